Source: an optimization exercise on an open RTL-to-GDS flow (aim: small area, a short achievable clock period and few clock cycles). Production flows keep margins and buffers that such runs may drop. Only simulation tests tie the RTL to the original design; equivalence was not proved. Runs are listed by start time; runs that overlapped did not see each other's results, and the first one shown may already differ from the original design. The series may have gaps, and a smaller design here may also do less where the tests do not look.

`flow/design.v`:
```
module goldschmidt_divider (
    input wire clk,
    input wire rst_n,
    input wire start,
    input wire [15:0] numerator,       
    input wire [15:0] denominator,     
    output reg [15:0] quotient,        
    output reg valid,
    output reg error
);
reg [4:0] count;
reg [15:0]temp;
localparam [3:0]
    IDLE              = 4'h0,
    VALIDATE_INPUT    = 4'h1,
    NORMALIZE_DENOM   = 4'h2,
    LOOKUP_INIT_APPROX= 4'h3,
    CONVERT           = 4'h4, 
	 FACTOR_CALC       = 4'hB,
    FIRST_MULT        = 4'h5, 
    GOLDSCHMIDT_ITER  = 4'h6, 
    APPLY_CORRECTION  = 4'h7,
    ROUND_RESULT      = 4'h8,
    OUTPUT_RESULT     = 4'h9,
    ERROR_STATE       = 4'hF;
localparam [31:0] Q8_24_ONE = 32'h01000000;   
localparam [31:0] Q8_24_TWO = 32'h02000000;   
localparam [15:0] Q4_12_ONE = 16'h1000;       
localparam [15:0] Q4_12_HALF = 16'h0800;      
localparam MAX_ITERATIONS = 3;
reg [3:0] state, next_state;
reg [2:0] iteration_counter;
reg [31:0] num_q8_24;         
reg [31:0] denom_q8_24;       
reg [31:0] factor_q8_24;      
reg [64:0] mul_temp_64;         
reg [15:0] num_reg, denom_reg;
reg[15:0] denom_norm_reg;
reg[4:0]p; 
reg signed[5:0] shift;
reg[15:0] factor_0;
reg [1:0] fmult_count;
reg [1:0] iter_mult_count;
 always @(*) begin
    if      (denom_reg[15]) p = 15;
    else if (denom_reg[14]) p = 14;
    else if (denom_reg[13]) p = 13;
    else if (denom_reg[12]) p = 12;
    else if (denom_reg[11]) p = 11;
    else if (denom_reg[10]) p = 10;
    else if (denom_reg[9 ]) p = 9;
    else if (denom_reg[8 ]) p = 8;
    else if (denom_reg[7 ]) p = 7;
    else if (denom_reg[6 ]) p = 6;
    else if (denom_reg[5 ]) p = 5;
    else if (denom_reg[4 ]) p = 4;
    else if (denom_reg[3 ]) p = 3;
    else if (denom_reg[2 ]) p = 2;
    else if (denom_reg[1 ]) p = 1;
    else if (denom_reg[0 ]) p = 0;
    else              p = 0; 
	 shift = $signed(11 - p);
	end
reg[2:0]index;
always @(*) begin
    case (index)
      3'd0: factor_0 = 16'd8192;   
      3'd1: factor_0 = 16'd7282;   
      3'd2: factor_0 = 16'd6554;   
      3'd3: factor_0 = 16'd5958;   
      3'd4: factor_0 = 16'd5461;   
      3'd5: factor_0 = 16'd5041;   
      3'd6: factor_0 = 16'd4681;   
      3'd7: factor_0 = 16'd4369;   
      default: factor_0= 16'd0;
    endcase
  end
always @(*) begin
    next_state = state;
    case (state)
        IDLE: begin
            if (start) 
                next_state = VALIDATE_INPUT;
        end
        VALIDATE_INPUT: begin
            if (denom_reg == 16'h0000)   
                next_state = ERROR_STATE;
            else if (num_reg == 16'h0000)   
                next_state = OUTPUT_RESULT;
				else if (denom_reg==16'h1000)    
						next_state= OUTPUT_RESULT;
				else if (num_reg==denom_reg)   
						next_state=OUTPUT_RESULT;
            else
                next_state = NORMALIZE_DENOM;
        end
        NORMALIZE_DENOM: begin
            next_state = LOOKUP_INIT_APPROX;
        end
        LOOKUP_INIT_APPROX: begin
            next_state = CONVERT;
        end
        CONVERT: begin
        next_state = FIRST_MULT; 
		  end
		  FIRST_MULT: begin
            if (fmult_count == 2'd2)
					next_state = FACTOR_CALC;
				else
					next_state = FIRST_MULT;   
        end
		  FACTOR_CALC: begin
				next_state = GOLDSCHMIDT_ITER;
		  end
        GOLDSCHMIDT_ITER: begin
            if (iter_mult_count == 2'd2) begin
					if (iteration_counter == MAX_ITERATIONS - 1)
						next_state = APPLY_CORRECTION;
					else
						next_state = FACTOR_CALC;   
				end else begin
					next_state = GOLDSCHMIDT_ITER;   
				end
        end
        APPLY_CORRECTION: begin
            next_state = ROUND_RESULT;
        end
        ROUND_RESULT: begin
            next_state = OUTPUT_RESULT;
        end
        OUTPUT_RESULT: begin
            next_state = IDLE;
        end
        ERROR_STATE: begin
            next_state = IDLE;
        end
        default: next_state = IDLE;
    endcase
end
always @(posedge clk) begin
        case (state)
            NORMALIZE_DENOM: begin
                if (shift >= 0) begin
							denom_norm_reg <= denom_reg << shift;
					end else begin
							denom_norm_reg <= denom_reg >> -shift;
							end
				end
            LOOKUP_INIT_APPROX: begin
                index <= denom_norm_reg[11:8] - 4'd8;
            end
            default: ;
        endcase
end
always @(posedge clk or negedge rst_n) begin
    if (!rst_n) begin
        state <= IDLE;
        valid <= 1'b0;
        error <= 1'b0;
        quotient <= 16'h0000;
        iteration_counter <= 3'b000;
        num_reg <= 16'h0000;
        denom_reg <= 16'h0000;
        num_q8_24 <= 32'h00000000;
        denom_q8_24 <= 32'h00000000;
        factor_q8_24 <= 32'h00000000;
        mul_temp_64 <= 64'h00000000;
		  fmult_count <= 2'd0;
		  iter_mult_count <= 2'd0;
    end else begin
        state <= next_state;
        case (state)
            IDLE: begin
                valid <= 1'b0;
                error <= 1'b0;
                if (start) begin
                    num_reg <= numerator;
                    denom_reg <= denominator;
                    iteration_counter <= 3'b000;
						  fmult_count <= 2'd0;
						  iter_mult_count <= 2'd0;
                end
            end
            VALIDATE_INPUT: begin
                if (num_reg == 16'h0000) 
                    quotient <= 16'h0000;   
					else if (denom_reg==16'h1000) 
						  quotient <= num_reg;
					else if (num_reg==denom_reg)
							quotient<=16'h1000;
            end
				CONVERT: begin 
            denom_q8_24 <= {denom_norm_reg, 12'b0};  
            num_q8_24 <= {num_reg, 12'b0}; 
				factor_q8_24 <= factor_0 << 12;  
				end
				FIRST_MULT: begin
					case (fmult_count)
						2'd0: begin
							mul_temp_64 <= num_q8_24 * factor_q8_24;
							fmult_count <= 2'd1;
						end
						2'd1: begin
							num_q8_24 <= mul_temp_64[55:24];
							mul_temp_64 <= denom_q8_24 * factor_q8_24;
							fmult_count <= 2'd2;
						end
						2'd2: begin
							denom_q8_24 <= mul_temp_64[55:24];
							fmult_count <= 2'd0;
						end
					endcase
				end
				FACTOR_CALC: begin
					factor_q8_24 <= Q8_24_TWO - denom_q8_24;
				end
            GOLDSCHMIDT_ITER: begin
					 case (iter_mult_count)
						  2'd0: begin
								mul_temp_64 <= num_q8_24 * factor_q8_24;
								iter_mult_count <= 2'd1;
						  end
						  2'd1: begin
								num_q8_24 <= mul_temp_64[55:24];
								mul_temp_64 <= denom_q8_24 * factor_q8_24;
								iter_mult_count <= 2'd2;
						  end
						  2'd2: begin
								denom_q8_24 <= mul_temp_64[55:24];
								iter_mult_count <= 2'd0;
								iteration_counter <= iteration_counter + 1;
						  end
					 endcase
				end
            APPLY_CORRECTION: begin
                if (shift>=0) begin
                    num_q8_24 <= num_q8_24 << (shift);
                end else begin
                    num_q8_24 <= num_q8_24 >> (-shift);
                end
            end
            ROUND_RESULT: begin
                quotient <= num_q8_24[27:12];   
            end
            OUTPUT_RESULT: begin
                valid <= 1'b1;
                error <= 1'b0;
            end
            ERROR_STATE: begin
                valid <= 1'b1;
                error <= 1'b1;
                quotient <= 16'h0000;
            end
        endcase
    end
end
endmodule
```
`flow/run.sh`:
```
#!/bin/bash
# synth_recipe.tcl (not shown) runs the flow's synth.tcl, then flattens the netlist and writes it again
# the make line also repeats each setting of config.mk as NAME=value (left out here)
make -C /OpenROAD-flow-scripts/flow DESIGN_CONFIG=/design/flow/config.mk WORK_HOME=/design/flow/orfs CLKGATE_MAP_FILE= SYNTH_SCRIPT=/design/flow/synth_recipe.tcl finish
```
`flow/config.mk`:
```
export PLATFORM = sky130hd
export DESIGN_NAME = goldschmidt_divider
export DESIGN_NICKNAME = goldschmidt_divider
export VERILOG_FILES = /design/flow/design.v
export SDC_FILE = /design/flow/constraint.sdc
export NUM_CORES = 4
export LEC_CHECK = 0
export CAP_MARGIN = 20
export CORE_MARGIN = 2
export CORE_UTILIZATION = 40
export SLEW_MARGIN = 20
```
`flow/constraint.sdc`:
```
create_clock -name core_clock -period 11.0 [get_ports {clk}]
set_input_delay 2.2000 -clock core_clock [delete_from_list [all_inputs] [get_ports {clk}]]
set_output_delay 2.2000 -clock core_clock [all_outputs]
set_load 0.01 [all_outputs]
```
==> results of run 1 <==
==> cell usage after synthesis, drive strengths merged (53+ instances only) <==
cell type,number
nor2,169
fa,1738
clkbuf,548
a21o,53
o21ai,195
ha,438
a21oi,173
buf,61
nand3,76
xor2,55
dfrtp,189
and2,1033
inv,1707
nand2,1265
xnor2,89
mux2i,150
==> layout make-up <==
type / instances / area [µm²]
Antenna cell: 2 / 5.005
Clock buffer: 32 / 757.0
Clock inverter: 22 / 221.5
Fill cell: 18900 / 109800
Inverter: 1709 / 6417
Multi-Input combinational cell: 5985 / 62350
Sequential cell: 222 / 5634
Tap cell: 2511 / 3142
Timing Repair Buffer: 227 / 1838
==> worst reg2reg max path, cell delays in order (launching register included) <==
cell and delay (ns):
dfrtp_2 0.89, buf_4 0.62, nand2_1 0.23, fa_1 0.53, fa_1 0.55, inv_1 0.06
fa_1 0.48, fa_1 0.58, fa_1 0.44, fa_1 0.47, fa_1 0.50, inv_1 0.06
fa_1 0.47, inv_1 0.04, ha_1 0.40, nand3_1 0.16, nor4_1 0.49, o221ai_1 0.24
o21ai_0 0.14, a31oi_1 0.12, a41oi_1 0.90, o21ai_0 0.40, o21ai_0 0.36, xnor2_1 0.16
o221ai_1 0.12
==> stage by stage <==
stage          area (µm²)  worst slack [ns]  cells  utilization [%]  hold WS (ns)
2_1_floorplan       76640             3.435   8525                -        0.4469
3_3_place_gp        79370             1.887  10650            41.73        0.4607
3_5_place_dp        79370             1.659  10650            41.73        0.4710
4_1_cts             80350             1.640  10710            42.25        0.4896
5_1_grt             80360             1.139  10710            42.26        0.5017
6_report            80370             1.451  10710            42.26        0.4905
==> worst max-delay path by stage <==
stage	depth (start not counted)	slack, ns	to
after floorplan	27	3.43	mul_temp_64[52]$_DFFE_PN0P_
after global placement	24	1.89	mul_temp_64[52]$_DFFE_PN0P_
after detailed placement	24	1.66	mul_temp_64[55]$_DFFE_PN0P_
after CTS	24	1.64	mul_temp_64[55]$_DFFE_PN0P_
after global routing	24	1.14	mul_temp_64[55]$_DFFE_PN0P_
final	24	1.45	mul_temp_64[55]$_DFFE_PN0P_
==> kinds of logic (layout without fill, tap and decap cells) <==
kind of cell,count (synthesis),after routing,share of synthesized area [%]
compound gates,714,714,6.021
other cells,0,2,0
buf+inv,2318,1990,11.50
fa+ha+maj,2176,2176,52.55
mux,225,225,3.531
flops,222,222,7.281
simple gates,2726,2726,17.46
xor+xnor,144,144,1.665
==> routing by layer <==
layer / up-vias / routed length (µm)
met4: 8 / 10600
met1: 30770 / 101900
met5: - / 51
li1: 24810 / -
met2: 2430 / 116300
met3: 509 / 18370
==> qor.csv, run 1 <==
metric,value,unit
"antenna viol nets, final",0,
met1 Use GR,34.91,%
number of global-route vias before repair,63690,
final hold vios,0,
crit path DAT,10.03,ns
CTS tree,yes,
Worst-path clk slew,0.06,ns
DR WL/cell,23.08,µm
setup bufs post-CTS,0,
Yosys reg bits,222,
routability-driven placement congestion ratio,0.9541,
antenna violations before repair,6,
WP data required,11.48,ns
IO Count,53,
Worst Hold Class,reg -> reg,
total global routing overflow,0,
max-slew violations,0,
Synth Net Count,10740,
"most used cell, CP",fa_1,
min cycle time layout,9.549,ns
die height,441.7,µm
Die ar.,195100,µm²
initial core utilization,40.30,%
count of cell types in the netlist,93,
Synthesis Warnings,1,
met2 usage,42.35,%
Area Overhead vs Synth,4.860,%
DRC Markers,0,
global route hottest layer,met2,
setup TNS,0,ns
Worst Hold End,factor_q8_24[20]$_DFFE_PN0P_,
Row Count,160,
main area contributors after synthesis,"fa_1 45%, and2_1 8.4%, inv_1 8.3%",
CP max FO,33,
Max Freq,104.7,MHz
Mean Syn Cell Area,8.991,µm²
1st-pass router iterations,8,
Post-synth EDFFs,19,
fraction of layout cells with a size suffix above 1,4.587,%
unrepaired setup endpoints after global routing,no,
CTS Buf Count,29,
reg2reg path depth,24,
"leading cell types in the layout, fill and taps excluded","1738 x fa_1, 1703 x inv_1, 1264 x nand2_1",
Clk Tree Root Cell,clkbuf_16,
Crit-path slowest cell,a41oi_1,
Synth Cell Area,76640,µm²
clk_skew,0.05914,ns
post-synthesis sequential area ratio,7.281,%
post-synth top area share,45.40,%
"commonest non-fill, non-tap cell in the layout",fa_1,
core footprint,190200,µm²
Skew-Pair Late Insertion Delay,0.65,ns
PostCTS Resize Cnt,0,
"area leader, netlist",fa_1,
nature of the critical path startpoint,flop,
worst path cell trace,buf_4 -> nand2_1 -> fa_1 -> fa_1 -> inv_1 -> fa_1 -> fa_1 -> fa_1 -> fa_1 -> fa_1 -> inv_1 -> fa_1 -> inv_1 -> ha_1 -> nand3_1 -> nor4_1 -> o221ai_1 -> o21ai_0 -> a31oi_1 -> a41oi_1 -> o21ai_0 -> o21ai_0 -> xnor2_1 -> o221ai_1,
Least-Margin Pin Slew,1.223,ns
r2r startpoint,factor_q8_24[17]$_DFFE_PN0P_,
clock buffer depth,3,
Post-synth ARST share,85.14,%
R2R Path End,mul_temp_64[55]$_DFFE_PN0P_,
CTS Hold Bufs,0,
CTS sink cnt,222,
GR Layer Usage met3,3.892,%
first-pass GRT wire length,390600,µm
hold path startpoint,factor_0[8]$_DFF_P_,
CP Buf/Inv Count,4,
ys flop type,dfrtp_1,
GRT Util Overall,25.88,%
H-tree depth,1,
Crit Path Class,reg -> reg,
"slowest stage delay, CP",0.90,ns
Max-cap violations,0,
Setup crit start,factor_q8_24[17]$_DFFE_PN0P_,
status,timing/DRC/antenna clean,
setup violators final,0,
Min-Delay Path Depth,2,
via count,58530,
port buffer count,52,
1st-iter DRT viols,4919,
CP Capture Type,flop,
Rel. slew slack,18.45,%
Via density,5.465,
largest net degree at the start of global routing,85,
HPWL Detailed,192300,µm
period utilization,86.81,%
synthesized instance count,8525,
Worst R2R Setup Slack,1.45,ns
fin nets,10390,
final wirelength,247200,µm
cell family with most CP delay,adder cells,
chip width,441.7,µm
Testbench counts, summed over its fixed seeds: cycles 367,940.
Power of run 1 is left out: the tool's default activity adds up to more than one toggle a clock period on the data nets, which glitch-free logic cannot reach.
==> run 2, diff against run 1 <==
==> flow/design.v (replaced) <==
module goldschmidt_divider (
    input wire clk,
    input wire rst_n,
    input wire start,
    input wire [15:0] numerator,       
    input wire [15:0] denominator,     
    output reg [15:0] quotient,        
    output reg valid,
    output reg error
);
reg        busy;
reg [4:0]  cnt;
reg [29:0] xn;       
reg [30:0] accn;
reg [25:0] xd;       
reg [26:0] accd;
reg [24:0] y;        
reg [3:0]  lz;       
reg        eq, dz;
wire first = (cnt == 5'd1) | (cnt == 5'd4) | (cnt == 5'd9) | (cnt == 5'd14);
wire last  = (cnt == 5'd3) | (cnt == 5'd8) | (cnt == 5'd13) | (cnt == 5'd18);
wire norm  = (cnt == 5'd0);
wire done  = (cnt == 5'd19);
wire [30:0] x2n = {xn, 1'b0};
wire [26:0] x2d = {xd, 1'b0};
wire [35:0] sumn = (first ? {5'd0, x2n} : {5'd0, accn}) + x2n * y[4:0];
wire [31:0] sumd = (first ? {5'd0, x2d} : {5'd0, accd}) + x2d * y[4:0];
wire [15:0] d = xd[15:0];
wire        z3 = (d[15:8] == 8'd0);
wire [15:0] d3 = z3 ? {d[7:0], 8'd0} : d;
wire        z2 = (d3[15:12] == 4'd0);
wire [15:0] d2 = z2 ? {d3[11:0], 4'd0} : d3;
wire        z1 = (d2[15:14] == 2'd0);
wire [15:0] d1 = z1 ? {d2[13:0], 2'd0} : d2;
wire        z0 = ~d1[15];
wire [15:0] d0 = z0 ? {d1[14:0], 1'b0} : d1;
wire [11:0] dn = d0[15:4];
reg [12:0] f0m1;     
always @(*) begin
    case (dn[10:8])
        3'd0: f0m1 = 13'd8191;
        3'd1: f0m1 = 13'd7281;
        3'd2: f0m1 = 13'd6553;
        3'd3: f0m1 = 13'd5957;
        3'd4: f0m1 = 13'd5460;
        3'd5: f0m1 = 13'd5040;
        3'd6: f0m1 = 13'd4680;
        default: f0m1 = 13'd4368;
    endcase
end
wire [44:0] qsh = {15'd0, xn} << lz;
always @(posedge clk or negedge rst_n) begin
    if (!rst_n) begin
        busy  <= 1'b0;
        valid <= 1'b0;
    end else begin
        valid <= busy & done;
        if (!busy)
            busy <= start;
        else if (done)
            busy <= 1'b0;
    end
end
always @(posedge clk) begin
    cnt  <= busy ? cnt + 5'd1 : 5'd0;
    accn <= sumn[35:5];
    accd <= sumd[31:5];
    quotient <= eq ? 16'h1000 : qsh[31:16];
    error    <= dz;
    if (!busy)
        xn <= {numerator, 14'd0};
    else if (last)
        xn <= sumn[34:5];
    if (!busy)
        xd <= {10'd0, denominator};
    else if (norm)
        xd <= {dn, 14'd0};
    else if (last)
        xd <= sumd[30:5];
    if (norm)
        y <= {12'd0, f0m1};
    else if (last)
        y <= ~sumd[29:5];
    else
        y <= {5'd0, y[24:5]};
    if (norm) begin
        lz <= {z3, z2, z1, z0};
        eq <= (xn[29:14] == d);
        dz <= (d == 16'd0);
    end
end
endmodule
==> run 2 against run 1 <==
Net effect:
- sequential share of layout area up 11 points
- setup slack improved by 2.0 ns
- global-route usage down 4.0 points
- hold slack worse by 0.13 ns
- fmax grew 27%
- routed wire length fell by 79%
- non-clock buffer count fell by 158
- register-to-register slack improved by 2.0 ns
- via count fell by 73%
- core utilization increased by 1.4 points
- cell count shrank 73%
==> qor.csv, run 2 <==
metric,value,unit
Synthesis Warnings,1,
"slowest stage delay, CP",0.57,ns
ys flop type,dfxtp_1,
hold path startpoint,dz$_DFFE_PP_,
DR WL/cell,18.51,µm
CTS Buf Count,17,
1st-iter DRT viols,1106,
final wirelength,52550,µm
setup TNS,0,ns
clock buffer depth,2,
fin worst setup slack,3.484,ns
Die ar.,49760,µm²
Row Count,80,
"area leader, netlist",fa_1,
Via density,5.550,
routability-driven placement congestion ratio,0.9204,
most common cell in the netlist,nand2_1,
crit path DAT,7.77,ns
status,timing/DRC/antenna clean,
fraction of layout cells with a size suffix above 1,7.329,%
CP max FO,56,
DRC Markers,0,
PostCTS Resize Cnt,0,
post-synthesis sequential area ratio,19.45,%
final hold vios,0,
# diodes,0,
biggest regs,"accn x30, xn x30",
setup bufs post-CTS,0,
H-tree depth,4,
via count,15760,
Post-synth EDFFs,38,
die height,223.1,µm
CTS tree,yes,
nature of the critical path startpoint,flop,
Clk Tree Root Cell,clkbuf_16,
number of global-route vias before repair,15900,
main area contributors after synthesis,"fa_1 16%, dfxtp_1 13%, ha_1 9.2%",
period utilization,68.32,%
Synth Net Count,2576,
Yosys reg bits,167,
total global routing overflow,0,
Setup crit start,y[2]$_DFF_P_,
Crit Path Class,reg -> reg,
Worst-path clk slew,0.07,ns
HPWL Detailed,40550,µm
min cycle time layout,7.516,ns
"commonest non-fill, non-tap cell in the layout",nand2_1,
"antenna viol nets, final",0,
Synth Cell Area,19190,µm²
synthesized instance count,2244,
antenna violations before repair,0,
CTS Hold Bufs,0,
CP Capture Type,flop,
port buffer count,52,
Max Freq,133.1,MHz
1st-pass router iterations,5,
Rel. slew slack,29.40,%
setup violators final,0,
count of cell types in the netlist,91,
Least-Margin Pin Slew,1.055,ns
post-synth top area share,16.27,%
IO Count,53,
GRT Util Overall,21.88,%
worst hold slack,0.3566,ns
Max-cap violations,0,
Setup WS pre-CTS,3.532,ns
Commonest cells post-synth,"247 x nand2_1, 230 x inv_1, 174 x and2_1",
Post-synth ARST share,1.198,%
max-slew violations,0,
fin nets,2543,
clk_skew,0.01556,ns
Area Overhead vs Synth,8.148,%
core footprint,47550,µm²
Skew-Pair Late Insertion Delay,0.50,ns
initial core utilization,40.37,%
Crit-path slowest cell,fa_1,
Mean Syn Cell Area,8.554,µm²
r2r startpoint,y[2]$_DFF_P_,
largest net degree at the start of global routing,58,
chip width,223.1,µm
Worst Hold Class,reg -> reg,
unrepaired setup endpoints after global routing,no,
WP data required,11.25,ns
CTS sink cnt,167,
"leading cell types in the layout, fill and taps excluded","247 x nand2_1, 230 x inv_1, 174 x and2_1",
first-pass GRT wire length,85860,µm
[run 2: changes by cell type in the layout (fill, tap and decap cells not counted), sizes merged, moves of 113 or more]
cell / change
and2: -856
buf: -158
dfrtp: -187
dfxtp: +113
fa: -1582
ha: -297
inv: -1473
nand2: -1017
o21ai: -114
[run 2: layout make-up]
class | instances | area, µm²
Tap cell | 615 | 769.5
Fill cell | 4646 | 26790
Sequential cell | 167 | 3735
Multi-Input combinational cell | 1717 | 14110
Clock buffer | 22 | 506.7
Clock inverter | 10 | 93.84
Timing Repair Buffer | 69 | 648.1
Inverter | 239 | 897.1
[run 2: through the flow]
| stage | utilization, % | cell area (µm²) | cells |
|---|---|---|---|
| 4_1_cts | 43.66 | 20760 | 2839 |
| 6_report | 43.66 | 20760 | 2839 |
| 3_5_place_dp | 42.40 | 20160 | 2807 |
| 5_1_grt | 43.66 | 20760 | 2839 |
| 3_3_place_gp | 42.40 | 20160 | 2807 |
| 2_1_floorplan | - | 19190 | 2244 |
[run 2: final timing paths]
| path | end | slack (ns) | cells past startpoint |
|---|---|---|---|
| worst min register to register | error$_DFF_P_ | 0.36 | 0 |
| worst max-delay path | xn[27]$_DFFE_PP_ | 3.48 | 27 |
| worst max register to register | xn[27]$_DFFE_PP_ | 3.48 | 27 |
| worst min-delay path | error$_DFF_P_ | 0.36 | 0 |
| max in group asynchronous | valid$_DFF_PN0_ | 9.02 | 1 |
| min in group asynchronous | busy$_DFF_PN0_ | 1.87 | 1 |
[run 2: cell families after synthesis]
| logic type | share of synthesized area, % |
|---|---|
| AO/OA/AOI/OAI | 17.01 |
| XOR/XNOR | 5.749 |
| adder cells (fa/ha/maj) | 25.46 |
| buffers and inverters | 7.164 |
| flip-flops | 19.45 |
| multiplexers | 7.144 |
| AND/OR/NAND/NOR | 18.02 |
[run 2: worst max-delay path, delay by kind of cell, from the launching register on]
kind | cells | cell delay, ns
and+or+nand+nor | 4 | 0.52
AOI/OAI and AO/OA | 14 | 3.58
buffers and inverters | 2 | 0.49
xor gates and xnor gates | 2 | 0.17
DFF | 1 | 0.31
adders and majority gates | 5 | 2.19
[run 2: routing by layer]
metal	wire (µm)	GRT usage, %	vias up	share of wire (%)
met5	0	0	-	0
met4	1425	7.166	0	2.7
met3	2356	3.490	78	4.5
met2	25360	37.10	380	48
met1	23400	28.45	7744	45
li1	-	-	7555	-
Testbench counts for the RTL of run 2, summed over its fixed seeds: cycles 336,000.
Power of run 2 is left out for the same reason.
==> run 3, diff against run 2 <==
--- a/flow/design.v
+++ b/flow/design.v
@@ -17,14 +17,14 @@
 reg [24:0] y;        
 reg [3:0]  lz;       
 reg        eq, dz;
-wire first = (cnt == 5'd1) | (cnt == 5'd4) | (cnt == 5'd9) | (cnt == 5'd14);
-wire last  = (cnt == 5'd3) | (cnt == 5'd8) | (cnt == 5'd13) | (cnt == 5'd18);
-wire norm  = (cnt == 5'd0);
-wire done  = (cnt == 5'd19);
+reg last, norm, done;
+wire [4:0] cnt_nx = busy ? cnt + 5'd1 : 5'd0;
 wire [30:0] x2n = {xn, 1'b0};
 wire [26:0] x2d = {xd, 1'b0};
-wire [35:0] sumn = (first ? {5'd0, x2n} : {5'd0, accn}) + x2n * y[4:0];
-wire [31:0] sumd = (first ? {5'd0, x2d} : {5'd0, accd}) + x2d * y[4:0];
+wire [35:0] sumn, sumd36;
+wire [31:0] sumd = sumd36[31:0];
+gs_macc #(.W(31), .O(36)) mn (.a(accn), .x(x2n), .y(y[4:0]), .s(sumn));
+gs_macc #(.W(27), .O(36)) md (.a(accd), .x(x2d), .y(y[4:0]), .s(sumd36));
 wire [15:0] d = xd[15:0];
 wire        z3 = (d[15:8] == 8'd0);
 wire [15:0] d3 = z3 ? {d[7:0], 8'd0} : d;
@@ -62,9 +62,24 @@
     end
 end
 always @(posedge clk) begin
-    cnt  <= busy ? cnt + 5'd1 : 5'd0;
-    accn <= sumn[35:5];
-    accd <= sumd[31:5];
+    cnt  <= cnt_nx;
+    norm <= (cnt_nx == 5'd0);
+    last <= (cnt_nx == 5'd3) | (cnt_nx == 5'd8) | (cnt_nx == 5'd13) | (cnt_nx == 5'd18);
+    done <= (cnt_nx == 5'd19);
+    if (!busy)
+        accn <= {numerator, 15'd0};
+    else if (norm)
+        accn <= x2n;
+    else if (last)
+        accn <= {sumn[34:5], 1'b0};
+    else
+        accn <= sumn[35:5];
+    if (norm)
+        accd <= {dn, 15'd0};
+    else if (last)
+        accd <= {sumd[30:5], 1'b0};
+    else
+        accd <= sumd[31:5];
     quotient <= eq ? 16'h1000 : qsh[31:16];
     error    <= dz;
     if (!busy)
@@ -90,3 +105,25 @@
     end
 end
 endmodule
+module gs_macc #(parameter W = 31, parameter O = 36) (
+    input  wire [W-1:0] a,
+    input  wire [W-1:0] x,
+    input  wire [4:0]   y,
+    output wire [O-1:0] s
+);
+wire [O-1:0] p0 = {{(O-W){1'b0}}, a};
+wire [O-1:0] p1 = {{(O-W){1'b0}}, x & {W{y[0]}}};
+wire [O-1:0] p2 = {{(O-W){1'b0}}, x & {W{y[1]}}} << 1;
+wire [O-1:0] p3 = {{(O-W){1'b0}}, x & {W{y[2]}}} << 2;
+wire [O-1:0] p4 = {{(O-W){1'b0}}, x & {W{y[3]}}} << 3;
+wire [O-1:0] p5 = {{(O-W){1'b0}}, x & {W{y[4]}}} << 4;
+wire [O-1:0] s1 = p0 ^ p1 ^ p2;
+wire [O-1:0] c1 = ((p0 & p1) | (p0 & p2) | (p1 & p2)) << 1;
+wire [O-1:0] s2 = p3 ^ p4 ^ p5;
+wire [O-1:0] c2 = ((p3 & p4) | (p3 & p5) | (p4 & p5)) << 1;
+wire [O-1:0] s3 = s1 ^ c1 ^ s2;
+wire [O-1:0] c3 = ((s1 & c1) | (s1 & s2) | (c1 & s2)) << 1;
+wire [O-1:0] s4 = s3 ^ c3 ^ c2;
+wire [O-1:0] c4 = ((s3 & c3) | (s3 & c2) | (c3 & c2)) << 1;
+assign s = s4 + c4;
+endmodule
==> run 3 against run 2 <==
Net effect:
- still clean on timing, DRC and antenna
- sequential cell count is 3 higher
- hold slack better by 0.0060 ns
- non-clock buffer count down 1
- critical endpoint is now accn[28]$_DFF_P_
- largest cell class unchanged
==> qor.csv, run 3 <==
metric,value,unit
IO Count,53,
first-pass GRT wire length,84030,µm
fraction of layout cells with a size suffix above 1,4.810,%
max-slew violations,0,
register area,3809,µm²
Setup WS pre-CTS,5.036,ns
Via density,5.543,
Synth Cell Area,18010,µm²
WP data required,11.34,ns
core footprint,44320,µm²
utilization after layout,43.88,%
period utilization,55.13,%
CP max FO,31,
clk_skew,0.01403,ns
Setup crit start,y[4]$_DFF_P_,
Synth Net Count,2435,
die height,216.2,µm
port buffer count,52,
most common cell in the netlist,nand2_1,
total global routing overflow,0,
Row Count,77,
unrepaired setup endpoints after global routing,no,
synthesized instance count,2119,
CP Capture Type,flop,
count of cell types in the netlist,81,
"leading cell types in the layout, fill and taps excluded","299 x nand2_1, 281 x inv_1, 214 x fa_1",
CTS Hold Bufs,0,
# diodes,0,
status,timing/DRC/antenna clean,
nature of the critical path startpoint,flop,
routability-driven placement congestion ratio,0.9063,
antenna violations before repair,0,
"area leader, netlist",fa_1,
post-synth top area share,23.78,%
Worst-path clk slew,0.08,ns
final hold vios,0,
Mean Syn Cell Area,8.500,µm²
initial core utilization,40.64,%
Commonest cells post-synth,"299 x nand2_1, 283 x inv_1, 214 x fa_1",
Synthesis Warnings,1,
CTS Buf Count,17,
setup TNS,0,ns
hold path startpoint,dz$_DFFE_PP_,
"antenna viol nets, final",0,
DR WL/cell,19.34,µm
Least-Margin Pin Slew,0.9515,ns
min cycle time layout,6.065,ns
fin nets,2382,
setup bufs post-CTS,0,
post-synthesis sequential area ratio,21.06,%
ys flop type,dfxtp_1,
Multi-input gate area,12600,µm²
chip width,216.2,µm
Skew-Pair Late Insertion Delay,0.48,ns
1st-pass router iterations,5,
CTS tree,yes,
number of global-route vias before repair,15350,
HPWL Detailed,37750,µm
"commonest non-fill, non-tap cell in the layout",nand2_1,
fin worst setup slack,4.935,ns
Rel. slew slack,36.41,%
setup violators final,0,
crit path DAT,6.40,ns
GRT Util Overall,22.98,%
Area Overhead vs Synth,7.975,%
clock buffer depth,2,
H-tree depth,4,
largest net degree at the start of global routing,57,
PostCTS Resize Cnt,0,
CTS sink cnt,170,
DRC Markers,0,
biggest regs,"accn x30, xn x30",
Crit Path Class,reg -> reg,
Fill cells,4414,
Post-synth ARST share,1.176,%
via count,14810,
1st-iter DRT viols,1000,
Post-synth EDFFs,38,
Max Freq,164.9,MHz
Clk Tree Root Cell,clkbuf_16,
Worst Hold Class,reg -> reg,
Max-cap violations,0,
Yosys reg bits,170,
r2r startpoint,y[4]$_DFF_P_,
final wirelength,51650,µm
main area contributors after synthesis,"fa_1 24%, dfxtp_1 14%, edfxtp_1 6.3%",
Die ar.,46740,µm²
-- run 3: final timing paths --
kind	to	slack (ns)	cells after the start
max in group asynchronous	busy$_DFF_PN0_	8.99	1
worst min-delay path	error$_DFF_P_	0.36	0
worst max-delay path	accn[28]$_DFF_P_	4.94	16
worst min register to register	error$_DFF_P_	0.36	0
worst max register to register	accn[28]$_DFF_P_	4.94	16
min in group asynchronous	valid$_DFF_PN0_	1.87	1
-- run 3: logic make-up after synthesis --
family	synth area share [%]
and+or+nand+nor	17.35
buffers and inverters	9.002
adders and majority gates	28.44
AOI/OAI and AO/OA	16.00
DFF	21.06
xor gates and xnor gates	3.258
muxes	4.883
-- run 3: layout make-up --
type | instances | area share (%)
timing repair buffer | 68 | 3.294
tap | 592 | 3.809
clock buffer | 21 | 2.483
inverter | 288 | 5.558
sequential | 170 | 19.58
clock inverter | 11 | 0.5018
multi-input combinational | 1521 | 64.77
-- run 3: critical path, cell delays in order (launching register included) --
cell	delay, ns
dfxtp_2	0.73
buf_4	0.47
nand2_1	0.14
fa_1	0.53
fa_1	0.57
inv_1	0.06
fa_1	0.44
ha_1	0.37
a21o_1	0.20
a211oi_1	0.31
a21oi_1	0.21
o31a_1	0.38
a21boi_0	0.72
o41ai_1	0.15
xnor2_1	0.33
mux2_2	0.21
o21ai_0	0.07
-- run 3: metrics by stage --
stage	cell area, µm²	cells	hold WS (ns)
after floorplan	18010	2119	0.3233
final	19450	2671	0.3626
after global placement	18870	2639	0.3530
after CTS	19450	2671	0.3681
after global routing	19450	2671	0.3816
after detailed placement	18870	2639	0.3525
-- run 3: metal layers --
metal | vias up | track usage [%] | part of all wire, %
met2 | 521 | 37.47 | 46
met1 | 7316 | 30.50 | 44
met4 | 0 | 9.817 | 3.9
li1 | 6853 | - | -
met3 | 116 | 3.340 | 5.9
met5 | - | 0 | 0
Testbench counts for the RTL of run 3, summed over its fixed seeds: cycles 336,000.
Power of run 3 is left out for the same reason.
==> run 4, diff against run 3 <==
--- a/flow/config.mk
+++ b/flow/config.mk
@@ -8,4 +8,5 @@
 export CAP_MARGIN = 20
 export CORE_MARGIN = 2
 export CORE_UTILIZATION = 40
+export SETUP_SLACK_MARGIN = 5
 export SLEW_MARGIN = 20
==> run 4 against run 3 <==
Net effect:
- still clean on timing, DRC and antenna
- die area unchanged
- global-route usage stayed put
- clock skew about the same
- fmax up 7.5%
- cell count did not move
- setup slack improved by 0.42 ns
- synthesized cell count stayed put
- first-iteration DRC count grew 5.6%
- critical endpoint unchanged
- largest cell class unchanged
- highest routed layer unchanged
==> qor.csv, run 4 <==
metric,value,unit
status,timing/DRC/antenna clean,
"leading cell types in the layout, fill and taps excluded","299 x nand2_1, 281 x inv_1, 214 x fa_1",
min cycle time layout,5.643,ns
Synth Cell Area,18010,µm²
Post-synth EDFFs,38,
die height,216.2,µm
Synth Net Count,2435,
HPWL Detailed,37750,µm
placed instance area,18870,µm²
first-pass GRT wire length,84030,µm
routability-driven placement congestion ratio,0.9063,
setup violators final,0,
initial core utilization,40.64,%
register area,3811,µm²
period utilization,51.30,%
Max Freq,177.2,MHz
post-synthesis sequential area ratio,21.06,%
hold path startpoint,dz$_DFFE_PP_,
Row Count,77,
Final Cell Area,19480,µm²
Least-Margin Pin Slew,0.9208,ns
Top Layer Used,met4,
GRT Util Overall,22.98,%
number of global-route vias before repair,15350,
Yosys reg bits,170,
Worst Hold End,error$_DFF_P_,
setup bufs post-CTS,0,
Mean Syn Cell Area,8.500,µm²
clk_skew,0.01362,ns
main area contributors after synthesis,"fa_1 24%, dfxtp_1 14%, edfxtp_1 6.3%",
Worst Hold Class,reg -> reg,
"commonest non-fill, non-tap cell in the layout",nand2_1,
met1 wire length,22810,µm
nature of the critical path startpoint,flop,
final wirelength,51670,µm
"antenna viol nets, final",0,
port buffer count,52,
reg2reg path depth,16,
Die ar.,46740,µm²
1st-pass router iterations,5,
Fill cells,4411,
Clk Tree Root Cell,clkbuf_16,
most common cell in the netlist,nand2_1,
Via density,5.551,
Post-synth ARST share,1.176,%
crit path DAT,5.98,ns
clock buffer depth,2,
CTS Buf Count,17,
H-tree depth,4,
R2R Path End,accn[28]$_DFF_P_,
Max-cap violations,0,
Crit Path Class,reg -> reg,
Worst R2R Setup Slack,5.36,ns
1st-iter DRT viols,1056,
chip width,216.2,µm
final hold vios,0,
Synthesis Warnings,1,
CP Capture Type,flop,
core footprint,44320,µm²
total global routing overflow,0,
Worst-path clk slew,0.08,ns
fin worst setup slack,5.357,ns
ys flop type,dfxtp_1,
IO Count,53,
DR WL/cell,19.34,µm
max-slew violations,0,
largest net degree at the start of global routing,57,
unrepaired setup endpoints after global routing,no,
Multi-input gate area,12610,µm²
Skew-Pair Late Insertion Delay,0.48,ns
"area leader, netlist",fa_1,
Rel. slew slack,38.47,%
fin nets,2382,
utilization after layout,43.95,%
Area Overhead vs Synth,8.141,%
CP max FO,31,
# diodes,0,
WP data required,11.34,ns
Min-Delay Path Depth,0,
antenna violations before repair,0,
CTS tree,yes,
CTS sink cnt,170,
r2r startpoint,y[4]$_DFF_P_,
DRC Markers,0,
synthesized instance count,2119,
via count,14830,
met3 WL,2948,µm
biggest regs,"accn x30, xn x30",
count of cell types in the netlist,81,
post-synth top area share,23.78,%
fraction of layout cells with a size suffix above 1,4.906,%
CTS Hold Bufs,0,
setup TNS,0,ns
routed wl met2,23920,µm
Setup WS pre-CTS,5.036,ns
Commonest cells post-synth,"299 x nand2_1, 283 x inv_1, 214 x fa_1",
[run 4: final cells by class]
class | instances | area share, %
Clock buffer | 21 | 2.479
Clock inverter | 11 | 0.5010
Inverter | 288 | 5.550
Multi-Input combinational cell | 1521 | 64.74
Sequential cell | 170 | 19.57
Tap cell | 592 | 3.803
Timing Repair Buffer | 68 | 3.366
[run 4: critical path, stage by stage (launching register included)]
cell and delay (ns):
dfxtp_4 0.57, buf_4 0.43, nand2_1 0.14, fa_1 0.53, fa_1 0.57, inv_1 0.06
fa_1 0.45, ha_1 0.37, a21o_1 0.21, a211oi_1 0.31, a21oi_1 0.21, o31a_1 0.38
a21boi_1 0.49, o41ai_1 0.14, xnor2_1 0.31, mux2_2 0.21, o21ai_0 0.07
[run 4: per-stage QoR]
stage               hold slack, ns  cells
detailed placement          0.3525   2639
CTS                         0.3681   2671
global placement            0.3530   2639
finish                      0.3620   2671
global route                0.3816   2671
floorplan                   0.3233   2119
[run 4: repair_timing]
action	CTS	global route
gates resized for setup	1	7
endpoints found under the hold margin	0	0
endpoints found under the setup margin	3	40
[run 4: worst max path at each step]
stage,startpoint,to,slack [ns],depth (start not counted)
final,y[4]$_DFF_P_,accn[28]$_DFF_P_,5.36,16
after global routing,xd[5]$_DFFE_PP_,accd[23]$_DFF_P_,5.04,16
after CTS,y[4]$_DFF_P_,accn[27]$_DFF_P_,5.08,16
after detailed placement,y[4]$_DFF_P_,accn[29]$_DFF_P_,5.04,16
after global placement,y[4]$_DFF_P_,xn[24]$_DFFE_PP_,5.17,15
after floorplan,y[4]$_DFF_P_,accd[23]$_DFF_P_,5.99,17
[run 4: per-layer routing]
metal / GRT usage, % / up-vias
li1: - / 6857
met1: 30.50 / 7365
met2: 37.47 / 482
met3: 3.340 / 122
met4: 9.817 / 0
met5: 0 / -
[run 4: kinds of logic after synthesis]
| family | share of synthesized area [%] |
|---|---|
| and+or+nand+nor | 17.35 |
| AOI/OAI and AO/OA | 16.00 |
| buffers and inverters | 9.002 |
| adders and majority gates | 28.44 |
| DFF | 21.06 |
| muxes | 4.883 |
| xor gates and xnor gates | 3.258 |
Power of run 4 is left out for the same reason.
==> run 5, diff against run 4 <==
--- a/flow/design.v
+++ b/flow/design.v
@@ -16,8 +16,8 @@
 reg [26:0] accd;
 reg [24:0] y;        
 reg [3:0]  lz;       
-reg        eq, dz;
-reg last, norm, done;
+reg        eq, dz, d3one;
+reg last, done;
 wire [4:0] cnt_nx = busy ? cnt + 5'd1 : 5'd0;
 wire [30:0] x2n = {xn, 1'b0};
 wire [26:0] x2d = {xd, 1'b0};
@@ -25,7 +25,7 @@
 wire [31:0] sumd = sumd36[31:0];
 gs_macc #(.W(31), .O(36)) mn (.a(accn), .x(x2n), .y(y[4:0]), .s(sumn));
 gs_macc #(.W(27), .O(36)) md (.a(accd), .x(x2d), .y(y[4:0]), .s(sumd36));
-wire [15:0] d = xd[15:0];
+wire [15:0] d = denominator;
 wire        z3 = (d[15:8] == 8'd0);
 wire [15:0] d3 = z3 ? {d[7:0], 8'd0} : d;
 wire        z2 = (d3[15:12] == 4'd0);
@@ -48,7 +48,8 @@
         default: f0m1 = 13'd4368;
     endcase
 end
-wire [44:0] qsh = {15'd0, xn} << lz;
+wire [29:0] n4  = xn + (d3one ? 30'd0 : {9'd0, accn[30:10]});
+wire [44:0] qsh = {15'd0, n4} << lz;
 always @(posedge clk or negedge rst_n) begin
     if (!rst_n) begin
         busy  <= 1'b0;
@@ -63,45 +64,30 @@
 end
 always @(posedge clk) begin
     cnt  <= cnt_nx;
-    norm <= (cnt_nx == 5'd0);
-    last <= (cnt_nx == 5'd3) | (cnt_nx == 5'd8) | (cnt_nx == 5'd13) | (cnt_nx == 5'd18);
-    done <= (cnt_nx == 5'd19);
-    if (!busy)
-        accn <= {numerator, 15'd0};
-    else if (norm)
-        accn <= x2n;
-    else if (last)
-        accn <= {sumn[34:5], 1'b0};
-    else
-        accn <= sumn[35:5];
-    if (norm)
-        accd <= {dn, 15'd0};
-    else if (last)
-        accd <= {sumd[30:5], 1'b0};
-    else
-        accd <= sumd[31:5];
+    last <= (cnt_nx == 5'd2) | (cnt_nx == 5'd7) | (cnt_nx == 5'd12);
+    done <= (cnt_nx == 5'd16);
     quotient <= eq ? 16'h1000 : qsh[31:16];
     error    <= dz;
-    if (!busy)
-        xn <= {numerator, 14'd0};
-    else if (last)
-        xn <= sumn[34:5];
-    if (!busy)
-        xd <= {10'd0, denominator};
-    else if (norm)
-        xd <= {dn, 14'd0};
-    else if (last)
-        xd <= sumd[30:5];
-    if (norm)
-        y <= {12'd0, f0m1};
-    else if (last)
-        y <= ~sumd[29:5];
-    else
-        y <= {5'd0, y[24:5]};
-    if (norm) begin
-        lz <= {z3, z2, z1, z0};
-        eq <= (xn[29:14] == d);
-        dz <= (d == 16'd0);
+    if (!busy) begin
+        xn   <= {numerator, 14'd0};
+        accn <= {numerator, 15'd0};
+        xd   <= {dn, 14'd0};
+        accd <= {dn, 15'd0};
+        y    <= {12'd0, f0m1};
+        lz   <= {z3, z2, z1, z0};
+        eq   <= (numerator == denominator);
+        dz   <= (denominator == 16'd0);
+    end else if (last) begin
+        xn   <= sumn[34:5];
+        accn <= {sumn[34:5], 1'b0};
+        xd   <= sumd[30:5];
+        accd <= {sumd[30:5], 1'b0};
+        y    <= ~sumd[29:5];
+        d3one <= sumd[29];
+    end else begin
+        accn <= sumn[35:5];
+        accd <= sumd[31:5];
+        y    <= {5'd0, y[24:5]};
     end
 end
 endmodule
==> run 5 against run 4 <==
Net effect:
- highest routed layer is now met5
- via count increased by 3.2%
- global-route usage shrank 0.82 points
- synthesized cell count rose by 3.5%
- sequential cell count is the same
- routed wire length fell by 1.2%
- hold slack worse by 0.011 ns
- fmax decreased by 0.89%
- cell count is 4.5% higher
- critical path depth grew 1
- die area grew 4.1%
- non-clock buffer count grew 1
==> qor.csv, run 5 <==
metric,value,unit
status,timing/DRC/antenna clean,
via count,15300,
Yosys reg bits,170,
largest net degree at the start of global routing,58,
CP max FO,47,
Skew-Pair Late Insertion Delay,0.49,ns
Area Overhead vs Synth,8.719,%
initial core utilization,40.37,%
worst path cell trace,buf_6 -> nand2_1 -> fa_1 -> fa_1 -> fa_1 -> inv_1 -> fa_1 -> a211o_1 -> a211oi_1 -> nor3_1 -> o2111ai_1 -> a21oi_1 -> o21ai_1 -> a21oi_1 -> xor2_1 -> and2_1 -> mux2_2,
WP data required,11.24,ns
1st-iter DRT viols,978,
Commonest cells post-synth,"315 x nand2_1, 274 x inv_1, 215 x fa_1",
main area contributors after synthesis,"fa_1 23%, dfxtp_1 14%, nand2_1 6.3%",
post-synth top area share,22.95,%
CTS sink cnt,170,
Post-synth ARST share,1.176,%
"slowest stage delay, CP",0.53,ns
CP Buf/Inv Count,2,
port buffer count,52,
Die ar.,48640,µm²
GR Layer Usage met3,3.904,%
period utilization,51.76,%
Worst-path clk slew,0.09,ns
"antenna viol nets, final",0,
Crit Path Class,reg -> reg,
clock buffer depth,2,
CP Capture Type,flop,
final wirelength,51060,µm
fin nets,2508,
"area leader, netlist",fa_1,
clk_skew,0.01757,ns
count of cell types in the netlist,99,
Rel. slew slack,27.07,%
Clk Tree Root Cell,clkbuf_16,
"commonest non-fill, non-tap cell in the layout",nand2_1,
PostCTS Resize Cnt,2,
H-tree depth,4,
Fill cells,4579,
setup bufs post-CTS,0,
antenna violations before repair,3,
most common cell in the netlist,nand2_1,
CTS tree,yes,
register area,3775,µm²
DR WL/cell,18.29,µm
Max Freq,175.6,MHz
Post-synth EDFFs,35,
chip width,220.5,µm
Synth Cell Area,18760,µm²
ys flop type,dfxtp_1,
crit path DAT,5.93,ns
GRT Util Overall,22.16,%
setup TNS,0,ns
global route hottest layer,met2,
cell family with most CP delay,adder cells,
min cycle time layout,5.693,ns
CTS Buf Count,17,
Crit-path slowest cell,fa_1,
CTS Hold Bufs,0,
HPWL Detailed,38730,µm
Mean Syn Cell Area,8.553,µm²
setup violators final,0,
IO Count,53,
"most used cell, CP",fa_1,
synthesized instance count,2193,
1st-pass router iterations,5,
core footprint,46460,µm²
biggest regs,"accn x30, xn x30",
routability-driven placement congestion ratio,0.8742,
final hold vios,0,
number of global-route vias before repair,15770,
Via density,5.482,
die height,220.5,µm
DRC Markers,0,
"leading cell types in the layout, fill and taps excluded","315 x nand2_1, 272 x inv_1, 215 x fa_1",
met1 Use GR,29.88,%
Synthesis Warnings,1,
max-slew violations,0,
Row Count,79,
unrepaired setup endpoints after global routing,yes,
Multi-input gate area,13510,µm²
nature of the critical path startpoint,flop,
Worst Hold Class,reg -> reg,
met2 usage,36.70,%
Max-cap violations,0,
post-synthesis sequential area ratio,20.07,%
fraction of layout cells with a size suffix above 1,5.266,%
total global routing overflow,0,
Synth Net Count,2530,
# diodes,0,
first-pass GRT wire length,83850,µm
Least-Margin Pin Slew,1.080,ns
-- run 5: cells by family (layout without fill, tap and decap cells) --
logic type	after synthesis	count (layout)	share of synthesized area (%)
xor+xnor	92	92	4.336
simple gates	737	737	18.74
flops	170	170	20.07
fa+ha+maj	302	302	28.75
mux	53	53	3.655
buf+inv	388	379	7.951
compound gates	451	451	16.50
-- run 5: worst paths after layout --
kind	to	slack, ns	start	cells after the start
worst min-delay path	error$_DFF_P_	0.35	dz$_DFFE_PN_	0
max in group asynchronous	busy$_DFF_PN0_	9.00	rst_n	1
worst max-delay path	xn[29]$_DFFE_PP_	5.31	y[4]$_DFF_P_	17
min in group asynchronous	valid$_DFF_PN0_	1.87	rst_n	1
worst min register to register	error$_DFF_P_	0.35	dz$_DFFE_PN_	0
worst max register to register	xn[29]$_DFFE_PP_	5.31	y[4]$_DFF_P_	17
-- run 5: stage by stage --
stage | hold slack, ns | instance area [µm²] | worst slack, ns | cells | util (%)
finish | 0.3514 | 20390 | 5.307 | 2791 | 43.89
global route | 0.3532 | 20390 | 4.920 | 2791 | 43.89
CTS | 0.3535 | 20370 | 5.033 | 2791 | 43.86
detailed placement | 0.3283 | 19740 | 4.938 | 2759 | 42.48
global placement | 0.3303 | 19740 | 5.023 | 2759 | 42.48
floorplan | 0.3233 | 18760 | 6.119 | 2193 | -
-- run 5: routing by layer --
metal | wire (µm) | share of wire (%)
met2 | 24090 | 47
met5 | 9 | 0.018
met3 | 2784 | 5.5
met4 | 1009 | 2.0
met1 | 23160 | 45
-- run 5: layout make-up --
type | count | share of cell area, %
tap | 607 | 3.724
clock inverter | 15 | 1.012
inverter | 278 | 5.142
timing repair buffer | 69 | 3.270
multi-input combinational | 1635 | 66.25
sequential | 170 | 18.51
clock buffer | 17 | 2.086
Testbench counts for the RTL of run 5, summed over its fixed seeds: cycles 288,000.
Power of run 5 is left out for the same reason.
==> run 6, diff against run 5 <==
==> flow/design.v (replaced) <==
module goldschmidt_divider (
    input wire clk,
    input wire rst_n,
    input wire start,
    input wire [15:0] numerator,       
    input wire [15:0] denominator,     
    output wire [15:0] quotient,       
    output reg valid,
    output wire error
);
reg        busy;
reg [2:0]  cnt;
reg [28:0] xn;       
reg [29:0] accn;
reg [24:0] xd;       
reg [25:0] accd;
reg [24:0] y;        
reg [3:0]  lz;       
reg        eq, dz, d3one;
wire [2:0] cnt_nx = busy ? cnt + 3'd1 : 3'd0;
wire       fin    = cnt[0];      
wire [42:0] sumn;
wire [38:0] sumd;
gs_mac #(.W(30), .O(43)) mn (.a(accn), .x({xn, 1'b0}), .y(y[12:0]), .s(sumn));
gs_mac #(.W(26), .O(39)) md (.a(accd), .x({xd, 1'b0}), .y(y[12:0]), .s(sumd));
wire [15:0] d = denominator;
wire        z3 = (d[15:8] == 8'd0);
wire [15:0] d3 = z3 ? {d[7:0], 8'd0} : d;
wire        z2 = (d3[15:12] == 4'd0);
wire [15:0] d2 = z2 ? {d3[11:0], 4'd0} : d3;
wire        z1 = (d2[15:14] == 2'd0);
wire [15:0] d1 = z1 ? {d2[13:0], 2'd0} : d2;
wire        z0 = ~d1[15];
wire [15:0] d0 = z0 ? {d1[14:0], 1'b0} : d1;
wire [11:0] dn = d0[15:4];
reg [12:0] f0m1;     
always @(*) begin
    case (dn[10:8])
        3'd0: f0m1 = 13'd8191;
        3'd1: f0m1 = 13'd7281;
        3'd2: f0m1 = 13'd6553;
        3'd3: f0m1 = 13'd5957;
        3'd4: f0m1 = 13'd5460;
        3'd5: f0m1 = 13'd5040;
        3'd6: f0m1 = 13'd4680;
        default: f0m1 = 13'd4368;
    endcase
end
wire [28:0] n4  = xn + (d3one ? 29'd0 : {11'd0, accn[29:12]});
wire [43:0] qsh = {15'd0, n4} << lz;
assign quotient = eq ? 16'h1000 : qsh[31:16];
assign error    = dz;
always @(posedge clk or negedge rst_n) begin
    if (!rst_n) begin
        busy  <= 1'b0;
        valid <= 1'b0;
    end else begin
        valid <= busy & (cnt == 3'd5);
        if (!busy)
            busy <= start;
        else if (cnt == 3'd5)
            busy <= 1'b0;
    end
end
always @(posedge clk) begin
    cnt <= cnt_nx;
    if (!busy) begin
        xn   <= {2'd0, numerator, 11'd0};
        accn <= {2'd0, numerator, 12'd0};
        xd   <= {2'd0, dn, 11'd0};
        accd <= {2'd0, dn, 12'd0};
        y    <= {12'd0, f0m1};
        lz   <= {z3, z2, z1, z0};
        eq   <= (numerator == denominator);
        dz   <= (denominator == 16'd0);
    end else if (fin) begin
        accn <= sumn[42:13];
        accd <= sumd[38:13];
        y    <= {13'd0, y[24:13]};
    end else begin
        xn   <= sumn[40:12];
        accn <= {sumn[40:12], 1'b0};
        xd   <= sumd[36:12];
        accd <= {sumd[36:12], 1'b0};
        y    <= ~sumd[36:12];
        d3one <= sumd[36];
    end
end
endmodule
module gs_mac #(parameter W = 30, parameter O = 43) (
    input  wire [W-1:0] a,
    input  wire [W-1:0] x,
    input  wire [12:0]  y,
    output wire [O-1:0] s
);
wire [O-1:0] p0 = {{(O-W){1'b0}}, x & {W{y[0]}}} << 0;
wire [O-1:0] p1 = {{(O-W){1'b0}}, x & {W{y[1]}}} << 1;
wire [O-1:0] p2 = {{(O-W){1'b0}}, x & {W{y[2]}}} << 2;
wire [O-1:0] p3 = {{(O-W){1'b0}}, x & {W{y[3]}}} << 3;
wire [O-1:0] p4 = {{(O-W){1'b0}}, x & {W{y[4]}}} << 4;
wire [O-1:0] p5 = {{(O-W){1'b0}}, x & {W{y[5]}}} << 5;
wire [O-1:0] p6 = {{(O-W){1'b0}}, x & {W{y[6]}}} << 6;
wire [O-1:0] p7 = {{(O-W){1'b0}}, x & {W{y[7]}}} << 7;
wire [O-1:0] p8 = {{(O-W){1'b0}}, x & {W{y[8]}}} << 8;
wire [O-1:0] p9 = {{(O-W){1'b0}}, x & {W{y[9]}}} << 9;
wire [O-1:0] p10 = {{(O-W){1'b0}}, x & {W{y[10]}}} << 10;
wire [O-1:0] p11 = {{(O-W){1'b0}}, x & {W{y[11]}}} << 11;
wire [O-1:0] p12 = {{(O-W){1'b0}}, x & {W{y[12]}}} << 12;
wire [O-1:0] pa = {{(O-W){1'b0}}, a};
wire [O-1:0] m0s = p0 ^ p1 ^ p2;
wire [O-1:0] m0c = ((p0 & p1) | (p0 & p2) | (p1 & p2)) << 1;
wire [O-1:0] m1s = p3 ^ p4 ^ p5;
wire [O-1:0] m1c = ((p3 & p4) | (p3 & p5) | (p4 & p5)) << 1;
wire [O-1:0] m2s = p6 ^ p7 ^ p8;
wire [O-1:0] m2c = ((p6 & p7) | (p6 & p8) | (p7 & p8)) << 1;
wire [O-1:0] m3s = p9 ^ p10 ^ p11;
wire [O-1:0] m3c = ((p9 & p10) | (p9 & p11) | (p10 & p11)) << 1;
wire [O-1:0] l0s0 = m0s ^ m0c ^ m1s;
wire [O-1:0] l0c0 = ((m0s & m0c) | (m0s & m1s) | (m0c & m1s)) << 1;
wire [O-1:0] l0s1 = m1c ^ m2s ^ m2c;
wire [O-1:0] l0c1 = ((m1c & m2s) | (m1c & m2c) | (m2s & m2c)) << 1;
wire [O-1:0] l0s2 = m3s ^ m3c ^ p12;
wire [O-1:0] l0c2 = ((m3s & m3c) | (m3s & p12) | (m3c & p12)) << 1;
wire [O-1:0] l1s0 = l0s0 ^ l0c0 ^ l0s1;
wire [O-1:0] l1c0 = ((l0s0 & l0c0) | (l0s0 & l0s1) | (l0c0 & l0s1)) << 1;
wire [O-1:0] l1s1 = l0c1 ^ l0s2 ^ l0c2;
wire [O-1:0] l1c1 = ((l0c1 & l0s2) | (l0c1 & l0c2) | (l0s2 & l0c2)) << 1;
wire [O-1:0] l2s0 = l1s0 ^ l1c0 ^ l1s1;
wire [O-1:0] l2c0 = ((l1s0 & l1c0) | (l1s0 & l1s1) | (l1c0 & l1s1)) << 1;
wire [O-1:0] l3s0 = l2s0 ^ l2c0 ^ l1c1;
wire [O-1:0] l3c0 = ((l2s0 & l2c0) | (l2s0 & l1c1) | (l2c0 & l1c1)) << 1;
wire [O-1:0] l4s0 = l3s0 ^ l3c0 ^ pa;
wire [O-1:0] l4c0 = ((l3s0 & l3c0) | (l3s0 & pa) | (l3c0 & pa)) << 1;
assign s = l4s0 + l4c0;
endmodule
==> run 6 against run 5 <==
Net effect:
- clock skew grew 0.00055 ns
- synthesized cell count is 58% higher
- highest routed layer unchanged
- hold slack gained 0.13 ns
- sequential cell count down 25
==> qor.csv, run 6 <==
metric,value,unit
"most used cell, CP",fa_1,
CP Capture Type,flop,
synthesized instance count,3475,
HPWL Detailed,62220,µm
post-synthesis sequential area ratio,10.50,%
Die ar.,79920,µm²
r2r startpoint,y[11]$_DFF_P_,
hold path startpoint,y[21]$_SDFF_PN0_,
WP data required,11.34,ns
Synth Net Count,4308,
CTS Buf Count,17,
Max-cap violations,0,
Crit-path slowest cell,fa_1,
Least-Margin Pin Slew,1.120,ns
Area Overhead vs Synth,28.89,%
ys flop type,dfxtp_1,
Worst R2R Setup Slack,4.48,ns
min cycle time layout,6.515,ns
Row Count,102,
largest net degree at the start of global routing,55,
CP Buf/Inv Count,7,
"antenna viol nets, final",0,
chip width,282.7,µm
routability-driven placement congestion ratio,0.9009,
Commonest cells post-synth,"619 x inv_1, 599 x fa_1, 464 x and2_1",
via count,26180,
CTS sink cnt,145,
fraction of layout cells with a size suffix above 1,25.31,%
"commonest non-fill, non-tap cell in the layout",inv_1,
main area contributors after synthesis,"fa_1 39%, and2_1 9.3%, ha_1 8.0%",
cell family with most CP delay,adder cells,
Yosys reg bits,145,
Min-Delay Path Depth,2,
fin nets,4542,
Mean Syn Cell Area,8.942,µm²
H-tree depth,4,
status,timing/DRC/antenna clean,
setup TNS,0,ns
clk_skew,0.01812,ns
core footprint,77210,µm²
clock buffer depth,2,
final hold vios,0,
DRC Markers,0,
biggest regs,"accn x29, xn x29",
die height,282.7,µm
1st-iter DRT viols,2067,
initial core utilization,40.24,%
"leading cell types in the layout, fill and taps excluded","572 x inv_1, 561 x fa_1, 431 x and2_1",
antenna violations before repair,12,
GRT Util Overall,26.39,%
total global routing overflow,0,
most common cell in the netlist,inv_1,
Worst Hold Class,reg -> reg,
final wirelength,107300,µm
number of global-route vias before repair,26820,
post-synth top area share,38.59,%
R2R Path End,accd[19]$_DFF_P_,
Clk Tree Root Cell,clkbuf_16,
crit path DAT,6.85,ns
max-slew violations,0,
Synth Cell Area,31070,µm²
Worst Hold End,y[8]$_DFF_P_,
Synthesis Warnings,1,
CTS tree,yes,
Skew-Pair Late Insertion Delay,0.44,ns
Crit Path Class,reg -> reg,
nature of the critical path startpoint,flop,
IO Count,53,
reg2reg path depth,25,
DR WL/cell,22.53,µm
first-pass GRT wire length,159300,µm
Worst-path clk slew,0.07,ns
Via density,5.495,
period utilization,59.23,%
unrepaired setup endpoints after global routing,yes,
count of cell types in the netlist,91,
Rel. slew slack,25.27,%
Max Freq,153.5,MHz
"slowest stage delay, CP",0.52,ns
Post-synth ARST share,1.379,%
CP max FO,11,
1st-pass router iterations,5,
"area leader, netlist",fa_1,
setup violators final,0,
Post-synth EDFFs,35,
port buffer count,52,
[run 6: changes by cell type after synthesis, sizes merged, moves of 8 or more]
cell	change
and2	+335
nand2b	-12
nor3	-15
o21ai	+17
a21oi	+8
clkbuf	+89
nand2	+56
a22o	+10
ha	+112
nor2b	-19
a211oi	-12
fa	+384
inv	+347
dfxtp	-25
[run 6: worst min-delay path, delay by kind of cell (launching register included)]
kind	cells	cell delay (ns)
AOI/OAI and AO/OA	2	0.13
DFF	1	0.31
[run 6: what timing repair did]
item | in CTS | in global routing
hold buffers | 0 | 0
setup endpoints to repair | 147 | 145
gates resized for setup | 483 | 361
hold endpoints to repair | 0 | 0
pin swaps | 231 | 176
cloned | 34 | 5
setup buffers | 204 | 85
[run 6: area by class of cell]
type,instances,area (µm²)
inverter,628,2357
sequential,145,3349
clock inverter,12,93.84
timing repair buffer,408,4812
multi-input combinational,2509,27650
fill,6783,37160
antenna,2,5.005
tap,1040,1301
clock buffer,20,478.0
[run 6: logic make-up after synthesis]
| logic type | Yosys count | share of synthesized area (%) |
|---|---|---|
| buf+inv | 821 | 10.04 |
| xor+xnor | 91 | 2.589 |
| compound gates | 480 | 10.49 |
| simple gates | 1088 | 17.87 |
| mux | 52 | 1.901 |
| flops | 145 | 10.50 |
| fa+ha+maj | 798 | 46.61 |
[run 6: layer usage]
| metal | global-route usage (%) | routed length, µm | up-vias | share of wire, % |
|---|---|---|---|---|
| met2 | 43.39 | 50200 | 1143 | 47 |
| li1 | - | - | 11310 | - |
| met1 | 35.47 | 43260 | 13430 | 40 |
| met4 | 9.456 | 5589 | 8 | 5.2 |
| met5 | 0 | 58 | - | 0.054 |
| met3 | 3.886 | 8211 | 287 | 7.7 |
[run 6: worst max path at each step]
stage,from,end,slack [ns],cells past startpoint
global route,y[10]$_DFF_P_,accd[19]$_DFF_P_,4.36,25
floorplan,y[9]$_DFF_P_,xd[18]$_DFFE_PP_,4.97,24
detailed placement,y[8]$_DFF_P_,accd[23]$_DFF_P_,3.59,22
CTS,y[5]$_DFF_P_,accd[19]$_DFF_P_,4.67,24
finish,y[11]$_DFF_P_,accd[19]$_DFF_P_,4.48,25
global placement,y[8]$_DFF_P_,accd[23]$_DFF_P_,3.64,22
[run 6: stage by stage]
stage / setup slack [ns] / util [%] / hold slack (ns) / cells / area, µm²
floorplan: 4.969 / - / 0.4470 / 3475 / 31380
global placement: 3.636 / 42.11 / 0.4625 / 4402 / 32520
detailed placement: 3.588 / 42.11 / 0.4698 / 4402 / 32520
CTS: 4.667 / 48.90 / 0.4835 / 4672 / 37760
global route: 4.360 / 51.87 / 0.5191 / 4763 / 40050
finish: 4.485 / 51.87 / 0.4850 / 4764 / 40050
Testbench counts for the RTL of run 6, summed over its fixed seeds: cycles 112,000.
Power of run 6 is left out for the same reason.
==> run 7, diff against run 6 <==
--- a/flow/design.v
+++ b/flow/design.v
@@ -90,46 +90,69 @@
 module gs_mac #(parameter W = 30, parameter O = 43) (
     input  wire [W-1:0] a,
     input  wire [W-1:0] x,
-    input  wire [12:0]  y,
+    input  wire [12:0] y,
     output wire [O-1:0] s
 );
-wire [O-1:0] p0 = {{(O-W){1'b0}}, x & {W{y[0]}}} << 0;
-wire [O-1:0] p1 = {{(O-W){1'b0}}, x & {W{y[1]}}} << 1;
-wire [O-1:0] p2 = {{(O-W){1'b0}}, x & {W{y[2]}}} << 2;
-wire [O-1:0] p3 = {{(O-W){1'b0}}, x & {W{y[3]}}} << 3;
-wire [O-1:0] p4 = {{(O-W){1'b0}}, x & {W{y[4]}}} << 4;
-wire [O-1:0] p5 = {{(O-W){1'b0}}, x & {W{y[5]}}} << 5;
-wire [O-1:0] p6 = {{(O-W){1'b0}}, x & {W{y[6]}}} << 6;
-wire [O-1:0] p7 = {{(O-W){1'b0}}, x & {W{y[7]}}} << 7;
-wire [O-1:0] p8 = {{(O-W){1'b0}}, x & {W{y[8]}}} << 8;
-wire [O-1:0] p9 = {{(O-W){1'b0}}, x & {W{y[9]}}} << 9;
-wire [O-1:0] p10 = {{(O-W){1'b0}}, x & {W{y[10]}}} << 10;
-wire [O-1:0] p11 = {{(O-W){1'b0}}, x & {W{y[11]}}} << 11;
-wire [O-1:0] p12 = {{(O-W){1'b0}}, x & {W{y[12]}}} << 12;
-wire [O-1:0] pa = {{(O-W){1'b0}}, a};
-wire [O-1:0] m0s = p0 ^ p1 ^ p2;
-wire [O-1:0] m0c = ((p0 & p1) | (p0 & p2) | (p1 & p2)) << 1;
-wire [O-1:0] m1s = p3 ^ p4 ^ p5;
-wire [O-1:0] m1c = ((p3 & p4) | (p3 & p5) | (p4 & p5)) << 1;
-wire [O-1:0] m2s = p6 ^ p7 ^ p8;
-wire [O-1:0] m2c = ((p6 & p7) | (p6 & p8) | (p7 & p8)) << 1;
-wire [O-1:0] m3s = p9 ^ p10 ^ p11;
-wire [O-1:0] m3c = ((p9 & p10) | (p9 & p11) | (p10 & p11)) << 1;
-wire [O-1:0] l0s0 = m0s ^ m0c ^ m1s;
-wire [O-1:0] l0c0 = ((m0s & m0c) | (m0s & m1s) | (m0c & m1s)) << 1;
-wire [O-1:0] l0s1 = m1c ^ m2s ^ m2c;
-wire [O-1:0] l0c1 = ((m1c & m2s) | (m1c & m2c) | (m2s & m2c)) << 1;
-wire [O-1:0] l0s2 = m3s ^ m3c ^ p12;
-wire [O-1:0] l0c2 = ((m3s & m3c) | (m3s & p12) | (m3c & p12)) << 1;
-wire [O-1:0] l1s0 = l0s0 ^ l0c0 ^ l0s1;
-wire [O-1:0] l1c0 = ((l0s0 & l0c0) | (l0s0 & l0s1) | (l0c0 & l0s1)) << 1;
-wire [O-1:0] l1s1 = l0c1 ^ l0s2 ^ l0c2;
-wire [O-1:0] l1c1 = ((l0c1 & l0s2) | (l0c1 & l0c2) | (l0s2 & l0c2)) << 1;
-wire [O-1:0] l2s0 = l1s0 ^ l1c0 ^ l1s1;
-wire [O-1:0] l2c0 = ((l1s0 & l1c0) | (l1s0 & l1s1) | (l1c0 & l1s1)) << 1;
-wire [O-1:0] l3s0 = l2s0 ^ l2c0 ^ l1c1;
-wire [O-1:0] l3c0 = ((l2s0 & l2c0) | (l2s0 & l1c1) | (l2c0 & l1c1)) << 1;
-wire [O-1:0] l4s0 = l3s0 ^ l3c0 ^ pa;
-wire [O-1:0] l4c0 = ((l3s0 & l3c0) | (l3s0 & pa) | (l3c0 & pa)) << 1;
-assign s = l4s0 + l4c0;
+wire [14:0] yy = {2'b00, y};
+wire [W+1:0] x1 = {2'b00, x};
+wire [W+1:0] x2 = {1'b0, x, 1'b0};
+wire b0h = yy[1], b0m = yy[0], b0l = 1'b0;
+wire one0 = b0m ^ b0l;
+wire two0 = (b0h & ~b0m & ~b0l) | (~b0h & b0m & b0l);
+wire neg0 = b0h & ~(b0m & b0l);
+wire [W+1:0] q0 = ({(W+2){one0}} & x1 | {(W+2){two0}} & x2) ^ {(W+2){neg0}};
+wire b1h = yy[3], b1m = yy[2], b1l = yy[1];
+wire one1 = b1m ^ b1l;
+wire two1 = (b1h & ~b1m & ~b1l) | (~b1h & b1m & b1l);
+wire neg1 = b1h & ~(b1m & b1l);
+wire [W+1:0] q1 = ({(W+2){one1}} & x1 | {(W+2){two1}} & x2) ^ {(W+2){neg1}};
+wire b2h = yy[5], b2m = yy[4], b2l = yy[3];
+wire one2 = b2m ^ b2l;
+wire two2 = (b2h & ~b2m & ~b2l) | (~b2h & b2m & b2l);
+wire neg2 = b2h & ~(b2m & b2l);
+wire [W+1:0] q2 = ({(W+2){one2}} & x1 | {(W+2){two2}} & x2) ^ {(W+2){neg2}};
+wire b3h = yy[7], b3m = yy[6], b3l = yy[5];
+wire one3 = b3m ^ b3l;
+wire two3 = (b3h & ~b3m & ~b3l) | (~b3h & b3m & b3l);
+wire neg3 = b3h & ~(b3m & b3l);
+wire [W+1:0] q3 = ({(W+2){one3}} & x1 | {(W+2){two3}} & x2) ^ {(W+2){neg3}};
+wire b4h = yy[9], b4m = yy[8], b4l = yy[7];
+wire one4 = b4m ^ b4l;
+wire two4 = (b4h & ~b4m & ~b4l) | (~b4h & b4m & b4l);
+wire neg4 = b4h & ~(b4m & b4l);
+wire [W+1:0] q4 = ({(W+2){one4}} & x1 | {(W+2){two4}} & x2) ^ {(W+2){neg4}};
+wire b5h = yy[11], b5m = yy[10], b5l = yy[9];
+wire one5 = b5m ^ b5l;
+wire two5 = (b5h & ~b5m & ~b5l) | (~b5h & b5m & b5l);
+wire neg5 = b5h & ~(b5m & b5l);
+wire [W+1:0] q5 = ({(W+2){one5}} & x1 | {(W+2){two5}} & x2) ^ {(W+2){neg5}};
+wire b6h = yy[13], b6m = yy[12], b6l = yy[11];
+wire one6 = b6m ^ b6l;
+wire two6 = (b6h & ~b6m & ~b6l) | (~b6h & b6m & b6l);
+wire neg6 = b6h & ~(b6m & b6l);
+wire [W+1:0] q6 = ({(W+2){one6}} & x1 | {(W+2){two6}} & x2) ^ {(W+2){neg6}};
+wire [O-1:0] r0 = ({{(O-W-2){1'b0}}, ~q0[W+1], q0[W:0]} << 0);
+wire [O-1:0] r1 = ({{(O-W-2){1'b0}}, ~q1[W+1], q1[W:0]} << 2) | ({{(O-1){1'b0}}, neg0} << 0);
+wire [O-1:0] r2 = ({{(O-W-2){1'b0}}, ~q2[W+1], q2[W:0]} << 4) | ({{(O-1){1'b0}}, neg1} << 2);
+wire [O-1:0] r3 = ({{(O-W-2){1'b0}}, ~q3[W+1], q3[W:0]} << 6) | ({{(O-1){1'b0}}, neg2} << 4);
+wire [O-1:0] r4 = ({{(O-W-2){1'b0}}, ~q4[W+1], q4[W:0]} << 8) | ({{(O-1){1'b0}}, neg3} << 6);
+wire [O-1:0] r5 = ({{(O-W-2){1'b0}}, ~q5[W+1], q5[W:0]} << 10) | ({{(O-1){1'b0}}, neg4} << 8);
+wire [O-1:0] r6 = ({{(O-W-2){1'b0}}, ~q6[W+1], q6[W:0]} << 12) | ({{(O-1){1'b0}}, neg5} << 10);
+wire [O-1:0] kc = {O{1'b0}} - (({{(O-1){1'b0}}, 1'b1} << (W+1+0)) + ({{(O-1){1'b0}}, 1'b1} << (W+1+2)) + ({{(O-1){1'b0}}, 1'b1} << (W+1+4)) + ({{(O-1){1'b0}}, 1'b1} << (W+1+6)) + ({{(O-1){1'b0}}, 1'b1} << (W+1+8)) + ({{(O-1){1'b0}}, 1'b1} << (W+1+10)) + ({{(O-1){1'b0}}, 1'b1} << (W+1+12)));
+wire [O-1:0] ra = {{(O-W){1'b0}}, a};
+wire [O-1:0] t0s0 = r0 ^ r1 ^ r2;
+wire [O-1:0] t0c0 = ((r0 & r1) | (r0 & r2) | (r1 & r2)) << 1;
+wire [O-1:0] t0s1 = r3 ^ r4 ^ r5;
+wire [O-1:0] t0c1 = ((r3 & r4) | (r3 & r5) | (r4 & r5)) << 1;
+wire [O-1:0] t0s2 = r6 ^ kc ^ ra;
+wire [O-1:0] t0c2 = ((r6 & kc) | (r6 & ra) | (kc & ra)) << 1;
+wire [O-1:0] t1s0 = t0s0 ^ t0c0 ^ t0s1;
+wire [O-1:0] t1c0 = ((t0s0 & t0c0) | (t0s0 & t0s1) | (t0c0 & t0s1)) << 1;
+wire [O-1:0] t1s1 = t0c1 ^ t0s2 ^ t0c2;
+wire [O-1:0] t1c1 = ((t0c1 & t0s2) | (t0c1 & t0c2) | (t0s2 & t0c2)) << 1;
+wire [O-1:0] t2s0 = t1s0 ^ t1c0 ^ t1s1;
+wire [O-1:0] t2c0 = ((t1s0 & t1c0) | (t1s0 & t1s1) | (t1c0 & t1s1)) << 1;
+wire [O-1:0] t3s0 = t2s0 ^ t2c0 ^ t1c1;
+wire [O-1:0] t3c0 = ((t2s0 & t2c0) | (t2s0 & t1c1) | (t2c0 & t1c1)) << 1;
+assign s = t3s0 + t3c0;
 endmodule
==> run 7 against run 6 <==
Net effect:
- routed wire length grew 7.0%
- core utilization shrank 0.66 points
- largest cell class unchanged
- clock skew shrank 0.0017 ns
- sequential cell count is the same
- hold slack lost 0.014 ns
- area after synthesis shrank 8.0%
- via count grew 4.7%
- setup slack gained 0.23 ns
- first-iteration DRC count grew 56%
- critical path depth shrank 4
==> qor.csv, run 7 <==
metric,value,unit
mux share of post-synthesis cell area,1.567,%
synthesized instance count,3425,
final hold vios,0,
H-tree depth,4,
1st-pass router iterations,8,
number of global-route vias before repair,26280,
final wirelength,114900,µm
CTS sink cnt,145,
CP Capture Type,primary output,
Post-synth ARST share,1.379,%
"area leader, netlist",fa_1,
setup TNS,0,ns
Clk Tree Root Cell,clkbuf_16,
chip width,271.3,µm
"commonest non-fill, non-tap cell in the layout",inv_1,
Rel. slew slack,37.50,%
Skew-Pair Late Insertion Delay,0.51,ns
Post-Synth XOR/XNOR Area,13.24,%
Mean Syn Cell Area,8.343,µm²
clk_skew,0.01639,ns
GRT Util Overall,29.55,%
fraction of the mapped netlist area in simple logic gates,9.379,%
1st-iter DRT viols,3222,
routability-driven placement congestion ratio,0.9469,
HPWL Detailed,70510,µm
count of cell types in the netlist,91,
CTS tree,yes,
Least-Margin Pin Slew,0.9374,ns
port buffer count,52,
Synthesis Warnings,1,
Post-synth EDFFs,35,
Row Count,98,
Worst-path clk slew,0.07,ns
Synth Area in Adders,31.39,%
largest family of logic cells by synthesized area,adder cells,
WP data required,8.80,ns
total global routing overflow,0,
ys flop type,dfxtp_1,
Worst Hold Class,reg -> reg,
fin nets,4126,
Die ar.,73600,µm²
via count,27410,
first-pass GRT wire length,165500,µm
post-synthesis sequential area ratio,11.42,%
Max Freq,159.1,MHz
most common cell in the netlist,inv_1,
"most used cell, CP",buf_4,
Max-cap violations,0,
Via density,6.044,
core footprint,71120,µm²
min cycle time layout,6.287,ns
CP max FO,7,
nature of the critical path startpoint,flop,
"antenna viol nets, final",0,
Synth Net Count,3982,
"slowest stage delay, CP",0.43,ns
Area Overhead vs Synth,27.44,%
post-synth top area share,22.77,%
DRC Markers,0,
antenna violations before repair,3,
biggest regs,"accn x29, xn x29",
die height,271.3,µm
Yosys reg bits,145,
status,timing/DRC/antenna clean,
main area contributors after synthesis,"fa_1 23%, xnor2_1 12%, ha_1 8.6%",
largest net degree at the start of global routing,66,
clock buffer depth,2,
Synth Cell Area,28580,µm²
CTS Buf Count,17,
period utilization,57.16,%
IO Count,53,
max-slew violations,0,
DR WL/cell,25.34,µm
Commonest cells post-synth,"537 x inv_1, 376 x xnor2_1, 325 x fa_1",
setup violators final,0,
"leading cell types in the layout, fill and taps excluded","515 x inv_1, 347 x xnor2_1, 306 x fa_1",
worst path cell trace,buf_6 -> buf_12 -> buf_4 -> nor2b_4 -> ha_4 -> a21oi_4 -> o211ai_1 -> buf_4 -> buf_4 -> a31oi_4 -> buf_12 -> a21oi_4 -> o31ai_2 -> a211oi_2 -> buf_4 -> mux2i_1 -> buf_4 -> buf_4 -> nand2_2 -> a221oi_2 -> buf_2,
crit path DAT,4.09,ns
fraction of layout cells with a size suffix above 1,22.84,%
Crit-path slowest cell,edfxtp_1,
unrepaired setup endpoints after global routing,yes,
compound-gate portion of the synthesized area,22.38,%
Crit Path Class,reg -> out,
initial core utilization,40.18,%
==> run 7: routing by layer <==
| layer | share of wire, % | track usage (%) | vias to the layer above |
|---|---|---|---|
| met5 | 0.010 | 0 | - |
| met4 | 6.2 | 14.55 | 2 |
| met3 | 11 | 6.227 | 394 |
| met2 | 44 | 45.93 | 1673 |
| met1 | 40 | 38.97 | 13470 |
| li1 | - | - | 11860 |
==> run 7: metrics by stage <==
step                      hold slack [ns]  std cells  utilization [%]  setup slack (ns)  area [µm²]
after global routing               0.4921       4533            51.20             4.577       36410
after floorplan                    0.4402       3425                -             5.001       28620
after global placement             0.4553       4214            41.85             3.353       29760
after detailed placement           0.4649       4214            41.85             3.356       29760
after CTS                          0.4750       4399            47.33             4.704       33660
final                              0.4706       4534            51.21             4.713       36420
==> run 7: what timing repair did <==
item,4_1_cts,5_1_grt
pin swaps,62,247
endpoints found under the hold margin,0,0
hold buffers,0,0
endpoints found under the setup margin,149,103
resized for setup,364,379
gates cloned,23,11
setup buffers,130,122
==> run 7: worst max-delay path, delay by kind of cell (launching register included) <==
| kind | cells | cell delay, ns |
|---|---|---|
| compound gates | 7 | 1.10 |
| flops | 1 | 0.43 |
| mux | 1 | 0.17 |
| simple gates | 2 | 0.19 |
| fa+ha+maj | 1 | 0.23 |
| buf+inv | 10 | 1.45 |
==> run 7: layout make-up <==
class,count,area [µm²]
Fill cell,6556,34700
Clock buffer,24,514.2
Clock inverter,8,66.31
Tap cell,950,1189
Timing Repair inverter,2,18.77
Antenna cell,2,5.005
Multi-Input combinational cell,2475,24910
Sequential cell,145,3314
Timing Repair Buffer,383,4282
Inverter,545,2122
==> run 7: logic make-up after synthesis <==
group / Yosys count
muxes: 41
and+or+nand+nor: 573
buffers and inverters: 806
AOI/OAI and AO/OA: 906
xor gates and xnor gates: 432
DFF: 145
adders and majority gates: 522
==> run 7: final timing paths <==
kind	start	endpoint	slack (ns)	cells after the start
max in group asynchronous	rst_n	valid$_DFF_PN0_	9.03	1
min in group asynchronous	rst_n	busy$_DFF_PN0_	1.85	1
worst min-delay path	xn[1]$_SDFFE_PN0N_	xn[1]$_SDFFE_PN0N_	0.47	2
worst max-delay path	d3one$_DFFE_PP_	quotient[7]	4.71	21
worst max register to register	y[9]$_DFF_P_	xd[19]$_DFFE_PP_	4.87	24
worst min register to register	xn[1]$_SDFFE_PN0N_	xn[1]$_SDFFE_PN0N_	0.47	2
Testbench counts for the RTL of run 7, summed over its fixed seeds: cycles 112,000.
Power of run 7 is left out for the same reason.
==> run 8, diff against run 7 <==
--- a/flow/config.mk
+++ b/flow/config.mk
@@ -8,5 +8,4 @@
 export CAP_MARGIN = 20
 export CORE_MARGIN = 2
 export CORE_UTILIZATION = 40
-export SETUP_SLACK_MARGIN = 5
 export SLEW_MARGIN = 20
==> run 8 against run 7 <==
Net effect:
- still clean on timing, DRC and antenna
- setup slack got worse by 1.8 ns
- clock skew decreased by 0.00090 ns
- design area decreased by 17%
- sequential share of layout area increased by 1.7 points
- cell count decreased by 6.4%
- register-to-register slack got worse by 1.9 ns
- core utilization decreased by 8.6 points
- first-iteration DRC count decreased by 19%
- area after synthesis unchanged
- via count decreased by 9.1%
- die area unchanged
- global-route usage decreased by 3.0 points
- critical path type is now reg -> reg
- largest cell class unchanged
==> qor.csv, run 8 <==
metric,value,unit
unrepaired setup endpoints after global routing,no,
antenna violations before repair,3,
CTS sink cnt,145,
Worst-path clk slew,0.07,ns
1st-iter DRT viols,2608,
hold path startpoint,xd[23]$_SDFFE_PN0N_,
setup TNS,0,ns
min cycle time layout,8.049,ns
Post-synth ARST share,1.379,%
"commonest non-fill, non-tap cell in the layout",inv_1,
Via density,5.876,
Min-Delay Path Depth,2,
Worst R2R Setup Slack,2.95,ns
routability-driven placement congestion ratio,0.9617,
ys flop type,dfxtp_1,
"area leader, netlist",fa_1,
"leading cell types in the layout, fill and taps excluded","535 x inv_1, 376 x xnor2_1, 325 x fa_1",
most common cell in the netlist,inv_1,
worst path cell trace,buf_4 -> nand3b_1 -> o21ai_4 -> buf_4 -> a22oi_1 -> xnor2_1 -> fa_1 -> inv_1 -> fa_1 -> fa_1 -> inv_1 -> fa_1 -> ha_1 -> and4_1 -> and4_1 -> a211oi_1 -> a211oi_1 -> o21ai_0 -> o31ai_1 -> a21oi_1 -> xor2_1 -> a221oi_1,
DRC Markers,0,
Crit Path Class,reg -> reg,
PostCTS Resize Cnt,0,
CTS Buf Count,17,
Die ar.,73600,µm²
CP Capture Type,flop,
via count,24920,
final wirelength,98050,µm
fin worst setup slack,2.951,ns
Max Freq,124.2,MHz
clock buffer depth,2,
r2r startpoint,y[1]$_DFF_P_,
"antenna viol nets, final",0,
number of global-route vias before repair,24570,
crit path DAT,8.37,ns
clk_skew,0.01548,ns
count of cell types in the netlist,91,
Max-cap violations,0,
CP max FO,38,
H-tree depth,4,
main area contributors after synthesis,"fa_1 23%, xnor2_1 12%, ha_1 8.6%",
fraction of layout cells with a size suffix above 1,4.134,%
status,timing/DRC/antenna clean,
post-synth top area share,22.77,%
"slowest stage delay, CP",0.91,ns
DR WL/cell,23.11,µm
period utilization,73.17,%
Commonest cells post-synth,"537 x inv_1, 376 x xnor2_1, 325 x fa_1",
1st-pass router iterations,6,
setup bufs post-CTS,0,
final hold vios,0,
Synthesis Warnings,1,
CTS tree,yes,
setup violators final,0,
R2R Path End,accd[23]$_DFF_P_,
cell family with most CP delay,compound AO/OA/AOI/OAI gates,
Synth Net Count,3982,
fin nets,3834,
synthesized instance count,3425,
chip width,271.3,µm
IO Count,53,
biggest regs,"accn x29, xn x29",
Worst Hold End,xd[23]$_SDFFE_PN0N_,
utilization after layout,42.59,%
first-pass GRT wire length,151200,µm
Final Cell Area,30290,µm²
post-synthesis sequential area ratio,11.42,%
Clk Tree Root Cell,clkbuf_16,
core footprint,71120,µm²
Area Overhead vs Synth,5.985,%
Crit-path slowest cell,a211oi_1,
HPWL Detailed,71690,µm
initial core utilization,40.18,%
Yosys reg bits,145,
"most used cell, CP",fa_1,
WP data required,11.32,ns
nature of the critical path startpoint,flop,
Mean Syn Cell Area,8.343,µm²
Post-synth EDFFs,35,
GRT Util Overall,26.57,%
CTS Hold Bufs,0,
Synth Cell Area,28580,µm²
port buffer count,52,
Worst Hold Class,reg -> reg,
Skew-Pair Late Insertion Delay,0.50,ns
reg2reg path depth,22,
Least-Margin Pin Slew,1.160,ns
Rel. slew slack,22.12,%
die height,271.3,µm
Row Count,98,
CP Buf/Inv Count,4,
Setup WS pre-CTS,3.185,ns
placed instance area,29710,µm²
max-slew violations,0,
total global routing overflow,0,
largest net degree at the start of global routing,64,
==> run 8: layout make-up <==
class	instances	area, µm²
Inverter	545	2048
Fill cell	7225	40830
Clock inverter	15	148.9
Tap cell	950	1189
Clock buffer	17	425.4
Antenna cell	2	5.005
Sequential cell	145	3268
Timing Repair Buffer	94	835.8
Multi-Input combinational cell	2474	22370
==> run 8: per-stage QoR <==
step | instances | hold slack, ns
3_3_place_gp | 4208 | 0.4408
6_report | 4242 | 0.4455
5_1_grt | 4240 | 0.4794
3_5_place_dp | 4208 | 0.4420
4_1_cts | 4240 | 0.4531
2_1_floorplan | 3425 | 0.4402
==> run 8: layer usage <==
metal  global-route usage, %  wire length (µm)  up-vias
met5                       0                12        -
met1                   36.00             41910    12190
met4                   9.731              3220        2
met3                   5.820              9154      189
li1                        -                 -    11280
met2                   41.53             43760     1263
==> run 8: kinds of logic (layout without fill, tap and decap cells) <==
family,count (synthesis),count (layout),share of synthesized area (%)
AO/OA/AOI/OAI,906,906,22.38
XOR/XNOR,432,432,13.24
adder cells (fa/ha/maj),522,522,31.39
buffers and inverters,806,671,10.62
flip-flops,145,145,11.42
multiplexers,41,41,1.567
other,0,2,0
AND/OR/NAND/NOR,573,573,9.379
==> run 8: how the worst max path moves through the flow <==
stage	start	endpoint	slack (ns)	depth (start not counted)
finish	y[1]$_DFF_P_	accd[23]$_DFF_P_	2.95	22
global route	y[1]$_DFF_P_	d3one$_DFFE_PP_	2.55	22
CTS	y[1]$_DFF_P_	accd[23]$_DFF_P_	3.11	22
detailed placement	y[1]$_DFF_P_	accd[23]$_DFF_P_	3.18	22
global placement	y[1]$_DFF_P_	d3one$_DFFE_PP_	3.27	22
floorplan	y[3]$_DFF_P_	xn[26]$_DFFE_PP_	4.66	22
==> run 8: worst reg2reg max path: stages, from the launching register on <==
cell	delay, ns
dfxtp_4	0.65
buf_4	0.59
nand3b_1	0.23
o21ai_4	0.37
buf_4	0.48
a22oi_1	0.14
xnor2_1	0.19
fa_1	0.53
inv_1	0.05
fa_1	0.49
fa_1	0.50
inv_1	0.05
fa_1	0.44
ha_1	0.35
and4_1	0.24
and4_1	0.20
a211oi_1	0.91
a211oi_1	0.27
o21ai_0	0.26
o31ai_1	0.20
a21oi_1	0.23
xor2_1	0.33
a221oi_1	0.15
Power of run 8 is left out for the same reason.
==> run 9, diff against run 8 <==
--- a/flow/design.v
+++ b/flow/design.v
@@ -14,15 +14,31 @@
 reg [29:0] accn;
 reg [24:0] xd;       
 reg [25:0] accd;
-reg [24:0] y;        
+reg [11:0] yh;       
+reg [6:0]  one_n, two_n, neg_n, one_d, two_d, neg_d;
 reg [3:0]  lz;       
 reg        eq, dz, d3one;
 wire [2:0] cnt_nx = busy ? cnt + 3'd1 : 3'd0;
 wire       fin    = cnt[0];      
 wire [42:0] sumn;
 wire [38:0] sumd;
-gs_mac #(.W(30), .O(43)) mn (.a(accn), .x({xn, 1'b0}), .y(y[12:0]), .s(sumn));
-gs_mac #(.W(26), .O(39)) md (.a(accd), .x({xd, 1'b0}), .y(y[12:0]), .s(sumd));
+gs_mac #(.W(30), .O(43)) mn (.a(accn), .x({xn, 1'b0}), .one(one_n), .two(two_n), .neg(neg_n), .s(sumn));
+gs_mac #(.W(26), .O(39)) md (.a(accd), .x({xd, 1'b0}), .one(one_d), .two(two_d), .neg(neg_d), .s(sumd));
+function [20:0] booth;       
+    input [12:0] v;
+    reg [15:0] w;
+    integer i;
+    begin
+        w = {2'b00, v, 1'b0};
+        for (i = 0; i < 7; i = i + 1) begin
+            booth[i]      = w[2*i+1] ^ w[2*i];
+            booth[7 + i]  = (w[2*i+2] & ~w[2*i+1] & ~w[2*i]) | (~w[2*i+2] & w[2*i+1] & w[2*i]);
+            booth[14 + i] = w[2*i+2] & ~(w[2*i+1] & w[2*i]);
+        end
+    end
+endfunction
+wire [12:0] nxdig = ~sumd[24:12];    
+wire [20:0] bnext = !busy ? booth(f0m1) : fin ? booth({1'b0, yh}) : booth(nxdig);
 wire [15:0] d = denominator;
 wire        z3 = (d[15:8] == 8'd0);
 wire [15:0] d3 = z3 ? {d[7:0], 8'd0} : d;
@@ -64,25 +80,25 @@
 end
 always @(posedge clk) begin
     cnt <= cnt_nx;
+    {neg_n, two_n, one_n} <= bnext;
+    {neg_d, two_d, one_d} <= bnext;
     if (!busy) begin
         xn   <= {2'd0, numerator, 11'd0};
         accn <= {2'd0, numerator, 12'd0};
         xd   <= {2'd0, dn, 11'd0};
         accd <= {2'd0, dn, 12'd0};
-        y    <= {12'd0, f0m1};
         lz   <= {z3, z2, z1, z0};
         eq   <= (numerator == denominator);
         dz   <= (denominator == 16'd0);
     end else if (fin) begin
         accn <= sumn[42:13];
         accd <= sumd[38:13];
-        y    <= {13'd0, y[24:13]};
     end else begin
         xn   <= sumn[40:12];
         accn <= {sumn[40:12], 1'b0};
         xd   <= sumd[36:12];
         accd <= {sumd[36:12], 1'b0};
-        y    <= ~sumd[36:12];
+        yh   <= ~sumd[36:25];
         d3one <= sumd[36];
     end
 end
@@ -90,46 +106,24 @@
 module gs_mac #(parameter W = 30, parameter O = 43) (
     input  wire [W-1:0] a,
     input  wire [W-1:0] x,
-    input  wire [12:0] y,
+    input  wire [6:0] one, two, neg,    
     output wire [O-1:0] s
 );
-wire [14:0] yy = {2'b00, y};
 wire [W+1:0] x1 = {2'b00, x};
 wire [W+1:0] x2 = {1'b0, x, 1'b0};
-wire b0h = yy[1], b0m = yy[0], b0l = 1'b0;
-wire one0 = b0m ^ b0l;
-wire two0 = (b0h & ~b0m & ~b0l) | (~b0h & b0m & b0l);
-wire neg0 = b0h & ~(b0m & b0l);
+wire one0 = one[0], two0 = two[0], neg0 = neg[0];
 wire [W+1:0] q0 = ({(W+2){one0}} & x1 | {(W+2){two0}} & x2) ^ {(W+2){neg0}};
-wire b1h = yy[3], b1m = yy[2], b1l = yy[1];
-wire one1 = b1m ^ b1l;
-wire two1 = (b1h & ~b1m & ~b1l) | (~b1h & b1m & b1l);
-wire neg1 = b1h & ~(b1m & b1l);
+wire one1 = one[1], two1 = two[1], neg1 = neg[1];
 wire [W+1:0] q1 = ({(W+2){one1}} & x1 | {(W+2){two1}} & x2) ^ {(W+2){neg1}};
-wire b2h = yy[5], b2m = yy[4], b2l = yy[3];
-wire one2 = b2m ^ b2l;
-wire two2 = (b2h & ~b2m & ~b2l) | (~b2h & b2m & b2l);
-wire neg2 = b2h & ~(b2m & b2l);
+wire one2 = one[2], two2 = two[2], neg2 = neg[2];
 wire [W+1:0] q2 = ({(W+2){one2}} & x1 | {(W+2){two2}} & x2) ^ {(W+2){neg2}};
-wire b3h = yy[7], b3m = yy[6], b3l = yy[5];
-wire one3 = b3m ^ b3l;
-wire two3 = (b3h & ~b3m & ~b3l) | (~b3h & b3m & b3l);
-wire neg3 = b3h & ~(b3m & b3l);
+wire one3 = one[3], two3 = two[3], neg3 = neg[3];
 wire [W+1:0] q3 = ({(W+2){one3}} & x1 | {(W+2){two3}} & x2) ^ {(W+2){neg3}};
-wire b4h = yy[9], b4m = yy[8], b4l = yy[7];
-wire one4 = b4m ^ b4l;
-wire two4 = (b4h & ~b4m & ~b4l) | (~b4h & b4m & b4l);
-wire neg4 = b4h & ~(b4m & b4l);
+wire one4 = one[4], two4 = two[4], neg4 = neg[4];
 wire [W+1:0] q4 = ({(W+2){one4}} & x1 | {(W+2){two4}} & x2) ^ {(W+2){neg4}};
-wire b5h = yy[11], b5m = yy[10], b5l = yy[9];
-wire one5 = b5m ^ b5l;
-wire two5 = (b5h & ~b5m & ~b5l) | (~b5h & b5m & b5l);
-wire neg5 = b5h & ~(b5m & b5l);
+wire one5 = one[5], two5 = two[5], neg5 = neg[5];
 wire [W+1:0] q5 = ({(W+2){one5}} & x1 | {(W+2){two5}} & x2) ^ {(W+2){neg5}};
-wire b6h = yy[13], b6m = yy[12], b6l = yy[11];
-wire one6 = b6m ^ b6l;
-wire two6 = (b6h & ~b6m & ~b6l) | (~b6h & b6m & b6l);
-wire neg6 = b6h & ~(b6m & b6l);
+wire one6 = one[6], two6 = two[6], neg6 = neg[6];
 wire [W+1:0] q6 = ({(W+2){one6}} & x1 | {(W+2){two6}} & x2) ^ {(W+2){neg6}};
 wire [O-1:0] r0 = ({{(O-W-2){1'b0}}, ~q0[W+1], q0[W:0]} << 0);
 wire [O-1:0] r1 = ({{(O-W-2){1'b0}}, ~q1[W+1], q1[W:0]} << 2) | ({{(O-1){1'b0}}, neg0} << 0);
--- a/flow/config.mk
+++ b/flow/config.mk
@@ -8,4 +8,5 @@
 export CAP_MARGIN = 20
 export CORE_MARGIN = 2
 export CORE_UTILIZATION = 40
+export SETUP_SLACK_MARGIN = 5
 export SLEW_MARGIN = 20
==> run 9 against run 8 <==
Net effect:
- sequential share of layout area rose by 0.25 points
- still clean on timing, DRC and antenna
- global-route usage rose by 0.91 points
- register-to-register slack improved by 2.0 ns
- fmax rose by 22%
==> qor.csv, run 9 <==
metric,value,unit
Synth Cell Area,28380,µm²
HPWL Detailed,64090,µm
routability-driven placement congestion ratio,0.8785,
"area leader, netlist",fa_1,
Worst-path clk slew,0.07,ns
core footprint,70150,µm²
met1 wire length,40720,µm
Synth Area in Adders,31.83,%
Crit-path slowest cell,mux4_2,
Via density,5.915,
worst path cell trace,buf_12 -> and2b_2 -> ha_1 -> and4b_1 -> o31a_1 -> o21a_4 -> o211ai_4 -> a21oi_2 -> or3_4 -> mux2_4 -> mux4_2 -> buf_4 -> a21o_1 -> a21oi_2 -> buf_2,
CTS sink cnt,152,
nature of the critical path startpoint,flop,
die height,270.4,µm
Least-Margin Pin Slew,1.075,ns
setup violators final,0,
CP max FO,11,
chip width,270.4,µm
port buffer count,52,
biggest regs,"accn x29, xn x29",
crit path DAT,4.40,ns
main area contributors after synthesis,"fa_1 23%, xnor2_1 12%, ha_1 8.9%",
WP data required,8.80,ns
max-slew violations,0,
status,timing/DRC/antenna clean,
Max Freq,151.5,MHz
ys flop type,dfxtp_1,
fraction of layout cells with a size suffix above 1,13.71,%
period utilization,60.03,%
"slowest stage delay, CP",0.49,ns
register area,3633,µm²
antenna violations before repair,2,
Multi-input gate area,22560,µm²
# diodes,0,
most common cell in the netlist,inv_1,
clock buffer depth,2,
Post-synth ARST share,1.316,%
Area Overhead vs Synth,15.94,%
Fill cells,6818,
1st-pass router iterations,6,
clk_skew,0.01374,ns
fin nets,3825,
met3 WL,11770,µm
Commonest cells post-synth,"536 x inv_1, 401 x xnor2_1, 325 x fa_1",
Synthesis Warnings,1,
post-synth top area share,22.93,%
largest net degree at the start of global routing,57,
number of global-route vias before repair,24480,
largest family of logic cells by synthesized area,adder cells,
Post-Synth XOR/XNOR Area,13.52,%
"antenna viol nets, final",0,
Skew-Pair Late Insertion Delay,0.47,ns
Worst Hold Class,reg -> reg,
compound-gate portion of the synthesized area,21.63,%
fraction of the mapped netlist area in simple logic gates,7.645,%
Synth Net Count,3824,
setup TNS,0,ns
"commonest non-fill, non-tap cell in the layout",inv_1,
mux share of post-synthesis cell area,2.050,%
Post-synth EDFFs,47,
total global routing overflow,0,
Yosys reg bits,152,
initial core utilization,40.45,%
Top Layer Used,met5,
"most used cell, CP",a21oi_2,
CTS Buf Count,17,
min cycle time layout,6.603,ns
CTS tree,yes,
Max-cap violations,0,
Clk Tree Root Cell,clkbuf_16,
via count,24940,
1st-iter DRT viols,2610,
cell family with most CP delay,compound AO/OA/AOI/OAI gates,
IO Count,53,
"leading cell types in the layout, fill and taps excluded","534 x inv_1, 384 x xnor2_1, 324 x fa_1",
unrepaired setup endpoints after global routing,yes,
final hold vios,0,
first-pass GRT wire length,153200,µm
Die ar.,73090,µm²
H-tree depth,4,
count of cell types in the netlist,100,
Mean Syn Cell Area,8.700,µm²
DR WL/cell,24.65,µm
CP Capture Type,primary output,
synthesized instance count,3262,
routed wl met2,45880,µm
CP Buf/Inv Count,3,
Rel. slew slack,28.28,%
post-synthesis sequential area ratio,12.42,%
final wirelength,103900,µm
Row Count,97,
DRC Markers,0,
Crit Path Class,reg -> out,
CTS Hold Bufs,0,
GRT Util Overall,27.49,%
==> run 9: cell types whose count changed in the layout (fill, tap and decap cells not counted), moves of 21 or more <==
cell,previous run,this run
bufbuf_16,0,21
buf_12,0,21
buf_4,42,122
o31ai_1,27,6
a21oi_1,149,96
nand2_1,228,157
dfxtp_1,106,66
nor2_1,138,109
a22oi_1,273,312
xor2_1,56,31
dfxtp_4,1,25
==> run 9: worst paths after layout <==
path / depth (start not counted) / slack [ns] / startpoint / to
worst max-delay path: 15 / 4.40 / d3one$_DFFE_PP_ / quotient[2]
worst max register to register: 21 / 4.97 / two_n[1]$_DFF_P_ / accn[26]$_DFF_P_
worst min register to register: 2 / 0.52 / cnt[2]$_SDFF_PN0_ / cnt[2]$_SDFF_PN0_
max in group asynchronous: 1 / 8.99 / rst_n / busy$_DFF_PN0_
worst min-delay path: 2 / 0.52 / cnt[2]$_SDFF_PN0_ / cnt[2]$_SDFF_PN0_
min in group asynchronous: 1 / 1.88 / rst_n / busy$_DFF_PN0_
==> run 9: cells by family after synthesis <==
family / count (synthesis)
adders and majority gates: 527
DFF: 152
xor gates and xnor gates: 438
AOI/OAI and AO/OA: 846
muxes: 50
buffers and inverters: 799
and+or+nand+nor: 450
==> run 9: cell type report <==
class / count / share of cell area, %
multi-input combinational: 2311 / 68.55
sequential: 152 / 11.04
timing repair buffer: 236 / 8.758
inverter: 545 / 6.267
tap: 940 / 3.575
clock buffer: 18 / 1.304
clock inverter: 14 / 0.4982
==> run 9: tightest hold or removal path: stages, from the launching register on <==
cell and delay (ns):
dfxtp_1 0.35, xnor2_1 0.07, nor2_1 0.07
==> run 9: per-layer routing <==
layer,vias up,track usage (%)
met5,-,0
met4,2,11.51
met3,312,6.979
met2,1361,43.70
met1,12250,35.45
li1,11010,-
==> run 9: through the flow <==
step	cells	hold slack [ns]	utilization (%)	setup WS, ns	area (µm²)
6_report	4216	0.5179	46.90	4.397	32900
5_1_grt	4216	0.5550	46.90	4.259	32900
4_1_cts	4172	0.5235	45.48	4.418	31900
3_5_place_dp	4049	0.5058	41.96	3.943	29430
3_3_place_gp	4049	0.4932	41.96	3.982	29430
2_1_floorplan	3262	0.4673	-	5.014	28380
==> run 9: what timing repair did <==
action / CTS / global route
pin swaps: 24 / 50
cloned: 21 / 7
hold endpoints to repair: 0 / 0
setup endpoints to repair: 140 / 70
gates resized for setup: 202 / 115
buffers inserted: 70 / 37
Testbench counts for the RTL of run 9, summed over its fixed seeds: cycles 112,000.
Power of run 9 is left out for the same reason.
==> run 10, diff against run 9 <==
--- a/flow/design.v
+++ b/flow/design.v
@@ -15,7 +15,7 @@
 reg [24:0] xd;       
 reg [25:0] accd;
 reg [11:0] yh;       
-reg [6:0]  one_n, two_n, neg_n, one_d, two_d, neg_d;
+reg [6:0]  one_n, two_n, neg_n, one_dn, two_dn, neg_dn;
 reg [3:0]  lz;       
 reg        eq, dz, d3one;
 wire [2:0] cnt_nx = busy ? cnt + 3'd1 : 3'd0;
@@ -23,7 +23,7 @@
 wire [42:0] sumn;
 wire [38:0] sumd;
 gs_mac #(.W(30), .O(43)) mn (.a(accn), .x({xn, 1'b0}), .one(one_n), .two(two_n), .neg(neg_n), .s(sumn));
-gs_mac #(.W(26), .O(39)) md (.a(accd), .x({xd, 1'b0}), .one(one_d), .two(two_d), .neg(neg_d), .s(sumd));
+gs_mac #(.W(26), .O(39)) md (.a(accd), .x({xd, 1'b0}), .one(~one_dn), .two(~two_dn), .neg(~neg_dn), .s(sumd));
 function [20:0] booth;       
     input [12:0] v;
     reg [15:0] w;
@@ -81,7 +81,7 @@
 always @(posedge clk) begin
     cnt <= cnt_nx;
     {neg_n, two_n, one_n} <= bnext;
-    {neg_d, two_d, one_d} <= bnext;
+    {neg_dn, two_dn, one_dn} <= ~bnext;
     if (!busy) begin
         xn   <= {2'd0, numerator, 11'd0};
         accn <= {2'd0, numerator, 12'd0};
==> run 10 against run 9 <==
Net effect:
- still clean
- core utilization is 0.49 points higher
- fmax up 7.9%
- critical endpoint is now quotient[7]
- register-to-register slack improved by 0.10 ns
- clock skew up 0.0035 ns
- via count is 4.1% higher
- setup slack improved by 0.49 ns
==> qor.csv, run 10 <==
metric,value,unit
fin nets,4072,
Commonest cells post-synth,"571 x inv_1, 389 x xnor2_1, 325 x fa_1",
antenna violations before repair,0,
period utilization,55.61,%
worst hold slack,0.5035,ns
biggest regs,"accn x29, xn x29",
WP data required,8.80,ns
1st-iter DRT viols,2601,
"antenna viol nets, final",0,
fraction of layout cells with a size suffix above 1,17.58,%
CP max FO,7,
Clk Tree Root Cell,clkbuf_16,
CTS Buf Count,17,
crit path DAT,3.92,ns
Final Cell Area,34630,µm²
min cycle time layout,6.117,ns
number of global-route vias before repair,25470,
setup TNS,0,ns
Post-synth EDFFs,47,
via count,25950,
CTS Hold Bufs,0,
max-slew violations,0,
HPWL Detailed,69220,µm
Post-synth ARST share,1.163,%
# diodes,0,
final wirelength,97880,µm
DRC Markers,0,
CTS tree,yes,
Max Freq,163.5,MHz
clock buffer depth,2,
"area leader, netlist",fa_1,
synthesized instance count,3456,
Max-cap violations,0,
first-pass GRT wire length,150200,µm
setup violators final,0,
"leading cell types in the layout, fill and taps excluded","550 x inv_1, 367 x xnor2_1, 322 x fa_1",
routability-driven placement congestion ratio,0.9131,
Crit Path Class,reg -> out,
Multi-input gate area,23850,µm²
Worst-path clk slew,0.07,ns
CP Capture Type,primary output,
status,timing/DRC/antenna clean,
clk_skew,0.01727,ns
CTS sink cnt,172,
Rel. slew slack,31.57,%
main area contributors after synthesis,"fa_1 22%, xnor2_1 12%, ha_1 8.6%",
Mean Syn Cell Area,8.545,µm²
final hold vios,0,
utilization after layout,47.39,%
chip width,275.7,µm
DR WL/cell,21.85,µm
port buffer count,52,
initial core utilization,40.41,%
Least-Margin Pin Slew,1.016,ns
Synth Cell Area,29530,µm²
Row Count,99,
IO Count,53,
Synth Net Count,4020,
count of cell types in the netlist,98,
post-synth top area share,22.03,%
unrepaired setup endpoints after global routing,yes,
nature of the critical path startpoint,flop,
1st-pass router iterations,6,
GRT Util Overall,25.43,%
core footprint,73080,µm²
most common cell in the netlist,inv_1,
register area,4013,µm²
Die ar.,76020,µm²
Synthesis Warnings,1,
"commonest non-fill, non-tap cell in the layout",inv_1,
post-synthesis sequential area ratio,13.29,%
Worst Hold Class,reg -> reg,
ys flop type,dfxtp_1,
die height,275.7,µm
H-tree depth,4,
Fill cells,7029,
Area Overhead vs Synth,17.27,%
Yosys reg bits,172,
Skew-Pair Late Insertion Delay,0.47,ns
total global routing overflow,0,
placed instance area,30590,µm²
largest net degree at the start of global routing,64,
Via density,5.793,
-- run 10: cell count changes after synthesis, moves of 10 or more --
cell	change
inv_1	+35
nor2b_1	+14
clkbuf_1	+10
nand3_1	+21
a22oi_1	-146
a22o_1	-13
dfxtp_1	+20
o22ai_1	+170
xnor2_1	-12
buf_1	+12
nor2_1	+16
-- run 10: worst max-delay path: stages (launching register included) --
cell	delay (ns)
edfxtp_1	0.52
buf_6	0.20
nor2b_4	0.13
ha_4	0.23
a21o_1	0.23
a211oi_4	0.28
o211ai_1	0.20
and3_4	0.26
buf_6	0.12
o21ai_4	0.16
xnor2_4	0.10
mux4_2	0.53
o21a_1	0.23
o211a_1	0.12
buf_2	0.13
-- run 10: area by class of cell --
type | instances | area share (%)
multi-input cells | 2430 | 68.88
well taps | 959 | 3.465
repair buffers | 304 | 7.948
clock inverters | 15 | 0.3685
flip-flops and latches | 172 | 11.59
repair inverters | 2 | 0.03613
clock buffers | 17 | 1.228
inverters | 581 | 6.492
-- run 10: worst paths after layout --
check,cells past startpoint,end,slack (ns),from
hold reg to reg,2,cnt[2]$_SDFF_PN0_,0.50,cnt[2]$_SDFF_PN0_
setup reg to reg,24,accd[22]$_DFF_P_,5.07,xd[13]$_DFFE_PP_
setup / recovery,14,quotient[7],4.88,d3one$_DFFE_PP_
hold / removal,2,cnt[2]$_SDFF_PN0_,0.50,cnt[2]$_SDFF_PN0_
min in group asynchronous,1,valid$_DFF_PN0_,1.88,rst_n
max in group asynchronous,1,busy$_DFF_PN0_,8.99,rst_n
-- run 10: routing by layer --
| metal | vias up | share of wire [%] | GRT usage (%) |
|---|---|---|---|
| met4 | 0 | 4.3 | 10.17 |
| met5 | - | 0 | 0 |
| met1 | 12840 | 42 | 34.51 |
| li1 | 11780 | - | - |
| met2 | 1152 | 46 | 41.16 |
| met3 | 177 | 7.0 | 3.097 |
-- run 10: through the flow --
stage / setup WS, ns / instances
CTS: 4.898 / 4410
detailed placement: 3.831 / 4244
finish: 4.883 / 4480
global route: 4.731 / 4480
global placement: 3.976 / 4244
floorplan: 5.008 / 3456
-- run 10: repair_timing --
action | CTS | global route
gates resized for setup | 287 | 185
buffers inserted | 133 | 68
pin swaps | 48 | 79
endpoints found under the setup margin | 155 | 116
gates cloned | 1 | 2
-- run 10: cell families after synthesis --
group	after synthesis	share of synthesized area, %
AO/OA/AOI/OAI	892	20.97
buffers and inverters	854	10.96
adder cells (fa/ha/maj)	529	30.67
AND/OR/NAND/NOR	516	8.651
XOR/XNOR	434	12.90
flip-flops	172	13.29
multiplexers	59	2.563
Testbench counts for the RTL of run 10, summed over its fixed seeds: cycles 112,000.
Power of run 10 is left out for the same reason.
==> run 11, diff against run 10 <==
--- a/flow/design.v
+++ b/flow/design.v
@@ -62,7 +62,9 @@
         default: f0m1 = 13'd4368;
     endcase
 end
-wire [28:0] n4  = xn + (d3one ? 29'd0 : {11'd0, accn[29:12]});
+reg  [10:0] xinc;
+wire [18:0] n4lo = {1'b0, xn[17:0]} + {1'b0, accn[29:12]};
+wire [28:0] n4   = {n4lo[18] ? xinc : xn[28:18], n4lo[17:0]};
 wire [43:0] qsh = {15'd0, n4} << lz;
 assign quotient = eq ? 16'h1000 : qsh[31:16];
 assign error    = dz;
@@ -80,6 +82,7 @@
 end
 always @(posedge clk) begin
     cnt <= cnt_nx;
+    xinc <= xn[28:18] + 11'd1;
     {neg_n, two_n, one_n} <= bnext;
     {neg_dn, two_dn, one_dn} <= ~bnext;
     if (!busy) begin
@@ -91,7 +94,7 @@
         eq   <= (numerator == denominator);
         dz   <= (denominator == 16'd0);
     end else if (fin) begin
-        accn <= sumn[42:13];
+        accn <= (cnt[2] & d3one) ? 30'd0 : sumn[42:13];
         accd <= sumd[38:13];
     end else begin
         xn   <= sumn[40:12];
--- a/flow/config.mk
+++ b/flow/config.mk
@@ -7,6 +7,6 @@
 export LEC_CHECK = 0
 export CAP_MARGIN = 20
 export CORE_MARGIN = 2
-export CORE_UTILIZATION = 40
+export CORE_UTILIZATION = 65
 export SETUP_SLACK_MARGIN = 5
 export SLEW_MARGIN = 20
==> run 11 against run 10 <==
Net effect:
- non-clock buffer count shrank 35
- synthesized cell count fell by 5.8%
- count of clock-buffer cells in the layout grew 3
- setup slack improved by 0.0040 ns
- area after synthesis shrank 2.8%
- routed wire length is 2.2% lower
- clock skew up 0.0013 ns
- critical endpoint is now quotient[12]
- largest cell class unchanged
- highest routed layer unchanged
==> qor.csv, run 11 <==
metric,value,unit
post-synth top area share,22.67,%
Worst-path clk slew,0.07,ns
1st-iter DRT viols,2897,
count of cell types in the netlist,100,
met1 wire length,34270,µm
first-pass GRT wire length,143900,µm
crit path DAT,3.91,ns
Worst Setup EP,quotient[12],
Clk Tree Root Cell,clkbuf_16,
utilization after layout,75.00,%
1st-pass router iterations,7,
fraction of the mapped netlist area in simple logic gates,7.158,%
fin nets,3871,
Synthesis Warnings,1,
Setup crit start,accn[12]$_DFF_P_,
via count,25600,
routed wl met2,45390,µm
Post-synth ARST share,1.093,%
Mean Syn Cell Area,8.813,µm²
Via density,6.559,
unrepaired setup endpoints after global routing,yes,
CTS tree,yes,
most common cell in the netlist,inv_1,
nature of the critical path startpoint,flop,
core footprint,43360,µm²
CP max FO,4,
Crit Path Class,reg -> out,
"commonest non-fill, non-tap cell in the layout",inv_1,
period utilization,55.58,%
Max-cap violations,0,
Placed Instances,3701,
GRT Util Overall,40.10,%
min cycle time layout,6.113,ns
met3 WL,8983,µm
final wirelength,95690,µm
Least-Margin Pin Slew,1.110,ns
Post-synth EDFFs,47,
clock buffer depth,2,
biggest regs,"accn x29, xn x29",
Rel. slew slack,25.92,%
Top Layer Used,met4,
Worst R2R Setup Slack,5.06,ns
Worst Hold Class,reg -> reg,
H-tree depth,4,
Skew-Pair Late Insertion Delay,0.46,ns
final hold vios,0,
Synth Cell Area,28700,µm²
largest family of logic cells by synthesized area,adder cells,
DR WL/cell,24.52,µm
"antenna viol nets, final",0,
HPWL Detailed,66030,µm
fraction of layout cells with a size suffix above 1,15.01,%
die height,214.1,µm
total global routing overflow,0,
Synth Area in Adders,31.65,%
# diodes,0,
chip width,214.1,µm
CTS Buf Count,17,
status,timing/DRC/antenna clean,
r2r startpoint,xd[13]$_DFFE_PP_,
initial core utilization,66.19,%
clk_skew,0.01857,ns
reg2reg path depth,26,
ys flop type,dfxtp_1,
Post-Layout Cell Count,3903,
compound-gate portion of the synthesized area,19.08,%
CTS sink cnt,183,
CP Capture Type,primary output,
mux share of post-synthesis cell area,3.487,%
Commonest cells post-synth,"555 x inv_1, 401 x xnor2_1, 325 x fa_1",
post-synthesis sequential area ratio,14.44,%
R2R Path End,one_dn[5]$_DFF_P_,
largest net degree at the start of global routing,56,
main area contributors after synthesis,"fa_1 23%, xnor2_1 12%, dfxtp_1 9.3%",
setup TNS,0,ns
antenna violations before repair,0,
Post-Synth XOR/XNOR Area,13.54,%
Max Freq,163.6,MHz
WP data required,8.80,ns
Row Count,76,
Yosys reg bits,183,
Synth Net Count,3823,
Fill cells,3227,
"leading cell types in the layout, fill and taps excluded","527 x inv_1, 394 x xnor2_1, 323 x fa_1",
setup violators final,0,
max-slew violations,0,
IO Count,53,
synthesized instance count,3257,
"area leader, netlist",fa_1,
number of global-route vias before repair,26020,
Die ar.,45850,µm²
Area Overhead vs Synth,13.30,%
DRC Markers,0,
routability-driven placement congestion ratio,0.9504,
port buffer count,52,
-- run 11: layout make-up --
cell class	count	area [µm²]	area share (%)
repair inverters	3	20.02	0.06156
inverters	566	2240	6.887
flip-flops and latches	183	4213	12.95
clock inverters	12	120.1	0.3693
multi-input cells	2265	22230	68.34
well taps	585	732.0	2.251
repair buffers	269	2492	7.664
clock buffers	20	478.0	1.470
-- run 11: worst max-delay path, stage by stage, from the launching register on --
cell and delay [ns]:
dfxtp_4 0.37, and2_4 0.16, fa_2 0.36, a21oi_2 0.16
o211a_1 0.23, o211ai_4 0.13, a211oi_4 0.31, a211oi_4 0.09
buf_6 0.14, clkbuf_16 0.15, mux2i_1 0.13, mux4_2 0.49
mux2_4 0.30, a221oi_2 0.25, buf_2 0.17
-- run 11: worst min path at each step --
| stage | startpoint | to | slack [ns] | depth (start not counted) |
|---|---|---|---|---|
| after detailed placement | xd[9]$_SDFFE_PN0N_ | xd[9]$_SDFFE_PN0N_ | 0.49 | 2 |
| after floorplan | xn[19]$_DFFE_PP_ | xinc[1]$_DFF_P_ | 0.46 | 1 |
| after global routing | xn[2]$_SDFFE_PN0N_ | xn[2]$_SDFFE_PN0N_ | 0.60 | 2 |
| after CTS | cnt[1]$_SDFF_PN0_ | cnt[1]$_SDFF_PN0_ | 0.57 | 3 |
| after global placement | xd[3]$_SDFFE_PN0N_ | xd[3]$_SDFFE_PN0N_ | 0.47 | 2 |
| final | cnt[1]$_SDFF_PN0_ | cnt[1]$_SDFF_PN0_ | 0.56 | 3 |
-- run 11: logic make-up after synthesis --
logic type,Yosys count
buf+inv,810
compound gates,783
fa+ha+maj,531
xor+xnor,443
simple gates,424
flops,183
mux,83
-- run 11: per-stage QoR --
| step | area, µm² | worst slack, ns | hold WS [ns] |
|---|---|---|---|
| after floorplan | 28710 | 5.005 | 0.4558 |
| after global placement | 29420 | 4.270 | 0.4728 |
| after detailed placement | 29420 | 4.091 | 0.4904 |
| after CTS | 31070 | 4.833 | 0.5677 |
| after global routing | 32520 | 4.799 | 0.5958 |
| final | 32520 | 4.887 | 0.5632 |
-- run 11: routing by layer --
layer  vias up  track usage [%]
met3       421            7.532
met1     12580            47.57
met2      1588            66.75
met5         -                0
li1      11010                -
met4         0            26.48
-- run 11: repair_timing --
item	in CTS	in global routing
pin swaps	12	31
buffers inserted	75	90
gates resized for setup	123	177
cloned	0	5
hold buffers	0	0
endpoints found under the setup margin	128	88
Testbench counts for the RTL of run 11, summed over its fixed seeds: cycles 112,000.
Power of run 11 is left out for the same reason.
==> run 12, diff against run 11 <==
--- a/flow/config.mk
+++ b/flow/config.mk
@@ -7,6 +7,6 @@
 export LEC_CHECK = 0
 export CAP_MARGIN = 20
 export CORE_MARGIN = 2
-export CORE_UTILIZATION = 65
+export CORE_UTILIZATION = 50
 export SETUP_SLACK_MARGIN = 5
 export SLEW_MARGIN = 20
==> run 12 against run 11 <==
Net effect:
- first-iteration DRC count fell by 9.7%
- hold slack improved by 0.0016 ns
- routed wire length rose by 2.5%
- clock skew fell by 0.0025 ns
- still clean
- via count fell by 2.7%
- die area rose by 29%
- critical path depth fell by 1
- fmax rose by 1.3%
- highest routed layer is now met5
- register-to-register slack improved by 0.06 ns
- setup slack improved by 0.080 ns
- synthesized cell count did not move
==> qor.csv, run 12 <==
metric,value,unit
status,timing/DRC/antenna clean,
mux share of post-synthesis cell area,3.487,%
"antenna viol nets, final",0,
# diodes,0,
Fill cells,5064,
Synthesis Warnings,1,
Least-Margin Pin Slew,1.066,ns
GRT Util Overall,32.66,%
Post-synth EDFFs,47,
antenna violations before repair,1,
Max-cap violations,0,
clk_skew,0.01606,ns
met3 WL,7509,µm
CP max FO,16,
initial core utilization,50.71,%
unrepaired setup endpoints after global routing,yes,
via count,24910,
Mean Syn Cell Area,8.813,µm²
Setup crit start,xn[7]$_SDFFE_PN0N_,
Synth Net Count,3823,
Post-Layout Cell Count,4049,
biggest regs,"accn x29, xn x29",
clock buffer depth,2,
port buffer count,52,
total global routing overflow,0,
Crit Path Class,reg -> out,
die height,243.6,µm
Clk Tree Root Cell,clkbuf_16,
routability-driven placement congestion ratio,0.9659,
synthesized instance count,3257,
CTS Buf Count,17,
Synth Cell Area,28700,µm²
fin nets,3846,
post-synth top area share,22.67,%
Worst Setup EP,quotient[12],
number of global-route vias before repair,25490,
Die ar.,59340,µm²
Worst-path clk slew,0.09,ns
Setup WS pre-CTS,3.557,ns
crit path DAT,3.83,ns
HPWL Detailed,69560,µm
main area contributors after synthesis,"fa_1 23%, xnor2_1 12%, dfxtp_1 9.3%",
largest net degree at the start of global routing,55,
"commonest non-fill, non-tap cell in the layout",inv_1,
Row Count,87,
Max Freq,165.7,MHz
fraction of the mapped netlist area in simple logic gates,7.158,%
fin worst setup slack,4.967,ns
first-pass GRT wire length,149900,µm
DRC Markers,0,
Yosys reg bits,183,
nature of the critical path startpoint,flop,
WP data required,8.80,ns
"leading cell types in the layout, fill and taps excluded","530 x inv_1, 397 x xnor2_1, 323 x fa_1",
CP Capture Type,primary output,
Commonest cells post-synth,"555 x inv_1, 401 x xnor2_1, 325 x fa_1",
1st-iter DRT viols,2615,
Skew-Pair Late Insertion Delay,0.46,ns
r2r startpoint,xd[13]$_DFFE_PP_,
"area leader, netlist",fa_1,
Rel. slew slack,28.82,%
setup violators final,0,
CTS sink cnt,183,
met1 wire length,38070,µm
Worst Hold Class,reg -> reg,
chip width,243.6,µm
DR WL/cell,24.22,µm
Placed Instances,3876,
H-tree depth,4,
CTS tree,yes,
1st-pass router iterations,6,
max-slew violations,0,
Post-Synth XOR/XNOR Area,13.54,%
routed wl met2,47240,µm
reg2reg path depth,23,
utilization after layout,57.25,%
Via density,6.152,
largest family of logic cells by synthesized area,adder cells,
count of cell types in the netlist,100,
Area Overhead vs Synth,12.91,%
core footprint,56600,µm²
fraction of layout cells with a size suffix above 1,13.88,%
final hold vios,0,
most common cell in the netlist,inv_1,
min cycle time layout,6.033,ns
final wirelength,98080,µm
R2R Path End,one_n[5]$_DFF_P_,
compound-gate portion of the synthesized area,19.08,%
Post-synth ARST share,1.093,%
post-synthesis sequential area ratio,14.44,%
ys flop type,dfxtp_1,
Worst R2R Setup Slack,5.12,ns
IO Count,53,
Synth Area in Adders,31.65,%
Top Layer Used,met5,
period utilization,54.85,%
setup TNS,0,ns
==> run 12: cell counts after synthesis <==
No cell type changed its count.
==> run 12: repair_timing <==
item                                    CTS  global route
hold buffers                              0             0
endpoints found under the setup margin  141            80
gates cloned                              0             2
buffers inserted                         86            53
resized for setup                       166           110
pin swaps                                15            39
==> run 12: kinds of logic (layout without fill, tap and decap cells) <==
logic type                 Yosys count  in the layout
muxes                               83             83
adders and majority gates          531            531
AOI/OAI and AO/OA                  783            783
buffers and inverters              810            846
and+or+nand+nor                    424            424
DFF                                183            183
xor gates and xnor gates           443            443
==> run 12: area by class of cell <==
type | count | area [µm²] | area share [%]
Clock buffer | 18 | 439.2 | 1.355
Clock inverter | 14 | 151.4 | 0.4671
Inverter | 566 | 2216 | 6.837
Multi-Input combinational cell | 2264 | 22120 | 68.26
Sequential cell | 183 | 4207 | 12.98
Tap cell | 756 | 945.9 | 2.919
Timing Repair Buffer | 247 | 2320 | 7.158
Timing Repair inverter | 1 | 7.507 | 0.02316
==> run 12: metal layers <==
metal / up-vias / track usage, %
met2: 1218 / 55.25
met4: 2 / 16.14
met1: 12430 / 40.74
li1: 10960 / -
met5: - / 0
met3: 292 / 4.880
==> run 12: worst max-delay path, cell delays in order (launching register included) <==
cell and delay, ns:
dfxtp_1 0.31, buf_4 0.21, ha_2 0.44, nand2_1 0.12, a211o_1 0.25, o211a_1 0.17, a211oi_2 0.21, xor2_1 0.26
buf_4 0.17, inv_1 0.04, mux4_2 0.47, mux2_4 0.31, a221oi_2 0.24, buf_2 0.16
==> run 12: worst min path at each step <==
stage,startpoint,slack [ns],cells past startpoint,end
3_3_place_gp,xd[6]$_SDFFE_PN0N_,0.48,2,xd[6]$_SDFFE_PN0N_
3_5_place_dp,xd[9]$_SDFFE_PN0N_,0.49,2,xd[9]$_SDFFE_PN0N_
2_1_floorplan,xn[19]$_DFFE_PP_,0.46,1,xinc[1]$_DFF_P_
4_1_cts,cnt[1]$_SDFF_PN0_,0.57,3,cnt[1]$_SDFF_PN0_
5_1_grt,xn[3]$_SDFFE_PN0N_,0.60,2,xn[3]$_SDFFE_PN0N_
6_report,cnt[1]$_SDFF_PN0_,0.56,3,cnt[1]$_SDFF_PN0_
==> run 12: through the flow <==
| step | hold slack, ns | instance area (µm²) |
|---|---|---|
| after global routing | 0.6039 | 32410 |
| after CTS | 0.5696 | 31460 |
| after floorplan | 0.4558 | 28710 |
| after detailed placement | 0.4894 | 29670 |
| after global placement | 0.4764 | 29670 |
| final | 0.5648 | 32410 |
Power of run 12 is left out for the same reason.
==> run 13, diff against run 12 <==
--- a/flow/design.v
+++ b/flow/design.v
@@ -66,7 +66,7 @@
 wire [18:0] n4lo = {1'b0, xn[17:0]} + {1'b0, accn[29:12]};
 wire [28:0] n4   = {n4lo[18] ? xinc : xn[28:18], n4lo[17:0]};
 wire [43:0] qsh = {15'd0, n4} << lz;
-assign quotient = eq ? 16'h1000 : qsh[31:16];
+assign quotient = qsh[31:16];
 assign error    = dz;
 always @(posedge clk or negedge rst_n) begin
     if (!rst_n) begin
@@ -90,14 +90,14 @@
         accn <= {2'd0, numerator, 12'd0};
         xd   <= {2'd0, dn, 11'd0};
         accd <= {2'd0, dn, 12'd0};
-        lz   <= {z3, z2, z1, z0};
+        lz   <= (numerator == denominator) ? 4'd0 : {z3, z2, z1, z0};
         eq   <= (numerator == denominator);
         dz   <= (denominator == 16'd0);
     end else if (fin) begin
-        accn <= (cnt[2] & d3one) ? 30'd0 : sumn[42:13];
+        accn <= (cnt[2] & (d3one | eq)) ? 30'd0 : sumn[42:13];
         accd <= sumd[38:13];
     end else begin
-        xn   <= sumn[40:12];
+        xn   <= (cnt[2] & eq) ? 29'h10000000 : sumn[40:12];
         accn <= {sumn[40:12], 1'b0};
         xd   <= sumd[36:12];
         accd <= {sumd[36:12], 1'b0};
--- a/flow/config.mk
+++ b/flow/config.mk
@@ -7,6 +7,6 @@
 export LEC_CHECK = 0
 export CAP_MARGIN = 20
 export CORE_MARGIN = 2
-export CORE_UTILIZATION = 50
+export CORE_UTILIZATION = 65
 export SETUP_SLACK_MARGIN = 5
 export SLEW_MARGIN = 20
==> run 13 against run 12 <==
Net effect:
- register-to-register slack got worse by 0.12 ns
- synthesized cell count rose by 2.8%
- still clean on timing, DRC and antenna
- via count up 7.7%
- sequential cell count stayed put
- cell count decreased by 0.17%
- core utilization rose by 19 points
- non-clock buffer count rose by 76
- largest cell class unchanged
==> qor.csv, run 13 <==
metric,value,unit
status,timing/DRC/antenna clean,
"leading cell types in the layout, fill and taps excluded","548 x inv_1, 392 x xnor2_1, 321 x fa_1",
core footprint,44220,µm²
post-synth top area share,22.37,%
Yosys reg bits,183,
# diodes,0,
total global routing overflow,0,
routability-driven placement congestion ratio,0.9652,
fin nets,4003,
Synthesis Warnings,1,
setup TNS,0,ns
Die ar.,46460,µm²
CTS Buf Count,17,
Least-Margin Pin Slew,1.037,ns
CTS Hold Bufs,0,
DR WL/cell,25.02,µm
setup violators final,0,
worst hold slack,0.5340,ns
IO Count,53,
clk_skew,0.01481,ns
Synth Cell Area,29090,µm²
initial core utilization,65.78,%
first-pass GRT wire length,152500,µm
Rel. slew slack,30.73,%
Worst Hold Class,reg -> reg,
die height,215.5,µm
main area contributors after synthesis,"fa_1 22%, xnor2_1 12%, dfxtp_1 9.2%",
reg2reg path depth,21,
Area Overhead vs Synth,15.60,%
nature of the critical path startpoint,flop,
H-tree depth,4,
WP data required,8.80,ns
port buffer count,52,
"commonest non-fill, non-tap cell in the layout",inv_1,
utilization after layout,76.04,%
via count,26830,
Post-synth ARST share,1.093,%
CTS tree,yes,
post-synthesis sequential area ratio,14.25,%
Clk Tree Root Cell,clkbuf_16,
synthesized instance count,3348,
1st-pass router iterations,6,
Worst-path clk slew,0.07,ns
Mean Syn Cell Area,8.689,µm²
Min-Delay Path Depth,2,
Skew-Pair Late Insertion Delay,0.47,ns
biggest regs,"accn x29, xn x29",
most common cell in the netlist,inv_1,
hold path startpoint,xd[1]$_SDFFE_PN0N_,
fraction of layout cells with a size suffix above 1,16.99,%
r2r startpoint,xn[11]$_DFFE_PP_,
HPWL Detailed,68020,µm
CTS sink cnt,183,
GRT Util Overall,42.38,%
Placed Instances,3786,
Via density,6.637,
clock buffer depth,2,
CP Capture Type,primary output,
1st-iter DRT viols,2798,
unrepaired setup endpoints after global routing,yes,
largest net degree at the start of global routing,54,
final wirelength,101100,µm
Crit Path Class,reg -> out,
min cycle time layout,6.109,ns
Synth Net Count,3914,
"antenna viol nets, final",0,
"area leader, netlist",fa_1,
Fill cells,3131,
antenna violations before repair,0,
Row Count,77,
CP max FO,5,
final hold vios,0,
chip width,215.5,µm
ys flop type,dfxtp_1,
Max Freq,163.7,MHz
crit path DAT,3.91,ns
Max-cap violations,0,
Setup crit start,xn[0]$_SDFFE_PN0N_,
Post-synth EDFFs,47,
period utilization,55.54,%
number of global-route vias before repair,27110,
Post-Layout Cell Count,4042,
Commonest cells post-synth,"576 x inv_1, 405 x xnor2_1, 325 x fa_1",
max-slew violations,0,
count of cell types in the netlist,92,
DRC Markers,0,
-- run 13: cell types whose count changed in the layout (fill, tap and decap cells not counted), sizes merged, moves of 8 or more --
cell / change
nor3: -14
a22o: -10
buf: +77
nand3: +11
nand4: +15
inv: +16
mux2i: -20
o21ai: +46
nand3b: -8
and2: +9
o211ai: +8
-- run 13: timing repair --
action | 4_1_cts | 5_1_grt
cloned | 3 | 2
setup buffers | 150 | 68
gates resized for setup | 220 | 173
pin swaps | 27 | 62
setup endpoints to repair | 163 | 107
-- run 13: kinds of logic after synthesis --
| logic type | count (synthesis) | share of synthesized area (%) |
|---|---|---|
| buf+inv | 840 | 10.95 |
| mux | 66 | 3.140 |
| compound gates | 852 | 19.90 |
| simple gates | 433 | 7.196 |
| flops | 183 | 14.25 |
| xor+xnor | 443 | 13.34 |
| fa+ha+maj | 531 | 31.23 |
-- run 13: metal layers --
metal / wire [µm] / global-route usage (%) / vias up
met2: 47380 / 70.19 / 1814
met5: 0 / 0 / -
met4: 9195 / 31.82 / 0
li1: - / - / 11460
met3: 9718 / 7.907 / 574
met1: 34850 / 49.05 / 12990
-- run 13: through the flow --
step | area [µm²] | setup WS [ns]
2_1_floorplan | 29100 | 5.005
3_3_place_gp | 29760 | 3.796
3_5_place_dp | 29760 | 3.713
4_1_cts | 32270 | 4.786
5_1_grt | 33630 | 4.809
6_report | 33630 | 4.891
-- run 13: worst max-delay path, stage by stage (launching register included) --
cell and delay (ns):
dfxtp_4 0.37, buf_12 0.14, nand2_4 0.05, fa_2 0.20, nor2b_2 0.04, o31a_1 0.28, o211ai_1 0.30, o21bai_2 0.17
a221oi_4 0.39, nand2_4 0.13, mux4_2 0.34, buf_6 0.15, mux2_4 0.27, mux4_2 0.47, buf_6 0.14
-- run 13: final timing paths --
| check | slack [ns] | end |
|---|---|---|
| max in group asynchronous | 8.98 | busy$_DFF_PN0_ |
| worst max register to register | 5.00 | accn[26]$_DFF_P_ |
| min in group asynchronous | 1.89 | busy$_DFF_PN0_ |
| worst min register to register | 0.53 | xd[1]$_SDFFE_PN0N_ |
| worst min-delay path | 0.53 | xd[1]$_SDFFE_PN0N_ |
| worst max-delay path | 4.89 | quotient[3] |
-- run 13: final cells by class --
cell class / instances / area (µm²) / area share (%)
Multi-Input combinational cell: 2327 / 22740 / 67.62
Sequential cell: 183 / 4248 / 12.63
Timing Repair Buffer: 323 / 2992 / 8.897
Inverter: 582 / 2295 / 6.824
Tap cell: 592 / 740.7 / 2.203
Clock buffer: 18 / 439.2 / 1.306
Clock inverter: 14 / 153.9 / 0.4577
Timing Repair inverter: 3 / 20.02 / 0.05953
Testbench counts for the RTL of run 13, summed over its fixed seeds: cycles 112,000.
Power of run 13 is left out for the same reason.
==> run 14, diff against run 13 <==
--- a/flow/design.v
+++ b/flow/design.v
@@ -128,25 +128,22 @@
 wire [W+1:0] q5 = ({(W+2){one5}} & x1 | {(W+2){two5}} & x2) ^ {(W+2){neg5}};
 wire one6 = one[6], two6 = two[6], neg6 = neg[6];
 wire [W+1:0] q6 = ({(W+2){one6}} & x1 | {(W+2){two6}} & x2) ^ {(W+2){neg6}};
-wire [O-1:0] r0 = ({{(O-W-2){1'b0}}, ~q0[W+1], q0[W:0]} << 0);
-wire [O-1:0] r1 = ({{(O-W-2){1'b0}}, ~q1[W+1], q1[W:0]} << 2) | ({{(O-1){1'b0}}, neg0} << 0);
-wire [O-1:0] r2 = ({{(O-W-2){1'b0}}, ~q2[W+1], q2[W:0]} << 4) | ({{(O-1){1'b0}}, neg1} << 2);
-wire [O-1:0] r3 = ({{(O-W-2){1'b0}}, ~q3[W+1], q3[W:0]} << 6) | ({{(O-1){1'b0}}, neg2} << 4);
-wire [O-1:0] r4 = ({{(O-W-2){1'b0}}, ~q4[W+1], q4[W:0]} << 8) | ({{(O-1){1'b0}}, neg3} << 6);
-wire [O-1:0] r5 = ({{(O-W-2){1'b0}}, ~q5[W+1], q5[W:0]} << 10) | ({{(O-1){1'b0}}, neg4} << 8);
-wire [O-1:0] r6 = ({{(O-W-2){1'b0}}, ~q6[W+1], q6[W:0]} << 12) | ({{(O-1){1'b0}}, neg5} << 10);
-wire [O-1:0] kc = {O{1'b0}} - (({{(O-1){1'b0}}, 1'b1} << (W+1+0)) + ({{(O-1){1'b0}}, 1'b1} << (W+1+2)) + ({{(O-1){1'b0}}, 1'b1} << (W+1+4)) + ({{(O-1){1'b0}}, 1'b1} << (W+1+6)) + ({{(O-1){1'b0}}, 1'b1} << (W+1+8)) + ({{(O-1){1'b0}}, 1'b1} << (W+1+10)) + ({{(O-1){1'b0}}, 1'b1} << (W+1+12)));
+wire [O-1:0] r0 = ({{(O-W-4){1'b0}}, ~q0[W+1], q0[W+1], q0[W+1], q0[W:0]} << 0);
+wire [O-1:0] r1 = ({{(O-W-3){1'b0}}, 1'b1, ~q1[W+1], q1[W:0]} << 2) | ({{(O-1){1'b0}}, neg0} << 0);
+wire [O-1:0] r2 = ({{(O-W-3){1'b0}}, 1'b1, ~q2[W+1], q2[W:0]} << 4) | ({{(O-1){1'b0}}, neg1} << 2);
+wire [O-1:0] r3 = ({{(O-W-3){1'b0}}, 1'b1, ~q3[W+1], q3[W:0]} << 6) | ({{(O-1){1'b0}}, neg2} << 4);
+wire [O-1:0] r4 = ({{(O-W-3){1'b0}}, 1'b1, ~q4[W+1], q4[W:0]} << 8) | ({{(O-1){1'b0}}, neg3} << 6);
+wire [O-1:0] r5 = ({{(O-W-3){1'b0}}, 1'b1, ~q5[W+1], q5[W:0]} << 10) | ({{(O-1){1'b0}}, neg4} << 8);
+wire [O-1:0] r6 = ({{(O-W-3){1'b0}}, 1'b1, ~q6[W+1], q6[W:0]} << 12) | ({{(O-1){1'b0}}, neg5} << 10);
 wire [O-1:0] ra = {{(O-W){1'b0}}, a};
 wire [O-1:0] t0s0 = r0 ^ r1 ^ r2;
 wire [O-1:0] t0c0 = ((r0 & r1) | (r0 & r2) | (r1 & r2)) << 1;
 wire [O-1:0] t0s1 = r3 ^ r4 ^ r5;
 wire [O-1:0] t0c1 = ((r3 & r4) | (r3 & r5) | (r4 & r5)) << 1;
-wire [O-1:0] t0s2 = r6 ^ kc ^ ra;
-wire [O-1:0] t0c2 = ((r6 & kc) | (r6 & ra) | (kc & ra)) << 1;
 wire [O-1:0] t1s0 = t0s0 ^ t0c0 ^ t0s1;
 wire [O-1:0] t1c0 = ((t0s0 & t0c0) | (t0s0 & t0s1) | (t0c0 & t0s1)) << 1;
-wire [O-1:0] t1s1 = t0c1 ^ t0s2 ^ t0c2;
-wire [O-1:0] t1c1 = ((t0c1 & t0s2) | (t0c1 & t0c2) | (t0s2 & t0c2)) << 1;
+wire [O-1:0] t1s1 = t0c1 ^ r6 ^ ra;
+wire [O-1:0] t1c1 = ((t0c1 & r6) | (t0c1 & ra) | (r6 & ra)) << 1;
 wire [O-1:0] t2s0 = t1s0 ^ t1c0 ^ t1s1;
 wire [O-1:0] t2c0 = ((t1s0 & t1c0) | (t1s0 & t1s1) | (t1c0 & t1s1)) << 1;
 wire [O-1:0] t3s0 = t2s0 ^ t2c0 ^ t1c1;
--- a/flow/config.mk
+++ b/flow/config.mk
@@ -7,6 +7,6 @@
 export LEC_CHECK = 0
 export CAP_MARGIN = 20
 export CORE_MARGIN = 2
-export CORE_UTILIZATION = 65
+export CORE_UTILIZATION = 50
 export SETUP_SLACK_MARGIN = 5
 export SLEW_MARGIN = 20
==> run 14 against run 13 <==
Net effect:
- setup slack gained 0.093 ns
- non-clock buffer count shrank 88
- core utilization shrank 19 points
- synthesized cell count shrank 1.1%
- hold slack gained 0.020 ns
- fmax grew 1.5%
- die area grew 28%
- critical path type unchanged
- critical endpoint is now quotient[4]
==> qor.csv, run 14 <==
metric,value,unit
status,timing/DRC/antenna clean,
final hold vios,0,
setup TNS,0,ns
final wirelength,100100,µm
antenna violations before repair,1,
largest net degree at the start of global routing,56,
WP data required,8.80,ns
Post-synth ARST share,1.093,%
clock buffer depth,2,
main area contributors after synthesis,"fa_1 22%, xnor2_1 12%, dfxtp_1 9.3%",
Via density,6.296,
cell family with most CP delay,multiplexers,
initial core utilization,50.31,%
CP max FO,6,
port buffer count,52,
Crit Path Class,reg -> out,
"leading cell types in the layout, fill and taps excluded","502 x inv_1, 390 x xnor2_1, 320 x fa_1",
CTS Hold Bufs,0,
fraction of layout cells with a size suffix above 1,14.13,%
Post-synth EDFFs,47,
post-synth top area share,22.27,%
Commonest cells post-synth,"526 x inv_1, 396 x xnor2_1, 321 x fa_1",
Max-cap violations,0,
period utilization,54.70,%
Yosys reg bits,183,
worst path cell trace,ha_4 -> a21o_1 -> a2111oi_4 -> nand3_4 -> a31oi_4 -> mux2_4 -> mux2i_4 -> mux2i_1 -> mux4_2 -> clkbuf_2,
nature of the critical path startpoint,flop,
DR WL/cell,24.46,µm
CTS tree,yes,
Die ar.,59660,µm²
Synth Cell Area,28860,µm²
# diodes,0,
CTS sink cnt,183,
Synthesis Warnings,1,
CP Capture Type,primary output,
1st-pass router iterations,5,
"commonest non-fill, non-tap cell in the layout",inv_1,
number of global-route vias before repair,26310,
IO Count,53,
biggest regs,"accn x29, xn x29",
Worst-path clk slew,0.08,ns
crit path DAT,3.82,ns
fin nets,3846,
clk_skew,0.01749,ns
most common cell in the netlist,inv_1,
"area leader, netlist",fa_1,
CP Buf/Inv Count,1,
core footprint,57370,µm²
min cycle time layout,6.017,ns
Clk Tree Root Cell,clkbuf_16,
HPWL Detailed,68950,µm
Skew-Pair Late Insertion Delay,0.50,ns
Rel. slew slack,17.29,%
max-slew violations,0,
count of cell types in the netlist,93,
Max Freq,166.2,MHz
"slowest stage delay, CP",0.51,ns
unrepaired setup endpoints after global routing,yes,
GRT Util Overall,33.06,%
Area Overhead vs Synth,13.05,%
Least-Margin Pin Slew,1.241,ns
Row Count,88,
setup violators final,0,
via count,25760,
synthesized instance count,3310,
post-synthesis sequential area ratio,14.36,%
total global routing overflow,0,
Synth Net Count,3842,
first-pass GRT wire length,152600,µm
"antenna viol nets, final",0,
1st-iter DRT viols,2204,
CTS Buf Count,17,
chip width,244.3,µm
Worst Hold Class,reg -> reg,
DRC Markers,0,
die height,244.3,µm
routability-driven placement congestion ratio,0.9560,
ys flop type,dfxtp_1,
H-tree depth,4,
Crit-path slowest cell,edfxtp_1,
Mean Syn Cell Area,8.719,µm²
[run 14: cell count changes in the layout (fill, tap and decap cells not counted), moves of 12 or more]
| cell | change |
|---|---|
| a22oi_1 | +20 |
| and2_1 | -12 |
| buf_4 | -75 |
| ha_1 | -20 |
| inv_1 | -46 |
| mux2i_1 | +28 |
| nor2_1 | +22 |
| nor3_1 | +17 |
| o21ai_1 | -13 |
[run 14: timing repair]
action	4_1_cts	5_1_grt
endpoints found under the hold margin	0	0
buffers inserted	61	62
pin swaps	13	36
gates cloned	2	7
endpoints found under the setup margin	162	95
resized for setup	179	168
[run 14: worst register-to-register path: stages (launching register included)]
cell and delay, ns:
dfxtp_4 0.42, buf_12 0.19, clkinvlp_4 0.11, buf_4 0.20, buf_12 0.16, xnor2_1 0.22
fa_1 0.49, fa_1 0.51, fa_1 0.50, inv_1 0.05, fa_1 0.44, ha_1 0.39
a21o_1 0.25, a21oi_1 0.16, nor2_1 0.05, o22a_1 0.28, o31a_1 0.38, a21o_1 0.25
a21oi_2 0.20, xor2_2 0.15, buf_4 0.17, o22ai_1 0.07
[run 14: final cells by class]
| cell class | instances | area [µm²] |
|---|---|---|
| timing repair inverter | 5 | 32.53 |
| fill | 5208 | 24740 |
| sequential | 183 | 4224 |
| clock buffer | 17 | 425.4 |
| clock inverter | 15 | 160.2 |
| inverter | 537 | 2123 |
| tap | 765 | 957.2 |
| multi-input combinational | 2335 | 22550 |
| timing repair buffer | 235 | 2151 |
[run 14: kinds of logic (layout without fill, tap and decap cells)]
group,after synthesis,in the layout,share of synthesized area (%)
buffers and inverters,794,809,10.41
adder cells (fa/ha/maj),497,497,29.90
AND/OR/NAND/NOR,474,476,8.034
multiplexers,84,84,3.603
XOR/XNOR,429,429,13.02
AO/OA/AOI/OAI,849,849,20.68
flip-flops,183,183,14.36
[run 14: metrics by stage]
stage | util [%] | hold WS (ns) | instance area [µm²] | std cells | setup WS, ns
2_1_floorplan | - | 0.4581 | 28870 | 3310 | 5.023
3_3_place_gp | 51.94 | 0.4957 | 29790 | 3928 | 3.591
3_5_place_dp | 51.94 | 0.5094 | 29790 | 3928 | 3.544
4_1_cts | 54.85 | 0.5273 | 31470 | 4023 | 4.792
5_1_grt | 56.87 | 0.5733 | 32630 | 4092 | 4.900
6_report | 56.87 | 0.5541 | 32630 | 4092 | 4.983
[run 14: worst paths after layout]
check / from / endpoint / slack (ns) / cells after the start
max: xn[15]$_DFFE_PP_ / quotient[4] / 4.98 / 10
min: xn[1]$_SDFFE_PN0N_ / xn[1]$_SDFFE_PN0N_ / 0.55 / 2
max reg2reg: neg_n[4]$_DFF_P_ / xn[20]$_DFFE_PP_ / 5.10 / 21
min reg2reg: xn[1]$_SDFFE_PN0N_ / xn[1]$_SDFFE_PN0N_ / 0.55 / 2
max in group asynchronous: rst_n / busy$_DFF_PN0_ / 8.97 / 1
min in group asynchronous: rst_n / busy$_DFF_PN0_ / 1.87 / 1
[run 14: per-layer routing]
metal	vias up	global-route usage (%)	wire length [µm]
li1	11320	-	-
met1	12780	40.87	38770
met2	1316	55.25	48080
met3	340	4.708	7368
met4	2	19.08	5880
met5	-	0	13
Testbench counts for the RTL of run 14, summed over its fixed seeds: cycles 112,000.
Power of run 14 is left out for the same reason.
==> run 15, diff against run 14 <==
--- a/flow/config.mk
+++ b/flow/config.mk
@@ -5,6 +5,7 @@
 export SDC_FILE = /design/flow/constraint.sdc
 export NUM_CORES = 4
 export LEC_CHECK = 0
+export ABC_AREA = 1
 export CAP_MARGIN = 20
 export CORE_MARGIN = 2
 export CORE_UTILIZATION = 50
==> run 15 against run 14 <==
Net effect:
- core utilization decreased by 2.2 points
- area after synthesis grew 0.59%
- critical path depth is 8 higher
- cell count up 11%
- design area down 3.4%
- count of clock-buffer cells in the layout is 2 higher
- hold slack got worse by 0.016 ns
- critical endpoint is now xn[19]$_DFFE_PP_
- critical path type is now reg -> reg
- highest routed layer is now met4
- sequential cell count stayed put
- setup slack improved by 0.11 ns
==> qor.csv, run 15 <==
metric,value,unit
Rel. slew slack,48.28,%
Fill cells,5597,
main area contributors after synthesis,"fa_1 22%, xor2_1 12%, dfxtp_1 9.2%",
DR WL/cell,22.70,µm
fin worst setup slack,5.091,ns
"commonest non-fill, non-tap cell in the layout",inv_1,
Synth Cell Area,29030,µm²
min cycle time layout,5.909,ns
synthesized instance count,3804,
post-synth top area share,22.14,%
1st-pass router iterations,6,
final hold vios,0,
CTS tree,yes,
CTS sink cnt,183,
fraction of layout cells with a size suffix above 1,8.457,%
# diodes,0,
1st-iter DRT viols,2220,
crit path DAT,6.08,ns
Post-Layout Cell Count,4549,
via count,26340,
unrepaired setup endpoints after global routing,yes,
Max Freq,169.2,MHz
total global routing overflow,0,
setup violators final,0,
first-pass GRT wire length,157900,µm
clk_skew,0.01263,ns
Setup WS pre-CTS,4.206,ns
Synth Net Count,4336,
H-tree depth,4,
post-synthesis sequential area ratio,14.28,%
largest net degree at the start of global routing,50,
Mean Syn Cell Area,7.631,µm²
Placed Instances,4442,
CTS Buf Count,17,
Max-cap violations,0,
DRC Markers,0,
nature of the critical path startpoint,flop,
Clk Tree Root Cell,clkbuf_16,
chip width,245.0,µm
Die ar.,60000,µm²
clock buffer depth,2,
GRT Util Overall,34.54,%
"antenna viol nets, final",0,
Area Overhead vs Synth,8.556,%
initial core utilization,50.41,%
Commonest cells post-synth,"703 x inv_1, 494 x nand2_1, 389 x o22ai_1",
"area leader, netlist",fa_1,
Row Count,88,
Via density,5.791,
biggest regs,"accn x29, xn x29",
IO Count,53,
routability-driven placement congestion ratio,1.017,
final wirelength,103200,µm
WP data required,11.17,ns
period utilization,53.72,%
CTS Hold Bufs,0,
Least-Margin Pin Slew,0.7676,ns
count of cell types in the netlist,54,
fin nets,4303,
core footprint,57590,µm²
status,timing/DRC/antenna clean,
CP max FO,28,
HPWL Detailed,80150,µm
Post-synth EDFFs,47,
die height,245.0,µm
Skew-Pair Late Insertion Delay,0.49,ns
most common cell in the netlist,inv_1,
Yosys reg bits,183,
max-slew violations,0,
Synthesis Warnings,1,
CP Capture Type,flop,
antenna violations before repair,0,
Crit Path Class,reg -> reg,
Worst-path clk slew,0.08,ns
number of global-route vias before repair,26490,
"leading cell types in the layout, fill and taps excluded","664 x inv_1, 490 x nand2_1, 388 x o22ai_1",
setup TNS,0,ns
Post-synth ARST share,1.093,%
ys flop type,dfxtp_1,
Worst Hold Class,reg -> reg,
port buffer count,52,
==> run 15: cell types whose count changed in the layout (fill, tap and decap cells not counted), sizes merged, moves of 55 or more <==
cell / delta
nand2: +375
xnor2: -367
xor2: +354
a22oi: -197
o22ai: +196
inv: +179
nand3: +165
buf: -89
o21ai: +71
mux2i: -55
==> run 15: cell families (layout without fill, tap and decap cells) <==
group           Yosys count  count (layout)  synth area share (%)
simple gates            960             960                 14.34
buf+inv                 953             933                 12.45
compound gates          790             790                 16.49
fa+ha+maj               497             497                 29.72
xor+xnor                416             416                 12.55
flops                   183             183                 14.28
mux                       5               5                0.1724
==> run 15: metal layers <==
layer,GRT usage [%],wire (µm),vias to the layer above
met5,0,0,-
met2,59.22,49630,1073
met4,18.11,6106,0
met1,42.78,41660,12750
li1,-,-,12260
met3,3.881,5849,263
==> run 15: timing repair <==
| action | CTS | global route |
|---|---|---|
| resized for setup | 48 | 86 |
| setup buffers | 29 | 45 |
| setup endpoints to repair | 97 | 72 |
| pin swaps | 0 | 7 |
| gates cloned | 0 | 1 |
==> run 15: final cells by class <==
type / instances / area (µm²) / area share, %
Tap cell: 765 / 957.2 / 3.037
Timing Repair Buffer: 156 / 1395 / 4.427
Inverter: 745 / 3002 / 9.525
Sequential cell: 183 / 4169 / 13.23
Clock inverter: 13 / 130.1 / 0.4129
Clock buffer: 19 / 432.9 / 1.374
Multi-Input combinational cell: 2668 / 21430 / 67.99
==> run 15: path summary, 6_finish.rpt <==
kind | startpoint | endpoint | slack [ns] | depth (start not counted)
min reg2reg | xn[27]$_SDFFE_PN0N_ | xinc[9]$_DFF_P_ | 0.54 | 1
max in group asynchronous | rst_n | valid$_DFF_PN0_ | 9.02 | 1
max | two_n[0]$_DFF_P_ | xn[19]$_DFFE_PP_ | 5.09 | 18
max reg2reg | two_n[0]$_DFF_P_ | xn[19]$_DFFE_PP_ | 5.09 | 18
min | xn[27]$_SDFFE_PN0N_ | xinc[9]$_DFF_P_ | 0.54 | 1
min in group asynchronous | rst_n | busy$_DFF_PN0_ | 1.87 | 1
==> run 15: per-stage QoR <==
stage                     hold slack (ns)  area [µm²]  utilization, %
after global routing               0.5671       31510           54.72
after CTS                          0.4915       30830           53.54
after detailed placement           0.4820       29930           51.97
after floorplan                    0.4504       29030               -
final                              0.5378       31510           54.72
after global placement             0.4797       29930           51.97
==> run 15: worst max-delay path, stage by stage, from the launching register on <==
cell	delay, ns
dfxtp_1	0.36
inv_2	0.51
o22ai_1	0.18
xor2_1	0.33
fa_1	0.47
inv_1	0.07
fa_1	0.45
fa_1	0.47
fa_1	0.53
inv_1	0.06
ha_1	0.38
a21o_1	0.23
a31oi_1	0.17
o21ai_0	0.15
a21oi_1	0.14
nand2_1	0.17
a21oi_1	0.34
xor2_1	0.32
o21ai_1	0.23
Power of run 15 is left out for the same reason.
==> run 16, diff against run 15 <==
--- a/flow/config.mk
+++ b/flow/config.mk
@@ -8,6 +8,6 @@
 export ABC_AREA = 1
 export CAP_MARGIN = 20
 export CORE_MARGIN = 2
-export CORE_UTILIZATION = 50
+export CORE_UTILIZATION = 60
 export SETUP_SLACK_MARGIN = 5
 export SLEW_MARGIN = 20
==> run 16 against run 15 <==
Net effect:
- die area shrank 16%
- count of clock-buffer cells in the layout shrank 2
- cell count shrank 2.9%
- setup slack lost 0.14 ns
- sequential share of layout area is essentially flat
- critical endpoint is now quotient[14]
- largest cell class unchanged
==> qor.csv, run 16 <==
metric,value,unit
CTS sink cnt,183,
fraction of layout cells with a size suffix above 1,10.31,%
largest net degree at the start of global routing,70,
Worst-path clk slew,0.08,ns
Post-synth EDFFs,47,
GRT Util Overall,42.21,%
Via density,6.403,
setup TNS,0,ns
final wirelength,106700,µm
via count,28280,
H-tree depth,4,
nature of the critical path startpoint,flop,
die height,224.0,µm
number of global-route vias before repair,27280,
clk_skew,0.02136,ns
antenna violations before repair,4,
Setup WS pre-CTS,4.411,ns
Die ar.,50160,µm²
CTS Hold Bufs,0,
clock buffer depth,2,
global route hottest layer,met2,
count of cell types in the netlist,54,
met2 usage,60.00,%
Synthesis Warnings,1,
Worst Hold Class,reg -> reg,
Post-synth ARST share,1.093,%
Max Freq,165.3,MHz
biggest regs,"accn x29, xn x29",
CP max FO,11,
Rel. slew slack,39.39,%
"commonest non-fill, non-tap cell in the layout",inv_1,
ys flop type,dfxtp_1,
initial core utilization,60.80,%
Yosys reg bits,183,
"antenna viol nets, final",0,
1st-pass router iterations,8,
fin worst setup slack,4.952,ns
CTS Buf Count,17,
post-synth top area share,22.14,%
HPWL Detailed,81510,µm
total global routing overflow,0,
synthesized instance count,3804,
min cycle time layout,6.048,ns
1st-iter DRT viols,3824,
Multi-input gate area,21630,µm²
CTS tree,yes,
DRC Markers,0,
Post-Layout Cell Count,4417,
post-synthesis sequential area ratio,14.28,%
Mean Syn Cell Area,7.631,µm²
most common cell in the netlist,inv_1,
fin nets,4321,
chip width,224.0,µm
routability-driven placement congestion ratio,1.075,
GR Layer Usage met3,11.27,%
max-slew violations,0,
status,timing/DRC/antenna clean,
"area leader, netlist",fa_1,
Max-cap violations,0,
Commonest cells post-synth,"703 x inv_1, 494 x nand2_1, 389 x o22ai_1",
# diodes,0,
"leading cell types in the layout, fill and taps excluded","664 x inv_1, 489 x nand2_1, 389 x o22ai_1",
Placed Instances,4286,
utilization after layout,66.64,%
Skew-Pair Late Insertion Delay,0.48,ns
core footprint,47750,µm²
Synth Cell Area,29030,µm²
main area contributors after synthesis,"fa_1 22%, xor2_1 12%, dfxtp_1 9.2%",
Row Count,80,
WP data required,8.80,ns
port buffer count,52,
Crit Path Class,reg -> out,
Fill cells,4048,
Synth Net Count,4336,
Least-Margin Pin Slew,0.9092,ns
register area,4222,µm²
first-pass GRT wire length,161000,µm
unrepaired setup endpoints after global routing,yes,
DR WL/cell,24.15,µm
Clk Tree Root Cell,clkbuf_16,
final hold vios,0,
period utilization,54.99,%
setup violators final,0,
met1 Use GR,59.78,%
crit path DAT,3.85,ns
IO Count,53,
CP Capture Type,primary output,
Area Overhead vs Synth,9.607,%
## run 16: worst paths after layout
path / start / end / slack (ns) / depth (start not counted)
min in group asynchronous: rst_n / valid$_DFF_PN0_ / 1.87 / 1
hold reg to reg: xn[27]$_SDFFE_PN0N_ / xinc[9]$_DFF_P_ / 0.55 / 1
hold / removal: xn[27]$_SDFFE_PN0N_ / xinc[9]$_DFF_P_ / 0.55 / 1
max in group asynchronous: rst_n / busy$_DFF_PN0_ / 9.02 / 1
setup / recovery: xn[16]$_DFFE_PP_ / quotient[14] / 4.95 / 17
setup reg to reg: xn[12]$_DFFE_PP_ / accn[24]$_DFF_P_ / 4.99 / 18
## run 16: cell families (layout without fill, tap and decap cells)
kind of cell               Yosys count  after routing  synth area share (%)
AOI/OAI and AO/OA                  790            790                 16.49
and+or+nand+nor                    960            960                 14.34
muxes                                5              5                0.1724
DFF                                183            183                 14.28
xor gates and xnor gates           416            416                 12.55
buffers and inverters              953            951                 12.45
adders and majority gates          497            497                 29.72
## run 16: area by class of cell
type,instances,area share (%)
Multi-Input combinational cell,2668,67.99
Sequential cell,183,13.27
Inverter,745,9.426
Timing Repair Buffer,171,4.963
Tap cell,615,2.418
Clock buffer,17,1.337
Clock inverter,15,0.5309
Timing Repair inverter,3,0.07078
## run 16: per-layer routing
metal	part of all wire, %	vias to the layer above
li1	-	12300
met1	41	13600
met3	13	404
met5	0.043	-
met2	41	1966
met4	5.4	6
## run 16: repair_timing
action / CTS / global route
cloned: 3 / 2
pin swaps: 3 / 9
setup endpoints to repair: 107 / 87
resized for setup: 72 / 145
buffers inserted: 10 / 84
## run 16: worst max-delay path, cell delays in order, from the launching register on
cell,delay [ns]
edfxtp_1,0.57
ha_1,0.43
inv_1,0.12
nor3_1,0.05
a211oi_1,0.19
o211ai_1,0.12
buf_4,0.17
buf_4,0.18
nand2_1,0.06
o21ai_0,0.09
o21ai_1,0.25
nand2_1,0.12
nand2_1,0.09
nand2_1,0.05
nand2_1,0.08
nand2_2,0.10
nand2_1,0.14
clkdlybuf4s50_1,0.55
## run 16: metrics by stage
| stage | cell area (µm²) | hold slack [ns] |
|---|---|---|
| 3_3_place_gp | 29690 | 0.4754 |
| 4_1_cts | 30570 | 0.5005 |
| 2_1_floorplan | 29030 | 0.4504 |
| 5_1_grt | 31820 | 0.5731 |
| 3_5_place_dp | 29690 | 0.4891 |
| 6_report | 31820 | 0.5521 |
Power of run 16 is left out for the same reason.
==> run 17, diff against run 16 <==
--- a/flow/config.mk
+++ b/flow/config.mk
@@ -6,8 +6,8 @@
 export NUM_CORES = 4
 export LEC_CHECK = 0
 export ABC_AREA = 1
-export CAP_MARGIN = 20
+export CAP_MARGIN = 10
 export CORE_MARGIN = 2
-export CORE_UTILIZATION = 60
+export CORE_UTILIZATION = 50
 export SETUP_SLACK_MARGIN = 5
-export SLEW_MARGIN = 20
+export SLEW_MARGIN = 10
==> run 17 against run 16 <==
Net effect:
- synthesized cell count unchanged
- critical endpoint is now xn[19]$_DFFE_PP_
- cell count increased by 3.0%
- core utilization shrank 12 points
- critical path depth increased by 1
- setup slack gained 0.13 ns
- global-route usage is 7.7 points lower
- count of clock-buffer cells in the layout is 2 higher
- register-to-register slack gained 0.09 ns
==> qor.csv, run 17 <==
metric,value,unit
status,timing/DRC/antenna clean,
CP max FO,28,
DRC Markers,0,
Crit Path Class,reg -> reg,
total global routing overflow,0,
Commonest cells post-synth,"703 x inv_1, 494 x nand2_1, 389 x o22ai_1",
ys flop type,dfxtp_1,
Mean Syn Cell Area,7.631,µm²
Rel. slew slack,30.36,%
setup TNS,0,ns
Area Overhead vs Synth,8.564,%
CTS Hold Bufs,0,
Via density,5.798,
antenna violations before repair,0,
Row Count,88,
GRT Util Overall,34.54,%
Worst-path clk slew,0.08,ns
final hold vios,0,
Max Freq,169.0,MHz
min cycle time layout,5.916,ns
CTS sink cnt,183,
Synth Net Count,4336,
post-synth top area share,22.14,%
post-synthesis sequential area ratio,14.28,%
number of global-route vias before repair,26490,
setup violators final,0,
Post-synth ARST share,1.093,%
first-pass GRT wire length,157900,µm
WP data required,11.17,ns
max-slew violations,0,
Max-cap violations,0,
fin worst setup slack,5.084,ns
synthesized instance count,3804,
routability-driven placement congestion ratio,1.017,
via count,26380,
clk_skew,0.01485,ns
Worst Hold Class,reg -> reg,
final wirelength,103300,µm
most common cell in the netlist,inv_1,
"area leader, netlist",fa_1,
chip width,245.0,µm
H-tree depth,4,
biggest regs,"accn x29, xn x29",
Setup WS pre-CTS,4.206,ns
CP Capture Type,flop,
die height,245.0,µm
fin nets,4303,
count of cell types in the netlist,54,
HPWL Detailed,80150,µm
IO Count,53,
period utilization,53.79,%
CTS Buf Count,17,
"commonest non-fill, non-tap cell in the layout",inv_1,
nature of the critical path startpoint,flop,
Synthesis Warnings,1,
unrepaired setup endpoints after global routing,yes,
main area contributors after synthesis,"fa_1 22%, xor2_1 12%, dfxtp_1 9.2%",
largest net degree at the start of global routing,50,
Post-synth EDFFs,47,
Yosys reg bits,183,
Fill cells,5596,
clock buffer depth,2,
Die ar.,60000,µm²
Skew-Pair Late Insertion Delay,0.49,ns
1st-iter DRT viols,2204,
Synth Cell Area,29030,µm²
CTS tree,yes,
"leading cell types in the layout, fill and taps excluded","664 x inv_1, 490 x nand2_1, 388 x o22ai_1",
Clk Tree Root Cell,clkbuf_16,
fraction of layout cells with a size suffix above 1,8.457,%
"antenna viol nets, final",0,
port buffer count,52,
DR WL/cell,22.70,µm
core footprint,57590,µm²
1st-pass router iterations,6,
Least-Margin Pin Slew,1.034,ns
crit path DAT,6.08,ns
initial core utilization,50.41,%
-- run 17: area by class of cell --
type                    instances  area [µm²]  share of cell area, %
multi-input cells            2668       21430                  67.99
flip-flops and latches        183        4169                  13.23
inverters                     745        3002                  9.524
repair buffers                156        1395                  4.427
well taps                     765       957.2                  3.037
clock buffers                  19       432.9                  1.374
clock inverters                13       130.1                 0.4129
diodes                          1       2.502               0.007940
-- run 17: stage by stage --
stage          utilization, %  instance area [µm²]  hold slack (ns)  cells
2_1_floorplan               -                29030           0.4504   3804
3_3_place_gp            51.97                29930           0.4797   4442
3_5_place_dp            51.97                29930           0.4820   4442
4_1_cts                 53.54                30830           0.4915   4503
5_1_grt                 54.72                31510           0.5671   4549
6_report                54.73                31520           0.5378   4550
-- run 17: critical path, stage by stage (launching register included) --
cell     delay (ns)
dfxtp_1        0.36
inv_2          0.50
o22ai_1        0.18
xor2_1         0.32
fa_1           0.47
inv_1          0.07
fa_1           0.45
fa_1           0.47
fa_1           0.53
inv_1          0.06
ha_1           0.38
a21o_1         0.23
a31oi_1        0.17
o21ai_0        0.15
a21oi_1        0.14
nand2_1        0.18
a21oi_1        0.34
xor2_1         0.32
o21ai_1        0.23
-- run 17: timing repair --
action | 4_1_cts | 5_1_grt
buffers inserted | 29 | 45
pin swaps | 0 | 7
gates cloned | 0 | 1
endpoints found under the setup margin | 97 | 72
resized for setup | 48 | 86
-- run 17: kinds of logic after synthesis --
family | Yosys count | synth area share, %
AOI/OAI and AO/OA | 790 | 16.49
and+or+nand+nor | 960 | 14.34
buffers and inverters | 953 | 12.45
DFF | 183 | 14.28
adders and majority gates | 497 | 29.72
xor gates and xnor gates | 416 | 12.55
muxes | 5 | 0.1724
-- run 17: worst paths after layout --
check | endpoint | cells past startpoint | from | slack, ns
max | xn[19]$_DFFE_PP_ | 18 | two_n[0]$_DFF_P_ | 5.08
min | xinc[9]$_DFF_P_ | 1 | xn[27]$_SDFFE_PN0N_ | 0.54
max reg2reg | xn[19]$_DFFE_PP_ | 18 | two_n[0]$_DFF_P_ | 5.08
min reg2reg | xinc[9]$_DFF_P_ | 1 | xn[27]$_SDFFE_PN0N_ | 0.54
max in group asynchronous | valid$_DFF_PN0_ | 1 | rst_n | 9.02
min in group asynchronous | busy$_DFF_PN0_ | 1 | rst_n | 1.87
-- run 17: per-layer routing --
metal	global-route usage [%]	part of all wire [%]	vias to the layer above
li1	-	-	12250
met1	42.78	40	12770
met2	59.22	48	1094
met3	3.881	5.7	269
met4	18.11	5.9	0
met5	0	0	-
Power of run 17 is left out for the same reason.
==> run 18, diff against run 17 <==
==> flow/flow/run.sh (new file) <==
#!/bin/bash
# The standard layout (standard.sh: the standard flow's own ORFS run, synthesis
# unchanged), with a larger setup margin for ORFS's timing repair.  The
# clock period and the constraints stay the design's.
set -euo pipefail
bash standard.sh SETUP_SLACK_MARGIN=6.5 finish > standard.log 2>&1
==> flow/standard.sh (new file) <==
#!/bin/bash
# synth_recipe.tcl (not shown) runs the flow's synth.tcl, then flattens the netlist and writes it again
# the make line also repeats each setting of config.mk as NAME=value (left out here)
make -C /OpenROAD-flow-scripts/flow DESIGN_CONFIG=/design/flow/config.mk WORK_HOME=/design/flow/orfs CLKGATE_MAP_FILE= SYNTH_SCRIPT=/design/flow/synth_recipe.tcl "${@:-finish}"
--- a/flow/config.mk
+++ b/flow/config.mk
@@ -6,8 +6,7 @@
 export NUM_CORES = 4
 export LEC_CHECK = 0
 export ABC_AREA = 1
-export CAP_MARGIN = 10
+export CAP_MARGIN = 20
 export CORE_MARGIN = 2
 export CORE_UTILIZATION = 50
-export SETUP_SLACK_MARGIN = 5
-export SLEW_MARGIN = 10
+export SLEW_MARGIN = 20
removed: flow/run.sh
==> run 18 against run 17 <==
Net effect:
- hold slack improved by 0.015 ns
- clock skew rose by 0.0041 ns
- core utilization rose by 16 points
- highest routed layer unchanged
==> qor.csv, run 18 <==
metric,value,unit
"antenna viol nets, final",0,
Yosys reg bits,183,
core footprint,57590,µm²
routability-driven placement congestion ratio,1.034,
DR WL/cell,25.26,µm
setup TNS,0,ns
CP Capture Type,primary output,
"commonest non-fill, non-tap cell in the layout",inv_1,
post-synth top area share,22.14,%
most common cell in the netlist,inv_1,
1st-iter DRT viols,2537,
number of global-route vias before repair,30090,
Synth Cell Area,29030,µm²
Synth Net Count,4336,
CTS Hold Bufs,0,
period utilization,49.27,%
Fill cells,4260,
status,timing/DRC/antenna clean,
"leading cell types in the layout, fill and taps excluded","581 x inv_1, 343 x nand2_1, 333 x xor2_1",
Setup crit start,xn[5]$_SDFFE_PN0N_,
Worst Hold Class,reg -> reg,
register area,4290,µm²
count of cell types in the netlist,54,
Post-synth EDFFs,47,
ys flop type,dfxtp_1,
Post-Layout Cell Count,4889,
Placed Instances,4438,
CTS Buf Count,17,
DRC Markers,0,
Multi-input gate area,26940,µm²
Commonest cells post-synth,"703 x inv_1, 494 x nand2_1, 389 x o22ai_1",
clk_skew,0.01890,ns
Max-cap violations,0,
worst hold slack,0.5529,ns
min cycle time layout,5.419,ns
final wirelength,123500,µm
initial core utilization,50.41,%
Crit Path Class,reg -> out,
synthesized instance count,3804,
chip width,245.0,µm
Worst-path clk slew,0.08,ns
Area Overhead vs Synth,41.27,%
via count,29520,
CP max FO,6,
nature of the critical path startpoint,flop,
CTS tree,yes,
Skew-Pair Late Insertion Delay,0.52,ns
first-pass GRT wire length,179600,µm
GRT Util Overall,39.67,%
H-tree depth,4,
Post-synth ARST share,1.093,%
hold path startpoint,xn[27]$_SDFFE_PN0N_,
Synthesis Warnings,1,
Die ar.,60000,µm²
largest net degree at the start of global routing,55,
Clk Tree Root Cell,clkbuf_16,
setup violators final,0,
"area leader, netlist",fa_1,
port buffer count,52,
crit path DAT,3.22,ns
total global routing overflow,0,
fraction of layout cells with a size suffix above 1,37.40,%
fin nets,4642,
main area contributors after synthesis,"fa_1 22%, xor2_1 12%, dfxtp_1 9.2%",
HPWL Detailed,81990,µm
clock buffer depth,2,
Least-Margin Pin Slew,0.9493,ns
die height,245.0,µm
Row Count,88,
final hold vios,0,
Rel. slew slack,36.71,%
Max Freq,184.5,MHz
r2r startpoint,xn[9]$_SDFFE_PN0N_,
post-synthesis sequential area ratio,14.28,%
antenna violations before repair,0,
biggest regs,"accn x29, xn x29",
unrepaired setup endpoints after global routing,yes,
max-slew violations,0,
Mean Syn Cell Area,7.631,µm²
1st-pass router iterations,5,
Worst R2R Setup Slack,5.61,ns
WP data required,8.80,ns
Via density,6.037,
IO Count,53,
CTS sink cnt,183,
## run 18: cell counts after synthesis
Identical to the previous run, type by type.
## run 18: path summary, 6_finish.rpt
path / endpoint / cells after the start
max: quotient[5] / 17
min: xinc[9]$_DFF_P_ / 1
max reg2reg: xn[16]$_DFFE_PP_ / 20
min reg2reg: xinc[9]$_DFF_P_ / 1
max in group asynchronous: busy$_DFF_PN0_ / 1
min in group asynchronous: valid$_DFF_PN0_ / 1
## run 18: cells by family after synthesis
kind of cell,Yosys count,share of synthesized area [%]
xor+xnor,416,12.55
mux,5,0.1724
fa+ha+maj,497,29.72
compound gates,790,16.49
simple gates,960,14.34
buf+inv,953,12.45
flops,183,14.28
## run 18: metrics by stage
stage	setup WS, ns	area [µm²]	utilization [%]
floorplan	6.275	30710	-
global placement	4.352	30790	53.46
detailed placement	4.301	30790	53.47
CTS	5.716	38400	66.68
global route	5.468	41010	71.21
finish	5.581	41010	71.21
## run 18: worst max-delay path, cell delays in order, from the launching register on
cell	delay, ns
dfxtp_2	0.44
ha_4	0.25
a21oi_1	0.24
o21ai_1	0.14
nand2_1	0.09
nand3_2	0.10
nand2_1	0.07
o211ai_1	0.09
buf_4	0.19
buf_8	0.15
nand2_4	0.06
o21ai_4	0.06
or2_4	0.24
o211ai_1	0.13
nand3_2	0.15
nand3_2	0.10
nand2_1	0.08
buf_2	0.14
## run 18: layout make-up
cell class              count  area share [%]
multi-input cells        2669           65.69
repair buffers            491           12.09
flip-flops and latches    183           10.46
inverters                 745           7.835
well taps                 765           2.334
clock buffers              17           1.037
clock inverters            15          0.5004
repair inverters            3         0.04882
diodes                      1        0.006102
## run 18: metal layers
| layer | up-vias | track usage (%) | routed length [µm] |
|---|---|---|---|
| met5 | - | 0 | 0 |
| met4 | 0 | 30.56 | 11310 |
| met3 | 503 | 5.970 | 7747 |
| met2 | 1444 | 68.08 | 60570 |
| met1 | 14640 | 44.35 | 43880 |
| li1 | 12930 | - | - |
## run 18: what timing repair did
action                                 in CTS  in global routing
cloned                                      9                  3
pin swaps                                 274                216
buffers inserted                          306                100
endpoints found under the hold margin       0                  0
resized for setup                        1121                388
setup endpoints to repair                 177                177
Power of run 18 is left out for the same reason.
==> run 19, diff against run 18 <==
==> flow/run.sh (new file) <==
#!/bin/bash
# synth_recipe.tcl (not shown) runs the flow's synth.tcl, then flattens the netlist and writes it again
# the make line also repeats each setting of config.mk as NAME=value (left out here)
make -C /OpenROAD-flow-scripts/flow DESIGN_CONFIG=/design/flow/config.mk WORK_HOME=/design/flow/orfs CLKGATE_MAP_FILE= SYNTH_SCRIPT=/design/flow/synth_recipe.tcl finish
--- a/flow/config.mk
+++ b/flow/config.mk
@@ -9,4 +9,6 @@
 export CAP_MARGIN = 20
 export CORE_MARGIN = 2
 export CORE_UTILIZATION = 50
+export PLACE_DENSITY = 0.75
+export SETUP_SLACK_MARGIN = 5
 export SLEW_MARGIN = 20
removed: flow/flow/run.sh
removed: flow/standard.sh
==> run 19 against run 18 <==
Net effect:
- sequential share of layout area rose by 2.6 points
- clock skew increased by 0.0038 ns
- global-route usage down 7.4 points
- via count is 7.5% lower
- area after synthesis did not move
- cell count fell by 6.4%
- hold slack lost 0.028 ns
- setup slack worse by 0.47 ns
- synthesized cell count stayed put
- count of clock-buffer cells in the layout is the same
- still clean
==> qor.csv, run 19 <==
metric,value,unit
setup TNS,0,ns
status,timing/DRC/antenna clean,
H-tree depth,4,
synthesized instance count,3804,
period utilization,53.52,%
most common cell in the netlist,inv_1,
"leading cell types in the layout, fill and taps excluded","665 x inv_1, 492 x nand2_1, 389 x o22ai_1",
DR WL/cell,21.46,µm
fin nets,4331,
die height,245.0,µm
antenna violations before repair,3,
Die ar.,60000,µm²
Area Overhead vs Synth,9.771,%
Rel. slew slack,42.02,%
Least-Margin Pin Slew,0.8697,ns
Worst-path clk slew,0.08,ns
first-pass GRT wire length,150300,µm
main area contributors after synthesis,"fa_1 22%, xor2_1 12%, dfxtp_1 9.2%",
Mean Syn Cell Area,7.631,µm²
fraction of layout cells with a size suffix above 1,9.024,%
"commonest non-fill, non-tap cell in the layout",inv_1,
min cycle time layout,5.887,ns
chip width,245.0,µm
R2R Path End,xn[24]$_DFFE_PP_,
Yosys reg bits,183,
Max Freq,169.9,MHz
ys flop type,dfxtp_1,
number of global-route vias before repair,25920,
port buffer count,52,
final hold vios,0,
Commonest cells post-synth,"703 x inv_1, 494 x nand2_1, 389 x o22ai_1",
clk_skew,0.02268,ns
core footprint,57590,µm²
DRC Markers,0,
CTS Hold Bufs,0,
Crit Path Class,reg -> reg,
Post-synth EDFFs,47,
CP Capture Type,flop,
IO Count,53,
max-slew violations,0,
Post-synth ARST share,1.093,%
crit path DAT,6.11,ns
largest net degree at the start of global routing,49,
Fill cells,5372,
initial core utilization,50.41,%
Worst Hold End,valid$_DFF_PN0_,
clock buffer depth,2,
WP data required,11.22,ns
"area leader, netlist",fa_1,
CP max FO,22,
1st-iter DRT viols,2979,
final wirelength,98250,µm
Max-cap violations,0,
count of cell types in the netlist,54,
HPWL Detailed,73920,µm
Worst Hold Class,reg -> reg,
reg2reg path depth,21,
Row Count,88,
via count,27320,
Synthesis Warnings,1,
Skew-Pair Late Insertion Delay,0.48,ns
Via density,5.967,
CTS tree,yes,
nature of the critical path startpoint,flop,
r2r startpoint,neg_n[3]$_DFF_P_,
setup violators final,0,
unrepaired setup endpoints after global routing,yes,
Synth Cell Area,29030,µm²
total global routing overflow,0,
hold path startpoint,cnt[2]$_SDFF_PN0_,
post-synth top area share,22.14,%
routability-driven placement congestion ratio,1.008,
Clk Tree Root Cell,clkbuf_16,
post-synthesis sequential area ratio,14.28,%
Worst R2R Setup Slack,5.11,ns
Min-Delay Path Depth,2,
CTS Buf Count,17,
CTS sink cnt,183,
biggest regs,"accn x29, xn x29",
GRT Util Overall,32.32,%
"antenna viol nets, final",0,
1st-pass router iterations,9,
Synth Net Count,4336,
==> run 19: cell counts after synthesis <==
No cell type changed its count.
==> run 19: cells by family after synthesis <==
| kind of cell | count (synthesis) | share of synthesized area, % |
|---|---|---|
| AO/OA/AOI/OAI | 790 | 16.49 |
| XOR/XNOR | 416 | 12.55 |
| adder cells (fa/ha/maj) | 497 | 29.72 |
| buffers and inverters | 953 | 12.45 |
| flip-flops | 183 | 14.28 |
| multiplexers | 5 | 0.1724 |
| AND/OR/NAND/NOR | 960 | 14.34 |
==> run 19: layout make-up <==
cell class                 instances  area, µm²  area share, %
inverter                         745       2999          9.412
multi-input combinational       2668      21380          67.11
timing repair buffer             181       1679          5.269
clock inverter                    15      232.7         0.7303
sequential                       183       4168          13.08
tap                              765      957.2          3.004
antenna                            1      2.502       0.007853
timing repair inverter             3      17.52        0.05497
clock buffer                      17      425.4          1.335
==> run 19: timing repair <==
item | CTS | global route
pin swaps | 0 | 4
endpoints found under the setup margin | 68 | 116
setup buffers | 5 | 89
hold endpoints to repair | 0 | 0
gates cloned | 0 | 4
resized for setup | 11 | 112
==> run 19: critical path: stages (launching register included) <==
cell and delay (ns):
dfxtp_1 0.31, buf_4 0.43, clkinvlp_4 0.19, buf_4 0.20, xor2_1 0.23, fa_1 0.49
fa_1 0.56, fa_1 0.51, inv_1 0.05, fa_1 0.45, ha_1 0.34, a21oi_1 0.22
o21ai_0 0.19, a21oi_1 0.20, o21ai_0 0.17, a21oi_1 0.30, o21bai_1 0.20, nand2_1 0.09
nand2_1 0.07, or2_2 0.30, nand3_1 0.07, nand2_1 0.05
==> run 19: worst max-delay path by stage <==
stage / startpoint / end
after floorplan: neg_dn[5]$_DFF_P_ / one_n[6]$_DFF_P_
after global placement: neg_dn[4]$_DFF_P_ / one_n[6]$_DFF_P_
after detailed placement: neg_dn[4]$_DFF_P_ / one_n[6]$_DFF_P_
after CTS: neg_n[3]$_DFF_P_ / xn[24]$_DFFE_PP_
after global routing: xn[15]$_DFFE_PP_ / quotient[11]
final: neg_n[3]$_DFF_P_ / xn[24]$_DFFE_PP_
==> run 19: per-layer routing <==
layer / share of wire, % / global-route usage [%] / wire length, µm / up-vias
met4: 3.1 / 9.164 / 3061 / 2
met2: 42 / 47.54 / 41520 / 1703
met3: 14 / 10.39 / 13390 / 241
li1: - / - / - / 12310
met5: 0.019 / 0 / 19 / -
met1: 41 / 45.36 / 40260 / 13060
==> run 19: stage by stage <==
stage | instances | utilization, % | cell area [µm²] | worst slack (ns) | hold slack [ns]
after floorplan | 3804 | - | 29030 | 5.597 | 0.4504
after global placement | 4446 | 52.02 | 29960 | 4.662 | 0.5194
after detailed placement | 4447 | 52.04 | 29970 | 4.625 | 0.5229
after CTS | 4484 | 53.29 | 30690 | 5.005 | 0.5357
after global routing | 4577 | 55.33 | 31860 | 4.908 | 0.5717
final | 4578 | 55.34 | 31870 | 5.113 | 0.5246
Power of run 19 is left out for the same reason.
==> run 20, diff against run 19 <==
--- a/flow/config.mk
+++ b/flow/config.mk
@@ -9,6 +9,5 @@
 export CAP_MARGIN = 20
 export CORE_MARGIN = 2
 export CORE_UTILIZATION = 50
-export PLACE_DENSITY = 0.75
-export SETUP_SLACK_MARGIN = 5
+export SETUP_SLACK_MARGIN = 4.5
 export SLEW_MARGIN = 20
==> run 20 against run 19 <==
Net effect:
- fmax shrank 7.3%
- hold slack lost 0.031 ns
- area after synthesis is the same
- highest routed layer is now met4
==> qor.csv, run 20 <==
metric,value,unit
status,timing/DRC/antenna clean,
Crit Path Class,reg -> reg,
initial core utilization,50.41,%
Rel. slew slack,44.00,%
Setup WS pre-CTS,4.206,ns
biggest regs,"accn x29, xn x29",
Via density,5.786,
Max Freq,157.4,MHz
max-slew violations,0,
WP data required,11.42,ns
Min-Delay Path Depth,1,
Skew-Pair Late Insertion Delay,0.49,ns
"area leader, netlist",fa_1,
CTS tree,yes,
Worst-path clk slew,0.08,ns
Mean Syn Cell Area,7.631,µm²
Row Count,88,
# diodes,0,
period utilization,57.75,%
Area Overhead vs Synth,5.918,%
fraction of layout cells with a size suffix above 1,5.335,%
HPWL Detailed,80150,µm
DR WL/cell,22.75,µm
1st-iter DRT viols,2040,
routability-driven placement congestion ratio,1.017,
Crit-path slowest cell,fa_1,
Synth Net Count,4336,
Final Cell Area,30750,µm²
fin nets,4249,
Post-synth ARST share,1.093,%
"commonest non-fill, non-tap cell in the layout",inv_1,
DRC Markers,0,
clock buffer depth,2,
"leading cell types in the layout, fill and taps excluded","690 x inv_1, 493 x nand2_1, 389 x o22ai_1",
main area contributors after synthesis,"fa_1 22%, xor2_1 12%, dfxtp_1 9.2%",
Worst Hold Class,reg -> reg,
port buffer count,52,
IO Count,53,
die height,245.0,µm
min cycle time layout,6.352,ns
core footprint,57590,µm²
ys flop type,dfxtp_1,
final wirelength,102300,µm
Yosys reg bits,183,
CTS Buf Count,17,
GRT Util Overall,34.37,%
Commonest cells post-synth,"703 x inv_1, 494 x nand2_1, 389 x o22ai_1",
unrepaired setup endpoints after global routing,yes,
clk_skew,0.01414,ns
setup violators final,0,
synthesized instance count,3804,
1st-pass router iterations,6,
Clk Tree Root Cell,clkbuf_16,
CTS Hold Bufs,0,
CP max FO,15,
H-tree depth,4,
placed instance area,29930,µm²
"slowest stage delay, CP",0.50,ns
post-synthesis sequential area ratio,14.28,%
CTS sink cnt,183,
first-pass GRT wire length,157000,µm
Synth Cell Area,29030,µm²
setup TNS,0,ns
fin worst setup slack,4.648,ns
crit path DAT,6.77,ns
via count,26010,
Max-cap violations,0,
Least-Margin Pin Slew,0.8388,ns
post-synth top area share,22.14,%
worst path cell trace,inv_1 -> o22ai_1 -> xor2_1 -> fa_1 -> inv_1 -> fa_1 -> fa_1 -> inv_1 -> fa_1 -> ha_1 -> a21oi_1 -> o21ai_0 -> a21oi_1 -> nand2_1 -> a21oi_1 -> inv_1 -> or2_2 -> nand2_1 -> ha_1 -> o22ai_1 -> inv_1 -> nand2_1,
Die ar.,60000,µm²
largest net degree at the start of global routing,50,
nature of the critical path startpoint,flop,
"most used cell, CP",inv_1,
Post-synth EDFFs,47,
number of global-route vias before repair,26280,
count of cell types in the netlist,54,
chip width,245.0,µm
Synthesis Warnings,1,
antenna violations before repair,1,
final hold vios,0,
reg2reg path depth,22,
most common cell in the netlist,inv_1,
total global routing overflow,0,
CP Capture Type,flop,
"antenna viol nets, final",0,
==> run 20: final timing paths <==
check / from / to / slack, ns
max reg2reg: xd[6]$_SDFFE_PN0N_ / one_dn[3]$_DFF_P_ / 4.65
max in group asynchronous: rst_n / valid$_DFF_PN0_ / 9.02
max: xd[6]$_SDFFE_PN0N_ / one_dn[3]$_DFF_P_ / 4.65
min reg2reg: xn[27]$_SDFFE_PN0N_ / xinc[9]$_DFF_P_ / 0.49
min in group asynchronous: rst_n / busy$_DFF_PN0_ / 1.87
min: xn[27]$_SDFFE_PN0N_ / xinc[9]$_DFF_P_ / 0.49
==> run 20: area by class of cell <==
| class | instances | area [µm²] |
|---|---|---|
| Fill cell | 5672 | 26840 |
| Multi-Input combinational cell | 2668 | 21290 |
| Sequential cell | 183 | 4156 |
| Inverter | 745 | 2859 |
| Tap cell | 765 | 957.2 |
| Timing Repair Buffer | 102 | 924.6 |
| Clock buffer | 19 | 432.9 |
| Clock inverter | 13 | 130.1 |
==> run 20: kinds of logic after synthesis <==
logic type / share of synthesized area (%)
and+or+nand+nor: 14.34
DFF: 14.28
adders and majority gates: 29.72
muxes: 0.1724
xor gates and xnor gates: 12.55
buffers and inverters: 12.45
AOI/OAI and AO/OA: 16.49
==> run 20: repair_timing <==
item,in CTS,in global routing
cloned,0,0
setup buffers,0,21
endpoints found under the setup margin,9,12
gates resized for setup,9,22
==> run 20: layer usage <==
metal	GRT usage (%)	vias up	routed length (µm)
met5	0	-	0
met4	17.84	0	5678
met3	3.575	230	5470
met2	58.90	1004	49560
met1	42.84	12640	41560
li1	-	12140	-
==> run 20: worst max-delay path: cells and delay by family (launching register included) <==
family                     cells  cell delay (ns)
DFF                            1             0.31
xor gates and xnor gates       1             0.19
buffers and inverters          5             0.84
and+or+nand+nor                4             0.88
AOI/OAI and AO/OA              6             1.43
adders and majority gates      6             2.62
==> run 20: metrics by stage <==
step / hold WS, ns / util [%] / instances
3_5_place_dp: 0.4820 / 51.97 / 4442
5_1_grt: 0.5174 / 53.39 / 4495
4_1_cts: 0.4915 / 52.97 / 4474
2_1_floorplan: 0.4504 / - / 3804
6_report: 0.4934 / 53.39 / 4495
3_3_place_gp: 0.4797 / 51.97 / 4442
Power of run 20 is left out for the same reason.
==> run 21, diff against run 20 <==
--- a/flow/design.v
+++ b/flow/design.v
@@ -66,7 +66,7 @@
 wire [18:0] n4lo = {1'b0, xn[17:0]} + {1'b0, accn[29:12]};
 wire [28:0] n4   = {n4lo[18] ? xinc : xn[28:18], n4lo[17:0]};
 wire [43:0] qsh = {15'd0, n4} << lz;
-assign quotient = qsh[31:16];
+assign quotient = eq ? 16'h1000 : qsh[31:16];
 assign error    = dz;
 always @(posedge clk or negedge rst_n) begin
     if (!rst_n) begin
@@ -90,14 +90,14 @@
         accn <= {2'd0, numerator, 12'd0};
         xd   <= {2'd0, dn, 11'd0};
         accd <= {2'd0, dn, 12'd0};
-        lz   <= (numerator == denominator) ? 4'd0 : {z3, z2, z1, z0};
+        lz   <= {z3, z2, z1, z0};
         eq   <= (numerator == denominator);
         dz   <= (denominator == 16'd0);
     end else if (fin) begin
-        accn <= (cnt[2] & (d3one | eq)) ? 30'd0 : sumn[42:13];
+        accn <= (cnt[2] & d3one) ? 30'd0 : sumn[42:13];
         accd <= sumd[38:13];
     end else begin
-        xn   <= (cnt[2] & eq) ? 29'h10000000 : sumn[40:12];
+        xn   <= sumn[40:12];
         accn <= {sumn[40:12], 1'b0};
         xd   <= sumd[36:12];
         accd <= {sumd[36:12], 1'b0};
--- a/flow/config.mk
+++ b/flow/config.mk
@@ -9,5 +9,5 @@
 export CAP_MARGIN = 20
 export CORE_MARGIN = 2
 export CORE_UTILIZATION = 50
-export SETUP_SLACK_MARGIN = 4.5
+export SETUP_SLACK_MARGIN = 5
 export SLEW_MARGIN = 20
==> run 21 against run 20 <==
Net effect:
- first-iteration DRC count shrank 6.3%
- register-to-register slack improved by 0.41 ns
- via count rose by 2.3%
- critical path type unchanged
- cell count up 2.2%
- setup slack improved by 0.41 ns
- sequential share of layout area is 0.48 points lower
- synthesized cell count increased by 0.58%
- critical endpoint is now xn[23]$_DFFE_PP_
==> qor.csv, run 21 <==
metric,value,unit
status,timing/DRC/antenna clean,
core footprint,57590,µm²
Max Freq,168.4,MHz
Post-synth ARST share,1.093,%
max-slew violations,0,
Synth Net Count,4358,
Clk Tree Root Cell,clkbuf_16,
Synth Cell Area,29120,µm²
number of global-route vias before repair,26720,
Max-cap violations,0,
Worst Hold Class,reg -> reg,
Worst-path clk slew,0.08,ns
IO Count,53,
DR WL/cell,22.13,µm
setup violators final,0,
CTS sink cnt,183,
"antenna viol nets, final",0,
Yosys reg bits,183,
via count,26600,
# diodes,0,
clock buffer depth,2,
unrepaired setup endpoints after global routing,yes,
Skew-Pair Late Insertion Delay,0.51,ns
largest net degree at the start of global routing,74,
Mean Syn Cell Area,7.610,µm²
Crit Path Class,reg -> reg,
GRT Util Overall,34.01,%
CTS Hold Bufs,0,
post-synth top area share,22.07,%
post-synthesis sequential area ratio,14.23,%
clk_skew,0.02463,ns
DRC Markers,0,
1st-iter DRT viols,1911,
Synthesis Warnings,1,
Row Count,88,
"commonest non-fill, non-tap cell in the layout",inv_1,
Via density,5.788,
nature of the critical path startpoint,flop,
1st-pass router iterations,5,
most common cell in the netlist,inv_1,
global route hottest layer,met2,
fin nets,4350,
crit path DAT,6.19,ns
WP data required,11.25,ns
CP Capture Type,flop,
antenna violations before repair,0,
Post-synth EDFFs,47,
first-pass GRT wire length,156300,µm
initial core utilization,50.56,%
die height,245.3,µm
setup TNS,0,ns
CTS tree,yes,
"leading cell types in the layout, fill and taps excluded","676 x inv_1, 488 x nand2_1, 372 x o22ai_1",
Rel. slew slack,40.88,%
chip width,245.3,µm
total global routing overflow,0,
HPWL Detailed,76670,µm
min cycle time layout,5.938,ns
Least-Margin Pin Slew,0.8868,ns
GR Layer Usage met3,5.271,%
final wirelength,101700,µm
ys flop type,dfxtp_1,
met1 Use GR,40.39,%
main area contributors after synthesis,"fa_1 22%, xor2_1 11%, dfxtp_1 9.2%",
port buffer count,52,
routability-driven placement congestion ratio,1.039,
Commonest cells post-synth,"712 x inv_1, 492 x nand2_1, 372 x o22ai_1, 372 x xor2_1, 321 x fa_1",
Area Overhead vs Synth,9.888,%
"area leader, netlist",fa_1,
period utilization,53.98,%
CTS Buf Count,17,
biggest regs,"accn x29, xn x29",
count of cell types in the netlist,61,
Die ar.,60180,µm²
final hold vios,0,
synthesized instance count,3826,
fraction of layout cells with a size suffix above 1,9.371,%
CP max FO,8,
H-tree depth,4,
met2 usage,58.85,%
-- run 21: changes by cell type after synthesis, moves of 6 or more --
| cell | change |
|---|---|
| a21o_1 | -7 |
| o22ai_1 | -17 |
| a21oi_1 | +20 |
| o21ai_0 | +27 |
| xnor2_1 | +6 |
| buf_1 | -18 |
| o21a_1 | -8 |
| xor2_1 | -15 |
| inv_1 | +9 |
| clkbuf_1 | +17 |
-- run 21: layout make-up --
cell class,instances,area [µm²]
multi-input combinational,2686,21520
timing repair buffer,179,1720
sequential,183,4170
inverter,750,3017
clock inverter,15,181.4
timing repair inverter,1,7.507
fill,5636,25590
tap,765,957.2
clock buffer,17,425.4
-- run 21: path summary, 6_finish.rpt --
path | startpoint | end | slack [ns] | depth (start not counted)
worst min-delay path | cnt[2]$_SDFF_PN0_ | valid$_DFF_PN0_ | 0.47 | 2
min in group asynchronous | rst_n | valid$_DFF_PN0_ | 1.85 | 1
worst max-delay path | xn[10]$_SDFFE_PN0N_ | xn[23]$_DFFE_PP_ | 5.06 | 21
worst min register to register | cnt[2]$_SDFF_PN0_ | valid$_DFF_PN0_ | 0.47 | 2
max in group asynchronous | rst_n | busy$_DFF_PN0_ | 9.03 | 1
worst max register to register | xn[10]$_SDFFE_PN0N_ | xn[23]$_DFFE_PP_ | 5.06 | 21
-- run 21: critical path: stages, from the launching register on --
cell and delay [ns]:
dfxtp_1 0.48, clkinvlp_4 0.29, buf_2 0.25, buf_4 0.15, o22ai_1 0.18, xor2_1 0.12
fa_1 0.55, inv_1 0.05, fa_1 0.50, fa_1 0.50, inv_1 0.06, fa_1 0.45
ha_1 0.40, a21oi_1 0.16, inv_1 0.08, a31oi_1 0.32, o21ai_0 0.21, a221oi_1 0.33
nand2_1 0.15, or2_2 0.30, nand3_1 0.09, nand2_1 0.06
-- run 21: cells by family (layout without fill, tap and decap cells) --
family | count (synthesis) | after routing | share of synthesized area, %
simple gates | 968 | 970 | 14.68
buf+inv | 959 | 962 | 12.53
compound gates | 812 | 812 | 16.69
fa+ha+maj | 497 | 497 | 29.63
xor+xnor | 407 | 407 | 12.24
flops | 183 | 183 | 14.23
-- run 21: metrics by stage --
| stage | area, µm² | util, % | std cells | hold WS [ns] | setup slack, ns |
|---|---|---|---|---|---|
| 4_1_cts | 30750 | 53.40 | 4504 | 0.4744 | 5.017 |
| 2_1_floorplan | 29120 | - | 3826 | 0.4415 | 5.404 |
| 3_5_place_dp | 30050 | 52.18 | 4469 | 0.4629 | 4.503 |
| 5_1_grt | 32000 | 55.56 | 4596 | 0.5094 | 4.963 |
| 3_3_place_gp | 30050 | 52.18 | 4469 | 0.4598 | 4.475 |
| 6_report | 32000 | 55.56 | 4596 | 0.4699 | 5.062 |
-- run 21: timing repair --
action	in CTS	in global routing
endpoints found under the hold margin	0	0
resized for setup	31	118
buffers inserted	3	89
pin swaps	1	5
endpoints found under the setup margin	143	103
cloned	0	3
-- run 21: per-layer routing --
| layer | routed length (µm) | up-vias |
|---|---|---|
| met5 | 0 | - |
| met4 | 6105 | 0 |
| met3 | 6610 | 314 |
| met2 | 49620 | 1140 |
| met1 | 39380 | 12770 |
| li1 | - | 12380 |
Testbench counts for the RTL of run 21, summed over its fixed seeds: cycles 112,000.
Power of run 21 is left out for the same reason.
==> run 22, diff against run 21 <==
==> flow/flow/run.sh (new file) <==
#!/bin/bash
# The standard layout (standard.sh), with one change to synthesis:
# SYNTH_ARGS=-noabc skips the quick ABC pass inside Yosys's "synth" fine
# stage, so extract_fa sees the adder trees as written and maps them to
# full adders without inverters between them.  Registers, their names and
# cell types are those of the standard synthesis; the final ABC mapping,
# floorplan, placement, CTS, routing and constraints are the standard ones.
set -euo pipefail
bash standard.sh SYNTH_ARGS=-noabc finish > standard.log 2>&1
==> flow/standard.sh (new file) <==
#!/bin/bash
# synth_recipe.tcl (not shown) runs the flow's synth.tcl, then flattens the netlist and writes it again
# the make line also repeats each setting of config.mk as NAME=value (left out here)
make -C /OpenROAD-flow-scripts/flow DESIGN_CONFIG=/design/flow/config.mk WORK_HOME=/design/flow/orfs CLKGATE_MAP_FILE= SYNTH_SCRIPT=/design/flow/synth_recipe.tcl "${@:-finish}"
removed: flow/run.sh
==> run 22 against run 21 <==
Net effect:
- sequential share of layout area up 0.79 points
- hold slack improved by 0.052 ns
- critical path type is now reg -> out
- fmax is 0.11% lower
- highest routed layer unchanged
- largest cell class unchanged
- non-clock buffer count is 61 lower
==> qor.csv, run 22 <==
metric,value,unit
most common cell in the netlist,nand2_1,
Worst R2R Setup Slack,5.08,ns
fin worst setup slack,5.056,ns
Commonest cells post-synth,"528 x nand2_1, 368 x o22ai_1, 368 x xor2_1",
1st-iter DRT viols,2196,
final wirelength,102900,µm
Row Count,86,
worst hold slack,0.5223,ns
# diodes,0,
worst path cell trace,nand2_4 -> inv_1 -> fa_1 -> nand3_1 -> nand2_1 -> nand2_1 -> nand2_1 -> nand2_1 -> nand2_2 -> nand2_4 -> nand2_8 -> o211ai_1 -> nand3_1 -> a21oi_2 -> o21ai_1 -> nor2_1 -> clkdlybuf4s50_1,
WP data required,8.80,ns
initial core utilization,50.55,%
Worst Hold Class,reg -> reg,
ys flop type,dfxtp_1,
total global routing overflow,0,
CP Buf/Inv Count,2,
"area leader, netlist",fa_1,
synthesized instance count,3466,
CTS tree,yes,
biggest regs,"accn x29, xn x29",
post-synth top area share,23.36,%
"leading cell types in the layout, fill and taps excluded","522 x nand2_1, 367 x o22ai_1, 366 x xor2_1",
Synth Cell Area,27850,µm²
Clk Tree Root Cell,clkbuf_16,
Worst Setup EP,quotient[15],
post-synthesis sequential area ratio,14.88,%
main area contributors after synthesis,"fa_1 23%, xor2_1 12%, dfxtp_1 9.6%",
DR WL/cell,24.70,µm
Max-cap violations,0,
fin nets,3951,
Least-Margin Pin Slew,1.062,ns
DRC Markers,0,
"commonest non-fill, non-tap cell in the layout",nand2_1,
min cycle time layout,5.944,ns
max-slew violations,0,
clk_skew,0.01259,ns
Die ar.,57600,µm²
number of global-route vias before repair,26810,
Rel. slew slack,29.18,%
routability-driven placement congestion ratio,1.018,
fraction of layout cells with a size suffix above 1,8.309,%
Worst-path clk slew,0.08,ns
die height,240.0,µm
Synthesis Warnings,1,
count of cell types in the netlist,58,
R2R Path End,one_n[4]$_DFF_P_,
H-tree depth,4,
period utilization,54.04,%
chip width,240.0,µm
Setup WS pre-CTS,4.525,ns
"antenna viol nets, final",0,
Max Freq,168.2,MHz
via count,25850,
Yosys reg bits,183,
hold path startpoint,yh[0]$_DFFE_PP_,
crit path DAT,3.74,ns
Crit Path Class,reg -> out,
core footprint,55090,µm²
status,timing/DRC/antenna clean,
"most used cell, CP",nand2_1,
nature of the critical path startpoint,flop,
Area Overhead vs Synth,8.321,%
final hold vios,0,
Mean Syn Cell Area,8.034,µm²
"slowest stage delay, CP",0.54,ns
Post-synth ARST share,1.093,%
Synth Net Count,4012,
Fill cells,5224,
Post-synth EDFFs,47,
WP depth,17,
antenna violations before repair,0,
clock buffer depth,2,
largest net degree at the start of global routing,79,
Via density,6.205,
setup violators final,0,
first-pass GRT wire length,157100,µm
r2r startpoint,xd[14]$_DFFE_PP_,
1st-pass router iterations,6,
cell family with most CP delay,simple AND/OR/NAND/NOR gates,
CTS Buf Count,17,
reg2reg path depth,19,
GRT Util Overall,35.95,%
CTS sink cnt,183,
Skew-Pair Late Insertion Delay,0.48,ns
IO Count,53,
HPWL Detailed,77070,µm
port buffer count,52,
setup TNS,0,ns
CP max FO,13,
Setup crit start,xn[0]$_SDFFE_PN0N_,
CP Capture Type,primary output,
Crit-path slowest cell,clkdlybuf4s50_1,
unrepaired setup endpoints after global routing,yes,
==> run 22: final cells by class <==
| class | count | area, µm² | area share (%) |
|---|---|---|---|
| sequential | 183 | 4170 | 13.83 |
| inverter | 337 | 1386 | 4.596 |
| timing repair buffer | 118 | 1176 | 3.899 |
| clock inverter | 15 | 225.2 | 0.7466 |
| tap | 748 | 935.9 | 3.103 |
| timing repair inverter | 1 | 7.507 | 0.02489 |
| multi-input combinational | 2747 | 21840 | 72.40 |
| clock buffer | 17 | 425.4 | 1.410 |
==> run 22: timing repair <==
| item | in CTS | in global routing |
|---|---|---|
| hold buffers | 0 | 0 |
| setup endpoints to repair | 31 | 52 |
| gates resized for setup | 46 | 68 |
| cloned | 1 | 1 |
| pin swaps | 4 | 5 |
| buffers inserted | 2 | 38 |
==> run 22: worst register-to-register path: stages, from the launching register on <==
cell,delay (ns)
edfxtp_1,0.42
inv_1,0.49
o22ai_1,0.22
xor2_1,0.20
fa_1,0.46
fa_1,0.55
fa_1,0.44
fa_1,0.47
ha_1,0.42
nand2_1,0.16
nor2_1,0.12
inv_1,0.11
nor2_1,0.17
nand4_1,0.13
o2111ai_2,0.21
xor2_2,0.27
inv_1,0.13
ha_1,0.32
a221oi_1,0.42
inv_1,0.08
==> run 22: layer usage <==
layer / track usage (%) / share of wire [%] / wire length [µm] / vias up
met5: 0 / 0 / 0 / -
met4: 22.79 / 6.9 / 7082 / 0
met3: 5.189 / 6.5 / 6696 / 337
met2: 60.61 / 48 / 49200 / 1208
met1: 43.13 / 39 / 39910 / 12700
li1: - / - / - / 11600
==> run 22: kinds of logic after synthesis <==
group | synth area share (%)
flops | 14.88
xor+xnor | 12.64
compound gates | 16.90
buf+inv | 7.364
fa+ha+maj | 31.72
simple gates | 16.49
==> run 22: how the worst min path moves through the flow <==
stage / cells past startpoint / slack, ns / endpoint
2_1_floorplan: 1 / 0.44 / xinc[9]$_DFF_P_
3_3_place_gp: 1 / 0.47 / xinc[9]$_DFF_P_
3_5_place_dp: 1 / 0.47 / xinc[9]$_DFF_P_
4_1_cts: 1 / 0.48 / xinc[9]$_DFF_P_
5_1_grt: 1 / 0.54 / two_n[0]$_DFF_P_
6_report: 1 / 0.52 / two_n[0]$_DFF_P_
==> run 22: through the flow <==
stage                     instances  util, %  instance area [µm²]
after floorplan                3466        -                27850
after global placement         4092    52.16                28730
after detailed placement       4092    52.16                28740
after CTS                      4127    53.58                29520
after global routing           4166    54.75                30160
final                          4166    54.75                30160
Power of run 22 is left out for the same reason.
==> run 23, diff against run 22 <==
==> flow/design.v (replaced) <==
module goldschmidt_divider (
    input wire clk,
    input wire rst_n,
    input wire start,
    input wire [15:0] numerator,       
    input wire [15:0] denominator,     
    output wire [15:0] quotient,       
    output reg valid,
    output wire error
);
reg        busy;
reg [2:0]  cnt;
reg [28:0] xn;       
reg [29:0] accn;
reg [24:0] xd;       
reg [25:0] accd;
reg [11:0] yh;       
reg [6:0]  one_n, two_n, neg_n, one_dn, two_dn, neg_dn;
reg [3:0]  lz;       
reg        eq, dz, d3one;
wire [2:0] cnt_nx = busy ? cnt + 3'd1 : 3'd0;
wire       fin    = cnt[0];      
wire [42:0] sumn;
wire [38:0] sumd;
gs_mac_n mn (.a(accn), .x({xn, 1'b0}), .one(one_n), .two(two_n), .neg(neg_n), .s(sumn));
gs_mac_d md (.a(accd), .x({xd, 1'b0}), .one(~one_dn), .two(~two_dn), .neg(~neg_dn), .s(sumd));
function [20:0] booth;       
    input [12:0] v;
    reg [15:0] w;
    integer i;
    begin
        w = {2'b00, v, 1'b0};
        for (i = 0; i < 7; i = i + 1) begin
            booth[i]      = w[2*i+1] ^ w[2*i];
            booth[7 + i]  = (w[2*i+2] & ~w[2*i+1] & ~w[2*i]) | (~w[2*i+2] & w[2*i+1] & w[2*i]);
            booth[14 + i] = w[2*i+2] & ~(w[2*i+1] & w[2*i]);
        end
    end
endfunction
wire [12:0] nxdig = ~sumd[24:12];    
wire [20:0] bnext = !busy ? booth(f0m1) : fin ? booth({1'b0, yh}) : booth(nxdig);
wire [15:0] d = denominator;
wire        z3 = (d[15:8] == 8'd0);
wire [15:0] d3 = z3 ? {d[7:0], 8'd0} : d;
wire        z2 = (d3[15:12] == 4'd0);
wire [15:0] d2 = z2 ? {d3[11:0], 4'd0} : d3;
wire        z1 = (d2[15:14] == 2'd0);
wire [15:0] d1 = z1 ? {d2[13:0], 2'd0} : d2;
wire        z0 = ~d1[15];
wire [15:0] d0 = z0 ? {d1[14:0], 1'b0} : d1;
wire [11:0] dn = d0[15:4];
reg [12:0] f0m1;     
always @(*) begin
    case (dn[10:8])
        3'd0: f0m1 = 13'd8191;
        3'd1: f0m1 = 13'd7281;
        3'd2: f0m1 = 13'd6553;
        3'd3: f0m1 = 13'd5957;
        3'd4: f0m1 = 13'd5460;
        3'd5: f0m1 = 13'd5040;
        3'd6: f0m1 = 13'd4680;
        default: f0m1 = 13'd4368;
    endcase
end
reg  [10:0] xinc;
wire [18:0] n4lo = {1'b0, xn[17:0]} + {1'b0, accn[29:12]};
wire [28:0] n4   = {n4lo[18] ? xinc : xn[28:18], n4lo[17:0]};
wire [43:0] qsh = {15'd0, n4} << lz;
assign quotient = eq ? 16'h1000 : qsh[31:16];
assign error    = dz;
always @(posedge clk or negedge rst_n) begin
    if (!rst_n) begin
        busy  <= 1'b0;
        valid <= 1'b0;
    end else begin
        valid <= busy & (cnt == 3'd5);
        if (!busy)
            busy <= start;
        else if (cnt == 3'd5)
            busy <= 1'b0;
    end
end
always @(posedge clk) begin
    cnt <= cnt_nx;
    xinc <= xn[28:18] + 11'd1;
    {neg_n, two_n, one_n} <= bnext;
    {neg_dn, two_dn, one_dn} <= ~bnext;
    if (!busy) begin
        xn   <= {2'd0, numerator, 11'd0};
        accn <= {2'd0, numerator, 12'd0};
        xd   <= {2'd0, dn, 11'd0};
        accd <= {2'd0, dn, 12'd0};
        lz   <= {z3, z2, z1, z0};
        eq   <= (numerator == denominator);
        dz   <= (denominator == 16'd0);
    end else if (fin) begin
        accn <= (cnt[2] & d3one) ? 30'd0 : sumn[42:13];
        accd <= sumd[38:13];
    end else begin
        xn   <= sumn[40:12];
        accn <= {sumn[40:12], 1'b0};
        xd   <= sumd[36:12];
        accd <= {sumd[36:12], 1'b0};
        yh   <= ~sumd[36:25];
        d3one <= sumd[36];
    end
end
endmodule
module gs_mac_n (
    input  wire [29:0] a,
    input  wire [29:0] x,
    input  wire [6:0] one, two, neg,
    output wire [42:0] s
);
wire [31:0] x1 = {2'b00, x};
wire [31:0] x2 = {1'b0, x, 1'b0};
wire [31:0] q0 = ({32{one[0]}} & x1 | {32{two[0]}} & x2) ^ {32{neg[0]}};
wire [31:0] q1 = ({32{one[1]}} & x1 | {32{two[1]}} & x2) ^ {32{neg[1]}};
wire [31:0] q2 = ({32{one[2]}} & x1 | {32{two[2]}} & x2) ^ {32{neg[2]}};
wire [31:0] q3 = ({32{one[3]}} & x1 | {32{two[3]}} & x2) ^ {32{neg[3]}};
wire [31:0] q4 = ({32{one[4]}} & x1 | {32{two[4]}} & x2) ^ {32{neg[4]}};
wire [31:0] q5 = ({32{one[5]}} & x1 | {32{two[5]}} & x2) ^ {32{neg[5]}};
wire [31:0] q6 = ({32{one[6]}} & x1 | {32{two[6]}} & x2) ^ {32{neg[6]}};
wire hs0 = q0[8] ^ q1[6];
wire hc0 = q0[8] & q1[6];
wire hs1 = q0[9] ^ q1[7];
wire hc1 = q0[9] & q1[7];
wire fs2 = q0[10] ^ q1[8] ^ q2[6];
wire fc2 = (q0[10] & q1[8]) | (q0[10] & q2[6]) | (q1[8] & q2[6]);
wire hs3 = q3[4] ^ q4[2];
wire hc3 = q3[4] & q4[2];
wire fs4 = q0[11] ^ q1[9] ^ q2[7];
wire fc4 = (q0[11] & q1[9]) | (q0[11] & q2[7]) | (q1[9] & q2[7]);
wire hs5 = q3[5] ^ q4[3];
wire hc5 = q3[5] & q4[3];
wire fs6 = q0[12] ^ q1[10] ^ q2[8];
wire fc6 = (q0[12] & q1[10]) | (q0[12] & q2[8]) | (q1[10] & q2[8]);
wire fs7 = q3[6] ^ q4[4] ^ q5[2];
wire fc7 = (q3[6] & q4[4]) | (q3[6] & q5[2]) | (q4[4] & q5[2]);
wire fs8 = q0[13] ^ q1[11] ^ q2[9];
wire fc8 = (q0[13] & q1[11]) | (q0[13] & q2[9]) | (q1[11] & q2[9]);
wire fs9 = q3[7] ^ q4[5] ^ q5[3];
wire fc9 = (q3[7] & q4[5]) | (q3[7] & q5[3]) | (q4[5] & q5[3]);
wire fs10 = q0[14] ^ q1[12] ^ q2[10];
wire fc10 = (q0[14] & q1[12]) | (q0[14] & q2[10]) | (q1[12] & q2[10]);
wire fs11 = q3[8] ^ q4[6] ^ q5[4];
wire fc11 = (q3[8] & q4[6]) | (q3[8] & q5[4]) | (q4[6] & q5[4]);
wire fs12 = q0[15] ^ q1[13] ^ q2[11];
wire fc12 = (q0[15] & q1[13]) | (q0[15] & q2[11]) | (q1[13] & q2[11]);
wire fs13 = q3[9] ^ q4[7] ^ q5[5];
wire fc13 = (q3[9] & q4[7]) | (q3[9] & q5[5]) | (q4[7] & q5[5]);
wire fs14 = q0[16] ^ q1[14] ^ q2[12];
wire fc14 = (q0[16] & q1[14]) | (q0[16] & q2[12]) | (q1[14] & q2[12]);
wire fs15 = q3[10] ^ q4[8] ^ q5[6];
wire fc15 = (q3[10] & q4[8]) | (q3[10] & q5[6]) | (q4[8] & q5[6]);
wire fs16 = q0[17] ^ q1[15] ^ q2[13];
wire fc16 = (q0[17] & q1[15]) | (q0[17] & q2[13]) | (q1[15] & q2[13]);
wire fs17 = q3[11] ^ q4[9] ^ q5[7];
wire fc17 = (q3[11] & q4[9]) | (q3[11] & q5[7]) | (q4[9] & q5[7]);
wire fs18 = q0[18] ^ q1[16] ^ q2[14];
wire fc18 = (q0[18] & q1[16]) | (q0[18] & q2[14]) | (q1[16] & q2[14]);
wire fs19 = q3[12] ^ q4[10] ^ q5[8];
wire fc19 = (q3[12] & q4[10]) | (q3[12] & q5[8]) | (q4[10] & q5[8]);
wire fs20 = q0[19] ^ q1[17] ^ q2[15];
wire fc20 = (q0[19] & q1[17]) | (q0[19] & q2[15]) | (q1[17] & q2[15]);
wire fs21 = q3[13] ^ q4[11] ^ q5[9];
wire fc21 = (q3[13] & q4[11]) | (q3[13] & q5[9]) | (q4[11] & q5[9]);
wire fs22 = q0[20] ^ q1[18] ^ q2[16];
wire fc22 = (q0[20] & q1[18]) | (q0[20] & q2[16]) | (q1[18] & q2[16]);
wire fs23 = q3[14] ^ q4[12] ^ q5[10];
wire fc23 = (q3[14] & q4[12]) | (q3[14] & q5[10]) | (q4[12] & q5[10]);
wire fs24 = q0[21] ^ q1[19] ^ q2[17];
wire fc24 = (q0[21] & q1[19]) | (q0[21] & q2[17]) | (q1[19] & q2[17]);
wire fs25 = q3[15] ^ q4[13] ^ q5[11];
wire fc25 = (q3[15] & q4[13]) | (q3[15] & q5[11]) | (q4[13] & q5[11]);
wire fs26 = q0[22] ^ q1[20] ^ q2[18];
wire fc26 = (q0[22] & q1[20]) | (q0[22] & q2[18]) | (q1[20] & q2[18]);
wire fs27 = q3[16] ^ q4[14] ^ q5[12];
wire fc27 = (q3[16] & q4[14]) | (q3[16] & q5[12]) | (q4[14] & q5[12]);
wire fs28 = q0[23] ^ q1[21] ^ q2[19];
wire fc28 = (q0[23] & q1[21]) | (q0[23] & q2[19]) | (q1[21] & q2[19]);
wire fs29 = q3[17] ^ q4[15] ^ q5[13];
wire fc29 = (q3[17] & q4[15]) | (q3[17] & q5[13]) | (q4[15] & q5[13]);
wire fs30 = q0[24] ^ q1[22] ^ q2[20];
wire fc30 = (q0[24] & q1[22]) | (q0[24] & q2[20]) | (q1[22] & q2[20]);
wire fs31 = q3[18] ^ q4[16] ^ q5[14];
wire fc31 = (q3[18] & q4[16]) | (q3[18] & q5[14]) | (q4[16] & q5[14]);
wire fs32 = q0[25] ^ q1[23] ^ q2[21];
wire fc32 = (q0[25] & q1[23]) | (q0[25] & q2[21]) | (q1[23] & q2[21]);
wire fs33 = q3[19] ^ q4[17] ^ q5[15];
wire fc33 = (q3[19] & q4[17]) | (q3[19] & q5[15]) | (q4[17] & q5[15]);
wire fs34 = q0[26] ^ q1[24] ^ q2[22];
wire fc34 = (q0[26] & q1[24]) | (q0[26] & q2[22]) | (q1[24] & q2[22]);
wire fs35 = q3[20] ^ q4[18] ^ q5[16];
wire fc35 = (q3[20] & q4[18]) | (q3[20] & q5[16]) | (q4[18] & q5[16]);
wire fs36 = q0[27] ^ q1[25] ^ q2[23];
wire fc36 = (q0[27] & q1[25]) | (q0[27] & q2[23]) | (q1[25] & q2[23]);
wire fs37 = q3[21] ^ q4[19] ^ q5[17];
wire fc37 = (q3[21] & q4[19]) | (q3[21] & q5[17]) | (q4[19] & q5[17]);
wire fs38 = q0[28] ^ q1[26] ^ q2[24];
wire fc38 = (q0[28] & q1[26]) | (q0[28] & q2[24]) | (q1[26] & q2[24]);
wire fs39 = q3[22] ^ q4[20] ^ q5[18];
wire fc39 = (q3[22] & q4[20]) | (q3[22] & q5[18]) | (q4[20] & q5[18]);
wire fs40 = q0[29] ^ q1[27] ^ q2[25];
wire fc40 = (q0[29] & q1[27]) | (q0[29] & q2[25]) | (q1[27] & q2[25]);
wire fs41 = q3[23] ^ q4[21] ^ q5[19];
wire fc41 = (q3[23] & q4[21]) | (q3[23] & q5[19]) | (q4[21] & q5[19]);
wire fs42 = q0[30] ^ q1[28] ^ q2[26];
wire fc42 = (q0[30] & q1[28]) | (q0[30] & q2[26]) | (q1[28] & q2[26]);
wire hs43 = q3[24] ^ q4[22];
wire hc43 = q3[24] & q4[22];
wire fs44 = q0[31] ^ q1[29] ^ q2[27];
wire fc44 = (q0[31] & q1[29]) | (q0[31] & q2[27]) | (q1[29] & q2[27]);
wire hs45 = q3[25] ^ q4[23];
wire hc45 = q3[25] & q4[23];
wire fs46 = q0[31] ^ q1[30] ^ q2[28];
wire fc46 = (q0[31] & q1[30]) | (q0[31] & q2[28]) | (q1[30] & q2[28]);
wire hs47 = q3[26] ^ q4[24];
wire hc47 = q3[26] & q4[24];
wire fs48 = ~q0[31] ^ ~q1[31] ^ q2[29];
wire fc48 = (~q0[31] & ~q1[31]) | (~q0[31] & q2[29]) | (~q1[31] & q2[29]);
wire hs49 = q3[27] ^ q4[25];
wire hc49 = q3[27] & q4[25];
wire fs50 = 1'b1 ^ q2[30] ^ q3[28];
wire fc50 = (1'b1 & q2[30]) | (1'b1 & q3[28]) | (q2[30] & q3[28]);
wire hs51 = q0[4] ^ q1[2];
wire hc51 = q0[4] & q1[2];
wire hs52 = q0[5] ^ q1[3];
wire hc52 = q0[5] & q1[3];
wire fs53 = q0[6] ^ q1[4] ^ q2[2];
wire fc53 = (q0[6] & q1[4]) | (q0[6] & q2[2]) | (q1[4] & q2[2]);
wire hs54 = q3[0] ^ neg[3];
wire hc54 = q3[0] & neg[3];
wire fs55 = q0[7] ^ q1[5] ^ q2[3];
wire fc55 = (q0[7] & q1[5]) | (q0[7] & q2[3]) | (q1[5] & q2[3]);
wire hs56 = q3[1] ^ a[7];
wire hc56 = q3[1] & a[7];
wire fs57 = q2[4] ^ q3[2] ^ q4[0];
wire fc57 = (q2[4] & q3[2]) | (q2[4] & q4[0]) | (q3[2] & q4[0]);
wire fs58 = neg[4] ^ a[8] ^ hs0;
wire fc58 = (neg[4] & a[8]) | (neg[4] & hs0) | (a[8] & hs0);
wire fs59 = q2[5] ^ q3[3] ^ q4[1];
wire fc59 = (q2[5] & q3[3]) | (q2[5] & q4[1]) | (q3[3] & q4[1]);
wire fs60 = a[9] ^ hs1 ^ hc0;
wire fc60 = (a[9] & hs1) | (a[9] & hc0) | (hs1 & hc0);
wire fs61 = q5[0] ^ neg[5] ^ a[10];
wire fc61 = (q5[0] & neg[5]) | (q5[0] & a[10]) | (neg[5] & a[10]);
wire fs62 = fs2 ^ hs3 ^ hc1;
wire fc62 = (fs2 & hs3) | (fs2 & hc1) | (hs3 & hc1);
wire fs63 = q5[1] ^ a[11] ^ fs4;
wire fc63 = (q5[1] & a[11]) | (q5[1] & fs4) | (a[11] & fs4);
wire fs64 = hs5 ^ fc2 ^ hc3;
wire fc64 = (hs5 & fc2) | (hs5 & hc3) | (fc2 & hc3);
wire fs65 = q6[0] ^ a[12] ^ fs6;
wire fc65 = (q6[0] & a[12]) | (q6[0] & fs6) | (a[12] & fs6);
wire fs66 = fs7 ^ fc4 ^ hc5;
wire fc66 = (fs7 & fc4) | (fs7 & hc5) | (fc4 & hc5);
wire fs67 = q6[1] ^ a[13] ^ fs8;
wire fc67 = (q6[1] & a[13]) | (q6[1] & fs8) | (a[13] & fs8);
wire fs68 = fs9 ^ fc6 ^ fc7;
wire fc68 = (fs9 & fc6) | (fs9 & fc7) | (fc6 & fc7);
wire fs69 = q6[2] ^ a[14] ^ fs10;
wire fc69 = (q6[2] & a[14]) | (q6[2] & fs10) | (a[14] & fs10);
wire fs70 = fs11 ^ fc8 ^ fc9;
wire fc70 = (fs11 & fc8) | (fs11 & fc9) | (fc8 & fc9);
wire fs71 = q6[3] ^ a[15] ^ fs12;
wire fc71 = (q6[3] & a[15]) | (q6[3] & fs12) | (a[15] & fs12);
wire fs72 = fs13 ^ fc10 ^ fc11;
wire fc72 = (fs13 & fc10) | (fs13 & fc11) | (fc10 & fc11);
wire fs73 = q6[4] ^ a[16] ^ fs14;
wire fc73 = (q6[4] & a[16]) | (q6[4] & fs14) | (a[16] & fs14);
wire fs74 = fs15 ^ fc12 ^ fc13;
wire fc74 = (fs15 & fc12) | (fs15 & fc13) | (fc12 & fc13);
wire fs75 = q6[5] ^ a[17] ^ fs16;
wire fc75 = (q6[5] & a[17]) | (q6[5] & fs16) | (a[17] & fs16);
wire fs76 = fs17 ^ fc14 ^ fc15;
wire fc76 = (fs17 & fc14) | (fs17 & fc15) | (fc14 & fc15);
wire fs77 = q6[6] ^ a[18] ^ fs18;
wire fc77 = (q6[6] & a[18]) | (q6[6] & fs18) | (a[18] & fs18);
wire fs78 = fs19 ^ fc16 ^ fc17;
wire fc78 = (fs19 & fc16) | (fs19 & fc17) | (fc16 & fc17);
wire fs79 = q6[7] ^ a[19] ^ fs20;
wire fc79 = (q6[7] & a[19]) | (q6[7] & fs20) | (a[19] & fs20);
wire fs80 = fs21 ^ fc18 ^ fc19;
wire fc80 = (fs21 & fc18) | (fs21 & fc19) | (fc18 & fc19);
wire fs81 = q6[8] ^ a[20] ^ fs22;
wire fc81 = (q6[8] & a[20]) | (q6[8] & fs22) | (a[20] & fs22);
wire fs82 = fs23 ^ fc20 ^ fc21;
wire fc82 = (fs23 & fc20) | (fs23 & fc21) | (fc20 & fc21);
wire fs83 = q6[9] ^ a[21] ^ fs24;
wire fc83 = (q6[9] & a[21]) | (q6[9] & fs24) | (a[21] & fs24);
wire fs84 = fs25 ^ fc22 ^ fc23;
wire fc84 = (fs25 & fc22) | (fs25 & fc23) | (fc22 & fc23);
wire fs85 = q6[10] ^ a[22] ^ fs26;
wire fc85 = (q6[10] & a[22]) | (q6[10] & fs26) | (a[22] & fs26);
wire fs86 = fs27 ^ fc24 ^ fc25;
wire fc86 = (fs27 & fc24) | (fs27 & fc25) | (fc24 & fc25);
wire fs87 = q6[11] ^ a[23] ^ fs28;
wire fc87 = (q6[11] & a[23]) | (q6[11] & fs28) | (a[23] & fs28);
wire fs88 = fs29 ^ fc26 ^ fc27;
wire fc88 = (fs29 & fc26) | (fs29 & fc27) | (fc26 & fc27);
wire fs89 = q6[12] ^ a[24] ^ fs30;
wire fc89 = (q6[12] & a[24]) | (q6[12] & fs30) | (a[24] & fs30);
wire fs90 = fs31 ^ fc28 ^ fc29;
wire fc90 = (fs31 & fc28) | (fs31 & fc29) | (fc28 & fc29);
wire fs91 = q6[13] ^ a[25] ^ fs32;
wire fc91 = (q6[13] & a[25]) | (q6[13] & fs32) | (a[25] & fs32);
wire fs92 = fs33 ^ fc30 ^ fc31;
wire fc92 = (fs33 & fc30) | (fs33 & fc31) | (fc30 & fc31);
wire fs93 = q6[14] ^ a[26] ^ fs34;
wire fc93 = (q6[14] & a[26]) | (q6[14] & fs34) | (a[26] & fs34);
wire fs94 = fs35 ^ fc32 ^ fc33;
wire fc94 = (fs35 & fc32) | (fs35 & fc33) | (fc32 & fc33);
wire fs95 = q6[15] ^ a[27] ^ fs36;
wire fc95 = (q6[15] & a[27]) | (q6[15] & fs36) | (a[27] & fs36);
wire fs96 = fs37 ^ fc34 ^ fc35;
wire fc96 = (fs37 & fc34) | (fs37 & fc35) | (fc34 & fc35);
wire fs97 = q6[16] ^ a[28] ^ fs38;
wire fc97 = (q6[16] & a[28]) | (q6[16] & fs38) | (a[28] & fs38);
wire fs98 = fs39 ^ fc36 ^ fc37;
wire fc98 = (fs39 & fc36) | (fs39 & fc37) | (fc36 & fc37);
wire fs99 = q6[17] ^ a[29] ^ fs40;
wire fc99 = (q6[17] & a[29]) | (q6[17] & fs40) | (a[29] & fs40);
wire fs100 = fs41 ^ fc38 ^ fc39;
wire fc100 = (fs41 & fc38) | (fs41 & fc39) | (fc38 & fc39);
wire fs101 = q5[20] ^ q6[18] ^ fs42;
wire fc101 = (q5[20] & q6[18]) | (q5[20] & fs42) | (q6[18] & fs42);
wire fs102 = hs43 ^ fc40 ^ fc41;
wire fc102 = (hs43 & fc40) | (hs43 & fc41) | (fc40 & fc41);
wire fs103 = q5[21] ^ q6[19] ^ fs44;
wire fc103 = (q5[21] & q6[19]) | (q5[21] & fs44) | (q6[19] & fs44);
wire fs104 = hs45 ^ fc42 ^ hc43;
wire fc104 = (hs45 & fc42) | (hs45 & hc43) | (fc42 & hc43);
wire fs105 = q5[22] ^ q6[20] ^ fs46;
wire fc105 = (q5[22] & q6[20]) | (q5[22] & fs46) | (q6[20] & fs46);
wire fs106 = hs47 ^ fc44 ^ hc45;
wire fc106 = (hs47 & fc44) | (hs47 & hc45) | (fc44 & hc45);
wire fs107 = q5[23] ^ q6[21] ^ fs48;
wire fc107 = (q5[23] & q6[21]) | (q5[23] & fs48) | (q6[21] & fs48);
wire fs108 = hs49 ^ fc46 ^ hc47;
wire fc108 = (hs49 & fc46) | (hs49 & hc47) | (fc46 & hc47);
wire fs109 = q4[26] ^ q5[24] ^ q6[22];
wire fc109 = (q4[26] & q5[24]) | (q4[26] & q6[22]) | (q5[24] & q6[22]);
wire fs110 = fs50 ^ fc48 ^ hc49;
wire fc110 = (fs50 & fc48) | (fs50 & hc49) | (fc48 & hc49);
wire fs111 = ~q2[31] ^ q3[29] ^ q4[27];
wire fc111 = (~q2[31] & q3[29]) | (~q2[31] & q4[27]) | (q3[29] & q4[27]);
wire fs112 = q5[25] ^ q6[23] ^ fc50;
wire fc112 = (q5[25] & q6[23]) | (q5[25] & fc50) | (q6[23] & fc50);
wire fs113 = 1'b1 ^ q3[30] ^ q4[28];
wire fc113 = (1'b1 & q3[30]) | (1'b1 & q4[28]) | (q3[30] & q4[28]);
wire hs114 = q5[26] ^ q6[24];
wire hc114 = q5[26] & q6[24];
wire fs115 = ~q3[31] ^ q4[29] ^ q5[27];
wire fc115 = (~q3[31] & q4[29]) | (~q3[31] & q5[27]) | (q4[29] & q5[27]);
wire hs116 = 1'b1 ^ q4[30];
wire hc116 = 1'b1 & q4[30];
wire hs117 = q0[2] ^ q1[0];
wire hc117 = q0[2] & q1[0];
wire hs118 = q0[3] ^ q1[1];
wire hc118 = q0[3] & q1[1];
wire fs119 = q2[0] ^ neg[2] ^ a[4];
wire fc119 = (q2[0] & neg[2]) | (q2[0] & a[4]) | (neg[2] & a[4]);
wire fs120 = q2[1] ^ a[5] ^ hs52;
wire fc120 = (q2[1] & a[5]) | (q2[1] & hs52) | (a[5] & hs52);
wire fs121 = a[6] ^ fs53 ^ hs54;
wire fc121 = (a[6] & fs53) | (a[6] & hs54) | (fs53 & hs54);
wire fs122 = fs55 ^ hs56 ^ fc53;
wire fc122 = (fs55 & hs56) | (fs55 & fc53) | (hs56 & fc53);
wire fs123 = fs57 ^ fs58 ^ fc55;
wire fc123 = (fs57 & fs58) | (fs57 & fc55) | (fs58 & fc55);
wire fs124 = fs59 ^ fs60 ^ fc57;
wire fc124 = (fs59 & fs60) | (fs59 & fc57) | (fs60 & fc57);
wire fs125 = fs61 ^ fs62 ^ fc59;
wire fc125 = (fs61 & fs62) | (fs61 & fc59) | (fs62 & fc59);
wire fs126 = fs63 ^ fs64 ^ fc61;
wire fc126 = (fs63 & fs64) | (fs63 & fc61) | (fs64 & fc61);
wire fs127 = fs65 ^ fs66 ^ fc63;
wire fc127 = (fs65 & fs66) | (fs65 & fc63) | (fs66 & fc63);
wire fs128 = fs67 ^ fs68 ^ fc65;
wire fc128 = (fs67 & fs68) | (fs67 & fc65) | (fs68 & fc65);
wire fs129 = fs69 ^ fs70 ^ fc67;
wire fc129 = (fs69 & fs70) | (fs69 & fc67) | (fs70 & fc67);
wire fs130 = fs71 ^ fs72 ^ fc69;
wire fc130 = (fs71 & fs72) | (fs71 & fc69) | (fs72 & fc69);
wire fs131 = fs73 ^ fs74 ^ fc71;
wire fc131 = (fs73 & fs74) | (fs73 & fc71) | (fs74 & fc71);
wire fs132 = fs75 ^ fs76 ^ fc73;
wire fc132 = (fs75 & fs76) | (fs75 & fc73) | (fs76 & fc73);
wire fs133 = fs77 ^ fs78 ^ fc75;
wire fc133 = (fs77 & fs78) | (fs77 & fc75) | (fs78 & fc75);
wire fs134 = fs79 ^ fs80 ^ fc77;
wire fc134 = (fs79 & fs80) | (fs79 & fc77) | (fs80 & fc77);
wire fs135 = fs81 ^ fs82 ^ fc79;
wire fc135 = (fs81 & fs82) | (fs81 & fc79) | (fs82 & fc79);
wire fs136 = fs83 ^ fs84 ^ fc81;
wire fc136 = (fs83 & fs84) | (fs83 & fc81) | (fs84 & fc81);
wire fs137 = fs85 ^ fs86 ^ fc83;
wire fc137 = (fs85 & fs86) | (fs85 & fc83) | (fs86 & fc83);
wire fs138 = fs87 ^ fs88 ^ fc85;
wire fc138 = (fs87 & fs88) | (fs87 & fc85) | (fs88 & fc85);
wire fs139 = fs89 ^ fs90 ^ fc87;
wire fc139 = (fs89 & fs90) | (fs89 & fc87) | (fs90 & fc87);
wire fs140 = fs91 ^ fs92 ^ fc89;
wire fc140 = (fs91 & fs92) | (fs91 & fc89) | (fs92 & fc89);
wire fs141 = fs93 ^ fs94 ^ fc91;
wire fc141 = (fs93 & fs94) | (fs93 & fc91) | (fs94 & fc91);
wire fs142 = fs95 ^ fs96 ^ fc93;
wire fc142 = (fs95 & fs96) | (fs95 & fc93) | (fs96 & fc93);
wire fs143 = fs97 ^ fs98 ^ fc95;
wire fc143 = (fs97 & fs98) | (fs97 & fc95) | (fs98 & fc95);
wire fs144 = fs99 ^ fs100 ^ fc97;
wire fc144 = (fs99 & fs100) | (fs99 & fc97) | (fs100 & fc97);
wire fs145 = fs101 ^ fs102 ^ fc99;
wire fc145 = (fs101 & fs102) | (fs101 & fc99) | (fs102 & fc99);
wire fs146 = fs103 ^ fs104 ^ fc101;
wire fc146 = (fs103 & fs104) | (fs103 & fc101) | (fs104 & fc101);
wire fs147 = fs105 ^ fs106 ^ fc103;
wire fc147 = (fs105 & fs106) | (fs105 & fc103) | (fs106 & fc103);
wire fs148 = fs107 ^ fs108 ^ fc105;
wire fc148 = (fs107 & fs108) | (fs107 & fc105) | (fs108 & fc105);
wire fs149 = fs109 ^ fs110 ^ fc107;
wire fc149 = (fs109 & fs110) | (fs109 & fc107) | (fs110 & fc107);
wire fs150 = fs111 ^ fs112 ^ fc109;
wire fc150 = (fs111 & fs112) | (fs111 & fc109) | (fs112 & fc109);
wire fs151 = fs113 ^ hs114 ^ fc111;
wire fc151 = (fs113 & hs114) | (fs113 & fc111) | (hs114 & fc111);
wire fs152 = q6[25] ^ fs115 ^ fc113;
wire fc152 = (q6[25] & fs115) | (q6[25] & fc113) | (fs115 & fc113);
wire fs153 = q5[28] ^ q6[26] ^ hs116;
wire fc153 = (q5[28] & q6[26]) | (q5[28] & hs116) | (q6[26] & hs116);
wire fs154 = ~q4[31] ^ q5[29] ^ q6[27];
wire fc154 = (~q4[31] & q5[29]) | (~q4[31] & q6[27]) | (q5[29] & q6[27]);
wire hs155 = 1'b1 ^ q5[30];
wire hc155 = 1'b1 & q5[30];
wire hs156 = q0[0] ^ neg[0];
wire hc156 = q0[0] & neg[0];
wire hs157 = q0[1] ^ a[1];
wire hc157 = q0[1] & a[1];
wire fs158 = neg[1] ^ a[2] ^ hs117;
wire fc158 = (neg[1] & a[2]) | (neg[1] & hs117) | (a[2] & hs117);
wire fs159 = a[3] ^ hs118 ^ hc117;
wire fc159 = (a[3] & hs118) | (a[3] & hc117) | (hs118 & hc117);
wire fs160 = hs51 ^ fs119 ^ hc118;
wire fc160 = (hs51 & fs119) | (hs51 & hc118) | (fs119 & hc118);
wire fs161 = hc51 ^ fs120 ^ fc119;
wire fc161 = (hc51 & fs120) | (hc51 & fc119) | (fs120 & fc119);
wire fs162 = hc52 ^ fs121 ^ fc120;
wire fc162 = (hc52 & fs121) | (hc52 & fc120) | (fs121 & fc120);
wire fs163 = hc54 ^ fs122 ^ fc121;
wire fc163 = (hc54 & fs122) | (hc54 & fc121) | (fs122 & fc121);
wire fs164 = hc56 ^ fs123 ^ fc122;
wire fc164 = (hc56 & fs123) | (hc56 & fc122) | (fs123 & fc122);
wire fs165 = fc58 ^ fs124 ^ fc123;
wire fc165 = (fc58 & fs124) | (fc58 & fc123) | (fs124 & fc123);
wire fs166 = fc60 ^ fs125 ^ fc124;
wire fc166 = (fc60 & fs125) | (fc60 & fc124) | (fs125 & fc124);
wire fs167 = fc62 ^ fs126 ^ fc125;
wire fc167 = (fc62 & fs126) | (fc62 & fc125) | (fs126 & fc125);
wire fs168 = fc64 ^ fs127 ^ fc126;
wire fc168 = (fc64 & fs127) | (fc64 & fc126) | (fs127 & fc126);
wire fs169 = fc66 ^ fs128 ^ fc127;
wire fc169 = (fc66 & fs128) | (fc66 & fc127) | (fs128 & fc127);
wire fs170 = fc68 ^ fs129 ^ fc128;
wire fc170 = (fc68 & fs129) | (fc68 & fc128) | (fs129 & fc128);
wire fs171 = fc70 ^ fs130 ^ fc129;
wire fc171 = (fc70 & fs130) | (fc70 & fc129) | (fs130 & fc129);
wire fs172 = fc72 ^ fs131 ^ fc130;
wire fc172 = (fc72 & fs131) | (fc72 & fc130) | (fs131 & fc130);
wire fs173 = fc74 ^ fs132 ^ fc131;
wire fc173 = (fc74 & fs132) | (fc74 & fc131) | (fs132 & fc131);
wire fs174 = fc76 ^ fs133 ^ fc132;
wire fc174 = (fc76 & fs133) | (fc76 & fc132) | (fs133 & fc132);
wire fs175 = fc78 ^ fs134 ^ fc133;
wire fc175 = (fc78 & fs134) | (fc78 & fc133) | (fs134 & fc133);
wire fs176 = fc80 ^ fs135 ^ fc134;
wire fc176 = (fc80 & fs135) | (fc80 & fc134) | (fs135 & fc134);
wire fs177 = fc82 ^ fs136 ^ fc135;
wire fc177 = (fc82 & fs136) | (fc82 & fc135) | (fs136 & fc135);
wire fs178 = fc84 ^ fs137 ^ fc136;
wire fc178 = (fc84 & fs137) | (fc84 & fc136) | (fs137 & fc136);
wire fs179 = fc86 ^ fs138 ^ fc137;
wire fc179 = (fc86 & fs138) | (fc86 & fc137) | (fs138 & fc137);
wire fs180 = fc88 ^ fs139 ^ fc138;
wire fc180 = (fc88 & fs139) | (fc88 & fc138) | (fs139 & fc138);
wire fs181 = fc90 ^ fs140 ^ fc139;
wire fc181 = (fc90 & fs140) | (fc90 & fc139) | (fs140 & fc139);
wire fs182 = fc92 ^ fs141 ^ fc140;
wire fc182 = (fc92 & fs141) | (fc92 & fc140) | (fs141 & fc140);
wire fs183 = fc94 ^ fs142 ^ fc141;
wire fc183 = (fc94 & fs142) | (fc94 & fc141) | (fs142 & fc141);
wire fs184 = fc96 ^ fs143 ^ fc142;
wire fc184 = (fc96 & fs143) | (fc96 & fc142) | (fs143 & fc142);
wire fs185 = fc98 ^ fs144 ^ fc143;
wire fc185 = (fc98 & fs144) | (fc98 & fc143) | (fs144 & fc143);
wire fs186 = fc100 ^ fs145 ^ fc144;
wire fc186 = (fc100 & fs145) | (fc100 & fc144) | (fs145 & fc144);
wire fs187 = fc102 ^ fs146 ^ fc145;
wire fc187 = (fc102 & fs146) | (fc102 & fc145) | (fs146 & fc145);
wire fs188 = fc104 ^ fs147 ^ fc146;
wire fc188 = (fc104 & fs147) | (fc104 & fc146) | (fs147 & fc146);
wire fs189 = fc106 ^ fs148 ^ fc147;
wire fc189 = (fc106 & fs148) | (fc106 & fc147) | (fs148 & fc147);
wire fs190 = fc108 ^ fs149 ^ fc148;
wire fc190 = (fc108 & fs149) | (fc108 & fc148) | (fs149 & fc148);
wire fs191 = fc110 ^ fs150 ^ fc149;
wire fc191 = (fc110 & fs150) | (fc110 & fc149) | (fs150 & fc149);
wire fs192 = fc112 ^ fs151 ^ fc150;
wire fc192 = (fc112 & fs151) | (fc112 & fc150) | (fs151 & fc150);
wire fs193 = hc114 ^ fs152 ^ fc151;
wire fc193 = (hc114 & fs152) | (hc114 & fc151) | (fs152 & fc151);
wire fs194 = fc115 ^ fs153 ^ fc152;
wire fc194 = (fc115 & fs153) | (fc115 & fc152) | (fs153 & fc152);
wire fs195 = hc116 ^ fs154 ^ fc153;
wire fc195 = (hc116 & fs154) | (hc116 & fc153) | (fs154 & fc153);
wire fs196 = q6[28] ^ hs155 ^ fc154;
wire fc196 = (q6[28] & hs155) | (q6[28] & fc154) | (hs155 & fc154);
wire fs197 = ~q5[31] ^ q6[29] ^ hc155;
wire fc197 = (~q5[31] & q6[29]) | (~q5[31] & hc155) | (q6[29] & hc155);
wire hs198 = 1'b1 ^ q6[30];
wire hc198 = 1'b1 & q6[30];
wire [42:0] t0 = {hs198, fs197, fs196, fs195, fs194, fs193, fs192, fs191, fs190, fs189, fs188, fs187, fs186, fs185, fs184, fs183, fs182, fs181, fs180, fs179, fs178, fs177, fs176, fs175, fs174, fs173, fs172, fs171, fs170, fs169, fs168, fs167, fs166, fs165, fs164, fs163, fs162, fs161, fs160, fs159, fs158, hs157, a[0]};
wire [42:0] t1 = {fc197, fc196, fc195, fc194, fc193, fc192, fc191, fc190, fc189, fc188, fc187, fc186, fc185, fc184, fc183, fc182, fc181, fc180, fc179, fc178, fc177, fc176, fc175, fc174, fc173, fc172, fc171, fc170, fc169, fc168, fc167, fc166, fc165, fc164, fc163, fc162, fc161, fc160, fc159, fc158, hc157, hc156, hs156};
assign s = t0 + t1;
endmodule
module gs_mac_d (
    input  wire [25:0] a,
    input  wire [25:0] x,
    input  wire [6:0] one, two, neg,
    output wire [38:0] s
);
wire [27:0] x1 = {2'b00, x};
wire [27:0] x2 = {1'b0, x, 1'b0};
wire [27:0] q0 = ({28{one[0]}} & x1 | {28{two[0]}} & x2) ^ {28{neg[0]}};
wire [27:0] q1 = ({28{one[1]}} & x1 | {28{two[1]}} & x2) ^ {28{neg[1]}};
wire [27:0] q2 = ({28{one[2]}} & x1 | {28{two[2]}} & x2) ^ {28{neg[2]}};
wire [27:0] q3 = ({28{one[3]}} & x1 | {28{two[3]}} & x2) ^ {28{neg[3]}};
wire [27:0] q4 = ({28{one[4]}} & x1 | {28{two[4]}} & x2) ^ {28{neg[4]}};
wire [27:0] q5 = ({28{one[5]}} & x1 | {28{two[5]}} & x2) ^ {28{neg[5]}};
wire [27:0] q6 = ({28{one[6]}} & x1 | {28{two[6]}} & x2) ^ {28{neg[6]}};
wire hs0 = q0[8] ^ q1[6];
wire hc0 = q0[8] & q1[6];
wire hs1 = q0[9] ^ q1[7];
wire hc1 = q0[9] & q1[7];
wire fs2 = q0[10] ^ q1[8] ^ q2[6];
wire fc2 = (q0[10] & q1[8]) | (q0[10] & q2[6]) | (q1[8] & q2[6]);
wire hs3 = q3[4] ^ q4[2];
wire hc3 = q3[4] & q4[2];
wire fs4 = q0[11] ^ q1[9] ^ q2[7];
wire fc4 = (q0[11] & q1[9]) | (q0[11] & q2[7]) | (q1[9] & q2[7]);
wire hs5 = q3[5] ^ q4[3];
wire hc5 = q3[5] & q4[3];
wire fs6 = q0[12] ^ q1[10] ^ q2[8];
wire fc6 = (q0[12] & q1[10]) | (q0[12] & q2[8]) | (q1[10] & q2[8]);
wire fs7 = q3[6] ^ q4[4] ^ q5[2];
wire fc7 = (q3[6] & q4[4]) | (q3[6] & q5[2]) | (q4[4] & q5[2]);
wire fs8 = q0[13] ^ q1[11] ^ q2[9];
wire fc8 = (q0[13] & q1[11]) | (q0[13] & q2[9]) | (q1[11] & q2[9]);
wire fs9 = q3[7] ^ q4[5] ^ q5[3];
wire fc9 = (q3[7] & q4[5]) | (q3[7] & q5[3]) | (q4[5] & q5[3]);
wire fs10 = q0[14] ^ q1[12] ^ q2[10];
wire fc10 = (q0[14] & q1[12]) | (q0[14] & q2[10]) | (q1[12] & q2[10]);
wire fs11 = q3[8] ^ q4[6] ^ q5[4];
wire fc11 = (q3[8] & q4[6]) | (q3[8] & q5[4]) | (q4[6] & q5[4]);
wire fs12 = q0[15] ^ q1[13] ^ q2[11];
wire fc12 = (q0[15] & q1[13]) | (q0[15] & q2[11]) | (q1[13] & q2[11]);
wire fs13 = q3[9] ^ q4[7] ^ q5[5];
wire fc13 = (q3[9] & q4[7]) | (q3[9] & q5[5]) | (q4[7] & q5[5]);
wire fs14 = q0[16] ^ q1[14] ^ q2[12];
wire fc14 = (q0[16] & q1[14]) | (q0[16] & q2[12]) | (q1[14] & q2[12]);
wire fs15 = q3[10] ^ q4[8] ^ q5[6];
wire fc15 = (q3[10] & q4[8]) | (q3[10] & q5[6]) | (q4[8] & q5[6]);
wire fs16 = q0[17] ^ q1[15] ^ q2[13];
wire fc16 = (q0[17] & q1[15]) | (q0[17] & q2[13]) | (q1[15] & q2[13]);
wire fs17 = q3[11] ^ q4[9] ^ q5[7];
wire fc17 = (q3[11] & q4[9]) | (q3[11] & q5[7]) | (q4[9] & q5[7]);
wire fs18 = q0[18] ^ q1[16] ^ q2[14];
wire fc18 = (q0[18] & q1[16]) | (q0[18] & q2[14]) | (q1[16] & q2[14]);
wire fs19 = q3[12] ^ q4[10] ^ q5[8];
wire fc19 = (q3[12] & q4[10]) | (q3[12] & q5[8]) | (q4[10] & q5[8]);
wire fs20 = q0[19] ^ q1[17] ^ q2[15];
wire fc20 = (q0[19] & q1[17]) | (q0[19] & q2[15]) | (q1[17] & q2[15]);
wire fs21 = q3[13] ^ q4[11] ^ q5[9];
wire fc21 = (q3[13] & q4[11]) | (q3[13] & q5[9]) | (q4[11] & q5[9]);
wire fs22 = q0[20] ^ q1[18] ^ q2[16];
wire fc22 = (q0[20] & q1[18]) | (q0[20] & q2[16]) | (q1[18] & q2[16]);
wire fs23 = q3[14] ^ q4[12] ^ q5[10];
wire fc23 = (q3[14] & q4[12]) | (q3[14] & q5[10]) | (q4[12] & q5[10]);
wire fs24 = q0[21] ^ q1[19] ^ q2[17];
wire fc24 = (q0[21] & q1[19]) | (q0[21] & q2[17]) | (q1[19] & q2[17]);
wire fs25 = q3[15] ^ q4[13] ^ q5[11];
wire fc25 = (q3[15] & q4[13]) | (q3[15] & q5[11]) | (q4[13] & q5[11]);
wire fs26 = q0[22] ^ q1[20] ^ q2[18];
wire fc26 = (q0[22] & q1[20]) | (q0[22] & q2[18]) | (q1[20] & q2[18]);
wire fs27 = q3[16] ^ q4[14] ^ q5[12];
wire fc27 = (q3[16] & q4[14]) | (q3[16] & q5[12]) | (q4[14] & q5[12]);
wire fs28 = q0[23] ^ q1[21] ^ q2[19];
wire fc28 = (q0[23] & q1[21]) | (q0[23] & q2[19]) | (q1[21] & q2[19]);
wire fs29 = q3[17] ^ q4[15] ^ q5[13];
wire fc29 = (q3[17] & q4[15]) | (q3[17] & q5[13]) | (q4[15] & q5[13]);
wire fs30 = q0[24] ^ q1[22] ^ q2[20];
wire fc30 = (q0[24] & q1[22]) | (q0[24] & q2[20]) | (q1[22] & q2[20]);
wire fs31 = q3[18] ^ q4[16] ^ q5[14];
wire fc31 = (q3[18] & q4[16]) | (q3[18] & q5[14]) | (q4[16] & q5[14]);
wire fs32 = q0[25] ^ q1[23] ^ q2[21];
wire fc32 = (q0[25] & q1[23]) | (q0[25] & q2[21]) | (q1[23] & q2[21]);
wire fs33 = q3[19] ^ q4[17] ^ q5[15];
wire fc33 = (q3[19] & q4[17]) | (q3[19] & q5[15]) | (q4[17] & q5[15]);
wire fs34 = q0[26] ^ q1[24] ^ q2[22];
wire fc34 = (q0[26] & q1[24]) | (q0[26] & q2[22]) | (q1[24] & q2[22]);
wire hs35 = q3[20] ^ q4[18];
wire hc35 = q3[20] & q4[18];
wire fs36 = q0[27] ^ q1[25] ^ q2[23];
wire fc36 = (q0[27] & q1[25]) | (q0[27] & q2[23]) | (q1[25] & q2[23]);
wire hs37 = q3[21] ^ q4[19];
wire hc37 = q3[21] & q4[19];
wire fs38 = q0[27] ^ q1[26] ^ q2[24];
wire fc38 = (q0[27] & q1[26]) | (q0[27] & q2[24]) | (q1[26] & q2[24]);
wire hs39 = q3[22] ^ q4[20];
wire hc39 = q3[22] & q4[20];
wire fs40 = ~q0[27] ^ ~q1[27] ^ q2[25];
wire fc40 = (~q0[27] & ~q1[27]) | (~q0[27] & q2[25]) | (~q1[27] & q2[25]);
wire hs41 = q3[23] ^ q4[21];
wire hc41 = q3[23] & q4[21];
wire fs42 = 1'b1 ^ q2[26] ^ q3[24];
wire fc42 = (1'b1 & q2[26]) | (1'b1 & q3[24]) | (q2[26] & q3[24]);
wire hs43 = q0[4] ^ q1[2];
wire hc43 = q0[4] & q1[2];
wire hs44 = q0[5] ^ q1[3];
wire hc44 = q0[5] & q1[3];
wire fs45 = q0[6] ^ q1[4] ^ q2[2];
wire fc45 = (q0[6] & q1[4]) | (q0[6] & q2[2]) | (q1[4] & q2[2]);
wire hs46 = q3[0] ^ neg[3];
wire hc46 = q3[0] & neg[3];
wire fs47 = q0[7] ^ q1[5] ^ q2[3];
wire fc47 = (q0[7] & q1[5]) | (q0[7] & q2[3]) | (q1[5] & q2[3]);
wire hs48 = q3[1] ^ a[7];
wire hc48 = q3[1] & a[7];
wire fs49 = q2[4] ^ q3[2] ^ q4[0];
wire fc49 = (q2[4] & q3[2]) | (q2[4] & q4[0]) | (q3[2] & q4[0]);
wire fs50 = neg[4] ^ a[8] ^ hs0;
wire fc50 = (neg[4] & a[8]) | (neg[4] & hs0) | (a[8] & hs0);
wire fs51 = q2[5] ^ q3[3] ^ q4[1];
wire fc51 = (q2[5] & q3[3]) | (q2[5] & q4[1]) | (q3[3] & q4[1]);
wire fs52 = a[9] ^ hs1 ^ hc0;
wire fc52 = (a[9] & hs1) | (a[9] & hc0) | (hs1 & hc0);
wire fs53 = q5[0] ^ neg[5] ^ a[10];
wire fc53 = (q5[0] & neg[5]) | (q5[0] & a[10]) | (neg[5] & a[10]);
wire fs54 = fs2 ^ hs3 ^ hc1;
wire fc54 = (fs2 & hs3) | (fs2 & hc1) | (hs3 & hc1);
wire fs55 = q5[1] ^ a[11] ^ fs4;
wire fc55 = (q5[1] & a[11]) | (q5[1] & fs4) | (a[11] & fs4);
wire fs56 = hs5 ^ fc2 ^ hc3;
wire fc56 = (hs5 & fc2) | (hs5 & hc3) | (fc2 & hc3);
wire fs57 = q6[0] ^ a[12] ^ fs6;
wire fc57 = (q6[0] & a[12]) | (q6[0] & fs6) | (a[12] & fs6);
wire fs58 = fs7 ^ fc4 ^ hc5;
wire fc58 = (fs7 & fc4) | (fs7 & hc5) | (fc4 & hc5);
wire fs59 = q6[1] ^ a[13] ^ fs8;
wire fc59 = (q6[1] & a[13]) | (q6[1] & fs8) | (a[13] & fs8);
wire fs60 = fs9 ^ fc6 ^ fc7;
wire fc60 = (fs9 & fc6) | (fs9 & fc7) | (fc6 & fc7);
wire fs61 = q6[2] ^ a[14] ^ fs10;
wire fc61 = (q6[2] & a[14]) | (q6[2] & fs10) | (a[14] & fs10);
wire fs62 = fs11 ^ fc8 ^ fc9;
wire fc62 = (fs11 & fc8) | (fs11 & fc9) | (fc8 & fc9);
wire fs63 = q6[3] ^ a[15] ^ fs12;
wire fc63 = (q6[3] & a[15]) | (q6[3] & fs12) | (a[15] & fs12);
wire fs64 = fs13 ^ fc10 ^ fc11;
wire fc64 = (fs13 & fc10) | (fs13 & fc11) | (fc10 & fc11);
wire fs65 = q6[4] ^ a[16] ^ fs14;
wire fc65 = (q6[4] & a[16]) | (q6[4] & fs14) | (a[16] & fs14);
wire fs66 = fs15 ^ fc12 ^ fc13;
wire fc66 = (fs15 & fc12) | (fs15 & fc13) | (fc12 & fc13);
wire fs67 = q6[5] ^ a[17] ^ fs16;
wire fc67 = (q6[5] & a[17]) | (q6[5] & fs16) | (a[17] & fs16);
wire fs68 = fs17 ^ fc14 ^ fc15;
wire fc68 = (fs17 & fc14) | (fs17 & fc15) | (fc14 & fc15);
wire fs69 = q6[6] ^ a[18] ^ fs18;
wire fc69 = (q6[6] & a[18]) | (q6[6] & fs18) | (a[18] & fs18);
wire fs70 = fs19 ^ fc16 ^ fc17;
wire fc70 = (fs19 & fc16) | (fs19 & fc17) | (fc16 & fc17);
wire fs71 = q6[7] ^ a[19] ^ fs20;
wire fc71 = (q6[7] & a[19]) | (q6[7] & fs20) | (a[19] & fs20);
wire fs72 = fs21 ^ fc18 ^ fc19;
wire fc72 = (fs21 & fc18) | (fs21 & fc19) | (fc18 & fc19);
wire fs73 = q6[8] ^ a[20] ^ fs22;
wire fc73 = (q6[8] & a[20]) | (q6[8] & fs22) | (a[20] & fs22);
wire fs74 = fs23 ^ fc20 ^ fc21;
wire fc74 = (fs23 & fc20) | (fs23 & fc21) | (fc20 & fc21);
wire fs75 = q6[9] ^ a[21] ^ fs24;
wire fc75 = (q6[9] & a[21]) | (q6[9] & fs24) | (a[21] & fs24);
wire fs76 = fs25 ^ fc22 ^ fc23;
wire fc76 = (fs25 & fc22) | (fs25 & fc23) | (fc22 & fc23);
wire fs77 = q6[10] ^ a[22] ^ fs26;
wire fc77 = (q6[10] & a[22]) | (q6[10] & fs26) | (a[22] & fs26);
wire fs78 = fs27 ^ fc24 ^ fc25;
wire fc78 = (fs27 & fc24) | (fs27 & fc25) | (fc24 & fc25);
wire fs79 = q6[11] ^ a[23] ^ fs28;
wire fc79 = (q6[11] & a[23]) | (q6[11] & fs28) | (a[23] & fs28);
wire fs80 = fs29 ^ fc26 ^ fc27;
wire fc80 = (fs29 & fc26) | (fs29 & fc27) | (fc26 & fc27);
wire fs81 = q6[12] ^ a[24] ^ fs30;
wire fc81 = (q6[12] & a[24]) | (q6[12] & fs30) | (a[24] & fs30);
wire fs82 = fs31 ^ fc28 ^ fc29;
wire fc82 = (fs31 & fc28) | (fs31 & fc29) | (fc28 & fc29);
wire fs83 = q6[13] ^ a[25] ^ fs32;
wire fc83 = (q6[13] & a[25]) | (q6[13] & fs32) | (a[25] & fs32);
wire fs84 = fs33 ^ fc30 ^ fc31;
wire fc84 = (fs33 & fc30) | (fs33 & fc31) | (fc30 & fc31);
wire fs85 = q5[16] ^ q6[14] ^ fs34;
wire fc85 = (q5[16] & q6[14]) | (q5[16] & fs34) | (q6[14] & fs34);
wire fs86 = hs35 ^ fc32 ^ fc33;
wire fc86 = (hs35 & fc32) | (hs35 & fc33) | (fc32 & fc33);
wire fs87 = q5[17] ^ q6[15] ^ fs36;
wire fc87 = (q5[17] & q6[15]) | (q5[17] & fs36) | (q6[15] & fs36);
wire fs88 = hs37 ^ fc34 ^ hc35;
wire fc88 = (hs37 & fc34) | (hs37 & hc35) | (fc34 & hc35);
wire fs89 = q5[18] ^ q6[16] ^ fs38;
wire fc89 = (q5[18] & q6[16]) | (q5[18] & fs38) | (q6[16] & fs38);
wire fs90 = hs39 ^ fc36 ^ hc37;
wire fc90 = (hs39 & fc36) | (hs39 & hc37) | (fc36 & hc37);
wire fs91 = q5[19] ^ q6[17] ^ fs40;
wire fc91 = (q5[19] & q6[17]) | (q5[19] & fs40) | (q6[17] & fs40);
wire fs92 = hs41 ^ fc38 ^ hc39;
wire fc92 = (hs41 & fc38) | (hs41 & hc39) | (fc38 & hc39);
wire fs93 = q4[22] ^ q5[20] ^ q6[18];
wire fc93 = (q4[22] & q5[20]) | (q4[22] & q6[18]) | (q5[20] & q6[18]);
wire fs94 = fs42 ^ fc40 ^ hc41;
wire fc94 = (fs42 & fc40) | (fs42 & hc41) | (fc40 & hc41);
wire fs95 = ~q2[27] ^ q3[25] ^ q4[23];
wire fc95 = (~q2[27] & q3[25]) | (~q2[27] & q4[23]) | (q3[25] & q4[23]);
wire fs96 = q5[21] ^ q6[19] ^ fc42;
wire fc96 = (q5[21] & q6[19]) | (q5[21] & fc42) | (q6[19] & fc42);
wire fs97 = 1'b1 ^ q3[26] ^ q4[24];
wire fc97 = (1'b1 & q3[26]) | (1'b1 & q4[24]) | (q3[26] & q4[24]);
wire hs98 = q5[22] ^ q6[20];
wire hc98 = q5[22] & q6[20];
wire fs99 = ~q3[27] ^ q4[25] ^ q5[23];
wire fc99 = (~q3[27] & q4[25]) | (~q3[27] & q5[23]) | (q4[25] & q5[23]);
wire hs100 = 1'b1 ^ q4[26];
wire hc100 = 1'b1 & q4[26];
wire hs101 = q0[2] ^ q1[0];
wire hc101 = q0[2] & q1[0];
wire hs102 = q0[3] ^ q1[1];
wire hc102 = q0[3] & q1[1];
wire fs103 = q2[0] ^ neg[2] ^ a[4];
wire fc103 = (q2[0] & neg[2]) | (q2[0] & a[4]) | (neg[2] & a[4]);
wire fs104 = q2[1] ^ a[5] ^ hs44;
wire fc104 = (q2[1] & a[5]) | (q2[1] & hs44) | (a[5] & hs44);
wire fs105 = a[6] ^ fs45 ^ hs46;
wire fc105 = (a[6] & fs45) | (a[6] & hs46) | (fs45 & hs46);
wire fs106 = fs47 ^ hs48 ^ fc45;
wire fc106 = (fs47 & hs48) | (fs47 & fc45) | (hs48 & fc45);
wire fs107 = fs49 ^ fs50 ^ fc47;
wire fc107 = (fs49 & fs50) | (fs49 & fc47) | (fs50 & fc47);
wire fs108 = fs51 ^ fs52 ^ fc49;
wire fc108 = (fs51 & fs52) | (fs51 & fc49) | (fs52 & fc49);
wire fs109 = fs53 ^ fs54 ^ fc51;
wire fc109 = (fs53 & fs54) | (fs53 & fc51) | (fs54 & fc51);
wire fs110 = fs55 ^ fs56 ^ fc53;
wire fc110 = (fs55 & fs56) | (fs55 & fc53) | (fs56 & fc53);
wire fs111 = fs57 ^ fs58 ^ fc55;
wire fc111 = (fs57 & fs58) | (fs57 & fc55) | (fs58 & fc55);
wire fs112 = fs59 ^ fs60 ^ fc57;
wire fc112 = (fs59 & fs60) | (fs59 & fc57) | (fs60 & fc57);
wire fs113 = fs61 ^ fs62 ^ fc59;
wire fc113 = (fs61 & fs62) | (fs61 & fc59) | (fs62 & fc59);
wire fs114 = fs63 ^ fs64 ^ fc61;
wire fc114 = (fs63 & fs64) | (fs63 & fc61) | (fs64 & fc61);
wire fs115 = fs65 ^ fs66 ^ fc63;
wire fc115 = (fs65 & fs66) | (fs65 & fc63) | (fs66 & fc63);
wire fs116 = fs67 ^ fs68 ^ fc65;
wire fc116 = (fs67 & fs68) | (fs67 & fc65) | (fs68 & fc65);
wire fs117 = fs69 ^ fs70 ^ fc67;
wire fc117 = (fs69 & fs70) | (fs69 & fc67) | (fs70 & fc67);
wire fs118 = fs71 ^ fs72 ^ fc69;
wire fc118 = (fs71 & fs72) | (fs71 & fc69) | (fs72 & fc69);
wire fs119 = fs73 ^ fs74 ^ fc71;
wire fc119 = (fs73 & fs74) | (fs73 & fc71) | (fs74 & fc71);
wire fs120 = fs75 ^ fs76 ^ fc73;
wire fc120 = (fs75 & fs76) | (fs75 & fc73) | (fs76 & fc73);
wire fs121 = fs77 ^ fs78 ^ fc75;
wire fc121 = (fs77 & fs78) | (fs77 & fc75) | (fs78 & fc75);
wire fs122 = fs79 ^ fs80 ^ fc77;
wire fc122 = (fs79 & fs80) | (fs79 & fc77) | (fs80 & fc77);
wire fs123 = fs81 ^ fs82 ^ fc79;
wire fc123 = (fs81 & fs82) | (fs81 & fc79) | (fs82 & fc79);
wire fs124 = fs83 ^ fs84 ^ fc81;
wire fc124 = (fs83 & fs84) | (fs83 & fc81) | (fs84 & fc81);
wire fs125 = fs85 ^ fs86 ^ fc83;
wire fc125 = (fs85 & fs86) | (fs85 & fc83) | (fs86 & fc83);
wire fs126 = fs87 ^ fs88 ^ fc85;
wire fc126 = (fs87 & fs88) | (fs87 & fc85) | (fs88 & fc85);
wire fs127 = fs89 ^ fs90 ^ fc87;
wire fc127 = (fs89 & fs90) | (fs89 & fc87) | (fs90 & fc87);
wire fs128 = fs91 ^ fs92 ^ fc89;
wire fc128 = (fs91 & fs92) | (fs91 & fc89) | (fs92 & fc89);
wire fs129 = fs93 ^ fs94 ^ fc91;
wire fc129 = (fs93 & fs94) | (fs93 & fc91) | (fs94 & fc91);
wire fs130 = fs95 ^ fs96 ^ fc93;
wire fc130 = (fs95 & fs96) | (fs95 & fc93) | (fs96 & fc93);
wire fs131 = fs97 ^ hs98 ^ fc95;
wire fc131 = (fs97 & hs98) | (fs97 & fc95) | (hs98 & fc95);
wire fs132 = q6[21] ^ fs99 ^ fc97;
wire fc132 = (q6[21] & fs99) | (q6[21] & fc97) | (fs99 & fc97);
wire fs133 = q5[24] ^ q6[22] ^ hs100;
wire fc133 = (q5[24] & q6[22]) | (q5[24] & hs100) | (q6[22] & hs100);
wire fs134 = ~q4[27] ^ q5[25] ^ q6[23];
wire fc134 = (~q4[27] & q5[25]) | (~q4[27] & q6[23]) | (q5[25] & q6[23]);
wire hs135 = 1'b1 ^ q5[26];
wire hc135 = 1'b1 & q5[26];
wire hs136 = q0[0] ^ neg[0];
wire hc136 = q0[0] & neg[0];
wire hs137 = q0[1] ^ a[1];
wire hc137 = q0[1] & a[1];
wire fs138 = neg[1] ^ a[2] ^ hs101;
wire fc138 = (neg[1] & a[2]) | (neg[1] & hs101) | (a[2] & hs101);
wire fs139 = a[3] ^ hs102 ^ hc101;
wire fc139 = (a[3] & hs102) | (a[3] & hc101) | (hs102 & hc101);
wire fs140 = hs43 ^ fs103 ^ hc102;
wire fc140 = (hs43 & fs103) | (hs43 & hc102) | (fs103 & hc102);
wire fs141 = hc43 ^ fs104 ^ fc103;
wire fc141 = (hc43 & fs104) | (hc43 & fc103) | (fs104 & fc103);
wire fs142 = hc44 ^ fs105 ^ fc104;
wire fc142 = (hc44 & fs105) | (hc44 & fc104) | (fs105 & fc104);
wire fs143 = hc46 ^ fs106 ^ fc105;
wire fc143 = (hc46 & fs106) | (hc46 & fc105) | (fs106 & fc105);
wire fs144 = hc48 ^ fs107 ^ fc106;
wire fc144 = (hc48 & fs107) | (hc48 & fc106) | (fs107 & fc106);
wire fs145 = fc50 ^ fs108 ^ fc107;
wire fc145 = (fc50 & fs108) | (fc50 & fc107) | (fs108 & fc107);
wire fs146 = fc52 ^ fs109 ^ fc108;
wire fc146 = (fc52 & fs109) | (fc52 & fc108) | (fs109 & fc108);
wire fs147 = fc54 ^ fs110 ^ fc109;
wire fc147 = (fc54 & fs110) | (fc54 & fc109) | (fs110 & fc109);
wire fs148 = fc56 ^ fs111 ^ fc110;
wire fc148 = (fc56 & fs111) | (fc56 & fc110) | (fs111 & fc110);
wire fs149 = fc58 ^ fs112 ^ fc111;
wire fc149 = (fc58 & fs112) | (fc58 & fc111) | (fs112 & fc111);
wire fs150 = fc60 ^ fs113 ^ fc112;
wire fc150 = (fc60 & fs113) | (fc60 & fc112) | (fs113 & fc112);
wire fs151 = fc62 ^ fs114 ^ fc113;
wire fc151 = (fc62 & fs114) | (fc62 & fc113) | (fs114 & fc113);
wire fs152 = fc64 ^ fs115 ^ fc114;
wire fc152 = (fc64 & fs115) | (fc64 & fc114) | (fs115 & fc114);
wire fs153 = fc66 ^ fs116 ^ fc115;
wire fc153 = (fc66 & fs116) | (fc66 & fc115) | (fs116 & fc115);
wire fs154 = fc68 ^ fs117 ^ fc116;
wire fc154 = (fc68 & fs117) | (fc68 & fc116) | (fs117 & fc116);
wire fs155 = fc70 ^ fs118 ^ fc117;
wire fc155 = (fc70 & fs118) | (fc70 & fc117) | (fs118 & fc117);
wire fs156 = fc72 ^ fs119 ^ fc118;
wire fc156 = (fc72 & fs119) | (fc72 & fc118) | (fs119 & fc118);
wire fs157 = fc74 ^ fs120 ^ fc119;
wire fc157 = (fc74 & fs120) | (fc74 & fc119) | (fs120 & fc119);
wire fs158 = fc76 ^ fs121 ^ fc120;
wire fc158 = (fc76 & fs121) | (fc76 & fc120) | (fs121 & fc120);
wire fs159 = fc78 ^ fs122 ^ fc121;
wire fc159 = (fc78 & fs122) | (fc78 & fc121) | (fs122 & fc121);
wire fs160 = fc80 ^ fs123 ^ fc122;
wire fc160 = (fc80 & fs123) | (fc80 & fc122) | (fs123 & fc122);
wire fs161 = fc82 ^ fs124 ^ fc123;
wire fc161 = (fc82 & fs124) | (fc82 & fc123) | (fs124 & fc123);
wire fs162 = fc84 ^ fs125 ^ fc124;
wire fc162 = (fc84 & fs125) | (fc84 & fc124) | (fs125 & fc124);
wire fs163 = fc86 ^ fs126 ^ fc125;
wire fc163 = (fc86 & fs126) | (fc86 & fc125) | (fs126 & fc125);
wire fs164 = fc88 ^ fs127 ^ fc126;
wire fc164 = (fc88 & fs127) | (fc88 & fc126) | (fs127 & fc126);
wire fs165 = fc90 ^ fs128 ^ fc127;
wire fc165 = (fc90 & fs128) | (fc90 & fc127) | (fs128 & fc127);
wire fs166 = fc92 ^ fs129 ^ fc128;
wire fc166 = (fc92 & fs129) | (fc92 & fc128) | (fs129 & fc128);
wire fs167 = fc94 ^ fs130 ^ fc129;
wire fc167 = (fc94 & fs130) | (fc94 & fc129) | (fs130 & fc129);
wire fs168 = fc96 ^ fs131 ^ fc130;
wire fc168 = (fc96 & fs131) | (fc96 & fc130) | (fs131 & fc130);
wire fs169 = hc98 ^ fs132 ^ fc131;
wire fc169 = (hc98 & fs132) | (hc98 & fc131) | (fs132 & fc131);
wire fs170 = fc99 ^ fs133 ^ fc132;
wire fc170 = (fc99 & fs133) | (fc99 & fc132) | (fs133 & fc132);
wire fs171 = hc100 ^ fs134 ^ fc133;
wire fc171 = (hc100 & fs134) | (hc100 & fc133) | (fs134 & fc133);
wire fs172 = q6[24] ^ hs135 ^ fc134;
wire fc172 = (q6[24] & hs135) | (q6[24] & fc134) | (hs135 & fc134);
wire fs173 = ~q5[27] ^ q6[25] ^ hc135;
wire fc173 = (~q5[27] & q6[25]) | (~q5[27] & hc135) | (q6[25] & hc135);
wire hs174 = 1'b1 ^ q6[26];
wire hc174 = 1'b1 & q6[26];
wire [38:0] t0 = {hs174, fs173, fs172, fs171, fs170, fs169, fs168, fs167, fs166, fs165, fs164, fs163, fs162, fs161, fs160, fs159, fs158, fs157, fs156, fs155, fs154, fs153, fs152, fs151, fs150, fs149, fs148, fs147, fs146, fs145, fs144, fs143, fs142, fs141, fs140, fs139, fs138, hs137, a[0]};
wire [38:0] t1 = {fc173, fc172, fc171, fc170, fc169, fc168, fc167, fc166, fc165, fc164, fc163, fc162, fc161, fc160, fc159, fc158, fc157, fc156, fc155, fc154, fc153, fc152, fc151, fc150, fc149, fc148, fc147, fc146, fc145, fc144, fc143, fc142, fc141, fc140, fc139, fc138, hc137, hc136, hs136};
assign s = t0 + t1;
endmodule
==> run 23 against run 22 <==
Net effect:
- still clean on timing, DRC and antenna
- die area down 0.98%
- cell count up 0.62%
- critical path depth up 4
- via count up 0.52%
- register-to-register slack better by 0.03 ns
- first-iteration DRC count down 13%
- area after synthesis down 1.0%
- core utilization up 0.96 points
- count of clock-buffer cells in the layout unchanged
- global-route usage down 0.22 points
==> qor.csv, run 23 <==
metric,value,unit
core footprint,54770,µm²
DR WL/cell,24.31,µm
CP Capture Type,flop,
Yosys reg bits,183,
min cycle time layout,5.887,ns
post-synthesis sequential area ratio,15.03,%
CTS Hold Bufs,0,
"slowest stage delay, CP",0.52,ns
worst path cell trace,clkinvlp_4 -> buf_4 -> o22ai_1 -> xor2_1 -> fa_1 -> fa_1 -> fa_1 -> fa_1 -> ha_1 -> a21oi_1 -> o21ai_0 -> a21oi_1 -> nand2_1 -> nand2_1 -> nand2_1 -> a21boi_2 -> o21bai_1 -> nand2_1 -> nand3b_1 -> nand3_1 -> nand2_1,
Worst Setup EP,xn[20]$_DFFE_PP_,
largest net degree at the start of global routing,53,
clk_skew,0.01647,ns
clock buffer depth,2,
H-tree depth,4,
Crit-path slowest cell,fa_1,
first-pass GRT wire length,154700,µm
WP depth,21,
"most used cell, CP",nand2_1,
max-slew violations,0,
"commonest non-fill, non-tap cell in the layout",nand2_1,
CP max FO,7,
1st-pass router iterations,5,
ys flop type,dfxtp_1,
DRC Markers,0,
Worst-path clk slew,0.08,ns
Area Overhead vs Synth,10.69,%
Max-cap violations,0,
Post-synth ARST share,1.093,%
CP Buf/Inv Count,2,
1st-iter DRT viols,1906,
Row Count,86,
CTS sink cnt,183,
biggest regs,"accn x29, xn x29",
"antenna viol nets, final",0,
Worst Hold Class,reg -> reg,
most common cell in the netlist,nand2_1,
Die ar.,57030,µm²
nature of the critical path startpoint,flop,
Via density,6.198,
fin nets,3986,
WP data required,11.24,ns
main area contributors after synthesis,"fa_1 23%, xor2_1 12%, dfxtp_1 9.7%",
IO Count,53,
Setup crit start,xn[4]$_SDFFE_PN0N_,
synthesized instance count,3480,
antenna violations before repair,0,
HPWL Detailed,76490,µm
die height,238.8,µm
CTS tree,yes,
Rel. slew slack,42.66,%
Worst R2R Setup Slack,5.11,ns
count of cell types in the netlist,58,
Mean Syn Cell Area,7.922,µm²
Synthesis Warnings,1,
post-synth top area share,23.45,%
crit path DAT,6.13,ns
GRT Util Overall,35.73,%
Clk Tree Root Cell,clkbuf_16,
routability-driven placement congestion ratio,0.9922,
Post-synth EDFFs,47,
Least-Margin Pin Slew,0.8601,ns
final wirelength,101900,µm
reg2reg path depth,21,
Synth Net Count,3992,
R2R Path End,xn[20]$_DFFE_PP_,
unrepaired setup endpoints after global routing,yes,
Max Freq,169.9,MHz
number of global-route vias before repair,26620,
Commonest cells post-synth,"527 x nand2_1, 368 x o22ai_1, 364 x xor2_1",
"leading cell types in the layout, fill and taps excluded","523 x nand2_1, 367 x o22ai_1, 358 x xor2_1",
CTS Buf Count,17,
setup TNS,0,ns
Crit Path Class,reg -> reg,
cell family with most CP delay,adder cells,
period utilization,53.52,%
initial core utilization,50.34,%
final hold vios,0,
"area leader, netlist",fa_1,
Skew-Pair Late Insertion Delay,0.50,ns
r2r startpoint,xn[4]$_SDFFE_PN0N_,
port buffer count,52,
fraction of layout cells with a size suffix above 1,11.56,%
via count,25980,
setup violators final,0,
status,timing/DRC/antenna clean,
chip width,238.8,µm
total global routing overflow,0,
Synth Cell Area,27570,µm²
==> run 23: stage by stage <==
stage	worst slack, ns	hold WS, ns	util [%]	std cells	area (µm²)
after CTS	5.008	0.4797	53.68	4117	29400
after global routing	4.958	0.5056	55.71	4191	30510
after floorplan	5.453	0.4407	-	3480	27570
after detailed placement	4.239	0.4689	51.73	4052	28330
after global placement	4.204	0.4600	51.73	4052	28330
final	5.113	0.4803	55.72	4192	30520
==> run 23: how the worst min path moves through the flow <==
stage,start,to,cells past startpoint
finish,cnt[2]$_SDFF_PN0_,valid$_DFF_PN0_,2
global route,cnt[2]$_SDFF_PN0_,valid$_DFF_PN0_,2
CTS,cnt[2]$_SDFF_PN0_,valid$_DFF_PN0_,2
detailed placement,cnt[2]$_SDFF_PN0_,valid$_DFF_PN0_,2
global placement,cnt[2]$_SDFF_PN0_,valid$_DFF_PN0_,2
floorplan,cnt[2]$_SDFF_PN0_,valid$_DFF_PN0_,2
==> run 23: logic make-up after synthesis <==
logic type	share of synthesized area (%)
simple gates	16.15
compound gates	17.66
buf+inv	8.033
fa+ha+maj	30.44
xor+xnor	12.64
flops	15.03
mux	0.03631
==> run 23: cell type report <==
cell class              count  area, µm²
repair buffers            175       1632
flip-flops and latches    183       4194
inverters                 374       1613
fillers                  5217      24250
well taps                 704      880.8
clock inverters            15      205.2
repair inverters            1      7.507
clock buffers              17      425.4
diodes                      1      2.502
multi-input cells        2722      21560
==> run 23: per-layer routing <==
layer | wire length, µm | GRT usage [%] | vias to the layer above
li1 | - | - | 11690
met2 | 49580 | 61.02 | 1213
met4 | 6843 | 22.14 | 0
met3 | 6486 | 4.988 | 325
met5 | 0 | 0 | -
met1 | 39000 | 42.55 | 12750
==> run 23: worst reg2reg max path: stages, from the launching register on <==
cell and delay (ns):
dfxtp_1 0.49, clkinvlp_4 0.28, buf_4 0.23, o22ai_1 0.18, xor2_1 0.22, fa_1 0.45
fa_1 0.52, fa_1 0.49, fa_1 0.48, ha_1 0.34, a21oi_1 0.22, o21ai_0 0.20
a21oi_1 0.22, nand2_1 0.14, nand2_1 0.08, nand2_1 0.09, a21boi_2 0.28, o21bai_1 0.21
nand2_1 0.12, nand3b_1 0.17, nand3_1 0.19, nand2_1 0.06
==> run 23: repair_timing <==
action / in CTS / in global routing
pin swaps: 0 / 10
gates resized for setup: 54 / 124
setup buffers: 33 / 70
gates cloned: 0 / 4
endpoints found under the setup margin: 70 / 70
hold endpoints to repair: 0 / 0
Testbench counts for the RTL of run 23, summed over its fixed seeds: cycles 112,000.
Power of run 23 is left out for the same reason.
==> run 24, diff against run 23 <==
==> flow/design.v: back to that of run 21 <==
==> flow/flow/run.sh (replaced) <==
#!/bin/bash
# The standard layout (standard.sh), with two changes: SYNTH_ARGS=-noabc
# skips the quick ABC pass inside Yosys's "synth" fine stage, so extract_fa
# sees the adder trees as written and maps them to full adders without
# inverters between them; and ORFS's timing repair aims for 5.4 ns of setup
# slack.  Registers, their names and cell types are those of the standard
# synthesis; the clock period and constraints are the design's.
set -euo pipefail
bash standard.sh SYNTH_ARGS=-noabc SETUP_SLACK_MARGIN=5.4 finish > standard.log 2>&1
--- a/flow/config.mk
+++ b/flow/config.mk
@@ -9,5 +9,4 @@
 export CAP_MARGIN = 20
 export CORE_MARGIN = 2
 export CORE_UTILIZATION = 50
-export SETUP_SLACK_MARGIN = 5
 export SLEW_MARGIN = 20
==> run 24 against run 23 <==
Net effect:
- highest routed layer unchanged
- non-clock buffer count up 60
- still clean on timing, DRC and antenna
- global-route usage increased by 0.75 points
- synthesized cell count fell by 0.40%
- area after synthesis rose by 1.0%
- count of clock-buffer cells in the layout stayed put
- sequential cell count unchanged
==> qor.csv, run 24 <==
metric,value,unit
max-slew violations,0,
CTS tree,yes,
period utilization,50.75,%
Max-cap violations,0,
Via density,6.263,
final wirelength,106800,µm
core footprint,55090,µm²
Synthesis Warnings,1,
Worst Hold Class,reg -> reg,
most common cell in the netlist,nand2_1,
Max Freq,179.1,MHz
Area Overhead vs Synth,15.97,%
Clk Tree Root Cell,clkbuf_16,
min cycle time layout,5.582,ns
DRC Markers,0,
"area leader, netlist",fa_1,
"commonest non-fill, non-tap cell in the layout",nand2_1,
total global routing overflow,0,
"antenna viol nets, final",0,
final hold vios,0,
count of cell types in the netlist,58,
setup violators final,0,
Die ar.,57600,µm²
Post-synth EDFFs,47,
WP data required,11.37,ns
clk_skew,0.01388,ns
Row Count,86,
GRT Util Overall,36.47,%
Worst-path clk slew,0.09,ns
post-synth top area share,23.36,%
CP Capture Type,flop,
clock buffer depth,2,
main area contributors after synthesis,"fa_1 23%, xor2_1 12%, dfxtp_1 9.6%",
1st-pass router iterations,6,
unrepaired setup endpoints after global routing,yes,
H-tree depth,4,
post-synthesis sequential area ratio,14.88,%
CTS sink cnt,183,
setup TNS,0,ns
fraction of layout cells with a size suffix above 1,17.65,%
HPWL Detailed,77070,µm
1st-iter DRT viols,2408,
via count,26880,
Yosys reg bits,183,
fin nets,4075,
IO Count,53,
"leading cell types in the layout, fill and taps excluded","500 x nand2_1, 361 x o22ai_1, 359 x xor2_1",
number of global-route vias before repair,27210,
Least-Margin Pin Slew,1.091,ns
Post-synth ARST share,1.093,%
port buffer count,52,
Mean Syn Cell Area,8.034,µm²
largest net degree at the start of global routing,79,
DR WL/cell,24.88,µm
antenna violations before repair,0,
Skew-Pair Late Insertion Delay,0.48,ns
chip width,240.0,µm
die height,240.0,µm
Synth Net Count,4012,
initial core utilization,50.55,%
routability-driven placement congestion ratio,1.018,
Commonest cells post-synth,"528 x nand2_1, 368 x o22ai_1, 368 x xor2_1",
first-pass GRT wire length,159200,µm
synthesized instance count,3466,
Rel. slew slack,27.24,%
ys flop type,dfxtp_1,
CP max FO,6,
CTS Buf Count,17,
Synth Cell Area,27850,µm²
crit path DAT,5.95,ns
Crit Path Class,reg -> reg,
Worst R2R Setup Slack,5.42,ns
status,timing/DRC/antenna clean,
biggest regs,"accn x29, xn x29",
nature of the critical path startpoint,flop,
[run 24: cells by family (layout without fill, tap and decap cells)]
logic type | Yosys count | count (layout) | synth area share, %
flip-flops | 183 | 183 | 14.88
adder cells (fa/ha/maj) | 511 | 511 | 31.72
AND/OR/NAND/NOR | 1044 | 1046 | 16.49
AO/OA/AOI/OAI | 789 | 789 | 16.90
buffers and inverters | 537 | 611 | 7.364
other | 0 | 1 | 0
XOR/XNOR | 402 | 402 | 12.64
[run 24: worst paths after layout]
path | startpoint | endpoint | cells after the start
setup / recovery | xd[8]$_SDFFE_PN0N_ | one_n[4]$_DFF_P_ | 20
hold / removal | xn[27]$_SDFFE_PN0N_ | xinc[9]$_DFF_P_ | 1
setup reg to reg | xd[8]$_SDFFE_PN0N_ | one_n[4]$_DFF_P_ | 20
hold reg to reg | xn[27]$_SDFFE_PN0N_ | xinc[9]$_DFF_P_ | 1
max in group asynchronous | rst_n | busy$_DFF_PN0_ | 1
min in group asynchronous | rst_n | valid$_DFF_PN0_ | 1
[run 24: layer usage]
layer  wire length, µm  GRT usage, %  part of all wire, %
met3              7464         5.695                  7.0
met4              7608         23.70                  7.1
met2             51240         61.35                   48
met5                 0             0                    0
met1             40450         43.39                   38
[run 24: per-stage QoR]
stage,setup WS (ns),util (%),instances,area [µm²],hold WS [ns]
after global routing,5.279,58.61,4290,32290,0.5192
after floorplan,5.788,-,3466,27850,0.4384
final,5.418,58.62,4291,32290,0.5075
after CTS,5.326,55.53,4207,30590,0.4988
after global placement,4.545,52.16,4092,28730,0.4678
after detailed placement,4.525,52.16,4092,28740,0.4656
[run 24: repair_timing]
action | in CTS | in global routing
endpoints found under the hold margin | 0 | 0
setup buffers | 81 | 76
gates cloned | 2 | 7
setup endpoints to repair | 114 | 115
hold buffers | 0 | 0
resized for setup | 172 | 269
pin swaps | 23 | 34
[run 24: area by class of cell]
cell class	count	area, µm²
Fill cell	5022	22800
Inverter	337	1508
Sequential cell	183	4212
Antenna cell	1	2.502
Clock buffer	17	425.4
Timing Repair Buffer	235	2206
Clock inverter	15	225.2
Multi-Input combinational cell	2748	22730
Timing Repair inverter	7	50.05
Tap cell	748	935.9
[run 24: critical path: stages (launching register included)]
cell	delay [ns]
dfxtp_2	0.39
clkinvlp_4	0.22
buf_4	0.20
o22ai_1	0.19
xor2_1	0.26
fa_1	0.46
fa_1	0.58
fa_1	0.43
fa_1	0.50
ha_4	0.33
nand2_1	0.13
nor2_1	0.15
inv_2	0.10
nor2_2	0.14
nand4_1	0.16
o2111ai_4	0.18
xor2_2	0.26
inv_2	0.09
ha_1	0.32
a221oi_2	0.31
inv_1	0.08
Testbench counts for the RTL of run 24, summed over its fixed seeds: cycles 112,000.
Power of run 24 is left out for the same reason.
--- run 25: outline of the changes from run 24 ---
flow/design.v: 152 -> 1240 lines; modules unchanged: 0
  goldschmidt_divider: edited, 108 -> 108 lines
  gs_mac_n: new, 417 lines, shown in part
  gs_mac_d: new, 369 lines, not shown
  gs_add43: new, 183 lines
  gs_add39: new, 163 lines
  removed: gs_mac
==> module goldschmidt_divider, changes in run 25 <==
@@ -22,8 +22,8 @@
 wire       fin    = cnt[0];      
 wire [42:0] sumn;
 wire [38:0] sumd;
-gs_mac #(.W(30), .O(43)) mn (.a(accn), .x({xn, 1'b0}), .one(one_n), .two(two_n), .neg(neg_n), .s(sumn));
-gs_mac #(.W(26), .O(39)) md (.a(accd), .x({xd, 1'b0}), .one(~one_dn), .two(~two_dn), .neg(~neg_dn), .s(sumd));
+gs_mac_n mn (.a(accn), .x({xn, 1'b0}), .one(one_n), .two(two_n), .neg(neg_n), .s(sumn));
+gs_mac_d md (.a(accd), .x({xd, 1'b0}), .one(~one_dn), .two(~two_dn), .neg(~neg_dn), .s(sumd));
 function [20:0] booth;       
     input [12:0] v;
     reg [15:0] w;
==> module gs_mac_n as of run 25, first 40 of 417 lines <==
module gs_mac_n (
    input  wire [29:0] a,
    input  wire [29:0] x,
    input  wire [6:0] one, two, neg,
    output wire [42:0] s
);
wire [31:0] x1 = {2'b00, x};
wire [31:0] x2 = {1'b0, x, 1'b0};
wire [31:0] q0 = ({32{one[0]}} & x1 | {32{two[0]}} & x2) ^ {32{neg[0]}};
wire [31:0] q1 = ({32{one[1]}} & x1 | {32{two[1]}} & x2) ^ {32{neg[1]}};
wire [31:0] q2 = ({32{one[2]}} & x1 | {32{two[2]}} & x2) ^ {32{neg[2]}};
wire [31:0] q3 = ({32{one[3]}} & x1 | {32{two[3]}} & x2) ^ {32{neg[3]}};
wire [31:0] q4 = ({32{one[4]}} & x1 | {32{two[4]}} & x2) ^ {32{neg[4]}};
wire [31:0] q5 = ({32{one[5]}} & x1 | {32{two[5]}} & x2) ^ {32{neg[5]}};
wire [31:0] q6 = ({32{one[6]}} & x1 | {32{two[6]}} & x2) ^ {32{neg[6]}};
wire hs0 = q0[8] ^ q1[6];
wire hc0 = q0[8] & q1[6];
wire hs1 = q0[9] ^ q1[7];
wire hc1 = q0[9] & q1[7];
wire fs2 = q0[10] ^ q1[8] ^ q2[6];
wire fc2 = (q0[10] & q1[8]) | (q0[10] & q2[6]) | (q1[8] & q2[6]);
wire hs3 = q3[4] ^ q4[2];
wire hc3 = q3[4] & q4[2];
wire fs4 = q0[11] ^ q1[9] ^ q2[7];
wire fc4 = (q0[11] & q1[9]) | (q0[11] & q2[7]) | (q1[9] & q2[7]);
wire hs5 = q3[5] ^ q4[3];
wire hc5 = q3[5] & q4[3];
wire fs6 = q0[12] ^ q1[10] ^ q2[8];
wire fc6 = (q0[12] & q1[10]) | (q0[12] & q2[8]) | (q1[10] & q2[8]);
wire fs7 = q3[6] ^ q4[4] ^ q5[2];
wire fc7 = (q3[6] & q4[4]) | (q3[6] & q5[2]) | (q4[4] & q5[2]);
wire fs8 = q0[13] ^ q1[11] ^ q2[9];
wire fc8 = (q0[13] & q1[11]) | (q0[13] & q2[9]) | (q1[11] & q2[9]);
wire fs9 = q3[7] ^ q4[5] ^ q5[3];
wire fc9 = (q3[7] & q4[5]) | (q3[7] & q5[3]) | (q4[5] & q5[3]);
wire fs10 = q0[14] ^ q1[12] ^ q2[10];
wire fc10 = (q0[14] & q1[12]) | (q0[14] & q2[10]) | (q1[12] & q2[10]);
wire fs11 = q3[8] ^ q4[6] ^ q5[4];
wire fc11 = (q3[8] & q4[6]) | (q3[8] & q5[4]) | (q4[6] & q5[4]);
wire fs12 = q0[15] ^ q1[13] ^ q2[11];
==> module gs_add43 as of run 25 <==
module gs_add43 (
    input  wire [42:0] a, b,
    output wire [42:0] s
);
wire [42:0] p = a ^ b;
wire [42:0] g = a & b;
wire G0_1 = g[1] | (p[1] & g[0]);
wire G0_3 = g[3] | (p[3] & g[2]);
wire P0_3 = p[3] & p[2];
wire G0_5 = g[5] | (p[5] & g[4]);
wire P0_5 = p[5] & p[4];
wire G0_7 = g[7] | (p[7] & g[6]);
wire P0_7 = p[7] & p[6];
wire G0_9 = g[9] | (p[9] & g[8]);
wire P0_9 = p[9] & p[8];
wire G0_11 = g[11] | (p[11] & g[10]);
wire P0_11 = p[11] & p[10];
wire G0_13 = g[13] | (p[13] & g[12]);
wire P0_13 = p[13] & p[12];
wire G0_15 = g[15] | (p[15] & g[14]);
wire P0_15 = p[15] & p[14];
wire G0_17 = g[17] | (p[17] & g[16]);
wire P0_17 = p[17] & p[16];
wire G0_19 = g[19] | (p[19] & g[18]);
wire P0_19 = p[19] & p[18];
wire G0_21 = g[21] | (p[21] & g[20]);
wire P0_21 = p[21] & p[20];
wire G0_23 = g[23] | (p[23] & g[22]);
wire P0_23 = p[23] & p[22];
wire G0_25 = g[25] | (p[25] & g[24]);
wire P0_25 = p[25] & p[24];
wire G0_27 = g[27] | (p[27] & g[26]);
wire P0_27 = p[27] & p[26];
wire G0_29 = g[29] | (p[29] & g[28]);
wire P0_29 = p[29] & p[28];
wire G0_31 = g[31] | (p[31] & g[30]);
wire P0_31 = p[31] & p[30];
wire G0_33 = g[33] | (p[33] & g[32]);
wire P0_33 = p[33] & p[32];
wire G0_35 = g[35] | (p[35] & g[34]);
wire P0_35 = p[35] & p[34];
wire G0_37 = g[37] | (p[37] & g[36]);
wire P0_37 = p[37] & p[36];
wire G0_39 = g[39] | (p[39] & g[38]);
wire P0_39 = p[39] & p[38];
wire G0_41 = g[41] | (p[41] & g[40]);
wire P0_41 = p[41] & p[40];
wire G1_2 = g[2] | (p[2] & G0_1);
wire G1_3 = G0_3 | (P0_3 & G0_1);
wire G1_6 = g[6] | (p[6] & G0_5);
wire P1_6 = p[6] & P0_5;
wire G1_7 = G0_7 | (P0_7 & G0_5);
wire P1_7 = P0_7 & P0_5;
wire G1_10 = g[10] | (p[10] & G0_9);
wire P1_10 = p[10] & P0_9;
wire G1_11 = G0_11 | (P0_11 & G0_9);
wire P1_11 = P0_11 & P0_9;
wire G1_14 = g[14] | (p[14] & G0_13);
wire P1_14 = p[14] & P0_13;
wire G1_15 = G0_15 | (P0_15 & G0_13);
wire P1_15 = P0_15 & P0_13;
wire G1_18 = g[18] | (p[18] & G0_17);
wire P1_18 = p[18] & P0_17;
wire G1_19 = G0_19 | (P0_19 & G0_17);
wire P1_19 = P0_19 & P0_17;
wire G1_22 = g[22] | (p[22] & G0_21);
wire P1_22 = p[22] & P0_21;
wire G1_23 = G0_23 | (P0_23 & G0_21);
wire P1_23 = P0_23 & P0_21;
wire G1_26 = g[26] | (p[26] & G0_25);
wire P1_26 = p[26] & P0_25;
wire G1_27 = G0_27 | (P0_27 & G0_25);
wire P1_27 = P0_27 & P0_25;
wire G1_30 = g[30] | (p[30] & G0_29);
wire P1_30 = p[30] & P0_29;
wire G1_31 = G0_31 | (P0_31 & G0_29);
wire P1_31 = P0_31 & P0_29;
wire G1_34 = g[34] | (p[34] & G0_33);
wire P1_34 = p[34] & P0_33;
wire G1_35 = G0_35 | (P0_35 & G0_33);
wire P1_35 = P0_35 & P0_33;
wire G1_38 = g[38] | (p[38] & G0_37);
wire P1_38 = p[38] & P0_37;
wire G1_39 = G0_39 | (P0_39 & G0_37);
wire P1_39 = P0_39 & P0_37;
wire G1_42 = g[42] | (p[42] & G0_41);
wire P1_42 = p[42] & P0_41;
wire G2_4 = g[4] | (p[4] & G1_3);
wire G2_5 = G0_5 | (P0_5 & G1_3);
wire G2_6 = G1_6 | (P1_6 & G1_3);
wire G2_7 = G1_7 | (P1_7 & G1_3);
wire G2_12 = g[12] | (p[12] & G1_11);
wire P2_12 = p[12] & P1_11;
wire G2_13 = G0_13 | (P0_13 & G1_11);
wire P2_13 = P0_13 & P1_11;
wire G2_14 = G1_14 | (P1_14 & G1_11);
wire P2_14 = P1_14 & P1_11;
wire G2_15 = G1_15 | (P1_15 & G1_11);
wire P2_15 = P1_15 & P1_11;
wire G2_20 = g[20] | (p[20] & G1_19);
wire P2_20 = p[20] & P1_19;
wire G2_21 = G0_21 | (P0_21 & G1_19);
wire P2_21 = P0_21 & P1_19;
wire G2_22 = G1_22 | (P1_22 & G1_19);
wire P2_22 = P1_22 & P1_19;
wire G2_23 = G1_23 | (P1_23 & G1_19);
wire P2_23 = P1_23 & P1_19;
wire G2_28 = g[28] | (p[28] & G1_27);
wire P2_28 = p[28] & P1_27;
wire G2_29 = G0_29 | (P0_29 & G1_27);
wire P2_29 = P0_29 & P1_27;
wire G2_30 = G1_30 | (P1_30 & G1_27);
wire P2_30 = P1_30 & P1_27;
wire G2_31 = G1_31 | (P1_31 & G1_27);
wire P2_31 = P1_31 & P1_27;
wire G2_36 = g[36] | (p[36] & G1_35);
wire P2_36 = p[36] & P1_35;
wire G2_37 = G0_37 | (P0_37 & G1_35);
wire P2_37 = P0_37 & P1_35;
wire G2_38 = G1_38 | (P1_38 & G1_35);
wire P2_38 = P1_38 & P1_35;
wire G2_39 = G1_39 | (P1_39 & G1_35);
wire P2_39 = P1_39 & P1_35;
wire G3_8 = g[8] | (p[8] & G2_7);
wire G3_9 = G0_9 | (P0_9 & G2_7);
wire G3_10 = G1_10 | (P1_10 & G2_7);
wire G3_11 = G1_11 | (P1_11 & G2_7);
wire G3_12 = G2_12 | (P2_12 & G2_7);
wire G3_13 = G2_13 | (P2_13 & G2_7);
wire G3_14 = G2_14 | (P2_14 & G2_7);
wire G3_15 = G2_15 | (P2_15 & G2_7);
wire G3_24 = g[24] | (p[24] & G2_23);
wire P3_24 = p[24] & P2_23;
wire G3_25 = G0_25 | (P0_25 & G2_23);
wire P3_25 = P0_25 & P2_23;
wire G3_26 = G1_26 | (P1_26 & G2_23);
wire P3_26 = P1_26 & P2_23;
wire G3_27 = G1_27 | (P1_27 & G2_23);
wire P3_27 = P1_27 & P2_23;
wire G3_28 = G2_28 | (P2_28 & G2_23);
wire P3_28 = P2_28 & P2_23;
wire G3_29 = G2_29 | (P2_29 & G2_23);
wire P3_29 = P2_29 & P2_23;
wire G3_30 = G2_30 | (P2_30 & G2_23);
wire P3_30 = P2_30 & P2_23;
wire G3_31 = G2_31 | (P2_31 & G2_23);
wire P3_31 = P2_31 & P2_23;
wire G3_40 = g[40] | (p[40] & G2_39);
wire P3_40 = p[40] & P2_39;
wire G3_41 = G0_41 | (P0_41 & G2_39);
wire P3_41 = P0_41 & P2_39;
wire G3_42 = G1_42 | (P1_42 & G2_39);
wire P3_42 = P1_42 & P2_39;
wire G4_16 = g[16] | (p[16] & G3_15);
wire G4_17 = G0_17 | (P0_17 & G3_15);
wire G4_18 = G1_18 | (P1_18 & G3_15);
wire G4_19 = G1_19 | (P1_19 & G3_15);
wire G4_20 = G2_20 | (P2_20 & G3_15);
wire G4_21 = G2_21 | (P2_21 & G3_15);
wire G4_22 = G2_22 | (P2_22 & G3_15);
wire G4_23 = G2_23 | (P2_23 & G3_15);
wire G4_24 = G3_24 | (P3_24 & G3_15);
wire G4_25 = G3_25 | (P3_25 & G3_15);
wire G4_26 = G3_26 | (P3_26 & G3_15);
wire G4_27 = G3_27 | (P3_27 & G3_15);
wire G4_28 = G3_28 | (P3_28 & G3_15);
wire G4_29 = G3_29 | (P3_29 & G3_15);
wire G4_30 = G3_30 | (P3_30 & G3_15);
wire G4_31 = G3_31 | (P3_31 & G3_15);
wire G5_32 = g[32] | (p[32] & G4_31);
wire G5_33 = G0_33 | (P0_33 & G4_31);
wire G5_34 = G1_34 | (P1_34 & G4_31);
wire G5_35 = G1_35 | (P1_35 & G4_31);
wire G5_36 = G2_36 | (P2_36 & G4_31);
wire G5_37 = G2_37 | (P2_37 & G4_31);
wire G5_38 = G2_38 | (P2_38 & G4_31);
wire G5_39 = G2_39 | (P2_39 & G4_31);
wire G5_40 = G3_40 | (P3_40 & G4_31);
wire G5_41 = G3_41 | (P3_41 & G4_31);
wire G5_42 = G3_42 | (P3_42 & G4_31);
wire [42:0] c = {G5_41, G5_40, G5_39, G5_38, G5_37, G5_36, G5_35, G5_34, G5_33, G5_32, G4_31, G4_30, G4_29, G4_28, G4_27, G4_26, G4_25, G4_24, G4_23, G4_22, G4_21, G4_20, G4_19, G4_18, G4_17, G4_16, G3_15, G3_14, G3_13, G3_12, G3_11, G3_10, G3_9, G3_8, G2_7, G2_6, G2_5, G2_4, G1_3, G1_2, G0_1, g[0], 1'b0};
assign s = p ^ c;
endmodule
==> module gs_add39 as of run 25 <==
module gs_add39 (
    input  wire [38:0] a, b,
    output wire [38:0] s
);
wire [38:0] p = a ^ b;
wire [38:0] g = a & b;
wire G0_1 = g[1] | (p[1] & g[0]);
wire G0_3 = g[3] | (p[3] & g[2]);
wire P0_3 = p[3] & p[2];
wire G0_5 = g[5] | (p[5] & g[4]);
wire P0_5 = p[5] & p[4];
wire G0_7 = g[7] | (p[7] & g[6]);
wire P0_7 = p[7] & p[6];
wire G0_9 = g[9] | (p[9] & g[8]);
wire P0_9 = p[9] & p[8];
wire G0_11 = g[11] | (p[11] & g[10]);
wire P0_11 = p[11] & p[10];
wire G0_13 = g[13] | (p[13] & g[12]);
wire P0_13 = p[13] & p[12];
wire G0_15 = g[15] | (p[15] & g[14]);
wire P0_15 = p[15] & p[14];
wire G0_17 = g[17] | (p[17] & g[16]);
wire P0_17 = p[17] & p[16];
wire G0_19 = g[19] | (p[19] & g[18]);
wire P0_19 = p[19] & p[18];
wire G0_21 = g[21] | (p[21] & g[20]);
wire P0_21 = p[21] & p[20];
wire G0_23 = g[23] | (p[23] & g[22]);
wire P0_23 = p[23] & p[22];
wire G0_25 = g[25] | (p[25] & g[24]);
wire P0_25 = p[25] & p[24];
wire G0_27 = g[27] | (p[27] & g[26]);
wire P0_27 = p[27] & p[26];
wire G0_29 = g[29] | (p[29] & g[28]);
wire P0_29 = p[29] & p[28];
wire G0_31 = g[31] | (p[31] & g[30]);
wire P0_31 = p[31] & p[30];
wire G0_33 = g[33] | (p[33] & g[32]);
wire P0_33 = p[33] & p[32];
wire G0_35 = g[35] | (p[35] & g[34]);
wire P0_35 = p[35] & p[34];
wire G0_37 = g[37] | (p[37] & g[36]);
wire P0_37 = p[37] & p[36];
wire G1_2 = g[2] | (p[2] & G0_1);
wire G1_3 = G0_3 | (P0_3 & G0_1);
wire G1_6 = g[6] | (p[6] & G0_5);
wire P1_6 = p[6] & P0_5;
wire G1_7 = G0_7 | (P0_7 & G0_5);
wire P1_7 = P0_7 & P0_5;
wire G1_10 = g[10] | (p[10] & G0_9);
wire P1_10 = p[10] & P0_9;
wire G1_11 = G0_11 | (P0_11 & G0_9);
wire P1_11 = P0_11 & P0_9;
wire G1_14 = g[14] | (p[14] & G0_13);
wire P1_14 = p[14] & P0_13;
wire G1_15 = G0_15 | (P0_15 & G0_13);
wire P1_15 = P0_15 & P0_13;
wire G1_18 = g[18] | (p[18] & G0_17);
wire P1_18 = p[18] & P0_17;
wire G1_19 = G0_19 | (P0_19 & G0_17);
wire P1_19 = P0_19 & P0_17;
wire G1_22 = g[22] | (p[22] & G0_21);
wire P1_22 = p[22] & P0_21;
wire G1_23 = G0_23 | (P0_23 & G0_21);
wire P1_23 = P0_23 & P0_21;
wire G1_26 = g[26] | (p[26] & G0_25);
wire P1_26 = p[26] & P0_25;
wire G1_27 = G0_27 | (P0_27 & G0_25);
wire P1_27 = P0_27 & P0_25;
wire G1_30 = g[30] | (p[30] & G0_29);
wire P1_30 = p[30] & P0_29;
wire G1_31 = G0_31 | (P0_31 & G0_29);
wire P1_31 = P0_31 & P0_29;
wire G1_34 = g[34] | (p[34] & G0_33);
wire P1_34 = p[34] & P0_33;
wire G1_35 = G0_35 | (P0_35 & G0_33);
wire P1_35 = P0_35 & P0_33;
wire G1_38 = g[38] | (p[38] & G0_37);
wire P1_38 = p[38] & P0_37;
wire G2_4 = g[4] | (p[4] & G1_3);
wire G2_5 = G0_5 | (P0_5 & G1_3);
wire G2_6 = G1_6 | (P1_6 & G1_3);
wire G2_7 = G1_7 | (P1_7 & G1_3);
wire G2_12 = g[12] | (p[12] & G1_11);
wire P2_12 = p[12] & P1_11;
wire G2_13 = G0_13 | (P0_13 & G1_11);
wire P2_13 = P0_13 & P1_11;
wire G2_14 = G1_14 | (P1_14 & G1_11);
wire P2_14 = P1_14 & P1_11;
wire G2_15 = G1_15 | (P1_15 & G1_11);
wire P2_15 = P1_15 & P1_11;
wire G2_20 = g[20] | (p[20] & G1_19);
wire P2_20 = p[20] & P1_19;
wire G2_21 = G0_21 | (P0_21 & G1_19);
wire P2_21 = P0_21 & P1_19;
wire G2_22 = G1_22 | (P1_22 & G1_19);
wire P2_22 = P1_22 & P1_19;
wire G2_23 = G1_23 | (P1_23 & G1_19);
wire P2_23 = P1_23 & P1_19;
wire G2_28 = g[28] | (p[28] & G1_27);
wire P2_28 = p[28] & P1_27;
wire G2_29 = G0_29 | (P0_29 & G1_27);
wire P2_29 = P0_29 & P1_27;
wire G2_30 = G1_30 | (P1_30 & G1_27);
wire P2_30 = P1_30 & P1_27;
wire G2_31 = G1_31 | (P1_31 & G1_27);
wire P2_31 = P1_31 & P1_27;
wire G2_36 = g[36] | (p[36] & G1_35);
wire P2_36 = p[36] & P1_35;
wire G2_37 = G0_37 | (P0_37 & G1_35);
wire P2_37 = P0_37 & P1_35;
wire G2_38 = G1_38 | (P1_38 & G1_35);
wire P2_38 = P1_38 & P1_35;
wire G3_8 = g[8] | (p[8] & G2_7);
wire G3_9 = G0_9 | (P0_9 & G2_7);
wire G3_10 = G1_10 | (P1_10 & G2_7);
wire G3_11 = G1_11 | (P1_11 & G2_7);
wire G3_12 = G2_12 | (P2_12 & G2_7);
wire G3_13 = G2_13 | (P2_13 & G2_7);
wire G3_14 = G2_14 | (P2_14 & G2_7);
wire G3_15 = G2_15 | (P2_15 & G2_7);
wire G3_24 = g[24] | (p[24] & G2_23);
wire P3_24 = p[24] & P2_23;
wire G3_25 = G0_25 | (P0_25 & G2_23);
wire P3_25 = P0_25 & P2_23;
wire G3_26 = G1_26 | (P1_26 & G2_23);
wire P3_26 = P1_26 & P2_23;
wire G3_27 = G1_27 | (P1_27 & G2_23);
wire P3_27 = P1_27 & P2_23;
wire G3_28 = G2_28 | (P2_28 & G2_23);
wire P3_28 = P2_28 & P2_23;
wire G3_29 = G2_29 | (P2_29 & G2_23);
wire P3_29 = P2_29 & P2_23;
wire G3_30 = G2_30 | (P2_30 & G2_23);
wire P3_30 = P2_30 & P2_23;
wire G3_31 = G2_31 | (P2_31 & G2_23);
wire P3_31 = P2_31 & P2_23;
wire G4_16 = g[16] | (p[16] & G3_15);
wire G4_17 = G0_17 | (P0_17 & G3_15);
wire G4_18 = G1_18 | (P1_18 & G3_15);
wire G4_19 = G1_19 | (P1_19 & G3_15);
wire G4_20 = G2_20 | (P2_20 & G3_15);
wire G4_21 = G2_21 | (P2_21 & G3_15);
wire G4_22 = G2_22 | (P2_22 & G3_15);
wire G4_23 = G2_23 | (P2_23 & G3_15);
wire G4_24 = G3_24 | (P3_24 & G3_15);
wire G4_25 = G3_25 | (P3_25 & G3_15);
wire G4_26 = G3_26 | (P3_26 & G3_15);
wire G4_27 = G3_27 | (P3_27 & G3_15);
wire G4_28 = G3_28 | (P3_28 & G3_15);
wire G4_29 = G3_29 | (P3_29 & G3_15);
wire G4_30 = G3_30 | (P3_30 & G3_15);
wire G4_31 = G3_31 | (P3_31 & G3_15);
wire G5_32 = g[32] | (p[32] & G4_31);
wire G5_33 = G0_33 | (P0_33 & G4_31);
wire G5_34 = G1_34 | (P1_34 & G4_31);
wire G5_35 = G1_35 | (P1_35 & G4_31);
wire G5_36 = G2_36 | (P2_36 & G4_31);
wire G5_37 = G2_37 | (P2_37 & G4_31);
wire G5_38 = G2_38 | (P2_38 & G4_31);
wire [38:0] c = {G5_37, G5_36, G5_35, G5_34, G5_33, G5_32, G4_31, G4_30, G4_29, G4_28, G4_27, G4_26, G4_25, G4_24, G4_23, G4_22, G4_21, G4_20, G4_19, G4_18, G4_17, G4_16, G3_15, G3_14, G3_13, G3_12, G3_11, G3_10, G3_9, G3_8, G2_7, G2_6, G2_5, G2_4, G1_3, G1_2, G0_1, g[0], 1'b0};
assign s = p ^ c;
endmodule
==> flow/flow/run.sh (replaced) <==
#!/bin/bash
# The standard layout (standard.sh), with one change to synthesis:
# SYNTH_ARGS=-noabc skips the quick ABC pass inside Yosys's "synth" fine
# stage, so extract_fa sees the adder trees as written and maps them to
# full adders without inverters between them.  Registers, their names and
# cell types are those of the standard synthesis; the final ABC mapping,
# floorplan, placement, CTS, routing and constraints are the standard ones.
set -euo pipefail
bash standard.sh SYNTH_ARGS=-noabc finish > standard.log 2>&1
--- a/flow/config.mk
+++ b/flow/config.mk
@@ -9,4 +9,5 @@
 export CAP_MARGIN = 20
 export CORE_MARGIN = 2
 export CORE_UTILIZATION = 50
+export SETUP_SLACK_MARGIN = 5
 export SLEW_MARGIN = 20
==> run 25 against run 24 <==
Net effect:
- still clean on timing, DRC and antenna
- setup slack lost 0.29 ns
- cell count shrank 9.8%
- non-clock buffer count shrank 24
- count of clock-buffer cells in the layout grew 1
- core utilization shrank 1.5 points
- first-iteration DRC count grew 8.1%
- largest cell class unchanged
- highest routed layer is now met5
==> qor.csv, run 25 <==
metric,value,unit
R2R Path End,accn[22]$_DFF_P_,
count of cell types in the netlist,56,
CP max FO,6,
Mean Syn Cell Area,8.296,µm²
Worst-path clk slew,0.08,ns
Fill cells,4719,
routability-driven placement congestion ratio,0.9657,
DRC Markers,0,
initial core utilization,50.71,%
main area contributors after synthesis,"fa_1 25%, xor2_1 12%, dfxtp_1 10%",
CTS sink cnt,183,
Row Count,83,
Clk Tree Root Cell,clkbuf_16,
synthesized instance count,3142,
HPWL Detailed,68420,µm
IO Count,53,
Synth Cell Area,26070,µm²
chip width,232.3,µm
number of global-route vias before repair,24490,
Skew-Pair Late Insertion Delay,0.51,ns
WP data required,8.80,ns
utilization after layout,57.13,%
setup violators final,0,
Synth Net Count,3658,
crit path DAT,3.68,ns
clk_skew,0.01777,ns
Via density,6.248,
Crit-path slowest cell,clkdlybuf4s50_1,
1st-iter DRT viols,2604,
Die ar.,53970,µm²
first-pass GRT wire length,145800,µm
fraction of layout cells with a size suffix above 1,13.77,%
"leading cell types in the layout, fill and taps excluded","445 x nand2_1, 370 x o22ai_1, 355 x xor2_1",
Post-synth EDFFs,47,
nature of the critical path startpoint,flop,
Synthesis Warnings,1,
period utilization,53.42,%
Min-Delay Path Depth,1,
"commonest non-fill, non-tap cell in the layout",nand2_1,
total global routing overflow,0,
r2r startpoint,xn[14]$_DFFE_PP_,
Placed Instances,3689,
fin nets,3691,
clock buffer depth,2,
Post-synth ARST share,1.093,%
Area Overhead vs Synth,12.67,%
via count,24170,
core footprint,51410,µm²
status,timing/DRC/antenna clean,
port buffer count,52,
antenna violations before repair,2,
min cycle time layout,5.877,ns
ys flop type,dfxtp_1,
1st-pass router iterations,7,
final hold vios,0,
Rel. slew slack,34.92,%
Worst R2R Setup Slack,5.15,ns
GRT Util Overall,35.97,%
hold path startpoint,xn[24]$_DFFE_PP_,
unrepaired setup endpoints after global routing,yes,
Max-cap violations,0,
cell family with most CP delay,simple AND/OR/NAND/NOR gates,
fin worst setup slack,5.123,ns
Max Freq,170.2,MHz
Setup WS pre-CTS,4.175,ns
reg2reg path depth,24,
largest net degree at the start of global routing,63,
post-synthesis sequential area ratio,15.90,%
post-synth top area share,25.11,%
"most used cell, CP",nand2_1,
CP Capture Type,primary output,
"antenna viol nets, final",0,
"area leader, netlist",fa_1,
CP Buf/Inv Count,2,
biggest regs,"accn x29, xn x29",
CTS tree,yes,
worst path cell trace,ha_1 -> nand2_1 -> nor2_1 -> inv_1 -> nor3_2 -> nand3_4 -> nand3_4 -> nand2_1 -> o21ai_0 -> nand2_1 -> o21ai_1 -> nand2_1 -> nand3_1 -> nand3_1 -> a21oi_2 -> clkdlybuf4s50_1,
Post-Layout Cell Count,3869,
Least-Margin Pin Slew,0.9751,ns
DR WL/cell,24.87,µm
CTS Buf Count,17,
H-tree depth,4,
Crit Path Class,reg -> out,
Yosys reg bits,183,
die height,232.3,µm
max-slew violations,0,
Worst Hold End,xinc[6]$_DFF_P_,
final wirelength,96220,µm
"slowest stage delay, CP",0.56,ns
Commonest cells post-synth,"454 x nand2_1, 373 x o22ai_1, 360 x xor2_1",
Worst Hold Class,reg -> reg,
most common cell in the netlist,nand2_1,
setup TNS,0,ns
==> run 25: changes by cell type in the layout (fill, tap and decap cells not counted), moves of 14 or more <==
| cell | previous run | this run |
|---|---|---|
| nand3_1 | 181 | 216 |
| o21ai_0 | 122 | 97 |
| nand2_1 | 500 | 445 |
| buf_12 | 25 | 11 |
| nor2_1 | 171 | 108 |
| a21oi_1 | 113 | 83 |
| a21oi_2 | 38 | 17 |
| ha_1 | 154 | 140 |
| nand2_2 | 32 | 18 |
| or2_2 | 38 | 12 |
==> run 25: worst max path at each step <==
| stage | to | cells after the start | slack (ns) | from |
|---|---|---|---|---|
| 2_1_floorplan | accn[22]$_DFF_P_ | 23 | 5.21 | neg_n[0]$_DFF_P_ |
| 3_3_place_gp | one_n[3]$_DFF_P_ | 17 | 4.29 | one_dn[2]$_DFF_P_ |
| 3_5_place_dp | one_n[3]$_DFF_P_ | 17 | 4.17 | two_dn[2]$_DFF_P_ |
| 4_1_cts | quotient[11] | 14 | 4.94 | accn[20]$_DFF_P_ |
| 5_1_grt | accn[22]$_DFF_P_ | 24 | 4.87 | xn[16]$_DFFE_PP_ |
| 6_report | quotient[11] | 16 | 5.12 | accn[18]$_DFF_P_ |
==> run 25: metrics by stage <==
step	instance area, µm²	hold slack [ns]
floorplan	26070	0.4304
global placement	26790	0.4555
detailed placement	26790	0.4612
CTS	28560	0.5367
global route	29370	0.5654
finish	29370	0.5434
==> run 25: routing by layer <==
layer / routed length (µm) / vias to the layer above / global-route usage, %
li1: - / 10670 / -
met1: 36430 / 11830 / 43.44
met2: 44990 / 1304 / 58.55
met3: 7714 / 374 / 7.404
met4: 7071 / 2 / 22.78
met5: 14 / - / 0
==> run 25: worst reg2reg max path, stage by stage (launching register included) <==
cell,delay (ns)
edfxtp_1,0.50
clkinvlp_4,0.24
buf_12,0.18
o22ai_1,0.15
xor2_1,0.22
fa_1,0.47
fa_1,0.50
fa_1,0.52
fa_1,0.59
ha_2,0.32
a21oi_2,0.17
o21ai_0,0.09
a21oi_1,0.14
inv_1,0.10
nand2_1,0.08
nand2_2,0.10
inv_1,0.07
nand2_1,0.15
nand2_2,0.13
nand2_4,0.12
fa_1,0.45
xor2_1,0.15
inv_1,0.09
o2bb2ai_2,0.06
o21bai_1,0.15
==> run 25: cell type report <==
cell class,instances,area (µm²),share of cell area (%)
Multi-Input combinational cell,2434,20360,69.32
Sequential cell,183,4222,14.37
Timing Repair Buffer,211,1892,6.442
Inverter,324,1438,4.895
Tap cell,680,850.8,2.897
Clock buffer,18,429.2,1.461
Clock inverter,14,150.1,0.5112
Timing Repair inverter,4,25.02,0.08521
Antenna cell,1,2.502,0.008521
==> run 25: cell families (layout without fill, tap and decap cells) <==
| logic type | after synthesis | in the layout | share of synthesized area [%] |
|---|---|---|---|
| AO/OA/AOI/OAI | 677 | 677 | 15.66 |
| XOR/XNOR | 387 | 387 | 13.00 |
| adder cells (fa/ha/maj) | 481 | 481 | 32.51 |
| buffers and inverters | 528 | 571 | 7.805 |
| flip-flops | 183 | 183 | 15.90 |
| multiplexers | 4 | 4 | 0.1536 |
| other | 0 | 1 | 0 |
| AND/OR/NAND/NOR | 882 | 885 | 14.97 |
==> run 25: repair_timing <==
action / in CTS / in global routing
pin swaps: 2 / 23
hold buffers: 0 / 0
setup buffers: 96 / 43
gates resized for setup: 107 / 114
endpoints found under the setup margin: 94 / 62
gates cloned: 1 / 6
Testbench counts for the RTL of run 25, summed over its fixed seeds: cycles 112,000.
Power of run 25 is left out for the same reason.
==> run 26, diff against run 25 <==
--- a/flow/design.v
+++ b/flow/design.v
@@ -62,9 +62,7 @@
         default: f0m1 = 13'd4368;
     endcase
 end
-reg  [10:0] xinc;
-wire [18:0] n4lo = {1'b0, xn[17:0]} + {1'b0, accn[29:12]};
-wire [28:0] n4   = {n4lo[18] ? xinc : xn[28:18], n4lo[17:0]};
+wire [28:0] n4   = xn + {11'd0, accn[29:12]};
 wire [43:0] qsh = {15'd0, n4} << lz;
 assign quotient = eq ? 16'h1000 : qsh[31:16];
 assign error    = dz;
@@ -82,7 +80,6 @@
 end
 always @(posedge clk) begin
     cnt <= cnt_nx;
-    xinc <= xn[28:18] + 11'd1;
     {neg_n, two_n, one_n} <= bnext;
     {neg_dn, two_dn, one_dn} <= ~bnext;
     if (!busy) begin
@@ -521,7 +518,7 @@
 wire hc198 = 1'b1 & q6[30];
 wire [42:0] t0 = {hs198, fs197, fs196, fs195, fs194, fs193, fs192, fs191, fs190, fs189, fs188, fs187, fs186, fs185, fs184, fs183, fs182, fs181, fs180, fs179, fs178, fs177, fs176, fs175, fs174, fs173, fs172, fs171, fs170, fs169, fs168, fs167, fs166, fs165, fs164, fs163, fs162, fs161, fs160, fs159, fs158, hs157, a[0]};
 wire [42:0] t1 = {fc197, fc196, fc195, fc194, fc193, fc192, fc191, fc190, fc189, fc188, fc187, fc186, fc185, fc184, fc183, fc182, fc181, fc180, fc179, fc178, fc177, fc176, fc175, fc174, fc173, fc172, fc171, fc170, fc169, fc168, fc167, fc166, fc165, fc164, fc163, fc162, fc161, fc160, fc159, fc158, hc157, hc156, hs156};
-gs_add43 add (.a(t0), .b(t1), .s(s));
+assign s = t0 + t1;
 endmodule
 module gs_mac_d (
     input  wire [25:0] a,
@@ -890,351 +887,5 @@
 wire hc174 = 1'b1 & q6[26];
 wire [38:0] t0 = {hs174, fs173, fs172, fs171, fs170, fs169, fs168, fs167, fs166, fs165, fs164, fs163, fs162, fs161, fs160, fs159, fs158, fs157, fs156, fs155, fs154, fs153, fs152, fs151, fs150, fs149, fs148, fs147, fs146, fs145, fs144, fs143, fs142, fs141, fs140, fs139, fs138, hs137, a[0]};
 wire [38:0] t1 = {fc173, fc172, fc171, fc170, fc169, fc168, fc167, fc166, fc165, fc164, fc163, fc162, fc161, fc160, fc159, fc158, fc157, fc156, fc155, fc154, fc153, fc152, fc151, fc150, fc149, fc148, fc147, fc146, fc145, fc144, fc143, fc142, fc141, fc140, fc139, fc138, hc137, hc136, hs136};
-gs_add39 add (.a(t0), .b(t1), .s(s));
-endmodule
-module gs_add43 (
-    input  wire [42:0] a, b,
-    output wire [42:0] s
-);
-wire [42:0] p = a ^ b;
-wire [42:0] g = a & b;
-wire G0_1 = g[1] | (p[1] & g[0]);
-wire G0_3 = g[3] | (p[3] & g[2]);
-wire P0_3 = p[3] & p[2];
-wire G0_5 = g[5] | (p[5] & g[4]);
-wire P0_5 = p[5] & p[4];
-wire G0_7 = g[7] | (p[7] & g[6]);
-wire P0_7 = p[7] & p[6];
-wire G0_9 = g[9] | (p[9] & g[8]);
-wire P0_9 = p[9] & p[8];
-wire G0_11 = g[11] | (p[11] & g[10]);
-wire P0_11 = p[11] & p[10];
-wire G0_13 = g[13] | (p[13] & g[12]);
-wire P0_13 = p[13] & p[12];
-wire G0_15 = g[15] | (p[15] & g[14]);
-wire P0_15 = p[15] & p[14];
-wire G0_17 = g[17] | (p[17] & g[16]);
-wire P0_17 = p[17] & p[16];
-wire G0_19 = g[19] | (p[19] & g[18]);
-wire P0_19 = p[19] & p[18];
-wire G0_21 = g[21] | (p[21] & g[20]);
-wire P0_21 = p[21] & p[20];
-wire G0_23 = g[23] | (p[23] & g[22]);
-wire P0_23 = p[23] & p[22];
-wire G0_25 = g[25] | (p[25] & g[24]);
-wire P0_25 = p[25] & p[24];
-wire G0_27 = g[27] | (p[27] & g[26]);
-wire P0_27 = p[27] & p[26];
-wire G0_29 = g[29] | (p[29] & g[28]);
-wire P0_29 = p[29] & p[28];
-wire G0_31 = g[31] | (p[31] & g[30]);
-wire P0_31 = p[31] & p[30];
-wire G0_33 = g[33] | (p[33] & g[32]);
-wire P0_33 = p[33] & p[32];
-wire G0_35 = g[35] | (p[35] & g[34]);
-wire P0_35 = p[35] & p[34];
-wire G0_37 = g[37] | (p[37] & g[36]);
-wire P0_37 = p[37] & p[36];
-wire G0_39 = g[39] | (p[39] & g[38]);
-wire P0_39 = p[39] & p[38];
-wire G0_41 = g[41] | (p[41] & g[40]);
-wire P0_41 = p[41] & p[40];
-wire G1_2 = g[2] | (p[2] & G0_1);
-wire G1_3 = G0_3 | (P0_3 & G0_1);
-wire G1_6 = g[6] | (p[6] & G0_5);
-wire P1_6 = p[6] & P0_5;
-wire G1_7 = G0_7 | (P0_7 & G0_5);
-wire P1_7 = P0_7 & P0_5;
-wire G1_10 = g[10] | (p[10] & G0_9);
-wire P1_10 = p[10] & P0_9;
-wire G1_11 = G0_11 | (P0_11 & G0_9);
-wire P1_11 = P0_11 & P0_9;
-wire G1_14 = g[14] | (p[14] & G0_13);
-wire P1_14 = p[14] & P0_13;
-wire G1_15 = G0_15 | (P0_15 & G0_13);
-wire P1_15 = P0_15 & P0_13;
-wire G1_18 = g[18] | (p[18] & G0_17);
-wire P1_18 = p[18] & P0_17;
-wire G1_19 = G0_19 | (P0_19 & G0_17);
-wire P1_19 = P0_19 & P0_17;
-wire G1_22 = g[22] | (p[22] & G0_21);
-wire P1_22 = p[22] & P0_21;
-wire G1_23 = G0_23 | (P0_23 & G0_21);
-wire P1_23 = P0_23 & P0_21;
-wire G1_26 = g[26] | (p[26] & G0_25);
-wire P1_26 = p[26] & P0_25;
-wire G1_27 = G0_27 | (P0_27 & G0_25);
-wire P1_27 = P0_27 & P0_25;
-wire G1_30 = g[30] | (p[30] & G0_29);
-wire P1_30 = p[30] & P0_29;
-wire G1_31 = G0_31 | (P0_31 & G0_29);
-wire P1_31 = P0_31 & P0_29;
-wire G1_34 = g[34] | (p[34] & G0_33);
-wire P1_34 = p[34] & P0_33;
-wire G1_35 = G0_35 | (P0_35 & G0_33);
-wire P1_35 = P0_35 & P0_33;
-wire G1_38 = g[38] | (p[38] & G0_37);
-wire P1_38 = p[38] & P0_37;
-wire G1_39 = G0_39 | (P0_39 & G0_37);
-wire P1_39 = P0_39 & P0_37;
-wire G1_42 = g[42] | (p[42] & G0_41);
-wire P1_42 = p[42] & P0_41;
-wire G2_4 = g[4] | (p[4] & G1_3);
-wire G2_5 = G0_5 | (P0_5 & G1_3);
-wire G2_6 = G1_6 | (P1_6 & G1_3);
-wire G2_7 = G1_7 | (P1_7 & G1_3);
-wire G2_12 = g[12] | (p[12] & G1_11);
-wire P2_12 = p[12] & P1_11;
-wire G2_13 = G0_13 | (P0_13 & G1_11);
-wire P2_13 = P0_13 & P1_11;
-wire G2_14 = G1_14 | (P1_14 & G1_11);
-wire P2_14 = P1_14 & P1_11;
-wire G2_15 = G1_15 | (P1_15 & G1_11);
-wire P2_15 = P1_15 & P1_11;
-wire G2_20 = g[20] | (p[20] & G1_19);
-wire P2_20 = p[20] & P1_19;
-wire G2_21 = G0_21 | (P0_21 & G1_19);
-wire P2_21 = P0_21 & P1_19;
-wire G2_22 = G1_22 | (P1_22 & G1_19);
-wire P2_22 = P1_22 & P1_19;
-wire G2_23 = G1_23 | (P1_23 & G1_19);
-wire P2_23 = P1_23 & P1_19;
-wire G2_28 = g[28] | (p[28] & G1_27);
-wire P2_28 = p[28] & P1_27;
-wire G2_29 = G0_29 | (P0_29 & G1_27);
-wire P2_29 = P0_29 & P1_27;
-wire G2_30 = G1_30 | (P1_30 & G1_27);
-wire P2_30 = P1_30 & P1_27;
-wire G2_31 = G1_31 | (P1_31 & G1_27);
-wire P2_31 = P1_31 & P1_27;
-wire G2_36 = g[36] | (p[36] & G1_35);
-wire P2_36 = p[36] & P1_35;
-wire G2_37 = G0_37 | (P0_37 & G1_35);
-wire P2_37 = P0_37 & P1_35;
-wire G2_38 = G1_38 | (P1_38 & G1_35);
-wire P2_38 = P1_38 & P1_35;
-wire G2_39 = G1_39 | (P1_39 & G1_35);
-wire P2_39 = P1_39 & P1_35;
-wire G3_8 = g[8] | (p[8] & G2_7);
-wire G3_9 = G0_9 | (P0_9 & G2_7);
-wire G3_10 = G1_10 | (P1_10 & G2_7);
-wire G3_11 = G1_11 | (P1_11 & G2_7);
-wire G3_12 = G2_12 | (P2_12 & G2_7);
-wire G3_13 = G2_13 | (P2_13 & G2_7);
-wire G3_14 = G2_14 | (P2_14 & G2_7);
-wire G3_15 = G2_15 | (P2_15 & G2_7);
-wire G3_24 = g[24] | (p[24] & G2_23);
-wire P3_24 = p[24] & P2_23;
-wire G3_25 = G0_25 | (P0_25 & G2_23);
-wire P3_25 = P0_25 & P2_23;
-wire G3_26 = G1_26 | (P1_26 & G2_23);
-wire P3_26 = P1_26 & P2_23;
-wire G3_27 = G1_27 | (P1_27 & G2_23);
-wire P3_27 = P1_27 & P2_23;
-wire G3_28 = G2_28 | (P2_28 & G2_23);
-wire P3_28 = P2_28 & P2_23;
-wire G3_29 = G2_29 | (P2_29 & G2_23);
-wire P3_29 = P2_29 & P2_23;
-wire G3_30 = G2_30 | (P2_30 & G2_23);
-wire P3_30 = P2_30 & P2_23;
-wire G3_31 = G2_31 | (P2_31 & G2_23);
-wire P3_31 = P2_31 & P2_23;
-wire G3_40 = g[40] | (p[40] & G2_39);
-wire P3_40 = p[40] & P2_39;
-wire G3_41 = G0_41 | (P0_41 & G2_39);
-wire P3_41 = P0_41 & P2_39;
-wire G3_42 = G1_42 | (P1_42 & G2_39);
-wire P3_42 = P1_42 & P2_39;
-wire G4_16 = g[16] | (p[16] & G3_15);
-wire G4_17 = G0_17 | (P0_17 & G3_15);
-wire G4_18 = G1_18 | (P1_18 & G3_15);
-wire G4_19 = G1_19 | (P1_19 & G3_15);
-wire G4_20 = G2_20 | (P2_20 & G3_15);
-wire G4_21 = G2_21 | (P2_21 & G3_15);
-wire G4_22 = G2_22 | (P2_22 & G3_15);
-wire G4_23 = G2_23 | (P2_23 & G3_15);
-wire G4_24 = G3_24 | (P3_24 & G3_15);
-wire G4_25 = G3_25 | (P3_25 & G3_15);
-wire G4_26 = G3_26 | (P3_26 & G3_15);
-wire G4_27 = G3_27 | (P3_27 & G3_15);
-wire G4_28 = G3_28 | (P3_28 & G3_15);
-wire G4_29 = G3_29 | (P3_29 & G3_15);
-wire G4_30 = G3_30 | (P3_30 & G3_15);
-wire G4_31 = G3_31 | (P3_31 & G3_15);
-wire G5_32 = g[32] | (p[32] & G4_31);
-wire G5_33 = G0_33 | (P0_33 & G4_31);
-wire G5_34 = G1_34 | (P1_34 & G4_31);
-wire G5_35 = G1_35 | (P1_35 & G4_31);
-wire G5_36 = G2_36 | (P2_36 & G4_31);
-wire G5_37 = G2_37 | (P2_37 & G4_31);
-wire G5_38 = G2_38 | (P2_38 & G4_31);
-wire G5_39 = G2_39 | (P2_39 & G4_31);
-wire G5_40 = G3_40 | (P3_40 & G4_31);
-wire G5_41 = G3_41 | (P3_41 & G4_31);
-wire G5_42 = G3_42 | (P3_42 & G4_31);
-wire [42:0] c = {G5_41, G5_40, G5_39, G5_38, G5_37, G5_36, G5_35, G5_34, G5_33, G5_32, G4_31, G4_30, G4_29, G4_28, G4_27, G4_26, G4_25, G4_24, G4_23, G4_22, G4_21, G4_20, G4_19, G4_18, G4_17, G4_16, G3_15, G3_14, G3_13, G3_12, G3_11, G3_10, G3_9, G3_8, G2_7, G2_6, G2_5, G2_4, G1_3, G1_2, G0_1, g[0], 1'b0};
-assign s = p ^ c;
-endmodule
-module gs_add39 (
-    input  wire [38:0] a, b,
-    output wire [38:0] s
-);
-wire [38:0] p = a ^ b;
-wire [38:0] g = a & b;
-wire G0_1 = g[1] | (p[1] & g[0]);
-wire G0_3 = g[3] | (p[3] & g[2]);
-wire P0_3 = p[3] & p[2];
-wire G0_5 = g[5] | (p[5] & g[4]);
-wire P0_5 = p[5] & p[4];
-wire G0_7 = g[7] | (p[7] & g[6]);
-wire P0_7 = p[7] & p[6];
-wire G0_9 = g[9] | (p[9] & g[8]);
-wire P0_9 = p[9] & p[8];
-wire G0_11 = g[11] | (p[11] & g[10]);
-wire P0_11 = p[11] & p[10];
-wire G0_13 = g[13] | (p[13] & g[12]);
-wire P0_13 = p[13] & p[12];
-wire G0_15 = g[15] | (p[15] & g[14]);
-wire P0_15 = p[15] & p[14];
-wire G0_17 = g[17] | (p[17] & g[16]);
-wire P0_17 = p[17] & p[16];
-wire G0_19 = g[19] | (p[19] & g[18]);
-wire P0_19 = p[19] & p[18];
-wire G0_21 = g[21] | (p[21] & g[20]);
-wire P0_21 = p[21] & p[20];
-wire G0_23 = g[23] | (p[23] & g[22]);
-wire P0_23 = p[23] & p[22];
-wire G0_25 = g[25] | (p[25] & g[24]);
-wire P0_25 = p[25] & p[24];
-wire G0_27 = g[27] | (p[27] & g[26]);
-wire P0_27 = p[27] & p[26];
-wire G0_29 = g[29] | (p[29] & g[28]);
-wire P0_29 = p[29] & p[28];
-wire G0_31 = g[31] | (p[31] & g[30]);
-wire P0_31 = p[31] & p[30];
-wire G0_33 = g[33] | (p[33] & g[32]);
-wire P0_33 = p[33] & p[32];
-wire G0_35 = g[35] | (p[35] & g[34]);
-wire P0_35 = p[35] & p[34];
-wire G0_37 = g[37] | (p[37] & g[36]);
-wire P0_37 = p[37] & p[36];
-wire G1_2 = g[2] | (p[2] & G0_1);
-wire G1_3 = G0_3 | (P0_3 & G0_1);
-wire G1_6 = g[6] | (p[6] & G0_5);
-wire P1_6 = p[6] & P0_5;
-wire G1_7 = G0_7 | (P0_7 & G0_5);
-wire P1_7 = P0_7 & P0_5;
-wire G1_10 = g[10] | (p[10] & G0_9);
-wire P1_10 = p[10] & P0_9;
-wire G1_11 = G0_11 | (P0_11 & G0_9);
-wire P1_11 = P0_11 & P0_9;
-wire G1_14 = g[14] | (p[14] & G0_13);
-wire P1_14 = p[14] & P0_13;
-wire G1_15 = G0_15 | (P0_15 & G0_13);
-wire P1_15 = P0_15 & P0_13;
-wire G1_18 = g[18] | (p[18] & G0_17);
-wire P1_18 = p[18] & P0_17;
-wire G1_19 = G0_19 | (P0_19 & G0_17);
-wire P1_19 = P0_19 & P0_17;
-wire G1_22 = g[22] | (p[22] & G0_21);
-wire P1_22 = p[22] & P0_21;
-wire G1_23 = G0_23 | (P0_23 & G0_21);
-wire P1_23 = P0_23 & P0_21;
-wire G1_26 = g[26] | (p[26] & G0_25);
-wire P1_26 = p[26] & P0_25;
-wire G1_27 = G0_27 | (P0_27 & G0_25);
-wire P1_27 = P0_27 & P0_25;
-wire G1_30 = g[30] | (p[30] & G0_29);
-wire P1_30 = p[30] & P0_29;
-wire G1_31 = G0_31 | (P0_31 & G0_29);
-wire P1_31 = P0_31 & P0_29;
-wire G1_34 = g[34] | (p[34] & G0_33);
-wire P1_34 = p[34] & P0_33;
-wire G1_35 = G0_35 | (P0_35 & G0_33);
-wire P1_35 = P0_35 & P0_33;
-wire G1_38 = g[38] | (p[38] & G0_37);
-wire P1_38 = p[38] & P0_37;
-wire G2_4 = g[4] | (p[4] & G1_3);
-wire G2_5 = G0_5 | (P0_5 & G1_3);
-wire G2_6 = G1_6 | (P1_6 & G1_3);
-wire G2_7 = G1_7 | (P1_7 & G1_3);
-wire G2_12 = g[12] | (p[12] & G1_11);
-wire P2_12 = p[12] & P1_11;
-wire G2_13 = G0_13 | (P0_13 & G1_11);
-wire P2_13 = P0_13 & P1_11;
-wire G2_14 = G1_14 | (P1_14 & G1_11);
-wire P2_14 = P1_14 & P1_11;
-wire G2_15 = G1_15 | (P1_15 & G1_11);
-wire P2_15 = P1_15 & P1_11;
-wire G2_20 = g[20] | (p[20] & G1_19);
-wire P2_20 = p[20] & P1_19;
-wire G2_21 = G0_21 | (P0_21 & G1_19);
-wire P2_21 = P0_21 & P1_19;
-wire G2_22 = G1_22 | (P1_22 & G1_19);
-wire P2_22 = P1_22 & P1_19;
-wire G2_23 = G1_23 | (P1_23 & G1_19);
-wire P2_23 = P1_23 & P1_19;
-wire G2_28 = g[28] | (p[28] & G1_27);
-wire P2_28 = p[28] & P1_27;
-wire G2_29 = G0_29 | (P0_29 & G1_27);
-wire P2_29 = P0_29 & P1_27;
-wire G2_30 = G1_30 | (P1_30 & G1_27);
-wire P2_30 = P1_30 & P1_27;
-wire G2_31 = G1_31 | (P1_31 & G1_27);
-wire P2_31 = P1_31 & P1_27;
-wire G2_36 = g[36] | (p[36] & G1_35);
-wire P2_36 = p[36] & P1_35;
-wire G2_37 = G0_37 | (P0_37 & G1_35);
-wire P2_37 = P0_37 & P1_35;
-wire G2_38 = G1_38 | (P1_38 & G1_35);
-wire P2_38 = P1_38 & P1_35;
-wire G3_8 = g[8] | (p[8] & G2_7);
-wire G3_9 = G0_9 | (P0_9 & G2_7);
-wire G3_10 = G1_10 | (P1_10 & G2_7);
-wire G3_11 = G1_11 | (P1_11 & G2_7);
-wire G3_12 = G2_12 | (P2_12 & G2_7);
-wire G3_13 = G2_13 | (P2_13 & G2_7);
-wire G3_14 = G2_14 | (P2_14 & G2_7);
-wire G3_15 = G2_15 | (P2_15 & G2_7);
-wire G3_24 = g[24] | (p[24] & G2_23);
-wire P3_24 = p[24] & P2_23;
-wire G3_25 = G0_25 | (P0_25 & G2_23);
-wire P3_25 = P0_25 & P2_23;
-wire G3_26 = G1_26 | (P1_26 & G2_23);
-wire P3_26 = P1_26 & P2_23;
-wire G3_27 = G1_27 | (P1_27 & G2_23);
-wire P3_27 = P1_27 & P2_23;
-wire G3_28 = G2_28 | (P2_28 & G2_23);
-wire P3_28 = P2_28 & P2_23;
-wire G3_29 = G2_29 | (P2_29 & G2_23);
-wire P3_29 = P2_29 & P2_23;
-wire G3_30 = G2_30 | (P2_30 & G2_23);
-wire P3_30 = P2_30 & P2_23;
-wire G3_31 = G2_31 | (P2_31 & G2_23);
-wire P3_31 = P2_31 & P2_23;
-wire G4_16 = g[16] | (p[16] & G3_15);
-wire G4_17 = G0_17 | (P0_17 & G3_15);
-wire G4_18 = G1_18 | (P1_18 & G3_15);
-wire G4_19 = G1_19 | (P1_19 & G3_15);
-wire G4_20 = G2_20 | (P2_20 & G3_15);
-wire G4_21 = G2_21 | (P2_21 & G3_15);
-wire G4_22 = G2_22 | (P2_22 & G3_15);
-wire G4_23 = G2_23 | (P2_23 & G3_15);
-wire G4_24 = G3_24 | (P3_24 & G3_15);
-wire G4_25 = G3_25 | (P3_25 & G3_15);
-wire G4_26 = G3_26 | (P3_26 & G3_15);
-wire G4_27 = G3_27 | (P3_27 & G3_15);
-wire G4_28 = G3_28 | (P3_28 & G3_15);
-wire G4_29 = G3_29 | (P3_29 & G3_15);
-wire G4_30 = G3_30 | (P3_30 & G3_15);
-wire G4_31 = G3_31 | (P3_31 & G3_15);
-wire G5_32 = g[32] | (p[32] & G4_31);
-wire G5_33 = G0_33 | (P0_33 & G4_31);
-wire G5_34 = G1_34 | (P1_34 & G4_31);
-wire G5_35 = G1_35 | (P1_35 & G4_31);
-wire G5_36 = G2_36 | (P2_36 & G4_31);
-wire G5_37 = G2_37 | (P2_37 & G4_31);
-wire G5_38 = G2_38 | (P2_38 & G4_31);
-wire [38:0] c = {G5_37, G5_36, G5_35, G5_34, G5_33, G5_32, G4_31, G4_30, G4_29, G4_28, G4_27, G4_26, G4_25, G4_24, G4_23, G4_22, G4_21, G4_20, G4_19, G4_18, G4_17, G4_16, G3_15, G3_14, G3_13, G3_12, G3_11, G3_10, G3_9, G3_8, G2_7, G2_6, G2_5, G2_4, G1_3, G1_2, G0_1, g[0], 1'b0};
-assign s = p ^ c;
+assign s = t0 + t1;
 endmodule
==> run 26 against run 25 <==
Net effect:
- still clean on timing, DRC and antenna
- critical path depth unchanged
- area after synthesis grew 4.9%
- non-clock buffer count down 43
- routed wire length grew 7.2%
- count of clock-buffer cells in the layout decreased by 1
- largest cell class unchanged
- cell count is 8.6% higher
- sequential cell count down 11
- design area up 3.7%
- setup slack got worse by 0.055 ns
==> qor.csv, run 26 <==
metric,value,unit
routability-driven placement congestion ratio,1.035,
unrepaired setup endpoints after global routing,yes,
1st-iter DRT viols,2364,
biggest regs,"accn x29, xn x29",
chip width,237.8,µm
Worst Hold Class,reg -> reg,
"slowest stage delay, CP",0.54,ns
period utilization,53.92,%
utilization after layout,56.50,%
Rel. slew slack,20.57,%
cell family with most CP delay,adder cells,
final hold vios,0,
GRT Util Overall,36.33,%
number of global-route vias before repair,26330,
CP Buf/Inv Count,2,
count of cell types in the netlist,59,
HPWL Detailed,77910,µm
Max-cap violations,0,
DR WL/cell,24.56,µm
total global routing overflow,0,
WP data required,11.25,ns
CTS Hold Bufs,0,
H-tree depth,4,
max-slew violations,0,
CTS tree,yes,
Least-Margin Pin Slew,1.190,ns
ys flop type,dfxtp_1,
min cycle time layout,5.932,ns
Synth Cell Area,27330,µm²
Max Freq,168.6,MHz
Area Overhead vs Synth,11.46,%
Crit-path slowest cell,fa_1,
1st-pass router iterations,7,
initial core utilization,50.69,%
DRC Markers,0,
Skew-Pair Late Insertion Delay,0.50,ns
Crit Path Class,reg -> reg,
Post-synth EDFFs,47,
Via density,6.211,
Fill cells,5094,
Synth Net Count,4009,
die height,237.8,µm
"leading cell types in the layout, fill and taps excluded","536 x nand2_1, 363 x o22ai_1, 350 x xor2_1",
nature of the critical path startpoint,flop,
Yosys reg bits,172,
most common cell in the netlist,nand2_1,
fraction of layout cells with a size suffix above 1,12.07,%
clk_skew,0.01730,ns
Mean Syn Cell Area,7.814,µm²
largest net degree at the start of global routing,80,
"antenna viol nets, final",0,
antenna violations before repair,3,
Post-synth ARST share,1.163,%
CP max FO,8,
"area leader, netlist",fa_1,
setup violators final,0,
# diodes,0,
"commonest non-fill, non-tap cell in the layout",nand2_1,
worst path cell trace,clkinvlp_4 -> buf_4 -> o22ai_1 -> xor2_1 -> fa_1 -> fa_1 -> fa_1 -> fa_1 -> ha_1 -> a21oi_1 -> o21ai_0 -> a21oi_2 -> nand3_2 -> xnor2_4 -> o21ai_1 -> o21bai_1,
register area,3980,µm²
Synthesis Warnings,1,
first-pass GRT wire length,155600,µm
post-synth top area share,23.66,%
synthesized instance count,3498,
CP Capture Type,flop,
core footprint,53920,µm²
Commonest cells post-synth,"548 x nand2_1, 367 x o22ai_1, 358 x xor2_1",
Multi-input gate area,21670,µm²
crit path DAT,6.18,ns
Worst-path clk slew,0.09,ns
setup TNS,0,ns
CTS Buf Count,17,
Die ar.,56550,µm²
post-synthesis sequential area ratio,14.36,%
fin nets,4002,
status,timing/DRC/antenna clean,
via count,26090,
"most used cell, CP",fa_1,
IO Count,53,
final wirelength,103100,µm
main area contributors after synthesis,"fa_1 24%, xor2_1 11%, dfxtp_1 9.0%",
Clk Tree Root Cell,clkbuf_16,
port buffer count,52,
clock buffer depth,2,
Row Count,85,
CTS sink cnt,172,
## run 26: cell count changes after synthesis, moves of 13 or more
cell	delta
buf_1	-13
a21oi_1	+44
o21ai_0	+54
nor2_1	+93
nand3_1	-23
inv_1	+68
nand2_1	+94
## run 26: layer usage
metal,share of wire [%],track usage (%)
met1,38,42.95
met2,47,60.20
met3,8.0,7.583
met4,7.1,23.19
met5,0.013,0
## run 26: per-stage QoR
| stage | std cells | hold WS (ns) | setup slack, ns | cell area [µm²] |
|---|---|---|---|---|
| 6_report | 4200 | 0.4853 | 5.068 | 30460 |
| 5_1_grt | 4200 | 0.5129 | 4.953 | 30460 |
| 4_1_cts | 4147 | 0.4861 | 4.971 | 29370 |
| 3_5_place_dp | 4060 | 0.4749 | 4.067 | 28050 |
| 3_3_place_gp | 4060 | 0.4707 | 3.939 | 28050 |
| 2_1_floorplan | 3498 | 0.4407 | 5.549 | 27330 |
## run 26: final cells by class
type | count | area share [%]
multi-input combinational | 2734 | 71.12
inverter | 393 | 5.606
tap | 696 | 2.859
timing repair buffer | 168 | 5.249
clock inverter | 15 | 0.5873
sequential | 172 | 13.06
clock buffer | 17 | 1.396
timing repair inverter | 5 | 0.1150
## run 26: logic make-up (layout without fill, tap and decap cells)
family | Yosys count | after routing | share of synthesized area (%)
flip-flops | 172 | 172 | 14.36
AO/OA/AOI/OAI | 790 | 790 | 17.15
buffers and inverters | 592 | 598 | 8.299
multiplexers | 1 | 1 | 0.03662
adder cells (fa/ha/maj) | 476 | 476 | 30.66
XOR/XNOR | 392 | 392 | 12.56
AND/OR/NAND/NOR | 1075 | 1075 | 16.94
## run 26: final timing paths
kind	slack, ns	startpoint	endpoint	depth (start not counted)
setup / recovery	5.07	xd[14]$_DFFE_PP_	accd[12]$_DFF_P_	16
max in group asynchronous	8.98	rst_n	busy$_DFF_PN0_	1
setup reg to reg	5.07	xd[14]$_DFFE_PP_	accd[12]$_DFF_P_	16
hold reg to reg	0.49	cnt[2]$_SDFF_PN0_	valid$_DFF_PN0_	2
hold / removal	0.49	cnt[2]$_SDFF_PN0_	valid$_DFF_PN0_	2
min in group asynchronous	1.88	rst_n	valid$_DFF_PN0_	1
## run 26: repair_timing
| item | 4_1_cts | 5_1_grt |
|---|---|---|
| gates cloned | 2 | 3 |
| buffers inserted | 53 | 50 |
| resized for setup | 78 | 163 |
| setup endpoints to repair | 92 | 95 |
| pin swaps | 2 | 8 |
## run 26: tightest hold or removal path: stages, from the launching register on
cell	delay, ns
dfxtp_1	0.34
nand2_1	0.07
nor2_1	0.05
Testbench counts for the RTL of run 26, summed over its fixed seeds: cycles 112,000.
Power of run 26 is left out for the same reason.
==> run 27, diff against run 26 <==
--- a/flow/design.v
+++ b/flow/design.v
@@ -62,7 +62,9 @@
         default: f0m1 = 13'd4368;
     endcase
 end
-wire [28:0] n4   = xn + {11'd0, accn[29:12]};
+reg  [10:0] xinc;
+wire [18:0] n4lo = {1'b0, xn[17:0]} + {1'b0, accn[29:12]};
+wire [28:0] n4   = {n4lo[18] ? xinc : xn[28:18], n4lo[17:0]};
 wire [43:0] qsh = {15'd0, n4} << lz;
 assign quotient = eq ? 16'h1000 : qsh[31:16];
 assign error    = dz;
@@ -80,6 +82,7 @@
 end
 always @(posedge clk) begin
     cnt <= cnt_nx;
+    xinc <= xn[28:18] + 11'd1;
     {neg_n, two_n, one_n} <= bnext;
     {neg_dn, two_dn, one_dn} <= ~bnext;
     if (!busy) begin
@@ -518,7 +521,7 @@
 wire hc198 = 1'b1 & q6[30];
 wire [42:0] t0 = {hs198, fs197, fs196, fs195, fs194, fs193, fs192, fs191, fs190, fs189, fs188, fs187, fs186, fs185, fs184, fs183, fs182, fs181, fs180, fs179, fs178, fs177, fs176, fs175, fs174, fs173, fs172, fs171, fs170, fs169, fs168, fs167, fs166, fs165, fs164, fs163, fs162, fs161, fs160, fs159, fs158, hs157, a[0]};
 wire [42:0] t1 = {fc197, fc196, fc195, fc194, fc193, fc192, fc191, fc190, fc189, fc188, fc187, fc186, fc185, fc184, fc183, fc182, fc181, fc180, fc179, fc178, fc177, fc176, fc175, fc174, fc173, fc172, fc171, fc170, fc169, fc168, fc167, fc166, fc165, fc164, fc163, fc162, fc161, fc160, fc159, fc158, hc157, hc156, hs156};
-assign s = t0 + t1;
+gs_add43 add (.a(t0), .b(t1), .s(s));
 endmodule
 module gs_mac_d (
     input  wire [25:0] a,
@@ -887,5 +890,231 @@
 wire hc174 = 1'b1 & q6[26];
 wire [38:0] t0 = {hs174, fs173, fs172, fs171, fs170, fs169, fs168, fs167, fs166, fs165, fs164, fs163, fs162, fs161, fs160, fs159, fs158, fs157, fs156, fs155, fs154, fs153, fs152, fs151, fs150, fs149, fs148, fs147, fs146, fs145, fs144, fs143, fs142, fs141, fs140, fs139, fs138, hs137, a[0]};
 wire [38:0] t1 = {fc173, fc172, fc171, fc170, fc169, fc168, fc167, fc166, fc165, fc164, fc163, fc162, fc161, fc160, fc159, fc158, fc157, fc156, fc155, fc154, fc153, fc152, fc151, fc150, fc149, fc148, fc147, fc146, fc145, fc144, fc143, fc142, fc141, fc140, fc139, fc138, hc137, hc136, hs136};
-assign s = t0 + t1;
+gs_add39 add (.a(t0), .b(t1), .s(s));
+endmodule
+module gs_add43 (
+    input  wire [42:0] a, b,
+    output wire [42:0] s
+);
+wire [42:0] p = a ^ b;
+wire [42:0] g = a & b;
+wire G0 = g[1] | (p[1] & g[0]);
+wire G1 = g[3] | (p[3] & g[2]);
+wire P1 = p[3] & p[2];
+wire G2 = g[5] | (p[5] & g[4]);
+wire P2 = p[5] & p[4];
+wire G3 = g[7] | (p[7] & g[6]);
+wire P3 = p[7] & p[6];
+wire G4 = g[9] | (p[9] & g[8]);
+wire P4 = p[9] & p[8];
+wire G5 = g[11] | (p[11] & g[10]);
+wire P5 = p[11] & p[10];
+wire G6 = g[13] | (p[13] & g[12]);
+wire P6 = p[13] & p[12];
+wire G7 = g[15] | (p[15] & g[14]);
+wire P7 = p[15] & p[14];
+wire G8 = g[17] | (p[17] & g[16]);
+wire P8 = p[17] & p[16];
+wire G9 = g[19] | (p[19] & g[18]);
+wire P9 = p[19] & p[18];
+wire G10 = g[21] | (p[21] & g[20]);
+wire P10 = p[21] & p[20];
+wire G11 = g[23] | (p[23] & g[22]);
+wire P11 = p[23] & p[22];
+wire G12 = g[25] | (p[25] & g[24]);
+wire P12 = p[25] & p[24];
+wire G13 = g[27] | (p[27] & g[26]);
+wire P13 = p[27] & p[26];
+wire G14 = g[29] | (p[29] & g[28]);
+wire P14 = p[29] & p[28];
+wire G15 = g[31] | (p[31] & g[30]);
+wire P15 = p[31] & p[30];
+wire G16 = g[33] | (p[33] & g[32]);
+wire P16 = p[33] & p[32];
+wire G17 = g[35] | (p[35] & g[34]);
+wire P17 = p[35] & p[34];
+wire G18 = g[37] | (p[37] & g[36]);
+wire P18 = p[37] & p[36];
+wire G19 = g[39] | (p[39] & g[38]);
+wire P19 = p[39] & p[38];
+wire G20 = g[41] | (p[41] & g[40]);
+wire P20 = p[41] & p[40];
+wire G21 = G1 | (P1 & G0);
+wire G22 = G3 | (P3 & G2);
+wire P22 = P3 & P2;
+wire G23 = G5 | (P5 & G4);
+wire P23 = P5 & P4;
+wire G24 = G7 | (P7 & G6);
+wire P24 = P7 & P6;
+wire G25 = G9 | (P9 & G8);
+wire P25 = P9 & P8;
+wire G26 = G11 | (P11 & G10);
+wire P26 = P11 & P10;
+wire G27 = G13 | (P13 & G12);
+wire P27 = P13 & P12;
+wire G28 = G15 | (P15 & G14);
+wire P28 = P15 & P14;
+wire G29 = G17 | (P17 & G16);
+wire P29 = P17 & P16;
+wire G30 = G19 | (P19 & G18);
+wire P30 = P19 & P18;
+wire G31 = G22 | (P22 & G21);
+wire G32 = G24 | (P24 & G23);
+wire P32 = P24 & P23;
+wire G33 = G26 | (P26 & G25);
+wire P33 = P26 & P25;
+wire G34 = G28 | (P28 & G27);
+wire P34 = P28 & P27;
+wire G35 = G30 | (P30 & G29);
+wire P35 = P30 & P29;
+wire G36 = G32 | (P32 & G31);
+wire G37 = G34 | (P34 & G33);
+wire P37 = P34 & P33;
+wire G38 = G37 | (P37 & G36);
+wire G39 = G33 | (P33 & G36);
+wire G40 = G35 | (P35 & G38);
+wire G41 = G23 | (P23 & G31);
+wire G42 = G25 | (P25 & G36);
+wire G43 = G27 | (P27 & G39);
+wire G44 = G29 | (P29 & G38);
+wire G45 = G2 | (P2 & G21);
+wire G46 = G4 | (P4 & G31);
+wire G47 = G6 | (P6 & G41);
+wire G48 = G8 | (P8 & G36);
+wire G49 = G10 | (P10 & G42);
+wire G50 = G12 | (P12 & G39);
+wire G51 = G14 | (P14 & G43);
+wire G52 = G16 | (P16 & G38);
+wire G53 = G18 | (P18 & G44);
+wire G54 = G20 | (P20 & G40);
+wire G55 = g[2] | (p[2] & G0);
+wire G56 = g[4] | (p[4] & G21);
+wire G57 = g[6] | (p[6] & G45);
+wire G58 = g[8] | (p[8] & G31);
+wire G59 = g[10] | (p[10] & G46);
+wire G60 = g[12] | (p[12] & G41);
+wire G61 = g[14] | (p[14] & G47);
+wire G62 = g[16] | (p[16] & G36);
+wire G63 = g[18] | (p[18] & G48);
+wire G64 = g[20] | (p[20] & G42);
+wire G65 = g[22] | (p[22] & G49);
+wire G66 = g[24] | (p[24] & G39);
+wire G67 = g[26] | (p[26] & G50);
+wire G68 = g[28] | (p[28] & G43);
+wire G69 = g[30] | (p[30] & G51);
+wire G70 = g[32] | (p[32] & G38);
+wire G71 = g[34] | (p[34] & G52);
+wire G72 = g[36] | (p[36] & G44);
+wire G73 = g[38] | (p[38] & G53);
+wire G74 = g[40] | (p[40] & G40);
+wire G75 = g[42] | (p[42] & G54);
+wire [42:0] c = {G54, G74, G40, G73, G53, G72, G44, G71, G52, G70, G38, G69, G51, G68, G43, G67, G50, G66, G39, G65, G49, G64, G42, G63, G48, G62, G36, G61, G47, G60, G41, G59, G46, G58, G31, G57, G45, G56, G21, G55, G0, g[0], 1'b0};
+assign s = p ^ c;
+endmodule
+module gs_add39 (
+    input  wire [38:0] a, b,
+    output wire [38:0] s
+);
+wire [38:0] p = a ^ b;
+wire [38:0] g = a & b;
+wire G0 = g[1] | (p[1] & g[0]);
+wire G1 = g[3] | (p[3] & g[2]);
+wire P1 = p[3] & p[2];
+wire G2 = g[5] | (p[5] & g[4]);
+wire P2 = p[5] & p[4];
+wire G3 = g[7] | (p[7] & g[6]);
+wire P3 = p[7] & p[6];
+wire G4 = g[9] | (p[9] & g[8]);
+wire P4 = p[9] & p[8];
+wire G5 = g[11] | (p[11] & g[10]);
+wire P5 = p[11] & p[10];
+wire G6 = g[13] | (p[13] & g[12]);
+wire P6 = p[13] & p[12];
+wire G7 = g[15] | (p[15] & g[14]);
+wire P7 = p[15] & p[14];
+wire G8 = g[17] | (p[17] & g[16]);
+wire P8 = p[17] & p[16];
+wire G9 = g[19] | (p[19] & g[18]);
+wire P9 = p[19] & p[18];
+wire G10 = g[21] | (p[21] & g[20]);
+wire P10 = p[21] & p[20];
+wire G11 = g[23] | (p[23] & g[22]);
+wire P11 = p[23] & p[22];
+wire G12 = g[25] | (p[25] & g[24]);
+wire P12 = p[25] & p[24];
+wire G13 = g[27] | (p[27] & g[26]);
+wire P13 = p[27] & p[26];
+wire G14 = g[29] | (p[29] & g[28]);
+wire P14 = p[29] & p[28];
+wire G15 = g[31] | (p[31] & g[30]);
+wire P15 = p[31] & p[30];
+wire G16 = g[33] | (p[33] & g[32]);
+wire P16 = p[33] & p[32];
+wire G17 = g[35] | (p[35] & g[34]);
+wire P17 = p[35] & p[34];
+wire G18 = g[37] | (p[37] & g[36]);
+wire P18 = p[37] & p[36];
+wire G19 = G1 | (P1 & G0);
+wire G20 = G3 | (P3 & G2);
+wire P20 = P3 & P2;
+wire G21 = G5 | (P5 & G4);
+wire P21 = P5 & P4;
+wire G22 = G7 | (P7 & G6);
+wire P22 = P7 & P6;
+wire G23 = G9 | (P9 & G8);
+wire P23 = P9 & P8;
+wire G24 = G11 | (P11 & G10);
+wire P24 = P11 & P10;
+wire G25 = G13 | (P13 & G12);
+wire P25 = P13 & P12;
+wire G26 = G15 | (P15 & G14);
+wire P26 = P15 & P14;
+wire G27 = G17 | (P17 & G16);
+wire P27 = P17 & P16;
+wire G28 = G20 | (P20 & G19);
+wire G29 = G22 | (P22 & G21);
+wire P29 = P22 & P21;
+wire G30 = G24 | (P24 & G23);
+wire P30 = P24 & P23;
+wire G31 = G26 | (P26 & G25);
+wire P31 = P26 & P25;
+wire G32 = G29 | (P29 & G28);
+wire G33 = G31 | (P31 & G30);
+wire P33 = P31 & P30;
+wire G34 = G33 | (P33 & G32);
+wire G35 = G30 | (P30 & G32);
+wire G36 = G21 | (P21 & G28);
+wire G37 = G23 | (P23 & G32);
+wire G38 = G25 | (P25 & G35);
+wire G39 = G27 | (P27 & G34);
+wire G40 = G2 | (P2 & G19);
+wire G41 = G4 | (P4 & G28);
+wire G42 = G6 | (P6 & G36);
+wire G43 = G8 | (P8 & G32);
+wire G44 = G10 | (P10 & G37);
+wire G45 = G12 | (P12 & G35);
+wire G46 = G14 | (P14 & G38);
+wire G47 = G16 | (P16 & G34);
+wire G48 = G18 | (P18 & G39);
+wire G49 = g[2] | (p[2] & G0);
+wire G50 = g[4] | (p[4] & G19);
+wire G51 = g[6] | (p[6] & G40);
+wire G52 = g[8] | (p[8] & G28);
+wire G53 = g[10] | (p[10] & G41);
+wire G54 = g[12] | (p[12] & G36);
+wire G55 = g[14] | (p[14] & G42);
+wire G56 = g[16] | (p[16] & G32);
+wire G57 = g[18] | (p[18] & G43);
+wire G58 = g[20] | (p[20] & G37);
+wire G59 = g[22] | (p[22] & G44);
+wire G60 = g[24] | (p[24] & G35);
+wire G61 = g[26] | (p[26] & G45);
+wire G62 = g[28] | (p[28] & G38);
+wire G63 = g[30] | (p[30] & G46);
+wire G64 = g[32] | (p[32] & G34);
+wire G65 = g[34] | (p[34] & G47);
+wire G66 = g[36] | (p[36] & G39);
+wire G67 = g[38] | (p[38] & G48);
+wire [38:0] c = {G48, G66, G39, G65, G47, G64, G34, G63, G46, G62, G38, G61, G45, G60, G35, G59, G44, G58, G37, G57, G43, G56, G32, G55, G42, G54, G36, G53, G41, G52, G28, G51, G40, G50, G19, G49, G0, g[0], 1'b0};
+assign s = p ^ c;
 endmodule
==> run 27 against run 26 <==
Net effect:
- still clean
- non-clock buffer count increased by 50
- core utilization up 0.85 points
- global-route usage fell by 3.5 points
- via count fell by 14%
- critical path depth rose by 7
- hold slack worse by 0.0095 ns
- sequential share of layout area up 1.4 points
- clock skew rose by 0.0013 ns
- fmax rose by 0.12%
==> qor.csv, run 27 <==
metric,value,unit
routability-driven placement congestion ratio,0.9293,
most common cell in the netlist,o22ai_1,
Commonest cells post-synth,"388 x o22ai_1, 365 x xor2_1, 351 x fa_1",
Die ar.,53200,µm²
Clk Tree Root Cell,clkbuf_16,
Worst R2R Setup Slack,5.08,ns
synthesized instance count,2937,
Crit Path Class,reg -> reg,
chip width,230.6,µm
CP Capture Type,flop,
global route hottest layer,met2,
fin nets,3513,
clk_skew,0.01862,ns
HPWL Detailed,62520,µm
post-synth top area share,27.36,%
Via density,6.152,
crit path DAT,6.31,ns
1st-pass router iterations,6,
"area leader, netlist",fa_1,
Rel. slew slack,29.19,%
"leading cell types in the layout, fill and taps excluded","374 x o22ai_1, 357 x xor2_1, 344 x fa_1",
Worst-path clk slew,0.09,ns
reg2reg path depth,23,
biggest regs,"accn x29, xn x29",
unrepaired setup endpoints after global routing,yes,
DR WL/cell,23.72,µm
nature of the critical path startpoint,flop,
via count,22560,
CTS Buf Count,17,
"antenna viol nets, final",0,
Fill cells,4603,
Synth Net Count,3477,
setup violators final,0,
max-slew violations,0,
die height,230.6,µm
port buffer count,52,
core footprint,51090,µm²
Synthesis Warnings,1,
GR Layer Usage met3,4.348,%
clock buffer depth,2,
setup TNS,0,ns
r2r startpoint,xd[5]$_SDFFE_PN0N_,
Post-synth ARST share,1.093,%
Max Freq,168.8,MHz
ys flop type,dfxtp_1,
total global routing overflow,0,
Worst Hold End,valid$_DFF_PN0_,
first-pass GRT wire length,133300,µm
R2R Path End,one_dn[6]$_DFF_P_,
IO Count,53,
Max-cap violations,0,
GRT Util Overall,32.84,%
CP max FO,5,
CTS Hold Bufs,0,
fraction of layout cells with a size suffix above 1,15.77,%
met1 Use GR,40.13,%
period utilization,53.86,%
DRC Markers,0,
largest net degree at the start of global routing,87,
CTS sink cnt,183,
min cycle time layout,5.924,ns
Skew-Pair Late Insertion Delay,0.49,ns
final hold vios,0,
WP data required,11.38,ns
main area contributors after synthesis,"fa_1 27%, xor2_1 12%, dfxtp_1 10%",
status,timing/DRC/antenna clean,
Post-synth EDFFs,47,
Area Overhead vs Synth,14.09,%
Least-Margin Pin Slew,1.062,ns
number of global-route vias before repair,22760,
Worst Hold Class,reg -> reg,
1st-iter DRT viols,2045,
Synth Cell Area,25680,µm²
CTS tree,yes,
initial core utilization,50.27,%
Mean Syn Cell Area,8.745,µm²
post-synthesis sequential area ratio,16.13,%
final wirelength,86980,µm
Multi-input gate area,20140,µm²
"commonest non-fill, non-tap cell in the layout",o22ai_1,
antenna violations before repair,0,
Min-Delay Path Depth,2,
register area,4228,µm²
H-tree depth,4,
met2 usage,56.24,%
Yosys reg bits,183,
hold path startpoint,cnt[2]$_SDFF_PN0_,
Row Count,83,
count of cell types in the netlist,60,
[run 27: cell types whose count changed in the layout (fill, tap and decap cells not counted), moves of 13 or more]
cell,delta
dfxtp_2,-14
nand2_1,-200
fa_1,+21
dfxtp_1,+13
or2_2,-14
nor2_1,-121
inv_1,-98
o21ai_0,-87
a21o_1,-15
buf_4,+41
a21oi_1,-69
[run 27: cell families after synthesis]
group,synth area share (%)
and+or+nand+nor,12.39
adders and majority gates,34.86
xor gates and xnor gates,13.33
DFF,16.13
buffers and inverters,7.682
AOI/OAI and AO/OA,15.60
[run 27: per-stage QoR]
step | instances | setup slack (ns) | area [µm²] | util [%] | hold slack [ns]
6_report | 3667 | 5.076 | 29300 | 57.35 | 0.4758
2_1_floorplan | 2937 | 5.052 | 25680 | - | 0.4407
5_1_grt | 3666 | 4.814 | 29300 | 57.35 | 0.5148
3_5_place_dp | 3485 | 3.924 | 26410 | 51.69 | 0.4643
3_3_place_gp | 3485 | 4.083 | 26410 | 51.69 | 0.4634
4_1_cts | 3597 | 5.001 | 28020 | 54.84 | 0.4777
[run 27: how the worst max path moves through the flow]
stage,cells after the start,endpoint,startpoint,slack (ns)
2_1_floorplan,22,one_dn[6]$_DFF_P_,neg_dn[3]$_DFF_P_,5.05
3_3_place_gp,21,neg_dn[5]$_DFF_P_,neg_dn[4]$_DFF_P_,4.08
3_5_place_dp,19,one_n[5]$_DFF_P_,neg_dn[4]$_DFF_P_,3.92
4_1_cts,23,one_dn[6]$_DFF_P_,xd[3]$_SDFFE_PN0N_,5.00
5_1_grt,23,one_dn[6]$_DFF_P_,xd[5]$_SDFFE_PN0N_,4.81
6_report,23,one_dn[6]$_DFF_P_,xd[5]$_SDFFE_PN0N_,5.08
[run 27: repair_timing]
| action | in CTS | in global routing |
|---|---|---|
| buffers inserted | 80 | 67 |
| pin swaps | 5 | 43 |
| resized for setup | 95 | 146 |
| cloned | 0 | 2 |
| endpoints found under the setup margin | 128 | 114 |
[run 27: per-layer routing]
| layer | vias up | routed length (µm) |
|---|---|---|
| met5 | - | 0 |
| met4 | 0 | 5992 |
| met3 | 280 | 4937 |
| met2 | 967 | 42370 |
| met1 | 11270 | 33680 |
| li1 | 10050 | - |
[run 27: final cells by class]
class	count	area share (%)
timing repair buffer	218	6.917
timing repair inverter	2	0.04270
sequential	183	14.43
inverter	309	4.782
clock inverter	15	0.7430
multi-input combinational	2242	68.72
clock buffer	17	1.452
tap	680	2.904
antenna	1	0.008540
[run 27: worst max-delay path, stage by stage (launching register included)]
cell        delay (ns)
dfxtp_2           0.35
clkinvlp_4        0.11
buf_12            0.15
o22ai_1           0.17
xor2_1            0.22
fa_1              0.47
fa_1              0.52
fa_1              0.57
fa_1              0.46
ha_4              0.30
a21oi_4           0.13
nor2_1            0.07
a211oi_1          0.23
o211ai_1          0.31
a21boi_4          0.28
o21ai_2           0.10
fa_2              0.40
xor2_2            0.17
inv_1             0.08
ha_1              0.28
inv_1             0.04
o211ai_1          0.16
a21boi_2          0.21
inv_2             0.04
Testbench counts for the RTL of run 27, summed over its fixed seeds: cycles 112,000.
Power of run 27 is left out for the same reason.
==> run 28, diff against run 27 <==
--- a/flow/design.v
+++ b/flow/design.v
@@ -15,7 +15,7 @@
 reg [24:0] xd;       
 reg [25:0] accd;
 reg [11:0] yh;       
-reg [6:0]  one_n, two_n, neg_n, one_dn, two_dn, neg_dn;
+reg [6:0]  one_n, two_n, neg_n;
 reg [3:0]  lz;       
 reg        eq, dz, d3one;
 wire [2:0] cnt_nx = busy ? cnt + 3'd1 : 3'd0;
@@ -23,7 +23,7 @@
 wire [42:0] sumn;
 wire [38:0] sumd;
 gs_mac_n mn (.a(accn), .x({xn, 1'b0}), .one(one_n), .two(two_n), .neg(neg_n), .s(sumn));
-gs_mac_d md (.a(accd), .x({xd, 1'b0}), .one(~one_dn), .two(~two_dn), .neg(~neg_dn), .s(sumd));
+gs_mac_d md (.a(accd), .x({xd, 1'b0}), .one(one_n), .two(two_n), .neg(neg_n), .s(sumd));
 function [20:0] booth;       
     input [12:0] v;
     reg [15:0] w;
@@ -84,7 +84,6 @@
     cnt <= cnt_nx;
     xinc <= xn[28:18] + 11'd1;
     {neg_n, two_n, one_n} <= bnext;
-    {neg_dn, two_dn, one_dn} <= ~bnext;
     if (!busy) begin
         xn   <= {2'd0, numerator, 11'd0};
         accn <= {2'd0, numerator, 12'd0};
@@ -898,117 +897,181 @@
 );
 wire [42:0] p = a ^ b;
 wire [42:0] g = a & b;
-wire G0 = g[1] | (p[1] & g[0]);
-wire G1 = g[3] | (p[3] & g[2]);
-wire P1 = p[3] & p[2];
-wire G2 = g[5] | (p[5] & g[4]);
-wire P2 = p[5] & p[4];
-wire G3 = g[7] | (p[7] & g[6]);
-wire P3 = p[7] & p[6];
-wire G4 = g[9] | (p[9] & g[8]);
-wire P4 = p[9] & p[8];
-wire G5 = g[11] | (p[11] & g[10]);
-wire P5 = p[11] & p[10];
-wire G6 = g[13] | (p[13] & g[12]);
-wire P6 = p[13] & p[12];
-wire G7 = g[15] | (p[15] & g[14]);
-wire P7 = p[15] & p[14];
-wire G8 = g[17] | (p[17] & g[16]);
-wire P8 = p[17] & p[16];
-wire G9 = g[19] | (p[19] & g[18]);
-wire P9 = p[19] & p[18];
-wire G10 = g[21] | (p[21] & g[20]);
-wire P10 = p[21] & p[20];
-wire G11 = g[23] | (p[23] & g[22]);
-wire P11 = p[23] & p[22];
-wire G12 = g[25] | (p[25] & g[24]);
-wire P12 = p[25] & p[24];
-wire G13 = g[27] | (p[27] & g[26]);
-wire P13 = p[27] & p[26];
-wire G14 = g[29] | (p[29] & g[28]);
-wire P14 = p[29] & p[28];
-wire G15 = g[31] | (p[31] & g[30]);
-wire P15 = p[31] & p[30];
-wire G16 = g[33] | (p[33] & g[32]);
-wire P16 = p[33] & p[32];
-wire G17 = g[35] | (p[35] & g[34]);
-wire P17 = p[35] & p[34];
-wire G18 = g[37] | (p[37] & g[36]);
-wire P18 = p[37] & p[36];
-wire G19 = g[39] | (p[39] & g[38]);
-wire P19 = p[39] & p[38];
-wire G20 = g[41] | (p[41] & g[40]);
-wire P20 = p[41] & p[40];
-wire G21 = G1 | (P1 & G0);
-wire G22 = G3 | (P3 & G2);
-wire P22 = P3 & P2;
-wire G23 = G5 | (P5 & G4);
-wire P23 = P5 & P4;
-wire G24 = G7 | (P7 & G6);
-wire P24 = P7 & P6;
-wire G25 = G9 | (P9 & G8);
-wire P25 = P9 & P8;
-wire G26 = G11 | (P11 & G10);
-wire P26 = P11 & P10;
-wire G27 = G13 | (P13 & G12);
-wire P27 = P13 & P12;
-wire G28 = G15 | (P15 & G14);
-wire P28 = P15 & P14;
-wire G29 = G17 | (P17 & G16);
-wire P29 = P17 & P16;
-wire G30 = G19 | (P19 & G18);
-wire P30 = P19 & P18;
-wire G31 = G22 | (P22 & G21);
-wire G32 = G24 | (P24 & G23);
-wire P32 = P24 & P23;
-wire G33 = G26 | (P26 & G25);
-wire P33 = P26 & P25;
-wire G34 = G28 | (P28 & G27);
-wire P34 = P28 & P27;
-wire G35 = G30 | (P30 & G29);
-wire P35 = P30 & P29;
-wire G36 = G32 | (P32 & G31);
-wire G37 = G34 | (P34 & G33);
-wire P37 = P34 & P33;
-wire G38 = G37 | (P37 & G36);
-wire G39 = G33 | (P33 & G36);
-wire G40 = G35 | (P35 & G38);
-wire G41 = G23 | (P23 & G31);
-wire G42 = G25 | (P25 & G36);
-wire G43 = G27 | (P27 & G39);
-wire G44 = G29 | (P29 & G38);
-wire G45 = G2 | (P2 & G21);
-wire G46 = G4 | (P4 & G31);
-wire G47 = G6 | (P6 & G41);
-wire G48 = G8 | (P8 & G36);
-wire G49 = G10 | (P10 & G42);
-wire G50 = G12 | (P12 & G39);
-wire G51 = G14 | (P14 & G43);
-wire G52 = G16 | (P16 & G38);
-wire G53 = G18 | (P18 & G44);
-wire G54 = G20 | (P20 & G40);
-wire G55 = g[2] | (p[2] & G0);
-wire G56 = g[4] | (p[4] & G21);
-wire G57 = g[6] | (p[6] & G45);
-wire G58 = g[8] | (p[8] & G31);
-wire G59 = g[10] | (p[10] & G46);
-wire G60 = g[12] | (p[12] & G41);
-wire G61 = g[14] | (p[14] & G47);
-wire G62 = g[16] | (p[16] & G36);
-wire G63 = g[18] | (p[18] & G48);
-wire G64 = g[20] | (p[20] & G42);
-wire G65 = g[22] | (p[22] & G49);
-wire G66 = g[24] | (p[24] & G39);
-wire G67 = g[26] | (p[26] & G50);
-wire G68 = g[28] | (p[28] & G43);
-wire G69 = g[30] | (p[30] & G51);
-wire G70 = g[32] | (p[32] & G38);
-wire G71 = g[34] | (p[34] & G52);
-wire G72 = g[36] | (p[36] & G44);
-wire G73 = g[38] | (p[38] & G53);
-wire G74 = g[40] | (p[40] & G40);
-wire G75 = g[42] | (p[42] & G54);
-wire [42:0] c = {G54, G74, G40, G73, G53, G72, G44, G71, G52, G70, G38, G69, G51, G68, G43, G67, G50, G66, G39, G65, G49, G64, G42, G63, G48, G62, G36, G61, G47, G60, G41, G59, G46, G58, G31, G57, G45, G56, G21, G55, G0, g[0], 1'b0};
+wire G0_1 = g[1] | (p[1] & g[0]);
+wire G0_3 = g[3] | (p[3] & g[2]);
+wire P0_3 = p[3] & p[2];
+wire G0_5 = g[5] | (p[5] & g[4]);
+wire P0_5 = p[5] & p[4];
+wire G0_7 = g[7] | (p[7] & g[6]);
+wire P0_7 = p[7] & p[6];
+wire G0_9 = g[9] | (p[9] & g[8]);
+wire P0_9 = p[9] & p[8];
+wire G0_11 = g[11] | (p[11] & g[10]);
+wire P0_11 = p[11] & p[10];
+wire G0_13 = g[13] | (p[13] & g[12]);
+wire P0_13 = p[13] & p[12];
+wire G0_15 = g[15] | (p[15] & g[14]);
+wire P0_15 = p[15] & p[14];
+wire G0_17 = g[17] | (p[17] & g[16]);
+wire P0_17 = p[17] & p[16];
+wire G0_19 = g[19] | (p[19] & g[18]);
+wire P0_19 = p[19] & p[18];
+wire G0_21 = g[21] | (p[21] & g[20]);
+wire P0_21 = p[21] & p[20];
+wire G0_23 = g[23] | (p[23] & g[22]);
+wire P0_23 = p[23] & p[22];
+wire G0_25 = g[25] | (p[25] & g[24]);
+wire P0_25 = p[25] & p[24];
+wire G0_27 = g[27] | (p[27] & g[26]);
+wire P0_27 = p[27] & p[26];
+wire G0_29 = g[29] | (p[29] & g[28]);
+wire P0_29 = p[29] & p[28];
+wire G0_31 = g[31] | (p[31] & g[30]);
+wire P0_31 = p[31] & p[30];
+wire G0_33 = g[33] | (p[33] & g[32]);
+wire P0_33 = p[33] & p[32];
+wire G0_35 = g[35] | (p[35] & g[34]);
+wire P0_35 = p[35] & p[34];
+wire G0_37 = g[37] | (p[37] & g[36]);
+wire P0_37 = p[37] & p[36];
+wire G0_39 = g[39] | (p[39] & g[38]);
+wire P0_39 = p[39] & p[38];
+wire G0_41 = g[41] | (p[41] & g[40]);
+wire P0_41 = p[41] & p[40];
+wire G1_2 = g[2] | (p[2] & G0_1);
+wire G1_3 = G0_3 | (P0_3 & G0_1);
+wire G1_6 = g[6] | (p[6] & G0_5);
+wire P1_6 = p[6] & P0_5;
+wire G1_7 = G0_7 | (P0_7 & G0_5);
+wire P1_7 = P0_7 & P0_5;
+wire G1_10 = g[10] | (p[10] & G0_9);
+wire P1_10 = p[10] & P0_9;
+wire G1_11 = G0_11 | (P0_11 & G0_9);
+wire P1_11 = P0_11 & P0_9;
+wire G1_14 = g[14] | (p[14] & G0_13);
+wire P1_14 = p[14] & P0_13;
+wire G1_15 = G0_15 | (P0_15 & G0_13);
+wire P1_15 = P0_15 & P0_13;
+wire G1_18 = g[18] | (p[18] & G0_17);
+wire P1_18 = p[18] & P0_17;
+wire G1_19 = G0_19 | (P0_19 & G0_17);
+wire P1_19 = P0_19 & P0_17;
+wire G1_22 = g[22] | (p[22] & G0_21);
+wire P1_22 = p[22] & P0_21;
+wire G1_23 = G0_23 | (P0_23 & G0_21);
+wire P1_23 = P0_23 & P0_21;
+wire G1_26 = g[26] | (p[26] & G0_25);
+wire P1_26 = p[26] & P0_25;
+wire G1_27 = G0_27 | (P0_27 & G0_25);
+wire P1_27 = P0_27 & P0_25;
+wire G1_30 = g[30] | (p[30] & G0_29);
+wire P1_30 = p[30] & P0_29;
+wire G1_31 = G0_31 | (P0_31 & G0_29);
+wire P1_31 = P0_31 & P0_29;
+wire G1_34 = g[34] | (p[34] & G0_33);
+wire P1_34 = p[34] & P0_33;
+wire G1_35 = G0_35 | (P0_35 & G0_33);
+wire P1_35 = P0_35 & P0_33;
+wire G1_38 = g[38] | (p[38] & G0_37);
+wire P1_38 = p[38] & P0_37;
+wire G1_39 = G0_39 | (P0_39 & G0_37);
+wire P1_39 = P0_39 & P0_37;
+wire G1_42 = g[42] | (p[42] & G0_41);
+wire P1_42 = p[42] & P0_41;
+wire G2_4 = g[4] | (p[4] & G1_3);
+wire G2_5 = G0_5 | (P0_5 & G1_3);
+wire G2_6 = G1_6 | (P1_6 & G1_3);
+wire G2_7 = G1_7 | (P1_7 & G1_3);
+wire G2_12 = g[12] | (p[12] & G1_11);
+wire P2_12 = p[12] & P1_11;
+wire G2_13 = G0_13 | (P0_13 & G1_11);
+wire P2_13 = P0_13 & P1_11;
+wire G2_14 = G1_14 | (P1_14 & G1_11);
+wire P2_14 = P1_14 & P1_11;
+wire G2_15 = G1_15 | (P1_15 & G1_11);
+wire P2_15 = P1_15 & P1_11;
+wire G2_20 = g[20] | (p[20] & G1_19);
+wire P2_20 = p[20] & P1_19;
+wire G2_21 = G0_21 | (P0_21 & G1_19);
+wire P2_21 = P0_21 & P1_19;
+wire G2_22 = G1_22 | (P1_22 & G1_19);
+wire P2_22 = P1_22 & P1_19;
+wire G2_23 = G1_23 | (P1_23 & G1_19);
+wire P2_23 = P1_23 & P1_19;
+wire G2_28 = g[28] | (p[28] & G1_27);
+wire P2_28 = p[28] & P1_27;
+wire G2_29 = G0_29 | (P0_29 & G1_27);
+wire P2_29 = P0_29 & P1_27;
+wire G2_30 = G1_30 | (P1_30 & G1_27);
+wire P2_30 = P1_30 & P1_27;
+wire G2_31 = G1_31 | (P1_31 & G1_27);
+wire P2_31 = P1_31 & P1_27;
+wire G2_36 = g[36] | (p[36] & G1_35);
+wire P2_36 = p[36] & P1_35;
+wire G2_37 = G0_37 | (P0_37 & G1_35);
+wire P2_37 = P0_37 & P1_35;
+wire G2_38 = G1_38 | (P1_38 & G1_35);
+wire P2_38 = P1_38 & P1_35;
+wire G2_39 = G1_39 | (P1_39 & G1_35);
+wire P2_39 = P1_39 & P1_35;
+wire G3_8 = g[8] | (p[8] & G2_7);
+wire G3_9 = G0_9 | (P0_9 & G2_7);
+wire G3_10 = G1_10 | (P1_10 & G2_7);
+wire G3_11 = G1_11 | (P1_11 & G2_7);
+wire G3_12 = G2_12 | (P2_12 & G2_7);
+wire G3_13 = G2_13 | (P2_13 & G2_7);
+wire G3_14 = G2_14 | (P2_14 & G2_7);
+wire G3_15 = G2_15 | (P2_15 & G2_7);
+wire G3_24 = g[24] | (p[24] & G2_23);
+wire P3_24 = p[24] & P2_23;
+wire G3_25 = G0_25 | (P0_25 & G2_23);
+wire P3_25 = P0_25 & P2_23;
+wire G3_26 = G1_26 | (P1_26 & G2_23);
+wire P3_26 = P1_26 & P2_23;
+wire G3_27 = G1_27 | (P1_27 & G2_23);
+wire P3_27 = P1_27 & P2_23;
+wire G3_28 = G2_28 | (P2_28 & G2_23);
+wire P3_28 = P2_28 & P2_23;
+wire G3_29 = G2_29 | (P2_29 & G2_23);
+wire P3_29 = P2_29 & P2_23;
+wire G3_30 = G2_30 | (P2_30 & G2_23);
+wire P3_30 = P2_30 & P2_23;
+wire G3_31 = G2_31 | (P2_31 & G2_23);
+wire P3_31 = P2_31 & P2_23;
+wire G3_40 = g[40] | (p[40] & G2_39);
+wire P3_40 = p[40] & P2_39;
+wire G3_41 = G0_41 | (P0_41 & G2_39);
+wire P3_41 = P0_41 & P2_39;
+wire G3_42 = G1_42 | (P1_42 & G2_39);
+wire P3_42 = P1_42 & P2_39;
+wire G4_16 = g[16] | (p[16] & G3_15);
+wire G4_17 = G0_17 | (P0_17 & G3_15);
+wire G4_18 = G1_18 | (P1_18 & G3_15);
+wire G4_19 = G1_19 | (P1_19 & G3_15);
+wire G4_20 = G2_20 | (P2_20 & G3_15);
+wire G4_21 = G2_21 | (P2_21 & G3_15);
+wire G4_22 = G2_22 | (P2_22 & G3_15);
+wire G4_23 = G2_23 | (P2_23 & G3_15);
+wire G4_24 = G3_24 | (P3_24 & G3_15);
+wire G4_25 = G3_25 | (P3_25 & G3_15);
+wire G4_26 = G3_26 | (P3_26 & G3_15);
+wire G4_27 = G3_27 | (P3_27 & G3_15);
+wire G4_28 = G3_28 | (P3_28 & G3_15);
+wire G4_29 = G3_29 | (P3_29 & G3_15);
+wire G4_30 = G3_30 | (P3_30 & G3_15);
+wire G4_31 = G3_31 | (P3_31 & G3_15);
+wire G5_32 = g[32] | (p[32] & G4_31);
+wire G5_33 = G0_33 | (P0_33 & G4_31);
+wire G5_34 = G1_34 | (P1_34 & G4_31);
+wire G5_35 = G1_35 | (P1_35 & G4_31);
+wire G5_36 = G2_36 | (P2_36 & G4_31);
+wire G5_37 = G2_37 | (P2_37 & G4_31);
+wire G5_38 = G2_38 | (P2_38 & G4_31);
+wire G5_39 = G2_39 | (P2_39 & G4_31);
+wire G5_40 = G3_40 | (P3_40 & G4_31);
+wire G5_41 = G3_41 | (P3_41 & G4_31);
+wire G5_42 = G3_42 | (P3_42 & G4_31);
+wire [42:0] c = {G5_41, G5_40, G5_39, G5_38, G5_37, G5_36, G5_35, G5_34, G5_33, G5_32, G4_31, G4_30, G4_29, G4_28, G4_27, G4_26, G4_25, G4_24, G4_23, G4_22, G4_21, G4_20, G4_19, G4_18, G4_17, G4_16, G3_15, G3_14, G3_13, G3_12, G3_11, G3_10, G3_9, G3_8, G2_7, G2_6, G2_5, G2_4, G1_3, G1_2, G0_1, g[0], 1'b0};
 assign s = p ^ c;
 endmodule
 module gs_add39 (
@@ -1017,104 +1080,160 @@
 );
 wire [38:0] p = a ^ b;
 wire [38:0] g = a & b;
-wire G0 = g[1] | (p[1] & g[0]);
-wire G1 = g[3] | (p[3] & g[2]);
-wire P1 = p[3] & p[2];
-wire G2 = g[5] | (p[5] & g[4]);
-wire P2 = p[5] & p[4];
-wire G3 = g[7] | (p[7] & g[6]);
-wire P3 = p[7] & p[6];
-wire G4 = g[9] | (p[9] & g[8]);
-wire P4 = p[9] & p[8];
-wire G5 = g[11] | (p[11] & g[10]);
-wire P5 = p[11] & p[10];
-wire G6 = g[13] | (p[13] & g[12]);
-wire P6 = p[13] & p[12];
-wire G7 = g[15] | (p[15] & g[14]);
-wire P7 = p[15] & p[14];
-wire G8 = g[17] | (p[17] & g[16]);
-wire P8 = p[17] & p[16];
-wire G9 = g[19] | (p[19] & g[18]);
-wire P9 = p[19] & p[18];
-wire G10 = g[21] | (p[21] & g[20]);
-wire P10 = p[21] & p[20];
-wire G11 = g[23] | (p[23] & g[22]);
-wire P11 = p[23] & p[22];
-wire G12 = g[25] | (p[25] & g[24]);
-wire P12 = p[25] & p[24];
-wire G13 = g[27] | (p[27] & g[26]);
-wire P13 = p[27] & p[26];
-wire G14 = g[29] | (p[29] & g[28]);
-wire P14 = p[29] & p[28];
-wire G15 = g[31] | (p[31] & g[30]);
-wire P15 = p[31] & p[30];
-wire G16 = g[33] | (p[33] & g[32]);
-wire P16 = p[33] & p[32];
-wire G17 = g[35] | (p[35] & g[34]);
-wire P17 = p[35] & p[34];
-wire G18 = g[37] | (p[37] & g[36]);
-wire P18 = p[37] & p[36];
-wire G19 = G1 | (P1 & G0);
-wire G20 = G3 | (P3 & G2);
-wire P20 = P3 & P2;
-wire G21 = G5 | (P5 & G4);
-wire P21 = P5 & P4;
-wire G22 = G7 | (P7 & G6);
-wire P22 = P7 & P6;
-wire G23 = G9 | (P9 & G8);
-wire P23 = P9 & P8;
-wire G24 = G11 | (P11 & G10);
-wire P24 = P11 & P10;
-wire G25 = G13 | (P13 & G12);
-wire P25 = P13 & P12;
-wire G26 = G15 | (P15 & G14);
-wire P26 = P15 & P14;
-wire G27 = G17 | (P17 & G16);
-wire P27 = P17 & P16;
-wire G28 = G20 | (P20 & G19);
-wire G29 = G22 | (P22 & G21);
-wire P29 = P22 & P21;
-wire G30 = G24 | (P24 & G23);
-wire P30 = P24 & P23;
-wire G31 = G26 | (P26 & G25);
-wire P31 = P26 & P25;
-wire G32 = G29 | (P29 & G28);
-wire G33 = G31 | (P31 & G30);
-wire P33 = P31 & P30;
-wire G34 = G33 | (P33 & G32);
-wire G35 = G30 | (P30 & G32);
-wire G36 = G21 | (P21 & G28);
-wire G37 = G23 | (P23 & G32);
-wire G38 = G25 | (P25 & G35);
-wire G39 = G27 | (P27 & G34);
-wire G40 = G2 | (P2 & G19);
-wire G41 = G4 | (P4 & G28);
-wire G42 = G6 | (P6 & G36);
-wire G43 = G8 | (P8 & G32);
-wire G44 = G10 | (P10 & G37);
-wire G45 = G12 | (P12 & G35);
-wire G46 = G14 | (P14 & G38);
-wire G47 = G16 | (P16 & G34);
-wire G48 = G18 | (P18 & G39);
-wire G49 = g[2] | (p[2] & G0);
-wire G50 = g[4] | (p[4] & G19);
-wire G51 = g[6] | (p[6] & G40);
-wire G52 = g[8] | (p[8] & G28);
-wire G53 = g[10] | (p[10] & G41);
-wire G54 = g[12] | (p[12] & G36);
-wire G55 = g[14] | (p[14] & G42);
-wire G56 = g[16] | (p[16] & G32);
-wire G57 = g[18] | (p[18] & G43);
-wire G58 = g[20] | (p[20] & G37);
-wire G59 = g[22] | (p[22] & G44);
-wire G60 = g[24] | (p[24] & G35);
-wire G61 = g[26] | (p[26] & G45);
-wire G62 = g[28] | (p[28] & G38);
-wire G63 = g[30] | (p[30] & G46);
-wire G64 = g[32] | (p[32] & G34);
-wire G65 = g[34] | (p[34] & G47);
-wire G66 = g[36] | (p[36] & G39);
-wire G67 = g[38] | (p[38] & G48);
-wire [38:0] c = {G48, G66, G39, G65, G47, G64, G34, G63, G46, G62, G38, G61, G45, G60, G35, G59, G44, G58, G37, G57, G43, G56, G32, G55, G42, G54, G36, G53, G41, G52, G28, G51, G40, G50, G19, G49, G0, g[0], 1'b0};
+wire G0_1 = g[1] | (p[1] & g[0]);
+wire G0_3 = g[3] | (p[3] & g[2]);
+wire P0_3 = p[3] & p[2];
+wire G0_5 = g[5] | (p[5] & g[4]);
+wire P0_5 = p[5] & p[4];
+wire G0_7 = g[7] | (p[7] & g[6]);
+wire P0_7 = p[7] & p[6];
+wire G0_9 = g[9] | (p[9] & g[8]);
+wire P0_9 = p[9] & p[8];
+wire G0_11 = g[11] | (p[11] & g[10]);
+wire P0_11 = p[11] & p[10];
+wire G0_13 = g[13] | (p[13] & g[12]);
+wire P0_13 = p[13] & p[12];
+wire G0_15 = g[15] | (p[15] & g[14]);
+wire P0_15 = p[15] & p[14];
+wire G0_17 = g[17] | (p[17] & g[16]);
+wire P0_17 = p[17] & p[16];
+wire G0_19 = g[19] | (p[19] & g[18]);
+wire P0_19 = p[19] & p[18];
+wire G0_21 = g[21] | (p[21] & g[20]);
+wire P0_21 = p[21] & p[20];
+wire G0_23 = g[23] | (p[23] & g[22]);
+wire P0_23 = p[23] & p[22];
+wire G0_25 = g[25] | (p[25] & g[24]);
+wire P0_25 = p[25] & p[24];
+wire G0_27 = g[27] | (p[27] & g[26]);
+wire P0_27 = p[27] & p[26];
+wire G0_29 = g[29] | (p[29] & g[28]);
+wire P0_29 = p[29] & p[28];
+wire G0_31 = g[31] | (p[31] & g[30]);
+wire P0_31 = p[31] & p[30];
+wire G0_33 = g[33] | (p[33] & g[32]);
+wire P0_33 = p[33] & p[32];
+wire G0_35 = g[35] | (p[35] & g[34]);
+wire P0_35 = p[35] & p[34];
+wire G0_37 = g[37] | (p[37] & g[36]);
+wire P0_37 = p[37] & p[36];
+wire G1_2 = g[2] | (p[2] & G0_1);
+wire G1_3 = G0_3 | (P0_3 & G0_1);
+wire G1_6 = g[6] | (p[6] & G0_5);
+wire P1_6 = p[6] & P0_5;
+wire G1_7 = G0_7 | (P0_7 & G0_5);
+wire P1_7 = P0_7 & P0_5;
+wire G1_10 = g[10] | (p[10] & G0_9);
+wire P1_10 = p[10] & P0_9;
+wire G1_11 = G0_11 | (P0_11 & G0_9);
+wire P1_11 = P0_11 & P0_9;
+wire G1_14 = g[14] | (p[14] & G0_13);
+wire P1_14 = p[14] & P0_13;
+wire G1_15 = G0_15 | (P0_15 & G0_13);
+wire P1_15 = P0_15 & P0_13;
+wire G1_18 = g[18] | (p[18] & G0_17);
+wire P1_18 = p[18] & P0_17;
+wire G1_19 = G0_19 | (P0_19 & G0_17);
+wire P1_19 = P0_19 & P0_17;
+wire G1_22 = g[22] | (p[22] & G0_21);
+wire P1_22 = p[22] & P0_21;
+wire G1_23 = G0_23 | (P0_23 & G0_21);
+wire P1_23 = P0_23 & P0_21;
+wire G1_26 = g[26] | (p[26] & G0_25);
+wire P1_26 = p[26] & P0_25;
+wire G1_27 = G0_27 | (P0_27 & G0_25);
+wire P1_27 = P0_27 & P0_25;
+wire G1_30 = g[30] | (p[30] & G0_29);
+wire P1_30 = p[30] & P0_29;
+wire G1_31 = G0_31 | (P0_31 & G0_29);
+wire P1_31 = P0_31 & P0_29;
+wire G1_34 = g[34] | (p[34] & G0_33);
+wire P1_34 = p[34] & P0_33;
+wire G1_35 = G0_35 | (P0_35 & G0_33);
+wire P1_35 = P0_35 & P0_33;
+wire G1_38 = g[38] | (p[38] & G0_37);
+wire P1_38 = p[38] & P0_37;
+wire G2_4 = g[4] | (p[4] & G1_3);
+wire G2_5 = G0_5 | (P0_5 & G1_3);
+wire G2_6 = G1_6 | (P1_6 & G1_3);
+wire G2_7 = G1_7 | (P1_7 & G1_3);
+wire G2_12 = g[12] | (p[12] & G1_11);
+wire P2_12 = p[12] & P1_11;
+wire G2_13 = G0_13 | (P0_13 & G1_11);
+wire P2_13 = P0_13 & P1_11;
+wire G2_14 = G1_14 | (P1_14 & G1_11);
+wire P2_14 = P1_14 & P1_11;
+wire G2_15 = G1_15 | (P1_15 & G1_11);
+wire P2_15 = P1_15 & P1_11;
+wire G2_20 = g[20] | (p[20] & G1_19);
+wire P2_20 = p[20] & P1_19;
+wire G2_21 = G0_21 | (P0_21 & G1_19);
+wire P2_21 = P0_21 & P1_19;
+wire G2_22 = G1_22 | (P1_22 & G1_19);
+wire P2_22 = P1_22 & P1_19;
+wire G2_23 = G1_23 | (P1_23 & G1_19);
+wire P2_23 = P1_23 & P1_19;
+wire G2_28 = g[28] | (p[28] & G1_27);
+wire P2_28 = p[28] & P1_27;
+wire G2_29 = G0_29 | (P0_29 & G1_27);
+wire P2_29 = P0_29 & P1_27;
+wire G2_30 = G1_30 | (P1_30 & G1_27);
+wire P2_30 = P1_30 & P1_27;
+wire G2_31 = G1_31 | (P1_31 & G1_27);
+wire P2_31 = P1_31 & P1_27;
+wire G2_36 = g[36] | (p[36] & G1_35);
+wire P2_36 = p[36] & P1_35;
+wire G2_37 = G0_37 | (P0_37 & G1_35);
+wire P2_37 = P0_37 & P1_35;
+wire G2_38 = G1_38 | (P1_38 & G1_35);
+wire P2_38 = P1_38 & P1_35;
+wire G3_8 = g[8] | (p[8] & G2_7);
+wire G3_9 = G0_9 | (P0_9 & G2_7);
+wire G3_10 = G1_10 | (P1_10 & G2_7);
+wire G3_11 = G1_11 | (P1_11 & G2_7);
+wire G3_12 = G2_12 | (P2_12 & G2_7);
+wire G3_13 = G2_13 | (P2_13 & G2_7);
+wire G3_14 = G2_14 | (P2_14 & G2_7);
+wire G3_15 = G2_15 | (P2_15 & G2_7);
+wire G3_24 = g[24] | (p[24] & G2_23);
+wire P3_24 = p[24] & P2_23;
+wire G3_25 = G0_25 | (P0_25 & G2_23);
+wire P3_25 = P0_25 & P2_23;
+wire G3_26 = G1_26 | (P1_26 & G2_23);
+wire P3_26 = P1_26 & P2_23;
+wire G3_27 = G1_27 | (P1_27 & G2_23);
+wire P3_27 = P1_27 & P2_23;
+wire G3_28 = G2_28 | (P2_28 & G2_23);
+wire P3_28 = P2_28 & P2_23;
+wire G3_29 = G2_29 | (P2_29 & G2_23);
+wire P3_29 = P2_29 & P2_23;
+wire G3_30 = G2_30 | (P2_30 & G2_23);
+wire P3_30 = P2_30 & P2_23;
+wire G3_31 = G2_31 | (P2_31 & G2_23);
+wire P3_31 = P2_31 & P2_23;
+wire G4_16 = g[16] | (p[16] & G3_15);
+wire G4_17 = G0_17 | (P0_17 & G3_15);
+wire G4_18 = G1_18 | (P1_18 & G3_15);
+wire G4_19 = G1_19 | (P1_19 & G3_15);
+wire G4_20 = G2_20 | (P2_20 & G3_15);
+wire G4_21 = G2_21 | (P2_21 & G3_15);
+wire G4_22 = G2_22 | (P2_22 & G3_15);
+wire G4_23 = G2_23 | (P2_23 & G3_15);
+wire G4_24 = G3_24 | (P3_24 & G3_15);
+wire G4_25 = G3_25 | (P3_25 & G3_15);
+wire G4_26 = G3_26 | (P3_26 & G3_15);
+wire G4_27 = G3_27 | (P3_27 & G3_15);
+wire G4_28 = G3_28 | (P3_28 & G3_15);
+wire G4_29 = G3_29 | (P3_29 & G3_15);
+wire G4_30 = G3_30 | (P3_30 & G3_15);
+wire G4_31 = G3_31 | (P3_31 & G3_15);
+wire G5_32 = g[32] | (p[32] & G4_31);
+wire G5_33 = G0_33 | (P0_33 & G4_31);
+wire G5_34 = G1_34 | (P1_34 & G4_31);
+wire G5_35 = G1_35 | (P1_35 & G4_31);
+wire G5_36 = G2_36 | (P2_36 & G4_31);
+wire G5_37 = G2_37 | (P2_37 & G4_31);
+wire G5_38 = G2_38 | (P2_38 & G4_31);
+wire [38:0] c = {G5_37, G5_36, G5_35, G5_34, G5_33, G5_32, G4_31, G4_30, G4_29, G4_28, G4_27, G4_26, G4_25, G4_24, G4_23, G4_22, G4_21, G4_20, G4_19, G4_18, G4_17, G4_16, G3_15, G3_14, G3_13, G3_12, G3_11, G3_10, G3_9, G3_8, G2_7, G2_6, G2_5, G2_4, G1_3, G1_2, G0_1, g[0], 1'b0};
 assign s = p ^ c;
 endmodule
==> run 28 against run 27 <==
Net effect:
- routed wire length is 1.8% lower
- first-iteration DRC count is 16% higher
- sequential cell count is 20 lower
- register-to-register slack better by 0.11 ns
- non-clock buffer count is 36 lower
- fmax is 1.8% higher
- sequential share of layout area is 1.1 points lower
- critical endpoint is now quotient[11]
==> qor.csv, run 28 <==
metric,value,unit
via count,23290,
CP Capture Type,primary output,
WP data required,8.80,ns
most common cell in the netlist,nand2_1,
Via density,6.101,
port buffer count,52,
Die ar.,53100,µm²
Post-Layout Cell Count,3818,
total global routing overflow,0,
IO Count,53,
CTS Buf Count,17,
Synth Cell Area,25640,µm²
"area leader, netlist",fa_1,
Fill cells,4656,
DR WL/cell,22.36,µm
"antenna viol nets, final",0,
first-pass GRT wire length,130800,µm
# diodes,0,
CTS tree,yes,
setup TNS,0,ns
"leading cell types in the layout, fill and taps excluded","493 x nand2_1, 374 x o22ai_1, 364 x xor2_1",
"commonest non-fill, non-tap cell in the layout",nand2_1,
Crit Path Class,reg -> out,
initial core utilization,50.89,%
count of cell types in the netlist,52,
post-synth top area share,25.53,%
antenna violations before repair,3,
Skew-Pair Late Insertion Delay,0.50,ns
GRT Util Overall,31.68,%
post-synthesis sequential area ratio,14.60,%
final wirelength,85380,µm
CTS sink cnt,163,
main area contributors after synthesis,"fa_1 26%, xor2_1 13%, o22ai_1 9.2%",
HPWL Detailed,63430,µm
clock buffer depth,2,
routability-driven placement congestion ratio,0.9366,
status,timing/DRC/antenna clean,
die height,230.4,µm
period utilization,52.89,%
Yosys reg bits,163,
1st-iter DRT viols,2376,
Post-synth EDFFs,47,
largest net degree at the start of global routing,61,
Max Freq,171.9,MHz
max-slew violations,0,
setup violators final,0,
Post-synth ARST share,1.227,%
Synth Net Count,3650,
synthesized instance count,3134,
H-tree depth,4,
Max-cap violations,0,
Worst Hold Class,reg -> reg,
ys flop type,dfxtp_1,
Setup WS pre-CTS,4.293,ns
Mean Syn Cell Area,8.180,µm²
Clk Tree Root Cell,clkbuf_16,
final hold vios,0,
1st-pass router iterations,6,
unrepaired setup endpoints after global routing,yes,
Rel. slew slack,31.44,%
Least-Margin Pin Slew,1.027,ns
biggest regs,"accn x29, xn x29",
core footprint,50380,µm²
Placed Instances,3678,
Worst-path clk slew,0.08,ns
worst hold slack,0.5431,ns
Commonest cells post-synth,"499 x nand2_1, 378 x o22ai_1, 366 x xor2_1",
nature of the critical path startpoint,flop,
Area Overhead vs Synth,11.55,%
clk_skew,0.01889,ns
crit path DAT,3.62,ns
CTS Hold Bufs,0,
chip width,230.4,µm
Row Count,82,
fin worst setup slack,5.182,ns
min cycle time layout,5.818,ns
number of global-route vias before repair,22860,
DRC Markers,0,
fraction of layout cells with a size suffix above 1,10.90,%
Synthesis Warnings,1,
CP max FO,7,
fin nets,3649,
[run 28: final cells by class]
type / count / area (µm²) / share of cell area (%)
timing repair buffer: 182 / 1837 / 6.423
clock inverter: 15 / 167.7 / 0.5863
clock buffer: 17 / 425.4 / 1.488
inverter: 305 / 1282 / 4.484
multi-input combinational: 2457 / 20200 / 70.64
tap: 672 / 840.8 / 2.940
timing repair inverter: 7 / 37.54 / 0.1313
sequential: 163 / 3806 / 13.31
[run 28: cell families (layout without fill, tap and decap cells)]
family                   count (synthesis)  count (layout)  synth area share, %
flip-flops                             163             163                14.60
buffers and inverters                  516             526                7.755
AO/OA/AOI/OAI                          647             647                15.33
XOR/XNOR                               377             377                12.88
adder cells (fa/ha/maj)                481             481                33.05
AND/OR/NAND/NOR                        950             952                16.38
[run 28: routing by layer]
layer	track usage [%]	share of wire (%)	vias to the layer above
met4	11.49	3.4	2
met1	43.88	43	11430
met5	0	0.015	-
met2	49.76	46	1080
met3	5.620	8.0	180
li1	-	-	10600
[run 28: critical path, cell delays in order (launching register included)]
cell,delay [ns]
edfxtp_1,0.48
ha_4,0.28
a21o_1,0.17
nand3_1,0.07
nand2_1,0.11
nor2_4,0.26
nand3_4,0.19
nand2_1,0.09
o21ai_0,0.10
or2_2,0.30
nand3_1,0.10
nand3_1,0.12
nand3_1,0.13
nand2_1,0.07
nor2_1,0.09
clkdlybuf4s50_1,0.54
[run 28: worst paths after layout]
kind                                startpoint          endpoint  slack, ns  cells after the start
min reg2reg                xn[27]$_SDFFE_PN0N_  xinc[10]$_DFF_P_       0.54                      2
max                           xn[15]$_DFFE_PP_      quotient[11]       5.18                     15
max in group asynchronous                rst_n    busy$_DFF_PN0_       9.03                      1
max reg2reg                   neg_n[4]$_DFF_P_  accn[22]$_DFF_P_       5.19                     20
min in group asynchronous                rst_n   valid$_DFF_PN0_       1.86                      1
min                        xn[27]$_SDFFE_PN0N_  xinc[10]$_DFF_P_       0.54                      2
[run 28: repair_timing]
item	4_1_cts	5_1_grt
gates cloned	1	9
endpoints found under the hold margin	0	0
setup buffers	1	97
resized for setup	56	120
setup endpoints to repair	115	65
pin swaps	0	12
[run 28: through the flow]
stage | utilization (%) | cell area [µm²]
4_1_cts | 54.00 | 27200
6_report | 56.77 | 28600
3_5_place_dp | 52.44 | 26420
2_1_floorplan | - | 25640
5_1_grt | 56.77 | 28600
3_3_place_gp | 52.44 | 26420
Testbench counts for the RTL of run 28, summed over its fixed seeds: cycles 112,000.
Power of run 28 is left out for the same reason.
==> run 29, diff against run 28 <==
--- a/flow/design.v
+++ b/flow/design.v
@@ -62,9 +62,7 @@
         default: f0m1 = 13'd4368;
     endcase
 end
-reg  [10:0] xinc;
-wire [18:0] n4lo = {1'b0, xn[17:0]} + {1'b0, accn[29:12]};
-wire [28:0] n4   = {n4lo[18] ? xinc : xn[28:18], n4lo[17:0]};
+wire [28:0] n4   = xn + {11'd0, accn[29:12]};
 wire [43:0] qsh = {15'd0, n4} << lz;
 assign quotient = eq ? 16'h1000 : qsh[31:16];
 assign error    = dz;
@@ -82,7 +80,6 @@
 end
 always @(posedge clk) begin
     cnt <= cnt_nx;
-    xinc <= xn[28:18] + 11'd1;
     {neg_n, two_n, one_n} <= bnext;
     if (!busy) begin
         xn   <= {2'd0, numerator, 11'd0};
==> run 29 against run 28 <==
Net effect:
- non-clock buffer count fell by 30
- via count grew 2.0%
- sequential cell count down 11
- cell count rose by 1.4%
- register-to-register slack worse by 0.09 ns
- fmax decreased by 1.5%
- die area is 0.11% higher
- clock skew decreased by 0.00075 ns
- setup slack worse by 0.086 ns
- first-iteration DRC count increased by 0.13%
==> qor.csv, run 29 <==
metric,value,unit
Die ar.,53160,µm²
met1 wire length,36880,µm
CP max FO,14,
Area Overhead vs Synth,10.27,%
fin nets,3693,
Top Layer Used,met5,
setup violators final,0,
met3 WL,7091,µm
1st-pass router iterations,8,
post-synthesis sequential area ratio,13.73,%
Max-cap violations,0,
Row Count,83,
synthesized instance count,3214,
Skew-Pair Late Insertion Delay,0.51,ns
GRT Util Overall,34.24,%
routed wl met2,41510,µm
antenna violations before repair,1,
biggest regs,"accn x29, xn x29",
"area leader, netlist",fa_1,
IO Count,53,
Max Freq,169.4,MHz
chip width,230.6,µm
"leading cell types in the layout, fill and taps excluded","563 x nand2_1, 369 x o22ai_1, 351 x xor2_1",
Mean Syn Cell Area,7.986,µm²
CTS tree,yes,
die height,230.6,µm
post-synth top area share,25.50,%
fraction of layout cells with a size suffix above 1,9.495,%
first-pass GRT wire length,139000,µm
Least-Margin Pin Slew,1.074,ns
via count,23760,
final hold vios,0,
crit path DAT,6.26,ns
core footprint,50990,µm²
status,timing/DRC/antenna clean,
Post-synth ARST share,1.316,%
period utilization,53.67,%
Via density,6.138,
Clk Tree Root Cell,clkbuf_16,
port buffer count,52,
Commonest cells post-synth,"569 x nand2_1, 371 x o22ai_1, 354 x xor2_1",
ys flop type,dfxtp_1,
nature of the critical path startpoint,flop,
Synth Cell Area,25670,µm²
Fill cells,4800,
unrepaired setup endpoints after global routing,yes,
Synthesis Warnings,1,
largest net degree at the start of global routing,74,
Setup WS pre-CTS,4.002,ns
main area contributors after synthesis,"fa_1 26%, xor2_1 12%, o22ai_1 9.0%",
CTS Buf Count,17,
Rel. slew slack,27.93,%
clk_skew,0.01814,ns
most common cell in the netlist,nand2_1,
DRC Markers,0,
Yosys reg bits,152,
1st-iter DRT viols,2379,
WP data required,11.36,ns
total global routing overflow,0,
"antenna viol nets, final",0,
Post-synth EDFFs,47,
number of global-route vias before repair,23620,
fin worst setup slack,5.096,ns
H-tree depth,4,
max-slew violations,0,
Crit Path Class,reg -> reg,
CP Capture Type,flop,
setup TNS,0,ns
clock buffer depth,2,
DR WL/cell,23.39,µm
# diodes,0,
routability-driven placement congestion ratio,0.9445,
Worst Hold Class,reg -> reg,
min cycle time layout,5.904,ns
Worst-path clk slew,0.08,ns
"commonest non-fill, non-tap cell in the layout",nand2_1,
Synth Net Count,3729,
count of cell types in the netlist,54,
CTS sink cnt,152,
final wirelength,90550,µm
HPWL Detailed,66470,µm
initial core utilization,50.34,%
-- run 29: through the flow --
| step | std cells | hold WS (ns) | utilization (%) | instance area [µm²] |
|---|---|---|---|---|
| after floorplan | 3214 | 0.4407 | - | 25670 |
| after global placement | 3770 | 0.4747 | 51.95 | 26490 |
| after detailed placement | 3770 | 0.4790 | 51.95 | 26490 |
| after CTS | 3819 | 0.4911 | 53.89 | 27480 |
| after global routing | 3871 | 0.5102 | 55.51 | 28300 |
| final | 3871 | 0.4834 | 55.51 | 28300 |
-- run 29: critical path, stage by stage, from the launching register on --
cell and delay [ns]:
edfxtp_1 0.44, inv_1 0.47, o22ai_1 0.16, xor2_1 0.20, fa_1 0.62, fa_1 0.46
fa_1 0.50, fa_1 0.49, ha_1 0.36, a21oi_1 0.16, o21ai_0 0.16, a21oi_2 0.28
o21ai_2 0.16, a21oi_1 0.20, nand2_2 0.17, fa_1 0.46, xor2_1 0.15, inv_1 0.07
o2bb2ai_1 0.07, o21bai_1 0.18
-- run 29: per-layer routing --
layer,vias to the layer above,GRT usage (%)
met2,1204,54.12
met4,2,18.65
met5,-,0
met1,11560,44.77
li1,10750,-
met3,247,5.954
-- run 29: kinds of logic (layout without fill, tap and decap cells) --
| kind of cell | Yosys count | in the layout | synth area share (%) |
|---|---|---|---|
| XOR/XNOR | 375 | 375 | 12.80 |
| AO/OA/AOI/OAI | 624 | 624 | 14.68 |
| buffers and inverters | 518 | 495 | 7.722 |
| flip-flops | 152 | 152 | 13.73 |
| AND/OR/NAND/NOR | 1063 | 1063 | 18.04 |
| multiplexers | 2 | 2 | 0.07800 |
| adder cells (fa/ha/maj) | 480 | 480 | 32.96 |
-- run 29: final timing paths --
path | slack [ns] | cells after the start | end | from
setup / recovery | 5.10 | 19 | accn[22]$_DFF_P_ | xn[11]$_DFFE_PP_
hold / removal | 0.48 | 2 | valid$_DFF_PN0_ | cnt[2]$_SDFF_PN0_
setup reg to reg | 5.10 | 19 | accn[22]$_DFF_P_ | xn[11]$_DFFE_PP_
hold reg to reg | 0.48 | 2 | valid$_DFF_PN0_ | cnt[2]$_SDFF_PN0_
max in group asynchronous | 9.03 | 1 | busy$_DFF_PN0_ | rst_n
min in group asynchronous | 1.85 | 1 | valid$_DFF_PN0_ | rst_n
-- run 29: timing repair --
action,in CTS,in global routing
hold buffers,0,0
endpoints found under the hold margin,0,0
gates resized for setup,74,99
pin swaps,1,3
gates cloned,1,1
buffers inserted,16,51
endpoints found under the setup margin,139,63
-- run 29: layout make-up --
class                      instances  area, µm²  area share [%]
clock inverter                    15      176.4          0.6233
timing repair inverter             1      5.005         0.01768
inverter                         310       1272           4.496
timing repair buffer             152       1519           5.367
tap                              680      850.8           3.006
clock buffer                      17      425.4           1.503
multi-input combinational       2544      20490           72.38
sequential                       152       3568           12.61
Testbench counts for the RTL of run 29, summed over its fixed seeds: cycles 112,000.
Power of run 29 is left out for the same reason.
==> run 30, diff against run 29 <==
--- a/flow/design.v
+++ b/flow/design.v
@@ -62,7 +62,9 @@
         default: f0m1 = 13'd4368;
     endcase
 end
-wire [28:0] n4   = xn + {11'd0, accn[29:12]};
+reg  [10:0] xinc;
+wire [18:0] n4lo = {1'b0, xn[17:0]} + {1'b0, accn[29:12]};
+wire [28:0] n4   = {n4lo[18] ? xinc : xn[28:18], n4lo[17:0]};
 wire [43:0] qsh = {15'd0, n4} << lz;
 assign quotient = eq ? 16'h1000 : qsh[31:16];
 assign error    = dz;
@@ -80,6 +82,7 @@
 end
 always @(posedge clk) begin
     cnt <= cnt_nx;
+    xinc <= xn[28:18] + 11'd1;
     {neg_n, two_n, one_n} <= bnext;
     if (!busy) begin
         xn   <= {2'd0, numerator, 11'd0};
--- a/flow/config.mk
+++ b/flow/config.mk
@@ -9,5 +9,6 @@
 export CAP_MARGIN = 20
 export CORE_MARGIN = 2
 export CORE_UTILIZATION = 50
+export CTS_BUF_LIST = sky130_fd_sc_hd__clkbuf_8
 export SETUP_SLACK_MARGIN = 5
 export SLEW_MARGIN = 20
==> run 30 against run 29 <==
Net effect:
- via count decreased by 1.9%
- hold slack improved by 0.038 ns
- largest cell class unchanged
- area after synthesis decreased by 0.12%
- core utilization increased by 0.47 points
- clock skew increased by 0.011 ns
- critical path type is now reg -> out
- fmax decreased by 0.67%
- register-to-register slack improved by 0.04 ns
- count of clock-buffer cells in the layout unchanged
==> qor.csv, run 30 <==
metric,value,unit
ys flop type,dfxtp_1,
Post-synth ARST share,1.227,%
port buffer count,52,
Synthesis Warnings,1,
"area leader, netlist",fa_1,
unrepaired setup endpoints after global routing,yes,
first-pass GRT wire length,131800,µm
main area contributors after synthesis,"fa_1 26%, xor2_1 13%, o22ai_1 9.2%",
max-slew violations,0,
count of cell types in the netlist,52,
Synth Net Count,3650,
CTS sink cnt,163,
Clk Tree Root Cell,clkbuf_8,
core footprint,50380,µm²
Row Count,82,
Worst-path clk slew,0.11,ns
DRC Markers,0,
clock buffer depth,2,
"commonest non-fill, non-tap cell in the layout",nand2_1,
Worst Hold Class,reg -> reg,
die height,230.4,µm
Die ar.,53100,µm²
Yosys reg bits,163,
post-synthesis sequential area ratio,14.60,%
initial core utilization,50.89,%
Rel. slew slack,31.94,%
crit path DAT,3.74,ns
Max-cap violations,0,
most common cell in the netlist,nand2_1,
status,timing/DRC/antenna clean,
Skew-Pair Late Insertion Delay,0.59,ns
fraction of layout cells with a size suffix above 1,10.32,%
H-tree depth,4,
routability-driven placement congestion ratio,0.9366,
placed instance area,26420,µm²
HPWL Detailed,63430,µm
synthesized instance count,3134,
setup TNS,0,ns
final wirelength,85380,µm
post-synth top area share,25.53,%
clk_skew,0.02874,ns
WP data required,8.80,ns
Least-Margin Pin Slew,1.020,ns
total global routing overflow,0,
Area Overhead vs Synth,9.990,%
Commonest cells post-synth,"499 x nand2_1, 378 x o22ai_1, 366 x xor2_1",
"antenna viol nets, final",0,
biggest regs,"accn x29, xn x29",
CTS Hold Bufs,0,
Max Freq,168.3,MHz
utilization after layout,55.98,%
Final Cell Area,28200,µm²
nature of the critical path startpoint,flop,
DR WL/cell,22.46,µm
final hold vios,0,
CTS Buf Count,17,
IO Count,53,
Crit Path Class,reg -> out,
chip width,230.4,µm
via count,23310,
Post-synth EDFFs,47,
Synth Cell Area,25640,µm²
CTS tree,yes,
CP max FO,7,
period utilization,54.03,%
Via density,6.131,
CP Capture Type,primary output,
fin nets,3632,
min cycle time layout,5.943,ns
number of global-route vias before repair,22970,
Mean Syn Cell Area,8.180,µm²
largest net degree at the start of global routing,61,
GRT Util Overall,31.99,%
"leading cell types in the layout, fill and taps excluded","493 x nand2_1, 374 x o22ai_1, 364 x xor2_1",
1st-iter DRT viols,2427,
setup violators final,0,
antenna violations before repair,3,
1st-pass router iterations,5,
[run 30: cell count changes after synthesis, moves of 10 or more]
| cell | before | now |
|---|---|---|
| a21oi_1 | 90 | 78 |
| dfxtp_1 | 103 | 114 |
| nand2_1 | 569 | 499 |
| nand3_1 | 271 | 250 |
| nor2_1 | 118 | 103 |
| o211ai_1 | 9 | 21 |
| o21ai_0 | 89 | 104 |
| xnor2_1 | 21 | 11 |
| xor2_1 | 354 | 366 |
[run 30: layout make-up]
type / count / area [µm²]
antenna: 1 / 2.502
clock buffer: 17 / 234.0
clock inverter: 15 / 167.7
fill: 4712 / 22180
inverter: 305 / 1266
multi-input combinational: 2458 / 20220
sequential: 163 / 3802
tap: 672 / 840.8
timing repair buffer: 165 / 1628
timing repair inverter: 6 / 32.53
[run 30: timing repair]
action / in CTS / in global routing
pin swaps: 2 / 12
gates cloned: 4 / 6
gates resized for setup: 77 / 110
endpoints found under the setup margin: 117 / 63
buffers inserted: 3 / 78
[run 30: routing by layer]
layer | wire, µm | global-route usage, % | vias up
li1 | - | - | 10560
met1 | 36720 | 44.41 | 11430
met2 | 38690 | 49.94 | 1114
met4 | 3128 | 12.40 | 2
met3 | 6837 | 5.422 | 206
met5 | 13 | 0 | -
[run 30: final timing paths]
path | startpoint | end | slack, ns | depth (start not counted)
max in group asynchronous | rst_n | busy$_DFF_PN0_ | 9.12 | 1
setup / recovery | accn[26]$_DFF_P_ | quotient[8] | 5.06 | 14
min in group asynchronous | rst_n | valid$_DFF_PN0_ | 1.76 | 1
hold / removal | xn[25]$_DFFE_PP_ | xinc[7]$_DFF_P_ | 0.52 | 1
setup reg to reg | xn[5]$_SDFFE_PN0N_ | accn[22]$_DFF_P_ | 5.14 | 21
hold reg to reg | xn[25]$_DFFE_PP_ | xinc[7]$_DFF_P_ | 0.52 | 1
[run 30: per-stage QoR]
stage | setup slack (ns) | hold WS [ns] | instances
after global placement | 4.406 | 0.4912 | 3678
after CTS | 4.969 | 0.5155 | 3717
after floorplan | 5.032 | 0.4407 | 3134
final | 5.057 | 0.5212 | 3802
after detailed placement | 4.293 | 0.4891 | 3678
after global routing | 4.889 | 0.5489 | 3801
[run 30: critical path, cell delays in order (launching register included)]
cell and delay, ns:
dfxtp_1 0.56, ha_4 0.29, nand4_1 0.20, a21oi_1 0.11, nor2_4 0.28, nand3_4 0.20
o21ai_0 0.34, nand2_1 0.13, nand2_1 0.11, nand2_1 0.06, nand2_1 0.09, nand2_1 0.07
nand3_1 0.14, a21oi_1 0.09, clkdlybuf4s50_1 0.50
[run 30: kinds of logic (layout without fill, tap and decap cells)]
kind of cell,after synthesis,in the layout,synth area share (%)
simple gates,950,953,16.38
compound gates,647,647,15.33
buf+inv,516,508,7.755
fa+ha+maj,481,481,33.05
xor+xnor,377,377,12.88
flops,163,163,14.60
other cells,0,1,0
Testbench counts for the RTL of run 30, summed over its fixed seeds: cycles 112,000.
Power of run 30 is left out for the same reason.
==> run 31, diff against run 30 <==
--- a/flow/config.mk
+++ b/flow/config.mk
@@ -9,6 +9,6 @@
 export CAP_MARGIN = 20
 export CORE_MARGIN = 2
 export CORE_UTILIZATION = 50
-export CTS_BUF_LIST = sky130_fd_sc_hd__clkbuf_8
+export CTS_BUF_LIST = sky130_fd_sc_hd__clkbuf_4 sky130_fd_sc_hd__clkbuf_8
 export SETUP_SLACK_MARGIN = 5
 export SLEW_MARGIN = 20
==> run 31 against run 30 <==
Net effect:
- still clean on timing, DRC and antenna
- sequential share of layout area unchanged
- setup slack unchanged
- routed wire length unchanged
- non-clock buffer count unchanged
- via count unchanged
- hold slack unchanged
- first-iteration DRC count unchanged
==> qor.csv, run 31 <==
metric,value,unit
WP data required,8.80,ns
Die ar.,53100,µm²
Yosys reg bits,163,
met1 wire length,36720,µm
die height,230.4,µm
Row Count,82,
worst path cell trace,ha_4 -> nand4_1 -> a21oi_1 -> nor2_4 -> nand3_4 -> o21ai_0 -> nand2_1 -> nand2_1 -> nand2_1 -> nand2_1 -> nand2_1 -> nand3_1 -> a21oi_1 -> clkdlybuf4s50_1,
final hold vios,0,
fraction of layout cells with a size suffix above 1,10.32,%
"most used cell, CP",nand2_1,
"commonest non-fill, non-tap cell in the layout",nand2_1,
main area contributors after synthesis,"fa_1 26%, xor2_1 13%, o22ai_1 9.2%",
HPWL Detailed,63430,µm
nature of the critical path startpoint,flop,
chip width,230.4,µm
"area leader, netlist",fa_1,
1st-iter DRT viols,2427,
ys flop type,dfxtp_1,
CP Buf/Inv Count,1,
Post-synth EDFFs,47,
clock buffer depth,2,
DRC Markers,0,
CTS Buf Count,17,
post-synth top area share,25.53,%
initial core utilization,50.89,%
Commonest cells post-synth,"499 x nand2_1, 378 x o22ai_1, 366 x xor2_1",
CP Capture Type,primary output,
Post-synth ARST share,1.227,%
core footprint,50380,µm²
CTS sink cnt,163,
crit path DAT,3.74,ns
Fill cells,4712,
IO Count,53,
Max-cap violations,0,
fin nets,3632,
Worst Hold Class,reg -> reg,
Synth Net Count,3650,
GRT Util Overall,31.99,%
setup TNS,0,ns
Crit Path Class,reg -> out,
met3 WL,6837,µm
Worst-path clk slew,0.11,ns
unrepaired setup endpoints after global routing,yes,
CTS tree,yes,
Synth Cell Area,25640,µm²
port buffer count,52,
Clk Tree Root Cell,clkbuf_8,
post-synthesis sequential area ratio,14.60,%
Max Freq,168.3,MHz
Multi-input gate area,20220,µm²
Crit-path slowest cell,dfxtp_1,
worst hold slack,0.5212,ns
"slowest stage delay, CP",0.56,ns
routed wl met2,38690,µm
largest net degree at the start of global routing,61,
cell family with most CP delay,simple AND/OR/NAND/NOR gates,
synthesized instance count,3134,
most common cell in the netlist,nand2_1,
antenna violations before repair,3,
"leading cell types in the layout, fill and taps excluded","493 x nand2_1, 374 x o22ai_1, 364 x xor2_1",
H-tree depth,4,
Least-Margin Pin Slew,1.020,ns
final wirelength,85380,µm
register area,3802,µm²
status,timing/DRC/antenna clean,
Rel. slew slack,31.94,%
Synthesis Warnings,1,
"antenna viol nets, final",0,
Top Layer Used,met5,
number of global-route vias before repair,22970,
utilization after layout,55.98,%
setup violators final,0,
Skew-Pair Late Insertion Delay,0.59,ns
CP max FO,7,
routability-driven placement congestion ratio,0.9366,
total global routing overflow,0,
via count,23310,
Area Overhead vs Synth,9.990,%
clk_skew,0.02874,ns
count of cell types in the netlist,52,
DR WL/cell,22.46,µm
first-pass GRT wire length,131800,µm
max-slew violations,0,
min cycle time layout,5.943,ns
Via density,6.131,
period utilization,54.03,%
CTS Hold Bufs,0,
biggest regs,"accn x29, xn x29",
Mean Syn Cell Area,8.180,µm²
1st-pass router iterations,5,
-- run 31: final cells by class --
cell class                 instances  share of cell area (%)
clock inverter                    15                  0.5946
sequential                       163                   13.48
timing repair inverter             6                  0.1154
clock buffer                      17                  0.8297
antenna                            1                0.008874
inverter                         305                   4.490
multi-input combinational       2458                   71.72
tap                              672                   2.982
timing repair buffer             165                   5.773
-- run 31: per-layer routing --
metal  GRT usage (%)  vias up
met5               0        -
met4           12.40        2
met3           5.422      206
met2           49.94     1114
met1           44.41    11430
li1                -    10560
-- run 31: worst paths after layout --
kind,slack [ns],startpoint,to,depth (start not counted)
worst max-delay path,5.06,accn[26]$_DFF_P_,quotient[8],14
worst min-delay path,0.52,xn[25]$_DFFE_PP_,xinc[7]$_DFF_P_,1
worst max register to register,5.14,xn[5]$_SDFFE_PN0N_,accn[22]$_DFF_P_,21
worst min register to register,0.52,xn[25]$_DFFE_PP_,xinc[7]$_DFF_P_,1
max in group asynchronous,9.12,rst_n,busy$_DFF_PN0_,1
min in group asynchronous,1.76,rst_n,valid$_DFF_PN0_,1
-- run 31: timing repair --
item / in CTS / in global routing
cloned: 4 / 6
setup endpoints to repair: 117 / 63
buffers inserted: 3 / 78
resized for setup: 77 / 110
pin swaps: 2 / 12
-- run 31: stage by stage --
step | worst slack, ns | instance area (µm²) | instances
2_1_floorplan | 5.032 | 25640 | 3134
3_3_place_gp | 4.406 | 26420 | 3678
3_5_place_dp | 4.293 | 26420 | 3678
4_1_cts | 4.969 | 27130 | 3717
5_1_grt | 4.889 | 28200 | 3801
6_report | 5.057 | 28200 | 3802
-- run 31: logic make-up (layout without fill, tap and decap cells) --
kind of cell	Yosys count	count (layout)	share of synthesized area, %
AOI/OAI and AO/OA	647	647	15.33
xor gates and xnor gates	377	377	12.88
adders and majority gates	481	481	33.05
buffers and inverters	516	508	7.755
DFF	163	163	14.60
other	0	1	0
and+or+nand+nor	950	953	16.38
-- run 31: worst register-to-register path, stage by stage (launching register included) --
cell and delay, ns:
dfxtp_1 0.35, inv_1 0.45, o22ai_2 0.21, xor2_2 0.19, fa_1 0.53, fa_1 0.52
fa_1 0.52, fa_1 0.49, ha_1 0.36, a21oi_2 0.18, o21ai_0 0.11, a21oi_2 0.23
o21ai_0 0.11, nand2_1 0.09, nand2_2 0.12, a21oi_2 0.20, nand2_4 0.13, fa_1 0.45
xor2_1 0.15, inv_1 0.07, o22ai_1 0.07, o21bai_1 0.20
Power of run 31 is left out for the same reason.
==> run 32, diff against run 31 <==
--- a/flow/config.mk
+++ b/flow/config.mk
@@ -9,6 +9,6 @@
 export CAP_MARGIN = 20
 export CORE_MARGIN = 2
 export CORE_UTILIZATION = 50
-export CTS_BUF_LIST = sky130_fd_sc_hd__clkbuf_4 sky130_fd_sc_hd__clkbuf_8
+export GPL_ROUTABILITY_DRIVEN = 0
 export SETUP_SLACK_MARGIN = 5
 export SLEW_MARGIN = 20
==> run 32 against run 31 <==
Net effect:
- routed wire length fell by 0.69%
- design area about the same
- fmax barely moved
- sequential share of layout area decreased by 0.068 points
- register-to-register slack barely moved
- via count is essentially flat
- area after synthesis unchanged
==> qor.csv, run 32 <==
metric,value,unit
Area Overhead vs Synth,9.932,%
Synth Cell Area,25640,µm²
placed instance area,26410,µm²
antenna violations before repair,4,
Least-Margin Pin Slew,1.002,ns
initial core utilization,50.89,%
total global routing overflow,0,
final wirelength,84790,µm
Synth Net Count,3650,
1st-iter DRT viols,2314,
chip width,230.4,µm
WP data required,8.80,ns
synthesized instance count,3134,
Final Cell Area,28180,µm²
Synthesis Warnings,1,
1st-pass router iterations,6,
unrepaired setup endpoints after global routing,yes,
min cycle time layout,5.948,ns
core footprint,50380,µm²
Row Count,82,
DR WL/cell,22.44,µm
utilization after layout,55.95,%
H-tree depth,4,
fin nets,3608,
Post-synth EDFFs,47,
"leading cell types in the layout, fill and taps excluded","491 x nand2_1, 372 x o22ai_1, 362 x xor2_1",
Crit Path Class,reg -> out,
Rel. slew slack,33.10,%
Max-cap violations,0,
Max Freq,168.1,MHz
"antenna viol nets, final",0,
ys flop type,dfxtp_1,
via count,23290,
GRT Util Overall,32.25,%
port buffer count,52,
post-synth top area share,25.53,%
HPWL Detailed,62850,µm
period utilization,54.07,%
post-synthesis sequential area ratio,14.60,%
main area contributors after synthesis,"fa_1 26%, xor2_1 13%, o22ai_1 9.2%",
most common cell in the netlist,nand2_1,
final hold vios,0,
first-pass GRT wire length,132400,µm
biggest regs,"accn x29, xn x29",
CP Capture Type,primary output,
largest net degree at the start of global routing,76,
CTS tree,yes,
Post-synth ARST share,1.227,%
clock buffer depth,2,
CTS Buf Count,17,
DRC Markers,0,
Skew-Pair Late Insertion Delay,0.50,ns
count of cell types in the netlist,52,
Worst R2R Setup Slack,5.15,ns
setup TNS,0,ns
number of global-route vias before repair,23020,
Yosys reg bits,163,
clk_skew,0.01638,ns
Mean Syn Cell Area,8.180,µm²
setup violators final,0,
Die ar.,53100,µm²
status,timing/DRC/antenna clean,
die height,230.4,µm
CP max FO,13,
nature of the critical path startpoint,flop,
Commonest cells post-synth,"499 x nand2_1, 378 x o22ai_1, 366 x xor2_1",
Worst-path clk slew,0.08,ns
fraction of layout cells with a size suffix above 1,9.147,%
Clk Tree Root Cell,clkbuf_16,
IO Count,53,
Worst Hold Class,reg -> reg,
max-slew violations,0,
crit path DAT,3.75,ns
CTS sink cnt,163,
Via density,6.164,
"commonest non-fill, non-tap cell in the layout",nand2_1,
"area leader, netlist",fa_1,
run 32: changes by cell type in the layout (fill, tap and decap cells not counted), sizes merged:
cell           delta
buf              -17
bufinv            -1
clkbuf            -1
clkdlybuf4s50     +5
clkinv            -3
clkinvlp          -1
diode             +1
dlymetal6s2s      -5
nand3             -1
run 32: cell type report:
type	count	area, µm²
fill	4708	22190
multi-input combinational	2457	20160
sequential	163	3781
timing repair buffer	147	1518
inverter	305	1254
tap	672	840.8
clock buffer	17	425.4
clock inverter	15	190.2
timing repair inverter	1	5.005
antenna	2	5.005
run 32: metrics by stage:
| stage | setup slack, ns | hold slack (ns) | cells |
|---|---|---|---|
| global placement | 4.450 | 0.4832 | 3677 |
| CTS | 4.977 | 0.5122 | 3719 |
| floorplan | 5.032 | 0.4407 | 3134 |
| finish | 5.052 | 0.5161 | 3779 |
| detailed placement | 4.309 | 0.4930 | 3677 |
| global route | 4.848 | 0.5342 | 3777 |
run 32: cell families after synthesis:
| kind of cell | Yosys count | synth area share (%) |
|---|---|---|
| AOI/OAI and AO/OA | 647 | 15.33 |
| buffers and inverters | 516 | 7.755 |
| and+or+nand+nor | 950 | 16.38 |
| xor gates and xnor gates | 377 | 12.88 |
| adders and majority gates | 481 | 33.05 |
| DFF | 163 | 14.60 |
run 32: critical path: stages, from the launching register on:
cell,delay [ns]
dfxtp_1,0.53
ha_1,0.38
nand4_1,0.21
a21oi_1,0.10
nor2_4,0.24
nand3_4,0.22
buf_4,0.19
nand2_1,0.06
o21ai_0,0.09
nand2_1,0.10
nand3_1,0.13
nand3_1,0.11
nand3_1,0.13
a21oi_1,0.18
clkdlybuf4s50_1,0.56
run 32: final timing paths:
kind | end | cells past startpoint | from
max in group asynchronous | busy$_DFF_PN0_ | 1 | rst_n
worst min register to register | xinc[7]$_DFF_P_ | 1 | xn[25]$_DFFE_PP_
worst min-delay path | xinc[7]$_DFF_P_ | 1 | xn[25]$_DFFE_PP_
worst max-delay path | quotient[10] | 14 | accn[26]$_DFF_P_
min in group asynchronous | valid$_DFF_PN0_ | 1 | rst_n
worst max register to register | accn[22]$_DFF_P_ | 22 | one_n[3]$_DFF_P_
run 32: timing repair:
item | CTS | global route
buffers inserted | 9 | 55
pin swaps | 0 | 11
gates resized for setup | 53 | 98
gates cloned | 1 | 2
hold buffers | 0 | 0
setup endpoints to repair | 125 | 67
run 32: metal layers:
metal  track usage, %  wire length [µm]
met2            49.32             38420
met3            5.719              7373
met5                0                12
met4            13.59              3093
met1            45.06             35890
Power of run 32 is left out for the same reason.
==> run 33, diff against run 32 <==
--- a/flow/config.mk
+++ b/flow/config.mk
@@ -9,6 +9,6 @@
 export CAP_MARGIN = 20
 export CORE_MARGIN = 2
 export CORE_UTILIZATION = 50
-export GPL_ROUTABILITY_DRIVEN = 0
+export GPL_TIMING_DRIVEN = 0
 export SETUP_SLACK_MARGIN = 5
 export SLEW_MARGIN = 20
==> run 33 against run 32 <==
Net effect:
- routed wire length up 25%
- core utilization up 2.0 points
- synthesized cell count unchanged
- sequential share of layout area shrank 0.42 points
- design area increased by 3.5%
- via count is 7.1% higher
- cell count up 4.1%
- setup slack improved by 0.060 ns
- global-route usage rose by 7.5 points
- highest routed layer unchanged
==> qor.csv, run 33 <==
metric,value,unit
fin nets,3760,
chip width,230.4,µm
"leading cell types in the layout, fill and taps excluded","486 x nand2_1, 363 x o22ai_1, 355 x xor2_1",
Max Freq,169.8,MHz
number of global-route vias before repair,24430,
Skew-Pair Late Insertion Delay,0.51,ns
fraction of layout cells with a size suffix above 1,13.29,%
Commonest cells post-synth,"499 x nand2_1, 378 x o22ai_1, 366 x xor2_1",
H-tree depth,4,
Via density,6.345,
post-synth top area share,25.53,%
final wirelength,105700,µm
setup TNS,0,ns
status,timing/DRC/antenna clean,
CTS Buf Count,17,
DR WL/cell,26.87,µm
post-synthesis sequential area ratio,14.60,%
reg2reg path depth,24,
Setup crit start,one_n[0]$_DFF_P_,
final hold vios,0,
DRC Markers,0,
first-pass GRT wire length,155300,µm
Worst-path clk slew,0.08,ns
largest net degree at the start of global routing,38,
biggest regs,"accn x29, xn x29",
total global routing overflow,0,
CTS Hold Bufs,0,
port buffer count,52,
main area contributors after synthesis,"fa_1 26%, xor2_1 13%, o22ai_1 9.2%",
via count,24950,
initial core utilization,50.89,%
CTS tree,yes,
"commonest non-fill, non-tap cell in the layout",nand2_1,
nature of the critical path startpoint,flop,
Clk Tree Root Cell,clkbuf_16,
Crit Path Class,reg -> reg,
CP max FO,6,
max-slew violations,0,
Die ar.,53100,µm²
clock buffer depth,2,
most common cell in the netlist,nand2_1,
Least-Margin Pin Slew,1.277,ns
"area leader, netlist",fa_1,
r2r startpoint,one_n[0]$_DFF_P_,
Fill cells,4765,
1st-iter DRT viols,3077,
GRT Util Overall,39.74,%
Rel. slew slack,14.89,%
Max-cap violations,0,
crit path DAT,6.27,ns
CP Capture Type,flop,
Worst Hold Class,reg -> reg,
unrepaired setup endpoints after global routing,yes,
CTS sink cnt,163,
Synth Net Count,3650,
clk_skew,0.01290,ns
Area Overhead vs Synth,13.83,%
Post-synth ARST share,1.227,%
antenna violations before repair,4,
"antenna viol nets, final",0,
Mean Syn Cell Area,8.180,µm²
Synth Cell Area,25640,µm²
die height,230.4,µm
1st-pass router iterations,6,
core footprint,50380,µm²
WP data required,11.38,ns
Row Count,82,
ys flop type,dfxtp_1,
Worst Setup EP,accn[22]$_DFF_P_,
HPWL Detailed,84090,µm
Synthesis Warnings,1,
routability-driven placement congestion ratio,1.001,
period utilization,53.53,%
Worst R2R Setup Slack,5.11,ns
count of cell types in the netlist,52,
min cycle time layout,5.888,ns
Yosys reg bits,163,
setup violators final,0,
R2R Path End,accn[22]$_DFF_P_,
Post-synth EDFFs,47,
synthesized instance count,3134,
IO Count,53,
[run 33: changes by cell type in the layout (fill, tap and decap cells not counted), sizes merged, moves of 2 or more]
cell,before,now
buf,94,107
clkbuf,18,161
clkdlybuf4s50,52,44
clkinv,28,17
clkinvlp,23,3
diode,2,4
dlymetal6s2s,0,8
inv,270,298
[run 33: metrics by stage]
stage / hold WS, ns / instance area, µm² / utilization [%] / instances / worst slack [ns]
final: 0.5006 / 29180 / 57.93 / 3933 / 5.112
after global routing: 0.5357 / 29170 / 57.91 / 3929 / 4.911
after CTS: 0.4984 / 28290 / 56.16 / 3896 / 4.983
after detailed placement: 0.4741 / 27000 / 53.61 / 3858 / 3.250
after global placement: 0.4752 / 27000 / 53.60 / 3858 / 3.305
after floorplan: 0.4407 / 25640 / - / 3134 / 5.032
[run 33: repair_timing]
item                                    in CTS  in global routing
gates resized for setup                    283                219
endpoints found under the hold margin        0                  0
gates cloned                                 0                  3
pin swaps                                    4                 38
endpoints found under the setup margin     152                 75
setup buffers                                6                 30
[run 33: worst max-delay path, stage by stage, from the launching register on]
cell and delay (ns):
dfxtp_2 0.36, clkinvlp_4 0.17, clkbuf_2 0.22, buf_4 0.17, clkbuf_16 0.16, o22ai_1 0.18
xor2_1 0.20, fa_1 0.50, fa_1 0.56, fa_1 0.45, fa_1 0.49, ha_1 0.22
a21oi_2 0.17, o21ai_0 0.13, a21oi_2 0.22, o21ai_0 0.12, nand2_1 0.09, nand2_2 0.13
a21oi_2 0.16, nand2_2 0.07, fa_1 0.43, xor2_1 0.15, inv_1 0.10, o22ai_1 0.09
o21bai_1 0.22
[run 33: worst min-delay path by stage]
stage                     slack [ns]               to               from  cells after the start
final                           0.50  xinc[1]$_DFF_P_   xn[19]$_DFFE_PP_                      1
after global routing            0.54  xinc[1]$_DFF_P_   xn[19]$_DFFE_PP_                      1
after CTS                       0.50  xinc[1]$_DFF_P_   xn[19]$_DFFE_PP_                      1
after detailed placement        0.47  xinc[1]$_DFF_P_   xn[19]$_DFFE_PP_                      1
after global placement          0.48  xinc[1]$_DFF_P_   xn[19]$_DFFE_PP_                      1
after floorplan                 0.44  valid$_DFF_PN0_  cnt[2]$_SDFF_PN0_                      2
[run 33: area by class of cell]
class / count / area [µm²] / share of cell area (%)
multi-input combinational: 2455 / 20410 / 69.96
sequential: 163 / 3791 / 12.99
buffer: 211 / 1460 / 5.004
inverter: 305 / 1185 / 4.060
timing repair buffer: 91 / 887.1 / 3.040
tap: 672 / 840.8 / 2.881
clock buffer: 18 / 429.2 / 1.471
clock inverter: 14 / 163.9 / 0.5617
antenna: 4 / 10.01 / 0.03430
[run 33: cells by family (layout without fill, tap and decap cells)]
group | after synthesis | count (layout) | share of synthesized area (%)
flip-flops | 163 | 163 | 14.60
AO/OA/AOI/OAI | 647 | 647 | 15.33
buffers and inverters | 516 | 639 | 7.755
adder cells (fa/ha/maj) | 481 | 481 | 33.05
XOR/XNOR | 377 | 377 | 12.88
other | 0 | 4 | 0
AND/OR/NAND/NOR | 950 | 950 | 16.38
[run 33: metal layers]
layer	GRT usage (%)	wire, µm	up-vias
li1	-	-	10810
met1	52.99	42810	12270
met2	59.09	45500	1518
met3	10.40	11290	348
met4	21.23	6059	2
met5	0	13	-
Power of run 33 is left out for the same reason.
==> run 34, diff against run 33 <==
--- a/flow/config.mk
+++ b/flow/config.mk
@@ -5,10 +5,8 @@
 export SDC_FILE = /design/flow/constraint.sdc
 export NUM_CORES = 4
 export LEC_CHECK = 0
-export ABC_AREA = 1
 export CAP_MARGIN = 20
 export CORE_MARGIN = 2
 export CORE_UTILIZATION = 50
-export GPL_TIMING_DRIVEN = 0
 export SETUP_SLACK_MARGIN = 5
 export SLEW_MARGIN = 20
==> run 34 against run 33 <==
Net effect:
- register-to-register slack lost 0.10 ns
- area after synthesis is essentially flat
- core utilization grew 3.0 points
- die area is essentially flat
- sequential cell count is the same
- synthesized cell count shrank 15%
- sequential share of layout area shrank 0.34 points
- critical path depth shrank 10
- design area grew 5.2%
- first-iteration DRC count shrank 5.7%
- largest cell class unchanged
- highest routed layer is now met4
==> qor.csv, run 34 <==
metric,value,unit
first-pass GRT wire length,148100,µm
total global routing overflow,0,
r2r startpoint,two_n[5]$_DFF_P_,
fraction of layout cells with a size suffix above 1,19.31,%
Die ar.,53110,µm²
Worst Hold Class,reg -> reg,
Synth Net Count,3176,
chip width,230.5,µm
Crit Path Class,reg -> out,
WP depth,14,
Yosys reg bits,163,
Synth Cell Area,25640,µm²
hold path startpoint,xn[3]$_SDFFE_PN0N_,
Commonest cells post-synth,"377 x xnor2_1, 327 x fa_1, 321 x a22oi_1",
1st-iter DRT viols,2902,
Worst-path clk slew,0.08,ns
final hold vios,0,
Max Freq,166.6,MHz
most common cell in the netlist,xnor2_1,
CP Capture Type,primary output,
GRT Util Overall,37.32,%
HPWL Detailed,59070,µm
Mean Syn Cell Area,9.639,µm²
status,timing/DRC/antenna clean,
Least-Margin Pin Slew,1.086,ns
setup TNS,0,ns
max-slew violations,0,
Post-synth EDFFs,47,
Via density,6.812,
1st-pass router iterations,7,
via count,23070,
CP Buf/Inv Count,3,
"antenna viol nets, final",0,
largest net degree at the start of global routing,55,
"area leader, netlist",fa_1,
unrepaired setup endpoints after global routing,yes,
cell family with most CP delay,multiplexers,
die height,230.5,µm
crit path DAT,3.80,ns
Skew-Pair Late Insertion Delay,0.49,ns
"leading cell types in the layout, fill and taps excluded","362 x xnor2_1, 310 x fa_1, 297 x a22oi_1",
routability-driven placement congestion ratio,0.9144,
IO Count,53,
reg2reg path depth,19,
core footprint,50380,µm²
period utilization,54.57,%
R2R Path End,accn[25]$_DFF_P_,
Synthesis Warnings,1,
CTS sink cnt,163,
Row Count,82,
nature of the critical path startpoint,flop,
met3 WL,11320,µm
main area contributors after synthesis,"fa_1 26%, xnor2_1 13%, a22oi_1 9.4%",
worst path cell trace,buf_4 -> ha_4 -> a211o_1 -> a211oi_4 -> o21ai_4 -> nand4_1 -> nand3b_1 -> buf_6 -> mux2i_2 -> mux2i_2 -> mux4_2 -> nor2_1 -> a221oi_1 -> dlygate4sd2_1,
post-synth top area share,25.53,%
Clk Tree Root Cell,clkbuf_16,
biggest regs,"accn x29, xn x29",
Worst R2R Setup Slack,5.01,ns
met1 wire length,36660,µm
worst hold slack,0.5262,ns
ys flop type,dfxtp_1,
Max-cap violations,0,
port buffer count,52,
DRC Markers,0,
final wirelength,99770,µm
Worst Setup EP,quotient[12],
setup violators final,0,
clk_skew,0.02206,ns
Setup WS pre-CTS,3.842,ns
fin worst setup slack,4.997,ns
initial core utilization,50.90,%
CP max FO,9,
number of global-route vias before repair,23110,
Area Overhead vs Synth,19.73,%
CTS Buf Count,17,
utilization after layout,60.94,%
WP data required,8.80,ns
"most used cell, CP",mux2i_2,
Top Layer Used,met4,
"slowest stage delay, CP",0.51,ns
post-synthesis sequential area ratio,14.60,%
clock buffer depth,2,
Post-synth ARST share,1.227,%
synthesized instance count,2660,
fin nets,3216,
Rel. slew slack,27.40,%
antenna violations before repair,1,
"commonest non-fill, non-tap cell in the layout",xnor2_1,
Fill cells,4187,
Crit-path slowest cell,mux4_2,
Setup crit start,xn[11]$_DFFE_PP_,
DR WL/cell,29.46,µm
H-tree depth,4,
routed wl met2,44450,µm
CTS tree,yes,
count of cell types in the netlist,95,
min cycle time layout,6.003,ns
run 34: how the worst min path moves through the flow:
stage | to | depth (start not counted)
after global placement | cnt[1]$_SDFF_PN0_ | 3
after global routing | xn[2]$_SDFFE_PN0N_ | 2
final | xn[3]$_SDFFE_PN0N_ | 2
after detailed placement | cnt[1]$_SDFF_PN0_ | 3
after floorplan | xinc[1]$_DFF_P_ | 1
after CTS | cnt[1]$_SDFF_PN0_ | 3
run 34: per-layer routing:
| metal | GRT usage, % | vias up |
|---|---|---|
| met5 | 0 | - |
| met1 | 47.28 | 11580 |
| li1 | - | 9583 |
| met3 | 8.943 | 397 |
| met4 | 23.25 | 0 |
| met2 | 57.57 | 1504 |
run 34: cells by family after synthesis:
family                     share of synthesized area (%)
muxes                                              3.714
DFF                                                14.60
buffers and inverters                              5.026
adders and majority gates                          33.05
xor gates and xnor gates                           14.47
AOI/OAI and AO/OA                                  21.02
and+or+nand+nor                                    8.115
run 34: through the flow:
| step | instances | area (µm²) |
|---|---|---|
| after floorplan | 2660 | 25660 |
| after global placement | 3171 | 26350 |
| after detailed placement | 3171 | 26350 |
| after CTS | 3343 | 29470 |
| after global routing | 3385 | 30700 |
| final | 3386 | 30700 |
run 34: repair_timing:
| action | in CTS | in global routing |
|---|---|---|
| hold buffers | 0 | 0 |
| resized for setup | 196 | 175 |
| buffers inserted | 116 | 37 |
| endpoints found under the setup margin | 140 | 81 |
| pin swaps | 23 | 102 |
| gates cloned | 24 | 3 |
run 34: worst min-delay path: cells and delay by family, from the launching register on:
| kind | cells | cell delay, ns |
|---|---|---|
| flip-flops | 1 | 0.39 |
| AND/OR/NAND/NOR | 2 | 0.10 |
run 34: area by class of cell:
cell class	count	area, µm²	share of cell area (%)
diodes	1	2.502	0.008151
clock inverters	14	135.1	0.4402
flip-flops and latches	163	3882	12.65
clock buffers	18	450.4	1.467
well taps	672	840.8	2.739
multi-input cells	2164	21770	70.92
repair buffers	270	3299	10.75
inverters	84	315.3	1.027
Power of run 34 is left out for the same reason.

static timing again, ports no longer ideal:
The flow's constraints put no driver on any port. The routed layouts listed below were extracted and timed again, unchanged, in two steps.
Step 1 sets driving cells, clkbuf_16 on the clock port and buf_2 on the other inputs (assumed; they add their load-dependent delay and slew).
Step 2, shift: input delay + t, output delay - t, t = (earliest + latest rising clock arrival at the registers) / 2. This alone moves slack from input paths to output paths.
a / b / c = ideal / step 1 / step 2; a / b = the first two.
| run | shift t [ns] | slack for setup (ns) | worst hold slack (ns) | worst setup path at the end | worst slew at a driven data input, ns |
|---|---|---|---|---|---|
| run 1 | 0.670 | 1.451 / 1.451 / 1.451 | 0.490 / 0.490 / 0.490 | register to register | 0.06 |
| run 2 | 0.540 | 3.484 / 3.484 / 3.484 | 0.357 / 0.357 / 0.357 | register to register | 0.06 |
| run 3 | 0.527 | 4.935 / 4.935 / 4.935 | 0.363 / 0.363 / 0.363 | register to register | 0.05 |
| run 4 | 0.528 | 5.357 / 5.357 / 5.357 | 0.362 / 0.362 / 0.362 | register to register | 0.05 |
| run 5 | 0.532 | 5.307 / 5.307 / 4.868 | 0.351 / 0.351 / 0.351 | input to register | 0.07 |
| run 6 | 0.496 | 4.485 / 4.485 / 4.485 | 0.485 / 0.485 / 0.485 | register to register | 0.04 |
| run 7 | 0.562 | 4.713 / 4.650 / 4.870 | 0.471 / 0.471 / 0.471 | register to register | 0.11 |
| run 8 | 0.559 | 2.951 / 2.951 / 2.951 | 0.446 / 0.446 / 0.446 | register to register | 0.05 |
| run 9 | 0.522 | 4.397 / 4.339 / 4.704 | 0.518 / 0.518 / 0.518 | input to register | 0.04 |
| run 10 | 0.518 | 4.883 / 4.830 / 4.750 | 0.504 / 0.504 / 0.504 | input to register | 0.05 |
| run 11 | 0.509 | 4.887 / 4.829 / 4.687 | 0.563 / 0.563 / 0.563 | input to register | 0.05 |
| run 12 | 0.517 | 4.967 / 4.904 / 4.783 | 0.565 / 0.565 / 0.565 | input to register | 0.05 |
| run 13 | 0.528 | 4.891 / 4.826 / 4.769 | 0.534 / 0.534 / 0.534 | input to register | 0.05 |
| run 14 | 0.557 | 4.983 / 4.918 / 4.688 | 0.554 / 0.554 / 0.554 | input to register | 0.05 |
| run 15 | 0.538 | 5.091 / 5.058 / 5.087 | 0.538 / 0.538 / 0.538 | input to register | 0.05 |
| run 16 | 0.533 | 4.952 / 4.890 / 4.994 | 0.552 / 0.552 / 0.552 | register to register | 0.08 |
| run 17 | 0.538 | 5.084 / 5.055 / 5.084 | 0.538 / 0.538 / 0.538 | register to register | 0.05 |
| run 18 | 0.566 | 5.581 / 5.522 / 5.557 | 0.553 / 0.553 / 0.553 | input to register | 0.06 |
| run 19 | 0.524 | 5.113 / 5.059 / 5.113 | 0.525 / 0.525 / 0.525 | register to register | 0.08 |
| run 20 | 0.539 | 4.648 / 4.648 / 4.648 | 0.493 / 0.493 / 0.493 | register to register | 0.05 |
| run 21 | 0.550 | 5.062 / 5.062 / 5.062 | 0.470 / 0.470 / 0.470 | register to register | 0.05 |
| run 22 | 0.528 | 5.056 / 5.005 / 5.081 | 0.522 / 0.522 / 0.522 | register to register | 0.06 |
| run 23 | 0.552 | 5.113 / 5.113 / 5.023 | 0.480 / 0.480 / 0.480 | input to register | 0.05 |
| run 24 | 0.530 | 5.418 / 5.418 / 5.242 | 0.508 / 0.508 / 0.508 | input to register | 0.06 |
| run 25 | 0.552 | 5.123 / 5.068 / 4.904 | 0.543 / 0.543 / 0.543 | input to register | 0.04 |
| run 26 | 0.552 | 5.068 / 5.068 / 5.068 | 0.485 / 0.485 / 0.485 | register to register | 0.05 |
| run 27 | 0.542 | 5.076 / 5.076 / 4.943 | 0.476 / 0.476 / 0.476 | input to register | 0.06 |
| run 28 | 0.557 | 5.182 / 5.117 / 5.191 | 0.543 / 0.543 / 0.543 | register to register | 0.06 |
| run 29 | 0.557 | 5.096 / 5.095 / 5.096 | 0.483 / 0.483 / 0.483 | register to register | 0.04 |
| run 30 | 0.631 | 5.057 / 4.999 / 5.141 | 0.521 / 0.521 / 0.521 | register to register | 0.05 |
| run 31 | 0.631 | 5.057 / 4.999 / 5.141 | 0.521 / 0.521 / 0.521 | register to register | 0.05 |
| run 32 | 0.558 | 5.052 / 4.990 / 5.150 | 0.516 / 0.516 / 0.516 | register to register | 0.06 |
| run 33 | 0.567 | 5.112 / 5.112 / 5.112 | 0.501 / 0.501 / 0.501 | register to register | 0.05 |
| run 34 | 0.546 | 4.997 / 4.933 / 4.757 | 0.526 / 0.526 / 0.526 | input to register | 0.04 |
After both steps every run listed still meets setup and hold. For run 5, which loses most, drivers alone change the setup slack by 0.000 ns; drivers and shift together by -0.439 ns.
